Source: an optimization exercise on an open RTL-to-GDS flow (aim: small area and a short achievable clock period). Production flows keep margins and buffers that such runs may drop. Where RTL was checked, it was by simulation tests only, not by an equivalence proof against the original. Runs are listed by start time; runs that overlapped did not see each other's results, and the first one shown may already differ from the original design. Some runs may be left out. An edit can pass the tests and still lose a function that they never use. The RTL of runs 2 to 5, 12, 14 to 16, 18, 21, 25 to 29, 32, 33 and 37 was laid out without a check of its function. No driver is modelled on the clock port, so clocking that relies on it looks cheaper here than on a real chip. Power figures rest on the tool's default switching activity, not on a simulated workload.

**flow/config.mk**
```make
export PLATFORM = sky130hd
export DESIGN_NAME = simple_cpu
export DESIGN_NICKNAME = simple_cpu
export VERILOG_FILES = /design/flow/design.v
export SDC_FILE = /design/flow/constraint.sdc
export NUM_CORES = 4
export LEC_CHECK = 0
export CAP_MARGIN = 20
export CORE_MARGIN = 2
export CORE_UTILIZATION = 40
export SLEW_MARGIN = 20
```
**flow/constraint.sdc**
```tcl
create_clock -name core_clock -period 4.0 [get_ports {clk}]
set_input_delay 0.8000 -clock core_clock [delete_from_list [all_inputs] [get_ports {clk}]]
set_output_delay 0.8000 -clock core_clock [all_outputs]
set_load 0.01 [all_outputs]
```
**flow/design.v**
```verilog
module alu( clk, rst, operand_a, operand_b, opcode, result);
    parameter DATA_WIDTH = 8;
    input clk, rst;
    input[DATA_WIDTH-1:0]operand_a,operand_b;
    input [3:0] opcode;
    output reg[DATA_WIDTH-1:0] result;
  always@(posedge clk)
    begin
     if (rst)
        result <= {DATA_WIDTH{1'b0}};
     else
     case(opcode)
        4'b0000:  
           result <= operand_a + operand_b ; 
        4'b0001:  
           result <= operand_a - operand_b;
        default: result <= {DATA_WIDTH{1'b0}}; 
     endcase
    end
endmodule
`timescale 1ns / 1ps
module reg_mem (addr, data_in, wen, clk, data_out);
    parameter DATA_WIDTH = 8;  
    parameter ADDR_BITS = 5;  
    input [ADDR_BITS-1:0] addr;
    input [DATA_WIDTH-1:0] data_in;
    input wen;
    input clk;
    output [DATA_WIDTH-1:0] data_out;
    reg [DATA_WIDTH-1:0] data_out;
    reg [DATA_WIDTH-1:0] mem_array [(2**ADDR_BITS)-1:0];
    always @(posedge clk) begin
        if (wen) begin  
            mem_array [addr] <= data_in;
            data_out <= {DATA_WIDTH{1'b0}};
        end
        else begin  
            data_out <= mem_array[addr];
        end
    end
endmodule
`timescale 1ns / 1ps
module CU (clk,rst, instr, result2, operand1, operand2, offset, opcode, sel1, sel3,w_r, regfile_a,regfile_b,regfile_c,regfile_d);
    parameter DATA_WIDTH = 8;  
    parameter ADDR_BITS = 5;  
    parameter INSTR_WIDTH =20; 
    input clk,rst;
    input [INSTR_WIDTH-1:0]instr;
    input [DATA_WIDTH-1:0] result2;
    output reg [DATA_WIDTH-1:0] operand1;
    output reg [DATA_WIDTH-1:0] operand2;
    output reg [DATA_WIDTH-1:0] offset;
    output reg [3:0] opcode;
    output reg sel1, sel3, w_r;
  output reg [DATA_WIDTH-1:0] regfile_a,regfile_b,regfile_c,regfile_d;
    reg [DATA_WIDTH-1:0] regfile[0:3];
    wire [INSTR_WIDTH-1:0]instruction = instr;
    parameter RESET = 4'b0000;
    parameter DECODE = 4'b0001;
    parameter EXECUTE = 4'b0010;
    parameter MEM_ACCESS = 4'b0100;
    parameter WRITE_BACK = 4'b1000;
    reg [3:0] state;
    always @(posedge clk) begin
        if (rst) begin  
            state <= RESET;
            regfile[0]<= 8'd0;
            regfile[1]<= 8'd1;
            regfile[2]<= 8'd2;
            regfile[3]<= 8'd3;
            operand1 <= {DATA_WIDTH{1'b0}};
            operand2 <= {DATA_WIDTH{1'b0}};
            offset <= {DATA_WIDTH{1'b0}};
            opcode <= 4'b1111;
            sel1 <= 0;
            sel3 <= 0;
            w_r <= 0;
            regfile_a <= {DATA_WIDTH{1'b0}};
            regfile_b <= {DATA_WIDTH{1'b0}};
            regfile_c <= {DATA_WIDTH{1'b0}};
            regfile_d <= {DATA_WIDTH{1'b0}};
        end else
        case (state)
            RESET : begin  
                if (instruction[19:18] == 2'b00)  begin
                    state <= RESET; 
                    end else begin
                    state <= DECODE;  
                    end
                regfile[0]<= 8'd0;
                regfile[1]<= 8'd1;
                regfile[2]<= 8'd2;
                regfile[3]<= 8'd3;
                operand1 <= {DATA_WIDTH{1'b0}};
                operand2 <= {DATA_WIDTH{1'b0}};
                offset <= {DATA_WIDTH{1'b0}};
                opcode <= 4'b1111;
                sel1 <= 0;
                sel3 <= 0;
                w_r <= 0;
            end
            DECODE : begin  
                state <= EXECUTE;  
                if (instruction[19:18] == 2'b1) begin  
                    operand1 <= regfile[instruction[15:14]];  
                    operand2 <= regfile[instruction[13:12]];  
                    offset <= instruction[11:4];
                    opcode <= instruction[3:0];
                   	sel1 <= 1;
                    sel3 <= 0;
                    w_r <= 0;
                end else if (instruction[19:18] == 2'b10) begin  
                    operand1 <= regfile[instruction[15:14]];  
                    operand2 <= regfile[instruction[17:16]];  
                    offset <= instruction[11:4];
                    opcode <= instruction[3:0];
                    sel1 <= 0;  
                    sel3 <= 1;  
                    w_r <= 0;
                end else if (instruction[19:18] == 2'b11) begin  
                  	operand2 <= regfile[instruction[15:14]];  
                    operand1 <= regfile[instruction[17:16]];  
                    offset <= instruction[11:4];
                    opcode <= instruction[3:0];
                    sel1 <= 0;  
                    sel3 <= 1;  
                    w_r <= 1;
                end
            end
            EXECUTE: begin  
                state <= MEM_ACCESS;  
                if (instruction[19:18] == 2'b01) begin  
                    state <= WRITE_BACK;
                    operand1 <= regfile[instruction[15:14]];  
                    operand2 <= regfile[instruction[13:12]];  
                    offset <= instruction[11:4];
                    opcode <= instruction[3:0];
                    sel1 <= 1;
                    sel3 <= 0;
                    w_r <= 0;
                end else if (instruction[19:18] == 2'b10) begin  
                    operand1 <= regfile[instruction[15:14]];  
                    operand2 <= regfile[instruction[17:16]];  
                    offset <= instruction[11:4];
                    opcode <= instruction[3:0];
                    sel1 <= 0;  
                    sel3 <= 1;  
                    w_r <= 0;
                end else if (instruction[19:18] == 2'b11) begin  
                  	operand2 <= regfile[instruction[15:14]];  
                    operand1 <= regfile[instruction[17:16]];  
                    offset <= instruction[11:4];
                    opcode <= instruction[3:0];
                    sel1 <= 0;  
                    sel3 <= 1;  
                    w_r <= 1;
                end   
                 regfile_a <= regfile[0];
                  regfile_b <= regfile[1];
                  regfile_c <= regfile[2];
                  regfile_d <= regfile[3];
            end
            MEM_ACCESS: begin  
                state <= WRITE_BACK;  
                if (instruction[19:18] == 2'b10) begin  
                    operand1 <= regfile[instruction[15:14]];  
                    operand2 <= regfile[instruction[17:16]];  
                    offset <= instruction[11:4];
                    opcode <= instruction[3:0];
                    sel1 <= 0;  
                    sel3 <= 1;  
                    w_r <= 0;
                end else if (instruction[19:18] == 2'b11) begin  
                    state <= DECODE;
                  	operand2 <= regfile[instruction[15:14]];  
                    operand1 <= regfile[instruction[17:16]];  
                    offset <= instruction[11:4];
                    opcode <= instruction[3:0];
                    sel1 <= 0;  
                    sel3 <= 1;  
                    w_r <= 1;
                end
            end
            WRITE_BACK: begin  
                state <= DECODE;  
                if (instruction[19:18] == 2'b01) begin  
                    regfile[instruction[17:16]] <= result2;  
                    operand1 <= regfile[instruction[15:14]];  
                    operand2 <= regfile[instruction[13:12]];  
                    offset <= instruction[11:4];
                    opcode <= instruction[3:0];
                    sel1 <= 1;
                    sel3 <= 0;
                    w_r <= 0;
                end else if (instruction[19:18] == 2'b11) begin  
                  operand2 <= regfile[instruction[15:14]];  
                    operand1 <= regfile[instruction[17:16]];  
                    offset <= instruction[11:4];
                    opcode <= instruction[3:0];
                    sel1 <= 0;  
                    sel3 <= 1;  
                    w_r <= 1; 
                end else if (instruction[19:18] == 2'b10) begin  
                  regfile[instruction[17:16]] <= result2;  
                    operand1 <= regfile[instruction[15:14]];  
                    operand2 <= regfile[instruction[17:16]];  
                    offset <= instruction[11:4];
                    opcode <= instruction[3:0];
                    sel1 <= 0;  
                    sel3 <= 1;  
                    w_r <= 0;
                end
            end
            default:  
            state <= RESET;  
        endcase
    end
endmodule
`timescale 1ns / 1ps
module simple_cpu( clk, rst, instruction, regfile_a,regfile_b,regfile_c,regfile_d);
    parameter DATA_WIDTH = 8;  
    parameter ADDR_BITS = 5;  
    parameter INSTR_WIDTH =20;  
    input [INSTR_WIDTH-1:0] instruction;
    input clk, rst;
    wire [ADDR_BITS-1:0] addr_i;
    wire [DATA_WIDTH-1:0] data_in_i, data_out_i, result2_i ;
    wire wen_i; 
    wire [DATA_WIDTH-1:0]operand_a_i, operand_b_i, result1_i;
    wire [3:0]opcode_i;
    wire [DATA_WIDTH-1:0]offset_i;
    wire sel1_i, sel3_i;
    wire [DATA_WIDTH-1:0] operand_1_i, operand_2_i;
    output [DATA_WIDTH-1:0] regfile_a,regfile_b,regfile_c,regfile_d;
    alu #(DATA_WIDTH) alu1 (clk, rst, operand_a_i, operand_b_i, opcode_i, result1_i);
    reg_mem  #(DATA_WIDTH,ADDR_BITS) data_memory(result1_i[ADDR_BITS-1:0], data_in_i, wen_i, clk, data_out_i);
    CU  #(DATA_WIDTH,ADDR_BITS, INSTR_WIDTH) CU1(clk, rst, instruction, result2_i,
        operand_1_i, operand_2_i, offset_i, opcode_i, sel1_i, sel3_i, wen_i, regfile_a,regfile_b,regfile_c,regfile_d);
    assign operand_a_i = operand_1_i;
    assign operand_b_i = (sel3_i == 0) ? operand_2_i : offset_i;
    assign data_in_i = operand_2_i;
    assign result2_i = (sel1_i == 0) ? data_out_i : result1_i;  
endmodule
```
**flow/run.sh**
```bash
#!/bin/bash
# synth_recipe.tcl (not shown) runs the flow's synth.tcl, then flattens the netlist and writes it again
# the make line also repeats each setting of config.mk as NAME=value (left out here)
make -C /OpenROAD-flow-scripts/flow DESIGN_CONFIG=/design/flow/config.mk WORK_HOME=/design/flow/orfs CLKGATE_MAP_FILE= SYNTH_SCRIPT=/design/flow/synth_recipe.tcl finish
```
==> results of run 1 <==
## cell usage after synthesis (all sizes together), types with 4 or more instances
| cell type | count |
|---|---|
| mux4 | 72 |
| a21oi | 53 |
| a211o | 12 |
| edfxtp | 288 |
| o22ai | 26 |
| o21bai | 8 |
| a31oi | 16 |
| nand2 | 116 |
| o21ai | 16 |
| nor2b | 4 |
| mux2 | 17 |
| nand3 | 5 |
| xor2 | 6 |
| xnor2 | 7 |
| dfxtp | 83 |
| or3b | 4 |
| o21a | 7 |
| o221ai | 7 |
| a22oi | 17 |
| a22o | 8 |
| or3 | 7 |
| nor2 | 89 |
| ha | 14 |
| clkbuf | 46 |
| o211ai | 8 |
| inv | 12 |
| and2 | 5 |
| a221oi | 9 |
| nand2b | 9 |
| a32oi | 15 |
| buf | 27 |
| mux2i | 47 |
| nand3b | 8 |
| nor3 | 16 |
## flip-flops by register name, summed over array words and instances (netlist names), 4 cells and up
signal	flops
data_memory.data_out	8
CU1.opcode	4
regfile_b	8
regfile_d	8
CU1.operand2	8
CU1.state	4
data_memory.mem_array	256
CU1.regfile	32
CU1.operand1	8
CU1.offset	8
alu1.result	8
CU1.regfile_c	7
regfile_a	8
## through the flow
stage                     utilization  power [mW]  std cells  hold slack [ns]
after global routing            0.468        8.65       1745            0.467
after detailed placement        0.436        4.90       1672            0.446
final                           0.468        8.38       1745            0.451
after CTS                       0.468        8.45       1745            0.455
after global placement          0.436        4.89       1672            0.442
after floorplan                     -        4.70       1124            0.450
## layer usage
layer | up-vias | track usage
met5 | - | 0
met4 | 0 | 0.0600
met3 | 68 | 0.0247
met2 | 303 | 0.319
met1 | 4971 | 0.252
li1 | 4538 | -
## report_power, final
part	internal, mW	total (mW)	switching, mW
combinational	0.234	0.562	0.329
sequential	4.19	4.26	0.0741
clock	2.04	3.56	1.52
## layout make-up
cell class | count | area [um^2] | share of cell area
tap | 525 | 657 | 0.0354
clock buffer | 45 | 1020 | 0.0550
multi-input combinational | 667 | 5420 | 0.292
inverter | 13 | 48.8 | 0.00263
clock inverter | 28 | 239 | 0.0129
timing repair buffer | 96 | 848 | 0.0457
sequential | 371 | 10300 | 0.556
## worst reg2reg max path: cells and delay by family, from the launching register on
| family | cells | cell delay (ns) |
|---|---|---|
| XOR/XNOR | 1 | 0.17 |
| multiplexers | 1 | 0.32 |
| AND/OR/NAND/NOR | 3 | 0.83 |
| AO/OA/AOI/OAI | 3 | 0.39 |
| adder cells (fa/ha/maj) | 2 | 0.56 |
| flip-flops | 1 | 0.74 |
## logic make-up after synthesis
kind of cell	Yosys count	synth area share
XOR/XNOR	13	0.00709
adder cells (fa/ha/maj)	15	0.0122
multiplexers	136	0.142
AO/OA/AOI/OAI	220	0.0939
flip-flops	371	0.642
AND/OR/NAND/NOR	283	0.0808
buffers and inverters	86	0.0217
## worst paths after layout
check               start             end  slack (ns)
min          regfile_b[7]    regfile_b[7]        0.45
max              CU1.sel3  alu1.result[6]        0.91
min reg2reg  regfile_b[7]    regfile_b[7]        0.45
max reg2reg      CU1.sel3  alu1.result[6]        0.91
==> results_dict.tcl, run 1 <==
set metrics [dict create \
    num_vias 9880 \
    finalCriticalPeriod_ns 3.09 \
    status "complete, no violations" \
    drv_cap 0 \
    crit_slowest_cell "dfxtp_1" \
    synth_edf_count 288 \
    fmax_mhz 323 \
    gp_routability_congestion 0.872 \
    drv_slew 0 \
    grt_start_max_net_pins 57 \
    clock_path_buffers 3 \
    fin_area_um2 18500 \
    crit_family "simple AND/OR/NAND/NOR gates" \
    clk-insertion-delay-late_ns 0.55 \
    antennaDiodeCount 0 \
    setup_violations 0 \
    core_um2 39600 \
    whs_path_depth 2 \
    cts.repair.resized 0 \
    clock_skew_ns 0.0167 \
    grt_pass1_vias 9760 \
    slew_headroom 0.307 \
    area_growth_pct 15.5 \
    yosys.area.top_type_share 0.539 \
    final_common_cell "edfxtp_1" \
    ys_ff_latch 371 \
    syn_nets 1161 \
    path_clk_slew_ns 0.06 \
    wl_per_cell_um 22.4 \
    synthTopCellsByArea "edfxtp_1 (54%), dfxtp_1 (10%), mux4_2 (10%)" \
    synth.distinct_cells 64 \
    synth_area_um2 16100 \
    fin_ws_ns 0.905 \
    io_buffers 53 \
    crit_path_start_kind "register" \
    crit_chain "mux2i_1 -> ha_1 -> nor2_1 -> xor2_1 -> ha_1 -> a21o_1 -> a21o_1 -> a21oi_1 -> or4b_2 -> nand3_1" \
    drt-vias-per-instance 5.66 \
    cts_buffers 40 \
    layout_common_cells "edfxtp_1 (288), nand2_1 (116), nor2_1 (89)" \
    wl_um 39100 \
    pre_cts_ws_ns 0.565 \
    n_fill_cell 3509 \
    rows 73 \
    htreeDepth 2 \
    root_buffer "clkbuf_16" \
    finalSetupTns_ns 0 \
    numClockSinks 371 \
    start_util 0.405 \
    critical_path_depth 10 \
    io_pins 54 \
    synth_top_area_cell "edfxtp_1" \
    die_w_um 204 \
    ys_seq_area_frac 0.642 \
    crit_fanout 17 \
    critical_path_class "reg -> reg" \
    overflow 0 \
    cp.buffers_inverters 0 \
    placed_area_um2 17300 \
    worstSetupEndpointType "register" \
    p_per_area_nw_per_um2 452 \
    die_h_um 204 \
    dieArea_um2 41800 \
    synthCells 1124 \
    nNetsFinal 1226 \
    cpPeakStageDelay_ns 0.74 \
    grt_setup_unrepaired "no" \
    cts.hold.buffers_added 0 \
    wl_met2_um 19400 \
    cts_tree "yes" \
    antenna_found_initial 1 \
    required_ns 4.46 \
    drtIter0Drc 906 \
    hold_path_class "reg -> reg" \
    wl_met3_um 1890 \
    dr.pass1.iters 5 \
    cts_setup_buffers 0 \
    worstPathArrival_ns 3.56 \
    antenna_left 0 \
    grt_usage 0.188 \
    wl_met1_um 16800 \
    period_share 0.774 \
    drc 0 \
    leakagePower_nw 5.68 \
    ys.flop_type "edfxtp_1" \
    synthArstFlopShare 0 \
    ir_drop_uv 369 \
    synth.avg_cell_area_um2 14.3 \
    reg2regPathDepth 10 \
    grt_pass1_wl_um 59400 \
    worst_pin_slew_ns 1.04 \
    drive_gt1_frac 0.166 \
    yosysWarnings 3 \
    hpwl_um 26100 \
    top_layer_used "met4" \
    hold_viol 0 \
]
==> run 2: changes to the inputs <==
==> flow/design.v (replaced) <==
module alu (clk, rst, operand_a, operand_b, en, sub, result);
    input clk, rst;
    input [7:0] operand_a, operand_b;
    input en, sub;
    output reg [7:0] result;
    wire [7:0] sum = operand_a + (operand_b ^ {8{sub}}) + {7'd0, sub};
    always @(posedge clk)
        result <= (en & ~rst) ? sum : 8'd0;
endmodule
module reg_mem (addr, data_in, wen, clk, data_out);
    input [4:0] addr;
    input [7:0] data_in;
    input wen;
    input clk;
    output reg [7:0] data_out;
    reg [7:0] mem_array [0:31];
    always @(posedge clk) begin
        if (wen)
            mem_array[addr] <= data_in;
        data_out <= wen ? 8'd0 : mem_array[addr];
    end
endmodule
module CU (clk, rst, instr, result, data_out, operand1, operand_b, store_data,
           alu_en, alu_sub, w_r, regfile_a, regfile_b, regfile_c, regfile_d);
    input clk, rst;
    input [19:0] instr;
    input [7:0] result, data_out;
    output reg [7:0] operand1, operand_b, store_data;
    output reg alu_en, alu_sub, w_r;
    output reg [7:0] regfile_a, regfile_b, regfile_c, regfile_d;
    localparam RESET = 3'd0, DECODE = 3'd1, EXECUTE = 3'd2, MEM_ACCESS = 3'd3, WRITE_BACK = 3'd4;
    reg [2:0] state;
    reg sel1;
    reg [7:0] regfile [0:3];
    wire [1:0] t = instr[19:18];
    wire is_std = (t == 2'b01);
    wire is_store = (t == 2'b11);
    wire in_reset = (state == RESET);
    wire load = (t != 2'b00) & ~in_reset & ~((state == MEM_ACCESS) & is_std);
    wire [1:0] idx1 = is_store ? instr[17:16] : instr[15:14];
    wire [7:0] result2 = sel1 ? result : data_out;
    wire wb = (state == WRITE_BACK) & (t[1] ^ t[0]);
    always @(posedge clk) begin
        if (load) begin
            operand1 <= regfile[idx1];
            operand_b <= is_std ? regfile[instr[13:12]] : instr[11:4];
            store_data <= regfile[instr[15:14]];
            alu_sub <= instr[0];
        end
        if (rst | in_reset) begin
            alu_en <= 1'b0;
            sel1 <= 1'b0;
            w_r <= 1'b0;
        end else if (load) begin
            alu_en <= (instr[3:1] == 3'b000);
            sel1 <= is_std;
            w_r <= is_store;
        end
        if (rst | in_reset) begin
            regfile[0] <= 8'd0;
            regfile[1] <= 8'd1;
            regfile[2] <= 8'd2;
            regfile[3] <= 8'd3;
        end else if (wb)
            regfile[instr[17:16]] <= result2;
        if (rst) begin
            regfile_a <= 8'd0;
            regfile_b <= 8'd0;
            regfile_c <= 8'd0;
            regfile_d <= 8'd0;
        end else if (state == EXECUTE) begin
            regfile_a <= regfile[0];
            regfile_b <= regfile[1];
            regfile_c <= regfile[2];
            regfile_d <= regfile[3];
        end
        if (rst)
            state <= RESET;
        else case (state)
            RESET:      state <= (t == 2'b00) ? RESET : DECODE;
            DECODE:     state <= EXECUTE;
            EXECUTE:    state <= is_std ? WRITE_BACK : MEM_ACCESS;
            MEM_ACCESS: state <= is_store ? DECODE : WRITE_BACK;
            WRITE_BACK: state <= DECODE;
            default:    state <= RESET;
        endcase
    end
endmodule
`timescale 1ns / 1ps
module simple_cpu (clk, rst, instruction, regfile_a, regfile_b, regfile_c, regfile_d);
    input clk, rst;
    input [19:0] instruction;
    output [7:0] regfile_a, regfile_b, regfile_c, regfile_d;
    wire [7:0] operand1, operand_b, store_data, result, data_out;
    wire alu_en, alu_sub, w_r;
    alu alu1 (clk, rst, operand1, operand_b, alu_en, alu_sub, result);
    reg_mem data_memory (result[4:0], store_data, w_r, clk, data_out);
    CU CU1 (clk, rst, instruction, result, data_out, operand1, operand_b, store_data,
            alu_en, alu_sub, w_r, regfile_a, regfile_b, regfile_c, regfile_d);
endmodule
==> results_dict.tcl, run 2 <==
set metrics [dict create \
    setup_violations 0 \
    synth_edf_count 313 \
    period_share 0.721 \
    overflow 0 \
    hold_path_class "reg -> reg" \
    start_util 0.407 \
    grt_setup_unrepaired "no" \
    yosysMostFrequentCell "edfxtp_1" \
    layout_common_cells "edfxtp_1 (313), mux2i_1 (143), nand2_1 (77)" \
    synth_xor_area_frac 0.00644 \
    crit_path_start_kind "register" \
    wl_met1_um 16000 \
    area_growth_pct 15.3 \
    cts_buffers 37 \
    cts_setup_buffers 0 \
    dr.pass1.iters 5 \
    num_vias 8614 \
    synthArstFlopShare 0 \
    synth_fa_ha_area_frac 0.00887 \
    ys.flop_type "edfxtp_1" \
    wl_met3_um 2640 \
    drv_slew 0 \
    synth_top_area_cell "edfxtp_1" \
    drive_gt1_frac 0.110 \
    htreeDepth 2 \
    synthSimpleGateAreaFrac 0.0749 \
    drv_cap 0 \
    required_ns 4.40 \
    grt_pass1_wl_um 54900 \
    hold_viol 0 \
    synth_top_family_by_area "multiplexers" \
    clock_path_buffers 3 \
    finalSetupTns_ns 0 \
    worstSetupEndpointType "register" \
    io_buffers 53 \
    clk-insertion-delay-late_ns 0.53 \
    fin_area_um2 17200 \
    cts.repair.resized 0 \
    wl_met2_um 17300 \
    io_pins 54 \
    gp_routability_congestion 0.854 \
    nNetsFinal 1062 \
    status "complete, no violations" \
    dieArea_um2 38900 \
    yosys.area.top_type_share 0.629 \
    synthTopCellsByCount "edfxtp_1 (313), mux2i_1 (143), nand2_1 (77)" \
    hpwl_um 24200 \
    crit_fanout 25 \
    antennaDiodeCount 0 \
    numClockSinks 367 \
    largest_reg_flops 256 \
    antenna_found_initial 0 \
    drt-vias-per-instance 5.64 \
    rows 70 \
    critical_path_class "reg -> reg" \
    ir_drop_uv 351 \
    placed_area_um2 16000 \
    ys_seq_area_frac 0.701 \
    synth_compound_area_frac 0.0484 \
    max_flop_register "data_memory.mem_array" \
    worstPathArrival_ns 3.29 \
    fin_ws_ns 1.11 \
    antenna_left 0 \
    synth.avg_cell_area_um2 15.3 \
    top_regs "data_memory.mem_array: 256 flops, CU1.regfile: 32 flops" \
    die_w_um 197 \
    cts_tree "yes" \
    root_buffer "clkbuf_16" \
    die_h_um 197 \
    wl_um 36800 \
    drtIter0Drc 883 \
    synth_area_um2 15000 \
    final_common_cell "edfxtp_1" \
    drc 0 \
    leakagePower_nw 5.33 \
    pre_cts_ws_ns 0.834 \
    wl_per_cell_um 24.1 \
    yosysWarnings 3 \
    top_layer_used "met4" \
    p_per_area_nw_per_um2 501 \
    grt_pass1_vias 8378 \
    clock_skew_ns 0.0241 \
    synthTopCellsByArea "edfxtp_1 (63%), mux2i_1 (9.6%), dfxtp_1 (7.2%)" \
    cts.hold.buffers_added 0 \
    synth.distinct_cells 50 \
    synth_mux_area_frac 0.140 \
    syn_nets 1009 \
    finalCriticalPeriod_ns 2.89 \
    synthCells 977 \
    worst_pin_slew_ns 1.05 \
    grt_start_max_net_pins 70 \
    core_um2 36700 \
    ys_ff_latch 367 \
    fmax_mhz 347 \
    grt_usage 0.191 \
    slew_headroom 0.298 \
    path_clk_slew_ns 0.06 \
]
## run 2: cell types whose count changed after synthesis, moves of 15 or more
cell	previous run	this run
mux2i_1	47	143
mux4_2	72	21
a31oi_1	16	1
nand2_1	116	77
clkbuf_1	46	23
a32oi_1	15	0
o22ai_1	26	65
dfxtp_1	83	54
nor2_1	89	67
a22oi_1	17	0
edfxtp_1	288	313
## run 2: worst paths after layout
kind              cells after the start      startpoint  slack (ns)                 endpoint
hold / removal                        2    regfile_c[2]        0.45             regfile_c[2]
setup reg to reg                      4  alu1.result[3]        1.11  data_memory.data_out[3]
setup / recovery                      4  alu1.result[3]        1.11  data_memory.data_out[3]
hold reg to reg                       2    regfile_c[2]        0.45             regfile_c[2]
## run 2: cells by family (layout without fill, tap and decap cells)
logic type	count (synthesis)	in the layout
muxes	176	176
xor gates and xnor gates	11	11
adders and majority gates	10	10
buffers and inverters	66	148
and+or+nand+nor	225	225
AOI/OAI and AO/OA	122	122
DFF	367	367
## run 2: cell type report
| cell class | count | area [um^2] |
|---|---|---|
| inverters | 7 | 26.3 |
| flip-flops and latches | 367 | 10500 |
| clock buffers | 47 | 983 |
| well taps | 468 | 586 |
| clock inverters | 21 | 272 |
| fillers | 3128 | 19500 |
| repair buffers | 73 | 719 |
| multi-input cells | 544 | 4170 |
## run 2: layer usage
| metal | vias to the layer above | global-route usage |
|---|---|---|
| met4 | 0 | 0.0515 |
| met1 | 4375 | 0.270 |
| li1 | 3889 | - |
| met2 | 291 | 0.303 |
| met3 | 59 | 0.0369 |
| met5 | - | 0 |
## run 2: worst max-delay path: stages, from the launching register on
cell       delay [ns]
dfxtp_1          0.97
nand4bb_1        0.65
o22ai_1          0.67
nor4_1           0.17
a21oi_1          0.30
## run 2: per-stage QoR
| stage | hold WS (ns) | util | instances | power [mW] |
|---|---|---|---|---|
| 2_1_floorplan | 0.481 | - | 977 | 4.86 |
| 3_3_place_gp | 0.444 | 0.434 | 1455 | 5.13 |
| 3_5_place_dp | 0.446 | 0.435 | 1458 | 5.15 |
| 4_1_cts | 0.454 | 0.469 | 1526 | 8.69 |
| 5_1_grt | 0.470 | 0.470 | 1527 | 8.90 |
| 6_report | 0.454 | 0.470 | 1527 | 8.64 |
## run 2: power by group
| group | switching [mW] | internal (mW) |
|---|---|---|
| clock | 1.43 | 2.15 |
| combinational | 0.365 | 0.242 |
| sequential | 0.124 | 4.34 |
==> run 3: changes to the inputs <==
--- a/flow/config.mk
+++ b/flow/config.mk
@@ -7,5 +7,7 @@
 export LEC_CHECK = 0
+export ABC_CLOCK_PERIOD_IN_PS = 1800
 export CAP_MARGIN = 20
 export CORE_MARGIN = 2
-export CORE_UTILIZATION = 40
+export CORE_UTILIZATION = 70
+export SETUP_SLACK_MARGIN = 2.2
 export SLEW_MARGIN = 20
==> results_dict.tcl, run 3 <==
set metrics [dict create \
    status "complete, no violations" \
    grt_setup_unrepaired "yes" \
    synth_area_um2 15000 \
    drv_slew 0 \
    ir_drop_uv 358 \
    crit_fanout 5 \
    netSwitchingFraction 0.249 \
    reg2reg_from "CU1.alu_sub" \
    clock_path_buffers 3 \
    drtIter0Drc 2056 \
    cp.buffers_inverters 1 \
    cts_tree "yes" \
    antenna_left 0 \
    synth.distinct_cells 50 \
    largest_reg_flops 256 \
    grt_start_max_net_pins 34 \
    core_um2 21000 \
    ys.flop_type "edfxtp_1" \
    fmax_mhz 467 \
    num_vias 10700 \
    path_clk_slew_ns 0.07 \
    start_util 0.711 \
    syn_nets 1009 \
    htreeDepth 2 \
    min_from "regfile_b[4]" \
    dr.pass1.iters 6 \
    cts.hold.buffers_added 0 \
    p_clk_frac 0.389 \
    crit_chain "buf_6 -> xor2_4 -> fa_2 -> a21o_1 -> a21oi_2 -> xnor2_1 -> nor2_1" \
    p_int_mw 6.69 \
    antennaDiodeCount 0 \
    period_share 0.536 \
    startpoint "CU1.alu_sub" \
    root_buffer "clkbuf_16" \
    yosysWarnings 3 \
    wl_per_cell_um 36.0 \
    top_regs "data_memory.mem_array: 256 flops, CU1.regfile: 32 flops" \
    layout_common_cells "edfxtp_1 (313), mux2i_1 (110), nand2_1 (73)" \
    io_buffers 53 \
    drv_cap 0 \
    drc 0 \
    ys_ff_latch 367 \
    grt_pass1_wl_um 60700 \
    p_sw_mw 2.22 \
    crit_family "flip-flops" \
    final_common_cell "edfxtp_1" \
    fin_ws_ns 1.86 \
    cpPeakStageDelay_ns 0.45 \
    synthCells 977 \
    finalCriticalPeriod_ns 2.14 \
    slew_headroom 0.562 \
    seqPwrFrac 0.506 \
    die_h_um 150 \
    yosysMostFrequentCell "edfxtp_1" \
    pre_cts_ws_ns 0.793 \
    leakagePower_nw 6.23 \
    placed_area_um2 16000 \
    dieArea_um2 22500 \
    worst_pin_slew_ns 0.638 \
    nNetsFinal 1155 \
    finalSetupTns_ns 0 \
    setup_violations 0 \
    synthTopCellsByArea "edfxtp_1 (63%), mux2i_1 (9.6%), dfxtp_1 (7.2%)" \
    worstSetupEndpointType "register" \
    synthTopCellsByCount "edfxtp_1 (313), mux2i_1 (143), nand2_1 (77)" \
    worstPathArrival_ns 2.54 \
    grt_usage 0.377 \
    hpwl_um 23600 \
    max_flop_register "data_memory.mem_array" \
    synth.avg_cell_area_um2 15.3 \
    io_pins 54 \
    hold_path_class "reg -> reg" \
    fin_area_um2 19400 \
    n_fill_cell 596 \
    grt_pass1_vias 9708 \
    pwr-share-comb 0.105 \
    required_ns 4.40 \
    die_w_um 150 \
    yosys.area.top_type_share 0.629 \
    drt-vias-per-instance 7.53 \
    wl_um 51300 \
    cts_buffers 36 \
    drive_gt1_frac 0.383 \
    synth_edf_count 313 \
    gp_routability_congestion 0.971 \
    crit_slowest_cell "edfxtp_1" \
    critical_path_class "reg -> reg" \
    clock_skew_ns 0.0205 \
    antenna_found_initial 1 \
    synth_top_area_cell "edfxtp_1" \
    overflow 0 \
    hold_viol 0 \
    rows 53 \
    numClockSinks 367 \
    crit_path_start_kind "register" \
    worst_hold_slack_ns 0.461 \
    synthArstFlopShare 0 \
    p_per_area_nw_per_um2 459 \
    clk-insertion-delay-late_ns 0.53 \
    area_growth_pct 30.0 \
    ys_seq_area_frac 0.701 \
]
-- run 3: final timing paths --
check	end	slack, ns	cells past startpoint
setup / recovery	alu1.result[4]	1.86	7
hold / removal	regfile_b[4]	0.46	2
setup reg to reg	alu1.result[4]	1.86	7
hold reg to reg	regfile_b[4]	0.46	2
-- run 3: metal layers --
metal  wire length (um)  part of all wire  GRT usage  up-vias
li1                   -                 -          -     4082
met1              16600              0.32      0.525     5207
met2              23300              0.45      0.575     1155
met3               7840              0.15      0.111      297
met4               3500             0.068      0.140        2
met5                 54            0.0011          0        -
-- run 3: through the flow --
| step | power (mW) | utilization | std cells |
|---|---|---|---|
| 2_1_floorplan | 4.89 | - | 977 |
| 5_1_grt | 9.04 | 0.924 | 1426 |
| 3_5_place_dp | 5.14 | 0.760 | 1257 |
| 3_3_place_gp | 5.11 | 0.760 | 1257 |
| 4_1_cts | 8.55 | 0.862 | 1382 |
| 6_report | 8.91 | 0.924 | 1426 |
-- run 3: power groups by stage --
| stage | Sequential (mW) | Clock, mW | Combinational, mW |
|---|---|---|---|
| floorplan | 4.52 | 0 | 0.376 |
| global placement | 4.64 | 0 | 0.474 |
| detailed placement | 4.64 | 0 | 0.500 |
| CTS | 4.56 | 3.34 | 0.644 |
| global route | 4.51 | 3.57 | 0.952 |
| finish | 4.51 | 3.47 | 0.935 |
-- run 3: cells by family after synthesis --
group,count (synthesis),share of synthesized area
flip-flops,367,0.701
AND/OR/NAND/NOR,225,0.0749
multiplexers,176,0.140
adder cells (fa/ha/maj),10,0.00887
XOR/XNOR,11,0.00644
buffers and inverters,66,0.0210
AO/OA/AOI/OAI,122,0.0484
-- run 3: layout make-up --
class                      count  area [um^2]  share of cell area
clock buffer                  49         1000              0.0516
clock inverter                17          166             0.00856
inverter                       7         46.3             0.00238
multi-input combinational    546         5520               0.284
sequential                   367        10500               0.542
tap                          275          344              0.0177
timing repair buffer         165         1830              0.0941
-- run 3: repair_timing --
item	4_1_cts	5_1_grt
resized for setup	252	157
setup buffers	55	32
pin swaps	26	44
endpoints found under the setup margin	454	304
gates cloned	4	4
-- run 3: worst min-delay path, delay by kind of cell, from the launching register on --
family	cells	cell delay (ns)
DFF	1	0.32
AOI/OAI and AO/OA	1	0.06
and+or+nand+nor	1	0.05
==> run 4: changes to the inputs <==
--- a/flow/design.v
+++ b/flow/design.v
@@ -15,8 +15,18 @@
     output reg [7:0] data_out;
-    reg [7:0] mem_array [0:31];
-    always @(posedge clk) begin
-        if (wen)
-            mem_array[addr] <= data_in;
-        data_out <= wen ? 8'd0 : mem_array[addr];
-    end
+    reg [255:0] mem_bits;
+    wire [31:0] hit;
+    wire [7:0] rd [0:32];
+    assign rd[0] = 8'd0;
+    genvar k;
+    generate
+        for (k = 0; k < 32; k = k + 1) begin : word
+            assign hit[k] = (addr == k);
+            always @(posedge clk)
+                if (wen & hit[k])
+                    mem_bits[8*k +: 8] <= data_in;
+            assign rd[k+1] = rd[k] | ({8{hit[k] & ~wen}} & mem_bits[8*k +: 8]);
+        end
+    endgenerate
+    always @(posedge clk)
+        data_out <= rd[32];
 endmodule
--- a/flow/config.mk
+++ b/flow/config.mk
@@ -7,3 +7,2 @@
 export LEC_CHECK = 0
-export ABC_CLOCK_PERIOD_IN_PS = 1800
 export CAP_MARGIN = 20
@@ -11,3 +10,4 @@
 export CORE_UTILIZATION = 70
-export SETUP_SLACK_MARGIN = 2.2
+export CTS_BUF_LIST = sky130_fd_sc_hd__clkbuf_8
+export CTS_CLUSTER_SIZE = 30
 export SLEW_MARGIN = 20
==> results_dict.tcl, run 4 <==
set metrics [dict create \
    status "complete, no violations" \
    max_flop_register "data_memory.mem_bits" \
    worstPathArrival_ns 3.43 \
    overflow 0 \
    synthTopCellsByCount "edfxtp_1 (313), a22oi_1 (122), nand2_1 (76)" \
    ys_seq_area_frac 0.725 \
    cts_setup_buffers 0 \
    clock_path_buffers 3 \
    clk-insertion-delay-late_ns 0.61 \
    wl_um 41500 \
    wl_per_cell_um 31.1 \
    synth.avg_cell_area_um2 15.0 \
    numClockSinks 367 \
    rows 52 \
    grt_usage 0.385 \
    r2r_slack_ns 1.10 \
    antennaDiodeCount 0 \
    worstSetupEndpointType "register" \
    reg2regPathDepth 5 \
    reg2reg_from "alu1.result[2]" \
    finalCriticalPeriod_ns 2.90 \
    ys.flop_type "edfxtp_1" \
    antenna_left 0 \
    grt_setup_unrepaired "no" \
    critPathCapture "data_memory.data_out[4]" \
    synth_top_area_cell "edfxtp_1" \
    ys_ff_latch 367 \
    num_vias 9583 \
    synthCells 963 \
    drv_slew 0 \
    synth_edf_count 313 \
    crit_fanout 16 \
    cpPeakStageDelay_ns 0.78 \
    cts.repair.resized 0 \
    period_share 0.726 \
    instances_no_fill 1333 \
    gp_routability_congestion 1.01 \
    p_clk_frac 0.363 \
    drv_cap 0 \
    yosysMostFrequentCell "edfxtp_1" \
    busiest_layer "met1" \
    drtIter0Drc 1676 \
    hold_viol 0 \
    pre_cts_ws_ns 0.619 \
    pwr-share-comb 0.073 \
    p_sw_mw 1.90 \
    cts_buffers 54 \
    dr.pass1.iters 5 \
    fin_ws_ns 1.10 \
    layout_common_cells "edfxtp_1 (313), a22oi_1 (122), nand2_1 (76)" \
    finalSetupTns_ns 0 \
    drc 0 \
    critical_path_class "reg -> reg" \
    htreeDepth 2 \
    cts_tree "yes" \
    io_buffers 53 \
    synth_area_um2 14500 \
    crit_path_start_kind "register" \
    largest_reg_flops 256 \
    place_inst 1228 \
    hpwl_um 27200 \
    worst_pin_slew_ns 1.22 \
    path_clk_slew_ns 0.06 \
    core_um2 20200 \
    startpoint "alu1.result[2]" \
    top_regs "data_memory.mem_bits: 256 flops, CU1.regfile: 32 flops" \
    ir_drop_uv 472 \
    yosysWarnings 3 \
    synthArstFlopShare 0 \
    final_common_cell "edfxtp_1" \
    drt-vias-per-instance 7.19 \
    hold_path_class "reg -> reg" \
    io_pins 54 \
    synthTopCellsByArea "edfxtp_1 (65%), dfxtp_1 (7.5%), a22oi_1 (6.3%)" \
    dieArea_um2 21800 \
    start_util 0.715 \
    clock_skew_ns 0.0401 \
    min_from "regfile_d[1]" \
    drive_gt1_frac 0.123 \
    leakagePower_nw 5.42 \
    worstReg2RegEnd "data_memory.data_out[4]" \
    synth.distinct_cells 52 \
    seqPwrFrac 0.565 \
    syn_nets 995 \
    required_ns 4.52 \
    grt_pass1_vias 9219 \
    yosys.area.top_type_share 0.650 \
    grt_use_met3 0.144 \
    met2_usage 0.542 \
    netSwitchingFraction 0.238 \
    crit_chain "nor4b_1 -> and2_0 -> a22oi_1 -> nand4_1 -> or4_1" \
    setup_violations 0 \
    die_w_um 148 \
    antenna_found_initial 0 \
    root_buffer "clkbuf_8" \
    die_h_um 148 \
    grt_pass1_wl_um 59500 \
    met1_usage 0.565 \
    nNetsFinal 1053 \
    cts.hold.buffers_added 0 \
    fmax_mhz 344 \
    crit_slowest_cell "and2_0" \
    p_int_mw 6.08 \
    slew_headroom 0.186 \
    grt_start_max_net_pins 42 \
    area_growth_pct 12.8 \
    p_per_area_nw_per_um2 489 \
]
==> run 4: cell count changes after synthesis, sizes merged, moves of 8 or more <==
cell and delta:
a22oi +122, and2 +25, and3 +19, buf -26
clkbuf +30, mux2i -130, nand3b -8, nand4 +29
nor4 -14, o22ai -65
==> run 4: power by group through the flow <==
stage / Combinational (mW) / Clock [mW] / Sequential (mW)
2_1_floorplan: 0.323 / 0 / 4.52
3_3_place_gp: 0.449 / 0 / 4.63
3_5_place_dp: 0.463 / 0 / 4.64
4_1_cts: 0.467 / 2.88 / 4.56
5_1_grt: 0.611 / 3.04 / 4.52
6_report: 0.579 / 2.89 / 4.51
==> run 4: layout make-up <==
class / count / area [um^2]
Fill cell: 1080 / 3920
Tap cell: 270 / 338
Sequential cell: 367 / 10500
Clock inverter: 42 / 256
Timing Repair Buffer: 65 / 714
Clock buffer: 56 / 771
Multi-Input combinational cell: 528 / 3740
Inverter: 5 / 18.8
==> run 4: worst min-delay path by stage <==
stage	endpoint	slack (ns)	cells after the start
global route	regfile_c[0]	0.48	2
finish	regfile_d[1]	0.46	2
floorplan	regfile_a[0]	0.48	2
global placement	regfile_a[5]	0.44	2
CTS	regfile_d[5]	0.45	2
detailed placement	regfile_d[5]	0.45	2
==> run 4: per-stage QoR <==
step                      hold WS, ns  area, um^2   util  total power [mW]
after floorplan                 0.481       14500      -              4.84
after global placement          0.443       15100  0.747              5.08
after detailed placement        0.446       15100  0.747              5.11
after CTS                       0.454       16200  0.798              7.91
after global routing            0.484       16300  0.806              8.17
final                           0.456       16300  0.806              7.98
==> run 4: cells by family after synthesis <==
kind of cell	count (synthesis)	synth area share
buf+inv	68	0.0193
compound gates	176	0.0868
mux	47	0.0543
fa+ha+maj	10	0.00917
xor+xnor	11	0.00666
simple gates	284	0.0992
flops	367	0.725
==> run 4: worst max-delay path, delay by kind of cell (launching register included) <==
family,cells,cell delay [ns]
compound gates,1,0.29
flops,1,0.63
simple gates,4,1.91
==> run 4: metal layers <==
layer	share of wire	vias up	wire length, um
met5	0	-	0
met4	0.038	0	1580
met3	0.17	149	6870
met2	0.44	963	18100
met1	0.36	4604	14900
li1	-	3867	-
==> run 5: changes to the inputs <==
--- a/flow/config.mk
+++ b/flow/config.mk
@@ -10,4 +10,3 @@
 export CORE_UTILIZATION = 70
-export CTS_BUF_LIST = sky130_fd_sc_hd__clkbuf_8
-export CTS_CLUSTER_SIZE = 30
+export SETUP_SLACK_MARGIN = 2.1
 export SLEW_MARGIN = 20
==> results_dict.tcl, run 5 <==
set metrics [dict create \
    setup_violations 0 \
    ys.flop_type "edfxtp_1" \
    yosysMostFrequentCell "edfxtp_1" \
    hold_path_class "reg -> reg" \
    clk-insertion-delay-late_ns 0.55 \
    worstPathArrival_ns 2.76 \
    max_flop_register "data_memory.mem_bits" \
    hold_viol 0 \
    worst_hold_slack_ns 0.461 \
    worstSetupEndpointType "register" \
    core_um2 20200 \
    cts_buffers 35 \
    clock_skew_ns 0.0304 \
    cts.hold.buffers_added 0 \
    die_w_um 148 \
    period_share 0.597 \
    synth.distinct_cells 52 \
    overflow 0 \
    io_pins 54 \
    synth_edf_count 313 \
    layout_common_cells "edfxtp_1 (313), nand2_1 (71), a22oi_1 (63)" \
    worstReg2RegEnd "data_memory.data_out[5]" \
    grt_usage 0.437 \
    rows 52 \
    drc 0 \
    synth_top_area_cell "edfxtp_1" \
    gp_routability_congestion 1.02 \
    reg2reg_from "alu1.result[3]" \
    p_per_area_nw_per_um2 469 \
    drt-vias-per-instance 8.06 \
    power_mw 8.73 \
    slew_headroom 0.178 \
    synthTopCellsByArea "edfxtp_1 (65%), dfxtp_1 (7.5%), a22oi_1 (6.3%)" \
    status "complete, no violations" \
    antenna_found_initial 2 \
    ys_seq_area_frac 0.725 \
    wl_per_cell_um 39.2 \
    yosysWarnings 3 \
    start_util 0.715 \
    hpwl_um 26800 \
    synthCells 963 \
    reg2regPathDepth 8 \
    finalCriticalPeriod_ns 2.39 \
    seq_area_um2 10500 \
    critical_path_class "reg -> reg" \
    grt_start_max_net_pins 42 \
    synth.avg_cell_area_um2 15.0 \
    crit_fanout 7 \
    top_regs "data_memory.mem_bits: 256 flops, CU1.regfile: 32 flops" \
    multi_input_area_um2 4860 \
    area_growth_pct 28.5 \
    whs_path_depth 2 \
    required_ns 4.38 \
    whs_endpoint "regfile_d[0]" \
    leakagePower_nw 6.14 \
    fmax_mhz 419 \
    wl_um 54800 \
    final_common_cell "edfxtp_1" \
    grt_pass1_vias 9756 \
    largest_reg_flops 256 \
    syn_nets 995 \
    die_h_um 148 \
    drv_slew 0 \
    drv_cap 0 \
    min_from "regfile_d[0]" \
    ir_drop_uv 518 \
    finalSetupTns_ns 0 \
    dr.pass1.iters 12 \
    io_buffers 53 \
    grt_pass1_wl_um 67200 \
    drive_gt1_frac 0.385 \
    worst_pin_slew_ns 1.23 \
    clock_path_buffers 3 \
    drtIter0Drc 2131 \
    crit_path_start_kind "register" \
    num_vias 11300 \
    n_fill_cell 569 \
    antenna_left 0 \
    synth_area_um2 14500 \
    htreeDepth 2 \
    numClockSinks 367 \
    synthTopCellsByCount "edfxtp_1 (313), a22oi_1 (122), nand2_1 (76)" \
    root_buffer "clkbuf_16" \
    cts_tree "yes" \
    yosys.area.top_type_share 0.650 \
    r2r_slack_ns 1.61 \
    ys_ff_latch 367 \
    path_clk_slew_ns 0.07 \
    dieArea_um2 21800 \
    grt_setup_unrepaired "yes" \
    synthArstFlopShare 0 \
    nNetsFinal 1135 \
]
run 5: cell count changes in the layout (fill, tap and decap cells not counted), moves of 19 or more:
cell,before,now
inv_1,25,2
buf_4,4,60
and2_1,22,2
buf_6,1,20
and2_4,0,24
clkbuf_8,56,2
clkdlybuf4s50_1,53,12
nor2_1,65,35
a22oi_1,122,63
a22oi_2,0,59
clkbuf_16,0,36
nor2_4,1,35
buf_12,0,25
run 5: cell families (layout without fill, tap and decap cells):
logic type	count (synthesis)	after routing	share of synthesized area
XOR/XNOR	11	11	0.00666
adder cells (fa/ha/maj)	10	10	0.00917
AO/OA/AOI/OAI	176	176	0.0868
flip-flops	367	367	0.725
buffers and inverters	68	230	0.0193
AND/OR/NAND/NOR	284	285	0.0992
other	0	2	0
multiplexers	47	47	0.0543
run 5: how the worst max path moves through the flow:
stage,to,slack (ns),depth (start not counted),start
global placement,CU1.regfile[1][0],0.70,6,instruction[18]
global route,data_memory.data_out[5],1.63,8,alu1.result[3]
finish,data_memory.data_out[5],1.61,8,alu1.result[3]
detailed placement,CU1.regfile[1][3],0.64,6,instruction[18]
floorplan,CU1.regfile[0][0],1.77,7,instruction[18]
CTS,alu1.result[7],1.83,8,CU1.alu_sub
run 5: repair_timing:
| item | in CTS | in global routing |
|---|---|---|
| gates resized for setup | 342 | 93 |
| setup endpoints to repair | 434 | 334 |
| pin swaps | 79 | 51 |
| setup buffers | 67 | 37 |
| cloned | 1 | 0 |
run 5: cell type report:
type | count | area share
flip-flops and latches | 367 | 0.566
multi-input cells | 529 | 0.262
repair buffers | 165 | 0.0942
clock buffers | 45 | 0.0514
well taps | 270 | 0.0182
clock inverters | 15 | 0.00687
inverters | 5 | 0.00182
diodes | 2 | 0.000269
run 5: per-stage QoR:
| stage | instance area [um^2] | setup WS [ns] | util | cells |
|---|---|---|---|---|
| 2_1_floorplan | 14700 | 1.77 | - | 963 |
| 3_3_place_gp | 15200 | 0.695 | 0.752 | 1225 |
| 3_5_place_dp | 15200 | 0.645 | 0.752 | 1225 |
| 4_1_cts | 17700 | 1.83 | 0.877 | 1353 |
| 5_1_grt | 18600 | 1.63 | 0.918 | 1396 |
| 6_report | 18600 | 1.61 | 0.919 | 1398 |
run 5: critical path: stages (launching register included):
cell,delay (ns)
dfxtp_4,0.36
buf_12,0.14
and4b_4,0.23
and2_4,0.18
buf_12,0.14
buf_4,0.13
a22oi_2,0.15
nand4_1,0.29
or4_1,0.61
run 5: layer usage:
| metal | GRT usage | routed length (um) |
|---|---|---|
| met1 | 0.617 | 16500 |
| met2 | 0.630 | 23100 |
| met4 | 0.160 | 4510 |
| met5 | 0 | 25 |
| met3 | 0.171 | 10700 |
run 5: where the power goes:
part           switching [mW]  internal (mW)  leakage, nW  total [mW]
clock                    1.53           1.82        0.530        3.35
combinational           0.481          0.364         2.27       0.846
sequential              0.191           4.34         3.34        4.53
==> run 6: changes to the inputs <==
==> flow/design.v (replaced) <==
module alu (clk, operand_a, operand_b, cin, en, result);
    input clk;
    input [7:0] operand_a, operand_b;
    input cin, en;
    output reg [7:0] result;
    wire [8:0] sum = {operand_a, 1'b1} + {operand_b, cin};
    always @(posedge clk)
        result <= en ? sum[8:1] : 8'd0;
endmodule
module reg_mem (addr, data_in, wen, mask, clk, data_out);
    input [4:0] addr;
    input [7:0] data_in;
    input wen, mask;
    input clk;
    output [7:0] data_out;
    reg [255:0] mem_bits;
    reg [3:0] rlo;
    reg [7:0] rhi;
    wire [7:0] rd [0:32];
    assign rd[0] = 8'd0;
    always @(posedge clk) begin
        rlo <= 4'b0001 << addr[1:0];
        rhi <= (wen | mask) ? 8'd0 : (8'b00000001 << addr[4:2]);
    end
    genvar k;
    generate
        for (k = 0; k < 32; k = k + 1) begin : word
            always @(posedge clk)
                if (wen & (addr == k))
                    mem_bits[8*k +: 8] <= data_in;
            assign rd[k+1] = rd[k] | ({8{rlo[k % 4] & rhi[k / 4]}} & mem_bits[8*k +: 8]);
        end
    endgenerate
    assign data_out = rd[32];
endmodule
module CU (clk, rst, instr, result, data_out, mem_mask, operand1, operand_b, store_data,
           alu_cin, alu_en, w_r, regfile_a, regfile_b, regfile_c, regfile_d);
    input clk, rst;
    input [19:0] instr;
    input [7:0] result, data_out;
    output mem_mask;
    output reg [7:0] operand1, operand_b, store_data;
    output reg alu_cin, alu_en, w_r;
    output reg [7:0] regfile_a, regfile_b, regfile_c, regfile_d;
    reg s_reset, s_decode, s_execute, s_mem, s_wb;
    reg sel1;
    reg [7:0] regfile [0:3];
    wire [1:0] t = instr[19:18];
    wire is_std = ~t[1] & t[0];
    wire is_load = t[1] & ~t[0];
    wire is_store = t[1] & t[0];
    wire ld_any = ~s_reset;
    wire ld_std = ~s_reset & ~s_mem;
    wire load = t[1] ? ld_any : (t[0] & ld_std);
    wire [7:0] x1 = regfile[instr[17:16]];
    wire [7:0] x2 = regfile[instr[15:14]];
    wire [7:0] x3 = regfile[instr[13:12]];
    wire s_reset_nx = rst | (s_reset & (t == 2'b00));
    wire sel1_nx = s_reset ? 1'b0 : (load ? is_std : sel1);
    assign mem_mask = sel1_nx | s_reset_nx;
    wire [7:0] result2 = data_out | (result & {8{sel1 & ~s_reset}});
    wire wb = s_wb & (is_std | is_load);
    always @(posedge clk) begin
        if (load) begin
            operand1 <= is_store ? x1 : x2;
            operand_b <= (is_std ? x3 : instr[11:4]) ^ {8{instr[0]}};
            store_data <= x2;
            alu_cin <= instr[0];
        end
        sel1 <= sel1_nx;
        if (s_reset)
            alu_en <= 1'b0;
        else if (load)
            alu_en <= (instr[3:1] == 3'b000);
        if (rst | s_reset)
            w_r <= 1'b0;
        else if (load)
            w_r <= is_store;
        if (s_reset | (wb & (instr[17:16] == 2'd0))) regfile[0] <= result2;
        if (s_reset | (wb & (instr[17:16] == 2'd1))) regfile[1] <= result2 | {7'd0, s_reset};
        if (s_reset | (wb & (instr[17:16] == 2'd2))) regfile[2] <= result2 | {6'd0, s_reset, 1'b0};
        if (s_reset | (wb & (instr[17:16] == 2'd3))) regfile[3] <= result2 | {6'd0, s_reset, s_reset};
        if (rst) begin
            regfile_a <= 8'd0;
            regfile_b <= 8'd0;
            regfile_c <= 8'd0;
            regfile_d <= 8'd0;
        end else if (s_execute) begin
            regfile_a <= regfile[0];
            regfile_b <= regfile[1];
            regfile_c <= regfile[2];
            regfile_d <= regfile[3];
        end
        s_reset <= s_reset_nx;
        s_decode <= ~rst & ((s_reset & (t != 2'b00)) | (s_mem & is_store) | s_wb);
        s_execute <= ~rst & s_decode;
        s_mem <= ~rst & s_execute & ~is_std;
        s_wb <= ~rst & ((s_execute & is_std) | (s_mem & ~is_store));
    end
endmodule
`timescale 1ns / 1ps
module simple_cpu (clk, rst, instruction, regfile_a, regfile_b, regfile_c, regfile_d);
    input clk, rst;
    input [19:0] instruction;
    output [7:0] regfile_a, regfile_b, regfile_c, regfile_d;
    wire [7:0] operand1, operand_b, store_data, result, data_out;
    wire alu_cin, alu_en, w_r, mem_mask;
    alu alu1 (clk, operand1, operand_b, alu_cin, alu_en, result);
    reg_mem data_memory (result[4:0], store_data, w_r, mem_mask, clk, data_out);
    CU CU1 (clk, rst, instruction, result, data_out, mem_mask, operand1, operand_b, store_data,
            alu_cin, alu_en, w_r, regfile_a, regfile_b, regfile_c, regfile_d);
endmodule
==> flow/flow/run.sh (new file) <==
#!/bin/bash
# The standard ORFS layout (standard.sh) with:
# - port buffers of buf_2 instead of the resizer's default delay cell;
# - CTS without dummy loads, built from clkbuf_8 in sink clusters of 16;
# - timing repair allowed to change a cell's footprint when sizing;
# - no full/half-adder cell extraction in synthesis (ABC maps the adder).
# Each tool's log stays under orfs/logs; make's own output goes to flow.log.
set -euo pipefail
export BUFFER_PORTS_ARGS="-buffer_cell sky130_fd_sc_hd__buf_2"
export CTS_ARGS="-sink_clustering_enable -repair_clock_nets -dont_use_dummy_load -buf_list sky130_fd_sc_hd__clkbuf_8 -sink_clustering_size 16 -sink_clustering_max_diameter 40"
bash standard.sh MATCH_CELL_FOOTPRINT=0 ADDER_MAP_FILE= finish > flow.log 2>&1
==> flow/standard.sh (new file) <==
#!/bin/bash
# synth_recipe.tcl (not shown) runs the flow's synth.tcl, then flattens the netlist and writes it again
# the make line also repeats each setting of config.mk as NAME=value (left out here)
make -C /OpenROAD-flow-scripts/flow DESIGN_CONFIG=/design/flow/config.mk WORK_HOME=/design/flow/orfs CLKGATE_MAP_FILE= SYNTH_SCRIPT=/design/flow/synth_recipe.tcl "${@:-finish}"
--- a/flow/config.mk
+++ b/flow/config.mk
@@ -7,2 +7,3 @@
 export LEC_CHECK = 0
+export ABC_AREA = 1
 export CAP_MARGIN = 20
@@ -10,3 +11,4 @@
 export CORE_UTILIZATION = 70
-export SETUP_SLACK_MARGIN = 2.1
+export SETUP_SLACK_MARGIN = 2.2
 export SLEW_MARGIN = 20
+export TNS_END_PERCENT = 10
removed: flow/run.sh
==> results_dict.tcl, run 6 <==
set metrics [dict create \
    status "complete, no violations" \
    drv_slew 0 \
    hpwl_um 27400 \
    start_util 0.711 \
    synth_top_area_cell "edfxtp_1" \
    yosysMostFrequentCell "nand2_1" \
    finalCriticalPeriod_ns 2.06 \
    synth_top_family_by_area "simple AND/OR/NAND/NOR gates" \
    wl_met2_um 18300 \
    critical_path_class "reg -> reg" \
    grt_start_max_net_pins 44 \
    synth_compound_area_frac 0.0564 \
    leakagePower_nw 6.47 \
    io_pins 54 \
    synth_fa_ha_area_frac 0 \
    p_per_area_nw_per_um2 436 \
    worst_pin_slew_ns 0.871 \
    die_w_um 150 \
    dieArea_um2 22500 \
    crit_fanout 8 \
    io_buffers 53 \
    dr.pass1.iters 6 \
    wl_per_cell_um 23.2 \
    wl_met1_um 15500 \
    clock_skew_ns 0.0549 \
    layout_common_cells "nand2_1 (455), edfxtp_1 (313), nor2_1 (101)" \
    period_share 0.515 \
    wl_met3_um 5200 \
    synth.distinct_cells 35 \
    ys.flop_type "edfxtp_1" \
    crit_chain "inv_1 -> nor2_1 -> nand2_1 -> nor2_2" \
    top_layer_used "met4" \
    gp_routability_congestion 0.990 \
    synthArstFlopShare 0 \
    core_um2 21000 \
    ys_ff_latch 373 \
    numClockSinks 373 \
    drive_gt1_frac 0.164 \
    worstSetupEndpointType "register" \
    cp.buffers_inverters 1 \
    overflow 0 \
    drc 0 \
    clk-insertion-delay-late_ns 0.57 \
    synthCells 1380 \
    grt_pass1_wl_um 58000 \
    cpPeakStageDelay_ns 0.48 \
    nNetsFinal 1497 \
    area_growth_pct 11.3 \
    yosysWarnings 4 \
    grt_pass1_vias 9887 \
    htreeDepth 2 \
    crit_slowest_cell "nor2_2" \
    rows 53 \
    crit_family "simple AND/OR/NAND/NOR gates" \
    grt_usage 0.355 \
    final_common_cell "nand2_1" \
    ys_seq_area_frac 0.712 \
    slew_headroom 0.419 \
    syn_nets 1402 \
    synthTopCellsByArea "edfxtp_1 (63%), nand2_1 (12%), dfxtp_1 (8.1%)" \
    setup_violations 0 \
    synth_mux_area_frac 0 \
    crit_path_start_kind "register" \
    worstPathArrival_ns 2.23 \
    yosys.area.top_type_share 0.631 \
    max_flop_register "data_memory.mem_bits" \
    fmax_mhz 485 \
    drt-vias-per-instance 6.31 \
    synthTopCellsByCount "nand2_1 (482), edfxtp_1 (313), nor2_1 (147)" \
    synth_edf_count 313 \
    synth_area_um2 14900 \
    drv_cap 0 \
    cts_tree "yes" \
    required_ns 4.17 \
    power_mw 7.22 \
    drtIter0Drc 1500 \
    hold_viol 0 \
    top_regs "data_memory.mem_bits: 256 flops, CU1.regfile: 32 flops" \
    synthSimpleGateAreaFrac 0.196 \
    root_buffer "clkbuf_8" \
    ir_drop_uv 400 \
    wl_um 40700 \
    largest_reg_flops 256 \
    synth.avg_cell_area_um2 10.8 \
    cts_buffers 36 \
    clock_path_buffers 3 \
    num_vias 11000 \
    path_clk_slew_ns 0.09 \
    grt_setup_unrepaired "yes" \
    synth_xor_area_frac 0.000588 \
    hold_path_class "reg -> reg" \
    antenna_found_initial 1 \
    antenna_left 0 \
    finalSetupTns_ns 0 \
    die_h_um 150 \
]
[run 6: changes by cell type in the layout (fill, tap and decap cells not counted), moves of 28 or more]
cell / previous run / this run
a22oi_1: 63 / 0
a22oi_2: 59 / 0
buf_2: 5 / 53
buf_4: 60 / 15
clkbuf_16: 36 / 0
clkbuf_8: 2 / 36
inv_1: 2 / 88
nand2_1: 71 / 455
nand3_1: 7 / 42
nor2_1: 35 / 101
nor2_2: 3 / 31
o21ai_0: 1 / 59
[run 6: repair_timing]
action                     CTS  global route
pin swaps                    0            32
setup endpoints to repair  309           284
setup buffers                0            14
resized for setup           49            98
hold buffers                 0             0
[run 6: logic make-up after synthesis]
kind of cell	count (synthesis)
AOI/OAI and AO/OA	148
xor gates and xnor gates	1
and+or+nand+nor	727
buffers and inverters	131
DFF	373
[run 6: path summary, 6_finish.rpt]
path | startpoint | endpoint | slack [ns] | depth (start not counted)
setup / recovery | alu1.result[1] | data_memory.mem_bits[176] | 1.94 | 4
hold / removal | CU1.s_decode | CU1.s_execute | 0.43 | 2
hold reg to reg | CU1.s_decode | CU1.s_execute | 0.43 | 2
setup reg to reg | alu1.result[1] | data_memory.mem_bits[176] | 1.94 | 4
[run 6: tightest hold or removal path, stage by stage (launching register included)]
cell and delay, ns:
dfxtp_1 0.30, inv_1 0.05, nor2_1 0.04
[run 6: final cells by class]
class                      count  area (um^2)
antenna                        1         2.50
clock buffer                  36          495
fill                        1295         4380
inverter                     112          442
multi-input combinational    876         4190
sequential                   373        10600
tap                          275          344
timing repair buffer          76          484
[run 6: power breakdown]
part | switching (mW) | internal (mW) | leakage (nW) | total (mW)
registers | 0.181 | 4.41 | 3.37 | 4.59
logic | 0.486 | 0.179 | 2.84 | 0.664
clock network | 1.15 | 0.806 | 0.259 | 1.96
total | 1.82 | 5.40 | 6.47 | 7.22
[run 6: layer usage]
metal / up-vias / global-route usage
met5: - / 0
met4: 0 / 0.111
met3: 151 / 0.0796
met2: 869 / 0.542
met1: 5185 / 0.518
li1: 4838 / -
[run 6: metrics by stage]
stage	utilization	std cells	setup WS, ns	hold slack, ns	instance area (um^2)
finish	0.791	1749	1.94	0.431	16600
floorplan	-	1380	2.06	0.388	14900
global placement	0.738	1696	1.68	0.412	15500
detailed placement	0.738	1696	1.61	0.416	15500
global route	0.791	1749	1.91	0.480	16600
CTS	0.770	1732	2.00	0.427	16100
==> run 7: changes to the inputs <==
--- a/flow/design.v
+++ b/flow/design.v
@@ -1,2 +1,2 @@
-module alu (clk, operand_a, operand_b, cin, en, result);
+module alu (clk, operand_a, operand_b, cin, en, result, next);
     input clk;
@@ -5,12 +5,14 @@
     output reg [7:0] result;
+    output [7:0] next;
     wire [8:0] sum = {operand_a, 1'b1} + {operand_b, cin};
+    assign next = en ? sum[8:1] : 8'd0;
     always @(posedge clk)
-        result <= en ? sum[8:1] : 8'd0;
+        result <= next;
 endmodule
-module reg_mem (addr, data_in, wen, mask, clk, data_out);
-    input [4:0] addr;
+module reg_mem (addr_next, data_in, wen, clk, data_out);
+    input [4:0] addr_next;
     input [7:0] data_in;
-    input wen, mask;
+    input wen;
     input clk;
-    output [7:0] data_out;
+    output reg [7:0] data_out;
     reg [255:0] mem_bits;
@@ -21,4 +23,4 @@
     always @(posedge clk) begin
-        rlo <= 4'b0001 << addr[1:0];
-        rhi <= (wen | mask) ? 8'd0 : (8'b00000001 << addr[4:2]);
+        rlo <= 4'b0001 << addr_next[1:0];
+        rhi <= 8'b00000001 << addr_next[4:2];
     end
@@ -27,11 +29,13 @@
         for (k = 0; k < 32; k = k + 1) begin : word
+            wire hit = rlo[k % 4] & rhi[k / 4];
             always @(posedge clk)
-                if (wen & (addr == k))
+                if (wen & hit)
                     mem_bits[8*k +: 8] <= data_in;
-            assign rd[k+1] = rd[k] | ({8{rlo[k % 4] & rhi[k / 4]}} & mem_bits[8*k +: 8]);
+            assign rd[k+1] = rd[k] | ({8{hit}} & mem_bits[8*k +: 8]);
         end
     endgenerate
-    assign data_out = rd[32];
+    always @(posedge clk)
+        data_out <= wen ? 8'd0 : rd[32];
 endmodule
-module CU (clk, rst, instr, result, data_out, mem_mask, operand1, operand_b, store_data,
+module CU (clk, rst, instr, result, data_out, operand1, operand_b, store_data,
            alu_cin, alu_en, w_r, regfile_a, regfile_b, regfile_c, regfile_d);
@@ -40,3 +44,2 @@
     input [7:0] result, data_out;
-    output mem_mask;
     output reg [7:0] operand1, operand_b, store_data;
@@ -59,4 +62,3 @@
     wire sel1_nx = s_reset ? 1'b0 : (load ? is_std : sel1);
-    assign mem_mask = sel1_nx | s_reset_nx;
-    wire [7:0] result2 = data_out | (result & {8{sel1 & ~s_reset}});
+    wire [7:0] result2 = sel1 ? result : data_out;
     wire wb = s_wb & (is_std | is_load);
@@ -78,6 +80,9 @@
             w_r <= is_store;
-        if (s_reset | (wb & (instr[17:16] == 2'd0))) regfile[0] <= result2;
-        if (s_reset | (wb & (instr[17:16] == 2'd1))) regfile[1] <= result2 | {7'd0, s_reset};
-        if (s_reset | (wb & (instr[17:16] == 2'd2))) regfile[2] <= result2 | {6'd0, s_reset, 1'b0};
-        if (s_reset | (wb & (instr[17:16] == 2'd3))) regfile[3] <= result2 | {6'd0, s_reset, s_reset};
+        if (s_reset) begin
+            regfile[0] <= 8'd0;
+            regfile[1] <= 8'd1;
+            regfile[2] <= 8'd2;
+            regfile[3] <= 8'd3;
+        end else if (wb)
+            regfile[instr[17:16]] <= result2;
         if (rst) begin
@@ -105,7 +110,7 @@
     output [7:0] regfile_a, regfile_b, regfile_c, regfile_d;
-    wire [7:0] operand1, operand_b, store_data, result, data_out;
-    wire alu_cin, alu_en, w_r, mem_mask;
-    alu alu1 (clk, operand1, operand_b, alu_cin, alu_en, result);
-    reg_mem data_memory (result[4:0], store_data, w_r, mem_mask, clk, data_out);
-    CU CU1 (clk, rst, instruction, result, data_out, mem_mask, operand1, operand_b, store_data,
+    wire [7:0] operand1, operand_b, store_data, result, result_next, data_out;
+    wire alu_cin, alu_en, w_r;
+    alu alu1 (clk, operand1, operand_b, alu_cin, alu_en, result, result_next);
+    reg_mem data_memory (result_next[4:0], store_data, w_r, clk, data_out);
+    CU CU1 (clk, rst, instruction, result, data_out, operand1, operand_b, store_data,
             alu_cin, alu_en, w_r, regfile_a, regfile_b, regfile_c, regfile_d);
--- a/flow/flow/run.sh
+++ b/flow/flow/run.sh
@@ -10,2 +10,3 @@
 export CTS_ARGS="-sink_clustering_enable -repair_clock_nets -dont_use_dummy_load -buf_list sky130_fd_sc_hd__clkbuf_8 -sink_clustering_size 16 -sink_clustering_max_diameter 40"
+export POST_CTS_TCL="$PWD/flow/post_cts.tcl"
 bash standard.sh MATCH_CELL_FOOTPRINT=0 ADDER_MAP_FILE= finish > flow.log 2>&1
==> flow/flow/post_cts.tcl (new file) <==
# extra setup repair after CTS: more passes, all endpoints
estimate_parasitics -placement
repair_timing -setup -setup_margin 2.3 -repair_tns 100 -max_passes 10000 -verbose
detailed_placement
==> results_dict.tcl, run 7 <==
set metrics [dict create \
    status "complete, no violations" \
    top_regs "data_memory.mem_bits: 256 flops, CU1.regfile: 32 flops" \
    synth.avg_cell_area_um2 10.6 \
    grt_start_max_net_pins 34 \
    crit_path_start_kind "register" \
    antennaDiodeCount 0 \
    required_ns 4.43 \
    pwr-share-comb 0.097 \
    synthTopCellsByCount "nand2_1 (468), edfxtp_1 (313), nor2_1 (194)" \
    critPathCapture "data_memory.data_out[6]" \
    pre_cts_ws_ns 1.38 \
    synth_edf_count 313 \
    ys_ff_latch 381 \
    synthSimpleGateAreaFrac 0.190 \
    fmax_mhz 540 \
    worst_pin_slew_ns 0.790 \
    clock_skew_ns 0.0605 \
    synth_top_area_cell "edfxtp_1" \
    drtIter0Drc 1580 \
    ys.flop_type "edfxtp_1" \
    p_sw_mw 1.83 \
    overflow 0 \
    drv_slew 0 \
    setup_violations 0 \
    r2r_slack_ns 2.15 \
    rows 54 \
    worstReg2RegEnd "data_memory.data_out[6]" \
    crit_fanout 8 \
    yosys.area.top_type_share 0.614 \
    hold_viol 0 \
    critical_path_class "reg -> reg" \
    yosysMostFrequentCell "nand2_1" \
    largest_reg_flops 256 \
    drive_gt1_frac 0.136 \
    startpoint "data_memory.rhi[1]" \
    fin_util 0.785 \
    netSwitchingFraction 0.247 \
    yosysWarnings 3 \
    drv_cap 0 \
    p_clk_frac 0.289 \
    finalCriticalPeriod_ns 1.85 \
    drc 0 \
    num_vias 11100 \
    io_pins 54 \
    worstPathArrival_ns 2.29 \
    slew_headroom 0.473 \
    final_common_cell "nand2_1" \
    cts_tree "yes" \
    wl_um 41100 \
    synth.distinct_cells 31 \
    synthArstFlopShare 0 \
    finalSetupTns_ns 0 \
    drt-vias-per-instance 6.14 \
    grt_pass1_wl_um 61200 \
    antenna_left 0 \
    wl_per_cell_um 22.8 \
    worstSetupEndpointType "register" \
    period_share 0.463 \
    clk-insertion-delay-late_ns 0.58 \
    grt_pass1_vias 10400 \
    synth_xor_area_frac 0.00629 \
    synth_top_family_by_area "simple AND/OR/NAND/NOR gates" \
    synth_fa_ha_area_frac 0 \
    numClockSinks 381 \
    layout_common_cells "nand2_1 (463), edfxtp_1 (313), nor2_1 (161)" \
    core_um2 21600 \
    synth_area_um2 15300 \
    reg2reg_from "data_memory.rhi[1]" \
    synth_mux_area_frac 0.00531 \
    synthCells 1446 \
    area_growth_pct 10.8 \
    fin_ws_ns 2.15 \
    hold_path_class "reg -> reg" \
    grt_setup_unrepaired "yes" \
    nNetsFinal 1548 \
    die_h_um 152 \
    p_per_area_nw_per_um2 436 \
    ys_seq_area_frac 0.702 \
    hpwl_um 27800 \
    path_clk_slew_ns 0.09 \
    max_flop_register "data_memory.mem_bits" \
    p_int_mw 5.57 \
    synthTopCellsByArea "edfxtp_1 (61%), nand2_1 (11%), dfxtp_1 (8.9%)" \
    leakagePower_nw 6.62 \
    dr.pass1.iters 5 \
    reg2regPathDepth 8 \
    gp_routability_congestion 0.922 \
    io_buffers 53 \
    ir_drop_uv 394 \
    die_w_um 152 \
    grt_usage 0.358 \
    seqPwrFrac 0.614 \
    syn_nets 1468 \
    synth_compound_area_frac 0.0597 \
    dieArea_um2 23100 \
    start_util 0.709 \
    antenna_found_initial 1 \
]
## run 7: worst min-delay path by stage
stage / start / end / cells past startpoint / slack, ns
2_1_floorplan: CU1.s_decode / CU1.s_execute / 2 / 0.39
3_3_place_gp: CU1.s_decode / CU1.s_execute / 2 / 0.39
3_5_place_dp: CU1.s_decode / CU1.s_execute / 2 / 0.40
5_1_grt: CU1.s_decode / CU1.s_execute / 2 / 0.41
6_report: CU1.s_decode / CU1.s_execute / 2 / 0.40
## run 7: layer usage
layer	vias up	routed length [um]	part of all wire	track usage
met5	-	0	0	0
met4	0	1320	0.032	0.112
met3	125	5700	0.14	0.0995
met2	747	18300	0.45	0.530
met1	5220	15800	0.38	0.528
li1	4978	-	-	-
## run 7: area by class of cell
class / instances / area, um^2
Sequential cell: 381 / 10800
Fill cell: 1394 / 4640
Multi-Input combinational cell: 924 / 4240
Clock buffer: 42 / 578
Timing Repair Buffer: 68 / 578
Inverter: 108 / 420
Tap cell: 280 / 350
Timing Repair inverter: 1 / 5.00
## run 7: cells by family after synthesis
group / count (synthesis)
XOR/XNOR: 11
buffers and inverters: 141
flip-flops: 381
multiplexers: 8
AO/OA/AOI/OAI: 173
AND/OR/NAND/NOR: 732
## run 7: stage by stage
stage / hold slack (ns) / instance area, um^2 / power [mW] / cells
final: 0.405 / 17000 / 7.40 / 1804
after global routing: 0.410 / 17000 / 7.61 / 1804
after detailed placement: 0.395 / 15900 / 5.25 / 1756
after global placement: 0.393 / 15900 / 5.23 / 1756
after floorplan: 0.388 / 15300 / 4.96 / 1446
## run 7: critical path, cell delays in order, from the launching register on
cell	delay (ns)
dfxtp_1	0.38
nand2_1	0.15
inv_1	0.20
nand2_1	0.11
nand2_1	0.14
inv_1	0.13
nand4_1	0.10
nor2_1	0.33
a21oi_1	0.17
## run 7: power by group through the flow
| stage | logic, mW | clock network (mW) | registers, mW |
|---|---|---|---|
| after floorplan | 0.378 | 0 | 4.58 |
| after global placement | 0.621 | 0 | 4.61 |
| after detailed placement | 0.636 | 0 | 4.62 |
| after global routing | 0.775 | 2.29 | 4.55 |
| final | 0.717 | 2.14 | 4.55 |
==> run 8: changes to the inputs <==
--- a/flow/flow/run.sh
+++ b/flow/flow/run.sh
@@ -10,3 +10,2 @@
 export CTS_ARGS="-sink_clustering_enable -repair_clock_nets -dont_use_dummy_load -buf_list sky130_fd_sc_hd__clkbuf_8 -sink_clustering_size 16 -sink_clustering_max_diameter 40"
-export POST_CTS_TCL="$PWD/flow/post_cts.tcl"
 bash standard.sh MATCH_CELL_FOOTPRINT=0 ADDER_MAP_FILE= finish > flow.log 2>&1
--- a/flow/config.mk
+++ b/flow/config.mk
@@ -7,3 +7,3 @@
 export LEC_CHECK = 0
-export ABC_AREA = 1
+export ABC_AREA = 0
 export CAP_MARGIN = 20
removed: flow/flow/post_cts.tcl
==> results_dict.tcl, run 8 <==
set metrics [dict create \
    slew_headroom 0.273 \
    final_common_cell "edfxtp_1" \
    cts.hold.buffers_added 0 \
    overflow 0 \
    n_fill_cell 1227 \
    yosysWarnings 3 \
    worstPathArrival_ns 2.36 \
    finalCriticalPeriod_ns 1.97 \
    critical_path_class "reg -> reg" \
    busiest_layer "met1" \
    crit_slowest_cell "edfxtp_1" \
    drt-vias-per-instance 7.02 \
    multi_input_area_um2 3980 \
    layout_common_cells "edfxtp_1 (313), nor2_1 (79), a22oi_1 (77)" \
    placed_area_um2 15500 \
    fin_util 0.775 \
    synth.distinct_cells 53 \
    max_flop_register "data_memory.mem_bits" \
    syn_nets 981 \
    synth_top_area_cell "edfxtp_1" \
    met2_usage 0.470 \
    synthCells 959 \
    cpPeakStageDelay_ns 0.45 \
    ys_seq_area_frac 0.722 \
    met1_usage 0.483 \
    yosysMostFrequentCell "edfxtp_1" \
    die_h_um 150 \
    numClockSinks 381 \
    drive_gt1_frac 0.203 \
    top_regs "data_memory.mem_bits: 256 flops, CU1.regfile: 32 flops" \
    crit_fanout 5 \
    setup_violations 0 \
    io_buffers 53 \
    synthArstFlopShare 0 \
    finalSetupTns_ns 0 \
    p_per_area_nw_per_um2 424 \
    yosys.area.top_type_share 0.631 \
    synth_area_um2 14900 \
    drc 0 \
    hold_path_class "reg -> reg" \
    antennaDiodeCount 0 \
    ys_ff_latch 381 \
    seq_area_um2 10800 \
    drv_slew 0 \
    rows 53 \
    gp_routability_congestion 0.953 \
    synthTopCellsByArea "edfxtp_1 (63%), dfxtp_1 (9.1%), a22oi_1 (4.1%)" \
    dieArea_um2 22500 \
    cts_buffers 37 \
    crit_path_start_kind "register" \
    grt_pass1_vias 8569 \
    nNetsFinal 1035 \
    hpwl_um 22800 \
    start_util 0.711 \
    grt_pass1_wl_um 52500 \
    path_clk_slew_ns 0.08 \
    clock_skew_ns 0.0402 \
    area_growth_pct 8.94 \
    required_ns 4.39 \
    cp.buffers_inverters 0 \
    drtIter0Drc 1113 \
    period_share 0.492 \
    num_vias 9025 \
    io_pins 54 \
    drv_cap 0 \
    synthTopCellsByCount "edfxtp_1 (313), a22oi_1 (82), nor2_1 (81)" \
    r2r_slack_ns 2.03 \
    cts_tree "yes" \
    worst_pin_slew_ns 1.09 \
    grt_start_max_net_pins 39 \
    hold_viol 0 \
    clock_path_buffers 3 \
    largest_reg_flops 256 \
    ir_drop_uv 377 \
    status "complete, no violations" \
    crit_family "simple AND/OR/NAND/NOR gates" \
    die_w_um 150 \
    clk-insertion-delay-late_ns 0.55 \
    fmax_mhz 508 \
    grt_use_met3 0.0912 \
    wl_um 36100 \
    crit_chain "or2_2 -> a21oi_1 -> nor2_1 -> mux2_2 -> a21oi_1 -> nor2_1" \
    ys.flop_type "edfxtp_1" \
    leakagePower_nw 5.58 \
    synth_edf_count 313 \
    synth.avg_cell_area_um2 15.5 \
    htreeDepth 2 \
    antenna_left 0 \
    wl_per_cell_um 28.1 \
    dr.pass1.iters 6 \
    worstSetupEndpointType "register" \
    root_buffer "clkbuf_8" \
    grt_usage 0.323 \
    grt_setup_unrepaired "yes" \
    antenna_found_initial 0 \
    fin_area_um2 16200 \
    core_um2 21000 \
]
## run 8: changes by cell type in the layout (fill, tap and decap cells not counted), moves of 68 or more
cell     delta
nand2_1   -435
o21ai_0    -68
nor2_1     -82
a22oi_1    +77
a21oi_1    -69
inv_1      -97
## run 8: layer usage
metal	vias to the layer above	routed length (um)
li1	3848	-
met3	91	4580
met1	4475	13900
met4	0	1050
met5	-	0
met2	611	16500
## run 8: timing repair
item	in CTS	in global routing
resized for setup	17	24
pin swaps	0	3
gates cloned	0	1
setup buffers	3	1
endpoints found under the setup margin	321	275
## run 8: cell families (layout without fill, tap and decap cells)
logic type	after synthesis	in the layout	synth area share
xor+xnor	22	22	0.0134
flops	381	381	0.722
buf+inv	74	126	0.0191
simple gates	205	205	0.0662
fa+ha+maj	2	2	0.00143
compound gates	194	194	0.103
mux	81	81	0.0753
## run 8: through the flow
step / total power [mW] / std cells / hold slack (ns) / setup slack [ns]
CTS: 6.89 / 1278 / 0.461 / 2.05
floorplan: 4.81 / 959 / 0.414 / 1.65
detailed placement: 4.98 / 1238 / 0.446 / 1.34
finish: 6.89 / 1286 / 0.466 / 2.03
global placement: 4.96 / 1238 / 0.439 / 1.41
global route: 7.08 / 1286 / 0.460 / 1.95
## run 8: power by group
group,internal (mW),leakage (nW),switching [mW],total (mW)
logic,0.191,1.89,0.239,0.429
clock network,0.827,0.266,1.14,1.97
registers,4.37,3.43,0.124,4.49
total,5.39,5.58,1.50,6.89
## run 8: path summary, 6_finish.rpt
path                            cells past startpoint        startpoint                  to
worst max register to register                      6  CU1.operand_b[1]  data_memory.rhi[4]
worst min register to register                      1      CU1.s_decode       CU1.s_execute
worst max-delay path                                6  CU1.operand_b[1]  data_memory.rhi[4]
worst min-delay path                                1      CU1.s_decode       CU1.s_execute
## run 8: worst register-to-register path: stages, from the launching register on
cell      delay, ns
edfxtp_1       0.45
or2_2          0.37
a21oi_1        0.24
nor2_1         0.10
mux2_2         0.29
a21oi_1        0.28
nor2_1         0.11
## run 8: final cells by class
type / count / area share
Tap cell: 275 / 0.0212
Sequential cell: 381 / 0.665
Multi-Input combinational cell: 504 / 0.245
Timing Repair inverter: 1 / 0.000462
Clock buffer: 37 / 0.0314
Timing Repair Buffer: 82 / 0.0358
Inverter: 6 / 0.00162
==> run 9: changes to the inputs <==
--- a/flow/design.v
+++ b/flow/design.v
@@ -1,2 +1,2 @@
-module alu (clk, operand_a, operand_b, cin, en, result, next);
+module alu (clk, operand_a, operand_b, cin, en, result, lo_next, hi_next);
     input clk;
@@ -5,10 +5,34 @@
     output reg [7:0] result;
-    output [7:0] next;
-    wire [8:0] sum = {operand_a, 1'b1} + {operand_b, cin};
-    assign next = en ? sum[8:1] : 8'd0;
+    output [3:0] lo_next;
+    output [7:0] hi_next;
+    wire [7:0] p = operand_a ^ operand_b;
+    wire [7:0] g = operand_a & operand_b;
+    wire G10 = g[1] | (p[1] & g[0]), P10 = p[1] & p[0];
+    wire G32 = g[3] | (p[3] & g[2]), P32 = p[3] & p[2];
+    wire G54 = g[5] | (p[5] & g[4]), P54 = p[5] & p[4];
+    wire G64 = g[6] | (p[6] & G54),  P64 = p[6] & P54;
+    wire G52 = G54 | (P54 & G32),    P52 = P54 & P32;
+    wire G62 = G64 | (P64 & G32),    P62 = P64 & P32;
+    wire [7:0] c;
+    assign c[0] = cin;
+    assign c[1] = g[0] | (p[0] & cin);
+    assign c[2] = G10 | (P10 & cin);
+    assign c[3] = g[2] | (p[2] & c[2]);
+    assign c[4] = G32 | (P32 & c[2]);
+    assign c[5] = g[4] | (p[4] & c[4]);
+    assign c[6] = G52 | (P52 & c[2]);
+    assign c[7] = G62 | (P62 & c[2]);
+    wire [7:0] sum = p ^ c;
     always @(posedge clk)
-        result <= next;
+        result <= en ? sum : 8'd0;
+    wire [1:0] s_lo = sum[1:0];
+    assign lo_next = en ? (4'b0001 << s_lo) : 4'b0001;
+    wire [2:0] s0 = operand_a[4:2] + operand_b[4:2];
+    wire [7:0] d0 = 8'b00000001 << s0;
+    wire [7:0] d1 = {d0[6:0], d0[7]};
+    assign hi_next = en ? (c[2] ? d1 : d0) : 8'b00000001;
 endmodule
-module reg_mem (addr_next, data_in, wen, clk, data_out);
-    input [4:0] addr_next;
+module reg_mem (lo_next, hi_next, data_in, wen, clk, data_out);
+    input [3:0] lo_next;
+    input [7:0] hi_next;
     input [7:0] data_in;
@@ -23,4 +47,4 @@
     always @(posedge clk) begin
-        rlo <= 4'b0001 << addr_next[1:0];
-        rhi <= 8'b00000001 << addr_next[4:2];
+        rlo <= lo_next;
+        rhi <= hi_next;
     end
@@ -110,6 +134,8 @@
     output [7:0] regfile_a, regfile_b, regfile_c, regfile_d;
-    wire [7:0] operand1, operand_b, store_data, result, result_next, data_out;
+    wire [7:0] operand1, operand_b, store_data, result, data_out;
+    wire [3:0] lo_next;
+    wire [7:0] hi_next;
     wire alu_cin, alu_en, w_r;
-    alu alu1 (clk, operand1, operand_b, alu_cin, alu_en, result, result_next);
-    reg_mem data_memory (result_next[4:0], store_data, w_r, clk, data_out);
+    alu alu1 (clk, operand1, operand_b, alu_cin, alu_en, result, lo_next, hi_next);
+    reg_mem data_memory (lo_next, hi_next, store_data, w_r, clk, data_out);
     CU CU1 (clk, rst, instruction, result, data_out, operand1, operand_b, store_data,
--- a/flow/config.mk
+++ b/flow/config.mk
@@ -11,3 +11,3 @@
 export CORE_UTILIZATION = 70
-export SETUP_SLACK_MARGIN = 2.2
+export SETUP_SLACK_MARGIN = 2.4
 export SLEW_MARGIN = 20
==> results_dict.tcl, run 9 <==
set metrics [dict create \
    layout_common_cells "edfxtp_1 (313), a22oi_1 (75), nor2_1 (69)" \
    num_vias 9743 \
    required_ns 4.39 \
    drc 0 \
    path_clk_slew_ns 0.07 \
    wl_per_cell_um 29.5 \
    cts_buffers 40 \
    antennaDiodeCount 0 \
    instances_no_fill 1357 \
    met1_usage 0.524 \
    whs_path_depth 1 \
    start_util 0.716 \
    met2_usage 0.488 \
    yosysMostFrequentCell "edfxtp_1" \
    die_w_um 151 \
    clock_skew_ns 0.0468 \
    drtIter0Drc 1560 \
    rows 53 \
    reg2reg_from "CU1.operand1[4]" \
    status "complete, no violations" \
    ys_ff_latch 381 \
    cpPeakStageDelay_ns 0.51 \
    seqPwrFrac 0.629 \
    slew_headroom 0.321 \
    crit_family "compound AO/OA/AOI/OAI gates" \
    cts_tree "yes" \
    synthTopCellsByArea "edfxtp_1 (62%), dfxtp_1 (9.0%), a22oi_1 (3.8%)" \
    synth_top_area_cell "edfxtp_1" \
    dr.pass1.iters 7 \
    p_per_area_nw_per_um2 418 \
    die_h_um 151 \
    grt_pass1_vias 8852 \
    cp.buffers_inverters 0 \
    fmax_mhz 538 \
    min_from "CU1.s_decode" \
    ys_seq_area_frac 0.713 \
    max_flop_register "data_memory.mem_bits" \
    crit_path_start_kind "register" \
    hold_viol 0 \
    io_buffers 53 \
    finalSetupTns_ns 0 \
    period_share 0.465 \
    reg2regPathDepth 4 \
    synth.distinct_cells 58 \
    whs_endpoint "CU1.s_execute" \
    drive_gt1_frac 0.257 \
    antenna_left 0 \
    multi_input_area_um2 4160 \
    busiest_layer "met1" \
    leakagePower_nw 5.92 \
    worstSetupEndpointType "register" \
    ys.flop_type "edfxtp_1" \
    htreeDepth 2 \
    final_common_cell "edfxtp_1" \
    root_buffer "clkbuf_8" \
    r2r_slack_ns 2.14 \
    drv_slew 0 \
    fin_util 0.808 \
    pwr-share-comb 0.076 \
    critical_path_class "reg -> reg" \
    io_pins 54 \
    grt_setup_unrepaired "yes" \
    area_growth_pct 12.8 \
    clk-insertion-delay-late_ns 0.58 \
    synth.avg_cell_area_um2 15.3 \
    hold_path_class "reg -> reg" \
    p_int_mw 5.50 \
    synthCells 988 \
    synthArstFlopShare 0 \
    synthTopCellsByCount "edfxtp_1 (313), a22oi_1 (76), nor2_1 (69)" \
    wl_um 40100 \
    nNetsFinal 1106 \
    setup_violations 0 \
    place_inst 1258 \
    ir_drop_uv 361 \
    syn_nets 1010 \
    synth_area_um2 15100 \
    yosysWarnings 3 \
    grt_usage 0.339 \
    grt_pass1_wl_um 54800 \
    crit_fanout 5 \
    worst_pin_slew_ns 1.02 \
    grt_start_max_net_pins 39 \
    p_clk_frac 0.295 \
    crit_slowest_cell "o311ai_0" \
    p_sw_mw 1.62 \
    numClockSinks 381 \
    overflow 0 \
    top_regs "data_memory.mem_bits: 256 flops, CU1.regfile: 32 flops" \
    hpwl_um 23500 \
    antenna_found_initial 0 \
    clock_path_buffers 3 \
    drt-vias-per-instance 7.18 \
    gp_routability_congestion 0.945 \
    synth_edf_count 313 \
    fin_ws_ns 2.14 \
    finalCriticalPeriod_ns 1.86 \
    core_um2 21100 \
    largest_reg_flops 256 \
    drv_cap 0 \
    crit_chain "xor2_1 -> a21o_1 -> nand2_1 -> o311ai_0" \
    worstReg2RegEnd "data_memory.rhi[0]" \
    dieArea_um2 22800 \
    netSwitchingFraction 0.228 \
    pre_cts_ws_ns 1.03 \
    yosys.area.top_type_share 0.623 \
    n_fill_cell 1108 \
    grt_use_met3 0.0792 \
    worstPathArrival_ns 2.25 \
    seq_area_um2 10800 \
]
## run 9: what timing repair did
action,CTS,global route
pin swaps,4,22
gates resized for setup,67,47
hold buffers,0,0
buffers inserted,19,28
setup endpoints to repair,404,339
cloned,2,2
## run 9: worst max path at each step
stage                    start                 end  slack (ns)  cells after the start
6_report       CU1.operand1[4]  data_memory.rhi[0]        2.14                      4
5_1_grt        CU1.operand1[4]  data_memory.rhi[0]        1.95                      4
4_1_cts           regfile_a[2]        regfile_a[2]        2.16                      1
3_5_place_dp   instruction[18]   CU1.regfile[0][1]        1.03                      6
3_3_place_gp   instruction[18]   CU1.regfile[0][4]        1.12                      6
2_1_floorplan  instruction[18]   CU1.regfile[0][0]        1.50                      9
## run 9: cell type report
cell class                      instances  area share
Sequential cell                       381       0.635
Multi-Input combinational cell        529       0.244
Timing Repair Buffer                  125      0.0660
Clock buffer                           40      0.0323
Tap cell                              275      0.0202
Inverter                                6     0.00154
Timing Repair inverter                  1    0.000441
## run 9: power by group through the flow
stage	clock, mW	combinational (mW)	sequential (mW)
after floorplan	0	0.304	4.52
after global placement	0	0.372	4.59
after detailed placement	0	0.385	4.60
after CTS	2.07	0.422	4.51
after global routing	2.24	0.570	4.48
final	2.10	0.542	4.47
## run 9: worst reg2reg max path, stage by stage, from the launching register on
cell	delay (ns)
edfxtp_1	0.48
xor2_1	0.39
a21o_1	0.18
nand2_1	0.15
o311ai_0	0.51
## run 9: cells by family after synthesis
logic type	share of synthesized area
buf+inv	0.0211
xor+xnor	0.0122
fa+ha+maj	0.000746
mux	0.0763
flops	0.713
compound gates	0.104
simple gates	0.0728
## run 9: metrics by stage
stage / power (mW) / instance area (um^2) / hold slack (ns)
3_3_place_gp: 4.96 / 15500 / 0.415
4_1_cts: 7.01 / 16400 / 0.437
3_5_place_dp: 4.99 / 15500 / 0.444
2_1_floorplan: 4.82 / 15100 / 0.414
6_report: 7.12 / 17000 / 0.446
5_1_grt: 7.29 / 17000 / 0.437
## run 9: layer usage
layer	share of wire	wire length, um
met2	0.45	17900
met4	0.030	1200
met3	0.15	6130
met5	0	0
met1	0.37	14800
==> run 10: changes to the inputs <==
--- a/flow/config.mk
+++ b/flow/config.mk
@@ -11,3 +11,3 @@
 export CORE_UTILIZATION = 70
-export SETUP_SLACK_MARGIN = 2.4
+export SETUP_SLACK_MARGIN = 2.5
 export SLEW_MARGIN = 20
==> results_dict.tcl, run 10 <==
set metrics [dict create \
    synthTopCellsByCount "edfxtp_1 (313), a22oi_1 (76), nor2_1 (69)" \
    pre_cts_ws_ns 1.05 \
    fmax_mhz 557 \
    worstSetupEndpointType "primary output" \
    leakagePower_nw 5.93 \
    grt_setup_unrepaired "yes" \
    antenna_found_initial 1 \
    wl_um 39900 \
    io_pins 54 \
    numClockSinks 381 \
    synth.distinct_cells 58 \
    pwr-share-comb 0.077 \
    slew_headroom 0.232 \
    crit_path_start_kind "register" \
    finalCriticalPeriod_ns 1.79 \
    crit_fanout 2 \
    p_sw_mw 1.58 \
    synthTopCellsByArea "edfxtp_1 (62%), dfxtp_1 (9.0%), a22oi_1 (3.8%)" \
    die_h_um 151 \
    start_util 0.716 \
    grt_pass1_wl_um 55600 \
    p_clk_frac 0.288 \
    critical_path_class "reg -> out" \
    grt_pass1_vias 8900 \
    overflow 0 \
    critical_path_depth 1 \
    setup_violations 0 \
    wl_met1_um 14400 \
    grt_start_max_net_pins 41 \
    worstPathArrival_ns 0.99 \
    drtIter0Drc 1586 \
    final_common_cell "edfxtp_1" \
    synth_edf_count 313 \
    p_per_area_nw_per_um2 409 \
    hold_path_class "in -> reg" \
    dieArea_um2 22800 \
    reg2regPathDepth 4 \
    power_mw 7.06 \
    worstReg2RegEnd "data_memory.data_out[1]" \
    hpwl_um 23100 \
    io_buffers 53 \
    fin_ws_ns 2.21 \
    num_vias 9681 \
    ys.flop_type "edfxtp_1" \
    crit_family "flip-flops" \
    antennaDiodeCount 0 \
    startpoint "regfile_d[3]" \
    cts_tree "yes" \
    r2r_slack_ns 2.21 \
    htreeDepth 2 \
    die_w_um 151 \
    clk-insertion-delay-late_ns 0.55 \
    antenna_left 0 \
    cpPeakStageDelay_ns 0.34 \
    synthCells 988 \
    rows 53 \
    top_regs "data_memory.mem_bits: 256 flops, CU1.regfile: 32 flops" \
    instances_no_fill 1352 \
    cts.hold.buffers_added 0 \
    cp.buffers_inverters 1 \
    area_growth_pct 14.3 \
    root_buffer "clkbuf_8" \
    synth_top_area_cell "edfxtp_1" \
    worst_hold_slack_ns 0.445 \
    ys_seq_area_frac 0.713 \
    ys_ff_latch 381 \
    layout_common_cells "edfxtp_1 (313), a22oi_1 (74), nor2_1 (68)" \
    wl_met3_um 6200 \
    ir_drop_uv 320 \
    worst_pin_slew_ns 1.15 \
    nNetsFinal 1101 \
    drt-vias-per-instance 7.16 \
    wl_met2_um 18200 \
    reg2reg_from "data_memory.rlo[1]" \
    yosysMostFrequentCell "edfxtp_1" \
    grt_usage 0.347 \
    period_share 0.448 \
    path_clk_slew_ns 0.09 \
    crit_chain "buf_6" \
    p_int_mw 5.49 \
    max_flop_register "data_memory.mem_bits" \
    critPathCapture "regfile_d[3]" \
    gp_routability_congestion 0.919 \
    place_inst 1258 \
    netSwitchingFraction 0.223 \
    syn_nets 1010 \
    wl_per_cell_um 29.5 \
    yosys.area.top_type_share 0.623 \
    synthArstFlopShare 0 \
    hold_viol 0 \
    core_um2 21100 \
    seqPwrFrac 0.635 \
    dr.pass1.iters 11 \
    drc 0 \
    cts_buffers 39 \
    clock_skew_ns 0.0455 \
    drive_gt1_frac 0.263 \
    synth_area_um2 15100 \
    required_ns 3.20 \
    drv_slew 0 \
    status "complete, no violations" \
    drv_cap 0 \
    finalSetupTns_ns 0 \
    yosysWarnings 3 \
    top_layer_used "met5" \
    clock_path_buffers 3 \
    crit_slowest_cell "dfxtp_2" \
    largest_reg_flops 256 \
    synth.avg_cell_area_um2 15.3 \
]
run 10: cell counts after synthesis:
Identical to the previous run, type by type.
run 10: per-layer routing:
| metal | vias to the layer above | global-route usage |
|---|---|---|
| met1 | 4695 | 0.503 |
| met4 | 2 | 0.109 |
| met5 | - | 0 |
| li1 | 4049 | - |
| met3 | 120 | 0.118 |
| met2 | 815 | 0.507 |
run 10: what timing repair did:
item | CTS | global route
cloned | 5 | 2
pin swaps | 17 | 17
endpoints found under the setup margin | 560 | 469
resized for setup | 84 | 74
buffers inserted | 26 | 16
run 10: power by group through the flow:
stage | clock network [mW] | logic [mW] | registers [mW]
global placement | 0 | 0.378 | 4.58
finish | 2.04 | 0.542 | 4.48
detailed placement | 0 | 0.392 | 4.59
floorplan | 0 | 0.307 | 4.52
global route | 2.19 | 0.569 | 4.49
CTS | 2.03 | 0.445 | 4.50
run 10: stage by stage:
stage           util  instance area (um^2)
2_1_floorplan      -                 15200
3_3_place_gp   0.737                 15500
3_5_place_dp   0.737                 15500
4_1_cts        0.792                 16700
5_1_grt        0.818                 17300
6_report       0.818                 17300
run 10: worst min-delay path by stage:
stage / start / to / slack (ns) / cells after the start
6_report: instruction[19] / CU1.sel1 / 0.45 / 2
5_1_grt: instruction[19] / CU1.sel1 / 0.43 / 2
3_5_place_dp: CU1.s_decode / CU1.s_execute / 0.44 / 1
2_1_floorplan: CU1.s_decode / CU1.s_execute / 0.41 / 1
4_1_cts: instruction[19] / CU1.sel1 / 0.42 / 2
3_3_place_gp: CU1.s_decode / CU1.s_execute / 0.42 / 1
run 10: kinds of logic (layout without fill, tap and decap cells):
group	after synthesis	after routing	share of synthesized area
compound gates	200	200	0.104
xor+xnor	21	21	0.0122
fa+ha+maj	1	1	0.000746
buf+inv	78	167	0.0211
flops	381	381	0.713
mux	84	84	0.0763
simple gates	223	223	0.0728
run 10: cell type report:
class	instances	area (um^2)
Tap cell	275	344
Fill cell	1072	3840
Clock buffer	39	537
Multi-Input combinational cell	529	4190
Inverter	6	26.3
Timing Repair Buffer	121	1310
Timing Repair inverter	1	7.51
Sequential cell	381	10800
==> run 11: changes to the inputs <==
--- a/flow/config.mk
+++ b/flow/config.mk
@@ -11,3 +11,3 @@
 export CORE_UTILIZATION = 70
-export SETUP_SLACK_MARGIN = 2.5
+export SETUP_SLACK_MARGIN = 2.6
 export SLEW_MARGIN = 20
==> results_dict.tcl, run 11 <==
set metrics [dict create \
    synth_compound_area_frac 0.104 \
    cpPeakStageDelay_ns 0.65 \
    rows 53 \
    place_inst 1258 \
    hold_viol 0 \
    drive_gt1_frac 0.293 \
    power_mw 7.15 \
    hold_path_class "reg -> reg" \
    synthCells 988 \
    ys.flop_type "edfxtp_1" \
    dr.pass1.iters 5 \
    drv_cap 0 \
    grt_start_max_net_pins 41 \
    antenna_found_initial 1 \
    drc 0 \
    synth_top_area_cell "edfxtp_1" \
    synthTopCellsByCount "edfxtp_1 (313), a22oi_1 (76), nor2_1 (69)" \
    nNetsFinal 1130 \
    critical_path_class "reg -> reg" \
    fin_area_um2 17600 \
    crit_chain "buf_12 -> buf_4 -> a22o_1 -> a222oi_1 -> a41oi_2" \
    path_clk_slew_ns 0.09 \
    hpwl_um 23800 \
    synth_mux_area_frac 0.0763 \
    antenna_left 0 \
    crit_path_start_kind "register" \
    synth_top_family_by_area "compound AO/OA/AOI/OAI gates" \
    crit_fanout 4 \
    grt_usage 0.365 \
    worstPathArrival_ns 2.23 \
    dieArea_um2 22800 \
    ir_drop_uv 408 \
    overflow 0 \
    start_util 0.716 \
    slew_headroom 0.252 \
    setup_violations 0 \
    largest_reg_flops 256 \
    p_per_area_nw_per_um2 406 \
    max_flop_register "data_memory.mem_bits" \
    grt_pass1_vias 9367 \
    status "complete, no violations" \
    synthTopCellsByArea "edfxtp_1 (62%), dfxtp_1 (9.0%), a22oi_1 (3.8%)" \
    instances_no_fill 1382 \
    numClockSinks 381 \
    synth_area_um2 15100 \
    grt_pass1_wl_um 59100 \
    clock_path_buffers 3 \
    layout_common_cells "edfxtp_1 (313), a22oi_1 (75), nor2_1 (68)" \
    cts_buffers 39 \
    root_buffer "clkbuf_8" \
    area_growth_pct 16.5 \
    cp.buffers_inverters 2 \
    worst_pin_slew_ns 1.12 \
    ys_seq_area_frac 0.713 \
    yosysMostFrequentCell "edfxtp_1" \
    synth.avg_cell_area_um2 15.3 \
    leakagePower_nw 6.08 \
    synthArstFlopShare 0 \
    crit_slowest_cell "a222oi_1" \
    final_common_cell "edfxtp_1" \
    ys_ff_latch 381 \
    drtIter0Drc 1622 \
    finalSetupTns_ns 0 \
    wl_um 41700 \
    top_regs "data_memory.mem_bits: 256 flops, CU1.regfile: 32 flops" \
    period_share 0.461 \
    synth_fa_ha_area_frac 0.000746 \
    required_ns 4.39 \
    crit_family "compound AO/OA/AOI/OAI gates" \
    pre_cts_ws_ns 1.02 \
    gp_routability_congestion 0.930 \
    synth.distinct_cells 58 \
    fmax_mhz 542 \
    synth_xor_area_frac 0.0122 \
    syn_nets 1010 \
    yosysWarnings 3 \
    yosys.area.top_type_share 0.623 \
    io_pins 54 \
    htreeDepth 2 \
    wl_per_cell_um 30.2 \
    io_buffers 53 \
    placed_area_um2 15500 \
    core_um2 21100 \
    drt-vias-per-instance 7.17 \
    n_fill_cell 1012 \
    fin_ws_ns 2.15 \
    synthSimpleGateAreaFrac 0.0728 \
    grt_setup_unrepaired "yes" \
    num_vias 9904 \
    drv_slew 0 \
    worstSetupEndpointType "register" \
    die_w_um 151 \
    synth_edf_count 313 \
    finalCriticalPeriod_ns 1.85 \
    die_h_um 151 \
    clock_skew_ns 0.0718 \
    cts_tree "yes" \
    clk-insertion-delay-late_ns 0.55 \
]
==> run 11: cell count changes in the layout (fill, tap and decap cells not counted), sizes merged <==
cell,before,now
clkbuf,45,43
buf,115,146
diode,0,1
==> run 11: path summary, 6_finish.rpt <==
| kind | startpoint | end | slack [ns] | depth (start not counted) |
|---|---|---|---|---|
| setup / recovery | data_memory.rhi[4] | data_memory.data_out[1] | 2.15 | 5 |
| hold / removal | CU1.s_decode | CU1.s_execute | 0.47 | 1 |
| setup reg to reg | data_memory.rhi[4] | data_memory.data_out[1] | 2.15 | 5 |
| hold reg to reg | CU1.s_decode | CU1.s_execute | 0.47 | 1 |
==> run 11: logic make-up after synthesis <==
logic type | count (synthesis)
AOI/OAI and AO/OA | 200
xor gates and xnor gates | 21
adders and majority gates | 1
buffers and inverters | 78
DFF | 381
muxes | 84
and+or+nand+nor | 223
==> run 11: per-stage QoR <==
stage | utilization | hold WS (ns)
2_1_floorplan | - | 0.414
3_3_place_gp | 0.737 | 0.422
3_5_place_dp | 0.737 | 0.446
4_1_cts | 0.805 | 0.479
5_1_grt | 0.834 | 0.495
6_report | 0.834 | 0.467
==> run 11: worst register-to-register path: stages, from the launching register on <==
cell and delay [ns]:
dfxtp_4 0.37, buf_12 0.13, buf_4 0.13, a22o_1 0.20
a222oi_1 0.65, a41oi_2 0.24
==> run 11: repair_timing <==
action / in CTS / in global routing
setup endpoints to repair: 706 / 426
gates resized for setup: 115 / 74
pin swaps: 20 / 17
hold buffers: 0 / 0
cloned: 5 / 0
endpoints found under the hold margin: 0 / 0
setup buffers: 47 / 25
==> run 11: power breakdown <==
part	switching, mW	leakage [nW]	internal (mW)
sequential	0.106	3.44	4.37
combinational	0.327	2.36	0.270
clock	1.20	0.280	0.870
==> run 11: cell type report <==
class / count / area [um^2] / area share
inverter: 6 / 26.3 / 0.00149
antenna: 1 / 2.50 / 0.000142
timing repair inverter: 1 / 7.51 / 0.000427
timing repair buffer: 150 / 1580 / 0.0897
multi-input combinational: 529 / 4240 / 0.241
clock buffer: 39 / 537 / 0.0305
sequential: 381 / 10800 / 0.617
tap: 275 / 344 / 0.0196
==> run 11: metal layers <==
metal,share of wire,wire length (um),GRT usage,vias up
met3,0.15,6450,0.107,132
met4,0.031,1300,0.119,2
met2,0.45,18700,0.530,870
met5,0.00031,13,0,-
met1,0.37,15300,0.542,4792
li1,-,-,-,4108
==> run 12: changes to the inputs <==
--- a/flow/design.v
+++ b/flow/design.v
@@ -1,2 +1,2 @@
-module alu (clk, operand_a, operand_b, cin, en, result, lo_next, hi_next);
+module alu (clk, operand_a, operand_b, cin, en, rlo, rhi, result, lo_next, hi_next);
     input clk;
@@ -4,3 +4,5 @@
     input cin, en;
-    output reg [7:0] result;
+    input [3:0] rlo;
+    input [7:0] rhi;
+    output [7:0] result;
     output [3:0] lo_next;
@@ -25,4 +27,11 @@
     wire [7:0] sum = p ^ c;
+    reg [7:5] result_hi;
     always @(posedge clk)
-        result <= en ? sum : 8'd0;
+        result_hi <= en ? sum[7:5] : 3'd0;
+    assign result = {result_hi,
+                     rhi[4] | rhi[5] | rhi[6] | rhi[7],
+                     rhi[2] | rhi[3] | rhi[6] | rhi[7],
+                     rhi[1] | rhi[3] | rhi[5] | rhi[7],
+                     rlo[2] | rlo[3],
+                     rlo[1] | rlo[3]};
     wire [1:0] s_lo = sum[1:0];
@@ -34,3 +43,3 @@
 endmodule
-module reg_mem (lo_next, hi_next, data_in, wen, clk, data_out);
+module reg_mem (lo_next, hi_next, data_in, wen, clk, data_out, rlo, rhi);
     input [3:0] lo_next;
@@ -42,4 +51,4 @@
     reg [255:0] mem_bits;
-    reg [3:0] rlo;
-    reg [7:0] rhi;
+    output reg [3:0] rlo;
+    output reg [7:0] rhi;
     wire [7:0] rd [0:32];
@@ -137,5 +146,7 @@
     wire [7:0] hi_next;
+    wire [3:0] rlo;
+    wire [7:0] rhi;
     wire alu_cin, alu_en, w_r;
-    alu alu1 (clk, operand1, operand_b, alu_cin, alu_en, result, lo_next, hi_next);
-    reg_mem data_memory (lo_next, hi_next, store_data, w_r, clk, data_out);
+    alu alu1 (clk, operand1, operand_b, alu_cin, alu_en, rlo, rhi, result, lo_next, hi_next);
+    reg_mem data_memory (lo_next, hi_next, store_data, w_r, clk, data_out, rlo, rhi);
     CU CU1 (clk, rst, instruction, result, data_out, operand1, operand_b, store_data,
--- a/flow/config.mk
+++ b/flow/config.mk
@@ -11,3 +11,3 @@
 export CORE_UTILIZATION = 70
-export SETUP_SLACK_MARGIN = 2.6
+export SETUP_SLACK_MARGIN = 2.5
 export SLEW_MARGIN = 20
==> results_dict.tcl, run 12 <==
set metrics [dict create \
    status "complete, no violations" \
    synth_area_um2 14900 \
    gp_routability_congestion 0.915 \
    top_regs "data_memory.mem_bits: 256 flops, CU1.regfile: 32 flops" \
    overflow 0 \
    dr.pass1.iters 7 \
    drive_gt1_frac 0.239 \
    ys_seq_area_frac 0.717 \
    startpoint "CU1.operand1[1]" \
    clk-insertion-delay-late_ns 0.58 \
    dieArea_um2 22400 \
    io_buffers 53 \
    worst_pin_slew_ns 1.06 \
    cts.hold.buffers_added 0 \
    antennaDiodeCount 0 \
    cpPeakStageDelay_ns 0.51 \
    synth.avg_cell_area_um2 15.0 \
    cts_tree "yes" \
    grt_setup_unrepaired "yes" \
    ys.flop_type "edfxtp_1" \
    rows 53 \
    cp.buffers_inverters 1 \
    drt-vias-per-instance 7.19 \
    io_pins 54 \
    syn_nets 1011 \
    drv_cap 0 \
    wl_per_cell_um 29.6 \
    yosysWarnings 3 \
    hpwl_um 23200 \
    grt_pass1_wl_um 55800 \
    nNetsFinal 1087 \
    period_share 0.480 \
    critical_path_depth 5 \
    start_util 0.710 \
    grt_usage 0.345 \
    synth_top_area_cell "edfxtp_1" \
    core_um2 21000 \
    synth_edf_count 313 \
    critical_path_class "reg -> reg" \
    crit_slowest_cell "xnor2_1" \
    p_per_area_nw_per_um2 416 \
    crit_fanout 8 \
    layout_common_cells "edfxtp_1 (313), a22oi_1 (82), nor2_1 (77)" \
    reg2regPathDepth 5 \
    drc 0 \
    path_clk_slew_ns 0.09 \
    area_growth_pct 12.4 \
    ir_drop_uv 366 \
    crit_path_start_kind "register" \
    finalCriticalPeriod_ns 1.92 \
    synthTopCellsByCount "edfxtp_1 (313), a22oi_1 (83), nor2_1 (79)" \
    antenna_left 0 \
    largest_reg_flops 256 \
    clock_path_buffers 3 \
    r2r_slack_ns 2.08 \
    synthCells 989 \
    htreeDepth 2 \
    worstPathArrival_ns 2.33 \
    synth.distinct_cells 58 \
    worstSetupEndpointType "register" \
    required_ns 4.41 \
    drv_slew 0 \
    slew_headroom 0.292 \
    hold_viol 0 \
    die_w_um 150 \
    crit_family "XOR/XNOR gates" \
    leakagePower_nw 5.68 \
    die_h_um 150 \
    grt_pass1_vias 9096 \
    min_from "CU1.s_decode" \
    reg2reg_from "CU1.operand1[1]" \
    setup_violations 0 \
    pre_cts_ws_ns 1.40 \
    hold_path_class "reg -> reg" \
    finalSetupTns_ns 0 \
    wl_um 39600 \
    worstReg2RegEnd "data_memory.rlo[1]" \
    drtIter0Drc 1508 \
    numClockSinks 376 \
    fmax_mhz 521 \
    antenna_found_initial 0 \
    critPathCapture "data_memory.rlo[1]" \
    yosys.area.top_type_share 0.632 \
    num_vias 9614 \
    ys_ff_latch 376 \
    yosysMostFrequentCell "edfxtp_1" \
    fin_ws_ns 2.08 \
    cts_buffers 39 \
    synthArstFlopShare 0 \
    root_buffer "clkbuf_8" \
    grt_start_max_net_pins 39 \
    final_common_cell "edfxtp_1" \
    clock_skew_ns 0.0511 \
    synthTopCellsByArea "edfxtp_1 (63%), dfxtp_1 (8.5%), a22oi_1 (4.2%)" \
    crit_chain "buf_6 -> xnor2_1 -> o21ai_0 -> a22oi_1 -> nor2_1" \
    max_flop_register "data_memory.mem_bits" \
]
run 12: cell types whose count changed after synthesis, sizes merged, moves of 5 or more:
cell / before / now
dfxtp: 68 / 63
a22oi: 76 / 83
nor4: 0 / 5
a22o: 51 / 31
a222oi: 16 / 11
a21oi: 12 / 30
mux2i: 52 / 44
nand2: 46 / 39
run 12: final cells by class:
cell class                      count  area [um^2]
Clock buffer                       39          537
Timing Repair inverter              1         7.51
Sequential cell                   376        10700
Timing Repair Buffer              107          912
Tap cell                          275          344
Fill cell                        1115         4230
Inverter                            7         30.0
Multi-Input combinational cell    533         4180
run 12: worst min-delay path by stage:
stage	end	slack [ns]	cells after the start
3_3_place_gp	CU1.s_execute	0.44	1
6_report	CU1.s_execute	0.45	1
5_1_grt	CU1.sel1	0.46	2
2_1_floorplan	CU1.s_execute	0.41	1
3_5_place_dp	CU1.s_execute	0.44	1
4_1_cts	CU1.s_execute	0.45	1
run 12: metal layers:
metal / part of all wire / wire, um / track usage / up-vias
met5: 0 / 0 / 0 / -
met4: 0.033 / 1300 / 0.0958 / 0
met3: 0.14 / 5360 / 0.0826 / 114
met2: 0.46 / 18300 / 0.521 / 756
met1: 0.37 / 14700 / 0.515 / 4735
li1: - / - / - / 4009
run 12: report_power, final:
part | switching (mW) | internal, mW
Clock | 1.17 | 0.870
Sequential | 0.116 | 4.31
Combinational | 0.274 | 0.214
run 12: metrics by stage:
step           hold slack, ns  total power, mW  instance area, um^2  utilization  cells
5_1_grt                 0.462             7.13                16700        0.798   1338
4_1_cts                 0.452             6.87                16200        0.773   1312
2_1_floorplan           0.414             4.75                15000            -    989
3_5_place_dp            0.439             4.91                15300        0.732   1256
6_report                0.448             6.96                16700        0.798   1338
3_3_place_gp            0.436             4.88                15300        0.732   1256
run 12: timing repair:
action                     in CTS  in global routing
pin swaps                      15                 16
setup buffers                  15                 22
setup endpoints to repair     460                412
gates cloned                    2                  0
resized for setup              68                 51
run 12: cell families (layout without fill, tap and decap cells):
| kind of cell | count (synthesis) | after routing | synth area share |
|---|---|---|---|
| AOI/OAI and AO/OA | 210 | 210 | 0.104 |
| xor gates and xnor gates | 20 | 20 | 0.0118 |
| adders and majority gates | 2 | 2 | 0.00143 |
| buffers and inverters | 80 | 154 | 0.0208 |
| DFF | 376 | 376 | 0.717 |
| muxes | 77 | 77 | 0.0728 |
| and+or+nand+nor | 224 | 224 | 0.0727 |
run 12: worst reg2reg max path, stage by stage (launching register included):
cell      delay, ns
edfxtp_1       0.50
buf_6          0.17
xnor2_1        0.51
o21ai_0        0.22
a22oi_1        0.28
nor2_1         0.09
==> run 13: changes to the inputs <==
--- a/flow/design.v
+++ b/flow/design.v
@@ -1,2 +1,2 @@
-module alu (clk, operand_a, operand_b, cin, en, rlo, rhi, result, lo_next, hi_next);
+module alu (clk, operand_a, operand_b, cin, en, result, lo_next, hi_next);
     input clk;
@@ -4,5 +4,3 @@
     input cin, en;
-    input [3:0] rlo;
-    input [7:0] rhi;
-    output [7:0] result;
+    output reg [7:0] result;
     output [3:0] lo_next;
@@ -27,11 +25,4 @@
     wire [7:0] sum = p ^ c;
-    reg [7:5] result_hi;
     always @(posedge clk)
-        result_hi <= en ? sum[7:5] : 3'd0;
-    assign result = {result_hi,
-                     rhi[4] | rhi[5] | rhi[6] | rhi[7],
-                     rhi[2] | rhi[3] | rhi[6] | rhi[7],
-                     rhi[1] | rhi[3] | rhi[5] | rhi[7],
-                     rlo[2] | rlo[3],
-                     rlo[1] | rlo[3]};
+        result <= en ? sum : 8'd0;
     wire [1:0] s_lo = sum[1:0];
@@ -43,3 +34,3 @@
 endmodule
-module reg_mem (lo_next, hi_next, data_in, wen, clk, data_out, rlo, rhi);
+module reg_mem (lo_next, hi_next, data_in, wen, clk, data_out);
     input [3:0] lo_next;
@@ -51,4 +42,4 @@
     reg [255:0] mem_bits;
-    output reg [3:0] rlo;
-    output reg [7:0] rhi;
+    reg [3:0] rlo;
+    reg [7:0] rhi;
     wire [7:0] rd [0:32];
@@ -146,7 +137,5 @@
     wire [7:0] hi_next;
-    wire [3:0] rlo;
-    wire [7:0] rhi;
     wire alu_cin, alu_en, w_r;
-    alu alu1 (clk, operand1, operand_b, alu_cin, alu_en, rlo, rhi, result, lo_next, hi_next);
-    reg_mem data_memory (lo_next, hi_next, store_data, w_r, clk, data_out, rlo, rhi);
+    alu alu1 (clk, operand1, operand_b, alu_cin, alu_en, result, lo_next, hi_next);
+    reg_mem data_memory (lo_next, hi_next, store_data, w_r, clk, data_out);
     CU CU1 (clk, rst, instruction, result, data_out, operand1, operand_b, store_data,
--- a/flow/config.mk
+++ b/flow/config.mk
@@ -10,3 +10,3 @@
 export CORE_MARGIN = 2
-export CORE_UTILIZATION = 70
+export CORE_UTILIZATION = 75
 export SETUP_SLACK_MARGIN = 2.5
==> results_dict.tcl, run 13 <==
set metrics [dict create \
    crit_path_start_kind "register" \
    crit_chain "nor2_1 -> o31a_1 -> buf_4 -> xor2_1 -> nor2_1" \
    ys.flop_type "edfxtp_1" \
    drive_gt1_frac 0.299 \
    cpPeakStageDelay_ns 0.52 \
    largest_reg_flops 256 \
    reg2regPathDepth 5 \
    synth_area_um2 15100 \
    grt_start_max_net_pins 39 \
    crit_family "simple AND/OR/NAND/NOR gates" \
    io_pins 54 \
    grt_setup_unrepaired "yes" \
    synthArstFlopShare 0 \
    synth_edf_count 313 \
    ys_seq_area_frac 0.713 \
    power_mw 7.15 \
    worstSetupEndpointType "register" \
    start_util 0.771 \
    p_per_area_nw_per_um2 406 \
    yosys.area.top_type_share 0.623 \
    seqPwrFrac 0.627 \
    leakagePower_nw 6.15 \
    status "complete, no violations" \
    critical_path_depth 5 \
    p_int_mw 5.44 \
    critical_path_class "reg -> reg" \
    wl_per_cell_um 34.4 \
    grt_usage 0.391 \
    numClockSinks 381 \
    p_sw_mw 1.72 \
    syn_nets 1010 \
    area_growth_pct 16.8 \
    clock_skew_ns 0.0511 \
    fin_util 0.900 \
    crit_top_cell "nor2_1" \
    crit_slowest_cell "edfxtp_1" \
    overflow 0 \
    drt-vias-per-instance 7.78 \
    dr.pass1.iters 8 \
    gp_routability_congestion 0.964 \
    core_um2 19600 \
    die_h_um 146 \
    layout_common_cells "edfxtp_1 (313), nor2_1 (68), a22oi_1 (67)" \
    synthTopCellsByCount "edfxtp_1 (313), a22oi_1 (76), nor2_1 (69)" \
    top_regs "data_memory.mem_bits: 256 flops, CU1.regfile: 32 flops" \
    setup_violations 0 \
    dieArea_um2 21300 \
    drv_cap 0 \
    synthCells 988 \
    synth_top_area_cell "edfxtp_1" \
    io_buffers 53 \
    ys_ff_latch 381 \
    worstReg2RegEnd "alu1.result[4]" \
    drv_slew 0 \
    crit_fanout 7 \
    root_buffer "clkbuf_8" \
    n_fill_cell 701 \
    yosysWarnings 3 \
    die_w_um 146 \
    instances_no_fill 1375 \
    fmax_mhz 520 \
    required_ns 4.42 \
    yosysMostFrequentCell "edfxtp_1" \
    htreeDepth 2 \
    worst_pin_slew_ns 1.17 \
    cts_tree "yes" \
    antennaDiodeCount 0 \
    cts.hold.buffers_added 0 \
    grt_pass1_wl_um 60400 \
    ir_drop_uv 379 \
    place_inst 1249 \
    clk-insertion-delay-late_ns 0.58 \
    p_clk_frac 0.287 \
    rows 51 \
    path_clk_slew_ns 0.09 \
    synth.distinct_cells 58 \
    whs_path_depth 2 \
    nNetsFinal 1134 \
    slew_headroom 0.219 \
    hold_path_class "in -> reg" \
    clock_path_buffers 3 \
    worstPathArrival_ns 2.34 \
    drtIter0Drc 1985 \
    drc 0 \
    synthTopCellsByArea "edfxtp_1 (62%), dfxtp_1 (9.0%), a22oi_1 (3.8%)" \
    period_share 0.481 \
    r2r_slack_ns 2.08 \
    netSwitchingFraction 0.240 \
    hpwl_um 23600 \
    synth.avg_cell_area_um2 15.3 \
    finalCriticalPeriod_ns 1.92 \
    pwr-share-comb 0.087 \
    min_from "instruction[19]" \
    antenna_found_initial 0 \
    finalSetupTns_ns 0 \
    max_flop_register "data_memory.mem_bits" \
    cts_buffers 36 \
    num_vias 10700 \
    hold_viol 0 \
    cp.buffers_inverters 1 \
    wl_um 47400 \
    final_common_cell "edfxtp_1" \
    whs_endpoint "CU1.sel1" \
    antenna_left 0 \
    grt_pass1_vias 9742 \
    reg2reg_from "CU1.operand1[2]" \
]
[run 13: changes by cell type after synthesis, sizes merged, moves of 3 or more]
cell and delta:
nand3 -3, nor4 -5, nand2 +7, o211ai -3, mux2i +8, a222oi +5
a22oi -7, xor2 +3, dfxtp +5, a21oi -18, or2 +3, a22o +20
[run 13: timing repair]
action,in CTS,in global routing
cloned,8,3
endpoints found under the hold margin,0,0
pin swaps,28,24
buffers inserted,41,31
resized for setup,112,69
endpoints found under the setup margin,548,437
[run 13: per-stage QoR]
step	hold slack [ns]	area, um^2	setup WS [ns]
6_report	0.414	17600	2.08
5_1_grt	0.412	17600	1.98
4_1_cts	0.411	16900	2.17
3_5_place_dp	0.421	15500	1.01
3_3_place_gp	0.420	15500	1.14
2_1_floorplan	0.414	15200	1.50
[run 13: power groups by stage]
stage	Sequential, mW	Clock, mW	Combinational, mW
floorplan	4.52	0	0.307
global placement	4.58	0	0.379
detailed placement	4.59	0	0.398
CTS	4.50	1.96	0.456
global route	4.49	2.14	0.633
finish	4.49	2.05	0.620
[run 13: cell families (layout without fill, tap and decap cells)]
logic type                 count (synthesis)  after routing  share of synthesized area
buffers and inverters                     78            200                     0.0211
adders and majority gates                  1              1                   0.000746
DFF                                      381            381                      0.713
and+or+nand+nor                          223            223                     0.0728
xor gates and xnor gates                  21             21                     0.0122
AOI/OAI and AO/OA                        200            200                      0.104
muxes                                     84             84                     0.0763
[run 13: final cells by class]
cell class                      instances  area (um^2)  share of cell area
Timing Repair Buffer                  157         1660              0.0941
Tap cell                              265          332              0.0188
Inverter                                6         26.3             0.00149
Multi-Input combinational cell        529         4280               0.242
Sequential cell                       381        10800               0.615
Timing Repair inverter                  1         7.51            0.000426
Clock buffer                           36          495              0.0281
[run 13: worst max path at each step]
stage          slack (ns)           endpoint             from
2_1_floorplan        1.50  CU1.regfile[0][0]  instruction[18]
3_3_place_gp         1.14  CU1.regfile[0][5]  instruction[18]
3_5_place_dp         1.01  CU1.regfile[0][3]  instruction[18]
4_1_cts              2.17       regfile_d[2]     regfile_d[2]
5_1_grt              1.98     alu1.result[4]  CU1.operand1[2]
6_report             2.08     alu1.result[4]  CU1.operand1[2]
[run 13: per-layer routing]
metal / global-route usage / routed length, um
met4: 0.163 / 3110
met5: 0 / 0
met3: 0.153 / 8700
met2: 0.582 / 21000
met1: 0.526 / 14600
==> run 14: changes to the inputs <==
--- a/flow/design.v
+++ b/flow/design.v
@@ -1,2 +1,2 @@
-module alu (clk, operand_a, operand_b, cin, en, result, lo_next, hi_next);
+module alu (clk, operand_a, operand_b, cin, en, rlo, rhi, result, lo_next, hi_next);
     input clk;
@@ -4,3 +4,5 @@
     input cin, en;
-    output reg [7:0] result;
+    input [3:0] rlo;
+    input [7:0] rhi;
+    output [7:0] result;
     output [3:0] lo_next;
@@ -25,4 +27,11 @@
     wire [7:0] sum = p ^ c;
+    reg [7:5] result_hi;
     always @(posedge clk)
-        result <= en ? sum : 8'd0;
+        result_hi <= en ? sum[7:5] : 3'd0;
+    assign result = {result_hi,
+                     rhi[4] | rhi[5] | rhi[6] | rhi[7],
+                     rhi[2] | rhi[3] | rhi[6] | rhi[7],
+                     rhi[1] | rhi[3] | rhi[5] | rhi[7],
+                     rlo[2] | rlo[3],
+                     rlo[1] | rlo[3]};
     wire [1:0] s_lo = sum[1:0];
@@ -34,3 +43,3 @@
 endmodule
-module reg_mem (lo_next, hi_next, data_in, wen, clk, data_out);
+module reg_mem (lo_next, hi_next, data_in, wen, clk, data_out, rlo, rhi);
     input [3:0] lo_next;
@@ -42,4 +51,4 @@
     reg [255:0] mem_bits;
-    reg [3:0] rlo;
-    reg [7:0] rhi;
+    output reg [3:0] rlo;
+    output reg [7:0] rhi;
     wire [7:0] rd [0:32];
@@ -137,5 +146,7 @@
     wire [7:0] hi_next;
+    wire [3:0] rlo;
+    wire [7:0] rhi;
     wire alu_cin, alu_en, w_r;
-    alu alu1 (clk, operand1, operand_b, alu_cin, alu_en, result, lo_next, hi_next);
-    reg_mem data_memory (lo_next, hi_next, store_data, w_r, clk, data_out);
+    alu alu1 (clk, operand1, operand_b, alu_cin, alu_en, rlo, rhi, result, lo_next, hi_next);
+    reg_mem data_memory (lo_next, hi_next, store_data, w_r, clk, data_out, rlo, rhi);
     CU CU1 (clk, rst, instruction, result, data_out, operand1, operand_b, store_data,
--- a/flow/config.mk
+++ b/flow/config.mk
@@ -10,3 +10,4 @@
 export CORE_MARGIN = 2
-export CORE_UTILIZATION = 75
+export CORE_UTILIZATION = 70
+export GPL_TIMING_DRIVEN = 0
 export SETUP_SLACK_MARGIN = 2.5
==> results_dict.tcl, run 14 <==
set metrics [dict create \
    status "complete, no violations" \
    hold_path_class "in -> reg" \
    overflow 0 \
    synth_area_um2 14900 \
    drv_slew 0 \
    crit_fanout 10 \
    synthCells 989 \
    worstPathArrival_ns 2.37 \
    n_fill_cell 1070 \
    io_pins 54 \
    top_regs "data_memory.mem_bits: 256 flops, CU1.regfile: 32 flops" \
    p_int_mw 5.43 \
    syn_nets 1011 \
    fmax_mhz 520 \
    finalSetupTns_ns 0 \
    worstSetupEndpointType "register" \
    clock_path_buffers 3 \
    pwr-share-comb 0.074 \
    period_share 0.481 \
    ys_ff_latch 376 \
    pre_cts_ws_ns 1.21 \
    p_clk_frac 0.301 \
    leakagePower_nw 5.84 \
    drc 0 \
    clock_skew_ns 0.0491 \
    rows 53 \
    setup_violations 0 \
    max_flop_register "data_memory.mem_bits" \
    num_vias 10000 \
    crit_chain "buf_6 -> a22o_1 -> a222oi_1 -> nand4_1 -> a21oi_2 -> a21oi_2" \
    largest_reg_flops 256 \
    ys.flop_type "edfxtp_1" \
    gp_routability_congestion 0.977 \
    yosysMostFrequentCell "edfxtp_1" \
    cts.hold.buffers_added 0 \
    htreeDepth 2 \
    place_inst 1309 \
    synthTopCellsByArea "edfxtp_1 (63%), dfxtp_1 (8.5%), a22oi_1 (4.2%)" \
    ir_drop_uv 376 \
    grt_start_max_net_pins 33 \
    die_h_um 150 \
    synthArstFlopShare 0 \
    die_w_um 150 \
    layout_common_cells "edfxtp_1 (313), nor2_1 (77), a22oi_1 (75)" \
    grt_pass1_vias 9164 \
    yosys.area.top_type_share 0.632 \
    fin_util 0.821 \
    core_um2 21000 \
    synthTopCellsByCount "edfxtp_1 (313), a22oi_1 (83), nor2_1 (79)" \
    synth_edf_count 313 \
    cts_buffers 40 \
    crit_top_cell "a21oi_2" \
    critical_path_class "reg -> reg" \
    final_common_cell "edfxtp_1" \
    drv_cap 0 \
    grt_setup_unrepaired "yes" \
    clk-insertion-delay-late_ns 0.57 \
    dieArea_um2 22400 \
    wl_per_cell_um 30.7 \
    io_buffers 45 \
    p_per_area_nw_per_um2 409 \
    cp.buffers_inverters 1 \
    antenna_left 0 \
    seqPwrFrac 0.625 \
    nNetsFinal 1132 \
    p_sw_mw 1.61 \
    fin_ws_ns 2.08 \
    synth.avg_cell_area_um2 15.0 \
    hold_viol 0 \
    antennaDiodeCount 0 \
    drive_gt1_frac 0.290 \
    crit_family "compound AO/OA/AOI/OAI gates" \
    grt_pass1_wl_um 58700 \
    wl_um 42400 \
    cpPeakStageDelay_ns 0.39 \
    grt_usage 0.374 \
    slew_headroom 0.248 \
    area_growth_pct 15.6 \
    netSwitchingFraction 0.229 \
    numClockSinks 376 \
    ys_seq_area_frac 0.717 \
    yosysWarnings 3 \
    crit_path_start_kind "register" \
    hpwl_um 26300 \
    required_ns 4.45 \
    drt-vias-per-instance 7.25 \
    worst_pin_slew_ns 1.13 \
    cts_tree "yes" \
    path_clk_slew_ns 0.07 \
    dr.pass1.iters 6 \
    crit_slowest_cell "a222oi_1" \
    synth_top_area_cell "edfxtp_1" \
    antenna_found_initial 0 \
    instances_no_fill 1383 \
    drtIter0Drc 1696 \
    finalCriticalPeriod_ns 1.92 \
    root_buffer "clkbuf_8" \
    start_util 0.710 \
    worst_hold_slack_ns 0.429 \
    synth.distinct_cells 58 \
]
run 14: cell count changes in the layout (fill, tap and decap cells not counted), sizes merged, moves of 7 or more:
cell,previous run,this run
nand2,46,39
a22o,51,31
a21oi,12,30
a22oi,76,83
mux2i,52,44
clkbuf,46,67
buf,147,124
run 14: cell type report:
cell class	count	area, um^2	share of cell area
multi-input combinational	533	4260	0.247
clock buffer	40	551	0.0320
buffer	73	647	0.0376
timing repair buffer	78	663	0.0385
tap	275	344	0.0200
inverter	7	30.0	0.00175
timing repair inverter	1	7.51	0.000436
sequential	376	10700	0.622
run 14: path summary, 6_finish.rpt:
kind	start	to	slack, ns	depth (start not counted)
setup / recovery	data_memory.rlo[0]	data_memory.data_out[6]	2.08	6
setup reg to reg	data_memory.rlo[0]	data_memory.data_out[6]	2.08	6
hold reg to reg	CU1.s_decode	CU1.s_execute	0.45	1
hold / removal	instruction[0]	CU1.alu_cin	0.43	1
run 14: what timing repair did:
item	CTS	global route
setup endpoints to repair	530	475
pin swaps	19	27
resized for setup	279	113
setup buffers	16	11
cloned	2	0
run 14: kinds of logic (layout without fill, tap and decap cells):
group	after synthesis	after routing	share of synthesized area
mux	77	77	0.0728
simple gates	224	224	0.0727
compound gates	210	210	0.104
xor+xnor	20	20	0.0118
buf+inv	80	199	0.0208
flops	376	376	0.717
fa+ha+maj	2	2	0.00143
run 14: through the flow:
step,power [mW],cell area [um^2]
floorplan,4.75,15000
detailed placement,4.92,15600
global route,7.17,17200
global placement,4.91,15600
CTS,6.95,16700
finish,7.04,17200
run 14: routing by layer:
layer  track usage  up-vias  wire length (um)
met3         0.127      148              6490
met5             0        -                 0
met2         0.536      865             18700
li1              -     4107                 -
met1         0.550     4905             15500
met4         0.123        0              1670
run 14: power by group through the flow:
stage | clock, mW | combinational, mW | sequential [mW]
final | 2.12 | 0.523 | 4.40
after global routing | 2.21 | 0.550 | 4.41
after CTS | 2.08 | 0.447 | 4.42
after detailed placement | 0 | 0.416 | 4.51
after global placement | 0 | 0.408 | 4.50
after floorplan | 0 | 0.291 | 4.46
==> run 15: changes to the inputs <==
--- a/flow/config.mk
+++ b/flow/config.mk
@@ -11,5 +11,4 @@
 export CORE_UTILIZATION = 70
-export GPL_TIMING_DRIVEN = 0
 export SETUP_SLACK_MARGIN = 2.5
 export SLEW_MARGIN = 20
-export TNS_END_PERCENT = 10
+export TNS_END_PERCENT = 20
==> results_dict.tcl, run 15 <==
set metrics [dict create \
    status "complete, no violations" \
    required_ns 4.48 \
    final_common_cell "edfxtp_1" \
    htreeDepth 2 \
    core_um2 21000 \
    hold_path_class "reg -> reg" \
    worst_hold_slack_ns 0.451 \
    grt_pass1_wl_um 54600 \
    drv_cap 0 \
    crit_path_start_kind "register" \
    ys_seq_area_frac 0.717 \
    fin_util 0.827 \
    worstReg2RegEnd "data_memory.rhi[2]" \
    drtIter0Drc 1719 \
    syn_nets 1011 \
    drt-vias-per-instance 7.30 \
    yosysWarnings 3 \
    hold_viol 0 \
    fin_ws_ns 2.08 \
    worstSetupEndpointType "register" \
    ys_ff_latch 376 \
    whs_endpoint "CU1.s_execute" \
    finalSetupTns_ns 0 \
    synth_top_area_cell "edfxtp_1" \
    synthTopCellsByCount "edfxtp_1 (313), a22oi_1 (83), nor2_1 (79)" \
    cts_buffers 38 \
    cts.hold.buffers_added 0 \
    synthTopCellsByArea "edfxtp_1 (63%), dfxtp_1 (8.5%), a22oi_1 (4.2%)" \
    root_buffer "clkbuf_8" \
    setup_violations 0 \
    rows 53 \
    antenna_left 0 \
    gp_routability_congestion 0.892 \
    numClockSinks 376 \
    pre_cts_ws_ns 1.46 \
    crit_fanout 5 \
    clock_path_buffers 3 \
    critical_path_class "reg -> reg" \
    area_growth_pct 16.5 \
    die_h_um 150 \
    nNetsFinal 1114 \
    yosysMostFrequentCell "edfxtp_1" \
    ir_drop_uv 435 \
    path_clk_slew_ns 0.08 \
    synthCells 989 \
    finalCriticalPeriod_ns 1.92 \
    synth_area_um2 14900 \
    cts_tree "yes" \
    reg2regPathDepth 5 \
    dieArea_um2 22400 \
    ys.flop_type "edfxtp_1" \
    overflow 0 \
    synth.avg_cell_area_um2 15.0 \
    grt_start_max_net_pins 39 \
    period_share 0.480 \
    p_per_area_nw_per_um2 403 \
    wl_per_cell_um 31.0 \
    fin_area_um2 17300 \
    layout_common_cells "edfxtp_1 (313), a22oi_1 (77), nor2_1 (76)" \
    r2r_slack_ns 2.08 \
    worst_pin_slew_ns 1.10 \
    synth_edf_count 313 \
    wl_um 42200 \
    largest_reg_flops 256 \
    clk-insertion-delay-late_ns 0.56 \
    worstPathArrival_ns 2.40 \
    top_regs "data_memory.mem_bits: 256 flops, CU1.regfile: 32 flops" \
    whs_path_depth 1 \
    reg2reg_from "CU1.operand1[0]" \
    synth.distinct_cells 58 \
    die_w_um 150 \
    io_buffers 53 \
    synthArstFlopShare 0 \
    grt_usage 0.336 \
    antennaDiodeCount 0 \
    min_from "CU1.s_decode" \
    antenna_found_initial 0 \
    drive_gt1_frac 0.294 \
    grt_setup_unrepaired "yes" \
    placed_area_um2 15300 \
    grt_pass1_vias 8887 \
    start_util 0.710 \
    hpwl_um 23200 \
    max_flop_register "data_memory.mem_bits" \
    dr.pass1.iters 6 \
    drv_slew 0 \
    yosys.area.top_type_share 0.632 \
    leakagePower_nw 5.90 \
    io_pins 54 \
    power_mw 6.99 \
    drc 0 \
    fmax_mhz 520 \
    place_inst 1258 \
    clock_skew_ns 0.0436 \
    num_vias 9968 \
    slew_headroom 0.266 \
    instances_no_fill 1365 \
]
run 15: how the worst max path moves through the flow:
| stage | start | cells past startpoint | endpoint | slack, ns |
|---|---|---|---|---|
| after global placement | instruction[18] | 4 | CU1.operand_b[4] | 1.49 |
| after floorplan | instruction[19] | 6 | CU1.regfile[0][0] | 1.80 |
| final | CU1.operand1[0] | 5 | data_memory.rhi[2] | 2.08 |
| after detailed placement | instruction[18] | 4 | CU1.operand_b[3] | 1.46 |
| after global routing | CU1.operand1[1] | 5 | data_memory.rhi[2] | 2.05 |
| after CTS | CU1.operand1[0] | 5 | data_memory.rhi[7] | 2.14 |
run 15: cell type report:
cell class	count	area, um^2
Sequential cell	376	10700
Fill cell	1037	3630
Clock buffer	38	523
Inverter	7	30.0
Tap cell	275	344
Timing Repair inverter	1	7.51
Multi-Input combinational cell	533	4260
Timing Repair Buffer	135	1420
run 15: logic make-up (layout without fill, tap and decap cells):
logic type      Yosys count  count (layout)  synth area share
fa+ha+maj                 2               2           0.00143
mux                      77              77            0.0728
flops                   376             376             0.717
buf+inv                  80             181            0.0208
simple gates            224             224            0.0727
compound gates          210             210             0.104
xor+xnor                 20              20            0.0118
run 15: critical path, stage by stage (launching register included):
cell,delay (ns)
edfxtp_1,0.44
maj3_2,0.37
a211o_1,0.35
o22a_1,0.28
o21ai_2,0.20
and3_4,0.21
run 15: timing repair:
action,in CTS,in global routing
gates resized for setup,64,129
setup buffers,15,41
setup endpoints to repair,473,381
pin swaps,8,40
cloned,2,6
run 15: power breakdown:
part / internal (mW) / total, mW / switching (mW)
clock network: 0.849 / 2.04 / 1.19
registers: 4.31 / 4.43 / 0.115
logic: 0.235 / 0.516 / 0.281
total: 5.40 / 6.99 / 1.59
run 15: layer usage:
layer  global-route usage  vias to the layer above  routed length, um  share of wire
met3               0.0826                      157               6500           0.15
met5                    0                        -                  0              0
met2                0.503                      834              19100           0.45
met4               0.0858                        0               1750          0.041
met1                0.508                     4906              14900           0.35
li1                     -                     4071                  -              -
==> run 16: changes to the inputs <==
--- a/flow/flow/run.sh
+++ b/flow/flow/run.sh
@@ -5,3 +5,4 @@
 # - timing repair allowed to change a cell's footprint when sizing;
-# - no full/half-adder cell extraction in synthesis (ABC maps the adder).
+# - no full/half-adder cell extraction in synthesis (ABC maps the adder);
+# - after CTS, greedy gate sizing on the worst path (post_cts.tcl, gsize.tcl).
 # Each tool's log stays under orfs/logs; make's own output goes to flow.log.
@@ -10,2 +11,3 @@
 export CTS_ARGS="-sink_clustering_enable -repair_clock_nets -dont_use_dummy_load -buf_list sky130_fd_sc_hd__clkbuf_8 -sink_clustering_size 16 -sink_clustering_max_diameter 40"
+export POST_CTS_TCL="$PWD/flow/post_cts.tcl"
 bash standard.sh MATCH_CELL_FOOTPRINT=0 ADDER_MAP_FILE= finish > flow.log 2>&1
==> flow/flow/gsize.tcl (new file) <==
# Greedy gate sizing on the worst setup path, run after CTS (placement
# parasitics). Each step tries every other drive strength of each cell on the
# current worst path and keeps the one change that most improves that path's
# endpoint slack without lowering the design's worst slack. Stops at the target
# slack, after max steps, or when no change helps.
proc gs_alts {inst} {
  set lc [$inst liberty_cell]
  if {$lc == "NULL"} { return {} }
  set n [get_name $lc]
  if {![regexp {^(sky130_fd_sc_hd__[a-z0-9]+)_([0-9]+)$} $n -> base drv]} { return {} }
  if {[string match "*clkbuf*" $base] || [string match "*clkinv*" $base] || [string match "*dlygate*" $base] || [string match "*clkdly*" $base]} { return {} }
  set out {}
  foreach c [get_lib_cells */${base}_*] {
    set cn [get_name $c]
    if {$cn != $n && [regexp "^${base}_\[0-9\]+\$" $cn]} { lappend out $cn }
  }
  return $out
}
proc gs_end_slack {pe} { return [$pe slack] }
proc gs_run {target max_steps} {
  set eps 1e-12
  set steps 0
  while {$steps < $max_steps} {
    set wns [sta::worst_slack_cmd max]
    if {$wns >= $target} { break }
    set pe [lindex [find_timing_paths -path_delay max -group_path_count 1] 0]
    set eppin [lindex [[$pe path] pins] 0]
    set ep_slack [$pe slack]
    set insts {}
    set epinst [sta::Pin_instance $eppin]
    set epname [get_full_name $eppin]
    foreach p [[$pe path] pins] {
      set inst [sta::Pin_instance $p]
      if {$inst == "NULL" || $inst == $epinst || [$inst liberty_cell] == "NULL"} { continue }
      if {[lsearch -exact $insts $inst] < 0} { lappend insts $inst }
    }
    set best_gain 0.0; set best_inst ""; set best_cell ""
    foreach inst $insts {
      set nm $inst
      set cur [get_name [$inst liberty_cell]]
      foreach alt [gs_alts $inst] {
        replace_cell $inst $alt
        estimate_parasitics -placement
        set w2 [sta::worst_slack_cmd max]
        if {[catch {set s2 [get_property [sta::find_pin $epname] slack_max]} err]} { puts "ERR $err [get_full_name $inst] $alt"; set s2 -1000 }
        set s2 [expr {$s2 * 1e-9}]
        replace_cell $inst $cur
        set gain [expr {min($s2, 10.0) - $ep_slack}]
        if {$w2 >= $wns - $eps && $gain > $best_gain + 1e-12} {
          set best_gain $gain; set best_inst $nm; set best_cell $alt
        }
      }
    }
    if {$best_inst == ""} { break }
    replace_cell $best_inst $best_cell
    estimate_parasitics -placement
    incr steps
  }
  puts "gsize: $steps changes, worst slack [sta::worst_slack_cmd max]"
}
==> flow/flow/post_cts.tcl (new file) <==
# After CTS: greedy drive-strength sizing on the worst setup path (gsize.tcl),
# then legalize; a few rounds, since legalizing moves cells.
source [file join [file dirname [info script]] gsize.tcl]
for {set r 0} {$r < 3} {incr r} {
  estimate_parasitics -placement
  gs_run 2.6e-9 400
  detailed_placement
  estimate_parasitics -placement
  puts "post_cts round $r: worst slack after legalizing [sta::worst_slack_cmd max]"
}
check_placement -verbose
--- a/flow/config.mk
+++ b/flow/config.mk
@@ -13,2 +13,2 @@
 export SLEW_MARGIN = 20
-export TNS_END_PERCENT = 20
+export TNS_END_PERCENT = 10
==> results_dict.tcl, run 16 <==
set metrics [dict create \
    critical_path_class "reg -> reg" \
    overflow 0 \
    p_per_area_nw_per_um2 414 \
    leakagePower_nw 5.70 \
    antennaDiodeCount 0 \
    drive_gt1_frac 0.244 \
    clk-insertion-delay-late_ns 0.56 \
    crit_fanout 5 \
    synth_compound_area_frac 0.104 \
    ys_ff_latch 376 \
    die_h_um 150 \
    yosysWarnings 3 \
    crit_path_start_kind "register" \
    ys.flop_type "edfxtp_1" \
    worstSetupEndpointType "register" \
    core_um2 21000 \
    numClockSinks 376 \
    pre_cts_ws_ns 1.40 \
    grt_usage 0.345 \
    worstPathArrival_ns 2.36 \
    synth_area_um2 14900 \
    synth.distinct_cells 58 \
    synthSimpleGateAreaFrac 0.0727 \
    drv_cap 0 \
    finalCriticalPeriod_ns 1.89 \
    synthArstFlopShare 0 \
    dr.pass1.iters 6 \
    finalSetupTns_ns 0 \
    die_w_um 150 \
    num_vias 9586 \
    fmax_mhz 529 \
    start_util 0.710 \
    io_pins 54 \
    synth_fa_ha_area_frac 0.00143 \
    antenna_left 0 \
    nNetsFinal 1089 \
    layout_common_cells "edfxtp_1 (313), a22oi_1 (83), nor2_1 (77)" \
    hpwl_um 23200 \
    wl_um 38900 \
    drt-vias-per-instance 7.15 \
    ys_seq_area_frac 0.717 \
    drv_slew 0 \
    path_clk_slew_ns 0.08 \
    synth_mux_area_frac 0.0728 \
    worst_pin_slew_ns 1.07 \
    synthTopCellsByCount "edfxtp_1 (313), a22oi_1 (83), nor2_1 (79)" \
    synth_edf_count 313 \
    period_share 0.473 \
    grt_start_max_net_pins 39 \
    yosys.area.top_type_share 0.632 \
    max_flop_register "data_memory.mem_bits" \
    drtIter0Drc 1342 \
    clock_skew_ns 0.0489 \
    grt_pass1_vias 9122 \
    rows 53 \
    synthCells 989 \
    worst_hold_slack_ns 0.448 \
    yosysMostFrequentCell "edfxtp_1" \
    grt_setup_unrepaired "yes" \
    fin_ws_ns 2.11 \
    hold_viol 0 \
    top_regs "data_memory.mem_bits: 256 flops, CU1.regfile: 32 flops" \
    dieArea_um2 22400 \
    synthTopCellsByArea "edfxtp_1 (63%), dfxtp_1 (8.5%), a22oi_1 (4.2%)" \
    required_ns 4.47 \
    ir_drop_uv 362 \
    syn_nets 1011 \
    area_growth_pct 12.6 \
    hold_path_class "reg -> reg" \
    largest_reg_flops 256 \
    synth_top_family_by_area "compound AO/OA/AOI/OAI gates" \
    grt_pass1_wl_um 55800 \
    synth_xor_area_frac 0.0118 \
    status "complete, no violations" \
    gp_routability_congestion 0.915 \
    final_common_cell "edfxtp_1" \
    synth.avg_cell_area_um2 15.0 \
    wl_per_cell_um 29.0 \
    drc 0 \
    setup_violations 0 \
    synth_top_area_cell "edfxtp_1" \
    slew_headroom 0.288 \
    cts_tree "yes" \
    antenna_found_initial 0 \
    io_buffers 53 \
]
[run 16: cell counts after synthesis]
Identical to the previous run, type by type.
[run 16: cells by family after synthesis]
family	Yosys count
simple gates	224
mux	77
buf+inv	80
compound gates	210
flops	376
xor+xnor	20
fa+ha+maj	2
[run 16: per-stage QoR]
| stage | instance area [um^2] | cells | power [mW] | util |
|---|---|---|---|---|
| detailed placement | 15300 | 1256 | 4.91 | 0.732 |
| finish | 16800 | 1340 | 6.94 | 0.800 |
| global placement | 15300 | 1256 | 4.88 | 0.732 |
| global route | 16800 | 1340 | 7.12 | 0.800 |
| floorplan | 15000 | 989 | 4.75 | - |
[run 16: critical path, stage by stage (launching register included)]
cell	delay (ns)
edfxtp_1	0.42
maj3_2	0.38
a221o_1	0.37
o211a_1	0.15
or3_4	0.34
a21oi_4	0.16
[run 16: layout make-up]
type,instances,area [um^2]
well taps,275,344
clock buffers,39,537
repair buffers,109,925
repair inverters,1,7.51
inverters,7,30.0
fillers,1131,4200
flip-flops and latches,376,10700
multi-input cells,533,4200
[run 16: report_power, final]
part | total, mW | switching [mW] | internal [mW]
clock | 2.03 | 1.16 | 0.869
sequential | 4.43 | 0.117 | 4.32
combinational | 0.482 | 0.267 | 0.215
[run 16: path summary, 6_finish.rpt]
path	startpoint	endpoint	slack, ns	depth (start not counted)
worst max-delay path	CU1.operand1[0]	alu1.result_hi[5]	2.11	5
worst min-delay path	CU1.s_decode	CU1.s_execute	0.45	1
worst max register to register	CU1.operand1[0]	alu1.result_hi[5]	2.11	5
worst min register to register	CU1.s_decode	CU1.s_execute	0.45	1
[run 16: routing by layer]
layer | global-route usage | share of wire | up-vias
met5 | 0 | 0 | -
met2 | 0.522 | 0.46 | 755
li1 | - | - | 4011
met4 | 0.0967 | 0.027 | 0
met1 | 0.513 | 0.38 | 4733
met3 | 0.0829 | 0.13 | 87
==> run 17: changes to the inputs <==
--- a/flow/design.v
+++ b/flow/design.v
@@ -1,2 +1,2 @@
-module alu (clk, operand_a, operand_b, cin, en, rlo, rhi, result, lo_next, hi_next);
+module alu (clk, operand_a, operand_b, cin, en, result, lo_next, hi_next);
     input clk;
@@ -4,5 +4,3 @@
     input cin, en;
-    input [3:0] rlo;
-    input [7:0] rhi;
-    output [7:0] result;
+    output reg [7:0] result;
     output [3:0] lo_next;
@@ -27,11 +25,4 @@
     wire [7:0] sum = p ^ c;
-    reg [7:5] result_hi;
     always @(posedge clk)
-        result_hi <= en ? sum[7:5] : 3'd0;
-    assign result = {result_hi,
-                     rhi[4] | rhi[5] | rhi[6] | rhi[7],
-                     rhi[2] | rhi[3] | rhi[6] | rhi[7],
-                     rhi[1] | rhi[3] | rhi[5] | rhi[7],
-                     rlo[2] | rlo[3],
-                     rlo[1] | rlo[3]};
+        result <= en ? sum : 8'd0;
     wire [1:0] s_lo = sum[1:0];
@@ -43,3 +34,3 @@
 endmodule
-module reg_mem (lo_next, hi_next, data_in, wen, clk, data_out, rlo, rhi);
+module reg_mem (lo_next, hi_next, data_in, wen, clk, data_out);
     input [3:0] lo_next;
@@ -51,4 +42,4 @@
     reg [255:0] mem_bits;
-    output reg [3:0] rlo;
-    output reg [7:0] rhi;
+    reg [3:0] rlo;
+    reg [7:0] rhi;
     wire [7:0] rd [0:32];
@@ -146,7 +137,5 @@
     wire [7:0] hi_next;
-    wire [3:0] rlo;
-    wire [7:0] rhi;
     wire alu_cin, alu_en, w_r;
-    alu alu1 (clk, operand1, operand_b, alu_cin, alu_en, rlo, rhi, result, lo_next, hi_next);
-    reg_mem data_memory (lo_next, hi_next, store_data, w_r, clk, data_out, rlo, rhi);
+    alu alu1 (clk, operand1, operand_b, alu_cin, alu_en, result, lo_next, hi_next);
+    reg_mem data_memory (lo_next, hi_next, store_data, w_r, clk, data_out);
     CU CU1 (clk, rst, instruction, result, data_out, operand1, operand_b, store_data,
==> results_dict.tcl, run 17 <==
set metrics [dict create \
    worst_pin_slew_ns 1.11 \
    placed_area_um2 15500 \
    fin_area_um2 17200 \
    nNetsFinal 1098 \
    path_clk_slew_ns 0.10 \
    top_regs "data_memory.mem_bits: 256 flops, CU1.regfile: 32 flops" \
    die_h_um 151 \
    drv_slew 0 \
    yosys.area.top_type_share 0.623 \
    drtIter0Drc 1582 \
    antennaDiodeCount 0 \
    yosysWarnings 3 \
    fmax_mhz 553 \
    gp_routability_congestion 0.919 \
    final_common_cell "edfxtp_1" \
    finalSetupTns_ns 0 \
    syn_nets 1010 \
    wl_um 39900 \
    finalCriticalPeriod_ns 1.81 \
    synthTopCellsByArea "edfxtp_1 (62%), dfxtp_1 (9.0%), a22oi_1 (3.8%)" \
    synthArstFlopShare 0 \
    critical_path_class "reg -> reg" \
    status "complete, no violations" \
    wl_per_cell_um 29.6 \
    num_vias 9629 \
    n_fill_cell 1070 \
    antenna_found_initial 1 \
    numClockSinks 381 \
    leakagePower_nw 5.92 \
    grt_setup_unrepaired "yes" \
    dr.pass1.iters 7 \
    start_util 0.716 \
    cts_tree "yes" \
    drv_cap 0 \
    period_share 0.452 \
    overflow 0 \
    ir_drop_uv 315 \
    ys.flop_type "edfxtp_1" \
    synth.avg_cell_area_um2 15.3 \
    hold_viol 0 \
    clock_skew_ns 0.0464 \
    area_growth_pct 14.2 \
    crit_path_start_kind "register" \
    synth_area_um2 15100 \
    antenna_left 0 \
    fin_util 0.817 \
    hold_path_class "in -> reg" \
    clk-insertion-delay-late_ns 0.55 \
    grt_pass1_vias 8900 \
    yosysMostFrequentCell "edfxtp_1" \
    synth_edf_count 313 \
    synthCells 988 \
    slew_headroom 0.260 \
    drt-vias-per-instance 7.14 \
    synthTopCellsByCount "edfxtp_1 (313), a22oi_1 (76), nor2_1 (69)" \
    layout_common_cells "edfxtp_1 (313), a22oi_1 (74), nor2_1 (68)" \
    max_flop_register "data_memory.mem_bits" \
    ys_seq_area_frac 0.713 \
    rows 53 \
    hpwl_um 23100 \
    worstPathArrival_ns 2.19 \
    drc 0 \
    setup_violations 0 \
    die_w_um 151 \
    drive_gt1_frac 0.262 \
    ys_ff_latch 381 \
    grt_usage 0.347 \
    largest_reg_flops 256 \
    grt_pass1_wl_um 55600 \
    io_buffers 53 \
    core_um2 21100 \
    crit_fanout 8 \
    required_ns 4.38 \
    dieArea_um2 22800 \
    grt_start_max_net_pins 41 \
    io_pins 54 \
    synth.distinct_cells 58 \
    worstSetupEndpointType "register" \
    synth_top_area_cell "edfxtp_1" \
    p_per_area_nw_per_um2 409 \
]
run 17: cell types whose count changed in the layout (fill, tap and decap cells not counted), moves of 5 or more:
cell	change
a21oi_1	-17
a222oi_1	+5
a22o_1	+21
a22oi_1	-9
buf_2	-29
buf_6	+33
dfxtp_1	-10
dfxtp_2	+16
mux2i_1	+7
nand2_1	+7
nor2_1	-9
nor2_2	+7
run 17: final cells by class:
cell class                 count  area, um^2  area share
multi-input combinational    529        4200       0.243
tap                          275         344      0.0200
clock buffer                  39         537      0.0311
timing repair inverter         1        7.51    0.000436
timing repair buffer         118        1290      0.0749
sequential                   381       10800       0.629
inverter                       6        26.3     0.00152
run 17: kinds of logic (layout without fill, tap and decap cells):
logic type,after synthesis,after routing,synth area share
DFF,381,381,0.713
adders and majority gates,1,1,0.000746
buffers and inverters,78,164,0.0211
AOI/OAI and AO/OA,200,200,0.104
xor gates and xnor gates,21,21,0.0122
muxes,84,84,0.0763
and+or+nand+nor,223,223,0.0728
run 17: where the power goes:
group / switching [mW] / internal (mW) / leakage [nW]
combinational: 0.296 / 0.243 / 2.20
clock: 1.16 / 0.869 / 0.280
sequential: 0.115 / 4.37 / 3.44
run 17: worst paths after layout:
kind | slack (ns) | to | cells past startpoint | start
setup / recovery | 2.19 | data_memory.data_out[5] | 5 | data_memory.rlo[0]
setup reg to reg | 2.19 | data_memory.data_out[5] | 5 | data_memory.rlo[0]
hold / removal | 0.45 | CU1.sel1 | 2 | instruction[19]
hold reg to reg | 0.45 | CU1.s_execute | 1 | CU1.s_decode
run 17: worst max-delay path, cell delays in order, from the launching register on:
cell and delay (ns):
dfxtp_4 0.37, buf_12 0.14, a222oi_1 0.34, inv_1 0.09, a222oi_1 0.47, a41oi_1 0.21
run 17: routing by layer:
metal  global-route usage  wire length [um]  vias to the layer above  part of all wire
met5                    0                13                        -           0.00033
met3                0.118              6010                      112              0.15
met2                0.507             18100                      805              0.45
met1                0.503             14700                     4671              0.37
li1                     -                 -                     4039                 -
met4                0.109              1150                        2             0.029
run 17: per-stage QoR:
step                      total power [mW]  setup WS [ns]  hold slack [ns]  std cells
after global routing                  7.24           2.13            0.429       1349
after global placement                4.96           1.13            0.416       1258
after floorplan                       4.83           1.50            0.414        988
after detailed placement              4.98           1.05            0.441       1258
final                                 7.06           2.19            0.445       1349
==> run 18: changes to the inputs <==
--- a/flow/design.v
+++ b/flow/design.v
@@ -1,2 +1,2 @@
-module alu (clk, operand_a, operand_b, cin, en, result, lo_next, hi_next);
+module alu (clk, operand_a, operand_b, cin, en, rlo, rhi, result, lo_next, hi_next);
     input clk;
@@ -4,3 +4,5 @@
     input cin, en;
-    output reg [7:0] result;
+    input [3:0] rlo;
+    input [7:0] rhi;
+    output [7:0] result;
     output [3:0] lo_next;
@@ -25,4 +27,11 @@
     wire [7:0] sum = p ^ c;
+    reg [7:5] result_hi;
     always @(posedge clk)
-        result <= en ? sum : 8'd0;
+        result_hi <= en ? sum[7:5] : 3'd0;
+    assign result = {result_hi,
+                     rhi[4] | rhi[5] | rhi[6] | rhi[7],
+                     rhi[2] | rhi[3] | rhi[6] | rhi[7],
+                     rhi[1] | rhi[3] | rhi[5] | rhi[7],
+                     rlo[2] | rlo[3],
+                     rlo[1] | rlo[3]};
     wire [1:0] s_lo = sum[1:0];
@@ -34,3 +43,3 @@
 endmodule
-module reg_mem (lo_next, hi_next, data_in, wen, clk, data_out);
+module reg_mem (lo_next, hi_next, data_in, wen, clk, data_out, rlo, rhi);
     input [3:0] lo_next;
@@ -42,4 +51,4 @@
     reg [255:0] mem_bits;
-    reg [3:0] rlo;
-    reg [7:0] rhi;
+    output reg [3:0] rlo;
+    output reg [7:0] rhi;
     wire [7:0] rd [0:32];
@@ -137,5 +146,7 @@
     wire [7:0] hi_next;
+    wire [3:0] rlo;
+    wire [7:0] rhi;
     wire alu_cin, alu_en, w_r;
-    alu alu1 (clk, operand1, operand_b, alu_cin, alu_en, result, lo_next, hi_next);
-    reg_mem data_memory (lo_next, hi_next, store_data, w_r, clk, data_out);
+    alu alu1 (clk, operand1, operand_b, alu_cin, alu_en, rlo, rhi, result, lo_next, hi_next);
+    reg_mem data_memory (lo_next, hi_next, store_data, w_r, clk, data_out, rlo, rhi);
     CU CU1 (clk, rst, instruction, result, data_out, operand1, operand_b, store_data,
==> flow/flow/run.sh (replaced) <==
#!/bin/bash
# The standard ORFS layout (standard.sh) with:
# - port buffers of buf_2 instead of the resizer's default delay cell;
# - CTS without dummy loads, built from clkbuf_8 in sink clusters of 16;
# - timing repair allowed to change a cell's footprint when sizing;
# - no full/half-adder cell extraction in synthesis (ABC maps the adder).
# Each tool's log stays under orfs/logs; make's own output goes to flow.log.
set -euo pipefail
export BUFFER_PORTS_ARGS="-buffer_cell sky130_fd_sc_hd__buf_2"
export CTS_ARGS="-sink_clustering_enable -repair_clock_nets -dont_use_dummy_load -buf_list sky130_fd_sc_hd__clkbuf_8 -sink_clustering_size 16 -sink_clustering_max_diameter 40"
bash standard.sh MATCH_CELL_FOOTPRINT=0 ADDER_MAP_FILE= finish > flow.log 2>&1
--- a/flow/config.mk
+++ b/flow/config.mk
@@ -11,3 +11,3 @@
 export CORE_UTILIZATION = 70
-export SETUP_SLACK_MARGIN = 2.5
+export SETUP_SLACK_MARGIN = 2.4
 export SLEW_MARGIN = 20
removed: flow/flow/gsize.tcl
removed: flow/flow/post_cts.tcl
==> results_dict.tcl, run 18 <==
set metrics [dict create \
    synthTopCellsByCount "edfxtp_1 (313), a22oi_1 (83), nor2_1 (79)" \
    slew_headroom 0.276 \
    multi_input_area_um2 4110 \
    worstSetupEndpointType "register" \
    crit_family "compound AO/OA/AOI/OAI gates" \
    final_common_cell "edfxtp_1" \
    synth_mux_area_frac 0.0728 \
    largest_reg_flops 256 \
    core_um2 21000 \
    cts.hold.buffers_added 0 \
    crit_chain "or2_1 -> a221o_1 -> o211a_1 -> or3_1 -> a21oi_2" \
    drt-vias-per-instance 7.15 \
    overflow 0 \
    synth_top_family_by_area "compound AO/OA/AOI/OAI gates" \
    drv_slew 0 \
    clock_skew_ns 0.0840 \
    synthSimpleGateAreaFrac 0.0727 \
    clock_path_buffers 3 \
    cp.buffers_inverters 0 \
    cts_tree "yes" \
    required_ns 4.46 \
    hold_path_class "reg -> reg" \
    seq_area_um2 10700 \
    synth_compound_area_frac 0.104 \
    hold_viol 0 \
    drive_gt1_frac 0.251 \
    area_growth_pct 12.9 \
    synth_edf_count 313 \
    clk-insertion-delay-late_ns 0.58 \
    nNetsFinal 1087 \
    drtIter0Drc 1460 \
    grt_pass1_wl_um 56100 \
    worstPathArrival_ns 2.35 \
    synthArstFlopShare 0 \
    htreeDepth 2 \
    period_share 0.474 \
    critical_path_class "reg -> reg" \
    drc 0 \
    ys.flop_type "edfxtp_1" \
    antenna_left 0 \
    ys_ff_latch 376 \
    rows 53 \
    crit_slowest_cell "edfxtp_1" \
    synthTopCellsByArea "edfxtp_1 (63%), dfxtp_1 (8.5%), a22oi_1 (4.2%)" \
    num_vias 9567 \
    numClockSinks 376 \
    cpPeakStageDelay_ns 0.45 \
    start_util 0.710 \
    antenna_found_initial 0 \
    synth_xor_area_frac 0.0118 \
    antennaDiodeCount 0 \
    dieArea_um2 22400 \
    ys_seq_area_frac 0.717 \
    finalSetupTns_ns 0 \
    fmax_mhz 528 \
    synthCells 989 \
    synth_top_area_cell "edfxtp_1" \
    power_mw 6.91 \
    wl_per_cell_um 28.7 \
    gp_routability_congestion 0.884 \
    yosysWarnings 3 \
    die_w_um 150 \
    synth_area_um2 14900 \
    path_clk_slew_ns 0.10 \
    dr.pass1.iters 6 \
    max_flop_register "data_memory.mem_bits" \
    die_h_um 150 \
    io_pins 54 \
    synth.avg_cell_area_um2 15.0 \
    io_buffers 53 \
    setup_violations 0 \
    root_buffer "clkbuf_8" \
    leakagePower_nw 5.70 \
    yosysMostFrequentCell "edfxtp_1" \
    drv_cap 0 \
    grt_start_max_net_pins 39 \
    syn_nets 1011 \
    n_fill_cell 1168 \
    grt_setup_unrepaired "yes" \
    cts_buffers 38 \
    grt_usage 0.348 \
    p_per_area_nw_per_um2 411 \
    hpwl_um 23300 \
    crit_fanout 5 \
    top_regs "data_memory.mem_bits: 256 flops, CU1.regfile: 32 flops" \
    finalCriticalPeriod_ns 1.90 \
    yosys.area.top_type_share 0.632 \
    status "complete, no violations" \
    layout_common_cells "edfxtp_1 (313), a22oi_1 (78), nor2_1 (77)" \
    synth.distinct_cells 58 \
    crit_path_start_kind "register" \
    synth_fa_ha_area_frac 0.00143 \
    ir_drop_uv 348 \
    wl_um 38400 \
    worst_pin_slew_ns 1.09 \
    grt_pass1_vias 9261 \
]
==> run 18: changes by cell type in the layout (fill, tap and decap cells not counted), sizes merged, moves of 6 or more <==
cell   change
a22o      -20
a21oi     +18
mux2i      -8
a22oi      +7
nand2      -7
buf        -6
==> run 18: path summary, 6_finish.rpt <==
| check | endpoint | startpoint | cells past startpoint | slack [ns] |
|---|---|---|---|---|
| setup reg to reg | alu1.result_hi[5] | CU1.operand1[1] | 5 | 2.10 |
| setup / recovery | alu1.result_hi[5] | CU1.operand1[1] | 5 | 2.10 |
| hold / removal | CU1.s_execute | CU1.s_decode | 1 | 0.46 |
| hold reg to reg | CU1.s_execute | CU1.s_decode | 1 | 0.46 |
==> run 18: worst reg2reg max path, delay by kind of cell (launching register included) <==
family	cells	cell delay, ns
simple gates	2	0.67
flops	1	0.45
compound gates	3	0.72
==> run 18: layout make-up <==
cell class                 instances  area share
multi-input combinational        533       0.245
sequential                       376       0.639
timing repair inverter             1    0.000447
timing repair buffer             108      0.0622
inverter                           7     0.00179
tap                              275      0.0205
clock buffer                      38      0.0311
==> run 18: metal layers <==
layer,vias to the layer above,track usage,routed length (um)
met5,-,0,0
met4,0,0.0925,1010
met3,86,0.0994,5640
met2,765,0.517,17600
met1,4696,0.517,14200
li1,4020,-,-
==> run 18: per-stage QoR <==
stage | worst slack (ns) | area [um^2] | hold WS [ns] | instances | util
CTS | 2.19 | 16500 | 0.457 | 1320 | 0.786
global route | 2.06 | 16800 | 0.473 | 1338 | 0.802
finish | 2.10 | 16800 | 0.464 | 1338 | 0.802
floorplan | 1.80 | 15000 | 0.414 | 989 | -
global placement | 1.49 | 15300 | 0.436 | 1257 | 0.732
detailed placement | 1.44 | 15300 | 0.444 | 1257 | 0.732
==> run 18: repair_timing <==
| action | CTS | global route |
|---|---|---|
| gates cloned | 3 | 0 |
| setup buffers | 22 | 13 |
| pin swaps | 15 | 13 |
| endpoints found under the hold margin | 0 | 0 |
| gates resized for setup | 111 | 36 |
| setup endpoints to repair | 402 | 368 |
==> run 18: cell families after synthesis <==
logic type      after synthesis
buf+inv                      80
flops                       376
xor+xnor                     20
simple gates                224
mux                          77
fa+ha+maj                     2
compound gates              210
==> run 18: report_power, final <==
group / total (mW) / internal [mW] / switching, mW
Clock: 2.01 / 0.848 / 1.16
Sequential: 4.43 / 4.31 / 0.111
Combinational: 0.476 / 0.211 / 0.265
Total: 6.91 / 5.37 / 1.54
==> run 19: changes to the inputs <==
--- a/flow/design.v
+++ b/flow/design.v
@@ -1,2 +1,2 @@
-module alu (clk, operand_a, operand_b, cin, en, rlo, rhi, result, lo_next, hi_next);
+module alu (clk, operand_a, operand_b, cin, en, result, lo_next, hi_next);
     input clk;
@@ -4,5 +4,3 @@
     input cin, en;
-    input [3:0] rlo;
-    input [7:0] rhi;
-    output [7:0] result;
+    output reg [7:0] result;
     output [3:0] lo_next;
@@ -27,11 +25,4 @@
     wire [7:0] sum = p ^ c;
-    reg [7:5] result_hi;
     always @(posedge clk)
-        result_hi <= en ? sum[7:5] : 3'd0;
-    assign result = {result_hi,
-                     rhi[4] | rhi[5] | rhi[6] | rhi[7],
-                     rhi[2] | rhi[3] | rhi[6] | rhi[7],
-                     rhi[1] | rhi[3] | rhi[5] | rhi[7],
-                     rlo[2] | rlo[3],
-                     rlo[1] | rlo[3]};
+        result <= en ? sum : 8'd0;
     wire [1:0] s_lo = sum[1:0];
@@ -43,3 +34,3 @@
 endmodule
-module reg_mem (lo_next, hi_next, data_in, wen, clk, data_out, rlo, rhi);
+module reg_mem (lo_next, hi_next, data_in, wen, clk, data_out);
     input [3:0] lo_next;
@@ -51,4 +42,4 @@
     reg [255:0] mem_bits;
-    output reg [3:0] rlo;
-    output reg [7:0] rhi;
+    reg [3:0] rlo;
+    reg [7:0] rhi;
     wire [7:0] rd [0:32];
@@ -146,7 +137,5 @@
     wire [7:0] hi_next;
-    wire [3:0] rlo;
-    wire [7:0] rhi;
     wire alu_cin, alu_en, w_r;
-    alu alu1 (clk, operand1, operand_b, alu_cin, alu_en, rlo, rhi, result, lo_next, hi_next);
-    reg_mem data_memory (lo_next, hi_next, store_data, w_r, clk, data_out, rlo, rhi);
+    alu alu1 (clk, operand1, operand_b, alu_cin, alu_en, result, lo_next, hi_next);
+    reg_mem data_memory (lo_next, hi_next, store_data, w_r, clk, data_out);
     CU CU1 (clk, rst, instruction, result, data_out, operand1, operand_b, store_data,
==> flow/flow/run.sh (replaced) <==
#!/bin/bash
# The standard ORFS layout (standard.sh) with:
# - port buffers of buf_2 instead of the resizer's default delay cell;
# - CTS without dummy loads, built from clkbuf_16 in sink clusters of 24;
# - timing repair allowed to change a cell's footprint when sizing;
# - no full/half-adder cell extraction in synthesis (ABC maps the adder).
# Each tool's log stays under orfs/logs; make's own output goes to flow.log.
set -euo pipefail
export BUFFER_PORTS_ARGS="-buffer_cell sky130_fd_sc_hd__buf_2"
export CTS_ARGS="-sink_clustering_enable -repair_clock_nets -dont_use_dummy_load -buf_list sky130_fd_sc_hd__clkbuf_16 -sink_clustering_size 24 -sink_clustering_max_diameter 70"
bash standard.sh MATCH_CELL_FOOTPRINT=0 ADDER_MAP_FILE= finish > flow.log 2>&1
--- a/flow/config.mk
+++ b/flow/config.mk
@@ -11,3 +11,3 @@
 export CORE_UTILIZATION = 70
-export SETUP_SLACK_MARGIN = 2.4
+export SETUP_SLACK_MARGIN = 2.5
 export SLEW_MARGIN = 20
==> results_dict.tcl, run 19 <==
set metrics [dict create \
    clk-insertion-delay-late_ns 0.56 \
    worst_pin_slew_ns 1.05 \
    rows 53 \
    worstSetupEndpointType "register" \
    clock_skew_ns 0.0662 \
    drive_gt1_frac 0.264 \
    synth.distinct_cells 58 \
    synth.avg_cell_area_um2 15.3 \
    dr.pass1.iters 7 \
    worstPathArrival_ns 2.17 \
    synth_top_area_cell "edfxtp_1" \
    ys_ff_latch 381 \
    period_share 0.459 \
    start_util 0.716 \
    io_pins 54 \
    fmax_mhz 545 \
    synth_edf_count 313 \
    drc 0 \
    drtIter0Drc 1488 \
    ys_seq_area_frac 0.713 \
    setup_violations 0 \
    antennaDiodeCount 0 \
    ys.flop_type "edfxtp_1" \
    dieArea_um2 22800 \
    required_ns 4.34 \
    num_vias 9705 \
    hold_path_class "reg -> reg" \
    p_int_mw 5.51 \
    grt_start_max_net_pins 41 \
    htreeDepth 1 \
    drt-vias-per-instance 7.23 \
    final_common_cell "edfxtp_1" \
    grt_pass1_wl_um 57300 \
    ir_drop_uv 454 \
    synthArstFlopShare 0 \
    clock_path_buffers 3 \
    cts_tree "yes" \
    core_um2 21100 \
    antenna_left 0 \
    largest_reg_flops 256 \
    grt_pass1_vias 8974 \
    hold_viol 0 \
    die_w_um 151 \
    crit_fanout 7 \
    multi_input_area_um2 4200 \
    cts.hold.buffers_added 0 \
    grt_setup_unrepaired "yes" \
    synthCells 988 \
    wl_um 40900 \
    cts_buffers 20 \
    finalCriticalPeriod_ns 1.84 \
    synth_top_family_by_area "compound AO/OA/AOI/OAI gates" \
    syn_nets 1010 \
    antenna_found_initial 0 \
    max_flop_register "data_memory.mem_bits" \
    synth_area_um2 15100 \
    critical_path_class "reg -> reg" \
    status "complete, no violations" \
    synthTopCellsByArea "edfxtp_1 (62%), dfxtp_1 (9.0%), a22oi_1 (3.8%)" \
    gp_routability_congestion 0.919 \
    io_buffers 53 \
    worst_hold_slack_ns 0.450 \
    synth_fa_ha_area_frac 0.000746 \
    p_per_area_nw_per_um2 408 \
    leakagePower_nw 5.98 \
    path_clk_slew_ns 0.09 \
    p_sw_mw 1.57 \
    yosys.area.top_type_share 0.623 \
    pwr-share-comb 0.078 \
    synthTopCellsByCount "edfxtp_1 (313), a22oi_1 (76), nor2_1 (69)" \
    crit_path_start_kind "register" \
    yosysWarnings 3 \
    drv_slew 0 \
    drv_cap 0 \
    top_regs "data_memory.mem_bits: 256 flops, CU1.regfile: 32 flops" \
    layout_common_cells "edfxtp_1 (313), a22oi_1 (68), nor2_1 (67)" \
    seq_area_um2 10800 \
    yosysMostFrequentCell "edfxtp_1" \
    p_clk_frac 0.290 \
    n_fill_cell 1057 \
    slew_headroom 0.303 \
    root_buffer "clkbuf_16" \
    grt_usage 0.357 \
    overflow 0 \
    numClockSinks 381 \
    synth_mux_area_frac 0.0763 \
    die_h_um 151 \
    finalSetupTns_ns 0 \
    synth_compound_area_frac 0.104 \
    area_growth_pct 15.0 \
    synth_xor_area_frac 0.0122 \
    nNetsFinal 1092 \
    wl_per_cell_um 30.4 \
    synthSimpleGateAreaFrac 0.0728 \
    seqPwrFrac 0.632 \
    netSwitchingFraction 0.222 \
    hpwl_um 23100 \
]
## run 19: final timing paths
path / start / endpoint / slack, ns / depth (start not counted)
hold reg to reg: CU1.s_decode / CU1.s_execute / 0.45 / 1
setup reg to reg: data_memory.rhi[3] / data_memory.data_out[1] / 2.16 / 4
hold / removal: CU1.s_decode / CU1.s_execute / 0.45 / 1
setup / recovery: data_memory.rhi[3] / data_memory.data_out[1] / 2.16 / 4
## run 19: final cells by class
type,instances,share of cell area
Inverter,6,0.00151
Timing Repair inverter,1,0.000432
Sequential cell,381,0.624
Clock buffer,20,0.0288
Timing Repair Buffer,131,0.0830
Multi-Input combinational cell,529,0.242
Tap cell,275,0.0198
## run 19: stage by stage
stage | area, um^2 | instances | worst slack (ns) | utilization | power, mW
floorplan | 15200 | 988 | 1.50 | - | 4.83
global placement | 15500 | 1258 | 1.13 | 0.737 | 4.96
detailed placement | 15500 | 1258 | 1.05 | 0.737 | 4.98
CTS | 16900 | 1319 | 2.24 | 0.803 | 6.98
global route | 17400 | 1343 | 2.12 | 0.823 | 7.23
finish | 17400 | 1343 | 2.16 | 0.823 | 7.08
## run 19: per-layer routing
layer	up-vias	wire length, um	GRT usage
met4	0	1340	0.114
met5	-	0	0
met3	116	6300	0.103
met1	4720	14700	0.527
li1	4029	-	-
met2	840	18500	0.525
## run 19: power by group through the flow
stage | Combinational [mW] | Sequential, mW | Clock [mW]
2_1_floorplan | 0.307 | 4.52 | 0
3_3_place_gp | 0.378 | 4.58 | 0
3_5_place_dp | 0.392 | 4.59 | 0
4_1_cts | 0.461 | 4.50 | 2.02
5_1_grt | 0.579 | 4.48 | 2.17
6_report | 0.555 | 4.47 | 2.05
## run 19: cell families after synthesis
family | Yosys count
flops | 381
simple gates | 223
compound gates | 200
mux | 84
buf+inv | 78
xor+xnor | 21
fa+ha+maj | 1
## run 19: critical path, cell delays in order (launching register included)
cell and delay (ns):
dfxtp_4 0.36, buf_12 0.14, a22o_1 0.20, a222oi_1 0.72
a41oi_1 0.23
## run 19: what timing repair did
item	in CTS	in global routing
setup endpoints to repair	438	429
hold endpoints to repair	0	0
resized for setup	131	36
setup buffers	35	15
cloned	6	2
pin swaps	19	18
==> run 20: changes to the inputs <==
==> flow/flow/run.sh (replaced) <==
#!/bin/bash
# The standard ORFS layout (standard.sh) with:
# - port buffers of buf_2 instead of the resizer's default delay cell;
# - CTS without dummy loads, built from clkbuf_16 in sink clusters of 32;
# - timing repair allowed to change a cell's footprint when sizing;
# - no full/half-adder cell extraction in synthesis (ABC maps the adder).
# Each tool's log stays under orfs/logs; make's own output goes to flow.log.
set -euo pipefail
export BUFFER_PORTS_ARGS="-buffer_cell sky130_fd_sc_hd__buf_2"
export CTS_ARGS="-sink_clustering_enable -repair_clock_nets -dont_use_dummy_load -buf_list sky130_fd_sc_hd__clkbuf_16 -sink_clustering_size 32 -sink_clustering_max_diameter 80"
bash standard.sh MATCH_CELL_FOOTPRINT=0 ADDER_MAP_FILE= finish > flow.log 2>&1
==> results_dict.tcl, run 20 <==
set metrics [dict create \
    place_inst 1258 \
    overflow 0 \
    synth_compound_area_frac 0.104 \
    synthCells 988 \
    hold_viol 0 \
    worst_pin_slew_ns 1.05 \
    crit_fanout 18 \
    cpPeakStageDelay_ns 0.41 \
    synthSimpleGateAreaFrac 0.0728 \
    clk-insertion-delay-late_ns 0.51 \
    antennaDiodeCount 0 \
    hpwl_um 23100 \
    grt_pass1_wl_um 56200 \
    cts.hold.buffers_added 0 \
    antenna_found_initial 0 \
    fin_area_um2 17100 \
    r2r_slack_ns 2.17 \
    synth_fa_ha_area_frac 0.000746 \
    wl_per_cell_um 29.9 \
    setup_violations 0 \
    instances_no_fill 1337 \
    grt_setup_unrepaired "yes" \
    syn_nets 1010 \
    clock_skew_ns 0.0303 \
    path_clk_slew_ns 0.11 \
    slew_headroom 0.299 \
    yosysWarnings 3 \
    synth.avg_cell_area_um2 15.3 \
    ys_seq_area_frac 0.713 \
    largest_reg_flops 256 \
    finalSetupTns_ns 0 \
    ys_ff_latch 381 \
    wl_um 40000 \
    dr.pass1.iters 7 \
    io_pins 54 \
    htreeDepth 1 \
    hold_path_class "reg -> reg" \
    crit_chain "buf_4 -> a22o_1 -> a22oi_1 -> and4_1 -> a31oi_1" \
    max_flop_register "data_memory.mem_bits" \
    ys.flop_type "edfxtp_1" \
    core_um2 21100 \
    io_buffers 53 \
    crit_path_start_kind "register" \
    gp_routability_congestion 0.919 \
    yosys.area.top_type_share 0.623 \
    drc 0 \
    synth_top_area_cell "edfxtp_1" \
    die_w_um 151 \
    critical_path_class "reg -> reg" \
    worstPathArrival_ns 2.20 \
    drt-vias-per-instance 7.17 \
    synthArstFlopShare 0 \
    grt_pass1_vias 8778 \
    synthTopCellsByCount "edfxtp_1 (313), a22oi_1 (76), nor2_1 (69)" \
    status "complete, no violations" \
    synth_xor_area_frac 0.0122 \
    n_fill_cell 1109 \
    final_common_cell "edfxtp_1" \
    multi_input_area_um2 4170 \
    placed_area_um2 15500 \
    synthTopCellsByArea "edfxtp_1 (62%), dfxtp_1 (9.0%), a22oi_1 (3.8%)" \
    start_util 0.716 \
    synth_area_um2 15100 \
    root_buffer "clkbuf_16" \
    area_growth_pct 13.1 \
    numClockSinks 381 \
    synth.distinct_cells 58 \
    synth_top_family_by_area "compound AO/OA/AOI/OAI gates" \
    antenna_left 0 \
    seq_area_um2 10800 \
    top_regs "data_memory.mem_bits: 256 flops, CU1.regfile: 32 flops" \
    synth_mux_area_frac 0.0763 \
    clock_path_buffers 3 \
    cts_buffers 16 \
    drive_gt1_frac 0.246 \
    required_ns 4.37 \
    nNetsFinal 1086 \
    fin_util 0.810 \
    startpoint "data_memory.rlo[3]" \
    die_h_um 151 \
    grt_usage 0.348 \
    crit_slowest_cell "dfxtp_4" \
    leakagePower_nw 5.88 \
    drtIter0Drc 1739 \
    synth_edf_count 313 \
    min_from "CU1.s_decode" \
    yosysMostFrequentCell "edfxtp_1" \
    cts_tree "yes" \
    reg2reg_from "data_memory.rlo[3]" \
    rows 53 \
    dieArea_um2 22800 \
    finalCriticalPeriod_ns 1.83 \
    period_share 0.456 \
    layout_common_cells "edfxtp_1 (313), a22oi_1 (75), nor2_1 (68)" \
    crit_family "compound AO/OA/AOI/OAI gates" \
    drv_cap 0 \
    fmax_mhz 548 \
    ir_drop_uv 371 \
    p_per_area_nw_per_um2 399 \
    cp.buffers_inverters 1 \
    worstSetupEndpointType "register" \
    drv_slew 0 \
    grt_start_max_net_pins 41 \
    num_vias 9582 \
]
run 20: cell counts after synthesis:
Identical to the previous run, type by type.
run 20: metal layers:
metal / share of wire / vias up / track usage
met5: 0 / - / 0
met4: 0.027 / 0 / 0.0879
met3: 0.15 / 92 / 0.0765
met2: 0.45 / 785 / 0.517
met1: 0.37 / 4686 / 0.539
li1: - / 4019 / -
run 20: cell type report:
class / count / area share
Timing Repair inverter: 1 / 0.000440
Multi-Input combinational cell: 529 / 0.244
Inverter: 6 / 0.00154
Clock buffer: 16 / 0.0235
Sequential cell: 381 / 0.634
Tap cell: 275 / 0.0202
Timing Repair Buffer: 129 / 0.0761
run 20: final timing paths:
kind | to | cells past startpoint
worst min-delay path | CU1.s_execute | 1
worst min register to register | CU1.s_execute | 1
worst max register to register | data_memory.data_out[3] | 5
worst max-delay path | data_memory.data_out[3] | 5
run 20: cells by family (layout without fill, tap and decap cells):
logic type	after synthesis	count (layout)
mux	84	84
simple gates	223	223
buf+inv	78	152
fa+ha+maj	1	1
flops	381	381
compound gates	200	200
xor+xnor	21	21
run 20: repair_timing:
action	4_1_cts	5_1_grt
cloned	6	1
resized for setup	95	38
pin swaps	19	14
setup buffers	33	16
endpoints found under the hold margin	0	0
setup endpoints to repair	581	473
run 20: report_power, final:
| group | switching [mW] | total [mW] | internal, mW |
|---|---|---|---|
| sequential | 0.107 | 4.47 | 4.37 |
| clock | 1.08 | 1.81 | 0.727 |
| combinational | 0.300 | 0.538 | 0.238 |
| total | 1.49 | 6.82 | 5.33 |
run 20: stage by stage:
stage,hold WS [ns],total power [mW],worst slack [ns]
global placement,0.416,4.96,1.13
detailed placement,0.441,4.98,1.05
floorplan,0.414,4.83,1.50
global route,0.453,6.98,2.18
CTS,0.442,6.75,2.21
finish,0.433,6.82,2.17
==> run 21: changes to the inputs <==
--- a/flow/design.v
+++ b/flow/design.v
@@ -1,6 +1,8 @@
-module alu (clk, operand_a, operand_b, cin, en, result, lo_next, hi_next);
+module alu (clk, operand_a, operand_b, cin, rlo, rhi, result, lo_next, hi_next);
     input clk;
     input [7:0] operand_a, operand_b;
-    input cin, en;
-    output reg [7:0] result;
+    input cin;
+    input [3:0] rlo;
+    input [7:0] rhi;
+    output [7:0] result;
     output [3:0] lo_next;
@@ -25,6 +27,13 @@
     wire [7:0] sum = p ^ c;
+    reg [7:5] result_hi;
     always @(posedge clk)
-        result <= en ? sum : 8'd0;
+        result_hi <= sum[7:5];
+    assign result = {result_hi,
+                     rhi[4] | rhi[5] | rhi[6] | rhi[7],
+                     rhi[2] | rhi[3] | rhi[6] | rhi[7],
+                     rhi[1] | rhi[3] | rhi[5] | rhi[7],
+                     rlo[2] | rlo[3],
+                     rlo[1] | rlo[3]};
     wire [1:0] s_lo = sum[1:0];
-    assign lo_next = en ? (4'b0001 << s_lo) : 4'b0001;
+    assign lo_next = 4'b0001 << s_lo;
     wire [2:0] s0 = operand_a[4:2] + operand_b[4:2];
@@ -32,5 +41,5 @@
     wire [7:0] d1 = {d0[6:0], d0[7]};
-    assign hi_next = en ? (c[2] ? d1 : d0) : 8'b00000001;
+    assign hi_next = c[2] ? d1 : d0;
 endmodule
-module reg_mem (lo_next, hi_next, data_in, wen, clk, data_out);
+module reg_mem (lo_next, hi_next, data_in, wen, clk, data_out, rlo, rhi);
     input [3:0] lo_next;
@@ -42,4 +51,4 @@
     reg [255:0] mem_bits;
-    reg [3:0] rlo;
-    reg [7:0] rhi;
+    output reg [3:0] rlo;
+    output reg [7:0] rhi;
     wire [7:0] rd [0:32];
@@ -64,3 +73,3 @@
 module CU (clk, rst, instr, result, data_out, operand1, operand_b, store_data,
-           alu_cin, alu_en, w_r, regfile_a, regfile_b, regfile_c, regfile_d);
+           alu_cin, w_r, regfile_a, regfile_b, regfile_c, regfile_d);
     input clk, rst;
@@ -69,3 +78,3 @@
     output reg [7:0] operand1, operand_b, store_data;
-    output reg alu_cin, alu_en, w_r;
+    output reg alu_cin, w_r;
     output reg [7:0] regfile_a, regfile_b, regfile_c, regfile_d;
@@ -84,2 +93,3 @@
     wire [7:0] x3 = regfile[instr[13:12]];
+    wire op_ok = ~s_reset & (instr[3:1] == 3'b000);
     wire s_reset_nx = rst | (s_reset & (t == 2'b00));
@@ -89,13 +99,10 @@
     always @(posedge clk) begin
-        if (load) begin
-            operand1 <= is_store ? x1 : x2;
-            operand_b <= (is_std ? x3 : instr[11:4]) ^ {8{instr[0]}};
+        if (load | s_reset) begin
+            operand1 <= op_ok ? (is_store ? x1 : x2) : 8'd0;
+            operand_b <= op_ok ? ((is_std ? x3 : instr[11:4]) ^ {8{instr[0]}}) : 8'd0;
+            alu_cin <= op_ok & instr[0];
+        end
+        if (load)
             store_data <= x2;
-            alu_cin <= instr[0];
-        end
         sel1 <= sel1_nx;
-        if (s_reset)
-            alu_en <= 1'b0;
-        else if (load)
-            alu_en <= (instr[3:1] == 3'b000);
         if (rst | s_reset)
@@ -137,7 +144,9 @@
     wire [7:0] hi_next;
-    wire alu_cin, alu_en, w_r;
-    alu alu1 (clk, operand1, operand_b, alu_cin, alu_en, result, lo_next, hi_next);
-    reg_mem data_memory (lo_next, hi_next, store_data, w_r, clk, data_out);
+    wire [3:0] rlo;
+    wire [7:0] rhi;
+    wire alu_cin, w_r;
+    alu alu1 (clk, operand1, operand_b, alu_cin, rlo, rhi, result, lo_next, hi_next);
+    reg_mem data_memory (lo_next, hi_next, store_data, w_r, clk, data_out, rlo, rhi);
     CU CU1 (clk, rst, instruction, result, data_out, operand1, operand_b, store_data,
-            alu_cin, alu_en, w_r, regfile_a, regfile_b, regfile_c, regfile_d);
+            alu_cin, w_r, regfile_a, regfile_b, regfile_c, regfile_d);
 endmodule
==> flow/flow/run.sh (replaced) <==
#!/bin/bash
# The standard ORFS layout (standard.sh) with:
# - port buffers of buf_2 instead of the resizer's default delay cell;
# - CTS without dummy loads, built from clkbuf_8 in sink clusters of 16;
# - timing repair allowed to change a cell's footprint when sizing;
# - no full/half-adder cell extraction in synthesis (ABC maps the adder).
# Each tool's log stays under orfs/logs; make's own output goes to flow.log.
set -euo pipefail
export BUFFER_PORTS_ARGS="-buffer_cell sky130_fd_sc_hd__buf_2"
export CTS_ARGS="-sink_clustering_enable -repair_clock_nets -dont_use_dummy_load -buf_list sky130_fd_sc_hd__clkbuf_8 -sink_clustering_size 16 -sink_clustering_max_diameter 40"
bash standard.sh MATCH_CELL_FOOTPRINT=0 ADDER_MAP_FILE= finish > flow.log 2>&1
==> results_dict.tcl, run 21 <==
set metrics [dict create \
    status "complete, no violations" \
    synthTopCellsByArea "edfxtp_1 (63%), dfxtp_1 (8.3%), a22oi_1 (4.3%)" \
    drive_gt1_frac 0.261 \
    cts_buffers 42 \
    cp.buffers_inverters 1 \
    root_buffer "clkbuf_8" \
    synth_xor_area_frac 0.0129 \
    final_common_cell "edfxtp_1" \
    crit_top_cell "a222oi_1" \
    crit_slowest_cell "a222oi_1" \
    wl_um 41700 \
    drc 0 \
    ys.flop_type "edfxtp_1" \
    fmax_mhz 480 \
    antennaDiodeCount 0 \
    ys_ff_latch 375 \
    overflow 0 \
    yosysMostFrequentCell "edfxtp_1" \
    synth_mux_area_frac 0.0663 \
    grt_setup_unrepaired "yes" \
    p_per_area_nw_per_um2 442 \
    dr.pass1.iters 6 \
    yosys.area.top_type_share 0.629 \
    crit_chain "buf_12 -> a222oi_1 -> nand3_1 -> a222oi_1 -> a31oi_1" \
    synth_compound_area_frac 0.107 \
    num_vias 9964 \
    clock_path_buffers 3 \
    worst_pin_slew_ns 1.10 \
    area_growth_pct 15.3 \
    die_w_um 150 \
    clk-insertion-delay-late_ns 0.58 \
    path_clk_slew_ns 0.09 \
    largest_reg_flops 256 \
    finalSetupTns_ns 0 \
    die_h_um 150 \
    synthArstFlopShare 0 \
    numClockSinks 375 \
    antenna_left 0 \
    drtIter0Drc 1454 \
    drt-vias-per-instance 7.20 \
    worstSetupEndpointType "register" \
    dieArea_um2 22500 \
    gp_routability_congestion 0.940 \
    hpwl_um 22200 \
    crit_fanout 2 \
    synth_fa_ha_area_frac 0.00159 \
    grt_usage 0.352 \
    synth.avg_cell_area_um2 14.9 \
    grt_pass1_vias 8993 \
    slew_headroom 0.266 \
    clock_skew_ns 0.0480 \
    ys_seq_area_frac 0.712 \
    io_pins 54 \
    synth_edf_count 313 \
    synthCells 1003 \
    drv_cap 0 \
    required_ns 4.41 \
    syn_nets 1025 \
    setup_violations 0 \
    grt_start_max_net_pins 42 \
    leakagePower_nw 5.96 \
    p_int_mw 5.67 \
    grt_pass1_wl_um 56500 \
    cts_tree "yes" \
    top_regs "data_memory.mem_bits: 256 flops, CU1.regfile: 32 flops" \
    hold_path_class "reg -> reg" \
    layout_common_cells "edfxtp_1 (313), nor2_1 (86), a22oi_1 (79)" \
    critical_path_class "reg -> reg" \
    worst_hold_slack_ns 0.413 \
    p_sw_mw 1.96 \
    p_clk_frac 0.286 \
    crit_path_start_kind "register" \
    synthSimpleGateAreaFrac 0.0771 \
    drv_slew 0 \
    period_share 0.521 \
    netSwitchingFraction 0.257 \
    synthTopCellsByCount "edfxtp_1 (313), nor2_1 (93), a22oi_1 (86)" \
    pwr-share-comb 0.125 \
    max_flop_register "data_memory.mem_bits" \
    wl_per_cell_um 30.2 \
    ir_drop_uv 388 \
    synth_top_family_by_area "compound AO/OA/AOI/OAI gates" \
    io_buffers 53 \
    cts.hold.buffers_added 0 \
    synth.distinct_cells 58 \
    worstPathArrival_ns 2.49 \
    r2r_slack_ns 1.92 \
    seqPwrFrac 0.589 \
    hold_viol 0 \
    synth_area_um2 15000 \
    synth_top_area_cell "edfxtp_1" \
    rows 53 \
    start_util 0.711 \
    antenna_found_initial 0 \
    crit_family "compound AO/OA/AOI/OAI gates" \
    cpPeakStageDelay_ns 0.61 \
    nNetsFinal 1133 \
    htreeDepth 2 \
    yosysWarnings 3 \
    finalCriticalPeriod_ns 2.08 \
    core_um2 21000 \
]
-- run 21: cell count changes after synthesis, moves of 4 or more --
cell	before	now
nor2_1	69	93
a22o_1	51	34
nand2_1	46	57
a22oi_1	76	86
mux2_2	8	0
mux2i_1	52	45
nor2_2	7	0
buf_2	6	12
dfxtp_1	68	62
a21oi_1	12	17
and3_1	37	33
clkbuf_1	58	54
o211ai_1	1	5
o21ai_0	9	13
-- run 21: final timing paths --
| kind | endpoint | cells past startpoint | from |
|---|---|---|---|
| setup / recovery | data_memory.data_out[3] | 5 | data_memory.rhi[6] |
| hold / removal | CU1.s_execute | 1 | CU1.s_decode |
| setup reg to reg | data_memory.data_out[3] | 5 | data_memory.rhi[6] |
| hold reg to reg | CU1.s_execute | 1 | CU1.s_decode |
-- run 21: routing by layer --
| layer | wire length (um) | share of wire | GRT usage |
|---|---|---|---|
| met3 | 6830 | 0.16 | 0.125 |
| met5 | 0 | 0 | 0 |
| met2 | 18900 | 0.45 | 0.500 |
| met4 | 1000 | 0.024 | 0.0953 |
| met1 | 15000 | 0.36 | 0.529 |
-- run 21: what timing repair did --
action / CTS / global route
pin swaps: 12 / 33
gates resized for setup: 41 / 101
setup endpoints to repair: 440 / 427
endpoints found under the hold margin: 0 / 0
gates cloned: 0 / 2
setup buffers: 27 / 42
-- run 21: area by class of cell --
class,instances,area (um^2)
Timing Repair Buffer,139,1260
Tap cell,275,344
Multi-Input combinational cell,545,4340
Sequential cell,375,10700
Inverter,8,30.0
Clock buffer,42,578
Fill cell,1089,3770
-- run 21: kinds of logic (layout without fill, tap and decap cells) --
family                   Yosys count  count (layout)
XOR/XNOR                          22              22
AND/OR/NAND/NOR                  244             244
multiplexers                      69              69
flip-flops                       375             375
buffers and inverters             83             189
adder cells (fa/ha/maj)            2               2
AO/OA/AOI/OAI                    208             208
-- run 21: power by group through the flow --
stage / combinational [mW] / sequential (mW) / clock (mW)
after floorplan: 0.482 / 4.48 / 0
after global placement: 0.585 / 4.63 / 0
after detailed placement: 0.597 / 4.63 / 0
after CTS: 0.741 / 4.50 / 2.13
after global routing: 0.989 / 4.50 / 2.30
final: 0.954 / 4.50 / 2.18
-- run 21: worst register-to-register path, cell delays in order (launching register included) --
cell and delay, ns:
dfxtp_4 0.38, buf_12 0.14, a222oi_1 0.29, nand3_1 0.27, a222oi_1 0.61, a31oi_1 0.24
-- run 21: metrics by stage --
step	worst slack [ns]	util	area, um^2	cells	total power, mW
after floorplan	1.84	-	15000	1003	4.96
after global placement	1.65	0.731	15400	1266	5.21
after detailed placement	1.60	0.731	15400	1266	5.23
after CTS	2.01	0.779	16400	1335	7.37
after global routing	1.96	0.820	17200	1384	7.79
final	1.92	0.820	17200	1384	7.63
==> run 22: changes to the inputs <==
==> flow/design.v: back to that of run 9 <==
--- a/flow/flow/run.sh
+++ b/flow/flow/run.sh
@@ -5,3 +5,5 @@
 # - timing repair allowed to change a cell's footprint when sizing;
-# - no full/half-adder cell extraction in synthesis (ABC maps the adder).
+# - no full/half-adder cell extraction in synthesis (ABC maps the adder);
+# - after CTS, greedy gate sizing on the worst path (post_cts.tcl, gsize.tcl).
+# - no timing repair after global routing.
 # Each tool's log stays under orfs/logs; make's own output goes to flow.log.
@@ -10,2 +12,3 @@
 export CTS_ARGS="-sink_clustering_enable -repair_clock_nets -dont_use_dummy_load -buf_list sky130_fd_sc_hd__clkbuf_8 -sink_clustering_size 16 -sink_clustering_max_diameter 40"
-bash standard.sh MATCH_CELL_FOOTPRINT=0 ADDER_MAP_FILE= finish > flow.log 2>&1
+export POST_CTS_TCL="$PWD/flow/post_cts.tcl"
+bash standard.sh SKIP_INCREMENTAL_REPAIR=1 MATCH_CELL_FOOTPRINT=0 ADDER_MAP_FILE= finish > flow.log 2>&1
==> flow/flow/gsize.tcl: back to that of run 16 <==
==> flow/flow/post_cts.tcl (new file) <==
# After CTS: greedy drive-strength sizing on the worst setup path (gsize.tcl),
# then legalize; a few rounds, since legalizing moves cells.
source [file join [file dirname [info script]] gsize.tcl]
for {set r 0} {$r < 3} {incr r} {
  estimate_parasitics -placement
  gs_run 2.6e-9 400
  detailed_placement
  estimate_parasitics -placement
  puts "post_cts round $r: worst slack after legalizing [sta::worst_slack_cmd max]"
}
check_placement -verbose
==> results_dict.tcl, run 22 <==
set metrics [dict create \
    status "complete, no violations" \
    crit_path_start_kind "register" \
    required_ns 4.47 \
    critical_path_class "reg -> reg" \
    overflow 0 \
    nNetsFinal 1077 \
    yosys.area.top_type_share 0.623 \
    top_regs "data_memory.mem_bits: 256 flops, CU1.regfile: 32 flops" \
    synthCells 988 \
    reg2regPathDepth 4 \
    numClockSinks 381 \
    worst_pin_slew_ns 1.20 \
    slew_headroom 0.202 \
    hold_path_class "reg -> reg" \
    dieArea_um2 22800 \
    synth.distinct_cells 58 \
    finalSetupTns_ns 0 \
    worstPathArrival_ns 2.35 \
    setup_violations 0 \
    yosysMostFrequentCell "edfxtp_1" \
    grt_pass1_vias 8900 \
    finalCriticalPeriod_ns 1.87 \
    fmax_mhz 533 \
    synthArstFlopShare 0 \
    ys_seq_area_frac 0.713 \
    grt_pass1_wl_um 55600 \
    antennaDiodeCount 0 \
    antenna_left 0 \
    ir_drop_uv 315 \
    rows 53 \
    min_from "CU1.s_decode" \
    period_share 0.469 \
    drv_slew 0 \
    drive_gt1_frac 0.213 \
    path_clk_slew_ns 0.09 \
    drt-vias-per-instance 7.08 \
    ys.flop_type "edfxtp_1" \
    area_growth_pct 10.6 \
    yosysWarnings 3 \
    largest_reg_flops 256 \
    final_common_cell "edfxtp_1" \
    place_inst 1258 \
    synthTopCellsByCount "edfxtp_1 (313), a22oi_1 (76), nor2_1 (69)" \
    wl_um 38600 \
    drtIter0Drc 1487 \
    hpwl_um 23100 \
    cts_tree "yes" \
    drv_cap 0 \
    r2r_slack_ns 2.13 \
    start_util 0.716 \
    whs_endpoint "CU1.s_execute" \
    clock_skew_ns 0.0460 \
    n_fill_cell 1173 \
    ys_ff_latch 381 \
    whs_path_depth 1 \
    synth.avg_cell_area_um2 15.3 \
    grt_start_max_net_pins 41 \
    p_per_area_nw_per_um2 418 \
    die_w_um 151 \
    core_um2 21100 \
    antenna_found_initial 1 \
    layout_common_cells "edfxtp_1 (313), a22oi_1 (76), nor2_1 (69)" \
    syn_nets 1010 \
    grt_usage 0.347 \
    fin_util 0.792 \
    io_buffers 53 \
    gp_routability_congestion 0.919 \
    synth_area_um2 15100 \
    num_vias 9402 \
    worstSetupEndpointType "register" \
    hold_viol 0 \
    dr.pass1.iters 9 \
    synth_edf_count 313 \
    instances_no_fill 1328 \
    worstReg2RegEnd "data_memory.rhi[2]" \
    wl_per_cell_um 29.0 \
    reg2reg_from "CU1.operand1[3]" \
    drc 0 \
    max_flop_register "data_memory.mem_bits" \
    synthTopCellsByArea "edfxtp_1 (62%), dfxtp_1 (9.0%), a22oi_1 (3.8%)" \
    synth_top_area_cell "edfxtp_1" \
    io_pins 54 \
    leakagePower_nw 5.74 \
    clk-insertion-delay-late_ns 0.54 \
    die_h_um 151 \
    crit_fanout 9 \
]
run 22: power by group:
| part | switching, mW | internal, mW | leakage (nW) |
|---|---|---|---|
| combinational | 0.256 | 0.202 | 2.03 |
| clock | 1.15 | 0.869 | 0.280 |
| sequential | 0.131 | 4.37 | 3.43 |
| total | 1.54 | 5.44 | 5.74 |
run 22: area by class of cell:
class                           instances  area [um^2]  share of cell area
Sequential cell                       381        10800               0.647
Multi-Input combinational cell        529         4110               0.246
Timing Repair Buffer                   97          867              0.0519
Clock buffer                           39          537              0.0322
Tap cell                              275          344              0.0206
Inverter                                6         26.3             0.00157
Timing Repair inverter                  1         7.51            0.000450
run 22: kinds of logic (layout without fill, tap and decap cells):
| family | after synthesis | after routing | synth area share |
|---|---|---|---|
| xor+xnor | 21 | 21 | 0.0122 |
| simple gates | 223 | 223 | 0.0728 |
| buf+inv | 78 | 143 | 0.0211 |
| fa+ha+maj | 1 | 1 | 0.000746 |
| flops | 381 | 381 | 0.713 |
| compound gates | 200 | 200 | 0.104 |
| mux | 84 | 84 | 0.0763 |
run 22: per-layer routing:
layer  global-route usage  up-vias  wire length [um]
li1                     -     3994                 -
met1                0.503     4550             14300
met2                0.507      748             17400
met3                0.118      108              5730
met4                0.109        2              1130
met5                    0        -                13
run 22: how the worst max path moves through the flow:
| stage | start | to | slack (ns) | cells after the start |
|---|---|---|---|---|
| after global routing | CU1.operand1[3] | data_memory.rhi[2] | 2.09 | 4 |
| after detailed placement | instruction[18] | CU1.regfile[0][4] | 1.05 | 6 |
| final | CU1.operand1[3] | data_memory.rhi[2] | 2.13 | 4 |
| after floorplan | instruction[18] | CU1.regfile[0][0] | 1.50 | 9 |
| after global placement | instruction[18] | CU1.regfile[0][5] | 1.13 | 6 |
run 22: through the flow:
step	area [um^2]	hold WS (ns)	setup slack (ns)	power [mW]
after floorplan	15200	0.414	1.50	4.83
after detailed placement	15500	0.441	1.05	4.98
final	16700	0.441	2.13	6.98
after global placement	15500	0.416	1.13	4.96
after global routing	16700	0.427	2.09	7.17
run 22: critical path, stage by stage (launching register included):
cell	delay (ns)
edfxtp_1	0.53
xnor2_1	0.57
nand3_1	0.21
a31oi_1	0.29
and3_1	0.19
==> run 23: changes to the inputs <==
--- a/flow/flow/run.sh
+++ b/flow/flow/run.sh
@@ -7,3 +7,2 @@
 # - after CTS, greedy gate sizing on the worst path (post_cts.tcl, gsize.tcl).
-# - no timing repair after global routing.
 # Each tool's log stays under orfs/logs; make's own output goes to flow.log.
@@ -13,2 +12,2 @@
 export POST_CTS_TCL="$PWD/flow/post_cts.tcl"
-bash standard.sh SKIP_INCREMENTAL_REPAIR=1 MATCH_CELL_FOOTPRINT=0 ADDER_MAP_FILE= finish > flow.log 2>&1
+bash standard.sh MATCH_CELL_FOOTPRINT=0 ADDER_MAP_FILE= finish > flow.log 2>&1
--- a/flow/config.mk
+++ b/flow/config.mk
@@ -11,3 +11,3 @@
 export CORE_UTILIZATION = 70
-export SETUP_SLACK_MARGIN = 2.5
+export SETUP_SLACK_MARGIN = 2.3
 export SLEW_MARGIN = 20
==> results_dict.tcl, run 23 <==
set metrics [dict create \
    die_w_um 151 \
    r2r_slack_ns 2.10 \
    synth_top_area_cell "edfxtp_1" \
    synthTopCellsByArea "edfxtp_1 (62%), dfxtp_1 (9.0%), a22oi_1 (3.8%)" \
    fmax_mhz 526 \
    worstSetupEndpointType "register" \
    grt_usage 0.333 \
    syn_nets 1010 \
    synthTopCellsByCount "edfxtp_1 (313), a22oi_1 (76), nor2_1 (69)" \
    reg2regPathDepth 2 \
    ys_seq_area_frac 0.713 \
    worstReg2RegEnd "data_memory.mem_bits[124]" \
    antenna_found_initial 0 \
    grt_pass1_vias 8836 \
    start_util 0.716 \
    dr.pass1.iters 5 \
    synth.avg_cell_area_um2 15.3 \
    status "complete, no violations" \
    worst_hold_slack_ns 0.447 \
    p_per_area_nw_per_um2 424 \
    fin_util 0.787 \
    max_flop_register "data_memory.mem_bits" \
    layout_common_cells "edfxtp_1 (313), a22oi_1 (75), nor2_1 (69)" \
    synthCells 988 \
    hpwl_um 23500 \
    yosysMostFrequentCell "edfxtp_1" \
    overflow 0 \
    dieArea_um2 22800 \
    die_h_um 151 \
    wl_um 37900 \
    core_um2 21100 \
    worstPathArrival_ns 2.08 \
    crit_path_start_kind "register" \
    antennaDiodeCount 0 \
    drtIter0Drc 1340 \
    ys.flop_type "edfxtp_1" \
    critPathCapture "data_memory.mem_bits[124]" \
    netSwitchingFraction 0.224 \
    slew_headroom 0.324 \
    hold_path_class "reg -> reg" \
    pwr-share-comb 0.069 \
    cp.buffers_inverters 1 \
    synth_edf_count 313 \
    clock_skew_ns 0.0404 \
    cpPeakStageDelay_ns 0.69 \
    critical_path_depth 2 \
    synthArstFlopShare 0 \
    n_fill_cell 1168 \
    reg2reg_from "CU1.w_r" \
    crit_chain "buf_4 -> and3_1" \
    yosysWarnings 3 \
    ys_ff_latch 381 \
    leakagePower_nw 5.72 \
    crit_slowest_cell "dfxtp_2" \
    area_growth_pct 9.90 \
    io_buffers 53 \
    grt_start_max_net_pins 39 \
    seqPwrFrac 0.636 \
    grt_pass1_wl_um 54000 \
    largest_reg_flops 256 \
    grt_setup_unrepaired "yes" \
    final_common_cell "edfxtp_1" \
    crit_fanout 30 \
    setup_violations 0 \
    crit_family "flip-flops" \
    num_vias 9492 \
    wl_per_cell_um 28.4 \
    numClockSinks 381 \
    drv_cap 0 \
    hold_viol 0 \
    gp_routability_congestion 0.945 \
    rows 53 \
    drive_gt1_frac 0.208 \
    nNetsFinal 1081 \
    io_pins 54 \
    finalSetupTns_ns 0 \
    antenna_left 0 \
    required_ns 4.18 \
    period_share 0.475 \
    yosys.area.top_type_share 0.623 \
    p_clk_frac 0.295 \
    drt-vias-per-instance 7.13 \
    synth_area_um2 15100 \
    ir_drop_uv 361 \
    p_sw_mw 1.58 \
    drv_slew 0 \
    cts_tree "yes" \
    synth.distinct_cells 58 \
    clk-insertion-delay-late_ns 0.56 \
    p_int_mw 5.47 \
    drc 0 \
    finalCriticalPeriod_ns 1.90 \
    critical_path_class "reg -> reg" \
    path_clk_slew_ns 0.06 \
    top_regs "data_memory.mem_bits: 256 flops, CU1.regfile: 32 flops" \
    worst_pin_slew_ns 1.01 \
    startpoint "CU1.w_r" \
]
==> run 23: metrics by stage <==
step           setup slack [ns]  std cells  cell area [um^2]  total power, mW
6_report                   2.10       1332             16600             7.04
5_1_grt                    2.05       1332             16600             7.22
3_5_place_dp               1.03       1258             15500             4.99
3_3_place_gp               1.12       1258             15500             4.96
2_1_floorplan              1.50        988             15100             4.82
==> run 23: per-layer routing <==
metal / vias to the layer above / GRT usage / wire length (um)
li1: 4000 / - / -
met1: 4623 / 0.510 / 14300
met2: 782 / 0.485 / 17000
met3: 87 / 0.0858 / 5660
met4: 0 / 0.0967 / 903
met5: - / 0 / 0
==> run 23: worst reg2reg max path, cell delays in order (launching register included) <==
cell and delay [ns]:
dfxtp_2 0.69, buf_4 0.30, and3_1 0.55
==> run 23: cell families (layout without fill, tap and decap cells) <==
kind of cell | after synthesis | in the layout | share of synthesized area
xor gates and xnor gates | 21 | 21 | 0.0122
adders and majority gates | 1 | 1 | 0.000746
and+or+nand+nor | 223 | 223 | 0.0728
DFF | 381 | 381 | 0.713
muxes | 84 | 84 | 0.0763
AOI/OAI and AO/OA | 200 | 200 | 0.104
buffers and inverters | 78 | 147 | 0.0211
==> run 23: worst min path at each step <==
stage | from | end | slack (ns) | cells after the start
3_5_place_dp | CU1.s_decode | CU1.s_execute | 0.44 | 1
2_1_floorplan | CU1.s_decode | CU1.s_execute | 0.41 | 1
5_1_grt | CU1.s_decode | CU1.s_execute | 0.45 | 1
6_report | CU1.s_decode | CU1.s_execute | 0.45 | 1
3_3_place_gp | CU1.s_decode | CU1.s_execute | 0.42 | 1
==> run 23: cell type report <==
class	instances	area [um^2]	share of cell area
Multi-Input combinational cell	529	4110	0.248
Tap cell	275	344	0.0207
Timing Repair Buffer	100	764	0.0461
Timing Repair inverter	1	7.51	0.000453
Clock buffer	40	551	0.0332
Sequential cell	381	10800	0.650
Inverter	6	26.3	0.00158
==> run 23: power by group through the flow <==
stage               sequential, mW  combinational, mW  clock (mW)
global placement              4.59              0.372           0
detailed placement            4.60              0.385           0
finish                        4.48              0.484        2.08
global route                  4.49              0.515        2.22
floorplan                     4.52              0.304           0
==> run 24: changes to the inputs <==
--- a/flow/flow/run.sh
+++ b/flow/flow/run.sh
@@ -6,3 +6,4 @@
 # - no full/half-adder cell extraction in synthesis (ABC maps the adder);
-# - after CTS, greedy gate sizing on the worst path (post_cts.tcl, gsize.tcl).
+# - after CTS and after global routing, greedy gate sizing on the worst path
+#   (post_cts.tcl, post_grt.tcl, gsize.tcl).
 # Each tool's log stays under orfs/logs; make's own output goes to flow.log.
@@ -12,2 +13,3 @@
 export POST_CTS_TCL="$PWD/flow/post_cts.tcl"
+export POST_GLOBAL_ROUTE_TCL="$PWD/flow/post_grt.tcl"
 bash standard.sh MATCH_CELL_FOOTPRINT=0 ADDER_MAP_FILE= finish > flow.log 2>&1
--- a/flow/flow/gsize.tcl
+++ b/flow/flow/gsize.tcl
@@ -1 +1,3 @@
+set ::gs_est {estimate_parasitics -placement}
+proc gs_estimate {} { eval $::gs_est }
 # Greedy gate sizing on the worst setup path, run after CTS (placement
@@ -42,3 +44,3 @@
         replace_cell $inst $alt
-        estimate_parasitics -placement
+        gs_estimate
         set w2 [sta::worst_slack_cmd max]
@@ -55,3 +57,3 @@
     replace_cell $best_inst $best_cell
-    estimate_parasitics -placement
+    gs_estimate
     incr steps
==> flow/flow/post_grt.tcl (new file) <==
# After global routing: greedy drive-strength sizing on the worst setup path
# with global-route parasitics (gsize.tcl), then legalize and reroute the
# changed nets incrementally.
source [file join [file dirname [info script]] gsize.tcl]
set ::gs_est {estimate_parasitics -global_routing}
global_route -start_incremental
estimate_parasitics -global_routing
puts "post_grt: worst slack before [sta::worst_slack_cmd max]"
gs_run 2.6e-9 300
detailed_placement
global_route -end_incremental
estimate_parasitics -global_routing
puts "post_grt: worst slack after [sta::worst_slack_cmd max]"
--- a/flow/config.mk
+++ b/flow/config.mk
@@ -11,3 +11,3 @@
 export CORE_UTILIZATION = 70
-export SETUP_SLACK_MARGIN = 2.3
+export SETUP_SLACK_MARGIN = 2.5
 export SLEW_MARGIN = 20
==> results_dict.tcl, run 24 <==
set metrics [dict create \
    status "complete, no violations" \
    grt_start_max_net_pins 41 \
    io_buffers 53 \
    layout_common_cells "edfxtp_1 (313), a22oi_1 (74), nor2_1 (68)" \
    core_um2 21100 \
    setup_violations 0 \
    wl_per_cell_um 29.6 \
    clock_skew_ns 0.0455 \
    final_common_cell "edfxtp_1" \
    synthArstFlopShare 0 \
    grt_usage 0.347 \
    cpPeakStageDelay_ns 0.41 \
    critical_path_class "reg -> reg" \
    drv_slew 0 \
    p_per_area_nw_per_um2 409 \
    start_util 0.716 \
    crit_top_cell "a22o_1" \
    synth.distinct_cells 58 \
    numClockSinks 381 \
    ir_drop_uv 318 \
    clk-insertion-delay-late_ns 0.55 \
    antenna_left 0 \
    netSwitchingFraction 0.223 \
    drt-vias-per-instance 7.15 \
    synth_fa_ha_area_frac 0.000746 \
    wl_um 40000 \
    drc 0 \
    crit_fanout 8 \
    synth.avg_cell_area_um2 15.3 \
    die_h_um 151 \
    crit_slowest_cell "dfxtp_4" \
    synth_top_area_cell "edfxtp_1" \
    top_regs "data_memory.mem_bits: 256 flops, CU1.regfile: 32 flops" \
    synth_xor_area_frac 0.0122 \
    antennaDiodeCount 0 \
    gp_routability_congestion 0.919 \
    yosysMostFrequentCell "edfxtp_1" \
    synthTopCellsByCount "edfxtp_1 (313), a22oi_1 (76), nor2_1 (69)" \
    crit_chain "clkbuf_4 -> a22o_1 -> a22o_1 -> a221oi_2 -> a41oi_1" \
    ys_seq_area_frac 0.713 \
    rows 53 \
    overflow 0 \
    whs_path_depth 2 \
    cts_tree "yes" \
    n_fill_cell 1070 \
    max_flop_register "data_memory.mem_bits" \
    p_int_mw 5.48 \
    synth_area_um2 15100 \
    grt_pass1_wl_um 55600 \
    worstSetupEndpointType "register" \
    ys_ff_latch 381 \
    antenna_found_initial 1 \
    crit_path_start_kind "register" \
    synthSimpleGateAreaFrac 0.0728 \
    largest_reg_flops 256 \
    yosysWarnings 3 \
    drive_gt1_frac 0.263 \
    synth_top_family_by_area "compound AO/OA/AOI/OAI gates" \
    finalSetupTns_ns 0 \
    yosys.area.top_type_share 0.623 \
    place_inst 1258 \
    synth_compound_area_frac 0.104 \
    area_growth_pct 14.3 \
    synth_edf_count 313 \
    synth_mux_area_frac 0.0763 \
    p_clk_frac 0.288 \
    synthTopCellsByArea "edfxtp_1 (62%), dfxtp_1 (9.0%), a22oi_1 (3.8%)" \
    finalCriticalPeriod_ns 1.82 \
    instances_no_fill 1349 \
    hold_path_class "in -> reg" \
    dieArea_um2 22800 \
    drv_cap 0 \
    required_ns 4.37 \
    worstPathArrival_ns 2.19 \
    period_share 0.454 \
    slew_headroom 0.236 \
    hold_viol 0 \
    syn_nets 1010 \
    seqPwrFrac 0.635 \
    pwr-share-comb 0.077 \
    die_w_um 151 \
    nNetsFinal 1098 \
    io_pins 54 \
    num_vias 9649 \
    path_clk_slew_ns 0.10 \
    grt_pass1_vias 8900 \
    hpwl_um 23100 \
    drtIter0Drc 1489 \
    worst_pin_slew_ns 1.15 \
    synthCells 988 \
    ys.flop_type "edfxtp_1" \
    fmax_mhz 551 \
    dr.pass1.iters 7 \
    reg2regPathDepth 5 \
    p_sw_mw 1.57 \
    leakagePower_nw 5.92 \
]
-- run 24: cell counts after synthesis --
Identical to the previous run, type by type.
-- run 24: stage by stage --
stage	cell area (um^2)	setup WS [ns]	total power, mW	hold slack [ns]	util
6_report	17300	2.18	7.06	0.448	0.818
3_3_place_gp	15500	1.13	4.96	0.416	0.737
3_5_place_dp	15500	1.05	4.98	0.441	0.737
2_1_floorplan	15200	1.50	4.83	0.414	-
-- run 24: cells by family after synthesis --
| kind of cell | Yosys count |
|---|---|
| buffers and inverters | 78 |
| flip-flops | 381 |
| AND/OR/NAND/NOR | 223 |
| multiplexers | 84 |
| adder cells (fa/ha/maj) | 1 |
| AO/OA/AOI/OAI | 200 |
| XOR/XNOR | 21 |
-- run 24: path summary, 6_finish.rpt --
kind         slack (ns)                from                       to
max reg2reg        2.18  data_memory.rlo[1]  data_memory.data_out[5]
max                2.18  data_memory.rlo[1]  data_memory.data_out[5]
min                0.45     instruction[19]                 CU1.sel1
min reg2reg        0.45        CU1.s_decode            CU1.s_execute
-- run 24: critical path, delay by kind of cell, from the launching register on --
kind            cells  cell delay (ns)
buf+inv             1             0.22
compound gates      4             1.00
flops               1             0.41
-- run 24: layer usage --
layer,track usage,vias up,part of all wire
met5,0,-,0.00033
met4,0.109,2,0.025
met3,0.118,100,0.16
met2,0.507,830,0.46
met1,0.503,4676,0.36
li1,-,4041,-
-- run 24: power groups by stage --
stage	sequential, mW	combinational [mW]	clock (mW)
after detailed placement	4.59	0.392	0
after floorplan	4.52	0.307	0
after global placement	4.58	0.378	0
final	4.49	0.544	2.03
-- run 24: area by class of cell --
type | instances | area, um^2 | share of cell area
Sequential cell | 381 | 10800 | 0.628
Multi-Input combinational cell | 529 | 4210 | 0.244
Timing Repair Buffer | 118 | 1290 | 0.0749
Clock buffer | 39 | 537 | 0.0311
Tap cell | 275 | 344 | 0.0199
Inverter | 6 | 26.3 | 0.00152
Timing Repair inverter | 1 | 7.51 | 0.000435
==> run 25: changes to the inputs <==
--- a/flow/design.v
+++ b/flow/design.v
@@ -1,2 +1,2 @@
-module alu (clk, operand_a, operand_b, cin, en, result, lo_next, hi_next);
+module alu (clk, operand_a, operand_b, cin, en, rlo, rhi, result, lo_next, hi_next);
     input clk;
@@ -4,3 +4,5 @@
     input cin, en;
-    output reg [7:0] result;
+    input [3:0] rlo;
+    input [7:0] rhi;
+    output [7:0] result;
     output [3:0] lo_next;
@@ -25,4 +27,11 @@
     wire [7:0] sum = p ^ c;
+    reg [7:5] result_hi;
     always @(posedge clk)
-        result <= en ? sum : 8'd0;
+        result_hi <= en ? sum[7:5] : 3'd0;
+    assign result = {result_hi,
+                     rhi[4] | rhi[5] | rhi[6] | rhi[7],
+                     rhi[2] | rhi[3] | rhi[6] | rhi[7],
+                     rhi[1] | rhi[3] | rhi[5] | rhi[7],
+                     rlo[2] | rlo[3],
+                     rlo[1] | rlo[3]};
     wire [1:0] s_lo = sum[1:0];
@@ -34,3 +43,3 @@
 endmodule
-module reg_mem (lo_next, hi_next, data_in, wen, clk, data_out);
+module reg_mem (lo_next, hi_next, data_in, wen, clk, data_out, rlo, rhi);
     input [3:0] lo_next;
@@ -42,4 +51,4 @@
     reg [255:0] mem_bits;
-    reg [3:0] rlo;
-    reg [7:0] rhi;
+    output reg [3:0] rlo;
+    output reg [7:0] rhi;
     wire [7:0] rd [0:32];
@@ -137,5 +146,7 @@
     wire [7:0] hi_next;
+    wire [3:0] rlo;
+    wire [7:0] rhi;
     wire alu_cin, alu_en, w_r;
-    alu alu1 (clk, operand1, operand_b, alu_cin, alu_en, result, lo_next, hi_next);
-    reg_mem data_memory (lo_next, hi_next, store_data, w_r, clk, data_out);
+    alu alu1 (clk, operand1, operand_b, alu_cin, alu_en, rlo, rhi, result, lo_next, hi_next);
+    reg_mem data_memory (lo_next, hi_next, store_data, w_r, clk, data_out, rlo, rhi);
     CU CU1 (clk, rst, instruction, result, data_out, operand1, operand_b, store_data,
==> results_dict.tcl, run 25 <==
set metrics [dict create \
    period_share 0.469 \
    grt_pass1_vias 9122 \
    yosysMostFrequentCell "edfxtp_1" \
    worstReg2RegEnd "alu1.result_hi[5]" \
    drt-vias-per-instance 7.18 \
    io_buffers 53 \
    placed_area_um2 15300 \
    max_flop_register "data_memory.mem_bits" \
    rows 53 \
    synth.avg_cell_area_um2 15.0 \
    cts_tree "yes" \
    die_h_um 150 \
    numClockSinks 376 \
    leakagePower_nw 5.70 \
    fin_util 0.799 \
    yosysWarnings 3 \
    synth_top_area_cell "edfxtp_1" \
    cpPeakStageDelay_ns 0.42 \
    finalCriticalPeriod_ns 1.88 \
    top_regs "data_memory.mem_bits: 256 flops, CU1.regfile: 32 flops" \
    overflow 0 \
    nNetsFinal 1089 \
    drv_cap 0 \
    worst_pin_slew_ns 1.09 \
    grt_pass1_wl_um 55800 \
    required_ns 4.47 \
    drv_slew 0 \
    dieArea_um2 22400 \
    synthCells 989 \
    ir_drop_uv 362 \
    place_inst 1256 \
    clock_skew_ns 0.0493 \
    core_um2 21000 \
    drc 0 \
    seq_area_um2 10700 \
    whs_path_depth 1 \
    crit_slowest_cell "edfxtp_1" \
    start_util 0.710 \
    synth_area_um2 14900 \
    synthTopCellsByCount "edfxtp_1 (313), a22oi_1 (83), nor2_1 (79)" \
    crit_chain "maj3_2 -> a221o_1 -> o211a_1 -> or3_1 -> a21oi_2" \
    instances_no_fill 1340 \
    gp_routability_congestion 0.915 \
    clk-insertion-delay-late_ns 0.56 \
    hold_viol 0 \
    fin_ws_ns 2.12 \
    hold_path_class "reg -> reg" \
    synth.distinct_cells 58 \
    fmax_mhz 533 \
    n_fill_cell 1134 \
    finalSetupTns_ns 0 \
    worstSetupEndpointType "register" \
    path_clk_slew_ns 0.08 \
    antennaDiodeCount 0 \
    r2r_slack_ns 2.12 \
    ys_ff_latch 376 \
    final_common_cell "edfxtp_1" \
    synth_edf_count 313 \
    num_vias 9618 \
    status "complete, no violations" \
    layout_common_cells "edfxtp_1 (313), a22oi_1 (83), nor2_1 (77)" \
    dr.pass1.iters 6 \
    yosys.area.top_type_share 0.632 \
    area_growth_pct 12.6 \
    hpwl_um 23200 \
    antenna_left 0 \
    reg2regPathDepth 5 \
    synthArstFlopShare 0 \
    synthTopCellsByArea "edfxtp_1 (63%), dfxtp_1 (8.5%), a22oi_1 (4.2%)" \
    setup_violations 0 \
    grt_start_max_net_pins 39 \
    p_per_area_nw_per_um2 414 \
    crit_path_start_kind "register" \
    drtIter0Drc 1348 \
    whs_endpoint "CU1.s_execute" \
    reg2reg_from "CU1.operand1[0]" \
    drive_gt1_frac 0.243 \
    die_w_um 150 \
    syn_nets 1011 \
    critical_path_class "reg -> reg" \
    multi_input_area_um2 4190 \
    slew_headroom 0.274 \
    worstPathArrival_ns 2.35 \
    ys_seq_area_frac 0.717 \
    antenna_found_initial 0 \
    min_from "CU1.s_decode" \
    fin_area_um2 16700 \
    wl_per_cell_um 29.1 \
    grt_usage 0.345 \
    io_pins 54 \
    ys.flop_type "edfxtp_1" \
    pre_cts_ws_ns 1.40 \
    largest_reg_flops 256 \
    wl_um 39000 \
    crit_fanout 5 \
]
-- run 25: cell count changes after synthesis, moves of 8 or more --
cell,change
a22o_1,-20
nor2_1,+10
mux2i_1,-8
a21oi_1,+18
-- run 25: power by group --
part	switching, mW	internal [mW]
Clock	1.16	0.869
Combinational	0.265	0.214
Sequential	0.117	4.32
Total	1.54	5.40
-- run 25: layer usage --
| metal | track usage | vias up | share of wire |
|---|---|---|---|
| met5 | 0 | - | 0 |
| met4 | 0.0967 | 0 | 0.028 |
| met3 | 0.0829 | 92 | 0.13 |
| met2 | 0.522 | 771 | 0.46 |
| met1 | 0.513 | 4741 | 0.38 |
| li1 | - | 4014 | - |
-- run 25: how the worst max path moves through the flow --
stage	from	endpoint	slack (ns)	cells past startpoint
6_report	CU1.operand1[0]	alu1.result_hi[5]	2.12	5
3_3_place_gp	instruction[18]	CU1.operand_b[4]	1.49	4
2_1_floorplan	instruction[19]	CU1.regfile[0][0]	1.80	6
3_5_place_dp	instruction[18]	CU1.operand_b[3]	1.40	4
-- run 25: worst max-delay path: cells and delay by family, from the launching register on --
kind,cells,cell delay (ns)
AO/OA/AOI/OAI,3,0.68
flip-flops,1,0.42
adder cells (fa/ha/maj),1,0.38
AND/OR/NAND/NOR,1,0.32
-- run 25: logic make-up (layout without fill, tap and decap cells) --
family          after synthesis  in the layout  synth area share
buf+inv                      80            156            0.0208
xor+xnor                     20             20            0.0118
simple gates                224            224            0.0727
fa+ha+maj                     2              2           0.00143
flops                       376            376             0.717
mux                          77             77            0.0728
compound gates              210            210             0.104
-- run 25: per-stage QoR --
| step | hold WS, ns | power, mW |
|---|---|---|
| 6_report | 0.448 | 6.94 |
| 2_1_floorplan | 0.414 | 4.75 |
| 3_3_place_gp | 0.436 | 4.88 |
| 3_5_place_dp | 0.439 | 4.91 |
-- run 25: layout make-up --
type	instances	area share
timing repair buffer	109	0.0552
multi-input combinational	533	0.250
clock buffer	39	0.0321
sequential	376	0.640
tap	275	0.0205
timing repair inverter	1	0.000448
inverter	7	0.00179
==> run 26: changes to the inputs <==
==> flow/design.v: back to that of run 21 <==
==> results_dict.tcl, run 26 <==
set metrics [dict create \
    ys_ff_latch 375 \
    synth_edf_count 313 \
    drv_slew 0 \
    place_inst 1266 \
    antenna_found_initial 2 \
    finalCriticalPeriod_ns 2.04 \
    seq_area_um2 10700 \
    wl_per_cell_um 29.9 \
    dr.pass1.iters 6 \
    finalSetupTns_ns 0 \
    drc 0 \
    period_share 0.511 \
    n_fill_cell 1110 \
    die_h_um 150 \
    dieArea_um2 22500 \
    clk-insertion-delay-late_ns 0.59 \
    synth_area_um2 15000 \
    grt_pass1_vias 8993 \
    synth.avg_cell_area_um2 14.9 \
    wl_um 41100 \
    reg2regPathDepth 5 \
    critical_path_class "reg -> reg" \
    syn_nets 1025 \
    rows 53 \
    drive_gt1_frac 0.258 \
    status "complete, no violations" \
    nNetsFinal 1124 \
    setup_violations 0 \
    gp_routability_congestion 0.940 \
    yosysWarnings 3 \
    crit_fanout 2 \
    hold_viol 0 \
    die_w_um 150 \
    antenna_left 0 \
    start_util 0.711 \
    drt-vias-per-instance 7.19 \
    cts_tree "yes" \
    whs_path_depth 1 \
    top_regs "data_memory.mem_bits: 256 flops, CU1.regfile: 32 flops" \
    yosys.area.top_type_share 0.629 \
    max_flop_register "data_memory.mem_bits" \
    antennaDiodeCount 0 \
    synthCells 1003 \
    worstPathArrival_ns 2.46 \
    numClockSinks 375 \
    p_per_area_nw_per_um2 442 \
    crit_path_start_kind "register" \
    grt_pass1_wl_um 56500 \
    clock_skew_ns 0.0454 \
    slew_headroom 0.300 \
    path_clk_slew_ns 0.08 \
    synth.distinct_cells 58 \
    worstSetupEndpointType "register" \
    ys_seq_area_frac 0.712 \
    grt_usage 0.352 \
    drv_cap 0 \
    hpwl_um 22200 \
    required_ns 4.41 \
    fin_util 0.816 \
    overflow 0 \
    final_common_cell "edfxtp_1" \
    core_um2 21000 \
    io_buffers 53 \
    leakagePower_nw 5.91 \
    io_pins 54 \
    yosysMostFrequentCell "edfxtp_1" \
    multi_input_area_um2 4370 \
    worst_pin_slew_ns 1.05 \
    synth_top_area_cell "edfxtp_1" \
    fmax_mhz 489 \
    synthTopCellsByCount "edfxtp_1 (313), nor2_1 (93), a22oi_1 (86)" \
    layout_common_cells "edfxtp_1 (313), nor2_1 (87), a22oi_1 (77)" \
    grt_start_max_net_pins 42 \
    ys.flop_type "edfxtp_1" \
    area_growth_pct 14.7 \
    hold_path_class "reg -> reg" \
    largest_reg_flops 256 \
    synthArstFlopShare 0 \
    ir_drop_uv 384 \
    instances_no_fill 1375 \
    synthTopCellsByArea "edfxtp_1 (63%), dfxtp_1 (8.3%), a22oi_1 (4.3%)" \
    drtIter0Drc 1341 \
    num_vias 9882 \
]
run 26: cell count changes in the layout (fill, tap and decap cells not counted), sizes merged, moves of 4 or more:
| cell | before | now |
|---|---|---|
| a21oi | 30 | 18 |
| a222oi | 11 | 18 |
| a22o | 31 | 35 |
| and3 | 39 | 33 |
| buf | 105 | 126 |
| mux2 | 9 | 0 |
| nand2 | 39 | 59 |
| nand3 | 25 | 21 |
| nor2 | 79 | 93 |
run 26: final timing paths:
kind	startpoint	endpoint	slack, ns
setup / recovery	data_memory.rhi[6]	data_memory.data_out[3]	1.96
setup reg to reg	data_memory.rhi[6]	data_memory.data_out[3]	1.96
hold reg to reg	CU1.s_decode	CU1.s_execute	0.41
hold / removal	CU1.s_decode	CU1.s_execute	0.41
run 26: cells by family (layout without fill, tap and decap cells):
group / count (synthesis) / after routing / synth area share
compound gates: 208 / 208 / 0.107
xor+xnor: 22 / 22 / 0.0129
flops: 375 / 375 / 0.712
simple gates: 244 / 245 / 0.0771
fa+ha+maj: 2 / 2 / 0.00159
buf+inv: 83 / 179 / 0.0233
mux: 69 / 69 / 0.0663
run 26: through the flow:
stage / setup slack [ns] / area [um^2] / hold slack [ns] / power (mW)
detailed placement: 1.60 / 15400 / 0.434 / 5.23
finish: 1.96 / 17200 / 0.411 / 7.59
floorplan: 1.84 / 15000 / 0.414 / 4.96
global placement: 1.65 / 15400 / 0.428 / 5.21
run 26: final cells by class:
class                           instances  area share
Tap cell                              275      0.0201
Clock buffer                           42      0.0337
Sequential cell                       375       0.623
Multi-Input combinational cell        546       0.255
Timing Repair Buffer                  129      0.0664
Inverter                                8     0.00175
run 26: metal layers:
metal / up-vias / GRT usage / wire length (um)
li1: 4109 / - / -
met1: 4868 / 0.529 / 14800
met2: 800 / 0.500 / 18400
met3: 101 / 0.125 / 6920
met4: 4 / 0.0953 / 943
met5: - / 0 / 27
run 26: report_power, final:
group | internal (mW) | total [mW] | switching, mW | leakage (nW)
clock | 0.933 | 2.17 | 1.23 | 0.302
sequential | 4.33 | 4.50 | 0.161 | 3.42
combinational | 0.385 | 0.923 | 0.538 | 2.19
run 26: critical path, stage by stage (launching register included):
cell and delay [ns]:
dfxtp_2 0.36, buf_6 0.14, a222oi_1 0.36, nand3_2 0.20, a222oi_1 0.58, a31oi_1 0.24
==> run 27: changes to the inputs <==
==> flow/design.v: back to that of run 12 <==
--- a/flow/config.mk
+++ b/flow/config.mk
@@ -11,3 +11,3 @@
 export CORE_UTILIZATION = 70
-export SETUP_SLACK_MARGIN = 2.5
+export SETUP_SLACK_MARGIN = 2.4
 export SLEW_MARGIN = 20
==> results_dict.tcl, run 27 <==
set metrics [dict create \
    status "complete, no violations" \
    drv_slew 0 \
    period_share 0.461 \
    io_buffers 53 \
    cts_tree "yes" \
    p_per_area_nw_per_um2 411 \
    grt_pass1_vias 9261 \
    die_h_um 150 \
    antenna_found_initial 0 \
    wl_um 38400 \
    pre_cts_ws_ns 1.44 \
    clk-insertion-delay-late_ns 0.59 \
    cp.buffers_inverters 1 \
    wl_per_cell_um 28.7 \
    grt_pass1_wl_um 56100 \
    crit_path_start_kind "register" \
    worstReg2RegEnd "alu1.result_hi[5]" \
    ys_ff_latch 376 \
    numClockSinks 376 \
    critical_path_class "reg -> reg" \
    p_sw_mw 1.53 \
    max_flop_register "data_memory.mem_bits" \
    gp_routability_congestion 0.884 \
    clock_skew_ns 0.0896 \
    min_from "CU1.s_decode" \
    dieArea_um2 22400 \
    p_int_mw 5.38 \
    seqPwrFrac 0.641 \
    synthTopCellsByCount "edfxtp_1 (313), a22oi_1 (83), nor2_1 (79)" \
    reg2regPathDepth 6 \
    whs_path_depth 1 \
    path_clk_slew_ns 0.10 \
    core_um2 21000 \
    cpPeakStageDelay_ns 0.45 \
    overflow 0 \
    synth_area_um2 14900 \
    crit_fanout 4 \
    area_growth_pct 13.0 \
    fmax_mhz 542 \
    die_w_um 150 \
    netSwitchingFraction 0.222 \
    whs_endpoint "CU1.s_execute" \
    io_pins 54 \
    syn_nets 1011 \
    crit_family "compound AO/OA/AOI/OAI gates" \
    synth_edf_count 313 \
    crit_chain "buf_4 -> a22o_1 -> a221o_1 -> o211a_2 -> or3_4 -> a21oi_4" \
    r2r_slack_ns 2.16 \
    synth.avg_cell_area_um2 15.0 \
    required_ns 4.47 \
    num_vias 9566 \
    finalSetupTns_ns 0 \
    largest_reg_flops 256 \
    layout_common_cells "edfxtp_1 (313), a22oi_1 (78), nor2_1 (77)" \
    top_regs "data_memory.mem_bits: 256 flops, CU1.regfile: 32 flops" \
    drive_gt1_frac 0.254 \
    synthArstFlopShare 0 \
    hold_path_class "reg -> reg" \
    fin_area_um2 16800 \
    synth_top_area_cell "edfxtp_1" \
    ys_seq_area_frac 0.717 \
    antennaDiodeCount 0 \
    synthCells 989 \
    drv_cap 0 \
    nNetsFinal 1087 \
    grt_start_max_net_pins 39 \
    yosysWarnings 3 \
    reg2reg_from "CU1.operand1[1]" \
    leakagePower_nw 5.70 \
    fin_ws_ns 2.16 \
    synthTopCellsByArea "edfxtp_1 (63%), dfxtp_1 (8.5%), a22oi_1 (4.2%)" \
    worst_pin_slew_ns 1.12 \
    drc 0 \
    synth.distinct_cells 58 \
    finalCriticalPeriod_ns 1.84 \
    grt_usage 0.348 \
    hpwl_um 23300 \
    drt-vias-per-instance 7.15 \
    yosysMostFrequentCell "edfxtp_1" \
    pwr-share-comb 0.069 \
    crit_slowest_cell "edfxtp_1" \
    worstSetupEndpointType "register" \
    start_util 0.710 \
    yosys.area.top_type_share 0.632 \
    final_common_cell "edfxtp_1" \
    dr.pass1.iters 5 \
    p_clk_frac 0.290 \
    worst_hold_slack_ns 0.464 \
    drtIter0Drc 1443 \
    placed_area_um2 15300 \
    n_fill_cell 1164 \
    slew_headroom 0.255 \
    hold_viol 0 \
    ir_drop_uv 348 \
    ys.flop_type "edfxtp_1" \
    rows 53 \
    worstPathArrival_ns 2.31 \
    antenna_left 0 \
    setup_violations 0 \
]
## run 27: power by group through the flow
stage          Combinational, mW  Sequential (mW)  Clock (mW)
6_report                   0.480             4.43        2.00
3_5_place_dp               0.364             4.54           0
3_3_place_gp               0.351             4.53           0
2_1_floorplan              0.287             4.46           0
## run 27: how the worst max path moves through the flow
stage               slack [ns]                end             from  depth (start not counted)
floorplan                 1.80  CU1.regfile[0][0]  instruction[19]                          6
global placement          1.49   CU1.operand_b[4]  instruction[18]                          4
detailed placement        1.44   CU1.operand_b[1]  instruction[18]                          4
finish                    2.16  alu1.result_hi[5]  CU1.operand1[1]                          6
## run 27: area by class of cell
| class | count | area (um^2) | share of cell area |
|---|---|---|---|
| clock buffer | 38 | 523 | 0.0311 |
| timing repair buffer | 108 | 1040 | 0.0621 |
| timing repair inverter | 1 | 7.51 | 0.000446 |
| sequential | 376 | 10700 | 0.639 |
| tap | 275 | 344 | 0.0205 |
| inverter | 7 | 30.0 | 0.00179 |
| multi-input combinational | 533 | 4130 | 0.245 |
## run 27: through the flow
| step | util | instances | total power [mW] |
|---|---|---|---|
| floorplan | - | 989 | 4.75 |
| global placement | 0.732 | 1257 | 4.88 |
| detailed placement | 0.732 | 1257 | 4.91 |
| finish | 0.802 | 1338 | 6.91 |
## run 27: kinds of logic (layout without fill, tap and decap cells)
kind of cell / count (synthesis) / after routing / synth area share
buffers and inverters: 80 / 154 / 0.0208
DFF: 376 / 376 / 0.717
and+or+nand+nor: 224 / 224 / 0.0727
xor gates and xnor gates: 20 / 20 / 0.0118
AOI/OAI and AO/OA: 210 / 210 / 0.104
muxes: 77 / 77 / 0.0728
adders and majority gates: 2 / 2 / 0.00143
## run 27: metal layers
| metal | routed length (um) | part of all wire | track usage | up-vias |
|---|---|---|---|---|
| met3 | 5550 | 0.14 | 0.0994 | 70 |
| li1 | - | - | - | 4018 |
| met4 | 826 | 0.022 | 0.0925 | 0 |
| met2 | 17700 | 0.46 | 0.517 | 781 |
| met5 | 0 | 0 | 0 | - |
| met1 | 14300 | 0.37 | 0.517 | 4697 |
==> run 28: changes to the inputs <==
--- a/flow/flow/run.sh
+++ b/flow/flow/run.sh
@@ -7,5 +7,7 @@
 # - after CTS and after global routing, greedy gate sizing on the worst path
-#   (post_cts.tcl, post_grt.tcl, gsize.tcl).
+#   (post_cts.tcl, post_grt.tcl, gsize.tcl);
+# - a222oi_1, which has no stronger size, added to the platform's don't-use list.
 # Each tool's log stays under orfs/logs; make's own output goes to flow.log.
 set -euo pipefail
+DONT_USE="sky130_fd_sc_hd__probe_p_8 sky130_fd_sc_hd__probec_p_8 sky130_fd_sc_hd__lpflow_bleeder_1 sky130_fd_sc_hd__lpflow_clkbufkapwr_1 sky130_fd_sc_hd__lpflow_clkbufkapwr_16 sky130_fd_sc_hd__lpflow_clkbufkapwr_2 sky130_fd_sc_hd__lpflow_clkbufkapwr_4 sky130_fd_sc_hd__lpflow_clkbufkapwr_8 sky130_fd_sc_hd__lpflow_clkinvkapwr_1 sky130_fd_sc_hd__lpflow_clkinvkapwr_16 sky130_fd_sc_hd__lpflow_clkinvkapwr_2 sky130_fd_sc_hd__lpflow_clkinvkapwr_4 sky130_fd_sc_hd__lpflow_clkinvkapwr_8 sky130_fd_sc_hd__lpflow_decapkapwr_12 sky130_fd_sc_hd__lpflow_decapkapwr_3 sky130_fd_sc_hd__lpflow_decapkapwr_4 sky130_fd_sc_hd__lpflow_decapkapwr_6 sky130_fd_sc_hd__lpflow_decapkapwr_8 sky130_fd_sc_hd__lpflow_inputiso0n_1 sky130_fd_sc_hd__lpflow_inputiso0p_1 sky130_fd_sc_hd__lpflow_inputiso1n_1 sky130_fd_sc_hd__lpflow_inputiso1p_1 sky130_fd_sc_hd__lpflow_inputisolatch_1 sky130_fd_sc_hd__lpflow_isobufsrc_1 sky130_fd_sc_hd__lpflow_isobufsrc_16 sky130_fd_sc_hd__lpflow_isobufsrc_2 sky130_fd_sc_hd__lpflow_isobufsrc_4 sky130_fd_sc_hd__lpflow_isobufsrc_8 sky130_fd_sc_hd__lpflow_isobufsrckapwr_16 sky130_fd_sc_hd__lpflow_lsbuf_lh_hl_isowell_tap_1 sky130_fd_sc_hd__lpflow_lsbuf_lh_hl_isowell_tap_2 sky130_fd_sc_hd__lpflow_lsbuf_lh_hl_isowell_tap_4 sky130_fd_sc_hd__lpflow_lsbuf_lh_isowell_4 sky130_fd_sc_hd__lpflow_lsbuf_lh_isowell_tap_1 sky130_fd_sc_hd__lpflow_lsbuf_lh_isowell_tap_2 sky130_fd_sc_hd__lpflow_lsbuf_lh_isowell_tap_4 sky130_fd_sc_hd__a222oi_1"
 export BUFFER_PORTS_ARGS="-buffer_cell sky130_fd_sc_hd__buf_2"
@@ -14,2 +16,2 @@
 export POST_GLOBAL_ROUTE_TCL="$PWD/flow/post_grt.tcl"
-bash standard.sh MATCH_CELL_FOOTPRINT=0 ADDER_MAP_FILE= finish > flow.log 2>&1
+bash standard.sh "DONT_USE_CELLS=$DONT_USE" MATCH_CELL_FOOTPRINT=0 ADDER_MAP_FILE= finish > flow.log 2>&1
--- a/flow/config.mk
+++ b/flow/config.mk
@@ -11,3 +11,3 @@
 export CORE_UTILIZATION = 70
-export SETUP_SLACK_MARGIN = 2.4
+export SETUP_SLACK_MARGIN = 2.5
 export SLEW_MARGIN = 20
==> results_dict.tcl, run 28 <==
set metrics [dict create \
    synthTopCellsByCount "edfxtp_1 (313), a22oi_1 (99), nor2_1 (79)" \
    worstPathArrival_ns 1.03 \
    area_growth_pct 15.6 \
    yosys.area.top_type_share 0.630 \
    yosysWarnings 3 \
    met1_usage 0.514 \
    fin_area_um2 17300 \
    p_per_area_nw_per_um2 406 \
    synth_area_um2 14900 \
    crit_fanout 2 \
    synthArstFlopShare 0 \
    crit_family "flip-flops" \
    crit_path_start_kind "register" \
    worst_pin_slew_ns 1.12 \
    yosysMostFrequentCell "edfxtp_1" \
    period_share 0.458 \
    fin_util 0.823 \
    synth.avg_cell_area_um2 14.9 \
    path_clk_slew_ns 0.08 \
    leakagePower_nw 5.90 \
    cp.buffers_inverters 1 \
    clock_skew_ns 0.0688 \
    rows 53 \
    hold_path_class "reg -> reg" \
    dieArea_um2 22500 \
    ys.flop_type "edfxtp_1" \
    wl_um 42400 \
    num_vias 9958 \
    clk-insertion-delay-late_ns 0.56 \
    antennaDiodeCount 0 \
    die_h_um 150 \
    antenna_left 0 \
    grt_usage 0.337 \
    top_regs "data_memory.mem_bits: 256 flops, CU1.regfile: 32 flops" \
    die_w_um 150 \
    ir_drop_uv 387 \
    layout_common_cells "edfxtp_1 (313), a22oi_1 (88), nor2_1 (77)" \
    n_fill_cell 1052 \
    synth_top_area_cell "edfxtp_1" \
    cts_tree "yes" \
    setup_violations 0 \
    drtIter0Drc 1569 \
    syn_nets 1023 \
    status "complete, no violations" \
    synthCells 1001 \
    grt_start_max_net_pins 39 \
    max_flop_register "data_memory.mem_bits" \
    finalSetupTns_ns 0 \
    cpPeakStageDelay_ns 0.35 \
    start_util 0.712 \
    io_pins 54 \
    grt_pass1_wl_um 54800 \
    antenna_found_initial 0 \
    finalCriticalPeriod_ns 1.83 \
    grt_use_met3 0.0723 \
    grt_pass1_vias 9032 \
    wl_per_cell_um 31.0 \
    critical_path_class "reg -> out" \
    synth.distinct_cells 57 \
    crit_slowest_cell "dfxtp_2" \
    met2_usage 0.500 \
    drc 0 \
    ys_seq_area_frac 0.714 \
    fmax_mhz 546 \
    busiest_layer "met1" \
    placed_area_um2 15400 \
    drv_slew 0 \
    hpwl_um 23000 \
    numClockSinks 376 \
    ys_ff_latch 376 \
    core_um2 21000 \
    synthTopCellsByArea "edfxtp_1 (63%), dfxtp_1 (8.4%), a22oi_1 (5.0%)" \
    worstSetupEndpointType "primary output" \
    hold_viol 0 \
    drt-vias-per-instance 7.28 \
    gp_routability_congestion 0.942 \
    required_ns 3.20 \
    worst_hold_slack_ns 0.454 \
    io_buffers 53 \
    crit_chain "buf_6" \
    drive_gt1_frac 0.275 \
    drv_cap 0 \
    largest_reg_flops 256 \
    slew_headroom 0.253 \
    dr.pass1.iters 6 \
    overflow 0 \
    nNetsFinal 1117 \
    synth_edf_count 313 \
    final_common_cell "edfxtp_1" \
]
==> run 28: layout make-up <==
type                            instances  area [um^2]  area share
Clock buffer                           39          537      0.0311
Inverter                                4         18.8     0.00109
Multi-Input combinational cell        547         4270       0.247
Sequential cell                       376        10800       0.623
Tap cell                              275          344      0.0199
Timing Repair Buffer                  126         1330      0.0768
Timing Repair inverter                  1         7.51    0.000435
==> run 28: worst paths after layout <==
path                            cells after the start                 end  slack (ns)       startpoint
worst min register to register                      1       CU1.s_execute        0.45     CU1.s_decode
worst min-delay path                                1       CU1.s_execute        0.45     CU1.s_decode
worst max-delay path                                1        regfile_a[0]        2.17     regfile_a[0]
worst max register to register                      5  data_memory.rhi[5]        2.17  CU1.operand1[1]
==> run 28: cell families after synthesis <==
| group | share of synthesized area |
|---|---|
| buffers and inverters | 0.0205 |
| and+or+nand+nor | 0.0784 |
| muxes | 0.0725 |
| xor gates and xnor gates | 0.0117 |
| DFF | 0.714 |
| AOI/OAI and AO/OA | 0.101 |
| adders and majority gates | 0.00142 |
==> run 28: per-stage QoR <==
stage,cells,power [mW],worst slack (ns)
2_1_floorplan,1001,4.75,1.80
3_3_place_gp,1266,4.88,1.48
3_5_place_dp,1266,4.90,1.38
6_report,1368,7.00,2.17
==> run 28: where the power goes <==
group / internal [mW] / total, mW / switching, mW
clock: 0.870 / 2.07 / 1.20
sequential: 4.31 / 4.43 / 0.115
combinational: 0.222 / 0.500 / 0.278
total: 5.40 / 7.00 / 1.59
==> run 28: routing by layer <==
metal | routed length [um] | share of wire | up-vias
met3 | 6600 | 0.16 | 110
met1 | 15100 | 0.36 | 4853
met2 | 19300 | 0.46 | 917
li1 | - | - | 4078
met4 | 1330 | 0.031 | 0
met5 | 0 | 0 | -
==> run 29: changes to the inputs <==
==> flow/flow/run.sh (replaced) <==
#!/bin/bash
# The standard ORFS layout (standard.sh) with:
# - port buffers of buf_2 instead of the resizer's default delay cell;
# - CTS without dummy loads, built from clkbuf_8 in sink clusters of 16;
# - timing repair allowed to change a cell's footprint when sizing;
# - no full/half-adder cell extraction in synthesis (ABC maps the adder);
# - after CTS and after global routing, greedy gate sizing on the worst path
#   (post_cts.tcl, post_grt.tcl, gsize.tcl).
# Each tool's log stays under orfs/logs; make's own output goes to flow.log.
set -euo pipefail
export BUFFER_PORTS_ARGS="-buffer_cell sky130_fd_sc_hd__buf_2"
export CTS_ARGS="-sink_clustering_enable -repair_clock_nets -dont_use_dummy_load -buf_list sky130_fd_sc_hd__clkbuf_8 -sink_clustering_size 16 -sink_clustering_max_diameter 40"
export POST_CTS_TCL="$PWD/flow/post_cts.tcl"
export POST_GLOBAL_ROUTE_TCL="$PWD/flow/post_grt.tcl"
bash standard.sh MATCH_CELL_FOOTPRINT=0 ADDER_MAP_FILE= finish > flow.log 2>&1
--- a/flow/config.mk
+++ b/flow/config.mk
@@ -10,3 +10,3 @@
 export CORE_MARGIN = 2
-export CORE_UTILIZATION = 70
+export CORE_UTILIZATION = 65
 export SETUP_SLACK_MARGIN = 2.5
==> results_dict.tcl, run 29 <==
set metrics [dict create \
    ys.flop_type "edfxtp_1" \
    fin_ws_ns 2.17 \
    worst_pin_slew_ns 1.09 \
    num_vias 9471 \
    dr.pass1.iters 5 \
    clk-insertion-delay-late_ns 0.55 \
    max_flop_register "data_memory.mem_bits" \
    hold_viol 0 \
    cts_tree "yes" \
    numClockSinks 376 \
    layout_common_cells "edfxtp_1 (313), a22oi_1 (82), nor2_1 (77)" \
    antenna_left 0 \
    ys_ff_latch 376 \
    wl_um 38300 \
    area_growth_pct 14.6 \
    grt_pass1_wl_um 56000 \
    pre_cts_ws_ns 1.40 \
    wl_per_cell_um 27.9 \
    crit_path_start_kind "register" \
    multi_input_area_um2 4160 \
    ys_seq_area_frac 0.717 \
    grt_pass1_vias 9042 \
    drive_gt1_frac 0.258 \
    worstPathArrival_ns 2.29 \
    crit_fanout 4 \
    drv_cap 0 \
    overflow 0 \
    io_buffers 53 \
    r2r_slack_ns 2.17 \
    cp.buffers_inverters 0 \
    rows 55 \
    instances_no_fill 1376 \
    nNetsFinal 1115 \
    synthTopCellsByArea "edfxtp_1 (63%), dfxtp_1 (8.5%), a22oi_1 (4.2%)" \
    dieArea_um2 24100 \
    synthArstFlopShare 0 \
    synthTopCellsByCount "edfxtp_1 (313), a22oi_1 (83), nor2_1 (79)" \
    drc 0 \
    drt-vias-per-instance 6.88 \
    p_per_area_nw_per_um2 409 \
    n_fill_cell 1373 \
    largest_reg_flops 256 \
    hpwl_um 23000 \
    antenna_found_initial 0 \
    placed_area_um2 15300 \
    setup_violations 0 \
    top_regs "data_memory.mem_bits: 256 flops, CU1.regfile: 32 flops" \
    critical_path_class "reg -> reg" \
    syn_nets 1011 \
    yosys.area.top_type_share 0.632 \
    ir_drop_uv 397 \
    synth_edf_count 313 \
    worstSetupEndpointType "register" \
    power_mw 6.97 \
    slew_headroom 0.270 \
    grt_usage 0.316 \
    drtIter0Drc 1196 \
    start_util 0.659 \
    hold_path_class "reg -> reg" \
    synth_area_um2 14900 \
    status "complete, no violations" \
    grt_start_max_net_pins 40 \
    io_pins 54 \
    drv_slew 0 \
    leakagePower_nw 5.84 \
    gp_routability_congestion 0.869 \
    required_ns 4.46 \
    path_clk_slew_ns 0.08 \
    clock_skew_ns 0.0478 \
    final_common_cell "edfxtp_1" \
    synth_top_area_cell "edfxtp_1" \
    yosysMostFrequentCell "edfxtp_1" \
    die_w_um 155 \
    cpPeakStageDelay_ns 0.43 \
    fin_area_um2 17100 \
    place_inst 1265 \
    finalCriticalPeriod_ns 1.83 \
    period_share 0.458 \
    seq_area_um2 10700 \
    fmax_mhz 546 \
    synthCells 989 \
    synth.avg_cell_area_um2 15.0 \
    crit_chain "maj3_2 -> a221o_1 -> o211a_2 -> or3_4 -> a21oi_4" \
    yosysWarnings 3 \
    synth.distinct_cells 58 \
    antennaDiodeCount 0 \
    die_h_um 155 \
    core_um2 22600 \
    finalSetupTns_ns 0 \
    crit_slowest_cell "edfxtp_1" \
    crit_family "compound AO/OA/AOI/OAI gates" \
]
-- run 29: cell count changes after synthesis, sizes merged, moves of 4 or more --
cell | before | now
a21oi | 11 | 30
a222oi | 0 | 11
a22o | 35 | 31
a22oi | 99 | 83
buf | 17 | 13
nand2 | 58 | 39
nand3 | 30 | 25
-- run 29: cells by family (layout without fill, tap and decap cells) --
group / Yosys count / count (layout) / share of synthesized area
XOR/XNOR: 20 / 20 / 0.0118
AO/OA/AOI/OAI: 210 / 210 / 0.104
buffers and inverters: 80 / 182 / 0.0208
adder cells (fa/ha/maj): 2 / 2 / 0.00143
flip-flops: 376 / 376 / 0.717
multiplexers: 77 / 77 / 0.0728
AND/OR/NAND/NOR: 224 / 224 / 0.0727
-- run 29: final timing paths --
kind,start,endpoint,cells after the start
setup / recovery,CU1.operand1[0],alu1.result_hi[5],5
hold / removal,CU1.s_decode,CU1.s_execute,1
setup reg to reg,CU1.operand1[0],alu1.result_hi[5],5
hold reg to reg,CU1.s_decode,CU1.s_execute,1
-- run 29: power breakdown --
group,internal (mW),leakage [nW],switching [mW]
combinational,0.222,2.16,0.264
clock,0.892,0.288,1.17
sequential,4.32,3.40,0.109
total,5.43,5.84,1.54
-- run 29: layer usage --
| metal | vias up | track usage | part of all wire |
|---|---|---|---|
| met5 | - | 0 | 0 |
| met4 | 0 | 0.0786 | 0.018 |
| met3 | 49 | 0.0632 | 0.12 |
| met2 | 638 | 0.475 | 0.46 |
| met1 | 4711 | 0.484 | 0.40 |
| li1 | 4073 | - | - |
-- run 29: stage by stage --
step,hold slack [ns],util
2_1_floorplan,0.414,-
3_3_place_gp,0.435,0.680
3_5_place_dp,0.464,0.680
6_report,0.446,0.755
-- run 29: cell type report --
class | count | share of cell area
repair inverters | 1 | 0.000440
inverters | 7 | 0.00176
clock buffers | 40 | 0.0323
well taps | 285 | 0.0209
repair buffers | 134 | 0.0721
flip-flops and latches | 376 | 0.629
multi-input cells | 533 | 0.244
==> run 30: changes to the inputs <==
--- a/flow/design.v
+++ b/flow/design.v
@@ -1,2 +1,2 @@
-module alu (clk, operand_a, operand_b, cin, en, rlo, rhi, result, lo_next, hi_next);
+module alu (clk, operand_a, operand_b, cin, en, result, lo_next, hi_next);
     input clk;
@@ -4,5 +4,3 @@
     input cin, en;
-    input [3:0] rlo;
-    input [7:0] rhi;
-    output [7:0] result;
+    output reg [7:0] result;
     output [3:0] lo_next;
@@ -27,11 +25,4 @@
     wire [7:0] sum = p ^ c;
-    reg [7:5] result_hi;
     always @(posedge clk)
-        result_hi <= en ? sum[7:5] : 3'd0;
-    assign result = {result_hi,
-                     rhi[4] | rhi[5] | rhi[6] | rhi[7],
-                     rhi[2] | rhi[3] | rhi[6] | rhi[7],
-                     rhi[1] | rhi[3] | rhi[5] | rhi[7],
-                     rlo[2] | rlo[3],
-                     rlo[1] | rlo[3]};
+        result <= en ? sum : 8'd0;
     wire [1:0] s_lo = sum[1:0];
@@ -43,3 +34,3 @@
 endmodule
-module reg_mem (lo_next, hi_next, data_in, wen, clk, data_out, rlo, rhi);
+module reg_mem (lo_next, hi_next, data_in, wen, clk, data_out);
     input [3:0] lo_next;
@@ -51,4 +42,4 @@
     reg [255:0] mem_bits;
-    output reg [3:0] rlo;
-    output reg [7:0] rhi;
+    reg [3:0] rlo;
+    reg [7:0] rhi;
     wire [7:0] rd [0:32];
@@ -146,7 +137,5 @@
     wire [7:0] hi_next;
-    wire [3:0] rlo;
-    wire [7:0] rhi;
     wire alu_cin, alu_en, w_r;
-    alu alu1 (clk, operand1, operand_b, alu_cin, alu_en, rlo, rhi, result, lo_next, hi_next);
-    reg_mem data_memory (lo_next, hi_next, store_data, w_r, clk, data_out, rlo, rhi);
+    alu alu1 (clk, operand1, operand_b, alu_cin, alu_en, result, lo_next, hi_next);
+    reg_mem data_memory (lo_next, hi_next, store_data, w_r, clk, data_out);
     CU CU1 (clk, rst, instruction, result, data_out, operand1, operand_b, store_data,
--- a/flow/config.mk
+++ b/flow/config.mk
@@ -10,4 +10,4 @@
 export CORE_MARGIN = 2
-export CORE_UTILIZATION = 65
-export SETUP_SLACK_MARGIN = 2.5
+export CORE_UTILIZATION = 70
+export SETUP_SLACK_MARGIN = 2.6
 export SLEW_MARGIN = 20
==> results_dict.tcl, run 30 <==
set metrics [dict create \
    grt_pass1_wl_um 59100 \
    nNetsFinal 1130 \
    synthArstFlopShare 0 \
    rows 53 \
    p_per_area_nw_per_um2 407 \
    grt_usage 0.365 \
    crit_path_start_kind "register" \
    die_h_um 151 \
    num_vias 9896 \
    top_layer_used "met5" \
    worstReg2RegEnd "data_memory.data_out[1]" \
    worstPathArrival_ns 2.20 \
    synth_top_area_cell "edfxtp_1" \
    synthTopCellsByArea "edfxtp_1 (62%), dfxtp_1 (9.0%), a22oi_1 (3.8%)" \
    reg2regPathDepth 5 \
    ys_ff_latch 381 \
    io_pins 54 \
    max_flop_register "data_memory.mem_bits" \
    n_fill_cell 1013 \
    worstSetupEndpointType "register" \
    drive_gt1_frac 0.294 \
    wl_per_cell_um 30.1 \
    die_w_um 151 \
    hold_viol 0 \
    wl_met3_um 6480 \
    synth_compound_area_frac 0.104 \
    synth_xor_area_frac 0.0122 \
    dieArea_um2 22800 \
    leakagePower_nw 6.08 \
    finalCriticalPeriod_ns 1.81 \
    synth_fa_ha_area_frac 0.000746 \
    synth_edf_count 313 \
    synthTopCellsByCount "edfxtp_1 (313), a22oi_1 (76), nor2_1 (69)" \
    path_clk_slew_ns 0.09 \
    area_growth_pct 16.4 \
    core_um2 21100 \
    synthSimpleGateAreaFrac 0.0728 \
    crit_fanout 4 \
    startpoint "data_memory.rhi[4]" \
    period_share 0.452 \
    worst_pin_slew_ns 1.13 \
    r2r_slack_ns 2.19 \
    drv_slew 0 \
    critPathCapture "data_memory.data_out[1]" \
    status "complete, no violations" \
    overflow 0 \
    grt_start_max_net_pins 41 \
    worst_hold_slack_ns 0.467 \
    synth.avg_cell_area_um2 15.3 \
    drv_cap 0 \
    power_mw 7.15 \
    finalSetupTns_ns 0 \
    numClockSinks 381 \
    layout_common_cells "edfxtp_1 (313), a22oi_1 (75), nor2_1 (68)" \
    antenna_found_initial 1 \
    gp_routability_congestion 0.930 \
    syn_nets 1010 \
    wl_um 41700 \
    clock_skew_ns 0.0714 \
    io_buffers 53 \
    synth.distinct_cells 58 \
    multi_input_area_um2 4240 \
    top_regs "data_memory.mem_bits: 256 flops, CU1.regfile: 32 flops" \
    critical_path_class "reg -> reg" \
    largest_reg_flops 256 \
    hpwl_um 23800 \
    drt-vias-per-instance 7.16 \
    reg2reg_from "data_memory.rhi[4]" \
    slew_headroom 0.250 \
    grt_pass1_vias 9367 \
    ys.flop_type "edfxtp_1" \
    yosysWarnings 3 \
    clk-insertion-delay-late_ns 0.56 \
    yosys.area.top_type_share 0.623 \
    final_common_cell "edfxtp_1" \
    dr.pass1.iters 9 \
    synthCells 988 \
    drc 0 \
    setup_violations 0 \
    ys_seq_area_frac 0.713 \
    fmax_mhz 553 \
    ir_drop_uv 409 \
    synth_top_family_by_area "compound AO/OA/AOI/OAI gates" \
    yosysMostFrequentCell "edfxtp_1" \
    drtIter0Drc 1622 \
    synth_area_um2 15100 \
    hold_path_class "reg -> reg" \
    wl_met2_um 18700 \
    antenna_left 0 \
    required_ns 4.39 \
    cts_tree "yes" \
    seq_area_um2 10800 \
    fin_util 0.833 \
    synth_mux_area_frac 0.0763 \
    wl_met1_um 15200 \
    start_util 0.716 \
]
==> run 30: cell count changes in the layout (fill, tap and decap cells not counted), sizes merged, moves of 3 or more <==
cell    previous run  this run
a22o              31        51
a21oi             30        12
buf              129       146
mux2i             44        52
a22oi             83        76
nand2             39        46
a222oi            11        16
dfxtp             63        68
nor4               5         0
nand3             25        22
o211ai             4         1
or2                2         5
xor2               5         8
==> run 30: where the power goes <==
group          internal (mW)  leakage, nW  total (mW)  switching (mW)
logic                  0.270         2.36       0.596           0.327
registers               4.37         3.44        4.47           0.106
clock network          0.870        0.280        2.08            1.21
total                   5.51         6.08        7.15            1.64
==> run 30: per-stage QoR <==
stage | cells | setup WS, ns | cell area, um^2
3_3_place_gp | 1258 | 1.12 | 15500
6_report | 1382 | 2.19 | 17600
2_1_floorplan | 988 | 1.50 | 15200
3_5_place_dp | 1258 | 1.02 | 15500
==> run 30: final cells by class <==
class | instances | share of cell area
sequential | 381 | 0.617
multi-input combinational | 529 | 0.242
timing repair buffer | 150 | 0.0892
clock buffer | 39 | 0.0306
tap | 275 | 0.0196
inverter | 6 | 0.00150
timing repair inverter | 1 | 0.000427
antenna | 1 | 0.000142
==> run 30: cells by family (layout without fill, tap and decap cells) <==
logic type / after synthesis / after routing
other cells: 0 / 1
buf+inv: 78 / 196
xor+xnor: 21 / 21
simple gates: 223 / 223
compound gates: 200 / 200
mux: 84 / 84
fa+ha+maj: 1 / 1
flops: 381 / 381
==> run 30: metal layers <==
layer,up-vias,GRT usage
met5,-,0
li1,4108,-
met2,858,0.530
met4,2,0.119
met1,4798,0.542
met3,130,0.107
==> run 30: worst min path at each step <==
stage	startpoint	to	slack (ns)	cells after the start
3_3_place_gp	CU1.s_decode	CU1.s_execute	0.42	1
3_5_place_dp	CU1.s_decode	CU1.s_execute	0.45	1
2_1_floorplan	CU1.s_decode	CU1.s_execute	0.41	1
6_report	CU1.s_decode	CU1.s_execute	0.47	1
==> run 30: worst max-delay path, cell delays in order, from the launching register on <==
cell and delay, ns:
dfxtp_2 0.35, buf_12 0.13, buf_4 0.13, a22o_1 0.19
a222oi_1 0.64, a41oi_2 0.23
==> run 31: changes to the inputs <==
--- a/flow/config.mk
+++ b/flow/config.mk
@@ -11,3 +11,3 @@
 export CORE_UTILIZATION = 70
-export SETUP_SLACK_MARGIN = 2.6
+export SETUP_SLACK_MARGIN = 2.4
 export SLEW_MARGIN = 20
==> results_dict.tcl, run 31 <==
set metrics [dict create \
    drive_gt1_frac 0.257 \
    worstReg2RegEnd "data_memory.rhi[3]" \
    io_buffers 53 \
    worstPathArrival_ns 1.03 \
    required_ns 3.20 \
    ys.flop_type "edfxtp_1" \
    antenna_found_initial 0 \
    slew_headroom 0.327 \
    drtIter0Drc 1671 \
    leakagePower_nw 5.90 \
    max_flop_register "data_memory.mem_bits" \
    start_util 0.716 \
    ir_drop_uv 363 \
    finalCriticalPeriod_ns 1.83 \
    io_pins 54 \
    wl_um 40200 \
    whs_path_depth 1 \
    synth.avg_cell_area_um2 15.3 \
    largest_reg_flops 256 \
    cp.buffers_inverters 1 \
    num_vias 9761 \
    finalSetupTns_ns 0 \
    worst_pin_slew_ns 1.01 \
    synth.distinct_cells 58 \
    ys_ff_latch 381 \
    core_um2 21100 \
    p_per_area_nw_per_um2 419 \
    status "complete, no violations" \
    die_w_um 151 \
    critical_path_class "reg -> out" \
    crit_path_start_kind "register" \
    rows 53 \
    hpwl_um 23500 \
    grt_pass1_vias 8849 \
    dieArea_um2 22800 \
    synth_top_area_cell "edfxtp_1" \
    crit_chain "buf_2" \
    hold_path_class "reg -> reg" \
    grt_start_max_net_pins 39 \
    synthTopCellsByArea "edfxtp_1 (62%), dfxtp_1 (9.0%), a22oi_1 (3.8%)" \
    drv_slew 0 \
    crit_slowest_cell "dfxtp_1" \
    reg2reg_from "CU1.alu_cin" \
    antennaDiodeCount 0 \
    layout_common_cells "edfxtp_1 (313), a22oi_1 (75), nor2_1 (69)" \
    path_clk_slew_ns 0.05 \
    clk-insertion-delay-late_ns 0.58 \
    drt-vias-per-instance 7.20 \
    critPathCapture "regfile_b[4]" \
    final_common_cell "edfxtp_1" \
    n_fill_cell 1109 \
    synthTopCellsByCount "edfxtp_1 (313), a22oi_1 (76), nor2_1 (69)" \
    critical_path_depth 1 \
    yosysMostFrequentCell "edfxtp_1" \
    clock_skew_ns 0.0467 \
    dr.pass1.iters 5 \
    worstSetupEndpointType "primary output" \
    yosysWarnings 3 \
    synth_area_um2 15100 \
    drv_cap 0 \
    startpoint "regfile_b[4]" \
    ys_seq_area_frac 0.713 \
    synth_edf_count 313 \
    r2r_slack_ns 2.21 \
    grt_pass1_wl_um 54800 \
    period_share 0.458 \
    worst_hold_slack_ns 0.447 \
    syn_nets 1010 \
    nNetsFinal 1104 \
    fmax_mhz 546 \
    yosys.area.top_type_share 0.623 \
    cts_tree "yes" \
    setup_violations 0 \
    numClockSinks 381 \
    grt_usage 0.339 \
    drc 0 \
    area_growth_pct 12.7 \
    hold_viol 0 \
    synthCells 988 \
    top_regs "data_memory.mem_bits: 256 flops, CU1.regfile: 32 flops" \
    die_h_um 151 \
    synthArstFlopShare 0 \
    crit_fanout 2 \
    antenna_left 0 \
    wl_per_cell_um 29.7 \
    overflow 0 \
    crit_family "flip-flops" \
    reg2regPathDepth 5 \
    cpPeakStageDelay_ns 0.34 \
    gp_routability_congestion 0.945 \
]
## run 31: cell counts after synthesis
No cell type changed its count.
## run 31: metrics by stage
step	utilization	instances	area [um^2]	worst slack, ns	power (mW)
2_1_floorplan	-	988	15100	1.50	4.82
3_3_place_gp	0.737	1258	15500	1.12	4.96
3_5_place_dp	0.737	1258	15500	1.03	4.99
6_report	0.807	1355	17000	2.17	7.12
## run 31: logic make-up after synthesis
kind of cell,share of synthesized area
AO/OA/AOI/OAI,0.104
XOR/XNOR,0.0122
flip-flops,0.713
multiplexers,0.0763
buffers and inverters,0.0211
AND/OR/NAND/NOR,0.0728
adder cells (fa/ha/maj),0.000746
## run 31: worst min-delay path by stage
| stage | end | from | slack [ns] |
|---|---|---|---|
| floorplan | CU1.s_execute | CU1.s_decode | 0.41 |
| global placement | CU1.s_execute | CU1.s_decode | 0.42 |
| detailed placement | CU1.s_execute | CU1.s_decode | 0.44 |
| finish | CU1.s_execute | CU1.s_decode | 0.45 |
## run 31: power by group
| part | switching, mW | internal [mW] | total [mW] | leakage [nW] |
|---|---|---|---|---|
| registers | 0.108 | 4.37 | 4.47 | 3.43 |
| logic | 0.305 | 0.237 | 0.542 | 2.18 |
| clock network | 1.21 | 0.891 | 2.10 | 0.288 |
| total | 1.63 | 5.50 | 7.12 | 5.90 |
## run 31: cell type report
class | instances | area [um^2] | area share
sequential | 381 | 10800 | 0.636
multi-input combinational | 529 | 4180 | 0.246
timing repair buffer | 123 | 1080 | 0.0636
clock buffer | 40 | 551 | 0.0324
tap | 275 | 344 | 0.0202
inverter | 6 | 26.3 | 0.00154
timing repair inverter | 1 | 7.51 | 0.000441
## run 31: per-layer routing
layer  routed length, um  vias up  track usage
met5                   0        -            0
met1               14800     4767        0.524
met4                1340        0        0.105
met3                6100      122       0.0786
li1                    -     4055            -
met2               17900      817        0.490
==> run 32: changes to the inputs <==
--- a/flow/design.v
+++ b/flow/design.v
@@ -1,2 +1,2 @@
-module alu (clk, operand_a, operand_b, cin, en, result, lo_next, hi_next);
+module alu (clk, operand_a, operand_b, cin, en, rlo, rhi, result, lo_next, hi_next);
     input clk;
@@ -4,3 +4,5 @@
     input cin, en;
-    output reg [7:0] result;
+    input [3:0] rlo;
+    input [7:0] rhi;
+    output [7:0] result;
     output [3:0] lo_next;
@@ -25,4 +27,11 @@
     wire [7:0] sum = p ^ c;
+    reg [7:5] result_hi;
     always @(posedge clk)
-        result <= en ? sum : 8'd0;
+        result_hi <= en ? sum[7:5] : 3'd0;
+    assign result = {result_hi,
+                     rhi[4] | rhi[5] | rhi[6] | rhi[7],
+                     rhi[2] | rhi[3] | rhi[6] | rhi[7],
+                     rhi[1] | rhi[3] | rhi[5] | rhi[7],
+                     rlo[2] | rlo[3],
+                     rlo[1] | rlo[3]};
     wire [1:0] s_lo = sum[1:0];
@@ -34,3 +43,3 @@
 endmodule
-module reg_mem (lo_next, hi_next, data_in, wen, clk, data_out);
+module reg_mem (lo_next, hi_next, data_in, wen, wen_next, clk, data_out, rlo, rhi);
     input [3:0] lo_next;
@@ -38,3 +47,3 @@
     input [7:0] data_in;
-    input wen;
+    input wen, wen_next;
     input clk;
@@ -42,4 +51,5 @@
     reg [255:0] mem_bits;
-    reg [3:0] rlo;
-    reg [7:0] rhi;
+    output reg [3:0] rlo;
+    output reg [7:0] rhi;
+    reg [3:0] rlo_rd;
     wire [7:0] rd [0:32];
@@ -48,2 +58,3 @@
         rlo <= lo_next;
+        rlo_rd <= wen_next ? 4'd0 : lo_next;
         rhi <= hi_next;
@@ -57,3 +68,3 @@
                     mem_bits[8*k +: 8] <= data_in;
-            assign rd[k+1] = rd[k] | ({8{hit}} & mem_bits[8*k +: 8]);
+            assign rd[k+1] = rd[k] | ({8{rlo_rd[k % 4] & rhi[k / 4]}} & mem_bits[8*k +: 8]);
         end
@@ -61,6 +72,6 @@
     always @(posedge clk)
-        data_out <= wen ? 8'd0 : rd[32];
+        data_out <= rd[32];
 endmodule
 module CU (clk, rst, instr, result, data_out, operand1, operand_b, store_data,
-           alu_cin, alu_en, w_r, regfile_a, regfile_b, regfile_c, regfile_d);
+           alu_cin, alu_en, w_r, w_r_next, regfile_a, regfile_b, regfile_c, regfile_d);
     input clk, rst;
@@ -70,2 +81,3 @@
     output reg alu_cin, alu_en, w_r;
+    output w_r_next;
     output reg [7:0] regfile_a, regfile_b, regfile_c, regfile_d;
@@ -86,2 +98,3 @@
     wire sel1_nx = s_reset ? 1'b0 : (load ? is_std : sel1);
+    assign w_r_next = (rst | s_reset) ? 1'b0 : (load ? is_store : w_r);
     wire [7:0] result2 = sel1 ? result : data_out;
@@ -100,6 +113,3 @@
             alu_en <= (instr[3:1] == 3'b000);
-        if (rst | s_reset)
-            w_r <= 1'b0;
-        else if (load)
-            w_r <= is_store;
+        w_r <= w_r_next;
         if (s_reset) begin
@@ -137,7 +147,9 @@
     wire [7:0] hi_next;
-    wire alu_cin, alu_en, w_r;
-    alu alu1 (clk, operand1, operand_b, alu_cin, alu_en, result, lo_next, hi_next);
-    reg_mem data_memory (lo_next, hi_next, store_data, w_r, clk, data_out);
+    wire [3:0] rlo;
+    wire [7:0] rhi;
+    wire alu_cin, alu_en, w_r, w_r_next;
+    alu alu1 (clk, operand1, operand_b, alu_cin, alu_en, rlo, rhi, result, lo_next, hi_next);
+    reg_mem data_memory (lo_next, hi_next, store_data, w_r, w_r_next, clk, data_out, rlo, rhi);
     CU CU1 (clk, rst, instruction, result, data_out, operand1, operand_b, store_data,
-            alu_cin, alu_en, w_r, regfile_a, regfile_b, regfile_c, regfile_d);
+            alu_cin, alu_en, w_r, w_r_next, regfile_a, regfile_b, regfile_c, regfile_d);
 endmodule
==> results_dict.tcl, run 32 <==
set metrics [dict create \
    pwr-share-comb 0.072 \
    yosysMostFrequentCell "edfxtp_1" \
    hpwl_um 23900 \
    synthArstFlopShare 0 \
    drtIter0Drc 1332 \
    synth_compound_area_frac 0.102 \
    synthTopCellsByArea "edfxtp_1 (62%), dfxtp_1 (8.9%), a22oi_1 (3.6%)" \
    finalCriticalPeriod_ns 1.87 \
    path_clk_slew_ns 0.08 \
    top_regs "data_memory.mem_bits: 256 flops, CU1.regfile: 32 flops" \
    crit_path_start_kind "register" \
    synthCells 980 \
    ys_ff_latch 380 \
    p_int_mw 5.47 \
    finalSetupTns_ns 0 \
    critical_path_class "reg -> reg" \
    crit_slowest_cell "edfxtp_1" \
    seqPwrFrac 0.632 \
    layout_common_cells "edfxtp_1 (313), nor2_1 (74), a22oi_1 (71)" \
    overflow 0 \
    synth_xor_area_frac 0.0122 \
    io_buffers 53 \
    worst_pin_slew_ns 0.996 \
    synth.distinct_cells 59 \
    largest_reg_flops 256 \
    synth_area_um2 15000 \
    p_per_area_nw_per_um2 417 \
    wl_um 38600 \
    nNetsFinal 1086 \
    synth.avg_cell_area_um2 15.3 \
    synth_mux_area_frac 0.0746 \
    drv_slew 0 \
    dieArea_um2 22700 \
    drc 0 \
    io_pins 54 \
    leakagePower_nw 5.84 \
    synth_top_area_cell "edfxtp_1" \
    ys_seq_area_frac 0.714 \
    fin_util 0.802 \
    crit_chain "and2_1 -> o21a_4 -> nand2b_4 -> mux2_4 -> o41ai_4" \
    period_share 0.467 \
    synthTopCellsByCount "edfxtp_1 (313), nor2_1 (79), a22oi_1 (73)" \
    core_um2 21100 \
    max_flop_register "data_memory.mem_bits" \
    antennaDiodeCount 0 \
    antenna_found_initial 0 \
    p_sw_mw 1.58 \
    fmax_mhz 535 \
    multi_input_area_um2 4310 \
    final_common_cell "edfxtp_1" \
    seq_area_um2 10800 \
    hold_path_class "reg -> reg" \
    yosys.area.top_type_share 0.625 \
    dr.pass1.iters 8 \
    rows 53 \
    worstSetupEndpointType "register" \
    grt_usage 0.342 \
    netSwitchingFraction 0.224 \
    setup_violations 0 \
    antenna_left 0 \
    syn_nets 1002 \
    worstPathArrival_ns 2.30 \
    n_fill_cell 1113 \
    grt_pass1_wl_um 55700 \
    start_util 0.713 \
    crit_fanout 6 \
    cpPeakStageDelay_ns 0.51 \
    num_vias 9542 \
    gp_routability_congestion 0.936 \
    cts_tree "yes" \
    clk-insertion-delay-late_ns 0.56 \
    slew_headroom 0.336 \
    grt_start_max_net_pins 39 \
    drive_gt1_frac 0.257 \
    yosysWarnings 3 \
    clock_skew_ns 0.0401 \
    required_ns 4.44 \
    die_h_um 151 \
    synthSimpleGateAreaFrac 0.0755 \
    status "complete, no violations" \
    drv_cap 0 \
    synth_fa_ha_area_frac 0.000749 \
    numClockSinks 380 \
    synth_edf_count 313 \
    crit_family "compound AO/OA/AOI/OAI gates" \
    drt-vias-per-instance 7.14 \
    ir_drop_uv 378 \
    wl_per_cell_um 28.8 \
    synth_top_family_by_area "compound AO/OA/AOI/OAI gates" \
    die_w_um 151 \
    cp.buffers_inverters 0 \
    ys.flop_type "edfxtp_1" \
    hold_viol 0 \
    grt_pass1_vias 9014 \
    area_growth_pct 12.5 \
    p_clk_frac 0.296 \
]
==> run 32: path summary, 6_finish.rpt <==
path	from	slack [ns]	cells past startpoint	end
hold / removal	CU1.s_decode	0.46	1	CU1.s_execute
hold reg to reg	CU1.s_decode	0.46	1	CU1.s_execute
setup reg to reg	CU1.operand1[1]	2.13	5	data_memory.rhi[4]
setup / recovery	CU1.operand1[1]	2.13	5	data_memory.rhi[4]
==> run 32: stage by stage <==
stage,power (mW),cells,setup slack (ns),area [um^2],hold slack (ns)
floorplan,4.81,980,1.80,15100,0.414
global placement,4.93,1254,1.47,15500,0.423
detailed placement,4.95,1254,1.43,15500,0.448
finish,7.05,1337,2.13,16900,0.461
==> run 32: cells by family after synthesis <==
family	Yosys count
flip-flops	380
buffers and inverters	73
multiplexers	81
AO/OA/AOI/OAI	190
AND/OR/NAND/NOR	234
adder cells (fa/ha/maj)	1
XOR/XNOR	21
==> run 32: cell type report <==
class	instances	share of cell area
repair buffers	111	0.0530
clock buffers	40	0.0325
multi-input cells	528	0.255
well taps	275	0.0203
flip-flops and latches	380	0.639
inverters	3	0.000666
==> run 32: power groups by stage <==
stage               clock (mW)  combinational [mW]  sequential [mW]
finish                    2.08               0.509             4.46
detailed placement           0               0.369             4.58
global placement             0               0.359             4.57
floorplan                    0               0.306             4.50
==> run 32: layer usage <==
metal	track usage	vias to the layer above	routed length, um
li1	-	4022	-
met1	0.522	4739	14500
met2	0.505	701	17800
met3	0.0727	80	5190
met4	0.110	0	1080
met5	0	-	0
==> run 33: changes to the inputs <==
--- a/flow/design.v
+++ b/flow/design.v
@@ -43,3 +43,3 @@
 endmodule
-module reg_mem (lo_next, hi_next, data_in, wen, wen_next, clk, data_out, rlo, rhi);
+module reg_mem (lo_next, hi_next, data_in, wen, clk, data_out, rlo, rhi);
     input [3:0] lo_next;
@@ -47,3 +47,3 @@
     input [7:0] data_in;
-    input wen, wen_next;
+    input wen;
     input clk;
@@ -53,3 +53,2 @@
     output reg [7:0] rhi;
-    reg [3:0] rlo_rd;
     wire [7:0] rd [0:32];
@@ -58,3 +57,2 @@
         rlo <= lo_next;
-        rlo_rd <= wen_next ? 4'd0 : lo_next;
         rhi <= hi_next;
@@ -68,3 +66,3 @@
                     mem_bits[8*k +: 8] <= data_in;
-            assign rd[k+1] = rd[k] | ({8{rlo_rd[k % 4] & rhi[k / 4]}} & mem_bits[8*k +: 8]);
+            assign rd[k+1] = rd[k] | ({8{hit}} & mem_bits[8*k +: 8]);
         end
@@ -72,6 +70,6 @@
     always @(posedge clk)
-        data_out <= rd[32];
+        data_out <= wen ? 8'd0 : rd[32];
 endmodule
 module CU (clk, rst, instr, result, data_out, operand1, operand_b, store_data,
-           alu_cin, alu_en, w_r, w_r_next, regfile_a, regfile_b, regfile_c, regfile_d);
+           alu_cin, alu_en, w_r, regfile_a, regfile_b, regfile_c, regfile_d);
     input clk, rst;
@@ -81,3 +79,2 @@
     output reg alu_cin, alu_en, w_r;
-    output w_r_next;
     output reg [7:0] regfile_a, regfile_b, regfile_c, regfile_d;
@@ -98,3 +95,2 @@
     wire sel1_nx = s_reset ? 1'b0 : (load ? is_std : sel1);
-    assign w_r_next = (rst | s_reset) ? 1'b0 : (load ? is_store : w_r);
     wire [7:0] result2 = sel1 ? result : data_out;
@@ -113,3 +109,6 @@
             alu_en <= (instr[3:1] == 3'b000);
-        w_r <= w_r_next;
+        if (rst | s_reset)
+            w_r <= 1'b0;
+        else if (load)
+            w_r <= is_store;
         if (s_reset) begin
@@ -149,7 +148,7 @@
     wire [7:0] rhi;
-    wire alu_cin, alu_en, w_r, w_r_next;
+    wire alu_cin, alu_en, w_r;
     alu alu1 (clk, operand1, operand_b, alu_cin, alu_en, rlo, rhi, result, lo_next, hi_next);
-    reg_mem data_memory (lo_next, hi_next, store_data, w_r, w_r_next, clk, data_out, rlo, rhi);
+    reg_mem data_memory (lo_next, hi_next, store_data, w_r, clk, data_out, rlo, rhi);
     CU CU1 (clk, rst, instruction, result, data_out, operand1, operand_b, store_data,
-            alu_cin, alu_en, w_r, w_r_next, regfile_a, regfile_b, regfile_c, regfile_d);
+            alu_cin, alu_en, w_r, regfile_a, regfile_b, regfile_c, regfile_d);
 endmodule
--- a/flow/config.mk
+++ b/flow/config.mk
@@ -11,3 +11,3 @@
 export CORE_UTILIZATION = 70
-export SETUP_SLACK_MARGIN = 2.4
+export SETUP_SLACK_MARGIN = 2.45
 export SLEW_MARGIN = 20
==> results_dict.tcl, run 33 <==
set metrics [dict create \
    status "complete, no violations" \
    ys.flop_type "edfxtp_1" \
    drtIter0Drc 1447 \
    grt_pass1_vias 9333 \
    worstPathArrival_ns 2.28 \
    finalSetupTns_ns 0 \
    seqPwrFrac 0.639 \
    max_flop_register "data_memory.mem_bits" \
    clock_skew_ns 0.0952 \
    drv_slew 0 \
    power_mw 6.93 \
    p_clk_frac 0.291 \
    area_growth_pct 13.6 \
    min_from "CU1.s_decode" \
    worstSetupEndpointType "register" \
    hpwl_um 23300 \
    setup_violations 0 \
    io_buffers 53 \
    largest_reg_flops 256 \
    synthTopCellsByCount "edfxtp_1 (313), a22oi_1 (83), nor2_1 (79)" \
    antenna_left 0 \
    finalCriticalPeriod_ns 1.85 \
    synth_top_family_by_area "compound AO/OA/AOI/OAI gates" \
    worstReg2RegEnd "data_memory.data_out[2]" \
    io_pins 54 \
    wl_per_cell_um 29.2 \
    yosys.area.top_type_share 0.632 \
    synth_mux_area_frac 0.0728 \
    synth_fa_ha_area_frac 0.00143 \
    dr.pass1.iters 9 \
    slew_headroom 0.222 \
    required_ns 4.44 \
    rows 53 \
    synth.avg_cell_area_um2 15.0 \
    synth_compound_area_frac 0.104 \
    synthSimpleGateAreaFrac 0.0727 \
    p_sw_mw 1.55 \
    synthTopCellsByArea "edfxtp_1 (63%), dfxtp_1 (8.5%), a22oi_1 (4.2%)" \
    seq_area_um2 10700 \
    final_common_cell "edfxtp_1" \
    crit_path_start_kind "register" \
    core_um2 21000 \
    syn_nets 1011 \
    drive_gt1_frac 0.254 \
    p_per_area_nw_per_um2 410 \
    gp_routability_congestion 0.884 \
    cts_tree "yes" \
    multi_input_area_um2 4110 \
    crit_fanout 12 \
    fmax_mhz 542 \
    critical_path_class "reg -> reg" \
    netSwitchingFraction 0.224 \
    whs_endpoint "CU1.s_execute" \
    pwr-share-comb 0.069 \
    instances_no_fill 1345 \
    clk-insertion-delay-late_ns 0.59 \
    start_util 0.710 \
    drt-vias-per-instance 7.19 \
    path_clk_slew_ns 0.10 \
    fin_area_um2 16900 \
    synth_xor_area_frac 0.0118 \
    placed_area_um2 15300 \
    nNetsFinal 1094 \
    dieArea_um2 22400 \
    p_int_mw 5.38 \
    drv_cap 0 \
    synthArstFlopShare 0 \
    synth_top_area_cell "edfxtp_1" \
    worst_pin_slew_ns 1.17 \
    reg2reg_from "data_memory.rhi[0]" \
    die_w_um 150 \
    place_inst 1257 \
    n_fill_cell 1136 \
    grt_usage 0.352 \
    ir_drop_uv 344 \
    synth_edf_count 313 \
    grt_pass1_wl_um 56900 \
    r2r_slack_ns 2.15 \
    numClockSinks 376 \
    yosysMostFrequentCell "edfxtp_1" \
    grt_start_max_net_pins 39 \
    hold_path_class "reg -> reg" \
    yosysWarnings 3 \
    top_regs "data_memory.mem_bits: 256 flops, CU1.regfile: 32 flops" \
    ys_seq_area_frac 0.717 \
    period_share 0.462 \
    hold_viol 0 \
    synthCells 989 \
    wl_um 39300 \
    reg2regPathDepth 5 \
    num_vias 9672 \
    overflow 0 \
    drc 0 \
    synth_area_um2 14900 \
    die_h_um 150 \
    antennaDiodeCount 0 \
    leakagePower_nw 5.75 \
    synth.distinct_cells 58 \
    antenna_found_initial 0 \
    layout_common_cells "edfxtp_1 (313), a22oi_1 (81), nor2_1 (77)" \
    ys_ff_latch 376 \
    whs_path_depth 1 \
]
## run 33: cell count changes in the layout (fill, tap and decap cells not counted), moves of 8 or more
| cell | before | now |
|---|---|---|
| a22oi_1 | 71 | 81 |
| o21ai_0 | 2 | 10 |
| dfxtp_1 | 31 | 21 |
| buf_2 | 48 | 30 |
| a22o_1 | 43 | 31 |
| a21oi_1 | 10 | 27 |
| buf_6 | 10 | 24 |
| a222oi_1 | 23 | 11 |
## run 33: worst max path at each step
stage	start	to	slack, ns	depth (start not counted)
3_3_place_gp	instruction[18]	CU1.operand_b[4]	1.49	4
3_5_place_dp	instruction[18]	CU1.operand_b[1]	1.44	4
2_1_floorplan	instruction[19]	CU1.regfile[0][0]	1.80	6
6_report	data_memory.rhi[0]	data_memory.data_out[2]	2.15	5
## run 33: metrics by stage
stage                     hold slack (ns)  setup slack, ns  utilization
after floorplan                     0.414             1.80            -
after global placement              0.436             1.49        0.732
after detailed placement            0.444             1.44        0.732
final                               0.468             2.15        0.807
## run 33: area by class of cell
type,instances,share of cell area
Sequential cell,376,0.636
Timing Repair Buffer,115,0.0677
Tap cell,275,0.0204
Clock buffer,38,0.0309
Inverter,7,0.00178
Multi-Input combinational cell,533,0.243
Timing Repair inverter,1,0.000444
## run 33: power groups by stage
stage / Sequential, mW / Combinational (mW) / Clock [mW]
finish: 4.43 / 0.481 / 2.02
detailed placement: 4.54 / 0.364 / 0
global placement: 4.53 / 0.351 / 0
floorplan: 4.46 / 0.287 / 0
## run 33: cells by family after synthesis
family | after synthesis
mux | 77
fa+ha+maj | 2
buf+inv | 80
simple gates | 224
flops | 376
xor+xnor | 20
compound gates | 210
## run 33: metal layers
layer | part of all wire | routed length [um] | GRT usage | up-vias
li1 | - | - | - | 4035
met1 | 0.37 | 14300 | 0.519 | 4738
met2 | 0.46 | 18000 | 0.522 | 792
met3 | 0.15 | 5770 | 0.102 | 107
met4 | 0.028 | 1110 | 0.104 | 0
met5 | 0 | 0 | 0 | -
## run 33: critical path, stage by stage, from the launching register on
cell and delay [ns]:
dfxtp_2 0.35, buf_6 0.17, a22oi_1 0.26, nand3_1 0.27, a222oi_1 0.54, a21oi_1 0.15
==> run 34: changes to the inputs <==
--- a/flow/design.v
+++ b/flow/design.v
@@ -1,2 +1,2 @@
-module alu (clk, operand_a, operand_b, cin, en, rlo, rhi, result, lo_next, hi_next);
+module alu (clk, operand_a, operand_b, cin, en, result, lo_next, hi_next);
     input clk;
@@ -4,5 +4,3 @@
     input cin, en;
-    input [3:0] rlo;
-    input [7:0] rhi;
-    output [7:0] result;
+    output reg [7:0] result;
     output [3:0] lo_next;
@@ -27,11 +25,4 @@
     wire [7:0] sum = p ^ c;
-    reg [7:5] result_hi;
     always @(posedge clk)
-        result_hi <= en ? sum[7:5] : 3'd0;
-    assign result = {result_hi,
-                     rhi[4] | rhi[5] | rhi[6] | rhi[7],
-                     rhi[2] | rhi[3] | rhi[6] | rhi[7],
-                     rhi[1] | rhi[3] | rhi[5] | rhi[7],
-                     rlo[2] | rlo[3],
-                     rlo[1] | rlo[3]};
+        result <= en ? sum : 8'd0;
     wire [1:0] s_lo = sum[1:0];
@@ -43,3 +34,3 @@
 endmodule
-module reg_mem (lo_next, hi_next, data_in, wen, clk, data_out, rlo, rhi);
+module reg_mem (lo_next, hi_next, data_in, wen, clk, data_out);
     input [3:0] lo_next;
@@ -51,4 +42,4 @@
     reg [255:0] mem_bits;
-    output reg [3:0] rlo;
-    output reg [7:0] rhi;
+    reg [3:0] rlo;
+    reg [7:0] rhi;
     wire [7:0] rd [0:32];
@@ -146,7 +137,5 @@
     wire [7:0] hi_next;
-    wire [3:0] rlo;
-    wire [7:0] rhi;
     wire alu_cin, alu_en, w_r;
-    alu alu1 (clk, operand1, operand_b, alu_cin, alu_en, rlo, rhi, result, lo_next, hi_next);
-    reg_mem data_memory (lo_next, hi_next, store_data, w_r, clk, data_out, rlo, rhi);
+    alu alu1 (clk, operand1, operand_b, alu_cin, alu_en, result, lo_next, hi_next);
+    reg_mem data_memory (lo_next, hi_next, store_data, w_r, clk, data_out);
     CU CU1 (clk, rst, instruction, result, data_out, operand1, operand_b, store_data,
==> results_dict.tcl, run 34 <==
set metrics [dict create \
    io_pins 54 \
    yosysWarnings 3 \
    multi_input_area_um2 4260 \
    cts_tree "yes" \
    synthCells 988 \
    clock_skew_ns 0.0580 \
    start_util 0.716 \
    critPathCapture "data_memory.rhi[0]" \
    grt_start_max_net_pins 41 \
    setup_violations 0 \
    finalSetupTns_ns 0 \
    synthTopCellsByCount "edfxtp_1 (313), a22oi_1 (76), nor2_1 (69)" \
    synthArstFlopShare 0 \
    r2r_slack_ns 2.14 \
    synth_top_area_cell "edfxtp_1" \
    dr.pass1.iters 17 \
    clk-insertion-delay-late_ns 0.58 \
    reg2reg_from "CU1.operand1[3]" \
    crit_fanout 6 \
    p_per_area_nw_per_um2 409 \
    dieArea_um2 22800 \
    ys_ff_latch 381 \
    startpoint "CU1.operand1[3]" \
    path_clk_slew_ns 0.08 \
    die_w_um 151 \
    yosysMostFrequentCell "edfxtp_1" \
    numClockSinks 381 \
    seq_area_um2 10800 \
    max_flop_register "data_memory.mem_bits" \
    drt-vias-per-instance 7.37 \
    ys_seq_area_frac 0.713 \
    gp_routability_congestion 0.989 \
    largest_reg_flops 256 \
    hold_path_class "reg -> reg" \
    drv_cap 0 \
    syn_nets 1010 \
    antenna_found_initial 0 \
    drc 0 \
    grt_usage 0.368 \
    power_mw 7.16 \
    antenna_left 0 \
    layout_common_cells "edfxtp_1 (313), a22oi_1 (71), nor2_1 (69)" \
    hpwl_um 23800 \
    period_share 0.465 \
    status "complete, no violations" \
    overflow 0 \
    drtIter0Drc 1440 \
    hold_viol 0 \
    fin_ws_ns 2.14 \
    drv_slew 0 \
    wl_um 42400 \
    synth.distinct_cells 58 \
    pre_cts_ws_ns 1.04 \
    worst_pin_slew_ns 1.14 \
    leakagePower_nw 6.04 \
    synthTopCellsByArea "edfxtp_1 (62%), dfxtp_1 (9.0%), a22oi_1 (3.8%)" \
    worstSetupEndpointType "register" \
    core_um2 21100 \
    nNetsFinal 1115 \
    ys.flop_type "edfxtp_1" \
    drive_gt1_frac 0.286 \
    n_fill_cell 1020 \
    yosys.area.top_type_share 0.623 \
    io_buffers 53 \
    critical_path_class "reg -> reg" \
    die_h_um 151 \
    synth.avg_cell_area_um2 15.3 \
    grt_pass1_wl_um 59300 \
    finalCriticalPeriod_ns 1.86 \
    area_growth_pct 15.9 \
    rows 53 \
    num_vias 10100 \
    crit_path_start_kind "register" \
    top_regs "data_memory.mem_bits: 256 flops, CU1.regfile: 32 flops" \
    reg2regPathDepth 4 \
    required_ns 4.40 \
    ir_drop_uv 389 \
    wl_per_cell_um 31.0 \
    worstReg2RegEnd "data_memory.rhi[0]" \
    synth_edf_count 313 \
    grt_pass1_vias 9455 \
    final_common_cell "edfxtp_1" \
    slew_headroom 0.243 \
    synth_area_um2 15100 \
    worst_hold_slack_ns 0.446 \
    worstPathArrival_ns 2.26 \
    fmax_mhz 538 \
]
[run 34: how the worst min path moves through the flow]
stage	startpoint	to	slack (ns)	cells after the start
finish	CU1.s_decode	CU1.s_execute	0.45	1
detailed placement	CU1.s_decode	CU1.s_execute	0.44	1
global placement	CU1.s_decode	CU1.s_execute	0.42	1
floorplan	CU1.s_decode	CU1.s_execute	0.41	1
[run 34: cell type report]
cell class | instances | share of cell area
Inverter | 6 | 0.00150
Multi-Input combinational cell | 529 | 0.244
Clock buffer | 40 | 0.0315
Timing Repair inverter | 1 | 0.000429
Antenna cell | 1 | 0.000143
Sequential cell | 381 | 0.620
Tap cell | 275 | 0.0197
Timing Repair Buffer | 134 | 0.0833
[run 34: worst max-delay path, cell delays in order (launching register included)]
cell and delay, ns:
edfxtp_1 0.59, or2_2 0.38, nand3_1 0.17, nand2_1 0.16, o311ai_0 0.42
[run 34: where the power goes]
| group | switching, mW | internal [mW] |
|---|---|---|
| combinational | 0.322 | 0.257 |
| sequential | 0.113 | 4.37 |
| clock | 1.21 | 0.892 |
[run 34: logic make-up (layout without fill, tap and decap cells)]
logic type,after synthesis,count (layout),synth area share
other,0,1,0
and+or+nand+nor,223,223,0.0728
buffers and inverters,78,181,0.0211
muxes,84,84,0.0763
xor gates and xnor gates,21,21,0.0122
AOI/OAI and AO/OA,200,200,0.104
adders and majority gates,1,1,0.000746
DFF,381,381,0.713
[run 34: per-stage QoR]
| stage | util | cells | instance area [um^2] |
|---|---|---|---|
| after global placement | 0.738 | 1260 | 15600 |
| after floorplan | - | 988 | 15100 |
| final | 0.829 | 1367 | 17500 |
| after detailed placement | 0.738 | 1260 | 15600 |
[run 34: metal layers]
layer | track usage | wire [um]
met5 | 0 | 0
met4 | 0.132 | 1540
met3 | 0.0943 | 6470
met2 | 0.547 | 19400
met1 | 0.540 | 15000
==> run 35: changes to the inputs <==
--- a/flow/config.mk
+++ b/flow/config.mk
@@ -10,4 +10,4 @@
 export CORE_MARGIN = 2
-export CORE_UTILIZATION = 70
-export SETUP_SLACK_MARGIN = 2.45
+export CORE_UTILIZATION = 72
+export SETUP_SLACK_MARGIN = 2.4
 export SLEW_MARGIN = 20
==> results_dict.tcl, run 35 <==
set metrics [dict create \
    period_share 0.469 \
    start_util 0.739 \
    ir_drop_uv 435 \
    cts_tree "yes" \
    area_growth_pct 15.0 \
    io_pins 54 \
    gp_routability_congestion 0.950 \
    nNetsFinal 1117 \
    synthCells 988 \
    synth_area_um2 15100 \
    required_ns 4.34 \
    place_inst 1253 \
    synthTopCellsByCount "edfxtp_1 (313), a22oi_1 (76), nor2_1 (69)" \
    io_buffers 53 \
    hpwl_um 23800 \
    synthTopCellsByArea "edfxtp_1 (62%), dfxtp_1 (9.0%), a22oi_1 (3.8%)" \
    setup_violations 0 \
    p_per_area_nw_per_um2 408 \
    synth_top_area_cell "edfxtp_1" \
    layout_common_cells "edfxtp_1 (313), a22oi_1 (70), nor2_1 (68)" \
    antennaDiodeCount 0 \
    grt_usage 0.354 \
    fmax_mhz 533 \
    num_vias 10100 \
    ys_seq_area_frac 0.713 \
    worstPathArrival_ns 2.22 \
    synth_edf_count 313 \
    antenna_left 0 \
    overflow 0 \
    clk-insertion-delay-late_ns 0.60 \
    dieArea_um2 22100 \
    ys_ff_latch 381 \
    yosys.area.top_type_share 0.623 \
    status "complete, no violations" \
    synth.distinct_cells 58 \
    drt-vias-per-instance 7.38 \
    finalCriticalPeriod_ns 1.88 \
    antenna_found_initial 1 \
    critical_path_class "reg -> reg" \
    top_regs "data_memory.mem_bits: 256 flops, CU1.regfile: 32 flops" \
    crit_path_start_kind "register" \
    grt_pass1_vias 9110 \
    yosysMostFrequentCell "edfxtp_1" \
    drtIter0Drc 1824 \
    path_clk_slew_ns 0.08 \
    rows 52 \
    clock_skew_ns 0.0902 \
    drv_cap 0 \
    largest_reg_flops 256 \
    hold_path_class "reg -> reg" \
    die_h_um 149 \
    slew_headroom 0.213 \
    drv_slew 0 \
    grt_pass1_wl_um 56500 \
    final_common_cell "edfxtp_1" \
    leakagePower_nw 6.04 \
    pre_cts_ws_ns 1.01 \
    synth.avg_cell_area_um2 15.3 \
    hold_viol 0 \
    core_um2 20400 \
    syn_nets 1010 \
    crit_fanout 5 \
    synthArstFlopShare 0 \
    dr.pass1.iters 9 \
    yosysWarnings 3 \
    fin_ws_ns 2.12 \
    finalSetupTns_ns 0 \
    numClockSinks 381 \
    max_flop_register "data_memory.mem_bits" \
    ys.flop_type "edfxtp_1" \
    die_w_um 149 \
    grt_start_max_net_pins 40 \
    instances_no_fill 1363 \
    wl_per_cell_um 31.9 \
    drc 0 \
    worstSetupEndpointType "register" \
    worst_pin_slew_ns 1.18 \
    wl_um 43500 \
    drive_gt1_frac 0.277 \
]
run 35: changes by cell type in the layout (fill, tap and decap cells not counted), moves of 5 or more:
cell	delta
buf_6	-9
buf_2	+8
dfxtp_2	-5
buf_4	+8
run 35: per-layer routing:
metal	up-vias	share of wire	routed length, um	track usage
met1	4842	0.34	14800	0.517
met5	-	0.00025	11	0
li1	4071	-	-	-
met3	171	0.17	7290	0.101
met2	969	0.45	19600	0.526
met4	2	0.040	1760	0.121
run 35: report_power, final:
group	switching, mW	internal, mW	total (mW)	leakage (nW)
combinational	0.312	0.245	0.557	2.33
sequential	0.113	4.37	4.48	3.44
clock	1.22	0.827	2.04	0.266
run 35: area by class of cell:
cell class,instances,area [um^2]
Sequential cell,381,10800
Multi-Input combinational cell,529,4210
Fill cell,940,3080
Timing Repair Buffer,139,1430
Clock buffer,37,509
Tap cell,270,338
Inverter,6,26.3
Timing Repair inverter,1,7.51
run 35: cells by family (layout without fill, tap and decap cells):
family,after synthesis,after routing,synth area share
flip-flops,381,381,0.713
AND/OR/NAND/NOR,223,223,0.0728
XOR/XNOR,21,21,0.0122
buffers and inverters,78,183,0.0211
adder cells (fa/ha/maj),1,1,0.000746
multiplexers,84,84,0.0763
AO/OA/AOI/OAI,200,200,0.104
run 35: worst paths after layout:
check | from | end | slack [ns] | cells past startpoint
setup / recovery | data_memory.rlo[1] | data_memory.data_out[5] | 2.12 | 5
hold / removal | CU1.s_decode | CU1.s_execute | 0.44 | 1
setup reg to reg | data_memory.rlo[1] | data_memory.data_out[5] | 2.12 | 5
hold reg to reg | CU1.s_decode | CU1.s_execute | 0.44 | 1
run 35: worst max-delay path, stage by stage, from the launching register on:
cell      delay [ns]
dfxtp_4         0.39
buf_12          0.15
a222oi_1        0.38
inv_1           0.10
a222oi_1        0.41
a41oi_1         0.22
run 35: stage by stage:
stage | hold WS [ns] | instance area (um^2) | power (mW) | util
after floorplan | 0.414 | 15100 | 4.82 | -
final | 0.444 | 17400 | 7.08 | 0.849
after global placement | 0.431 | 15500 | 4.97 | 0.761
after detailed placement | 0.436 | 15500 | 4.99 | 0.761
==> run 36: changes to the inputs <==
--- a/flow/config.mk
+++ b/flow/config.mk
@@ -10,4 +10,4 @@
 export CORE_MARGIN = 2
-export CORE_UTILIZATION = 72
-export SETUP_SLACK_MARGIN = 2.4
+export CORE_UTILIZATION = 70
+export SETUP_SLACK_MARGIN = 2.35
 export SLEW_MARGIN = 20
==> results_dict.tcl, run 36 <==
set metrics [dict create \
    status "complete, no violations" \
    multi_input_area_um2 4170 \
    yosysWarnings 3 \
    slew_headroom 0.316 \
    clk-insertion-delay-late_ns 0.57 \
    crit_fanout 2 \
    worst_pin_slew_ns 1.03 \
    crit_chain "buf_2" \
    crit_slowest_cell "dfxtp_1" \
    p_sw_mw 1.61 \
    drv_cap 0 \
    wl_um 39900 \
    seq_area_um2 10800 \
    ys_ff_latch 381 \
    dieArea_um2 22800 \
    top_regs "data_memory.mem_bits: 256 flops, CU1.regfile: 32 flops" \
    synthCells 988 \
    pwr-share-comb 0.076 \
    leakagePower_nw 5.92 \
    finalCriticalPeriod_ns 1.84 \
    drtIter0Drc 1366 \
    die_w_um 151 \
    final_common_cell "edfxtp_1" \
    critical_path_class "reg -> out" \
    synth_top_area_cell "edfxtp_1" \
    fmax_mhz 543 \
    cts_tree "yes" \
    worstSetupEndpointType "primary output" \
    yosysMostFrequentCell "edfxtp_1" \
    largest_reg_flops 256 \
    antenna_found_initial 0 \
    n_fill_cell 1103 \
    gp_routability_congestion 0.945 \
    crit_family "flip-flops" \
    placed_area_um2 15500 \
    grt_usage 0.333 \
    ir_drop_uv 363 \
    synthTopCellsByArea "edfxtp_1 (62%), dfxtp_1 (9.0%), a22oi_1 (3.8%)" \
    grt_pass1_vias 8825 \
    rows 53 \
    cp.buffers_inverters 1 \
    antenna_left 0 \
    ys_seq_area_frac 0.713 \
    drt-vias-per-instance 7.14 \
    max_flop_register "data_memory.mem_bits" \
    area_growth_pct 12.6 \
    drv_slew 0 \
    numClockSinks 381 \
    yosys.area.top_type_share 0.623 \
    p_per_area_nw_per_um2 417 \
    num_vias 9706 \
    synth_edf_count 313 \
    nNetsFinal 1109 \
    seqPwrFrac 0.630 \
    ys.flop_type "edfxtp_1" \
    netSwitchingFraction 0.226 \
    grt_pass1_wl_um 54100 \
    overflow 0 \
    synth.avg_cell_area_um2 15.3 \
    dr.pass1.iters 5 \
    die_h_um 151 \
    synth_area_um2 15100 \
    crit_path_start_kind "register" \
    p_clk_frac 0.294 \
    wl_per_cell_um 29.4 \
    start_util 0.716 \
    synthTopCellsByCount "edfxtp_1 (313), a22oi_1 (76), nor2_1 (69)" \
    hold_path_class "reg -> reg" \
    synthArstFlopShare 0 \
    antennaDiodeCount 0 \
    core_um2 21100 \
    layout_common_cells "edfxtp_1 (313), a22oi_1 (74), nor2_1 (69)" \
    drc 0 \
    io_pins 54 \
    syn_nets 1010 \
    cpPeakStageDelay_ns 0.34 \
    grt_start_max_net_pins 39 \
    clock_skew_ns 0.0433 \
    fin_area_um2 17000 \
    period_share 0.460 \
    hpwl_um 23500 \
    drive_gt1_frac 0.242 \
    synth.distinct_cells 58 \
    p_int_mw 5.49 \
    finalSetupTns_ns 0 \
    worstPathArrival_ns 1.04 \
    hold_viol 0 \
    path_clk_slew_ns 0.09 \
    required_ns 3.20 \
    io_buffers 53 \
    setup_violations 0 \
]
[run 36: cell count changes in the layout (fill, tap and decap cells not counted), moves of 7 or more]
| cell | before | now |
|---|---|---|
| dfxtp_2 | 31 | 5 |
| buf_4 | 55 | 47 |
| dfxtp_1 | 27 | 54 |
| buf_2 | 28 | 52 |
| buf_8 | 4 | 11 |
| buf_6 | 29 | 6 |
[run 36: worst paths after layout]
check             cells past startpoint                  to  slack [ns]             from
hold / removal                        1       CU1.s_execute        0.45     CU1.s_decode
hold reg to reg                       1       CU1.s_execute        0.45     CU1.s_decode
setup reg to reg                      6  data_memory.rhi[2]        2.17  CU1.operand1[0]
setup / recovery                      1        regfile_a[2]        2.16     regfile_a[2]
[run 36: stage by stage]
step	cells	hold slack [ns]	util	worst slack, ns	power, mW
after floorplan	988	0.414	-	1.50	4.82
after global placement	1258	0.415	0.737	1.12	4.96
after detailed placement	1258	0.444	0.737	1.03	4.99
final	1360	0.445	0.806	2.16	7.10
[run 36: cell type report]
| type | instances | area share |
|---|---|---|
| Sequential cell | 381 | 0.635 |
| Multi-Input combinational cell | 529 | 0.245 |
| Timing Repair Buffer | 128 | 0.0649 |
| Clock buffer | 40 | 0.0324 |
| Tap cell | 275 | 0.0202 |
| Inverter | 6 | 0.00155 |
| Timing Repair inverter | 1 | 0.000442 |
[run 36: power groups by stage]
stage | sequential [mW] | combinational [mW] | clock (mW)
global placement | 4.59 | 0.372 | 0
detailed placement | 4.60 | 0.385 | 0
finish | 4.47 | 0.542 | 2.08
floorplan | 4.52 | 0.304 | 0
[run 36: routing by layer]
layer	wire, um	vias to the layer above	share of wire	track usage
li1	-	4053	-	-
met4	1280	0	0.032	0.102
met3	6160	129	0.15	0.0901
met2	17800	832	0.45	0.485
met1	14700	4692	0.37	0.505
met5	0	-	0	0
[run 36: cells by family (layout without fill, tap and decap cells)]
logic type,Yosys count,count (layout),synth area share
XOR/XNOR,21,21,0.0122
flip-flops,381,381,0.713
AO/OA/AOI/OAI,200,200,0.104
AND/OR/NAND/NOR,223,223,0.0728
multiplexers,84,84,0.0763
adder cells (fa/ha/maj),1,1,0.000746
buffers and inverters,78,175,0.0211
==> run 37: changes to the inputs <==
--- a/flow/design.v
+++ b/flow/design.v
@@ -34,3 +34,3 @@
 endmodule
-module reg_mem (lo_next, hi_next, data_in, wen, clk, data_out);
+module reg_mem (lo_next, hi_next, data_in, wen, wen_next, clk, data_out);
     input [3:0] lo_next;
@@ -38,3 +38,3 @@
     input [7:0] data_in;
-    input wen;
+    input wen, wen_next;
     input clk;
@@ -42,3 +42,3 @@
     reg [255:0] mem_bits;
-    reg [3:0] rlo;
+    reg [3:0] rlo, rlo_rd;
     reg [7:0] rhi;
@@ -48,2 +48,3 @@
         rlo <= lo_next;
+        rlo_rd <= wen_next ? 4'd0 : lo_next;
         rhi <= hi_next;
@@ -57,3 +58,3 @@
                     mem_bits[8*k +: 8] <= data_in;
-            assign rd[k+1] = rd[k] | ({8{hit}} & mem_bits[8*k +: 8]);
+            assign rd[k+1] = rd[k] | ({8{rlo_rd[k % 4] & rhi[k / 4]}} & mem_bits[8*k +: 8]);
         end
@@ -61,6 +62,6 @@
     always @(posedge clk)
-        data_out <= wen ? 8'd0 : rd[32];
+        data_out <= rd[32];
 endmodule
 module CU (clk, rst, instr, result, data_out, operand1, operand_b, store_data,
-           alu_cin, alu_en, w_r, regfile_a, regfile_b, regfile_c, regfile_d);
+           alu_cin, alu_en, w_r, w_r_next, regfile_a, regfile_b, regfile_c, regfile_d);
     input clk, rst;
@@ -70,2 +71,3 @@
     output reg alu_cin, alu_en, w_r;
+    output w_r_next;
     output reg [7:0] regfile_a, regfile_b, regfile_c, regfile_d;
@@ -86,2 +88,3 @@
     wire sel1_nx = s_reset ? 1'b0 : (load ? is_std : sel1);
+    assign w_r_next = (rst | s_reset) ? 1'b0 : (load ? is_store : w_r);
     wire [7:0] result2 = sel1 ? result : data_out;
@@ -100,6 +103,3 @@
             alu_en <= (instr[3:1] == 3'b000);
-        if (rst | s_reset)
-            w_r <= 1'b0;
-        else if (load)
-            w_r <= is_store;
+        w_r <= w_r_next;
         if (s_reset) begin
@@ -137,7 +137,7 @@
     wire [7:0] hi_next;
-    wire alu_cin, alu_en, w_r;
+    wire alu_cin, alu_en, w_r, w_r_next;
     alu alu1 (clk, operand1, operand_b, alu_cin, alu_en, result, lo_next, hi_next);
-    reg_mem data_memory (lo_next, hi_next, store_data, w_r, clk, data_out);
+    reg_mem data_memory (lo_next, hi_next, store_data, w_r, w_r_next, clk, data_out);
     CU CU1 (clk, rst, instruction, result, data_out, operand1, operand_b, store_data,
-            alu_cin, alu_en, w_r, regfile_a, regfile_b, regfile_c, regfile_d);
+            alu_cin, alu_en, w_r, w_r_next, regfile_a, regfile_b, regfile_c, regfile_d);
 endmodule
--- a/flow/config.mk
+++ b/flow/config.mk
@@ -11,3 +11,3 @@
 export CORE_UTILIZATION = 70
-export SETUP_SLACK_MARGIN = 2.35
+export SETUP_SLACK_MARGIN = 2.4
 export SLEW_MARGIN = 20
==> results_dict.tcl, run 37 <==
set metrics [dict create \
    finalCriticalPeriod_ns 1.96 \
    synth.avg_cell_area_um2 15.1 \
    netSwitchingFraction 0.227 \
    antenna_found_initial 1 \
    area_growth_pct 14.0 \
    status "complete, no violations" \
    syn_nets 1027 \
    wl_met1_um 13000 \
    gp_routability_congestion 0.978 \
    n_fill_cell 1062 \
    synth_edf_count 313 \
    synth_area_um2 15200 \
    layout_common_cells "edfxtp_1 (313), nor2_1 (80), a22oi_1 (63)" \
    power_mw 7.12 \
    seqPwrFrac 0.635 \
    p_int_mw 5.50 \
    period_share 0.489 \
    start_util 0.718 \
    required_ns 4.43 \
    cp.buffers_inverters 1 \
    setup_violations 0 \
    p_per_area_nw_per_um2 411 \
    core_um2 21200 \
    yosys.area.top_type_share 0.619 \
    synthTopCellsByCount "edfxtp_1 (313), nor2_1 (82), dfxtp_1 (72)" \
    antenna_left 0 \
    num_vias 9706 \
    overflow 0 \
    place_inst 1278 \
    dieArea_um2 22900 \
    critical_path_depth 5 \
    hold_viol 0 \
    clk-insertion-delay-late_ns 0.58 \
    numClockSinks 385 \
    top_layer_used "met4" \
    ys.flop_type "edfxtp_1" \
    crit_chain "buf_12 -> a222oi_1 -> nand2_1 -> a222oi_1 -> nand3_1" \
    ys_seq_area_frac 0.714 \
    synthCells 1005 \
    wl_um 39600 \
    grt_pass1_wl_um 57300 \
    drive_gt1_frac 0.267 \
    die_h_um 151 \
    crit_top_cell "a222oi_1" \
    dr.pass1.iters 8 \
    wl_per_cell_um 28.9 \
    max_flop_register "data_memory.mem_bits" \
    synth_top_area_cell "edfxtp_1" \
    io_pins 54 \
    grt_start_max_net_pins 39 \
    nNetsFinal 1123 \
    finalSetupTns_ns 0 \
    rows 53 \
    grt_pass1_vias 9490 \
    io_buffers 53 \
    wl_met3_um 4250 \
    worst_pin_slew_ns 1.07 \
    worstSetupEndpointType "register" \
    p_sw_mw 1.61 \
    cts_tree "yes" \
    synthArstFlopShare 0 \
    synthTopCellsByArea "edfxtp_1 (62%), dfxtp_1 (9.5%), mux4_2 (3.6%)" \
    drv_cap 0 \
    reg2regPathDepth 5 \
    grt_usage 0.349 \
    crit_path_start_kind "register" \
    cpPeakStageDelay_ns 0.57 \
    hpwl_um 24300 \
    drt-vias-per-instance 7.06 \
    whs_path_depth 2 \
    fmax_mhz 511 \
    ys_ff_latch 385 \
    crit_fanout 20 \
    synth.distinct_cells 55 \
    drv_slew 0 \
    leakagePower_nw 6.02 \
    crit_family "compound AO/OA/AOI/OAI gates" \
    drtIter0Drc 1086 \
    top_regs "data_memory.mem_bits: 256 flops, CU1.regfile: 32 flops" \
    antennaDiodeCount 0 \
    drc 0 \
    largest_reg_flops 256 \
    critical_path_class "reg -> reg" \
    final_common_cell "edfxtp_1" \
    pwr-share-comb 0.074 \
    clock_skew_ns 0.0584 \
    slew_headroom 0.284 \
    p_clk_frac 0.291 \
    ir_drop_uv 362 \
    hold_path_class "in -> reg" \
    instances_no_fill 1374 \
    die_w_um 151 \
    yosysWarnings 3 \
    crit_slowest_cell "a222oi_1" \
    wl_met2_um 20100 \
    path_clk_slew_ns 0.09 \
    worstPathArrival_ns 2.38 \
    yosysMostFrequentCell "edfxtp_1" \
]
==> run 37: changes by cell type after synthesis, moves of 3 or more <==
cell,previous run,this run
a21oi_1,12,9
a222oi_1,16,19
a22o_1,51,45
a22oi_1,76,69
dfxtp_1,68,72
nand2_1,46,50
nand3_1,22,34
nand4_1,5,8
nor2_1,69,82
o21ai_0,9,6
o22ai_1,3,0
or3_1,4,1
xnor2_1,13,20
xor2_1,8,4
==> run 37: logic make-up after synthesis <==
family,after synthesis,synth area share
simple gates,256,0.0819
mux,82,0.0745
compound gates,180,0.0942
xor+xnor,24,0.0138
flops,385,0.714
buf+inv,76,0.0206
fa+ha+maj,2,0.00140
==> run 37: area by class of cell <==
cell class / instances / area [um^2] / share of cell area
Clock buffer: 38 / 523 / 0.0302
Sequential cell: 385 / 10900 / 0.630
Timing Repair Buffer: 126 / 1200 / 0.0692
Multi-Input combinational cell: 544 / 4320 / 0.249
Tap cell: 275 / 344 / 0.0199
Inverter: 6 / 22.5 / 0.00130
==> run 37: path summary, 6_finish.rpt <==
| check | from | to | slack, ns |
|---|---|---|---|
| worst max-delay path | data_memory.rhi[7] | data_memory.data_out[6] | 2.04 |
| worst max register to register | data_memory.rhi[7] | data_memory.data_out[6] | 2.04 |
| worst min register to register | CU1.s_decode | CU1.s_execute | 0.47 |
| worst min-delay path | instruction[19] | CU1.sel1 | 0.44 |
==> run 37: through the flow <==
stage / hold slack, ns / area [um^2] / worst slack (ns) / util
after global placement: 0.430 / 15600 / 1.08 / 0.740
after detailed placement: 0.461 / 15600 / 1.00 / 0.740
after floorplan: 0.414 / 15200 / 1.50 / -
final: 0.435 / 17300 / 2.04 / 0.819
==> run 37: worst reg2reg max path, cell delays in order, from the launching register on <==
cell	delay, ns
dfxtp_4	0.39
buf_12	0.18
a222oi_1	0.32
nand2_1	0.17
a222oi_1	0.57
nand3_1	0.17
==> run 37: per-layer routing <==
metal  global-route usage  vias to the layer above
met4                0.172                        0
met2                0.596                      723
met1                0.435                     4726
met5                    0                        -
li1                     -                     4103
met3               0.0599                      154
==> run 37: power groups by stage <==
stage	Sequential, mW	Clock (mW)	Combinational (mW)
after floorplan	4.55	0	0.303
after global placement	4.62	0	0.368
after detailed placement	4.63	0	0.380
final	4.52	2.07	0.524

[static timing again, ports no longer ideal]
No port has a modelled driver above. Below, the same layouts with a new extraction and two added sets of constraints. Step 1: set_driving_cell puts a clkbuf_16 on clk and a buf_2 on each other input, an assumption about the parent block. Step 2 times the ports against the registers' clock, not the clock port: input delays grow and output delays shrink by t, the midpoint of the rising clock arrivals with the driver on. Slacks: ideal ports / drivers / drivers and shift; pairs: ideal ports / drivers.
run	t, ns	slack for setup (ns)	worst register clock-pin slew, ns
run 1	0.597	0.905 / 0.905 / 0.523	0.06 / 0.06
run 2	0.571	1.115 / 1.115 / 0.798	0.07 / 0.07
run 3	0.574	1.858 / 1.858 / 1.570	0.07 / 0.07
run 4	0.632	1.096 / 1.096 / 0.550	0.07 / 0.07
run 5	0.578	1.612 / 1.612 / 1.336	0.09 / 0.09
run 6	0.582	1.939 / 1.939 / 1.532	0.10 / 0.10
run 7	0.599	2.148 / 2.122 / 1.667	0.10 / 0.10
run 8	0.571	2.031 / 2.031 / 1.551	0.10 / 0.10
run 9	0.603	2.141 / 2.117 / 1.656	0.11 / 0.11
run 10	0.568	2.206 / 2.163 / 1.715	0.09 / 0.09
run 11	0.565	2.155 / 2.155 / 1.699	0.10 / 0.10
run 12	0.590	2.081 / 2.081 / 1.697	0.10 / 0.10
run 13	0.593	2.076 / 2.076 / 1.682	0.10 / 0.10
run 14	0.598	2.076 / 2.076 / 1.669	0.10 / 0.10
run 15	0.588	2.078 / 2.078 / 1.692	0.10 / 0.10
run 16	0.585	2.110 / 2.110 / 1.711	0.10 / 0.10
run 17	0.568	2.190 / 2.164 / 1.712	0.10 / 0.10
run 18	0.583	2.105 / 2.105 / 1.651	0.10 / 0.10
run 19	0.574	2.164 / 2.164 / 1.695	0.10 / 0.10
run 20	0.554	2.175 / 2.160 / 1.701	0.12 / 0.12
run 21	0.605	1.916 / 1.916 / 1.741	0.10 / 0.10
run 22	0.566	2.125 / 2.125 / 1.706	0.09 / 0.09
run 23	0.591	2.099 / 2.099 / 1.621	0.10 / 0.10
run 24	0.569	2.183 / 2.160 / 1.705	0.10 / 0.10
run 25	0.588	2.125 / 2.125 / 1.700	0.10 / 0.10
run 26	0.607	1.957 / 1.957 / 1.751	0.10 / 0.10
run 27	0.585	2.156 / 2.148 / 1.648	0.10 / 0.10
run 28	0.585	2.169 / 2.121 / 1.694	0.09 / 0.09
run 29	0.575	2.169 / 2.166 / 1.661	0.10 / 0.10
run 30	0.569	2.192 / 2.155 / 1.697	0.10 / 0.10
run 31	0.599	2.170 / 2.124 / 1.658	0.10 / 0.10
run 32	0.589	2.132 / 2.132 / 1.697	0.10 / 0.10
run 33	0.587	2.153 / 2.153 / 1.661	0.11 / 0.11
run 34	0.591	2.140 / 2.131 / 1.700	0.10 / 0.10
run 35	0.592	2.124 / 2.124 / 1.681	0.10 / 0.10
run 36	0.593	2.159 / 2.113 / 1.664	0.09 / 0.09
run 37	0.597	2.045 / 2.045 / 1.640	0.10 / 0.10
After both steps setup and hold are still met in every run listed. The setup slack of run 4, which loses most, moves by 0.000 ns with the drivers and by -0.546 ns with both steps.
